Context: an optimization exercise on an open-source flow, tuned for small area, a short achievable clock period and few clock cycles per item. The choices shown serve that exercise and are no tape-out recipe.
RTL that was checked went through simulation tests only; none was proved equivalent to the original.
Order is by start time. A run may have started before the one above it ended, and the first run may already hold edits.
The series may have gaps, and a smaller design here may also do less where the tests do not look.
For runs 2 to 7, 11, 22, 33 and 41, only the layout was checked, not whether the RTL still works.
No driver is modelled on the clock port, so clocking that relies on it looks cheaper here than on a real chip.
No activity file was given, so power comes from the tool's default toggle rates.

**design.v**
```verilog
module main(
    input clk, rst, start,
    input [3:0] ip,
    output reg [59:0] ans,
    output reg finish
    );
    reg [3:0]  d;       
    reg [6:0]  cnt;     
    reg [47:0] s;       
    reg [11:0] v;       
    wire [11:0] g, keep, frz;
    genvar i;
    generate
        for (i = 0; i < 12; i = i + 1) begin : pos
            assign g[i]    = v[i] && (s[4*i+:4] >= d);
            assign frz[i]  = (cnt >= 90 + i);
            assign keep[i] = frz[i] || (|g[11:i]);
        end
    endgenerate
    wire [11:0] vn = {keep[10:0], 1'b1};
    wire [11:0] wr = vn & ~keep;
    wire [3:0] s11 = s[47:44];
    wire [3:0] u = (v[11] && s11 >= d) ? s11 : d;
    wire [47:0] num = {s[3:0], s[7:4], s[11:8], s[15:12], s[19:16], s[23:20],
                       s[27:24], s[31:28], s[35:32], s[39:36], s[43:40], u};
    reg [59:0] sum;
    reg [15:0] c;
    integer k;
    always @(*) begin
        c[0] = 1'b0;
        for (k = 0; k < 15; k = k + 1) begin : add
            reg [4:0] t;
            t = ans[4*k+:4] + (k < 12 ? num[4*k+:4] : 4'd0) + c[k];
            if (t > 9) begin
                sum[4*k+:4] = t - 10;
                c[k+1] = 1'b1;
            end else begin
                sum[4*k+:4] = t[3:0];
                c[k+1] = 1'b0;
            end
        end
    end
    always @(posedge clk) begin
        d <= ip;
        if (rst) begin
            finish <= 1'b1;
            ans <= 60'd0;
        end else if (finish) begin
            cnt <= 7'd0;
            if (start) finish <= 1'b0;
        end else begin
            cnt <= cnt + 7'd1;
            if (cnt == 7'd0) v <= 12'd0;
            else begin
                v <= vn;
                for (k = 0; k < 12; k = k + 1)
                    if (wr[k]) s[4*k+:4] <= d;
            end
            if (cnt == 7'd100) begin
                finish <= 1'b1;
                ans <= sum;
            end
        end
    end
endmodule
```
**run.sh**
```bash
#!/bin/bash
# synth_recipe.tcl (not shown) runs the flow's synth.tcl, then flattens the netlist and writes it again
# the make line also repeats each setting of config.mk as NAME=value (left out here)
make -C /OpenROAD-flow-scripts/flow DESIGN_CONFIG=/design/flow/config.mk WORK_HOME=/design/flow/orfs CLKGATE_MAP_FILE= SYNTH_SCRIPT=/design/flow/synth_recipe.tcl finish
```
**config.mk**
```make
export PLATFORM = sky130hd
export DESIGN_NAME = main
export DESIGN_NICKNAME = main
export VERILOG_FILES = /design/flow/design.v
export SDC_FILE = /design/flow/constraint.sdc
export NUM_CORES = 4
export LEC_CHECK = 0
export CAP_MARGIN = 20
export CORE_MARGIN = 2
export CORE_UTILIZATION = 40
export SLEW_MARGIN = 20
```
**constraint.sdc**
```tcl
create_clock -name core_clock -period 25.0 [get_ports {clk}]
set_input_delay 5.0000 -clock core_clock [delete_from_list [all_inputs] [get_ports {clk}]]
set_output_delay 5.0000 -clock core_clock [all_outputs]
set_load 0.01 [all_outputs]
```
==> results of run 1 <==
-- worst min-delay path: stages, from the launching register on --
cell	delay [ps]
dfxtp_1	330
nand2_1	60
a21oi_1	50
-- worst max-delay path by stage --
stage	from	to	cells after the start
floorplan	d[2]	ans[57]	122
global placement	s[44]	ans[57]	120
detailed placement	s[44]	ans[57]	118
CTS	s[44]	ans[57]	125
global route	s[44]	ans[57]	122
finish	d[1]	ans[57]	122
-- metrics by stage --
stage               power (mW)   util  setup WS [ps]  area (µm²)
floorplan                0.283      -           40.8        9330
global placement         0.302  0.461           -357       10500
detailed placement       0.303  0.461          -1280       10500
CTS                      0.547  0.492           16.0       11200
global route             0.570  0.517           -266       11700
finish                   0.546  0.517           1070       11700
-- cell type report --
type                       count  area [µm²]  area share
clock inverter                15         131      0.0112
sequential                   132        3320       0.282
multi-input combinational    716        6100       0.519
tap                          285         357      0.0304
timing repair buffer         128        1120      0.0957
inverter                      79         297      0.0252
clock buffer                  17         425      0.0362
-- layer usage --
layer  GRT usage  part of all wire  wire length [µm]  vias up
li1            -                 -                 -     3697
met1       0.252              0.47             10300     3497
met2       0.303              0.47             10400      139
met3      0.0415             0.056              1240       20
met4      0.0428             0.012               255        0
met5           0                 0                 0        -
-- power by group --
| part | switching [mW] | internal [mW] |
|---|---|---|
| sequential | 0.00388 | 0.232 |
| clock | 0.105 | 0.137 |
| combinational | 0.0378 | 0.0313 |
-- cell families after synthesis --
family | after synthesis | synth area share
and+or+nand+nor | 275 | 0.151
AOI/OAI and AO/OA | 248 | 0.183
adders and majority gates | 147 | 0.217
DFF | 132 | 0.357
buffers and inverters | 108 | 0.0463
xor gates and xnor gates | 33 | 0.0312
muxes | 13 | 0.0142
-- layout by cell type, fill, tap and decap left out, drive strengths merged, types with 11 or more instances in the layout --
cell | synthesis | routed
ha | 124 | 124
nand2 | 88 | 88
inv | 79 | 82
nor2 | 70 | 70
edfxtp | 67 | 67
clkdlybuf4s50 | 0 | 66
dfxtp | 65 | 65
buf | 14 | 62
a21oi | 57 | 57
o21ai | 52 | 52
a21o | 36 | 36
xnor2 | 28 | 28
fa | 23 | 23
nor3 | 19 | 19
nand2b | 19 | 19
o21a | 17 | 17
clkbuf | 15 | 17
a211oi | 16 | 16
nand3 | 15 | 15
or3 | 12 | 12
mux2i | 12 | 12
and3b | 11 | 11
a41oi | 11 | 11
-- sequential cells by signal, indices dropped and copies added, names as in the netlist --
signal / flops
ans: 60
s: 48
v: 12
cnt: 7
d: 4
finish: 1
-- what timing repair did --
action / in CTS / in global routing
endpoints found under the setup margin: 4 / 7
setup buffers: 5 / 25
pin swaps: 6 / 57
hold endpoints to repair: 0 / 0
resized for setup: 27 / 107
==> results.py, run 1 <==
metrics = {
    "floorplanning": {
        "initial_utilization": 0.408,
        "dieArea_um2": 24400,
        "die_y_um": 156,
        "die_w_um": 156,
        "top_level_ports": 68,
        "rows": 55,
        "coreArea_um2": 22700,
    },
    "worst_setup_path": {
        "endpoint_kind": "register",
        "critPathArrivalTime_ps": 24250,
        "crit_slowest_cell": "fa_2",
        "critPathMaxFanout": 4,
        "regToRegStartpoint": "d[1]",
        "timing.rr.end": "ans[57]",
        "cpPeakStageDelay_ps": 590,
        "critPathTopFamily": "adder cells",
        "start_kind": "register",
        "required_ps": 25320,
        "r2r_setup_slack_ps": 1070,
        "crit_buf_inv": 35,
        "worst-r2r-cell-count": 122,
        "path_class": "register to register",
    },
    "timing": {
        "drv_slew": 0,
        "fin_crit_ps": 23930,
        "hold_viol_final": 0,
        "fin_worst_skew_ps": 8.88,
        "period_share": 0.957,
        "max_slew_margin": 0.360,
        "hold_ws_ps": 479,
        "tightest_slew_ps": 959,
        "tns_ps": 0,
        "setup_viol": 0,
        "max_freq_mhz": 41.8,
    },
    "min_path": {
        "hold_depth": 2,
        "hold_path_end": "ans[22]",
        "hp-class": "register to register",
        "hp-start": "ans[22]",
    },
    "cells_and_area": {
        "drive_gt1_frac": 0.208,
        "antenna_cells": 0,
        "fillers": 2061,
        "final_nets": 1228,
        "area_growth_pct": 26.7,
        "final_cells": 1372,
    },
    "run": {
        "cap_violations": 0,
    },
    "clock_tree": {
        "clk_pin_slew_ps": 60,
        "cts_tree": "done",
        "cts-root-buf": "clkbuf_16",
        "cts_sinks": 132,
        "htreeDepth": 4,
        "holdBufCountCts": 0,
        "clockBufferDepth": 2,
        "cts_buffers": 17,
        "insertion_delay_ps": 430,
    },
    "pwr": {
        "p_leak_nw": 4.87,
        "peakVddDrop_mv": 0.0342,
        "power_density_nw_per_um2": 46.5,
    },
    "place": {
        "gp_congestion": 0.846,
        "io_buffers": 67,
        "dp_cells": 1310,
        "detailed_place_hpwl_um": 14900,
    },
    "synth": {
        "synth_common_cells": "ha_1 (124), nand2_1 (86), inv_1 (79), nor2_1 (69), edfxtp_1 (67)",
        "netlist_area_um2": 9270,
        "ys_warn_count": 1,
        "synth_most_common_cell": "ha_1",
        "avgSynthCellArea_um2": 9.70,
        "synthFlopType": "edfxtp_1",
        "syn_inst": 956,
        "yosys.area.top_type": "edfxtp_1",
        "synth-seq-cells": 132,
        "synth.top_cell.area_share": 0.217,
        "synthDistinctLibCells": 65,
        "yosys-top-cells-area": "edfxtp_1 (22%), ha_1 (17%), dfxtp_1 (14%)",
        "async_flop_share": 0,
        "synth_edf_count": 67,
        "synth_seq_area_share": 0.357,
    },
    "global_routing": {
        "grt_max_degree": 61,
        "grt_use_total": 0.186,
        "antenna_found_initial": 0,
        "grt_pass1_wl_um": 36100,
        "overflow": 0,
        "first_global_vias": 7216,
    },
    "routing": {
        "antenna_left": 0,
        "remaining_drc_errors": 0,
        "num_vias": 7353,
        "drt-total-wl_um": 22200,
        "firstDrtPassIters": 4,
        "drt_iter0_markers": 345,
        "post_drt_wl_per_cell_um": 16.2,
        "vias_per_cell": 5.36,
    },
    "outcome": {
        "status": "complete, no violations",
    },
}
Testbench counts, summed over its fixed seeds: cycles 19,584, lines 192.
==> inputs of run 2 (changes only) <==
==> design.v (replaced) <==
module main(
    input clk, rst, start,
    input [3:0] ip,
    output reg [59:0] ans,
    output reg finish
    );
    function automatic ge4(input [3:0] x, input [3:0] y);
        reg r;
        integer j;
        begin
            r = 1'b1;
            for (j = 0; j < 4; j = j + 1)
                r = (x[j] ^ y[j]) ? x[j] : r;
            ge4 = r;
        end
    endfunction
    function automatic gek(input [6:0] x, input [6:0] k);
        reg r;
        integer j;
        begin
            r = 1'b1;
            for (j = 0; j < 7; j = j + 1)
                r = k[j] ? (x[j] & r) : (x[j] | r);
            gek = r;
        end
    endfunction
    reg [3:0]  d;       
    reg [6:0]  cnt;     
    reg [47:0] s;       
    reg [11:0] v;       
    wire [11:0] g, keep, frz;
    genvar i;
    generate
        for (i = 0; i < 12; i = i + 1) begin : pos
            assign g[i]    = v[i] & ge4(s[4*i+:4], d);
            assign frz[i]  = gek(cnt, 90 + i);
            assign keep[i] = frz[i] | (|g[11:i]);
        end
    endgenerate
    wire [11:0] vn = {keep[10:0], 1'b1};
    wire [11:0] wr = vn & ~keep;
    wire load = !finish && cnt == 7'd100;
    wire [3:0] s11 = s[47:44];
    wire [3:0] u = g[11] ? s11 : d;
    wire [47:0] num = {s[3:0], s[7:4], s[11:8], s[15:12], s[19:16], s[23:20],
                       s[27:24], s[31:28], s[35:32], s[39:36], s[43:40], u};
    wire [59:0] b = {12'd0, load ? num : 48'd0};
    wire [14:0] gd, pd;
    wire [14:0] s0;
    wire [2:0] m [0:14];
    generate
        for (i = 0; i < 15; i = i + 1) begin : dg
            wire [3:0] x = ans[4*i+:4];
            wire [3:0] y = b[4*i+:4];
            wire [4:0] sd;
            wire [4:0] c;
            assign c[0] = 1'b0;
            genvar j;
            for (j = 0; j < 4; j = j + 1) begin : rc
                assign sd[j] = x[j] ^ y[j] ^ c[j];
                assign c[j+1] = (x[j] & y[j]) | (c[j] & (x[j] ^ y[j]));
            end
            assign sd[4] = c[4];
            wire [3:0] h = sd[4:1];
            assign s0[i] = sd[0];
            assign gd[i] = h[3] | (h[2] & (h[1] | h[0]));
            assign pd[i] = h[2] & ~h[1] & ~h[0] & sd[0];
            assign m[i] = h[3] ? (h[0] ? 3'b100 : 3'b011) :
                          gd[i] ? {1'b0, h[1] & h[0], h[1] & ~h[0]} : h[2:0];
        end
    endgenerate
    wire [15:0] cy;
    assign cy[0] = 1'b0;
    generate
        for (i = 0; i < 15; i = i + 1) begin : cc
            assign cy[i+1] = gd[i] | (pd[i] & cy[i]);
        end
    endgenerate
    wire [59:0] sum;
    generate
        for (i = 0; i < 15; i = i + 1) begin : fin
            wire inc = s0[i] & cy[i];
            wire [2:0] mi = m[i];
            assign sum[4*i] = s0[i] ^ cy[i];
            assign sum[4*i+1+:3] = !inc ? mi :
                {mi[1] & mi[0], mi[1] ^ mi[0], ~mi[0] & ~mi[2]};
        end
    endgenerate
    always @(posedge clk) begin
        d <= ip;
        ans <= rst ? 60'd0 : sum;
        finish <= rst | (finish ? !start : load);
        cnt <= finish ? 7'd0 : cnt + 7'd1;
        v <= (cnt == 7'd0) ? 12'd0 : vn;
        for (integer k = 0; k < 12; k = k + 1)
            if (wr[k]) s[4*k+:4] <= d;
    end
endmodule
==> run 2 against run 1 <==
  * Synthesized cell count down 11%
  * Worst hold slack worse by 27 ps
  * Routed wire length fell by 29%
  * Fmax rose to 3.6 times the previous value
  * Design area shrank 20%
  * Combinational power fell by 77%
  * Non-clock buffer count fell by 55
  * Register-to-register slack improved by 18000 ps
  * Sequential share of layout area rose by 5.0 points
  * Sequential power decreased by 3%
  * Clock power grew 4%
==> results.py, run 2 <==
metrics = {
    "routing": {
        "post_drt_wl_per_cell_um": 13.3,
        "vias_per_cell": 4.93,
        "antenna_left": 0,
        "drt-total-wl_um": 15800,
        "drt_iter0_markers": 273,
        "firstDrtPassIters": 6,
        "remaining_drc_errors": 0,
        "num_vias": 5846,
    },
    "cells_and_area": {
        "largestRegisters": "ans x60, s x48, v x12",
        "top_register": "ans",
        "largest_reg_flops": 60,
        "final_nets": 994,
        "fillers": 1867,
        "multi_input_area_um2": 4370,
        "antenna_cells": 0,
        "mostFrequentLayoutCell": "nand2_1",
        "drive_gt1_frac": 0.0630,
        "area_growth_pct": 19.2,
        "final_cell_mix": "nand2_1 (96), dfxtp_1 (84), nor2_1 (76)",
        "fin_util": 0.485,
        "regArea_um2": 3120,
    },
    "timing": {
        "rsz0062_at_grt": "no",
        "hold_viol_final": 0,
        "fin_worst_skew_ps": 5.27,
        "tns_ps": 0,
        "drv_slew": 0,
        "tightest_slew_ps": 806,
        "setup_viol": 0,
        "fin_crit_ps": 6570,
        "period_share": 0.263,
        "max_freq_mhz": 152,
        "max_slew_margin": 0.463,
    },
    "worst_setup_path": {
        "timing.rr.end": "ans[57]",
        "required_ps": 20000,
        "r2r_setup_slack_ps": 19050,
        "path_class": "register to output port",
        "crit_buf_inv": 1,
        "critPathArrivalTime_ps": 1570,
        "endpoint_kind": "output port",
        "cpPeakStageDelay_ps": 620,
        "critPathMaxFanout": 10,
        "worst-r2r-cell-count": 22,
        "critPathTopFamily": "buffers and inverters",
        "crit_path_cell_trace": "clkdlybuf4s50_1",
        "crit_slowest_cell": "clkdlybuf4s50_1",
        "regToRegStartpoint": "d[2]",
        "start_kind": "register",
    },
    "clock_tree": {
        "clk_pin_slew_ps": 60,
        "cts_tree": "done",
        "insertion_delay_ps": 420,
        "cts-root-buf": "clkbuf_16",
        "post_cts_resized": 0,
        "clockBufferDepth": 2,
        "cts_setup_buffers": 0,
        "holdBufCountCts": 0,
        "cts_buffers": 17,
        "cts_sinks": 132,
        "htreeDepth": 4,
    },
    "min_path": {
        "hp-start": "cnt[0]",
        "hp-class": "register to register",
        "hold_depth": 1,
        "hold_path_end": "cnt[0]",
    },
    "synth": {
        "syn_inst": 847,
        "synthDistinctLibCells": 61,
        "synth_common_cells": "nand2_1 (96), dfxtp_1 (84), nor2_1 (76), inv_1 (68), a21oi_1 (49)",
        "synth_most_common_cell": "nand2_1",
        "netlist_area_um2": 7890,
        "async_flop_share": 0,
        "synth-seq-cells": 132,
        "synth.top_cell.area_share": 0.213,
        "yosys.area.top_type": "dfxtp_1",
        "synth_edf_count": 48,
        "synthFlopType": "dfxtp_1",
        "synth_seq_area_share": 0.396,
        "ys_warn_count": 1,
        "avgSynthCellArea_um2": 9.31,
        "yosys-top-cells-area": "dfxtp_1 (21%), edfxtp_1 (18%), fa_1 (9.1%)",
    },
    "floorplanning": {
        "die_y_um": 144,
        "die_w_um": 144,
        "coreArea_um2": 19400,
        "rows": 51,
        "dieArea_um2": 20900,
        "initial_utilization": 0.407,
        "top_level_ports": 68,
    },
    "global_routing": {
        "grt_pass1_wl_um": 26800,
        "first_global_vias": 5685,
        "antenna_found_initial": 0,
        "overflow": 0,
        "grt_use_total": 0.163,
        "grt_max_degree": 62,
    },
    "place": {
        "gp_congestion": 0.798,
        "io_buffers": 67,
        "detailed_place_hpwl_um": 11400,
    },
    "pwr": {
        "fin_total_pwr_uw": 497,
        "p_leak_nw": 3.47,
        "power_density_nw_per_um2": 52.8,
        "peakVddDrop_mv": 0.0466,
    },
    "run": {
        "cap_violations": 0,
    },
    "outcome": {
        "status": "complete, no violations",
    },
}
run 2: cell count changes after synthesis, sizes merged, moves of 13 or more:
cell    previous run  this run
nor2b              6        38
xnor2             28         5
dfxtp             65        84
a21o              36         7
edfxtp            67        48
clkbuf            15        29
and2               6        20
ha               124        44
o21a              17         4
maj3               0        29
a211oi            16         1
nor3              19         5
fa                23        36
run 2: how the worst max path moves through the flow:
stage / start / end / slack, ps / cells past startpoint
detailed placement: finish / finish / 18880 / 1
floorplan: rst / finish / 19290 / 3
CTS: finish / finish / 18420 / 1
finish: finish / finish / 18430 / 1
global placement: finish / finish / 18880 / 1
global route: finish / finish / 18360 / 1
run 2: stage by stage:
| stage | cells | hold WS, ps | cell area [µm²] | setup WS [ps] |
|---|---|---|---|---|
| after CTS | 1185 | 457 | 9400 | 18420 |
| final | 1185 | 453 | 9400 | 18430 |
| after global routing | 1185 | 482 | 9400 | 18360 |
| after detailed placement | 1153 | 442 | 8800 | 18880 |
| after global placement | 1153 | 434 | 8800 | 18880 |
| after floorplan | 847 | 415 | 7890 | 19290 |
run 2: logic make-up (layout without fill, tap and decap cells):
group           after synthesis  count (layout)  share of synthesized area
fa+ha+maj                   109             109                      0.200
xor+xnor                      9               9                    0.00999
mux                          23              23                     0.0303
compound gates              159             159                      0.119
buf+inv                     104             177                     0.0511
flops                       132             132                      0.396
simple gates                311             311                      0.194
run 2: per-layer routing:
layer  vias up  GRT usage  share of wire
met3        18     0.0305          0.029
met5         -          0              0
li1       3032          -              -
met1      2719      0.227           0.52
met2        77      0.255           0.44
met4         0     0.0531          0.015
run 2: power breakdown:
group	total, mW	leakage (nW)	internal [mW]	switching (mW)
combinational	0.0162	2.08	0.00632	0.00987
clock	0.251	0.273	0.155	0.0962
sequential	0.230	1.12	0.227	0.00289
total	0.497	3.47	0.388	0.109
run 2: area by class of cell:
class	instances	share of cell area
well taps	265	0.0353
flip-flops and latches	132	0.332
multi-input cells	611	0.465
repair buffers	73	0.0756
inverters	72	0.0288
clock buffers	20	0.0498
clock inverters	12	0.0136
==> inputs of run 3 (changes only) <==
--- a/config.mk
+++ b/config.mk
@@ -6,4 +6,5 @@
 export NUM_CORES = 4
 export LEC_CHECK = 0
+export ABC_AREA = 1
 export CAP_MARGIN = 20
 export CORE_MARGIN = 2
==> run 3 against run 2 <==
  * Count of clock-buffer cells in the layout shrank 3
  * Worst hold slack worse by 5.9 ps
  * First-iteration DRC count rose by 27%
  * Sequential power about the same
  * Cell count grew 12%
  * Design area fell by 0.20%
  * Area after synthesis down 0.97%
  * Setup slack got worse by 270 ps
  * Die area down 0.95%
  * Synthesized cell count up 15%
  * Sequential share of layout area is 0.066 points higher
  * Register-to-register slack worse by 330 ps
  * Critical endpoint is now ans[11]
  * Largest cell class unchanged
  * Largest power group unchanged
  * Highest routed layer unchanged
==> results.py, run 3 <==
metrics = {
    "cells_and_area": {
        "final_cell_mix": "inv_1 (220), nand2_1 (189), nor2_1 (113)",
        "largest_reg_flops": 60,
        "final_nets": 1132,
        "top_register": "ans",
        "mostFrequentLayoutCell": "inv_1",
        "fillers": 1871,
        "drive_gt1_frac": 0.0737,
        "largestRegisters": "ans x60, s x48, v x12",
        "antenna_cells": 0,
        "area_growth_pct": 20.1,
    },
    "synth": {
        "synth_common_cells": "inv_1 (220), nand2_1 (189), nor2_1 (113), dfxtp_1 (84), edfxtp_1 (48)",
        "async_flop_share": 0,
        "ys_warn_count": 1,
        "synth_most_common_cell": "inv_1",
        "synthFlopType": "dfxtp_1",
        "synth-seq-cells": 132,
        "syn_inst": 973,
        "synth.top_cell.area_share": 0.215,
        "yosys.area.top_type": "dfxtp_1",
        "synth_seq_area_share": 0.400,
        "synthDistinctLibCells": 36,
        "yosys-top-cells-area": "dfxtp_1 (22%), edfxtp_1 (18%), inv_1 (11%)",
        "synth_edf_count": 48,
        "avgSynthCellArea_um2": 8.03,
        "netlist_area_um2": 7810,
    },
    "timing": {
        "hold_viol_final": 0,
        "tns_ps": 0,
        "fin_worst_skew_ps": 6.78,
        "rsz0062_at_grt": "no",
        "hold_ws_ps": 447,
        "max_freq_mhz": 146,
        "period_share": 0.274,
        "drv_slew": 0,
        "setup_viol": 0,
        "max_slew_margin": 0.422,
        "tightest_slew_ps": 860,
        "fin_crit_ps": 6840,
    },
    "min_path": {
        "hp-start": "cnt[0]",
        "hp-class": "register to register",
    },
    "pwr": {
        "power_density_nw_per_um2": 53.7,
        "p_seq_frac": 0.457,
        "power_frac_clock": 0.508,
        "power_frac_comb": 0.035,
        "switching_share": 0.226,
        "power_switching_uw": 114,
        "p_int_uw": 390,
        "peakVddDrop_mv": 0.0461,
        "p_leak_nw": 4.39,
    },
    "outcome": {
        "status": "complete, no violations",
    },
    "clock_tree": {
        "holdBufCountCts": 0,
        "clk_pin_slew_ps": 60,
        "htreeDepth": 4,
        "cts-root-buf": "clkbuf_16",
        "cts_buffers": 17,
        "cts_setup_buffers": 0,
        "clockBufferDepth": 2,
        "cts_sinks": 132,
        "post_cts_resized": 0,
        "insertion_delay_ps": 420,
        "cts_tree": "done",
    },
    "worst_setup_path": {
        "r2r_setup_slack_ps": 18720,
        "crit_path_end": "ans[11]",
        "crit_start": "rst",
        "regToRegStartpoint": "d[1]",
        "critPathArrivalTime_ps": 7150,
        "path_class": "input port to register",
        "start_kind": "input port",
        "worst-r2r-cell-count": 46,
        "critPathMaxFanout": 43,
        "required_ps": 25310,
        "timing.rr.end": "ans[59]",
        "endpoint_kind": "register",
    },
    "place": {
        "detailed_place_hpwl_um": 11700,
        "gp_congestion": 0.819,
        "io_buffers": 67,
    },
    "routing": {
        "antenna_left": 0,
        "post_drt_wl_per_cell_um": 12.1,
        "drt_iter0_markers": 348,
        "drt-total-wl_um": 16000,
        "vias_per_cell": 4.66,
        "firstDrtPassIters": 6,
        "remaining_drc_errors": 0,
        "num_vias": 6169,
    },
    "floorplanning": {
        "rows": 51,
        "die_w_um": 144,
        "initial_utilization": 0.404,
        "dieArea_um2": 20700,
        "top_level_ports": 68,
        "die_y_um": 144,
        "coreArea_um2": 19300,
    },
    "global_routing": {
        "overflow": 0,
        "grt_max_degree": 44,
        "antenna_found_initial": 0,
        "grt_pass1_wl_um": 26400,
        "first_global_vias": 5635,
        "grt_use_total": 0.163,
    },
    "run": {
        "cap_violations": 0,
    },
}
run 3: changes by cell type after synthesis, sizes merged, moves of 16 or more:
cell | previous run | this run
inv | 72 | 224
nand2 | 96 | 219
nor2b | 38 | 0
and2 | 20 | 0
maj3 | 29 | 0
mux2i | 16 | 0
nor2 | 76 | 113
o22ai | 1 | 22
nand2b | 16 | 0
run 3: cell type report:
class / instances / area (µm²) / share of cell area
Clock buffer: 17 / 425 / 0.0454
Clock inverter: 15 / 181 / 0.0193
Inverter: 226 / 848 / 0.0904
Multi-Input combinational cell: 597 / 3770 / 0.402
Sequential cell: 132 / 3120 / 0.333
Tap cell: 265 / 332 / 0.0353
Timing Repair Buffer: 71 / 701 / 0.0747
run 3: worst min-delay path by stage:
stage	end	slack, ps	cells after the start
CTS	cnt[0]	440	1
detailed placement	cnt[0]	430	1
global route	cnt[0]	460	1
finish	cnt[0]	450	1
global placement	cnt[0]	420	1
floorplan	cnt[0]	400	1
run 3: critical path, cell delays in order:
cell             delay [ps]
clkdlybuf4s50_1         450
buf_4                   410
clkinv_1                810
o211ai_1                370
inv_1                    60
run 3: per-layer routing:
metal	vias up	track usage	routed length [µm]
met5	-	0	0
met1	2851	0.222	7960
met4	0	0.0516	211
met3	12	0.0347	504
met2	91	0.259	7340
li1	3215	-	-
run 3: logic make-up after synthesis:
family / synth area share
adders and majority gates: 0.163
buffers and inverters: 0.118
xor gates and xnor gates: 0.00224
and+or+nand+nor: 0.194
DFF: 0.400
AOI/OAI and AO/OA: 0.123
run 3: power groups by stage:
stage | Combinational, mW | Clock [mW] | Sequential, mW
after floorplan | 0.0124 | 0 | 0.234
after global placement | 0.0176 | 0 | 0.235
after detailed placement | 0.0178 | 0 | 0.235
after CTS | 0.0179 | 0.261 | 0.230
after global routing | 0.0201 | 0.270 | 0.231
final | 0.0177 | 0.256 | 0.230
run 3: metrics by stage:
step                instance area [µm²]  worst slack [ps]  power (mW)  utilization  std cells
CTS                                9380             18150       0.510        0.485       1323
finish                             9380             18160       0.504        0.485       1323
floorplan                          7810             19110       0.246            -        973
detailed placement                 8770             17700       0.253        0.454       1291
global route                       9380             18020       0.521        0.485       1323
global placement                   8770             17730       0.253        0.454       1291
==> inputs of run 4 (changes only) <==
--- a/design.v
+++ b/design.v
@@ -27,26 +27,24 @@
     reg [3:0]  d;       
     reg [6:0]  cnt;     
+    reg        busy;    
     reg [47:0] s;       
     reg [11:0] v;       
-    wire [11:0] g, keep, frz;
+    wire [11:0] keep;
     genvar i;
     generate
         for (i = 0; i < 12; i = i + 1) begin : pos
-            assign g[i]    = v[i] & ge4(s[4*i+:4], d);
-            assign frz[i]  = gek(cnt, 90 + i);
-            assign keep[i] = frz[i] | (|g[11:i]);
+            assign keep[i] = gek(cnt, 90 + i) | (v[i] & ge4(s[4*i+:4], d));
         end
     endgenerate
     wire [11:0] vn = {keep[10:0], 1'b1};
     wire [11:0] wr = vn & ~keep;
-    wire load = !finish && cnt == 7'd100;
+    wire load = busy && cnt == 7'd100;
     wire [3:0] s11 = s[47:44];
-    wire [3:0] u = g[11] ? s11 : d;
+    wire [3:0] u = (v[11] & ge4(s11, d)) ? s11 : d;
     wire [47:0] num = {s[3:0], s[7:4], s[11:8], s[15:12], s[19:16], s[23:20],
                        s[27:24], s[31:28], s[35:32], s[39:36], s[43:40], u};
     wire [59:0] b = {12'd0, load ? num : 48'd0};
     wire [14:0] gd, pd;
-    wire [14:0] s0;
-    wire [2:0] m [0:14];
+    wire [3:0] r [0:14];
     generate
         for (i = 0; i < 15; i = i + 1) begin : dg
@@ -62,10 +60,10 @@
             end
             assign sd[4] = c[4];
-            wire [3:0] h = sd[4:1];
-            assign s0[i] = sd[0];
+            wire [3:0] h = sd[4:1];       
             assign gd[i] = h[3] | (h[2] & (h[1] | h[0]));
-            assign pd[i] = h[2] & ~h[1] & ~h[0] & sd[0];
-            assign m[i] = h[3] ? (h[0] ? 3'b100 : 3'b011) :
-                          gd[i] ? {1'b0, h[1] & h[0], h[1] & ~h[0]} : h[2:0];
+            assign r[i][0] = sd[0];
+            assign r[i][3:1] = h[3] ? (h[0] ? 3'b100 : 3'b011) :
+                               gd[i] ? {1'b0, h[1] & h[0], h[1] & ~h[0]} : h[2:0];
+            assign pd[i] = r[i][3] & r[i][0];
         end
     endgenerate
@@ -80,9 +78,10 @@
     generate
         for (i = 0; i < 15; i = i + 1) begin : fin
-            wire inc = s0[i] & cy[i];
-            wire [2:0] mi = m[i];
-            assign sum[4*i] = s0[i] ^ cy[i];
-            assign sum[4*i+1+:3] = !inc ? mi :
-                {mi[1] & mi[0], mi[1] ^ mi[0], ~mi[0] & ~mi[2]};
+            wire [3:0] ri = r[i];
+            wire t = ri[0] & cy[i];
+            assign sum[4*i]   = ri[0] ^ cy[i];
+            assign sum[4*i+1] = (ri[1] ^ t) & ~(ri[3] & t);
+            assign sum[4*i+2] = ri[2] ^ (ri[1] & t);
+            assign sum[4*i+3] = (ri[3] & ~t) | (ri[2] & ri[1] & t);
         end
     endgenerate
@@ -91,5 +90,6 @@
         ans <= rst ? 60'd0 : sum;
         finish <= rst | (finish ? !start : load);
-        cnt <= finish ? 7'd0 : cnt + 7'd1;
+        busy <= !rst & (busy ? !load : (finish & start));
+        cnt <= busy ? cnt + 7'd1 : 7'd0;
         v <= (cnt == 7'd0) ? 12'd0 : vn;
         for (integer k = 0; k < 12; k = k + 1)
==> run 4 against run 3 <==
  * Die area shrank 2.1%
  * Sequential share of layout area grew 0.99 points
  * Fmax grew 4.8%
  * Worst hold slack gained 40 ps
  * Total power shrank 2.1%
  * Area after synthesis shrank 2.2%
  * Global-route usage grew 0.077 points
  * Clock skew grew 0.96 ps
  * First-iteration DRC count shrank 22%
  * Via count shrank 4.0%
  * Count of clock-buffer cells in the layout grew 12
  * Design area shrank 2.3%
==> results.py, run 4 <==
metrics = {
    "outcome": {
        "status": "complete, no violations",
    },
    "worst_setup_path": {
        "start_kind": "input port",
        "critPathMaxFanout": 23,
        "path_class": "input port to register",
        "required_ps": 25340,
        "endpoint_kind": "register",
        "critPathArrivalTime_ps": 6860,
    },
    "floorplanning": {
        "top_level_ports": 68,
        "die_w_um": 142,
        "dieArea_um2": 20200,
        "die_y_um": 142,
        "coreArea_um2": 18700,
        "rows": 50,
        "initial_utilization": 0.408,
    },
    "global_routing": {
        "antenna_found_initial": 0,
        "grt_max_degree": 45,
        "grt_pass1_wl_um": 26100,
        "overflow": 0,
        "grt_use_total": 0.163,
        "first_global_vias": 5665,
    },
    "timing": {
        "max_slew_margin": 0.498,
        "hold_viol_final": 0,
        "fin_worst_skew_ps": 7.75,
        "period_share": 0.261,
        "fin_crit_ps": 6520,
        "setup_viol": 0,
        "tns_ps": 0,
        "drv_slew": 0,
        "max_freq_mhz": 153,
        "tightest_slew_ps": 752,
        "rsz0062_at_grt": "no",
    },
    "routing": {
        "remaining_drc_errors": 0,
        "drt_iter0_markers": 273,
        "antenna_left": 0,
        "drt-total-wl_um": 15800,
        "post_drt_wl_per_cell_um": 12.8,
        "num_vias": 5922,
        "vias_per_cell": 4.80,
        "firstDrtPassIters": 5,
    },
    "clock_tree": {
        "clk_pin_slew_ps": 50,
        "insertion_delay_ps": 420,
        "post_cts_resized": 0,
        "cts_setup_buffers": 0,
        "cts_tree": "done",
        "cts-root-buf": "clkbuf_16",
        "htreeDepth": 4,
        "holdBufCountCts": 0,
        "cts_buffers": 17,
        "cts_sinks": 133,
        "clockBufferDepth": 2,
    },
    "cells_and_area": {
        "largest_reg_flops": 60,
        "top_register": "ans",
        "antenna_cells": 0,
        "stdcell_area_um2": 9170,
        "area_growth_pct": 20.0,
        "final_cell_mix": "inv_1 (151), nand2_1 (142), nor2_1 (112)",
        "final_nets": 1074,
        "drive_gt1_frac": 0.0960,
        "mostFrequentLayoutCell": "inv_1",
        "largestRegisters": "ans x60, s x48, v x12",
    },
    "synth": {
        "syn_inst": 913,
        "synth-adder-area-share": 0.168,
        "synth_edf_count": 48,
        "synth-compound-area-share": 0.134,
        "async_flop_share": 0,
        "synth.top_cell.area_share": 0.223,
        "synth_most_common_cell": "inv_1",
        "synth_seq_area_share": 0.411,
        "muxShareOfSynthArea": 0,
        "synth-seq-cells": 133,
        "yosys-top-cells-area": "dfxtp_1 (22%), edfxtp_1 (19%), fa_1 (9.4%)",
        "yosys.area_share.simple": 0.189,
        "synth_common_cells": "inv_1 (151), nand2_1 (142), nor2_1 (112), dfxtp_1 (85), a21oi_1 (73)",
        "avgSynthCellArea_um2": 8.37,
        "netlist_area_um2": 7640,
        "ys_warn_count": 1,
        "synthDistinctLibCells": 33,
        "yosys.area.top_type": "dfxtp_1",
        "synth_xor_xnor_area_share": 0.00229,
        "synth_top_family_by_area": "simple AND/OR/NAND/NOR gates",
        "synthFlopType": "dfxtp_1",
    },
    "place": {
        "io_buffers": 67,
        "gp_congestion": 0.765,
        "detailed_place_hpwl_um": 11200,
        "placed_area_um2": 8580,
    },
    "min_path": {
        "hp-class": "register to register",
    },
    "pwr": {
        "power_density_nw_per_um2": 53.8,
        "peakVddDrop_mv": 0.0515,
        "p_leak_nw": 4.39,
    },
    "run": {
        "cap_violations": 0,
    },
}
## run 4: cells by family after synthesis
logic type                 Yosys count
adders and majority gates           81
DFF                                133
AOI/OAI and AO/OA                  184
and+or+nand+nor                    317
xor gates and xnor gates             2
buffers and inverters              196
## run 4: final cells by class
class                           count  area [µm²]
Clock buffer                       29         520
Clock inverter                      3        65.1
Fill cell                        1797        9540
Inverter                          178         668
Multi-Input combinational cell    584        3760
Sequential cell                   133        3140
Tap cell                          234         293
Timing Repair Buffer               73         716
## run 4: critical path: stages
cell and delay, ps:
clkdlybuf4s50_1 390, buf_4 240, inv_1 530, buf_4 390
o21ai_0 130, a21oi_1 150
## run 4: final timing paths
| check | from | endpoint | slack, ps | cells after the start |
|---|---|---|---|---|
| worst min-delay path | cnt[4] | cnt[4] | 490 | 2 |
| worst max register to register | cnt[5] | ans[58] | 18620 | 44 |
| worst max-delay path | rst | ans[55] | 18480 | 6 |
| worst min register to register | cnt[4] | cnt[4] | 490 | 2 |
## run 4: power breakdown
part | total (mW) | internal, mW | switching [mW] | leakage, nW
combinational | 0.0162 | 0.00489 | 0.0113 | 2.98
sequential | 0.229 | 0.227 | 0.00176 | 1.12
clock | 0.248 | 0.160 | 0.0882 | 0.286
total | 0.493 | 0.392 | 0.101 | 4.39
## run 4: per-layer routing
layer  GRT usage  vias to the layer above  part of all wire
met2       0.263                      117              0.46
li1            -                     3078                 -
met1       0.217                     2707              0.49
met3      0.0377                       20             0.042
met4      0.0579                        0             0.015
met5           0                        -                 0
## run 4: through the flow
| stage | power (mW) | hold slack, ps | util | cells | setup slack, ps |
|---|---|---|---|---|---|
| after floorplan | 0.243 | 441 | - | 913 | 19390 |
| after global placement | 0.249 | 471 | 0.459 | 1202 | 18100 |
| after detailed placement | 0.250 | 479 | 0.459 | 1202 | 18060 |
| after CTS | 0.499 | 488 | 0.490 | 1234 | 18500 |
| after global routing | 0.510 | 506 | 0.490 | 1234 | 17980 |
| final | 0.493 | 486 | 0.490 | 1234 | 18480 |
==> inputs of run 5 (changes only) <==
--- a/config.mk
+++ b/config.mk
@@ -10,3 +10,6 @@
 export CORE_MARGIN = 2
 export CORE_UTILIZATION = 40
+export CTS_BUF_LIST = sky130_fd_sc_hd__clkbuf_4
+export CTS_CLUSTER_DIAMETER = 100
+export CTS_CLUSTER_SIZE = 40
 export SLEW_MARGIN = 20
==> run 5 against run 4 <==
  * Cell count stayed put
  * Still clean on timing, DRC and antenna
  * Design area is 3.5% lower
  * Total power is 22% lower
  * Fmax is 0.17% lower
  * Routed wire length is 0.81% lower
  * Setup slack worse by 11 ps
  * Largest power group is now sequential cells
  * Synthesized cell count stayed put
  * Count of clock-buffer cells in the layout is 5 lower
  * Clock power is 43% lower
  * Critical path depth is 5 lower
==> results.py, run 5 <==
metrics = {
    "cells_and_area": {
        "top_register": "ans",
        "fillers": 1845,
        "mostFrequentLayoutCell": "inv_1",
        "final_cell_mix": "inv_1 (151), nand2_1 (142), nor2_1 (112)",
        "regArea_um2": 3140,
        "antenna_cells": 0,
        "final_nets": 1074,
        "largest_reg_flops": 60,
        "area_growth_pct": 15.8,
        "largestRegisters": "ans x60, s x48, v x12",
        "drive_gt1_frac": 0.0980,
        "multi_input_area_um2": 3760,
    },
    "timing": {
        "setup_viol": 0,
        "tns_ps": 0,
        "fin_worst_skew_ps": 17.3,
        "rsz0062_at_grt": "no",
        "fin_crit_ps": 6540,
        "tightest_slew_ps": 744,
        "max_freq_mhz": 153,
        "hold_viol_final": 0,
        "max_slew_margin": 0.499,
        "drv_slew": 0,
        "period_share": 0.261,
    },
    "clock_tree": {
        "cts_buffers": 17,
        "clockBufferDepth": 2,
        "insertion_delay_ps": 550,
        "cts_sinks": 133,
        "post_cts_resized": 0,
        "cts-root-buf": "clkbuf_4",
        "holdBufCountCts": 0,
        "htreeDepth": 4,
        "clk_pin_slew_ps": 110,
        "cts_tree": "done",
        "cts_setup_buffers": 0,
    },
    "synth": {
        "ys_warn_count": 1,
        "async_flop_share": 0,
        "synth.top_cell.area_share": 0.223,
        "yosys.area.top_type": "dfxtp_1",
        "syn_inst": 913,
        "synth_most_common_cell": "inv_1",
        "synth_edf_count": 48,
        "synthFlopType": "dfxtp_1",
        "synthDistinctLibCells": 33,
        "synth_seq_area_share": 0.411,
        "avgSynthCellArea_um2": 8.37,
        "synth-seq-cells": 133,
        "yosys-top-cells-area": "dfxtp_1 (22%), edfxtp_1 (19%), fa_1 (9.4%)",
        "synth_common_cells": "inv_1 (151), nand2_1 (142), nor2_1 (112), dfxtp_1 (85), a21oi_1 (73)",
        "netlist_area_um2": 7640,
    },
    "place": {
        "gp_congestion": 0.765,
        "detailed_place_hpwl_um": 11200,
        "io_buffers": 67,
    },
    "worst_setup_path": {
        "endpoint_kind": "output port",
        "critPathArrivalTime_ps": 1540,
        "critPathTopFamily": "buffers and inverters",
        "crit_cells": 1,
        "crit_start": "ans[50]",
        "crit_path_end": "ans[50]",
        "crit_buf_inv": 1,
        "crit_path_cell_trace": "clkdlybuf4s50_1",
        "start_kind": "register",
        "required_ps": 20000,
        "path_class": "register to output port",
        "r2r_setup_slack_ps": 18620,
        "worst-r2r-cell-count": 46,
        "cpPeakStageDelay_ps": 570,
        "timing.rr.end": "ans[58]",
        "critPathMaxFanout": 5,
        "crit_slowest_cell": "clkdlybuf4s50_1",
        "regToRegStartpoint": "d[0]",
    },
    "run": {
        "cap_violations": 0,
    },
    "routing": {
        "remaining_drc_errors": 0,
        "antenna_left": 0,
        "drt-total-wl_um": 15600,
        "firstDrtPassIters": 5,
        "post_drt_wl_per_cell_um": 12.7,
        "vias_per_cell": 4.78,
        "drt_iter0_markers": 247,
        "num_vias": 5897,
    },
    "min_path": {
        "hp-class": "register to register",
    },
    "floorplanning": {
        "top_level_ports": 68,
        "coreArea_um2": 18700,
        "rows": 50,
        "initial_utilization": 0.408,
        "dieArea_um2": 20200,
        "die_y_um": 142,
        "die_w_um": 142,
    },
    "global_routing": {
        "grt_use_total": 0.164,
        "first_global_vias": 5607,
        "grt_pass1_wl_um": 26000,
        "grt_max_degree": 45,
        "overflow": 0,
        "antenna_found_initial": 0,
    },
    "pwr": {
        "peakVddDrop_mv": 0.0260,
        "fin_total_pwr_uw": 385,
        "p_leak_nw": 4.26,
        "power_density_nw_per_um2": 43.5,
    },
    "outcome": {
        "status": "complete, no violations",
    },
}
==> run 5: changes by cell type in the layout (fill, tap and decap cells not counted), sizes merged <==
| cell | change |
|---|---|
| clkbuf | -5 |
| clkinv | +5 |
==> run 5: cell type report <==
type,count,area share
clock buffer,24,0.0204
clock inverter,8,0.00948
inverter,178,0.0755
multi-input combinational,584,0.425
sequential,133,0.355
tap,234,0.0331
timing repair buffer,73,0.0809
==> run 5: cell families (layout without fill, tap and decap cells) <==
family	count (synthesis)	count (layout)	synth area share
AND/OR/NAND/NOR	317	317	0.189
AO/OA/AOI/OAI	184	184	0.134
buffers and inverters	196	283	0.0963
XOR/XNOR	2	2	0.00229
adder cells (fa/ha/maj)	81	81	0.168
flip-flops	133	133	0.411
==> run 5: power by group <==
part	switching, mW	internal (mW)
clock	0.0751	0.0654
combinational	0.0113	0.00489
sequential	0.00180	0.227
total	0.0882	0.297
==> run 5: layer usage <==
layer  up-vias  share of wire  GRT usage  routed length [µm]
met5         -              0          0                   0
met4         0          0.016     0.0616                 251
met3        20          0.040     0.0421                 627
met2        95           0.46      0.261                7210
met1      2699           0.48      0.215                7550
li1       3083              -          -                   -
==> run 5: per-stage QoR <==
step	instance area (µm²)	worst slack, ps	hold WS [ps]	instances	utilization
finish	8850	18460	493	1234	0.473
global route	8850	17980	514	1234	0.473
CTS	8850	18390	494	1234	0.473
detailed placement	8580	18060	479	1202	0.459
global placement	8580	18100	471	1202	0.459
floorplan	7640	19390	441	913	-
==> run 5: worst min-delay path by stage <==
stage | from | endpoint | slack [ps] | cells past startpoint
2_1_floorplan | cnt[0] | cnt[0] | 440 | 1
3_3_place_gp | cnt[0] | cnt[0] | 470 | 1
3_5_place_dp | cnt[4] | cnt[4] | 480 | 2
4_1_cts | cnt[4] | cnt[4] | 490 | 2
5_1_grt | cnt[4] | cnt[4] | 510 | 2
6_report | cnt[4] | cnt[4] | 490 | 2
==> inputs of run 6 (changes only) <==
==> flow/run.sh (new file) <==
#!/bin/bash
# Standard layout, with plain buffers on the ports.
set -euo pipefail
export BUFFER_PORTS_ARGS="-buffer_cell sky130_fd_sc_hd__buf_1"
bash standard.sh > standard.log 2>&1
==> standard.sh (new file) <==
#!/bin/bash
# synth_recipe.tcl (not shown) runs the flow's synth.tcl, then flattens the netlist and writes it again
# the make line also repeats each setting of config.mk as NAME=value (left out here)
make -C /OpenROAD-flow-scripts/flow DESIGN_CONFIG=/design/flow/config.mk WORK_HOME=/design/flow/orfs CLKGATE_MAP_FILE= SYNTH_SCRIPT=/design/flow/synth_recipe.tcl "${@:-finish}"
removed: run.sh
==> run 6 against run 5 <==
  * Via count down 2.5%
  * Count of clock-buffer cells in the layout down 7
  * Utilization down 2.2 points
  * Register-to-register slack better by 90 ps
  * Largest power group unchanged
==> results.py, run 6 <==
metrics = {
    "pwr": {
        "fin_total_pwr_uw": 383,
        "peakVddDrop_mv": 0.0267,
        "p_leak_nw": 4.10,
        "power_density_nw_per_um2": 45.4,
        "power_frac_comb": 0.040,
        "power_frac_clock": 0.364,
        "switching_share": 0.247,
        "power_switching_uw": 94.5,
        "p_int_uw": 289,
        "p_seq_frac": 0.596,
    },
    "clock_tree": {
        "htreeDepth": 4,
        "cts-root-buf": "clkbuf_4",
        "cts_setup_buffers": 0,
        "clk_pin_slew_ps": 120,
        "cts_sinks": 133,
        "insertion_delay_ps": 550,
        "post_cts_resized": 0,
        "cts_tree": "done",
        "clockBufferDepth": 2,
        "cts_buffers": 17,
        "holdBufCountCts": 0,
    },
    "worst_setup_path": {
        "start_kind": "register",
        "worst-r2r-cell-count": 46,
        "critPathMaxFanout": 13,
        "crit_start": "d[0]",
        "r2r_setup_slack_ps": 18710,
        "required_ps": 25490,
        "worst_path_most_repeated_cell": "nand2_2",
        "endpoint_kind": "register",
        "crit_path_end": "ans[58]",
        "crit_slowest_cell": "dfxtp_1",
        "path_class": "register to register",
        "timing.rr.end": "ans[58]",
        "crit_buf_inv": 4,
        "critPathTopFamily": "adder cells",
        "regToRegStartpoint": "d[0]",
        "critPathArrivalTime_ps": 6780,
        "crit_cells": 46,
        "cpPeakStageDelay_ps": 710,
    },
    "floorplanning": {
        "die_y_um": 142,
        "initial_utilization": 0.408,
        "rows": 50,
        "dieArea_um2": 20200,
        "top_level_ports": 68,
        "die_w_um": 142,
        "coreArea_um2": 18700,
    },
    "synth": {
        "synth_most_common_cell": "inv_1",
        "synth_seq_area_share": 0.411,
        "synth_common_cells": "inv_1 (151), nand2_1 (142), nor2_1 (112), dfxtp_1 (85), a21oi_1 (73)",
        "synth_edf_count": 48,
        "yosys.area.top_type": "dfxtp_1",
        "yosys-top-cells-area": "dfxtp_1 (22%), edfxtp_1 (19%), fa_1 (9.4%)",
        "synth.top_cell.area_share": 0.223,
        "syn_inst": 913,
        "ys_warn_count": 1,
        "async_flop_share": 0,
        "synthFlopType": "dfxtp_1",
        "avgSynthCellArea_um2": 8.37,
        "netlist_area_um2": 7640,
        "synth-seq-cells": 133,
        "synthDistinctLibCells": 33,
    },
    "place": {
        "placed_area_um2": 8160,
        "io_buffers": 67,
        "gp_congestion": 0.771,
        "detailed_place_hpwl_um": 11000,
        "dp_cells": 1202,
        "dp_slack_ps": 18410,
    },
    "global_routing": {
        "grt_pass1_wl_um": 25700,
        "grt_use_total": 0.161,
        "antenna_found_initial": 1,
        "overflow": 0,
        "grt_max_degree": 45,
        "first_global_vias": 5573,
    },
    "timing": {
        "hold_viol_final": 0,
        "tightest_slew_ps": 705,
        "drv_slew": 0,
        "max_freq_mhz": 159,
        "fin_ws_ps": 18710,
        "fin_worst_skew_ps": 13.4,
        "setup_viol": 0,
        "fin_crit_ps": 6290,
        "tns_ps": 0,
        "max_slew_margin": 0.530,
        "period_share": 0.251,
        "hold_ws_ps": 492,
        "rsz0062_at_grt": "no",
    },
    "routing": {
        "antenna_left": 0,
        "vias_per_cell": 4.65,
        "firstDrtPassIters": 7,
        "num_vias": 5749,
        "post_drt_wl_per_cell_um": 12.4,
        "drt-total-wl_um": 15300,
        "remaining_drc_errors": 0,
        "drt_iter0_markers": 270,
    },
    "cells_and_area": {
        "fillers": 1839,
        "stdcell_area_um2": 8430,
        "fin_util": 0.451,
        "mostFrequentLayoutCell": "inv_1",
        "largest_reg_flops": 60,
        "top_register": "ans",
        "final_cells": 1236,
        "drive_gt1_frac": 0.0990,
        "area_growth_pct": 10.4,
        "largestRegisters": "ans x60, s x48, v x12",
        "final_cell_mix": "inv_1 (151), nand2_1 (142), nor2_1 (112)",
        "final_nets": 1074,
    },
    "outcome": {
        "status": "complete, no violations",
    },
    "min_path": {
        "hp-class": "register to register",
    },
    "run": {
        "cap_violations": 0,
    },
}
[run 6: logic make-up after synthesis]
kind of cell / share of synthesized area
xor gates and xnor gates: 0.00229
and+or+nand+nor: 0.189
AOI/OAI and AO/OA: 0.134
adders and majority gates: 0.168
DFF: 0.411
buffers and inverters: 0.0963
[run 6: worst min-delay path by stage]
stage | start | endpoint | slack [ps] | cells past startpoint
2_1_floorplan | cnt[0] | cnt[0] | 440 | 1
3_3_place_gp | cnt[0] | cnt[0] | 470 | 1
3_5_place_dp | cnt[4] | cnt[4] | 480 | 2
4_1_cts | cnt[4] | cnt[4] | 490 | 2
5_1_grt | cnt[4] | cnt[4] | 540 | 2
6_report | cnt[4] | cnt[4] | 490 | 2
[run 6: worst reg2reg max path, delay by kind of cell, from the launching register on]
kind                     cells  cell delay, ps
adder cells (fa/ha/maj)      7            2190
buffers and inverters        4             530
AND/OR/NAND/NOR             29            1970
flip-flops                   1             710
AO/OA/AOI/OAI                6             820
[run 6: final cells by class]
class	count	area (µm²)	share of cell area
Multi-Input combinational cell	584	3760	0.446
Sequential cell	133	3140	0.373
Inverter	178	668	0.0792
Timing Repair Buffer	73	297	0.0352
Tap cell	234	293	0.0347
Clock inverter	15	138	0.0163
Clock buffer	17	128	0.0151
Antenna cell	2	5.00	0.000593
[run 6: layer usage]
metal | global-route usage | wire length [µm] | vias to the layer above
met4 | 0.0474 | 204 | 0
li1 | - | - | 3083
met1 | 0.213 | 7490 | 2556
met2 | 0.259 | 6870 | 96
met5 | 0 | 0 | -
met3 | 0.0434 | 711 | 14
[run 6: power groups by stage]
stage	combinational [mW]	sequential [mW]	clock (mW)
3_3_place_gp	0.0154	0.233	0
2_1_floorplan	0.00990	0.233	0
3_5_place_dp	0.0156	0.233	0
5_1_grt	0.0174	0.229	0.154
4_1_cts	0.0157	0.228	0.145
6_report	0.0154	0.228	0.140
==> inputs of run 7 (changes only) <==
==> flow/run.sh (replaced) <==
#!/bin/bash
# Standard layout, with plain buffers on the ports and timing repair aimed
# well past the 25 ns constraint.
set -euo pipefail
export BUFFER_PORTS_ARGS="-buffer_cell sky130_fd_sc_hd__buf_1"
export SETUP_SLACK_MARGIN=19
bash standard.sh > standard.log 2>&1
==> run 7 against run 6 <==
  * Combinational power rose by 16%
  * First-iteration DRC count up 6.7%
  * Sequential share of layout area fell by 3.5 points
  * Clock power is essentially flat
  * Routed wire length up 9.2%
  * Critical path depth decreased by 45
  * Highest routed layer unchanged
  * Setup slack better by 260 ps
  * Register-to-register slack improved by 690 ps
  * Clock skew up 2.2 ps
  * Critical path type is now register to output port
==> results.py, run 7 <==
metrics = {
    "outcome": {
        "status": "complete, no violations",
    },
    "synth": {
        "synthDistinctLibCells": 33,
        "synth.top_cell.area_share": 0.223,
        "synth_seq_area_share": 0.411,
        "async_flop_share": 0,
        "yosys.area_share.simple": 0.189,
        "yosys.area.top_type": "dfxtp_1",
        "netlist_area_um2": 7640,
        "synth-adder-area-share": 0.168,
        "synth_xor_xnor_area_share": 0.00229,
        "synth-compound-area-share": 0.134,
        "yosys-top-cells-area": "dfxtp_1 (22%), edfxtp_1 (19%), fa_1 (9.4%)",
        "ys_warn_count": 1,
        "synth_top_family_by_area": "simple AND/OR/NAND/NOR gates",
        "synth-seq-cells": 133,
        "synthFlopType": "dfxtp_1",
        "syn_inst": 913,
        "synth_most_common_cell": "inv_1",
        "avgSynthCellArea_um2": 8.37,
        "muxShareOfSynthArea": 0,
        "synth_edf_count": 48,
        "synth_common_cells": "inv_1 (151), nand2_1 (142), nor2_1 (112), dfxtp_1 (85), a21oi_1 (73)",
    },
    "worst_setup_path": {
        "crit_start": "finish",
        "path_class": "register to output port",
        "crit_path_cell_trace": "buf_6",
        "endpoint_kind": "output port",
        "critPathMaxFanout": 3,
        "regToRegStartpoint": "cnt[1]",
        "start_kind": "register",
        "critPathArrivalTime_ps": 1030,
        "cpPeakStageDelay_ps": 370,
        "crit_slowest_cell": "dfxtp_2",
        "critPathTopFamily": "flip-flops",
        "required_ps": 20000,
        "crit_cells": 1,
        "worst-r2r-cell-count": 47,
        "crit_buf_inv": 1,
    },
    "routing": {
        "vias_per_cell": 4.71,
        "remaining_drc_errors": 0,
        "drt_iter0_markers": 288,
        "post_drt_wl_per_cell_um": 12.8,
        "num_vias": 6112,
        "firstDrtPassIters": 4,
        "antenna_left": 0,
        "drt-total-wl_um": 16700,
    },
    "clock_tree": {
        "insertion_delay_ps": 550,
        "htreeDepth": 4,
        "cts_tree": "done",
        "clockBufferDepth": 2,
        "cts-root-buf": "clkbuf_4",
        "cts_sinks": 133,
        "cts_buffers": 17,
        "clk_pin_slew_ps": 120,
    },
    "cells_and_area": {
        "top_register": "ans",
        "final_cells": 1299,
        "mostFrequentLayoutCell": "inv_1",
        "largest_reg_flops": 60,
        "largestRegisters": "ans x60, s x48, v x12",
        "fin_util": 0.512,
        "area_growth_pct": 25.3,
        "drive_gt1_frac": 0.284,
        "final_nets": 1137,
        "final_cell_mix": "inv_1 (148), nand2_1 (140), nor2_1 (111)",
        "stdcell_area_um2": 9580,
    },
    "global_routing": {
        "grt_pass1_wl_um": 26700,
        "overflow": 0,
        "antenna_found_initial": 1,
        "grt_max_degree": 45,
        "grt_use_total": 0.167,
        "first_global_vias": 5851,
    },
    "timing": {
        "period_share": 0.241,
        "setup_viol": 0,
        "rsz0062_at_grt": "yes",
        "tns_ps": 0,
        "hold_viol_final": 0,
        "max_freq_mhz": 166,
        "hold_ws_ps": 463,
        "tightest_slew_ps": 606,
        "max_slew_margin": 0.594,
        "drv_slew": 0,
        "fin_crit_ps": 6030,
        "fin_worst_skew_ps": 15.7,
    },
    "floorplanning": {
        "coreArea_um2": 18700,
        "die_w_um": 142,
        "rows": 50,
        "initial_utilization": 0.408,
        "die_y_um": 142,
        "dieArea_um2": 20200,
        "top_level_ports": 68,
    },
    "place": {
        "dp_cells": 1202,
        "gp_congestion": 0.771,
        "detailed_place_hpwl_um": 11000,
        "placed_area_um2": 8160,
        "io_buffers": 67,
    },
    "pwr": {
        "switching_share": 0.249,
        "p_seq_frac": 0.591,
        "p_int_uw": 290,
        "power_frac_comb": 0.046,
        "p_leak_nw": 4.80,
        "power_switching_uw": 96.3,
        "peakVddDrop_mv": 0.0269,
        "power_frac_clock": 0.363,
        "power_density_nw_per_um2": 40.4,
    },
    "min_path": {
        "hold_depth": 1,
        "hp-start": "cnt[0]",
        "hp-class": "register to register",
    },
    "run": {
        "cap_violations": 0,
    },
}
run 7: cell types whose count changed in the layout (fill, tap and decap cells not counted), moves of 3 or more:
cell | previous run | this run
buf_1 | 67 | 6
buf_6 | 0 | 61
buf_4 | 6 | 63
dfxtp_1 | 85 | 19
inv_1 | 151 | 148
dfxtp_2 | 0 | 64
run 7: cell families (layout without fill, tap and decap cells):
logic type                 count (synthesis)  in the layout
DFF                                      133            133
xor gates and xnor gates                   2              2
AOI/OAI and AO/OA                        184            184
adders and majority gates                 81             81
and+or+nand+nor                          317            317
other                                      0              2
buffers and inverters                    196            346
run 7: metrics by stage:
step	power [mW]	setup WS, ps
finish	0.387	18970
global route	0.403	18880
CTS	0.390	18940
detailed placement	0.249	18410
global placement	0.249	18460
floorplan	0.243	19390
run 7: worst paths after layout:
check	slack [ps]	to
max reg2reg	19400	ans[58]
max	18970	finish
min reg2reg	460	cnt[0]
min	460	cnt[0]
run 7: metal layers:
layer / track usage / wire length (µm) / vias to the layer above
met5: 0 / 0 / -
met4: 0.0479 / 279 / 0
met3: 0.0437 / 781 / 23
met2: 0.273 / 7750 / 110
met1: 0.218 / 7870 / 2768
li1: - / - / 3211
run 7: what timing repair did:
item | in CTS | in global routing
hold buffers | 0 | 0
pin swaps | 0 | 5
gates resized for setup | 188 | 29
hold endpoints to repair | 0 | 0
endpoints found under the setup margin | 71 | 88
setup buffers | 47 | 12
gates cloned | 0 | 4
run 7: power by group through the flow:
stage / Sequential [mW] / Combinational (mW) / Clock [mW]
6_report: 0.228 / 0.0178 / 0.140
5_1_grt: 0.229 / 0.0197 / 0.155
4_1_cts: 0.228 / 0.0160 / 0.145
3_5_place_dp: 0.233 / 0.0156 / 0
3_3_place_gp: 0.233 / 0.0154 / 0
2_1_floorplan: 0.233 / 0.00990 / 0
run 7: cell type report:
cell class / instances / area (µm²)
timing repair buffer: 134 / 1270
fill: 1725 / 9130
inverter: 178 / 691
timing repair inverter: 2 / 10.0
antenna: 2 / 5.00
tap: 234 / 293
clock inverter: 15 / 138
sequential: 133 / 3230
clock buffer: 17 / 128
multi-input combinational: 584 / 3810
==> inputs of run 8 (changes only) <==
--- a/design.v
+++ b/design.v
@@ -69,10 +69,27 @@
     endgenerate
     wire [15:0] cy;
-    assign cy[0] = 1'b0;
+    wire [3:0] gg, pg, cg;
+    generate
+        for (i = 0; i < 4; i = i + 1) begin : grp
+            wire [3:0] gi = gd[4*i+:4];
+            wire [3:0] pi = (i == 3) ? {1'b0, pd[14:12]} : pd[4*i+:4];
+            assign gg[i] = gi[3] | (pi[3] & (gi[2] | (pi[2] & (gi[1] | (pi[1] & gi[0])))));
+            assign pg[i] = &pi;
+        end
+    endgenerate
+    assign cg[0] = 1'b0;
+    assign cg[1] = gg[0];
+    assign cg[2] = gg[1] | (pg[1] & gg[0]);
+    assign cg[3] = gg[2] | (pg[2] & gg[1]) | (pg[2] & pg[1] & gg[0]);
     generate
         for (i = 0; i < 15; i = i + 1) begin : cc
-            assign cy[i+1] = gd[i] | (pd[i] & cy[i]);
+            if (i % 4 == 0) begin : first
+                assign cy[i] = cg[i/4];
+            end else begin : next
+                assign cy[i] = gd[i-1] | (pd[i-1] & cy[i-1]);
+            end
         end
     endgenerate
+    assign cy[15] = 1'b0;
     wire [59:0] sum;
     generate
==> flow/run.sh (replaced) <==
#!/bin/bash
# Standard layout, with plain buffers on the ports.
set -euo pipefail
export BUFFER_PORTS_ARGS="-buffer_cell sky130_fd_sc_hd__buf_1"
bash standard.sh > standard.log 2>&1
==> run 8 against run 7 <==
  * Routed wire length fell by 2.0%
  * Combinational power fell by 16%
  * Register-to-register slack got worse by 110 ps
  * Still clean on timing, DRC and antenna
  * Global-route usage rose by 0.23 points
==> results.py, run 8 <==
metrics = {
    "worst_setup_path": {
        "start_kind": "register",
        "required_ps": 20000,
        "path_class": "register to output port",
        "crit_slowest_cell": "dfxtp_1",
        "critPathTopFamily": "flip-flops",
        "crit_buf_inv": 1,
        "cpPeakStageDelay_ps": 430,
        "crit_path_cell_trace": "buf_1",
        "critPathArrivalTime_ps": 1140,
        "endpoint_kind": "output port",
        "critPathMaxFanout": 2,
    },
    "routing": {
        "vias_per_cell": 4.76,
        "firstDrtPassIters": 5,
        "drt_iter0_markers": 390,
        "drt-total-wl_um": 16300,
        "antenna_left": 0,
        "post_drt_wl_per_cell_um": 13.0,
        "remaining_drc_errors": 0,
        "num_vias": 5971,
    },
    "pwr": {
        "power_switching_uw": 90.5,
        "fin_total_pwr_uw": 369,
        "p_leak_nw": 3.91,
        "p_seq_frac": 0.620,
        "power_density_nw_per_um2": 44.1,
        "power_frac_comb": 0.041,
        "switching_share": 0.246,
        "power_frac_clock": 0.340,
        "p_int_uw": 278,
        "peakVddDrop_mv": 0.0251,
    },
    "floorplanning": {
        "coreArea_um2": 18700,
        "die_w_um": 142,
        "dieArea_um2": 20200,
        "rows": 50,
        "die_y_um": 142,
        "top_level_ports": 68,
        "initial_utilization": 0.407,
    },
    "timing": {
        "fin_worst_skew_ps": 16.8,
        "setup_viol": 0,
        "max_freq_mhz": 163,
        "tns_ps": 0,
        "rsz0062_at_grt": "no",
        "hold_viol_final": 0,
        "max_slew_margin": 0.474,
        "period_share": 0.246,
        "fin_ws_ps": 18860,
        "tightest_slew_ps": 789,
        "fin_crit_ps": 6140,
        "drv_slew": 0,
    },
    "cells_and_area": {
        "drive_gt1_frac": 0.0686,
        "final_cells": 1255,
        "largestRegisters": "ans x60, s x48, v x12",
        "largest_reg_flops": 60,
        "mostFrequentLayoutCell": "inv_1",
        "area_growth_pct": 9.82,
        "fillers": 1874,
        "top_register": "ans",
        "final_nets": 1094,
        "final_cell_mix": "inv_1 (184), nand2_1 (149), nor2_1 (117)",
    },
    "synth": {
        "synth-seq-cells": 133,
        "yosys.area.top_type": "dfxtp_1",
        "synthFlopType": "dfxtp_1",
        "netlist_area_um2": 7620,
        "ys_warn_count": 2,
        "async_flop_share": 0,
        "syn_inst": 933,
        "synth.top_cell.area_share": 0.223,
        "synth_seq_area_share": 0.413,
        "synthDistinctLibCells": 38,
        "synth_common_cells": "inv_1 (184), nand2_1 (149), nor2_1 (117), dfxtp_1 (85), a21oi_1 (73)",
        "synth_edf_count": 48,
        "synth_most_common_cell": "inv_1",
        "avgSynthCellArea_um2": 8.17,
        "yosys-top-cells-area": "dfxtp_1 (22%), edfxtp_1 (19%), fa_1 (9.5%)",
    },
    "clock_tree": {
        "cts-root-buf": "clkbuf_4",
        "cts_buffers": 17,
        "post_cts_resized": 0,
        "cts_tree": "done",
        "holdBufCountCts": 0,
        "cts_sinks": 133,
        "clk_pin_slew_ps": 110,
        "insertion_delay_ps": 540,
        "htreeDepth": 4,
        "clockBufferDepth": 2,
        "cts_setup_buffers": 0,
    },
    "run": {
        "cap_violations": 0,
    },
    "place": {
        "dp_slack_ps": 18480,
        "dp_cells": 1222,
        "detailed_place_hpwl_um": 12000,
        "io_buffers": 67,
        "gp_congestion": 0.859,
    },
    "global_routing": {
        "first_global_vias": 5589,
        "grt_pass1_wl_um": 26700,
        "grt_use_total": 0.169,
        "antenna_found_initial": 1,
        "overflow": 0,
        "grt_max_degree": 29,
    },
    "min_path": {
        "hp-class": "register to register",
    },
    "outcome": {
        "status": "complete, no violations",
    },
}
## run 8: cell types whose count changed after synthesis, sizes merged, moves of 2 or more
| cell | delta |
|---|---|
| buf | +4 |
| o221ai | -3 |
| nand3 | +14 |
| o21a | +2 |
| inv | +13 |
| nand2 | -2 |
| clkinv | -3 |
| nor4 | -2 |
| nor2 | -5 |
| clkbuf | -4 |
| maj3 | +2 |
| a21oi | +3 |
## run 8: layout make-up
type	count	area (µm²)	share of cell area
diodes	1	2.50	0.000299
clock buffers	18	135	0.0162
clock inverters	14	93.8	0.0112
inverters	188	706	0.0843
multi-input cells	594	3700	0.442
flip-flops and latches	133	3140	0.376
well taps	234	293	0.0350
repair buffers	73	297	0.0354
## run 8: cell families (layout without fill, tap and decap cells)
| group | after synthesis | after routing | synth area share |
|---|---|---|---|
| flip-flops | 133 | 133 | 0.413 |
| XOR/XNOR | 1 | 1 | 0.00115 |
| AND/OR/NAND/NOR | 321 | 321 | 0.174 |
| buffers and inverters | 206 | 293 | 0.102 |
| adder cells (fa/ha/maj) | 83 | 83 | 0.171 |
| AO/OA/AOI/OAI | 189 | 189 | 0.139 |
| other | 0 | 1 | 0 |
## run 8: power groups by stage
stage	combinational, mW	sequential (mW)	clock, mW
after global routing	0.0169	0.229	0.141
after floorplan	0.00947	0.233	0
after CTS	0.0153	0.229	0.131
after global placement	0.0152	0.233	0
after detailed placement	0.0153	0.233	0
final	0.0150	0.228	0.125
## run 8: per-layer routing
layer | GRT usage | up-vias | wire [µm]
li1 | - | 3141 | -
met1 | 0.221 | 2708 | 7790
met2 | 0.281 | 101 | 7710
met3 | 0.0350 | 21 | 592
met4 | 0.0563 | 0 | 248
met5 | 0 | - | 0
## run 8: worst paths after layout
path / slack (ps) / to / depth (start not counted) / from
setup / recovery: 18860 / ans[27] / 1 / ans[27]
hold / removal: 460 / cnt[0] / 1 / cnt[0]
setup reg to reg: 19290 / ans[58] / 34 / d[0]
hold reg to reg: 460 / cnt[0] / 1 / cnt[0]
## run 8: per-stage QoR
stage          utilization  instance area [µm²]  hold slack [ps]
2_1_floorplan            -                 7620              417
3_3_place_gp         0.435                 8140              430
3_5_place_dp         0.435                 8140              440
4_1_cts              0.447                 8360              461
5_1_grt              0.447                 8370              473
6_report             0.447                 8370              463
Testbench counts for the RTL of run 8, summed over its fixed seeds: cycles 19,584, lines 192.
==> inputs of run 9 (changes only) <==
--- a/config.mk
+++ b/config.mk
@@ -10,6 +10,6 @@
 export CORE_MARGIN = 2
 export CORE_UTILIZATION = 40
-export CTS_BUF_LIST = sky130_fd_sc_hd__clkbuf_4
+export CTS_BUF_LIST = sky130_fd_sc_hd__clkbuf_8
 export CTS_CLUSTER_DIAMETER = 100
-export CTS_CLUSTER_SIZE = 40
+export CTS_CLUSTER_SIZE = 30
 export SLEW_MARGIN = 20
==> run 9 against run 8 <==
  * Synthesized cell count unchanged
  * Cell count about the same
  * Largest cell class unchanged
  * Design area up 1.7%
  * Total power rose by 12%
  * Sequential power barely moved
  * Combinational power about the same
  * Die area unchanged
  * Largest power group unchanged
==> results.py, run 9 <==
metrics = {
    "timing": {
        "fin_worst_skew_ps": 14.5,
        "setup_viol": 0,
        "period_share": 0.241,
        "hold_viol_final": 0,
        "drv_slew": 0,
        "tightest_slew_ps": 795,
        "fin_ws_ps": 18970,
        "fin_crit_ps": 6030,
        "max_freq_mhz": 166,
        "tns_ps": 0,
        "max_slew_margin": 0.469,
        "hold_ws_ps": 456,
        "rsz0062_at_grt": "no",
    },
    "pwr": {
        "power_density_nw_per_um2": 48.6,
        "peakVddDrop_mv": 0.0272,
        "p_leak_nw": 3.97,
        "fin_total_pwr_uw": 414,
    },
    "clock_tree": {
        "holdBufCountCts": 0,
        "htreeDepth": 4,
        "cts_sinks": 133,
        "cts_tree": "done",
        "cts_setup_buffers": 0,
        "clk_pin_slew_ps": 80,
        "post_cts_resized": 0,
        "clockBufferDepth": 2,
        "insertion_delay_ps": 440,
        "cts_buffers": 17,
        "cts-root-buf": "clkbuf_8",
    },
    "place": {
        "io_buffers": 67,
        "detailed_place_hpwl_um": 12000,
        "gp_congestion": 0.859,
        "dp_slack_ps": 18480,
    },
    "synth": {
        "synthFlopType": "dfxtp_1",
        "synthDistinctLibCells": 38,
        "synth.top_cell.area_share": 0.223,
        "avgSynthCellArea_um2": 8.17,
        "synth-seq-cells": 133,
        "yosys-top-cells-area": "dfxtp_1 (22%), edfxtp_1 (19%), fa_1 (9.5%)",
        "synth_common_cells": "inv_1 (184), nand2_1 (149), nor2_1 (117), dfxtp_1 (85), a21oi_1 (73)",
        "netlist_area_um2": 7620,
        "synth_edf_count": 48,
        "async_flop_share": 0,
        "synth_most_common_cell": "inv_1",
        "ys_warn_count": 2,
        "yosys.area.top_type": "dfxtp_1",
        "syn_inst": 933,
        "synth_seq_area_share": 0.413,
    },
    "routing": {
        "antenna_left": 0,
        "drt-total-wl_um": 16400,
        "firstDrtPassIters": 5,
        "num_vias": 5947,
        "vias_per_cell": 4.74,
        "remaining_drc_errors": 0,
        "post_drt_wl_per_cell_um": 13.0,
        "drt_iter0_markers": 372,
    },
    "cells_and_area": {
        "fin_util": 0.455,
        "final_nets": 1094,
        "antenna_cells": 0,
        "drive_gt1_frac": 0.0716,
        "top_register": "ans",
        "largest_reg_flops": 60,
        "mostFrequentLayoutCell": "inv_1",
        "fillers": 1855,
        "largestRegisters": "ans x60, s x48, v x12",
        "final_cell_mix": "inv_1 (185), nand2_1 (149), nor2_1 (117)",
        "area_growth_pct": 11.7,
    },
    "worst_setup_path": {
        "crit_path_cell_trace": "buf_1",
        "start_kind": "register",
        "timing.rr.end": "ans[58]",
        "worst-r2r-cell-count": 34,
        "regToRegStartpoint": "d[0]",
        "crit_buf_inv": 1,
        "critPathMaxFanout": 2,
        "crit_path_end": "ans[27]",
        "crit_slowest_cell": "dfxtp_1",
        "crit_start": "ans[27]",
        "r2r_setup_slack_ps": 19240,
        "required_ps": 20000,
        "critPathTopFamily": "flip-flops",
        "path_class": "register to output port",
        "endpoint_kind": "output port",
        "cpPeakStageDelay_ps": 410,
        "crit_cells": 1,
        "critPathArrivalTime_ps": 1030,
    },
    "floorplanning": {
        "coreArea_um2": 18700,
        "initial_utilization": 0.407,
        "dieArea_um2": 20200,
        "die_y_um": 142,
        "die_w_um": 142,
        "top_level_ports": 68,
        "rows": 50,
    },
    "global_routing": {
        "first_global_vias": 5601,
        "antenna_found_initial": 0,
        "grt_use_total": 0.169,
        "grt_max_degree": 29,
        "grt_pass1_wl_um": 26800,
        "overflow": 0,
    },
    "min_path": {
        "hp-class": "register to register",
    },
    "outcome": {
        "status": "complete, no violations",
    },
    "run": {
        "cap_violations": 0,
    },
}
run 9: kinds of logic (layout without fill, tap and decap cells):
family | Yosys count | after routing | share of synthesized area
compound gates | 189 | 189 | 0.139
flops | 133 | 133 | 0.413
buf+inv | 206 | 293 | 0.102
xor+xnor | 1 | 1 | 0.00115
simple gates | 321 | 321 | 0.174
fa+ha+maj | 83 | 83 | 0.171
run 9: worst min-delay path by stage:
stage / from / end / slack [ps] / cells past startpoint
floorplan: cnt[0] / cnt[0] / 420 / 1
global placement: cnt[0] / cnt[0] / 430 / 1
detailed placement: cnt[0] / cnt[0] / 440 / 1
CTS: cnt[0] / cnt[0] / 460 / 1
global route: cnt[0] / cnt[0] / 470 / 1
finish: cnt[0] / cnt[0] / 460 / 1
run 9: power breakdown:
group	switching, mW	internal (mW)
registers	0.00177	0.227
clock network	0.0827	0.0873
logic	0.0111	0.00391
run 9: cell type report:
type,count,area [µm²],share of cell area
flip-flops and latches,133,3140,0.369
repair buffers,73,297,0.0349
clock inverters,11,82.6,0.00971
well taps,234,293,0.0344
multi-input cells,594,3700,0.435
inverters,188,706,0.0830
clock buffers,21,289,0.0340
run 9: routing by layer:
metal,global-route usage,part of all wire,vias up
li1,-,-,3132
met1,0.224,0.48,2691
met2,0.280,0.46,104
met3,0.0313,0.036,20
met4,0.0595,0.017,0
met5,0,0,-
run 9: through the flow:
stage / instances / cell area (µm²)
floorplan: 933 / 7620
global placement: 1222 / 8140
detailed placement: 1222 / 8140
CTS: 1254 / 8510
global route: 1254 / 8510
finish: 1254 / 8510
run 9: worst register-to-register path, delay by kind of cell, from the launching register on:
family                     cells  cell delay (ps)
adders and majority gates      7             2170
AOI/OAI and AO/OA              6              840
DFF                            1              740
and+or+nand+nor               17             1270
buffers and inverters          4              710
==> inputs of run 10 (changes only) <==
==> run.sh (new file) <==
#!/bin/bash
# synth_recipe.tcl (not shown) runs the flow's synth.tcl, then flattens the netlist and writes it again
# the make line also repeats each setting of config.mk as NAME=value (left out here)
make -C /OpenROAD-flow-scripts/flow DESIGN_CONFIG=/design/flow/config.mk WORK_HOME=/design/flow/orfs CLKGATE_MAP_FILE= SYNTH_SCRIPT=/design/flow/synth_recipe.tcl finish
removed: flow/run.sh
removed: standard.sh
==> run 10 against run 9 <==
  * Sequential power about the same
  * First-iteration DRC count decreased by 20%
  * Setup slack worse by 370 ps
  * Combinational power is 4% higher
  * Critical endpoint is now ans[50]
  * Largest cell class unchanged
  * Highest routed layer unchanged
  * Largest power group unchanged
  * Non-clock buffer count unchanged
  * Critical path depth unchanged
==> results.py, run 10 <==
metrics = {
    "outcome": {
        "status": "complete, no violations",
    },
    "place": {
        "dp_cells": 1222,
        "detailed_place_hpwl_um": 11800,
        "gp_congestion": 0.843,
        "io_buffers": 67,
        "placed_area_um2": 8550,
    },
    "worst_setup_path": {
        "regToRegStartpoint": "d[0]",
        "endpoint_kind": "output port",
        "crit_cells": 1,
        "required_ps": 20000,
        "critPathArrivalTime_ps": 1400,
        "crit_buf_inv": 1,
        "cpPeakStageDelay_ps": 560,
        "worst-r2r-cell-count": 34,
        "crit_slowest_cell": "clkdlybuf4s50_1",
        "path_class": "register to output port",
        "timing.rr.end": "ans[58]",
        "crit_path_cell_trace": "clkdlybuf4s50_1",
        "r2r_setup_slack_ps": 19250,
        "critPathTopFamily": "buffers and inverters",
        "start_kind": "register",
        "critPathMaxFanout": 5,
    },
    "routing": {
        "num_vias": 5953,
        "drt_iter0_markers": 297,
        "antenna_left": 0,
        "drt-total-wl_um": 16000,
        "post_drt_wl_per_cell_um": 12.8,
        "firstDrtPassIters": 5,
        "vias_per_cell": 4.75,
        "remaining_drc_errors": 0,
    },
    "clock_tree": {
        "cts_tree": "done",
        "holdBufCountCts": 0,
        "cts_buffers": 17,
        "insertion_delay_ps": 440,
        "clockBufferDepth": 2,
        "cts_setup_buffers": 0,
        "htreeDepth": 4,
        "post_cts_resized": 0,
        "cts_sinks": 133,
        "cts-root-buf": "clkbuf_8",
        "clk_pin_slew_ps": 70,
    },
    "min_path": {
        "hp-start": "cnt[0]",
        "hold_depth": 1,
        "hp-class": "register to register",
        "hold_path_end": "cnt[0]",
    },
    "synth": {
        "synth-seq-cells": 133,
        "synth_seq_area_share": 0.413,
        "synthDistinctLibCells": 38,
        "async_flop_share": 0,
        "netlist_area_um2": 7620,
        "synth_most_common_cell": "inv_1",
        "synthFlopType": "dfxtp_1",
        "synth_edf_count": 48,
        "ys_warn_count": 2,
        "synth.top_cell.area_share": 0.223,
        "yosys-top-cells-area": "dfxtp_1 (22%), edfxtp_1 (19%), fa_1 (9.5%)",
        "yosys.area.top_type": "dfxtp_1",
        "syn_inst": 933,
        "avgSynthCellArea_um2": 8.17,
        "synth_common_cells": "inv_1 (184), nand2_1 (149), nor2_1 (117), dfxtp_1 (85), a21oi_1 (73)",
    },
    "cells_and_area": {
        "final_cells": 1254,
        "mostFrequentLayoutCell": "inv_1",
        "top_register": "ans",
        "stdcell_area_um2": 8890,
        "final_cell_mix": "inv_1 (185), nand2_1 (149), nor2_1 (117)",
        "fin_util": 0.475,
        "largest_reg_flops": 60,
        "largestRegisters": "ans x60, s x48, v x12",
        "area_growth_pct": 16.7,
        "antenna_cells": 0,
        "drive_gt1_frac": 0.0686,
        "final_nets": 1094,
    },
    "pwr": {
        "peakVddDrop_mv": 0.0317,
        "power_density_nw_per_um2": 45.1,
        "p_leak_nw": 4.10,
    },
    "floorplanning": {
        "initial_utilization": 0.407,
        "rows": 50,
        "coreArea_um2": 18700,
        "die_w_um": 142,
        "top_level_ports": 68,
        "dieArea_um2": 20200,
        "die_y_um": 142,
    },
    "timing": {
        "period_share": 0.256,
        "tns_ps": 0,
        "rsz0062_at_grt": "no",
        "hold_viol_final": 0,
        "tightest_slew_ps": 796,
        "drv_slew": 0,
        "fin_worst_skew_ps": 9.90,
        "max_freq_mhz": 156,
        "setup_viol": 0,
        "max_slew_margin": 0.469,
        "fin_crit_ps": 6400,
    },
    "global_routing": {
        "grt_use_total": 0.170,
        "grt_max_degree": 29,
        "overflow": 0,
        "antenna_found_initial": 0,
        "grt_pass1_wl_um": 27000,
        "first_global_vias": 5681,
    },
    "run": {
        "cap_violations": 0,
    },
}
==> run 10: cell counts after synthesis <==
Identical to the previous run, type by type.
==> run 10: report_power, final <==
part / internal (mW) / switching, mW / total (mW)
Sequential: 0.227 / 0.00174 / 0.229
Combinational: 0.00466 / 0.0109 / 0.0156
Clock: 0.0752 / 0.0818 / 0.157
==> run 10: metrics by stage <==
stage | power (mW) | worst slack [ps] | hold slack [ps]
3_5_place_dp | 0.249 | 18160 | 448
2_1_floorplan | 0.243 | 19420 | 417
5_1_grt | 0.420 | 18510 | 483
6_report | 0.401 | 18600 | 460
4_1_cts | 0.407 | 18550 | 465
3_3_place_gp | 0.249 | 18180 | 438
==> run 10: per-layer routing <==
metal  up-vias  global-route usage  routed length (µm)
met5         -                   0                   0
met4         0              0.0532                 203
met3        15              0.0357                 640
met2        87               0.275                7420
met1      2715               0.231                7780
li1       3136                   -                   -
==> run 10: cell families after synthesis <==
kind of cell,share of synthesized area
DFF,0.413
and+or+nand+nor,0.174
buffers and inverters,0.102
adders and majority gates,0.171
xor gates and xnor gates,0.00115
AOI/OAI and AO/OA,0.139
==> run 10: how the worst max path moves through the flow <==
stage / from / endpoint / slack [ps]
after detailed placement: rst / ans[26] / 18160
after floorplan: rst / ans[47] / 19420
after CTS: ans[31] / ans[31] / 18550
after global placement: rst / ans[42] / 18180
final: ans[50] / ans[50] / 18600
after global routing: rst / ans[46] / 18510
==> run 10: layout make-up <==
class | count | area [µm²]
sequential | 133 | 3140
tap | 234 | 293
multi-input combinational | 594 | 3700
timing repair buffer | 73 | 716
inverter | 188 | 706
fill | 1862 | 9820
clock buffer | 17 | 234
clock inverter | 15 | 98.8
==> inputs of run 11 (changes only) <==
==> design.v (replaced) <==
module main(
    input clk, rst, start,
    input [3:0] ip,
    output reg [59:0] ans,
    output reg finish
    );
    function automatic ge4(input [3:0] x, input [3:0] y);
        reg r;
        integer j;
        begin
            r = 1'b1;
            for (j = 0; j < 4; j = j + 1)
                r = (x[j] ^ y[j]) ? x[j] : r;
            ge4 = r;
        end
    endfunction
    function automatic gek(input [6:0] x, input [6:0] k);
        reg r;
        integer j;
        begin
            r = 1'b1;
            for (j = 0; j < 7; j = j + 1)
                r = k[j] ? (x[j] & r) : (x[j] | r);
            gek = r;
        end
    endfunction
    reg [3:0]  d;       
    reg [6:0]  cnt;     
    reg        busy;    
    reg [47:0] s;       
    reg [11:0] v;       
    wire [11:0] keep, frz;
    genvar i;
    generate
        for (i = 0; i < 12; i = i + 1) begin : pos
            assign frz[i]  = gek(cnt, 90 + i);
            assign keep[i] = frz[i] | (v[i] & ge4(s[4*i+:4], d));
        end
    endgenerate
    wire [11:0] vn = {keep[10:0], 1'b1};
    wire [11:0] wr = vn & ~keep;
    wire rot  = busy & gek(cnt, 86);
    wire addx = gek(cnt, 89);
    wire [11:0] sel = frz ^ {frz[10:0], addx};
    reg  [3:0] ss;
    reg        sv;
    integer k;
    always @(*) begin
        ss = 4'd0;
        sv = 1'b0;
        for (k = 0; k < 12; k = k + 1) begin
            ss = ss | (s[4*k+:4] & {4{sel[k]}});
            sv = sv | (v[k] & sel[k]);
        end
    end
    wire [3:0] x = (sv & ge4(ss, d)) ? ss : (d & {4{addx}});
    wire [3:0] a = ans[59:56];
    wire [4:0] sd;
    wire [4:0] c;
    assign c[0] = 1'b0;
    genvar j;
    generate
        for (j = 0; j < 4; j = j + 1) begin : rc
            assign sd[j] = a[j] ^ x[j] ^ c[j];
            assign c[j+1] = (a[j] & x[j]) | (c[j] & (a[j] ^ x[j]));
        end
    endgenerate
    assign sd[4] = c[4];
    wire [3:0] h = sd[4:1];
    wire cout = h[3] | (h[2] & (h[1] | h[0]));
    wire [3:0] lo = {h[3] ? (h[0] ? 3'b100 : 3'b011) :
                     cout ? {1'b0, h[1] & h[0], h[1] & ~h[0]} : h[2:0], sd[0]};
    wire [14:0] cy;
    assign cy[0] = cout;
    generate
        for (i = 0; i < 14; i = i + 1) begin : ch
            assign cy[i+1] = cy[i] & ans[4*i+3] & ans[4*i];
        end
    endgenerate
    wire [13:0] inc = cy[13:0] & {frz[10:0], 3'b111};
    wire [59:0] turned;
    assign turned[3:0] = lo;
    generate
        for (i = 1; i < 15; i = i + 1) begin : tn
            wire [3:0] q = ans[4*(i-1)+:4];
            wire t = inc[i-1];
            assign turned[4*i]   = q[0] ^ t;
            assign turned[4*i+1] = (q[1] ^ (t & q[0])) & ~(t & q[3]);
            assign turned[4*i+2] = q[2] ^ (t & q[1] & q[0]);
            assign turned[4*i+3] = q[3] ^ (t & q[0] & (q[3] | (q[2] & q[1])));
        end
    endgenerate
    always @(posedge clk) begin
        d <= ip;
        if (rst) ans <= 60'd0;
        else if (rot) ans <= turned;
        finish <= rst | (finish ? !start : (cnt == 7'd100));
        busy <= !rst & (busy ? (cnt != 7'd100) : (finish & start));
        cnt <= busy ? cnt + 7'd1 : 7'd0;
        v <= (cnt == 7'd0) ? 12'd0 : vn;
        for (k = 0; k < 12; k = k + 1)
            if (wr[k]) s[4*k+:4] <= d;
    end
endmodule
==> flow/run.sh (new file) <==
#!/bin/bash
# Standard layout, with plain buffers on the ports.
set -euo pipefail
export BUFFER_PORTS_ARGS="-buffer_cell sky130_fd_sc_hd__buf_1"
bash standard.sh > standard.log 2>&1
==> standard.sh (new file) <==
#!/bin/bash
# synth_recipe.tcl (not shown) runs the flow's synth.tcl, then flattens the netlist and writes it again
# the make line also repeats each setting of config.mk as NAME=value (left out here)
make -C /OpenROAD-flow-scripts/flow DESIGN_CONFIG=/design/flow/config.mk WORK_HOME=/design/flow/orfs CLKGATE_MAP_FILE= SYNTH_SCRIPT=/design/flow/synth_recipe.tcl "${@:-finish}"
removed: run.sh
==> run 11 against run 10 <==
  * Still clean
  * Sequential power barely moved
  * Clock power increased by about 40%
  * Die area decreased by 8.9%
  * Combinational power barely moved
  * Clock skew rose by 3.3 ps
  * Worst hold slack worse by 9.2 ps
  * Global-route usage is 2.2 points higher
  * Largest cell class unchanged
==> results.py, run 11 <==
metrics = {
    "worst_setup_path": {
        "start_kind": "register",
        "cpPeakStageDelay_ps": 540,
        "endpoint_kind": "register",
        "crit_slowest_cell": "fa_1",
        "critPathMaxFanout": 5,
        "worst_path_most_repeated_cell": "nand2_1",
        "critPathTopFamily": "simple AND/OR/NAND/NOR gates",
        "crit_buf_inv": 3,
        "required_ps": 25380,
        "critPathArrivalTime_ps": 7060,
        "path_class": "register to register",
        "r2r_setup_slack_ps": 18320,
    },
    "synth": {
        "avgSynthCellArea_um2": 7.75,
        "netlist_area_um2": 6930,
        "yosys-top-cells-area": "dfxtp_1 (25%), edfxtp_1 (21%), nand2_1 (9.6%)",
        "async_flop_share": 0,
        "synthFlopType": "dfxtp_1",
        "syn_inst": 894,
        "synth_edf_count": 48,
        "synth.top_cell.area_share": 0.246,
        "ys_warn_count": 1,
        "synth_common_cells": "nand2_1 (178), inv_1 (120), nor2_1 (101), dfxtp_1 (85), a21oi_1 (70)",
        "synth_most_common_cell": "nand2_1",
        "synth-seq-cells": 133,
        "yosys.area.top_type": "dfxtp_1",
        "synthDistinctLibCells": 44,
        "synth_seq_area_share": 0.454,
    },
    "routing": {
        "vias_per_cell": 5.05,
        "remaining_drc_errors": 0,
        "drt_iter0_markers": 355,
        "num_vias": 6041,
        "post_drt_wl_per_cell_um": 14.6,
        "firstDrtPassIters": 5,
        "drt-total-wl_um": 17500,
        "antenna_left": 0,
    },
    "global_routing": {
        "grt_pass1_wl_um": 27600,
        "first_global_vias": 5437,
        "antenna_found_initial": 0,
        "grt_use_total": 0.192,
        "grt_max_degree": 65,
        "overflow": 0,
    },
    "clock_tree": {
        "cts_setup_buffers": 0,
        "clockBufferDepth": 2,
        "cts_tree": "done",
        "htreeDepth": 4,
        "cts-root-buf": "clkbuf_8",
        "cts_buffers": 17,
        "cts_sinks": 133,
        "insertion_delay_ps": 470,
        "clk_pin_slew_ps": 80,
        "holdBufCountCts": 0,
        "post_cts_resized": 0,
    },
    "timing": {
        "rsz0062_at_grt": "no",
        "tightest_slew_ps": 1070,
        "setup_viol": 0,
        "tns_ps": 0,
        "max_slew_margin": 0.284,
        "max_freq_mhz": 150,
        "hold_viol_final": 0,
        "drv_slew": 0,
        "period_share": 0.267,
        "fin_crit_ps": 6680,
        "fin_worst_skew_ps": 13.2,
    },
    "pwr": {
        "peakVddDrop_mv": 0.0330,
        "power_density_nw_per_um2": 58.8,
        "p_leak_nw": 3.38,
        "fin_total_pwr_uw": 464,
    },
    "cells_and_area": {
        "regArea_um2": 3140,
        "area_growth_pct": 14.0,
        "final_nets": 988,
        "top_register": "ans",
        "mostFrequentLayoutCell": "nand2_1",
        "multi_input_area_um2": 3220,
        "antenna_cells": 0,
        "largest_reg_flops": 60,
        "drive_gt1_frac": 0.0772,
        "fillers": 1741,
        "final_cell_mix": "nand2_1 (178), inv_1 (121), nor2_1 (101)",
        "largestRegisters": "ans x60, s x48, v x12",
    },
    "floorplanning": {
        "top_level_ports": 68,
        "rows": 48,
        "initial_utilization": 0.405,
        "die_w_um": 136,
        "die_y_um": 136,
        "dieArea_um2": 18400,
        "coreArea_um2": 17100,
    },
    "place": {
        "detailed_place_hpwl_um": 12300,
        "gp_congestion": 0.813,
        "io_buffers": 67,
    },
    "outcome": {
        "status": "complete, no violations",
    },
    "min_path": {
        "hp-class": "register to register",
    },
    "run": {
        "cap_violations": 0,
    },
}
-- run 11: cell types whose count changed in the layout (fill, tap and decap cells not counted), moves of 7 or more --
| cell | change |
|---|---|
| nor2_1 | -16 |
| nand2_1 | +29 |
| fa_1 | -33 |
| inv_1 | -64 |
| o21ai_0 | -10 |
| a211oi_1 | +8 |
| nand3_1 | +33 |
| buf_1 | +67 |
| clkdlybuf4s50_1 | -67 |
| clkinv_2 | -7 |
| nand2_2 | -13 |
| ha_1 | -25 |
-- run 11: area by class of cell --
cell class,count,share of cell area
Timing Repair Buffer,73,0.0375
Tap cell,225,0.0356
Multi-Input combinational cell,609,0.408
Inverter,125,0.0594
Clock buffer,17,0.0296
Clock inverter,15,0.0318
Sequential cell,133,0.398
-- run 11: cells by family (layout without fill, tap and decap cells) --
| kind of cell | Yosys count | in the layout | share of synthesized area |
|---|---|---|---|
| AO/OA/AOI/OAI | 195 | 195 | 0.166 |
| flip-flops | 133 | 133 | 0.454 |
| buffers and inverters | 152 | 230 | 0.0824 |
| AND/OR/NAND/NOR | 378 | 378 | 0.234 |
| adder cells (fa/ha/maj) | 27 | 27 | 0.0502 |
| XOR/XNOR | 9 | 9 | 0.0136 |
-- run 11: metrics by stage --
step	utilization	cell area (µm²)	worst slack, ps	instances	hold slack [ps]
after global placement	0.433	7410	18370	1165	436
after floorplan	-	6930	19140	894	417
after CTS	0.461	7900	18370	1197	447
after detailed placement	0.433	7410	18380	1165	436
final	0.461	7900	18320	1197	451
after global routing	0.461	7900	17780	1197	485
-- run 11: path summary, 6_finish.rpt --
path | start | endpoint | cells past startpoint
min | cnt[0] | cnt[0] | 1
max reg2reg | cnt[1] | ans[55] | 38
min reg2reg | cnt[0] | cnt[0] | 1
max | cnt[1] | ans[55] | 38
-- run 11: worst register-to-register path: cells and delay by family (launching register included) --
family / cells / cell delay (ps)
and+or+nand+nor: 23 / 3050
adders and majority gates: 7 / 2280
AOI/OAI and AO/OA: 5 / 700
DFF: 1 / 370
buffers and inverters: 3 / 220
-- run 11: power by group --
group	switching, mW	leakage, nW	internal, mW
Sequential	0.00198	1.12	0.226
Combinational	0.0117	2.02	0.00428
Clock	0.0904	0.239	0.130
-- run 11: metal layers --
| metal | vias to the layer above | track usage | routed length, µm |
|---|---|---|---|
| met5 | - | 0 | 0 |
| met4 | 0 | 0.0579 | 205 |
| met3 | 16 | 0.0445 | 777 |
| met2 | 131 | 0.299 | 7950 |
| met1 | 2766 | 0.266 | 8570 |
| li1 | 3128 | - | - |
==> inputs of run 12 (changes only) <==
--- a/design.v
+++ b/design.v
@@ -42,5 +42,10 @@
     wire rot  = busy & gek(cnt, 86);
     wire addx = gek(cnt, 89);
-    wire [11:0] sel = frz ^ {frz[10:0], addx};
+    wire [11:0] sel;
+    generate
+        for (i = 0; i < 12; i = i + 1) begin : sl
+            assign sel[i] = cnt == 89 + i;
+        end
+    endgenerate
     reg  [3:0] ss;
     reg        sv;
@@ -71,12 +76,12 @@
     wire [3:0] lo = {h[3] ? (h[0] ? 3'b100 : 3'b011) :
                      cout ? {1'b0, h[1] & h[0], h[1] & ~h[0]} : h[2:0], sd[0]};
-    wire [14:0] cy;
-    assign cy[0] = cout;
+    wire [13:0] en;
+    assign en[0] = 1'b1;
     generate
-        for (i = 0; i < 14; i = i + 1) begin : ch
-            assign cy[i+1] = cy[i] & ans[4*i+3] & ans[4*i];
+        for (i = 0; i < 13; i = i + 1) begin : ch
+            assign en[i+1] = en[i] & ans[4*i+3] & ans[4*i];
         end
     endgenerate
-    wire [13:0] inc = cy[13:0] & {frz[10:0], 3'b111};
+    wire [13:0] inc = {14{cout}} & en & {frz[10:0], 3'b111};
     wire [59:0] turned;
     assign turned[3:0] = lo;
--- a/flow/run.sh
+++ b/flow/run.sh
@@ -3,3 +3,4 @@
 set -euo pipefail
 export BUFFER_PORTS_ARGS="-buffer_cell sky130_fd_sc_hd__buf_1"
+export SETUP_SLACK_MARGIN=19.2
 bash standard.sh > standard.log 2>&1
==> run 12 against run 11 <==
  * Highest routed layer unchanged
  * Non-clock buffer count rose by 71
  * Worst hold slack improved by 35 ps
  * Register-to-register slack improved by 1200 ps
  * Routed wire length rose by 20%
  * Sequential power barely moved
  * Cell count rose by 7.5%
==> results.py, run 12 <==
metrics = {
    "clock_tree": {
        "cts_buffers": 17,
        "cts-root-buf": "clkbuf_8",
        "cts_sinks": 133,
        "clockBufferDepth": 2,
        "holdBufCountCts": 0,
        "clk_pin_slew_ps": 70,
        "cts_tree": "done",
        "htreeDepth": 4,
        "insertion_delay_ps": 460,
    },
    "cells_and_area": {
        "final_nets": 1080,
        "mostFrequentLayoutCell": "nand2_1",
        "antenna_cells": 0,
        "drive_gt1_frac": 0.254,
        "top_register": "ans",
        "largest_reg_flops": 60,
        "largestRegisters": "ans x60, s x48, v x12",
        "final_cell_mix": "nand2_1 (168), nor2_1 (115), inv_1 (103)",
        "area_growth_pct": 27.9,
    },
    "routing": {
        "antenna_left": 0,
        "post_drt_wl_per_cell_um": 16.3,
        "drt-total-wl_um": 21000,
        "firstDrtPassIters": 5,
        "num_vias": 6739,
        "remaining_drc_errors": 0,
        "drt_iter0_markers": 488,
        "vias_per_cell": 5.24,
    },
    "timing": {
        "rsz0062_at_grt": "yes",
        "setup_viol": 0,
        "fin_crit_ps": 5940,
        "tightest_slew_ps": 1070,
        "fin_worst_skew_ps": 7.93,
        "period_share": 0.238,
        "max_freq_mhz": 168,
        "drv_slew": 0,
        "max_slew_margin": 0.287,
        "tns_ps": 0,
        "hold_viol_final": 0,
    },
    "worst_setup_path": {
        "endpoint_kind": "output port",
        "crit_buf_inv": 1,
        "critPathMaxFanout": 5,
        "crit_path_cell_trace": "buf_6",
        "start_kind": "register",
        "cpPeakStageDelay_ps": 390,
        "critPathArrivalTime_ps": 940,
        "required_ps": 20000,
        "critPathTopFamily": "flip-flops",
        "crit_slowest_cell": "dfxtp_4",
        "path_class": "register to output port",
    },
    "global_routing": {
        "antenna_found_initial": 0,
        "overflow": 0,
        "grt_max_degree": 67,
        "grt_use_total": 0.228,
        "first_global_vias": 6366,
        "grt_pass1_wl_um": 32900,
    },
    "synth": {
        "synthFlopType": "dfxtp_1",
        "synth.top_cell.area_share": 0.240,
        "synth_common_cells": "nand2_1 (168), nor2_1 (116), inv_1 (96), dfxtp_1 (85), nand3_1 (82)",
        "synth_seq_area_share": 0.444,
        "avgSynthCellArea_um2": 7.76,
        "syn_inst": 913,
        "synth_most_common_cell": "nand2_1",
        "synthDistinctLibCells": 44,
        "synth-seq-cells": 133,
        "ys_warn_count": 1,
        "async_flop_share": 0,
        "yosys.area.top_type": "dfxtp_1",
        "synth_edf_count": 48,
        "netlist_area_um2": 7090,
        "yosys-top-cells-area": "dfxtp_1 (24%), edfxtp_1 (20%), nand2_1 (8.9%)",
    },
    "floorplanning": {
        "rows": 48,
        "dieArea_um2": 18800,
        "die_w_um": 137,
        "coreArea_um2": 17300,
        "top_level_ports": 68,
        "initial_utilization": 0.410,
        "die_y_um": 137,
    },
    "outcome": {
        "status": "complete, no violations",
    },
    "min_path": {
        "hp-class": "register to register",
    },
    "pwr": {
        "power_density_nw_per_um2": 46.0,
        "p_leak_nw": 4.07,
        "fin_total_pwr_uw": 417,
        "peakVddDrop_mv": 0.0266,
    },
    "place": {
        "detailed_place_hpwl_um": 13200,
        "gp_congestion": 0.871,
        "io_buffers": 67,
    },
    "run": {
        "cap_violations": 0,
    },
}
run 12: area by class of cell:
cell class                 instances  area, µm²
clock buffer                      19        262
timing repair buffer             144       1300
fill                            1650       8230
multi-input combinational        644       3410
sequential                       133       3290
clock inverter                    13        105
tap                              225        282
inverter                         107        405
timing repair inverter             2       15.0
run 12: worst paths after layout:
path,start,to,slack [ps],depth (start not counted)
worst min register to register,cnt[0],cnt[0],490,1
worst max register to register,cnt[1],ans[23],19550,29
worst min-delay path,cnt[0],cnt[0],490,1
worst max-delay path,ans[4],ans[4],19060,1
run 12: repair_timing:
action                                  in CTS  in global routing
endpoints found under the setup margin     100                 84
pin swaps                                    0                  1
buffers inserted                            59                 14
gates resized for setup                    216                  3
cloned                                       2                  1
run 12: logic make-up after synthesis:
family / synth area share
xor gates and xnor gates: 0.0148
AOI/OAI and AO/OA: 0.135
buffers and inverters: 0.0786
adders and majority gates: 0.0625
DFF: 0.444
and+or+nand+nor: 0.262
muxes: 0.00300
run 12: routing by layer:
| layer | global-route usage | routed length (µm) | vias to the layer above |
|---|---|---|---|
| met5 | 0 | 0 | - |
| met1 | 0.307 | 9550 | 3171 |
| met2 | 0.357 | 9760 | 195 |
| met4 | 0.0756 | 387 | 0 |
| li1 | - | - | 3341 |
| met3 | 0.0574 | 1320 | 32 |
run 12: power by group:
group	switching, mW	leakage (nW)	internal (mW)
sequential	0.00355	1.16	0.224
clock	0.0825	0.219	0.0904
combinational	0.0117	2.68	0.00548
run 12: stage by stage:
step / utilization / hold WS (ps) / instance area, µm² / instances / worst slack, ps
floorplan: - / 433 / 7090 / 913 / 19210
global placement: 0.434 / 462 / 7500 / 1179 / 18370
detailed placement: 0.434 / 463 / 7500 / 1179 / 18300
CTS: 0.516 / 489 / 8930 / 1272 / 19030
global route: 0.524 / 506 / 9060 / 1287 / 19020
finish: 0.524 / 486 / 9060 / 1287 / 19060
Testbench counts for the RTL of run 12, summed over its fixed seeds: cycles 19,584, lines 192.
==> inputs of run 13 (changes only) <==
==> flow/run.sh (replaced) <==
#!/bin/bash
# Standard layout, with plain buffers on the ports.
set -euo pipefail
export BUFFER_PORTS_ARGS="-buffer_cell sky130_fd_sc_hd__buf_1"
export SETUP_SLACK_MARGIN=19.0
bash standard.sh > standard.log 2>&1
==> run 13 against run 12 <==
  * Design area fell by 8.2%
  * Area after synthesis did not move
  * Sequential share of layout area rose by 3.6 points
  * Worst hold slack got worse by 1.0 ps
  * Count of clock-buffer cells in the layout did not move
  * Global-route usage fell by 1.4 points
  * Die area did not move
  * Fmax fell by 0.36%
  * Non-clock buffer count fell by 53
  * Clock power barely moved
  * Combinational power fell by 9%
==> results.py, run 13 <==
metrics = {
    "synth": {
        "yosys-top-cells-area": "dfxtp_1 (24%), edfxtp_1 (20%), nand2_1 (8.9%)",
        "synth_edf_count": 48,
        "netlist_area_um2": 7090,
        "async_flop_share": 0,
        "yosys.area.top_type": "dfxtp_1",
        "avgSynthCellArea_um2": 7.76,
        "synth.top_cell.area_share": 0.240,
        "synth_most_common_cell": "nand2_1",
        "synthDistinctLibCells": 44,
        "synth_common_cells": "nand2_1 (168), nor2_1 (116), inv_1 (96), dfxtp_1 (85), nand3_1 (82)",
        "syn_inst": 913,
        "synth_seq_area_share": 0.444,
        "synth-seq-cells": 133,
        "synthFlopType": "dfxtp_1",
        "ys_warn_count": 1,
    },
    "cells_and_area": {
        "fin_util": 0.481,
        "top_register": "ans",
        "fillers": 1749,
        "multi_input_area_um2": 3390,
        "largest_reg_flops": 60,
        "drive_gt1_frac": 0.212,
        "final_cells": 1232,
        "largestRegisters": "ans x60, s x48, v x12",
        "stdcell_area_um2": 8320,
        "final_cell_mix": "nand2_1 (168), nor2_1 (116), inv_1 (103)",
        "area_growth_pct": 17.4,
        "mostFrequentLayoutCell": "nand2_1",
        "antenna_cells": 0,
        "final_nets": 1025,
        "regArea_um2": 3320,
    },
    "pwr": {
        "switching_share": 0.232,
        "p_leak_nw": 3.74,
        "power_density_nw_per_um2": 49.7,
        "p_int_uw": 317,
        "power_frac_clock": 0.415,
        "power_frac_comb": 0.038,
        "peakVddDrop_mv": 0.0264,
        "p_seq_frac": 0.547,
        "power_switching_uw": 95.9,
    },
    "routing": {
        "remaining_drc_errors": 0,
        "antenna_left": 0,
        "drt-total-wl_um": 19400,
        "firstDrtPassIters": 5,
        "post_drt_wl_per_cell_um": 15.7,
        "vias_per_cell": 5.16,
        "drt_iter0_markers": 498,
        "num_vias": 6354,
    },
    "timing": {
        "rsz0062_at_grt": "yes",
        "period_share": 0.239,
        "fin_crit_ps": 5970,
        "setup_viol": 0,
        "tightest_slew_ps": 1070,
        "hold_viol_final": 0,
        "tns_ps": 0,
        "max_freq_mhz": 168,
        "max_slew_margin": 0.283,
        "fin_worst_skew_ps": 11.7,
        "drv_slew": 0,
    },
    "global_routing": {
        "grt_pass1_wl_um": 30800,
        "grt_max_degree": 67,
        "antenna_found_initial": 0,
        "overflow": 0,
        "grt_use_total": 0.214,
        "first_global_vias": 5891,
    },
    "floorplanning": {
        "die_w_um": 137,
        "coreArea_um2": 17300,
        "die_y_um": 137,
        "top_level_ports": 68,
        "initial_utilization": 0.410,
        "dieArea_um2": 18800,
        "rows": 48,
    },
    "place": {
        "io_buffers": 67,
        "placed_area_um2": 7500,
        "detailed_place_hpwl_um": 13200,
        "dp_cells": 1179,
        "gp_congestion": 0.871,
    },
    "worst_setup_path": {
        "crit_start": "ans[59]",
        "crit_cells": 1,
        "crit_slowest_cell": "dfxtp_4",
        "path_class": "register to output port",
        "required_ps": 20000,
        "critPathMaxFanout": 3,
        "worst-r2r-cell-count": 28,
        "crit_buf_inv": 1,
        "regToRegStartpoint": "cnt[4]",
        "endpoint_kind": "output port",
        "start_kind": "register",
        "crit_path_cell_trace": "buf_4",
        "cpPeakStageDelay_ps": 360,
        "crit_path_end": "ans[59]",
        "r2r_setup_slack_ps": 19570,
        "timing.rr.end": "ans[23]",
        "critPathArrivalTime_ps": 970,
        "critPathTopFamily": "flip-flops",
    },
    "clock_tree": {
        "htreeDepth": 4,
        "cts-root-buf": "clkbuf_8",
        "cts_sinks": 133,
        "clk_pin_slew_ps": 70,
        "clockBufferDepth": 2,
        "insertion_delay_ps": 460,
        "cts_buffers": 17,
        "holdBufCountCts": 0,
        "cts_tree": "done",
    },
    "min_path": {
        "hp-class": "register to register",
    },
    "outcome": {
        "status": "complete, no violations",
    },
    "run": {
        "cap_violations": 0,
    },
}
## run 13: cell types whose count changed in the layout (fill, tap and decap cells not counted), sizes merged
cell | before | now
buf | 144 | 87
clkbuf | 19 | 23
clkinvlp | 3 | 2
nor2 | 127 | 126
## run 13: logic make-up after synthesis
group	count (synthesis)	synth area share
simple gates	421	0.262
compound gates	172	0.135
buf+inv	137	0.0786
flops	133	0.444
fa+ha+maj	36	0.0625
xor+xnor	12	0.0148
mux	2	0.00300
## run 13: layer usage
layer / vias to the layer above / GRT usage / share of wire
met3: 31 / 0.0489 / 0.051
met5: - / 0 / 0
met1: 2936 / 0.295 / 0.48
met2: 160 / 0.329 / 0.45
li1: 3227 / - / -
met4: 0 / 0.0722 / 0.019
## run 13: area by class of cell
type,instances,area share
Timing Repair inverter,1,0.000902
Clock inverter,13,0.0126
Sequential cell,133,0.399
Clock buffer,19,0.0314
Timing Repair Buffer,91,0.0664
Inverter,107,0.0487
Multi-Input combinational cell,643,0.408
Tap cell,225,0.0338
## run 13: worst reg2reg max path: cells and delay by family (launching register included)
family	cells	cell delay [ps]
flip-flops	1	480
adder cells (fa/ha/maj)	5	1860
AO/OA/AOI/OAI	4	540
buffers and inverters	2	120
AND/OR/NAND/NOR	17	2340
## run 13: worst min-delay path by stage
stage,from,end,slack [ps],depth (start not counted)
2_1_floorplan,cnt[0],cnt[0],430,1
3_3_place_gp,cnt[0],cnt[0],460,1
3_5_place_dp,cnt[0],cnt[0],460,1
4_1_cts,cnt[0],cnt[0],490,1
5_1_grt,cnt[0],cnt[0],510,1
6_report,cnt[0],cnt[0],480,1
## run 13: power groups by stage
stage | clock, mW | sequential [mW] | combinational (mW)
floorplan | 0 | 0.233 | 0.0108
global placement | 0 | 0.235 | 0.0150
detailed placement | 0 | 0.235 | 0.0153
CTS | 0.175 | 0.229 | 0.0157
global route | 0.185 | 0.226 | 0.0175
finish | 0.172 | 0.226 | 0.0157
## run 13: metrics by stage
| step | power [mW] | hold slack (ps) | setup WS, ps |
|---|---|---|---|
| after floorplan | 0.244 | 433 | 19210 |
| after global placement | 0.250 | 462 | 18370 |
| after detailed placement | 0.250 | 463 | 18300 |
| after CTS | 0.419 | 489 | 19000 |
| after global routing | 0.429 | 505 | 18970 |
| final | 0.413 | 485 | 19030 |
## run 13: what timing repair did
item                                    in CTS  in global routing
endpoints found under the setup margin      99                 44
buffers inserted                             1                 19
gates resized for setup                    131                 43
gates cloned                                 1                  0
==> inputs of run 14 (changes only) <==
==> flow/run.sh (replaced) <==
#!/bin/bash
# Standard layout, with plain buffers on the ports.
set -euo pipefail
export BUFFER_PORTS_ARGS="-buffer_cell sky130_fd_sc_hd__buf_1"
bash standard.sh > standard.log 2>&1
--- a/config.mk
+++ b/config.mk
@@ -9,5 +9,5 @@
 export CAP_MARGIN = 20
 export CORE_MARGIN = 2
-export CORE_UTILIZATION = 40
+export CORE_UTILIZATION = 60
 export CTS_BUF_LIST = sky130_fd_sc_hd__clkbuf_8
 export CTS_CLUSTER_DIAMETER = 100
==> run 14 against run 13 <==
  * Routed wire length is 6.1% lower
  * Critical path depth stayed put
  * Total power is 8.6% higher
  * Critical path type unchanged
==> results.py, run 14 <==
metrics = {
    "outcome": {
        "status": "complete, no violations",
    },
    "timing": {
        "hold_ws_ps": 474,
        "period_share": 0.247,
        "tightest_slew_ps": 1020,
        "fin_worst_skew_ps": 14.4,
        "hold_viol_final": 0,
        "rsz0062_at_grt": "no",
        "max_slew_margin": 0.318,
        "fin_ws_ps": 18840,
        "setup_viol": 0,
        "fin_crit_ps": 6160,
        "tns_ps": 0,
        "max_freq_mhz": 162,
        "drv_slew": 0,
    },
    "floorplanning": {
        "top_level_ports": 68,
        "die_w_um": 113,
        "initial_utilization": 0.618,
        "coreArea_um2": 11500,
        "dieArea_um2": 12700,
        "die_y_um": 113,
        "rows": 39,
    },
    "min_path": {
        "hp-class": "register to register",
    },
    "synth": {
        "synthFlopType": "dfxtp_1",
        "async_flop_share": 0,
        "yosys.area.top_type": "dfxtp_1",
        "synth_most_common_cell": "nand2_1",
        "synth.top_cell.area_share": 0.240,
        "yosys-top-cells-area": "dfxtp_1 (24%), edfxtp_1 (20%), nand2_1 (8.9%)",
        "syn_inst": 913,
        "ys_warn_count": 1,
        "netlist_area_um2": 7090,
        "synth-seq-cells": 133,
        "synth_seq_area_share": 0.444,
        "synth_edf_count": 48,
        "synthDistinctLibCells": 44,
        "synth_common_cells": "nand2_1 (168), nor2_1 (116), inv_1 (96), dfxtp_1 (85), nand3_1 (82)",
        "avgSynthCellArea_um2": 7.76,
    },
    "clock_tree": {
        "cts-root-buf": "clkbuf_8",
        "cts_sinks": 133,
        "post_cts_resized": 0,
        "clockBufferDepth": 2,
        "insertion_delay_ps": 460,
        "holdBufCountCts": 0,
        "clk_pin_slew_ps": 70,
        "cts_tree": "done",
        "htreeDepth": 4,
        "cts_buffers": 17,
        "cts_setup_buffers": 0,
    },
    "worst_setup_path": {
        "r2r_setup_slack_ps": 19550,
        "required_ps": 20000,
        "crit_path_cell_trace": "buf_1",
        "crit_buf_inv": 1,
        "start_kind": "register",
        "critPathTopFamily": "flip-flops",
        "crit_slowest_cell": "dfxtp_1",
        "path_class": "register to output port",
        "cpPeakStageDelay_ps": 490,
        "endpoint_kind": "output port",
        "critPathArrivalTime_ps": 1160,
        "critPathMaxFanout": 6,
    },
    "cells_and_area": {
        "largestRegisters": "ans x60, s x48, v x12",
        "antenna_cells": 0,
        "top_register": "ans",
        "area_growth_pct": 10.9,
        "final_nets": 1003,
        "largest_reg_flops": 60,
        "stdcell_area_um2": 7860,
        "mostFrequentLayoutCell": "nand2_1",
        "drive_gt1_frac": 0.0731,
        "final_cell_mix": "nand2_1 (168), nor2_1 (116), inv_1 (99)",
        "fillers": 989,
    },
    "place": {
        "placed_area_um2": 7370,
        "gp_congestion": 0.941,
        "io_buffers": 67,
        "dp_slack_ps": 18320,
        "detailed_place_hpwl_um": 12700,
    },
    "global_routing": {
        "first_global_vias": 6156,
        "overflow": 0,
        "grt_use_total": 0.301,
        "grt_max_degree": 67,
        "antenna_found_initial": 0,
        "grt_pass1_wl_um": 30500,
    },
    "pwr": {
        "power_frac_comb": 0.035,
        "power_density_nw_per_um2": 57.1,
        "p_seq_frac": 0.512,
        "fin_total_pwr_uw": 449,
        "p_int_uw": 350,
        "p_leak_nw": 3.35,
        "peakVddDrop_mv": 0.0447,
        "power_switching_uw": 98.2,
        "power_frac_clock": 0.453,
        "switching_share": 0.219,
    },
    "routing": {
        "drt_iter0_markers": 668,
        "met3_length_um": 1080,
        "post_drt_wl_per_cell_um": 16.1,
        "antenna_left": 0,
        "vias_per_cell": 5.77,
        "wl_met2_um": 8160,
        "drt-total-wl_um": 18200,
        "wl_met1_um": 8490,
        "firstDrtPassIters": 5,
        "num_vias": 6509,
        "routed.top_layer": "met4",
        "remaining_drc_errors": 0,
    },
    "run": {
        "cap_violations": 0,
    },
}
[run 14: changes by cell type in the layout (fill, tap and decap cells not counted), moves of 3 or more]
cell       delta
buf_4        -26
dfxtp_2      -22
buf_2        -48
dfxtp_1      +61
buf_1        +61
dfxtp_4      -39
inv_1         -4
bufinv_16     +3
buf_6         -6
clkbuf_2      -4
[run 14: cell families (layout without fill, tap and decap cells)]
group,count (synthesis),after routing,synth area share
compound gates,172,172,0.135
xor+xnor,12,12,0.0148
fa+ha+maj,36,36,0.0625
buf+inv,137,209,0.0786
flops,133,133,0.444
mux,2,2,0.00300
simple gates,421,421,0.262
[run 14: path summary, 6_finish.rpt]
kind | startpoint | end | cells after the start
max | ans[0] | ans[0] | 1
min reg2reg | cnt[0] | cnt[0] | 1
min | cnt[0] | cnt[0] | 1
max reg2reg | cnt[4] | ans[23] | 26
[run 14: layout make-up]
class | instances | area [µm²] | share of cell area
timing repair buffer | 70 | 304 | 0.0387
clock inverter | 14 | 193 | 0.0245
inverter | 107 | 402 | 0.0511
sequential | 133 | 3140 | 0.400
clock buffer | 18 | 248 | 0.0315
tap | 143 | 179 | 0.0228
multi-input combinational | 643 | 3390 | 0.432
[run 14: per-stage QoR]
stage | utilization | instances
after floorplan | - | 913
after global placement | 0.643 | 1094
after detailed placement | 0.643 | 1094
after CTS | 0.682 | 1126
after global routing | 0.685 | 1128
final | 0.685 | 1128
[run 14: power groups by stage]
stage	Clock, mW	Combinational [mW]	Sequential [mW]
floorplan	0	0.0108	0.233
global placement	0	0.0144	0.235
detailed placement	0	0.0149	0.235
CTS	0.204	0.0150	0.230
global route	0.213	0.0172	0.230
finish	0.203	0.0155	0.230
[run 14: layer usage]
metal / vias to the layer above / global-route usage
li1: 3192 / -
met1: 3033 / 0.420
met2: 245 / 0.467
met3: 39 / 0.0513
met4: 0 / 0.120
met5: - / 0
==> inputs of run 15 (changes only) <==
--- a/config.mk
+++ b/config.mk
@@ -9,6 +9,6 @@
 export CAP_MARGIN = 20
 export CORE_MARGIN = 2
-export CORE_UTILIZATION = 60
-export CTS_BUF_LIST = sky130_fd_sc_hd__clkbuf_8
+export CORE_UTILIZATION = 40
+export CTS_BUF_LIST = sky130_fd_sc_hd__clkbuf_16
 export CTS_CLUSTER_DIAMETER = 100
 export CTS_CLUSTER_SIZE = 30
==> run 15 against run 14 <==
  * Cell count up 7.4%
  * Sequential power about the same
  * Largest cell class unchanged
  * Still clean
  * Largest power group is now the clock network
  * Clock skew down 6.2 ps
==> results.py, run 15 <==
metrics = {
    "outcome": {
        "status": "complete, no violations",
    },
    "floorplanning": {
        "die_y_um": 137,
        "rows": 48,
        "coreArea_um2": 17300,
        "initial_utilization": 0.410,
        "die_w_um": 137,
        "dieArea_um2": 18800,
        "top_level_ports": 68,
    },
    "synth": {
        "syn_inst": 913,
        "synth_top_family_by_area": "simple AND/OR/NAND/NOR gates",
        "synth-seq-cells": 133,
        "synth-compound-area-share": 0.135,
        "yosys.area.top_type": "dfxtp_1",
        "yosys.area_share.simple": 0.262,
        "avgSynthCellArea_um2": 7.76,
        "async_flop_share": 0,
        "synthFlopType": "dfxtp_1",
        "synth_seq_area_share": 0.444,
        "synth_common_cells": "nand2_1 (168), nor2_1 (116), inv_1 (96), dfxtp_1 (85), nand3_1 (82)",
        "synth_edf_count": 48,
        "ys_warn_count": 1,
        "synth.top_cell.area_share": 0.240,
        "yosys-top-cells-area": "dfxtp_1 (24%), edfxtp_1 (20%), nand2_1 (8.9%)",
        "muxShareOfSynthArea": 0.00300,
        "synth-adder-area-share": 0.0625,
        "synth_xor_xnor_area_share": 0.0148,
        "netlist_area_um2": 7090,
        "synthDistinctLibCells": 44,
        "synth_most_common_cell": "nand2_1",
    },
    "routing": {
        "post_drt_wl_per_cell_um": 15.8,
        "antenna_left": 0,
        "remaining_drc_errors": 0,
        "firstDrtPassIters": 5,
        "drt_iter0_markers": 521,
        "drt-total-wl_um": 19200,
        "vias_per_cell": 5.20,
        "num_vias": 6296,
    },
    "cells_and_area": {
        "largest_reg_flops": 60,
        "drive_gt1_frac": 0.0700,
        "antenna_cells": 0,
        "final_nets": 1004,
        "top_register": "ans",
        "largestRegisters": "ans x60, s x48, v x12",
        "final_cell_mix": "nand2_1 (168), nor2_1 (116), inv_1 (103)",
        "final_cells": 1211,
        "area_growth_pct": 13.4,
        "mostFrequentLayoutCell": "nand2_1",
    },
    "pwr": {
        "fin_total_pwr_uw": 479,
        "peakVddDrop_mv": 0.0496,
        "p_leak_nw": 3.41,
        "power_density_nw_per_um2": 59.6,
    },
    "timing": {
        "tns_ps": 0,
        "fin_crit_ps": 6090,
        "setup_viol": 0,
        "max_slew_margin": 0.286,
        "hold_viol_final": 0,
        "period_share": 0.243,
        "tightest_slew_ps": 1070,
        "max_freq_mhz": 164,
        "drv_slew": 0,
        "fin_worst_skew_ps": 8.20,
        "rsz0062_at_grt": "no",
        "fin_ws_ps": 18910,
    },
    "global_routing": {
        "grt_pass1_wl_um": 30600,
        "overflow": 0,
        "grt_use_total": 0.213,
        "grt_max_degree": 67,
        "antenna_found_initial": 0,
        "first_global_vias": 5880,
    },
    "clock_tree": {
        "cts_buffers": 17,
        "cts_tree": "done",
        "holdBufCountCts": 0,
        "clockBufferDepth": 2,
        "htreeDepth": 4,
        "cts_setup_buffers": 0,
        "clk_pin_slew_ps": 60,
        "cts_sinks": 133,
        "post_cts_resized": 0,
        "insertion_delay_ps": 430,
        "cts-root-buf": "clkbuf_16",
    },
    "worst_setup_path": {
        "crit_slowest_cell": "dfxtp_1",
        "crit_path_cell_trace": "buf_1",
        "crit_cells": 1,
        "critPathTopFamily": "flip-flops",
        "start_kind": "register",
        "endpoint_kind": "output port",
        "crit_buf_inv": 1,
        "cpPeakStageDelay_ps": 470,
        "required_ps": 20000,
        "critPathArrivalTime_ps": 1090,
        "path_class": "register to output port",
        "worst-r2r-cell-count": 28,
        "critPathMaxFanout": 6,
    },
    "place": {
        "io_buffers": 67,
        "detailed_place_hpwl_um": 13200,
        "dp_cells": 1179,
        "gp_congestion": 0.871,
        "dp_slack_ps": 18300,
    },
    "min_path": {
        "hold_depth": 1,
        "hp-class": "register to register",
    },
    "run": {
        "cap_violations": 0,
    },
}
[run 15: layer usage]
layer	share of wire	global-route usage	wire length, µm	up-vias
met5	0	0	0	-
met4	0.014	0.0739	274	0
met3	0.043	0.0526	829	19
met2	0.46	0.328	8820	137
met1	0.48	0.292	9230	2951
li1	-	-	-	3189
[run 15: cells by family after synthesis]
logic type | after synthesis
compound gates | 172
xor+xnor | 12
fa+ha+maj | 36
buf+inv | 137
flops | 133
mux | 2
simple gates | 421
[run 15: metrics by stage]
stage | util | hold slack, ps | instance area, µm²
after global placement | 0.434 | 462 | 7500
final | 0.465 | 482 | 8040
after detailed placement | 0.434 | 463 | 7500
after floorplan | - | 433 | 7090
after CTS | 0.465 | 485 | 8040
after global routing | 0.465 | 501 | 8040
[run 15: layout make-up]
type	instances	area, µm²
multi-input combinational	643	3390
clock inverter	15	113
timing repair buffer	71	282
fill	1762	9260
clock buffer	17	425
sequential	133	3140
inverter	107	402
tap	225	282
[run 15: where the power goes]
part	internal [mW]	switching, mW
sequential	0.227	0.00356
combinational	0.00450	0.0109
clock	0.142	0.0906
total	0.374	0.105
[run 15: worst paths after layout]
| check | from | end | slack, ps |
|---|---|---|---|
| worst min register to register | cnt[0] | cnt[0] | 480 |
| worst max register to register | cnt[4] | ans[23] | 19580 |
| worst min-delay path | cnt[0] | cnt[0] | 480 |
| worst max-delay path | ans[3] | ans[3] | 18910 |
==> inputs of run 16 (changes only) <==
--- a/config.mk
+++ b/config.mk
@@ -6,9 +6,8 @@
 export NUM_CORES = 4
 export LEC_CHECK = 0
-export ABC_AREA = 1
 export CAP_MARGIN = 20
 export CORE_MARGIN = 2
 export CORE_UTILIZATION = 40
-export CTS_BUF_LIST = sky130_fd_sc_hd__clkbuf_16
+export CTS_BUF_LIST = sky130_fd_sc_hd__clkbuf_8
 export CTS_CLUSTER_DIAMETER = 100
 export CTS_CLUSTER_SIZE = 30
==> run 16 against run 15 <==
  * Still clean
  * Total power down 10%
  * Sequential share of layout area increased by 2.4 points
  * Critical path depth is 23 higher
  * Setup slack lost 860 ps
  * First-iteration DRC count increased by 2.7%
  * Clock power is 22% lower
  * Worst hold slack improved by 31 ps
  * Critical endpoint is now ans[57]
==> results.py, run 16 <==
metrics = {
    "worst_setup_path": {
        "crit_start": "cnt[1]",
        "regToRegStartpoint": "cnt[1]",
        "endpoint_kind": "register",
        "crit_path_cell_trace": "inv_1 > ha_1 > and4bb_2 > and2_0 > a2bb2oi_1 > and3_1 > maj3_1 > o21ai_0 > a22oi_2 > mux2i_1 > ha_1 > fa_1 > fa_1 > fa_1 > o21a_1 > o2111a_2 > nand4_4 > nor4_2 > nand2_1 > nor3_1 > ha_1 > xor2_1 > nand3_1 > a21oi_1",
        "r2r_setup_slack_ps": 18050,
        "critPathArrivalTime_ps": 7320,
        "cpPeakStageDelay_ps": 720,
        "crit_buf_inv": 1,
        "timing.rr.end": "ans[57]",
        "worst-r2r-cell-count": 24,
        "crit_slowest_cell": "nor4_2",
        "start_kind": "register",
        "required_ps": 25380,
        "critPathTopFamily": "adder cells",
        "critPathMaxFanout": 12,
        "path_class": "register to register",
    },
    "synth": {
        "synthFlopType": "dfxtp_1",
        "synth_seq_area_share": 0.467,
        "synth_edf_count": 48,
        "syn_inst": 700,
        "netlist_area_um2": 6730,
        "synth_most_common_cell": "dfxtp_1",
        "avgSynthCellArea_um2": 9.62,
        "async_flop_share": 0,
        "synthDistinctLibCells": 58,
        "yosys.area.top_type": "dfxtp_1",
        "synth.top_cell.area_share": 0.253,
        "synth_common_cells": "dfxtp_1 (85), nand2_1 (67), nor2_1 (61), edfxtp_1 (48), a21oi_1 (47)",
        "ys_warn_count": 1,
        "yosys-top-cells-area": "dfxtp_1 (25%), edfxtp_1 (21%), ha_1 (3.9%)",
        "synth-seq-cells": 133,
    },
    "cells_and_area": {
        "drive_gt1_frac": 0.0638,
        "final_nets": 786,
        "final_cell_mix": "dfxtp_1 (85), nand2_1 (67), buf_1 (66)",
        "antenna_cells": 0,
        "fin_util": 0.458,
        "fillers": 1559,
        "top_register": "ans",
        "largestRegisters": "ans x60, s x48, v x12",
        "largest_reg_flops": 60,
        "area_growth_pct": 12.4,
        "mostFrequentLayoutCell": "dfxtp_1",
    },
    "global_routing": {
        "grt_pass1_wl_um": 29600,
        "grt_use_total": 0.213,
        "overflow": 0,
        "grt_max_degree": 77,
        "first_global_vias": 5323,
        "antenna_found_initial": 0,
    },
    "min_path": {
        "hp-class": "register to register",
        "hold_depth": 2,
        "hp-start": "v[3]",
        "hold_path_end": "v[4]",
    },
    "run": {
        "cap_violations": 0,
    },
    "timing": {
        "fin_worst_skew_ps": 15.1,
        "rsz0062_at_grt": "no",
        "tightest_slew_ps": 798,
        "hold_ws_ps": 513,
        "hold_viol_final": 0,
        "period_share": 0.278,
        "setup_viol": 0,
        "fin_crit_ps": 6950,
        "max_freq_mhz": 144,
        "tns_ps": 0,
        "max_slew_margin": 0.468,
        "drv_slew": 0,
    },
    "floorplanning": {
        "dieArea_um2": 17900,
        "die_y_um": 134,
        "rows": 47,
        "top_level_ports": 68,
        "coreArea_um2": 16500,
        "die_w_um": 134,
        "initial_utilization": 0.408,
    },
    "pwr": {
        "p_leak_nw": 2.55,
        "peakVddDrop_mv": 0.0321,
        "power_density_nw_per_um2": 56.6,
    },
    "place": {
        "io_buffers": 67,
        "gp_congestion": 0.984,
        "detailed_place_hpwl_um": 13200,
    },
    "routing": {
        "num_vias": 5714,
        "vias_per_cell": 5.78,
        "post_drt_wl_per_cell_um": 19.1,
        "firstDrtPassIters": 7,
        "antenna_left": 0,
        "drt_iter0_markers": 535,
        "drt-total-wl_um": 18800,
        "remaining_drc_errors": 0,
    },
    "clock_tree": {
        "cts_tree": "done",
        "holdBufCountCts": 0,
        "cts_setup_buffers": 0,
        "post_cts_resized": 0,
        "clockBufferDepth": 2,
        "cts_sinks": 133,
        "htreeDepth": 4,
        "cts_buffers": 17,
        "insertion_delay_ps": 450,
        "clk_pin_slew_ps": 80,
        "cts-root-buf": "clkbuf_8",
    },
    "outcome": {
        "status": "complete, no violations",
    },
}
==> run 16: how the worst max path moves through the flow <==
stage              end  cells after the start
5_1_grt        ans[53]                     25
3_3_place_gp   ans[53]                     25
2_1_floorplan  ans[53]                     25
3_5_place_dp   ans[57]                     24
4_1_cts        ans[57]                     24
6_report       ans[57]                     24
==> run 16: worst reg2reg max path, cell delays in order (launching register included) <==
cell and delay, ps:
dfxtp_1 370, inv_1 140, ha_1 410, and4bb_2 320, and2_0 330, a2bb2oi_1 160, and3_1 200, maj3_1 360
o21ai_0 260, a22oi_2 170, mux2i_1 150, ha_1 210, fa_1 410, fa_1 430, fa_1 590, o21a_1 160
o2111a_2 250, nand4_4 150, nor4_2 720, nand2_1 200, nor3_1 240, ha_1 230, xor2_1 170, nand3_1 100
a21oi_1 160
==> run 16: through the flow <==
| step | area [µm²] | instances | setup WS, ps | power [mW] |
|---|---|---|---|---|
| 3_5_place_dp | 7160 | 956 | 17830 | 0.251 |
| 3_3_place_gp | 7160 | 956 | 17980 | 0.251 |
| 4_1_cts | 7560 | 988 | 17800 | 0.432 |
| 5_1_grt | 7570 | 988 | 17610 | 0.444 |
| 2_1_floorplan | 6730 | 700 | 18950 | 0.245 |
| 6_report | 7570 | 988 | 18050 | 0.429 |
==> run 16: layout make-up <==
type | count | area (µm²) | share of cell area
flip-flops and latches | 133 | 3140 | 0.415
repair buffers | 75 | 313 | 0.0413
multi-input cells | 507 | 3360 | 0.444
inverters | 21 | 78.8 | 0.0104
clock inverters | 15 | 166 | 0.0220
well taps | 220 | 275 | 0.0364
clock buffers | 17 | 234 | 0.0309
==> run 16: per-layer routing <==
layer	vias to the layer above	GRT usage	wire (µm)
met1	2803	0.284	8470
met3	25	0.0422	939
met2	195	0.349	9120
met4	0	0.0662	304
met5	-	0	0
li1	2691	-	-
==> run 16: logic make-up after synthesis <==
logic type	share of synthesized area
XOR/XNOR	0.0416
multiplexers	0.0106
AND/OR/NAND/NOR	0.197
adder cells (fa/ha/maj)	0.0851
AO/OA/AOI/OAI	0.163
buffers and inverters	0.0353
flip-flops	0.467
==> run 16: report_power, final <==
group	switching, mW	internal, mW
combinational	0.0114	0.00579
sequential	0.00285	0.227
clock	0.0844	0.0974
==> inputs of run 17 (changes only) <==
--- a/config.mk
+++ b/config.mk
@@ -6,4 +6,5 @@
 export NUM_CORES = 4
 export LEC_CHECK = 0
+export ABC_AREA = 1
 export CAP_MARGIN = 20
 export CORE_MARGIN = 2
==> run 17 against run 16 <==
  * Still clean on timing, DRC and antenna
  * Routed wire length grew 0.41%
  * Worst hold slack lost 32 ps
  * Design area grew 3.9%
  * Sequential share of layout area shrank 1.6 points
  * Fmax grew 14%
  * Setup slack gained 830 ps
  * First-iteration DRC count shrank 18%
  * Clock skew shrank 7.1 ps
  * Die area grew 5.1%
  * Critical endpoint is now ans[1]
  * Largest power group unchanged
  * Highest routed layer unchanged
==> results.py, run 17 <==
metrics = {
    "clock_tree": {
        "cts-root-buf": "clkbuf_8",
        "cts_tree": "done",
        "post_cts_resized": 0,
        "cts_sinks": 133,
        "clk_pin_slew_ps": 70,
        "htreeDepth": 4,
        "cts_setup_buffers": 0,
        "cts_buffers": 17,
        "holdBufCountCts": 0,
        "insertion_delay_ps": 460,
        "clockBufferDepth": 2,
    },
    "outcome": {
        "status": "complete, no violations",
    },
    "timing": {
        "hold_viol_final": 0,
        "fin_worst_skew_ps": 7.94,
        "drv_slew": 0,
        "rsz0062_at_grt": "no",
        "max_freq_mhz": 163,
        "setup_viol": 0,
        "tightest_slew_ps": 1050,
        "fin_crit_ps": 6120,
        "tns_ps": 0,
        "period_share": 0.245,
        "max_slew_margin": 0.296,
    },
    "worst_setup_path": {
        "regToRegStartpoint": "cnt[4]",
        "endpoint_kind": "output port",
        "crit_path_cell_trace": "buf_1",
        "crit_buf_inv": 1,
        "critPathTopFamily": "flip-flops",
        "cpPeakStageDelay_ps": 450,
        "critPathArrivalTime_ps": 1120,
        "critPathMaxFanout": 5,
        "crit_cells": 1,
        "start_kind": "register",
        "worst-r2r-cell-count": 28,
        "timing.rr.end": "ans[23]",
        "crit_slowest_cell": "dfxtp_1",
        "r2r_setup_slack_ps": 19590,
        "required_ps": 20000,
        "path_class": "register to output port",
    },
    "pwr": {
        "switching_share": 0.231,
        "power_frac_clock": 0.413,
        "p_seq_frac": 0.550,
        "p_leak_nw": 3.33,
        "p_int_uw": 322,
        "power_switching_uw": 96.8,
        "power_frac_comb": 0.037,
        "peakVddDrop_mv": 0.0258,
        "power_density_nw_per_um2": 53.2,
    },
    "synth": {
        "syn_inst": 913,
        "synth-seq-cells": 133,
        "netlist_area_um2": 7090,
        "avgSynthCellArea_um2": 7.76,
        "yosys.area.top_type": "dfxtp_1",
        "async_flop_share": 0,
        "synth_most_common_cell": "nand2_1",
        "yosys-top-cells-area": "dfxtp_1 (24%), edfxtp_1 (20%), nand2_1 (8.9%)",
        "synth_common_cells": "nand2_1 (168), nor2_1 (116), inv_1 (96), dfxtp_1 (85), nand3_1 (82)",
        "synth_seq_area_share": 0.444,
        "synth_edf_count": 48,
        "synthFlopType": "dfxtp_1",
        "synthDistinctLibCells": 44,
        "ys_warn_count": 1,
        "synth.top_cell.area_share": 0.240,
    },
    "cells_and_area": {
        "area_growth_pct": 11.0,
        "drive_gt1_frac": 0.0710,
        "largest_reg_flops": 60,
        "largestRegisters": "ans x60, s x48, v x12",
        "final_nets": 1004,
        "mostFrequentLayoutCell": "nand2_1",
        "fillers": 1791,
        "antenna_cells": 0,
        "final_cells": 1211,
        "top_register": "ans",
        "final_cell_mix": "nand2_1 (168), nor2_1 (116), inv_1 (103)",
    },
    "routing": {
        "antenna_left": 0,
        "vias_per_cell": 5.24,
        "post_drt_wl_per_cell_um": 15.6,
        "drt-total-wl_um": 18900,
        "num_vias": 6341,
        "firstDrtPassIters": 5,
        "remaining_drc_errors": 0,
        "drt_iter0_markers": 441,
    },
    "place": {
        "gp_congestion": 0.871,
        "detailed_place_hpwl_um": 13200,
        "io_buffers": 67,
        "dp_cells": 1179,
    },
    "floorplanning": {
        "die_w_um": 137,
        "dieArea_um2": 18800,
        "initial_utilization": 0.410,
        "rows": 48,
        "top_level_ports": 68,
        "coreArea_um2": 17300,
        "die_y_um": 137,
    },
    "global_routing": {
        "antenna_found_initial": 0,
        "grt_pass1_wl_um": 30400,
        "overflow": 0,
        "first_global_vias": 5848,
        "grt_use_total": 0.210,
        "grt_max_degree": 67,
    },
    "min_path": {
        "hold_path_end": "cnt[0]",
        "hp-class": "register to register",
        "hp-start": "cnt[0]",
        "hold_depth": 1,
    },
    "run": {
        "cap_violations": 0,
    },
}
==> run 17: cell types whose count changed after synthesis, sizes merged, moves of 14 or more <==
cell,delta
a211oi,-14
a311oi,-15
and2,-18
and3,-15
inv,+84
nand2,+107
nand2b,-16
nand3,+66
nand4b,-15
nor2,+65
o21ai,+48
xnor2,-18
==> run 17: how the worst max path moves through the flow <==
stage	from	end	slack [ps]
global placement	rst	ans[1]	18370
detailed placement	rst	ans[1]	18300
finish	ans[1]	ans[1]	18880
CTS	rst	ans[17]	18790
global route	ans[0]	ans[0]	18790
floorplan	rst	ans[44]	19210
==> run 17: cell families after synthesis <==
group,after synthesis,synth area share
muxes,2,0.00300
and+or+nand+nor,421,0.262
adders and majority gates,36,0.0625
DFF,133,0.444
AOI/OAI and AO/OA,172,0.135
buffers and inverters,137,0.0786
xor gates and xnor gates,12,0.0148
==> run 17: per-layer routing <==
layer	GRT usage	vias up	wire, µm
met5	0	-	0
met4	0.0722	0	406
met3	0.0500	30	927
met2	0.323	163	8600
met1	0.289	2962	8980
li1	-	3186	-
==> run 17: power by group through the flow <==
stage	Clock [mW]	Combinational, mW	Sequential, mW
floorplan	0	0.0108	0.233
global placement	0	0.0150	0.235
detailed placement	0	0.0153	0.235
CTS	0.175	0.0154	0.230
global route	0.185	0.0172	0.231
finish	0.173	0.0154	0.230
==> run 17: cell type report <==
cell class	instances	area (µm²)	area share
clock buffer	19	262	0.0332
clock inverter	13	105	0.0134
sequential	133	3140	0.400
inverter	107	402	0.0511
timing repair buffer	71	282	0.0358
tap	225	282	0.0358
multi-input combinational	643	3390	0.431
==> run 17: per-stage QoR <==
step | cell area (µm²) | hold slack [ps] | power, mW | utilization | setup WS [ps]
floorplan | 7090 | 433 | 0.244 | - | 19210
finish | 7870 | 481 | 0.418 | 0.455 | 18880
global placement | 7500 | 462 | 0.250 | 0.434 | 18370
CTS | 7870 | 489 | 0.421 | 0.455 | 18790
global route | 7870 | 505 | 0.433 | 0.455 | 18790
detailed placement | 7500 | 463 | 0.250 | 0.434 | 18300
==> inputs of run 18 (changes only) <==
--- a/design.v
+++ b/design.v
@@ -26,4 +26,5 @@
     endfunction
     reg [3:0]  d;       
+    localparam [6:0] B = 7'd26;
     reg [6:0]  cnt;     
     reg        busy;    
@@ -34,5 +35,5 @@
     generate
         for (i = 0; i < 12; i = i + 1) begin : pos
-            assign frz[i]  = gek(cnt, 90 + i);
+            assign frz[i]  = gek(cnt, B + 90 + i);
             assign keep[i] = frz[i] | (v[i] & ge4(s[4*i+:4], d));
         end
@@ -40,10 +41,10 @@
     wire [11:0] vn = {keep[10:0], 1'b1};
     wire [11:0] wr = vn & ~keep;
-    wire rot  = busy & gek(cnt, 86);
-    wire addx = gek(cnt, 89);
+    wire rot  = busy & gek(cnt, B + 86);
+    wire addx = gek(cnt, B + 89);
     wire [11:0] sel;
     generate
         for (i = 0; i < 12; i = i + 1) begin : sl
-            assign sel[i] = cnt == 89 + i;
+            assign sel[i] = cnt == B + 89 + i;
         end
     endgenerate
@@ -90,8 +91,9 @@
             wire [3:0] q = ans[4*(i-1)+:4];
             wire t = inc[i-1];
+            wire t0 = t & q[0];
             assign turned[4*i]   = q[0] ^ t;
-            assign turned[4*i+1] = (q[1] ^ (t & q[0])) & ~(t & q[3]);
-            assign turned[4*i+2] = q[2] ^ (t & q[1] & q[0]);
-            assign turned[4*i+3] = q[3] ^ (t & q[0] & (q[3] | (q[2] & q[1])));
+            assign turned[4*i+1] = q[1] ^ (t0 & ~q[3]);
+            assign turned[4*i+2] = q[2] ^ (t0 & q[1]);
+            assign turned[4*i+3] = q[3] ^ (t0 & (q[3] | (q[2] & q[1])));
         end
     endgenerate
@@ -100,8 +102,8 @@
         if (rst) ans <= 60'd0;
         else if (rot) ans <= turned;
-        finish <= rst | (finish ? !start : (cnt == 7'd100));
-        busy <= !rst & (busy ? (cnt != 7'd100) : (finish & start));
-        cnt <= busy ? cnt + 7'd1 : 7'd0;
-        v <= (cnt == 7'd0) ? 12'd0 : vn;
+        finish <= rst | (finish ? !start : (cnt == B + 7'd100));
+        busy <= !rst & (busy ? (cnt != B + 7'd100) : (finish & start));
+        cnt <= busy ? cnt + 7'd1 : B;
+        v <= (cnt == B) ? 12'd0 : vn;
         for (k = 0; k < 12; k = k + 1)
             if (wr[k]) s[4*k+:4] <= d;
==> run 18 against run 17 <==
  * Count of clock-buffer cells in the layout shrank 1
  * Fmax grew 0.77%
  * Register-to-register slack lost 630 ps
  * Routed wire length shrank 12%
  * Still clean
  * Design area shrank 4.7%
  * Critical path depth is the same
  * Combinational power grew 5%
  * Global-route usage shrank 1.6 points
  * First-iteration DRC count shrank 31%
  * Via count shrank 12%
==> results.py, run 18 <==
metrics = {
    "min_path": {
        "hp-class": "register to register",
    },
    "worst_setup_path": {
        "crit_buf_inv": 1,
        "crit_slowest_cell": "dfxtp_1",
        "required_ps": 20000,
        "start_kind": "register",
        "crit_path_end": "ans[3]",
        "critPathTopFamily": "flip-flops",
        "r2r_setup_slack_ps": 18960,
        "crit_cells": 1,
        "crit_path_cell_trace": "buf_1",
        "crit_start": "ans[3]",
        "regToRegStartpoint": "cnt[6]",
        "critPathArrivalTime_ps": 1070,
        "endpoint_kind": "output port",
        "path_class": "register to output port",
        "critPathMaxFanout": 6,
        "cpPeakStageDelay_ps": 430,
        "timing.rr.end": "ans[29]",
        "worst-r2r-cell-count": 29,
    },
    "routing": {
        "firstDrtPassIters": 5,
        "post_drt_wl_per_cell_um": 15.0,
        "drt_iter0_markers": 305,
        "vias_per_cell": 5.07,
        "drt-total-wl_um": 16600,
        "antenna_left": 0,
        "remaining_drc_errors": 0,
        "num_vias": 5588,
    },
    "cells_and_area": {
        "top_register": "ans",
        "multi_input_area_um2": 3170,
        "largest_reg_flops": 60,
        "fin_util": 0.457,
        "stdcell_area_um2": 7500,
        "mostFrequentLayoutCell": "nand2_1",
        "antenna_cells": 0,
        "drive_gt1_frac": 0.0839,
        "regArea_um2": 3140,
        "area_growth_pct": 12.6,
        "final_cell_mix": "nand2_1 (140), nor2_1 (138), dfxtp_1 (85)",
        "fillers": 1684,
        "largestRegisters": "ans x60, s x48, v x12",
        "final_nets": 900,
    },
    "place": {
        "gp_congestion": 0.845,
        "io_buffers": 67,
        "detailed_place_hpwl_um": 11700,
        "placed_area_um2": 7090,
    },
    "timing": {
        "period_share": 0.243,
        "drv_slew": 0,
        "hold_viol_final": 0,
        "fin_worst_skew_ps": 11.4,
        "max_slew_margin": 0.357,
        "max_freq_mhz": 165,
        "tightest_slew_ps": 963,
        "fin_crit_ps": 6070,
        "rsz0062_at_grt": "no",
        "setup_viol": 0,
        "tns_ps": 0,
    },
    "clock_tree": {
        "clockBufferDepth": 2,
        "cts_sinks": 133,
        "cts_tree": "done",
        "insertion_delay_ps": 450,
        "cts_buffers": 17,
        "holdBufCountCts": 0,
        "cts_setup_buffers": 0,
        "htreeDepth": 4,
        "clk_pin_slew_ps": 70,
        "post_cts_resized": 0,
        "cts-root-buf": "clkbuf_8",
    },
    "synth": {
        "synth-seq-cells": 133,
        "synth_edf_count": 48,
        "netlist_area_um2": 6660,
        "synth_common_cells": "nand2_1 (140), nor2_1 (138), dfxtp_1 (85), a21oi_1 (66), inv_1 (52)",
        "synth.top_cell.area_share": 0.255,
        "synthDistinctLibCells": 42,
        "yosys.area.top_type": "dfxtp_1",
        "synthFlopType": "dfxtp_1",
        "synth_most_common_cell": "nand2_1",
        "yosys-top-cells-area": "dfxtp_1 (26%), edfxtp_1 (22%), nand2_1 (7.9%)",
        "ys_warn_count": 1,
        "async_flop_share": 0,
        "syn_inst": 810,
        "synth_seq_area_share": 0.472,
        "avgSynthCellArea_um2": 8.22,
    },
    "pwr": {
        "power_density_nw_per_um2": 57.7,
        "switching_share": 0.231,
        "p_seq_frac": 0.533,
        "p_leak_nw": 2.99,
        "power_frac_clock": 0.429,
        "p_int_uw": 333,
        "peakVddDrop_mv": 0.0285,
        "power_switching_uw": 99.8,
        "power_frac_comb": 0.037,
        "fin_total_pwr_uw": 432,
    },
    "outcome": {
        "status": "complete, no violations",
    },
    "floorplanning": {
        "die_y_um": 133,
        "die_w_um": 133,
        "top_level_ports": 68,
        "initial_utilization": 0.406,
        "rows": 47,
        "dieArea_um2": 17700,
        "coreArea_um2": 16400,
    },
    "global_routing": {
        "grt_use_total": 0.194,
        "grt_max_degree": 63,
        "antenna_found_initial": 0,
        "grt_pass1_wl_um": 27000,
        "overflow": 0,
        "first_global_vias": 5254,
    },
    "run": {
        "cap_violations": 0,
    },
}
-- run 18: power groups by stage --
stage / registers, mW / logic [mW] / clock network [mW]
floorplan: 0.234 / 0.0121 / 0
global placement: 0.236 / 0.0163 / 0
detailed placement: 0.236 / 0.0163 / 0
CTS: 0.231 / 0.0164 / 0.190
global route: 0.231 / 0.0183 / 0.199
finish: 0.231 / 0.0162 / 0.186
-- run 18: worst min-delay path by stage --
stage / end / slack [ps] / start / cells past startpoint
after global routing: cnt[0] / 510 / cnt[0] / 1
after detailed placement: cnt[0] / 460 / cnt[0] / 1
after global placement: cnt[0] / 460 / cnt[0] / 1
final: cnt[0] / 480 / cnt[0] / 1
after CTS: cnt[0] / 480 / cnt[0] / 1
after floorplan: cnt[0] / 430 / cnt[0] / 1
-- run 18: stage by stage --
step                hold WS, ps  instances  worst slack, ps
floorplan                   433        810            19320
global placement            455       1070            18700
detailed placement          464       1070            18710
CTS                         482       1102            18890
global route                512       1102            18310
finish                      478       1102            18930
-- run 18: logic make-up (layout without fill, tap and decap cells) --
kind of cell               count (synthesis)  in the layout  share of synthesized area
and+or+nand+nor                          374            374                      0.250
AOI/OAI and AO/OA                        163            163                      0.140
DFF                                      133            133                      0.472
buffers and inverters                     90            162                     0.0537
adders and majority gates                 34             34                     0.0635
xor gates and xnor gates                  16             16                     0.0210
-- run 18: per-layer routing --
layer  track usage  share of wire  vias up
li1              -              -     2873
met1         0.258           0.47     2601
met2         0.318           0.48       98
met3        0.0398          0.035       16
met4        0.0585          0.014        0
met5             0              0        -
-- run 18: layout make-up --
| class | instances | share of cell area |
|---|---|---|
| Multi-Input combinational cell | 587 | 0.422 |
| Tap cell | 220 | 0.0367 |
| Timing Repair Buffer | 70 | 0.0367 |
| Clock buffer | 18 | 0.0330 |
| Clock inverter | 14 | 0.0217 |
| Sequential cell | 133 | 0.419 |
| Inverter | 60 | 0.0304 |
Testbench counts for the RTL of run 18, summed over its fixed seeds: cycles 19,584, lines 192.
==> inputs of run 19 (changes only) <==
==> flow/run.sh (replaced) <==
#!/bin/bash
# The standard layout with two changes: plain buf_1 cells as the port
# buffers, and the flip-flops that drive the outputs one size up.
set -euo pipefail
export BUFFER_PORTS_ARGS="-buffer_cell sky130_fd_sc_hd__buf_1"
export PRE_RESIZE_TCL="$PWD/flow/upsize_out.tcl"
bash standard.sh > standard.log 2>&1
==> flow/upsize_out.tcl (new file) <==
# Hook run before the resize step: the flip-flops that drive output ports
# through their port buffers get a stronger drive (same function, same cell
# type, larger size), to speed up the paths to the outputs.
set n 0
foreach p [get_ports *] {
  if {[get_property $p direction] != "output"} { continue }
  set net [get_nets [get_name $p]]
  foreach pin [get_pins -of_objects $net -filter "direction==output"] {
    set buf [get_cells -of_objects $pin]
    foreach in [get_pins -of_objects $buf -filter "direction==input"] {
      set n2 [get_nets -of_objects $in]
      foreach dp [get_pins -of_objects $n2 -filter "direction==output"] {
        set ff [get_cells -of_objects $dp]
        if {[get_property $ff ref_name] == "sky130_fd_sc_hd__dfxtp_1"} {
          replace_cell $ff sky130_fd_sc_hd__dfxtp_2
          incr n
        }
      }
    }
  }
}
puts "upsize_out: $n output flip-flops upsized"
==> run 19 against run 18 <==
  * Total power grew 1.9%
  * Non-clock buffer count did not move
  * Sequential share of layout area is 0.50 points higher
  * Sequential power about the same
  * Area after synthesis stayed put
  * Die area stayed put
  * Routed wire length down 0.15%
  * Utilization increased by 0.56 points
  * First-iteration DRC count increased by 17%
==> results.py, run 19 <==
metrics = {
    "routing": {
        "vias_per_cell": 5.06,
        "firstDrtPassIters": 4,
        "post_drt_wl_per_cell_um": 15.0,
        "num_vias": 5574,
        "drt-total-wl_um": 16500,
        "drt_iter0_markers": 358,
        "remaining_drc_errors": 0,
        "antenna_left": 0,
    },
    "synth": {
        "ys_warn_count": 1,
        "synth_edf_count": 48,
        "syn_inst": 810,
        "synth_seq_area_share": 0.472,
        "synth-compound-area-share": 0.140,
        "synth.top_cell.area_share": 0.255,
        "yosys.area.top_type": "dfxtp_1",
        "synth-seq-cells": 133,
        "synth-adder-area-share": 0.0635,
        "synthDistinctLibCells": 42,
        "muxShareOfSynthArea": 0,
        "synthFlopType": "dfxtp_1",
        "yosys-top-cells-area": "dfxtp_1 (26%), edfxtp_1 (22%), nand2_1 (7.9%)",
        "netlist_area_um2": 6660,
        "synth_xor_xnor_area_share": 0.0210,
        "yosys.area_share.simple": 0.250,
        "synth_top_family_by_area": "simple AND/OR/NAND/NOR gates",
        "synth_common_cells": "nand2_1 (140), nor2_1 (138), dfxtp_1 (85), a21oi_1 (66), inv_1 (52)",
        "async_flop_share": 0,
        "avgSynthCellArea_um2": 8.22,
        "synth_most_common_cell": "nand2_1",
    },
    "worst_setup_path": {
        "path_class": "register to register",
        "endpoint_kind": "register",
        "start_kind": "register",
        "crit_start": "cnt[6]",
        "cpPeakStageDelay_ps": 530,
        "crit_slowest_cell": "o21ai_1",
        "critPathArrivalTime_ps": 6420,
        "worst-r2r-cell-count": 29,
        "worst_path_most_repeated_cell": "nand2_1",
        "required_ps": 25320,
        "regToRegStartpoint": "cnt[6]",
        "critPathMaxFanout": 21,
    },
    "floorplanning": {
        "dieArea_um2": 17700,
        "die_y_um": 133,
        "top_level_ports": 68,
        "initial_utilization": 0.406,
        "die_w_um": 133,
        "rows": 47,
        "coreArea_um2": 16400,
    },
    "cells_and_area": {
        "stdcell_area_um2": 7590,
        "area_growth_pct": 13.9,
        "mostFrequentLayoutCell": "nand2_1",
        "drive_gt1_frac": 0.152,
        "top_register": "ans",
        "regArea_um2": 3220,
        "multi_input_area_um2": 3170,
        "largestRegisters": "ans x60, s x48, v x12",
        "final_cell_mix": "nand2_1 (140), nor2_1 (138), a21oi_1 (66), buf_1 (66), dfxtp_2 (61)",
        "fillers": 1671,
        "antenna_cells": 0,
        "largest_reg_flops": 60,
        "final_nets": 900,
    },
    "place": {
        "placed_area_um2": 7160,
        "gp_congestion": 0.845,
        "detailed_place_hpwl_um": 11700,
        "io_buffers": 67,
    },
    "timing": {
        "tightest_slew_ps": 968,
        "fin_worst_skew_ps": 12.1,
        "fin_crit_ps": 6100,
        "rsz0062_at_grt": "no",
        "period_share": 0.244,
        "tns_ps": 0,
        "hold_viol_final": 0,
        "max_slew_margin": 0.353,
        "drv_slew": 0,
        "max_freq_mhz": 164,
        "setup_viol": 0,
    },
    "clock_tree": {
        "clk_pin_slew_ps": 80,
        "clockBufferDepth": 2,
        "post_cts_resized": 0,
        "htreeDepth": 4,
        "holdBufCountCts": 0,
        "insertion_delay_ps": 450,
        "cts_setup_buffers": 0,
        "cts_sinks": 133,
        "cts-root-buf": "clkbuf_8",
        "cts_buffers": 17,
        "cts_tree": "done",
    },
    "pwr": {
        "p_leak_nw": 3.03,
        "peakVddDrop_mv": 0.0358,
        "power_density_nw_per_um2": 58.1,
        "p_int_uw": 340,
        "power_frac_comb": 0.037,
        "power_frac_clock": 0.440,
        "p_seq_frac": 0.523,
        "switching_share": 0.229,
        "power_switching_uw": 101,
    },
    "global_routing": {
        "grt_max_degree": 63,
        "grt_use_total": 0.193,
        "antenna_found_initial": 0,
        "first_global_vias": 5287,
        "overflow": 0,
        "grt_pass1_wl_um": 26900,
    },
    "run": {
        "cap_violations": 0,
    },
    "min_path": {
        "hp-start": "cnt[0]",
        "hp-class": "register to register",
        "hold_depth": 1,
    },
    "outcome": {
        "status": "complete, no violations",
    },
}
run 19: cell counts after synthesis:
Identical to the previous run, type by type.
run 19: per-layer routing:
| layer | track usage | share of wire | vias to the layer above |
|---|---|---|---|
| met1 | 0.262 | 0.48 | 2560 |
| met3 | 0.0410 | 0.037 | 31 |
| met5 | 0 | 0 | - |
| met2 | 0.301 | 0.46 | 109 |
| met4 | 0.0741 | 0.026 | 0 |
| li1 | - | - | 2874 |
run 19: final cells by class:
type                    count  share of cell area
inverters                  60              0.0300
clock buffers              17              0.0308
clock inverters            15              0.0252
flip-flops and latches    133               0.424
well taps                 220              0.0363
repair buffers             70              0.0363
multi-input cells         587               0.417
run 19: worst paths after layout:
| kind | to | slack, ps |
|---|---|---|
| worst max-delay path | ans[49] | 18900 |
| worst min-delay path | cnt[0] | 470 |
| worst max register to register | ans[49] | 18900 |
| worst min register to register | cnt[0] | 470 |
run 19: kinds of logic after synthesis:
| kind of cell | Yosys count |
|---|---|
| AO/OA/AOI/OAI | 163 |
| buffers and inverters | 90 |
| adder cells (fa/ha/maj) | 34 |
| flip-flops | 133 |
| AND/OR/NAND/NOR | 374 |
| XOR/XNOR | 16 |
run 19: power groups by stage:
stage / Sequential [mW] / Combinational (mW) / Clock, mW
floorplan: 0.234 / 0.0121 / 0
global placement: 0.236 / 0.0163 / 0
detailed placement: 0.236 / 0.0164 / 0
CTS: 0.231 / 0.0164 / 0.197
global route: 0.231 / 0.0183 / 0.207
finish: 0.231 / 0.0162 / 0.194
run 19: critical path, delay by kind of cell (launching register included):
family                     cells  cell delay (ps)
and+or+nand+nor               18             2310
DFF                            1              410
AOI/OAI and AO/OA              3              750
buffers and inverters          3              650
adders and majority gates      5             1810
run 19: through the flow:
step / utilization / power [mW] / worst slack, ps / instances / hold WS (ps)
after floorplan: - / 0.246 / 19320 / 810 / 433
after detailed placement: 0.437 / 0.252 / 18700 / 1070 / 465
after global routing: 0.463 / 0.456 / 18350 / 1102 / 498
final: 0.463 / 0.441 / 18900 / 1102 / 472
after global placement: 0.432 / 0.252 / 18700 / 1070 / 455
after CTS: 0.463 / 0.444 / 18890 / 1102 / 481
==> inputs of run 20 (changes only) <==
==> flow/run.sh (replaced) <==
#!/bin/bash
# The standard layout with three changes: plain buf_1 cells as the port
# buffers, the flip-flops that drive the outputs one size up, and the
# timing repair after global routing aimed past the 25 ns constraint.
set -euo pipefail
export BUFFER_PORTS_ARGS="-buffer_cell sky130_fd_sc_hd__buf_1"
export PRE_RESIZE_TCL="$PWD/flow/upsize_out.tcl"
bash standard.sh cts > standard_cts.log 2>&1
export SETUP_SLACK_MARGIN=19.05
bash standard.sh > standard.log 2>&1
==> run 20 against run 19 <==
  * Still clean
  * Cell count increased by 4.2%
  * Design area increased by 11%
  * Die area unchanged
  * Non-clock buffer count increased by 45
  * Register-to-register slack improved by 630 ps
  * Sequential power about the same
  * Global-route usage unchanged
  * Flip-flop and latch count unchanged
  * Count of clock-buffer cells in the layout unchanged
  * Critical path type is now register to output port
  * Critical endpoint is now ans[2]
  * Highest routed layer unchanged
==> results.py, run 20 <==
metrics = {
    "synth": {
        "yosys-top-cells-area": "dfxtp_1 (26%), edfxtp_1 (22%), nand2_1 (7.9%)",
        "async_flop_share": 0,
        "synth_most_common_cell": "nand2_1",
        "synth_common_cells": "nand2_1 (140), nor2_1 (138), dfxtp_1 (85), a21oi_1 (66), inv_1 (52)",
        "synth-seq-cells": 133,
        "syn_inst": 810,
        "synth.top_cell.area_share": 0.255,
        "synthDistinctLibCells": 42,
        "avgSynthCellArea_um2": 8.22,
        "synth_seq_area_share": 0.472,
        "synth_edf_count": 48,
        "ys_warn_count": 1,
        "yosys.area.top_type": "dfxtp_1",
        "synthFlopType": "dfxtp_1",
        "netlist_area_um2": 6660,
    },
    "cells_and_area": {
        "final_nets": 946,
        "mostFrequentLayoutCell": "nand2_1",
        "top_register": "ans",
        "antenna_cells": 0,
        "stdcell_area_um2": 8410,
        "largestRegisters": "ans x60, s x48, v x12",
        "largest_reg_flops": 60,
        "final_cell_mix": "nand2_1 (140), nor2_1 (138), a21oi_1 (66)",
        "drive_gt1_frac": 0.262,
        "area_growth_pct": 26.3,
    },
    "place": {
        "io_buffers": 67,
        "detailed_place_hpwl_um": 11700,
        "placed_area_um2": 7160,
        "gp_congestion": 0.845,
    },
    "routing": {
        "post_drt_wl_per_cell_um": 15.2,
        "drt-total-wl_um": 17500,
        "drt_iter0_markers": 359,
        "wl_met1_um": 8170,
        "met3_length_um": 638,
        "vias_per_cell": 5.06,
        "remaining_drc_errors": 0,
        "firstDrtPassIters": 4,
        "num_vias": 5808,
        "wl_met2_um": 8330,
        "antenna_left": 0,
        "routed.top_layer": "met4",
    },
    "timing": {
        "max_slew_margin": 0.342,
        "tns_ps": 0,
        "tightest_slew_ps": 986,
        "max_freq_mhz": 168,
        "period_share": 0.237,
        "drv_slew": 0,
        "setup_viol": 0,
        "rsz0062_at_grt": "yes",
        "fin_worst_skew_ps": 12.4,
        "hold_viol_final": 0,
        "fin_crit_ps": 5940,
    },
    "clock_tree": {
        "cts-root-buf": "clkbuf_8",
        "insertion_delay_ps": 450,
        "cts_tree": "done",
        "clockBufferDepth": 2,
        "cts_buffers": 17,
        "clk_pin_slew_ps": 80,
        "htreeDepth": 4,
        "holdBufCountCts": 0,
        "cts_sinks": 133,
    },
    "global_routing": {
        "grt_use_total": 0.193,
        "grt_max_degree": 63,
        "first_global_vias": 5287,
        "antenna_found_initial": 0,
        "overflow": 0,
        "grt_pass1_wl_um": 26900,
    },
    "worst_setup_path": {
        "crit_path_cell_trace": "buf_6",
        "cpPeakStageDelay_ps": 370,
        "critPathTopFamily": "flip-flops",
        "critPathArrivalTime_ps": 940,
        "required_ps": 20000,
        "crit_slowest_cell": "dfxtp_4",
        "critPathMaxFanout": 4,
        "path_class": "register to output port",
        "crit_buf_inv": 1,
        "endpoint_kind": "output port",
        "start_kind": "register",
    },
    "floorplanning": {
        "die_w_um": 133,
        "dieArea_um2": 17700,
        "die_y_um": 133,
        "coreArea_um2": 16400,
        "initial_utilization": 0.406,
        "top_level_ports": 68,
        "rows": 47,
    },
    "pwr": {
        "peakVddDrop_mv": 0.0364,
        "p_leak_nw": 3.57,
        "fin_total_pwr_uw": 438,
        "power_density_nw_per_um2": 52.1,
    },
    "min_path": {
        "hp-class": "register to register",
    },
    "outcome": {
        "status": "complete, no violations",
    },
    "run": {
        "cap_violations": 0,
    },
}
-- run 20: cell count changes in the layout (fill, tap and decap cells not counted), sizes merged --
cell	before	now
buf	69	103
clkbuf	18	29
clkinvlp	1	3
clkinv	7	6
-- run 20: area by class of cell --
class | instances | area, µm²
clock buffer | 17 | 234
timing repair inverter | 1 | 5.00
inverter | 60 | 234
tap | 220 | 275
clock inverter | 15 | 191
timing repair buffer | 115 | 992
multi-input combinational | 587 | 3180
fill | 1568 | 8000
sequential | 133 | 3290
-- run 20: layer usage --
metal | up-vias | GRT usage
met2 | 124 | 0.301
met4 | 0 | 0.0741
met1 | 2686 | 0.262
met3 | 22 | 0.0410
met5 | - | 0
li1 | 2976 | -
-- run 20: stage by stage --
| stage | setup WS (ps) | hold WS [ps] | instances | utilization |
|---|---|---|---|---|
| after global placement | 18700 | 455 | 1070 | 0.432 |
| after global routing | 18990 | 498 | 1148 | 0.513 |
| final | 19060 | 474 | 1148 | 0.513 |
| after detailed placement | 18700 | 465 | 1070 | 0.437 |
| after CTS | 18890 | 481 | 1102 | 0.463 |
| after floorplan | 19320 | 433 | 810 | - |
-- run 20: path summary, 6_finish.rpt --
path	startpoint	to	slack [ps]	cells past startpoint
max	ans[2]	ans[2]	19060	1
min	cnt[0]	cnt[0]	470	1
max reg2reg	cnt[5]	ans[49]	19530	29
min reg2reg	cnt[0]	cnt[0]	470	1
-- run 20: logic make-up after synthesis --
kind of cell | share of synthesized area
AND/OR/NAND/NOR | 0.250
AO/OA/AOI/OAI | 0.140
flip-flops | 0.472
buffers and inverters | 0.0537
adder cells (fa/ha/maj) | 0.0635
XOR/XNOR | 0.0210
-- run 20: report_power, final --
part	switching, mW	internal (mW)
registers	0.00377	0.224
clock network	0.0862	0.108
logic	0.0115	0.00514
total	0.101	0.337
-- run 20: timing repair --
item                       in CTS  in global routing
hold endpoints to repair        0                  0
gates resized for setup         0                204
buffers inserted                0                 45
setup endpoints to repair       0                110
-- run 20: worst reg2reg max path, delay by kind of cell, from the launching register on --
kind / cells / cell delay [ps]
buffers and inverters: 3 / 490
AOI/OAI and AO/OA: 3 / 520
and+or+nand+nor: 18 / 2080
DFF: 1 / 440
adders and majority gates: 5 / 1820
==> inputs of run 21 (changes only) <==
--- a/flow/run.sh
+++ b/flow/run.sh
@@ -7,4 +7,5 @@
 export PRE_RESIZE_TCL="$PWD/flow/upsize_out.tcl"
 bash standard.sh cts > standard_cts.log 2>&1
-export SETUP_SLACK_MARGIN=19.05
+export SETUP_SLACK_MARGIN=19.0
+export TNS_END_PERCENT=0
 bash standard.sh > standard.log 2>&1
==> run 21 against run 20 <==
  * Routed wire length decreased by 4.6%
  * Design area decreased by 9.2%
  * Sequential share of layout area increased by 3.0 points
  * Largest power group unchanged
  * Critical path depth unchanged
  * Still clean
  * Worst hold slack improved by 1.4 ps
==> results.py, run 21 <==
metrics = {
    "clock_tree": {
        "clockBufferDepth": 2,
        "post_cts_resized": 0,
        "cts_sinks": 133,
        "cts_buffers": 17,
        "clk_pin_slew_ps": 90,
        "cts_setup_buffers": 0,
        "cts_tree": "done",
        "insertion_delay_ps": 460,
        "cts-root-buf": "clkbuf_8",
        "htreeDepth": 4,
        "holdBufCountCts": 0,
    },
    "worst_setup_path": {
        "r2r_setup_slack_ps": 19480,
        "start_kind": "register",
        "crit_path_cell_trace": "buf_1",
        "path_class": "register to output port",
        "cpPeakStageDelay_ps": 350,
        "timing.rr.end": "ans[49]",
        "crit_buf_inv": 1,
        "crit_path_end": "ans[56]",
        "required_ps": 20000,
        "worst-r2r-cell-count": 29,
        "crit_cells": 1,
        "critPathTopFamily": "flip-flops",
        "crit_slowest_cell": "dfxtp_2",
        "critPathArrivalTime_ps": 990,
        "endpoint_kind": "output port",
        "critPathMaxFanout": 3,
        "regToRegStartpoint": "cnt[5]",
        "crit_start": "ans[56]",
    },
    "cells_and_area": {
        "mostFrequentLayoutCell": "nand2_1",
        "final_cells": 1103,
        "top_register": "ans",
        "antenna_cells": 0,
        "drive_gt1_frac": 0.176,
        "final_cell_mix": "nand2_1 (140), nor2_1 (138), a21oi_1 (66)",
        "largest_reg_flops": 60,
        "final_nets": 901,
        "fin_util": 0.466,
        "largestRegisters": "ans x60, s x48, v x12",
        "area_growth_pct": 14.7,
    },
    "synth": {
        "ys_warn_count": 1,
        "avgSynthCellArea_um2": 8.22,
        "synth-seq-cells": 133,
        "syn_inst": 810,
        "synth_common_cells": "nand2_1 (140), nor2_1 (138), dfxtp_1 (85), a21oi_1 (66), inv_1 (52)",
        "synth_edf_count": 48,
        "synth_seq_area_share": 0.472,
        "async_flop_share": 0,
        "yosys.area.top_type": "dfxtp_1",
        "synthDistinctLibCells": 42,
        "synth_most_common_cell": "nand2_1",
        "netlist_area_um2": 6660,
        "yosys-top-cells-area": "dfxtp_1 (26%), edfxtp_1 (22%), nand2_1 (7.9%)",
        "synthFlopType": "dfxtp_1",
        "synth.top_cell.area_share": 0.255,
    },
    "timing": {
        "max_freq_mhz": 167,
        "fin_ws_ps": 19010,
        "drv_slew": 0,
        "setup_viol": 0,
        "tns_ps": 0,
        "rsz0062_at_grt": "yes",
        "max_slew_margin": 0.348,
        "fin_crit_ps": 5990,
        "fin_worst_skew_ps": 15.4,
        "period_share": 0.240,
        "hold_viol_final": 0,
        "tightest_slew_ps": 976,
    },
    "pwr": {
        "fin_total_pwr_uw": 441,
        "peakVddDrop_mv": 0.0361,
        "power_density_nw_per_um2": 57.7,
        "p_leak_nw": 3.10,
    },
    "global_routing": {
        "antenna_found_initial": 0,
        "grt_pass1_wl_um": 26900,
        "grt_max_degree": 63,
        "overflow": 0,
        "first_global_vias": 5287,
        "grt_use_total": 0.193,
    },
    "floorplanning": {
        "coreArea_um2": 16400,
        "rows": 47,
        "initial_utilization": 0.406,
        "dieArea_um2": 17700,
        "die_w_um": 133,
        "die_y_um": 133,
        "top_level_ports": 68,
    },
    "place": {
        "gp_congestion": 0.845,
        "dp_cells": 1070,
        "io_buffers": 67,
        "detailed_place_hpwl_um": 11700,
        "dp_slack_ps": 18700,
    },
    "routing": {
        "drt-total-wl_um": 16700,
        "post_drt_wl_per_cell_um": 15.1,
        "firstDrtPassIters": 5,
        "vias_per_cell": 5.08,
        "remaining_drc_errors": 0,
        "drt_iter0_markers": 355,
        "num_vias": 5602,
        "antenna_left": 0,
    },
    "run": {
        "cap_violations": 0,
    },
    "min_path": {
        "hp-start": "cnt[0]",
        "hp-class": "register to register",
    },
    "outcome": {
        "status": "complete, no violations",
    },
}
==> run 21: layer usage <==
metal / global-route usage / vias to the layer above / share of wire
met5: 0 / - / 0
met2: 0.301 / 108 / 0.46
li1: - / 2880 / -
met3: 0.0410 / 30 / 0.038
met4: 0.0741 / 0 / 0.025
met1: 0.262 / 2584 / 0.48
==> run 21: worst min path at each step <==
stage                   to  slack (ps)  cells past startpoint
floorplan           cnt[0]         430                      1
global placement    cnt[0]         460                      1
detailed placement  cnt[0]         460                      1
CTS                 cnt[0]         480                      1
global route        cnt[0]         500                      1
finish              cnt[0]         480                      1
==> run 21: cell families after synthesis <==
family | count (synthesis) | share of synthesized area
fa+ha+maj | 34 | 0.0635
flops | 133 | 0.472
buf+inv | 90 | 0.0537
compound gates | 163 | 0.140
xor+xnor | 16 | 0.0210
simple gates | 374 | 0.250
==> run 21: cell type report <==
type,instances,area [µm²]
fillers,1656,8770
flip-flops and latches,133,3220
multi-input cells,587,3180
repair buffers,70,298
well taps,220,275
clock buffers,17,234
inverters,60,234
clock inverters,15,191
repair inverters,1,5.00
==> run 21: power breakdown <==
group	internal, mW	switching, mW	total (mW)
Clock	0.108	0.0862	0.194
Sequential	0.227	0.00375	0.231
Combinational	0.00499	0.0114	0.0164
Total	0.340	0.101	0.441
==> run 21: stage by stage <==
stage | cell area [µm²] | hold slack [ps]
finish | 7640 | 476
global route | 7640 | 498
detailed placement | 7160 | 465
CTS | 7590 | 481
floorplan | 6660 | 433
global placement | 7090 | 455
==> inputs of run 22 (changes only) <==
--- a/design.v
+++ b/design.v
@@ -43,20 +43,28 @@
     wire rot  = busy & gek(cnt, B + 86);
     wire addx = gek(cnt, B + 89);
-    wire [11:0] sel;
+    wire [11:0] nsel;
     generate
         for (i = 0; i < 12; i = i + 1) begin : sl
-            assign sel[i] = cnt == B + 89 + i;
+            assign nsel[i] = cnt == B + 88 + i;
         end
     endgenerate
-    reg  [3:0] ss;
-    reg        sv;
+    reg [3:0] ns;
+    reg       nv, nw;
     integer k;
     always @(*) begin
-        ss = 4'd0;
-        sv = 1'b0;
+        ns = 4'd0;
+        nv = 1'b0;
+        nw = 1'b0;
         for (k = 0; k < 12; k = k + 1) begin
-            ss = ss | (s[4*k+:4] & {4{sel[k]}});
-            sv = sv | (v[k] & sel[k]);
+            ns = ns | (s[4*k+:4] & {4{nsel[k]}});
+            nv = nv | (vn[k] & nsel[k]);
+            nw = nw | (wr[k] & nsel[k]);
         end
+    end
+    reg [3:0] ss;       
+    reg       sv;       
+    always @(posedge clk) begin
+        ss <= nw ? d : ns;
+        sv <= nv;
     end
     wire [3:0] x = (sv & ge4(ss, d)) ? ss : (d & {4{addx}});
@@ -106,6 +114,6 @@
         cnt <= busy ? cnt + 7'd1 : B;
         v <= (cnt == B) ? 12'd0 : vn;
-        for (k = 0; k < 12; k = k + 1)
-            if (wr[k]) s[4*k+:4] <= d;
+        for (integer m = 0; m < 12; m = m + 1)
+            if (wr[m]) s[4*m+:4] <= d;
     end
 endmodule
==> flow/run.sh (replaced) <==
#!/bin/bash
# The standard layout with two changes: plain buf_1 cells as the port
# buffers, and the flip-flops that drive the outputs one size up.
set -euo pipefail
export BUFFER_PORTS_ARGS="-buffer_cell sky130_fd_sc_hd__buf_1"
export PRE_RESIZE_TCL="$PWD/flow/upsize_out.tcl"
bash standard.sh > standard.log 2>&1
==> run 22 against run 21 <==
  * Still clean on timing, DRC and antenna
  * Clock power fell by 2%
  * Setup slack worse by 230 ps
  * Global-route usage up 0.68 points
  * Design area increased by 6.2%
  * Routed wire length grew 12%
  * Combinational power rose by 24%
  * Critical endpoint is now ans[57]
  * Largest power group unchanged
==> results.py, run 22 <==
metrics = {
    "cells_and_area": {
        "mostFrequentLayoutCell": "nand2_1",
        "final_nets": 1020,
        "antenna_cells": 0,
        "final_cells": 1231,
        "largestRegisters": "ans x60, s x48, v x12",
        "largest_reg_flops": 60,
        "drive_gt1_frac": 0.142,
        "area_growth_pct": 12.6,
        "top_register": "ans",
        "regArea_um2": 3320,
        "final_cell_mix": "nand2_1 (213), nor2_1 (122), inv_1 (107)",
        "multi_input_area_um2": 3370,
        "stdcell_area_um2": 8110,
        "fillers": 1800,
    },
    "clock_tree": {
        "cts-root-buf": "clkbuf_8",
        "cts_tree": "done",
        "holdBufCountCts": 0,
        "cts_setup_buffers": 0,
        "clk_pin_slew_ps": 80,
        "clockBufferDepth": 2,
        "post_cts_resized": 0,
        "cts_sinks": 138,
        "insertion_delay_ps": 450,
        "cts_buffers": 17,
        "htreeDepth": 4,
    },
    "synth": {
        "async_flop_share": 0,
        "synth.top_cell.area_share": 0.250,
        "synthDistinctLibCells": 47,
        "synthFlopType": "dfxtp_1",
        "synth_seq_area_share": 0.450,
        "yosys.area.top_type": "dfxtp_1",
        "avgSynthCellArea_um2": 7.77,
        "synth_common_cells": "nand2_1 (213), nor2_1 (122), inv_1 (106), dfxtp_1 (90), o21ai_0 (67)",
        "ys_warn_count": 1,
        "synth-seq-cells": 138,
        "synth_most_common_cell": "nand2_1",
        "yosys-top-cells-area": "dfxtp_1 (25%), edfxtp_1 (20%), nand2_1 (11%)",
        "netlist_area_um2": 7210,
        "synth_edf_count": 48,
        "syn_inst": 927,
    },
    "global_routing": {
        "overflow": 0,
        "first_global_vias": 5903,
        "antenna_found_initial": 1,
        "grt_use_total": 0.199,
        "grt_pass1_wl_um": 30700,
        "grt_max_degree": 64,
    },
    "outcome": {
        "status": "complete, no violations",
    },
    "worst_setup_path": {
        "path_class": "input port to register",
        "start_kind": "input port",
        "endpoint_kind": "register",
        "crit_path_cell_trace": "clkbuf_2 > inv_1 > o21ai_0 > a21oi_1",
        "critPathArrivalTime_ps": 6530,
        "critPathMaxFanout": 41,
        "crit_slowest_cell": "clkbuf_2",
        "cpPeakStageDelay_ps": 680,
        "r2r_setup_slack_ps": 19390,
        "crit_buf_inv": 2,
        "required_ps": 25300,
        "critPathTopFamily": "buffers and inverters",
    },
    "min_path": {
        "hp-class": "register to register",
    },
    "place": {
        "detailed_place_hpwl_um": 13600,
        "gp_congestion": 0.913,
        "placed_area_um2": 7710,
        "io_buffers": 67,
        "dp_slack_ps": 18310,
        "dp_cells": 1199,
    },
    "timing": {
        "drv_slew": 0,
        "tightest_slew_ps": 972,
        "fin_ws_ps": 18770,
        "tns_ps": 0,
        "rsz0062_at_grt": "no",
        "max_freq_mhz": 161,
        "fin_worst_skew_ps": 15.0,
        "hold_viol_final": 0,
        "period_share": 0.249,
        "fin_crit_ps": 6230,
        "setup_viol": 0,
        "max_slew_margin": 0.351,
    },
    "floorplanning": {
        "die_y_um": 138,
        "dieArea_um2": 19100,
        "top_level_ports": 68,
        "initial_utilization": 0.404,
        "die_w_um": 138,
        "rows": 49,
        "coreArea_um2": 17800,
    },
    "routing": {
        "remaining_drc_errors": 0,
        "drt_iter0_markers": 464,
        "post_drt_wl_per_cell_um": 15.1,
        "antenna_left": 0,
        "num_vias": 6226,
        "firstDrtPassIters": 5,
        "drt-total-wl_um": 18600,
        "vias_per_cell": 5.06,
    },
    "run": {
        "cap_violations": 0,
    },
    "pwr": {
        "p_leak_nw": 3.52,
        "power_density_nw_per_um2": 55.2,
        "peakVddDrop_mv": 0.0372,
        "fin_total_pwr_uw": 448,
    },
}
[run 22: metal layers]
metal | part of all wire | routed length, µm | vias to the layer above | track usage
met5 | 0 | 0 | - | 0
met4 | 0.017 | 308 | 0 | 0.0585
met3 | 0.048 | 900 | 24 | 0.0430
met2 | 0.46 | 8490 | 144 | 0.313
met1 | 0.48 | 8890 | 2883 | 0.279
li1 | - | - | 3175 | -
[run 22: logic make-up after synthesis]
family          count (synthesis)  share of synthesized area
buf+inv                       145                     0.0828
flops                         138                      0.450
compound gates                181                      0.147
fa+ha+maj                      24                     0.0448
xor+xnor                       15                     0.0182
simple gates                  424                      0.257
[run 22: metrics by stage]
| stage | hold slack (ps) | util |
|---|---|---|
| floorplan | 419 | - |
| global placement | 457 | 0.428 |
| detailed placement | 463 | 0.432 |
| CTS | 483 | 0.455 |
| global route | 529 | 0.455 |
| finish | 482 | 0.455 |
[run 22: worst paths after layout]
kind	start	end	cells after the start
hold reg to reg	cnt[0]	cnt[0]	1
hold / removal	cnt[0]	cnt[0]	1
setup reg to reg	d[1]	ans[29]	25
setup / recovery	rst	ans[57]	4
[run 22: power breakdown]
group,total [mW],leakage (nW),switching (mW),internal [mW]
logic,0.0203,2.11,0.0150,0.00528
clock network,0.190,0.214,0.0909,0.0989
registers,0.238,1.20,0.00279,0.235
total,0.448,3.52,0.109,0.339
[run 22: layout make-up]
class | instances | share of cell area
Inverter | 116 | 0.0540
Tap cell | 229 | 0.0353
Clock inverter | 15 | 0.0213
Timing Repair Buffer | 72 | 0.0358
Multi-Input combinational cell | 644 | 0.416
Clock buffer | 17 | 0.0288
Sequential cell | 138 | 0.409
==> inputs of run 23 (changes only) <==
--- a/design.v
+++ b/design.v
@@ -43,28 +43,20 @@
     wire rot  = busy & gek(cnt, B + 86);
     wire addx = gek(cnt, B + 89);
-    wire [11:0] nsel;
+    wire [11:0] sel;
     generate
         for (i = 0; i < 12; i = i + 1) begin : sl
-            assign nsel[i] = cnt == B + 88 + i;
+            assign sel[i] = cnt == B + 89 + i;
         end
     endgenerate
-    reg [3:0] ns;
-    reg       nv, nw;
+    reg  [3:0] ss;
+    reg        sv;
     integer k;
     always @(*) begin
-        ns = 4'd0;
-        nv = 1'b0;
-        nw = 1'b0;
+        ss = 4'd0;
+        sv = 1'b0;
         for (k = 0; k < 12; k = k + 1) begin
-            ns = ns | (s[4*k+:4] & {4{nsel[k]}});
-            nv = nv | (vn[k] & nsel[k]);
-            nw = nw | (wr[k] & nsel[k]);
+            ss = ss | (s[4*k+:4] & {4{sel[k]}});
+            sv = sv | (v[k] & sel[k]);
         end
-    end
-    reg [3:0] ss;       
-    reg       sv;       
-    always @(posedge clk) begin
-        ss <= nw ? d : ns;
-        sv <= nv;
     end
     wire [3:0] x = (sv & ge4(ss, d)) ? ss : (d & {4{addx}});
@@ -114,6 +106,6 @@
         cnt <= busy ? cnt + 7'd1 : B;
         v <= (cnt == B) ? 12'd0 : vn;
-        for (integer m = 0; m < 12; m = m + 1)
-            if (wr[m]) s[4*m+:4] <= d;
+        for (k = 0; k < 12; k = k + 1)
+            if (wr[k]) s[4*k+:4] <= d;
     end
 endmodule
==> flow/run.sh (replaced) <==
#!/bin/bash
# The standard layout with three changes: plain buf_1 cells as the port
# buffers, the flip-flops that drive the outputs one size up, and the
# timing repair after global routing aimed at its worst path, past the
# 25 ns constraint.
set -euo pipefail
export BUFFER_PORTS_ARGS="-buffer_cell sky130_fd_sc_hd__buf_1"
export PRE_RESIZE_TCL="$PWD/flow/upsize_out.tcl"
bash standard.sh cts > standard_cts.log 2>&1
export SETUP_SLACK_MARGIN=19.0
export TNS_END_PERCENT=0
bash standard.sh > standard.log 2>&1
==> run 23 against run 22 <==
  * Still clean
  * Design area is 5.8% lower
  * Register-to-register slack gained 90 ps
  * Flip-flop and latch count is 5 lower
  * Worst hold slack worse by 5.8 ps
==> results.py, run 23 <==
metrics = {
    "place": {
        "dp_slack_ps": 18700,
        "gp_congestion": 0.845,
        "io_buffers": 67,
        "detailed_place_hpwl_um": 11700,
        "placed_area_um2": 7160,
    },
    "pwr": {
        "p_leak_nw": 3.10,
        "power_density_nw_per_um2": 57.7,
        "peakVddDrop_mv": 0.0361,
        "fin_total_pwr_uw": 441,
    },
    "clock_tree": {
        "clk_pin_slew_ps": 90,
        "cts_sinks": 133,
        "cts_buffers": 17,
        "insertion_delay_ps": 460,
        "cts-root-buf": "clkbuf_8",
        "cts_tree": "done",
        "cts_setup_buffers": 0,
        "clockBufferDepth": 2,
        "htreeDepth": 4,
    },
    "floorplanning": {
        "initial_utilization": 0.406,
        "dieArea_um2": 17700,
        "die_y_um": 133,
        "coreArea_um2": 16400,
        "rows": 47,
        "die_w_um": 133,
        "top_level_ports": 68,
    },
    "routing": {
        "num_vias": 5602,
        "antenna_left": 0,
        "vias_per_cell": 5.08,
        "drt-total-wl_um": 16700,
        "firstDrtPassIters": 5,
        "remaining_drc_errors": 0,
        "drt_iter0_markers": 355,
        "post_drt_wl_per_cell_um": 15.1,
    },
    "worst_setup_path": {
        "crit_slowest_cell": "dfxtp_2",
        "crit_buf_inv": 1,
        "required_ps": 20000,
        "cpPeakStageDelay_ps": 350,
        "start_kind": "register",
        "critPathArrivalTime_ps": 990,
        "crit_path_cell_trace": "buf_1",
        "path_class": "register to output port",
        "endpoint_kind": "output port",
        "critPathMaxFanout": 3,
        "critPathTopFamily": "flip-flops",
    },
    "synth": {
        "async_flop_share": 0,
        "synth_edf_count": 48,
        "synth-compound-area-share": 0.140,
        "synth.top_cell.area_share": 0.255,
        "synth_most_common_cell": "nand2_1",
        "synth_seq_area_share": 0.472,
        "netlist_area_um2": 6660,
        "synth-seq-cells": 133,
        "synth_xor_xnor_area_share": 0.0210,
        "yosys.area.top_type": "dfxtp_1",
        "avgSynthCellArea_um2": 8.22,
        "synth-adder-area-share": 0.0635,
        "yosys-top-cells-area": "dfxtp_1 (26%), edfxtp_1 (22%), nand2_1 (7.9%)",
        "synth_common_cells": "nand2_1 (140), nor2_1 (138), dfxtp_1 (85), a21oi_1 (66), inv_1 (52)",
        "yosys.area_share.simple": 0.250,
        "ys_warn_count": 1,
        "synthFlopType": "dfxtp_1",
        "syn_inst": 810,
        "muxShareOfSynthArea": 0,
        "synthDistinctLibCells": 42,
        "synth_top_family_by_area": "simple AND/OR/NAND/NOR gates",
    },
    "cells_and_area": {
        "largestRegisters": "ans x60, s x48, v x12",
        "largest_reg_flops": 60,
        "fillers": 1656,
        "drive_gt1_frac": 0.176,
        "mostFrequentLayoutCell": "nand2_1",
        "multi_input_area_um2": 3180,
        "regArea_um2": 3220,
        "antenna_cells": 0,
        "stdcell_area_um2": 7640,
        "final_nets": 901,
        "top_register": "ans",
        "area_growth_pct": 14.7,
        "final_cell_mix": "nand2_1 (140), nor2_1 (138), a21oi_1 (66)",
    },
    "global_routing": {
        "first_global_vias": 5287,
        "grt_pass1_wl_um": 26900,
        "antenna_found_initial": 0,
        "grt_max_degree": 63,
        "grt_use_total": 0.193,
        "overflow": 0,
    },
    "timing": {
        "fin_ws_ps": 19010,
        "period_share": 0.240,
        "max_freq_mhz": 167,
        "tns_ps": 0,
        "drv_slew": 0,
        "fin_crit_ps": 5990,
        "max_slew_margin": 0.348,
        "setup_viol": 0,
        "tightest_slew_ps": 976,
        "rsz0062_at_grt": "yes",
        "hold_viol_final": 0,
        "fin_worst_skew_ps": 15.4,
    },
    "min_path": {
        "hp-class": "register to register",
    },
    "outcome": {
        "status": "complete, no violations",
    },
    "run": {
        "cap_violations": 0,
    },
}
run 23: changes by cell type after synthesis, sizes merged, moves of 8 or more:
cell / previous run / this run
nor3: 25 / 17
nand3: 27 / 42
nor2: 130 / 156
a31oi: 1 / 10
maj3: 0 / 10
o21ai: 69 / 43
inv: 116 / 58
nand2: 218 / 145
run 23: cells by family after synthesis:
group | Yosys count
compound gates | 163
xor+xnor | 16
fa+ha+maj | 34
buf+inv | 90
flops | 133
simple gates | 374
run 23: timing repair:
| item | CTS | global route |
|---|---|---|
| setup endpoints to repair | 0 | 103 |
| hold buffers | 0 | 0 |
| resized for setup | 0 | 25 |
| hold endpoints to repair | 0 | 0 |
run 23: area by class of cell:
type	count	share of cell area
Clock buffer	17	0.0306
Clock inverter	15	0.0251
Inverter	60	0.0306
Multi-Input combinational cell	587	0.416
Sequential cell	133	0.422
Tap cell	220	0.0360
Timing Repair Buffer	70	0.0390
Timing Repair inverter	1	0.000655
run 23: routing by layer:
| layer | GRT usage | share of wire | vias to the layer above |
|---|---|---|---|
| met4 | 0.0741 | 0.025 | 0 |
| met2 | 0.301 | 0.46 | 108 |
| met3 | 0.0410 | 0.038 | 30 |
| met5 | 0 | 0 | - |
| met1 | 0.262 | 0.48 | 2584 |
| li1 | - | - | 2880 |
run 23: stage by stage:
stage,cells,utilization,hold WS [ps]
floorplan,810,-,433
global placement,1070,0.432,455
detailed placement,1070,0.437,465
CTS,1102,0.463,481
global route,1103,0.466,498
finish,1103,0.466,476
run 23: final timing paths:
path,from,endpoint,slack (ps),cells after the start
hold / removal,cnt[0],cnt[0],480,1
setup reg to reg,cnt[5],ans[49],19480,29
hold reg to reg,cnt[0],cnt[0],480,1
setup / recovery,ans[56],ans[56],19010,1
run 23: report_power, final:
| group | internal [mW] | leakage (nW) | switching, mW | total [mW] |
|---|---|---|---|---|
| combinational | 0.00499 | 1.71 | 0.0114 | 0.0164 |
| clock | 0.108 | 0.225 | 0.0862 | 0.194 |
| sequential | 0.227 | 1.16 | 0.00375 | 0.231 |
| total | 0.340 | 3.10 | 0.101 | 0.441 |
Testbench counts for the RTL of run 23, summed over its fixed seeds: cycles 19,584, lines 192.
==> inputs of run 24 (changes only) <==
--- a/flow/run.sh
+++ b/flow/run.sh
@@ -6,4 +6,5 @@
 set -euo pipefail
 export BUFFER_PORTS_ARGS="-buffer_cell sky130_fd_sc_hd__buf_1"
+export REMOVE_ABC_BUFFERS=1
 export PRE_RESIZE_TCL="$PWD/flow/upsize_out.tcl"
 bash standard.sh cts > standard_cts.log 2>&1
==> run 24 against run 23 <==
  * Combinational power is essentially flat
  * Die area stayed put
  * Area after synthesis unchanged
  * Highest routed layer unchanged
  * Register-to-register slack better by 160 ps
  * Synthesized cell count stayed put
  * Sequential power about the same
  * Routed wire length fell by 2.0%
  * Design area decreased by 0.95%
  * Still clean on timing, DRC and antenna
  * Clock power down 11%
==> results.py, run 24 <==
metrics = {
    "pwr": {
        "p_int_uw": 324,
        "switching_share": 0.230,
        "p_seq_frac": 0.549,
        "power_switching_uw": 96.5,
        "power_frac_comb": 0.039,
        "p_leak_nw": 3.02,
        "power_frac_clock": 0.412,
        "power_density_nw_per_um2": 55.6,
        "peakVddDrop_mv": 0.0284,
    },
    "routing": {
        "num_vias": 5579,
        "drt_iter0_markers": 354,
        "drt-total-wl_um": 16300,
        "remaining_drc_errors": 0,
        "post_drt_wl_per_cell_um": 14.8,
        "firstDrtPassIters": 5,
        "vias_per_cell": 5.06,
        "antenna_left": 0,
    },
    "clock_tree": {
        "clockBufferDepth": 2,
        "cts_sinks": 133,
        "clk_pin_slew_ps": 80,
        "htreeDepth": 4,
        "cts_buffers": 17,
        "cts-root-buf": "clkbuf_8",
        "cts_tree": "done",
        "insertion_delay_ps": 450,
    },
    "synth": {
        "yosys.area_share.simple": 0.250,
        "muxShareOfSynthArea": 0,
        "synth.top_cell.area_share": 0.255,
        "synth_xor_xnor_area_share": 0.0210,
        "synth-adder-area-share": 0.0635,
        "syn_inst": 810,
        "synth_common_cells": "nand2_1 (140), nor2_1 (138), dfxtp_1 (85), a21oi_1 (66), inv_1 (52)",
        "ys_warn_count": 1,
        "synth_edf_count": 48,
        "avgSynthCellArea_um2": 8.22,
        "synth_most_common_cell": "nand2_1",
        "synth_seq_area_share": 0.472,
        "netlist_area_um2": 6660,
        "yosys-top-cells-area": "dfxtp_1 (26%), edfxtp_1 (22%), nand2_1 (7.9%)",
        "synth-compound-area-share": 0.140,
        "synth_top_family_by_area": "simple AND/OR/NAND/NOR gates",
        "async_flop_share": 0,
        "synthDistinctLibCells": 42,
        "synth-seq-cells": 133,
        "synthFlopType": "dfxtp_1",
        "yosys.area.top_type": "dfxtp_1",
    },
    "place": {
        "dp_cells": 1070,
        "io_buffers": 67,
        "detailed_place_hpwl_um": 11500,
        "gp_congestion": 0.868,
    },
    "floorplanning": {
        "dieArea_um2": 17700,
        "top_level_ports": 68,
        "die_y_um": 133,
        "coreArea_um2": 16400,
        "rows": 47,
        "initial_utilization": 0.406,
        "die_w_um": 133,
    },
    "global_routing": {
        "grt_use_total": 0.189,
        "first_global_vias": 5172,
        "antenna_found_initial": 0,
        "grt_max_degree": 63,
        "grt_pass1_wl_um": 26200,
        "overflow": 0,
    },
    "timing": {
        "max_slew_margin": 0.346,
        "drv_slew": 0,
        "tightest_slew_ps": 980,
        "fin_worst_skew_ps": 15.8,
        "hold_viol_final": 0,
        "hold_ws_ps": 478,
        "period_share": 0.241,
        "max_freq_mhz": 166,
        "rsz0062_at_grt": "yes",
        "tns_ps": 0,
        "setup_viol": 0,
        "fin_crit_ps": 6020,
    },
    "cells_and_area": {
        "top_register": "ans",
        "antenna_cells": 0,
        "fillers": 1655,
        "final_nets": 900,
        "final_cell_mix": "nand2_1 (140), nor2_1 (138), a21oi_1 (66), buf_1 (66), dfxtp_2 (61)",
        "drive_gt1_frac": 0.155,
        "area_growth_pct": 13.6,
        "largestRegisters": "ans x60, s x48, v x12",
        "final_cells": 1102,
        "mostFrequentLayoutCell": "nand2_1",
        "largest_reg_flops": 60,
    },
    "min_path": {
        "hp-class": "register to register",
        "hp-start": "cnt[0]",
    },
    "worst_setup_path": {
        "critPathArrivalTime_ps": 1020,
        "crit_buf_inv": 1,
        "regToRegStartpoint": "cnt[1]",
        "critPathMaxFanout": 4,
        "endpoint_kind": "output port",
        "path_class": "register to output port",
        "cpPeakStageDelay_ps": 380,
        "crit_path_cell_trace": "buf_1",
        "start_kind": "register",
        "crit_start": "ans[54]",
        "crit_slowest_cell": "dfxtp_2",
        "required_ps": 20000,
        "critPathTopFamily": "flip-flops",
    },
    "outcome": {
        "status": "complete, no violations",
    },
    "run": {
        "cap_violations": 0,
    },
}
-- run 24: changes by cell type in the layout (fill, tap and decap cells not counted), sizes merged --
cell and change:
clkbuf -16, clkinvlp -2, inv -1, bufinv -2, clkinv +2, buf +18
-- run 24: layer usage --
layer  vias to the layer above  GRT usage  share of wire
li1                       2871          -              -
met1                      2601      0.251           0.48
met2                        87      0.304           0.47
met3                        20     0.0375          0.034
met4                         0     0.0711          0.018
met5                         -          0              0
-- run 24: final timing paths --
path                  end  slack [ps]  cells past startpoint
setup / recovery  ans[54]       18980                      1
hold reg to reg    cnt[0]         480                      1
hold / removal     cnt[0]         480                      1
setup reg to reg  ans[49]       19640                     31
-- run 24: cell families (layout without fill, tap and decap cells) --
logic type	after synthesis	after routing
AO/OA/AOI/OAI	163	163
XOR/XNOR	16	16
adder cells (fa/ha/maj)	34	34
buffers and inverters	90	162
flip-flops	133	133
AND/OR/NAND/NOR	374	374
-- run 24: area by class of cell --
type | instances | area, µm² | area share
clock buffers | 19 | 262 | 0.0346
multi-input cells | 587 | 3180 | 0.421
clock inverters | 13 | 116 | 0.0154
repair buffers | 70 | 275 | 0.0364
flip-flops and latches | 133 | 3220 | 0.426
inverters | 60 | 234 | 0.0309
well taps | 220 | 275 | 0.0364
-- run 24: what timing repair did --
action / CTS / global route
setup buffers: 0 / 0
endpoints found under the setup margin: 0 / 101
hold buffers: 0 / 0
gates resized for setup: 0 / 6
-- run 24: power groups by stage --
stage | logic [mW] | registers [mW] | clock network (mW)
6_report | 0.0164 | 0.231 | 0.173
5_1_grt | 0.0183 | 0.231 | 0.187
4_1_cts | 0.0165 | 0.231 | 0.177
3_5_place_dp | 0.0164 | 0.236 | 0
3_3_place_gp | 0.0162 | 0.236 | 0
2_1_floorplan | 0.0107 | 0.234 | 0
-- run 24: through the flow --
step                 util  total power, mW  area (µm²)  setup slack (ps)
floorplan               -            0.245        6530             19440
global placement    0.432            0.252        7090             18710
detailed placement  0.437            0.252        7160             18680
CTS                 0.460            0.425        7540             18930
global route        0.461            0.436        7570             18930
finish              0.461            0.420        7570             18980
==> inputs of run 25 (changes only) <==
--- a/flow/run.sh
+++ b/flow/run.sh
@@ -7,4 +7,5 @@
 export BUFFER_PORTS_ARGS="-buffer_cell sky130_fd_sc_hd__buf_1"
 export REMOVE_ABC_BUFFERS=1
+export CTS_ARGS="-sink_clustering_enable -repair_clock_nets -sink_clustering_size 30 -sink_clustering_max_diameter 100 -buf_list sky130_fd_sc_hd__clkbuf_8 -root_buf sky130_fd_sc_hd__clkbuf_16 -dont_use_dummy_load"
 export PRE_RESIZE_TCL="$PWD/flow/upsize_out.tcl"
 bash standard.sh cts > standard_cts.log 2>&1
==> run 25 against run 24 <==
  * Still clean on timing, DRC and antenna
  * Clock skew increased by 6.7 ps
  * Combinational power about the same
  * Clock power decreased by 23%
  * Count of clock-buffer cells in the layout decreased by 2
  * Design area decreased by 1.8%
  * Largest cell class unchanged
  * Highest routed layer unchanged
==> results.py, run 25 <==
metrics = {
    "synth": {
        "syn_inst": 810,
        "synth_most_common_cell": "nand2_1",
        "async_flop_share": 0,
        "synth_seq_area_share": 0.472,
        "yosys-top-cells-area": "dfxtp_1 (26%), edfxtp_1 (22%), nand2_1 (7.9%)",
        "netlist_area_um2": 6660,
        "avgSynthCellArea_um2": 8.22,
        "synth_common_cells": "nand2_1 (140), nor2_1 (138), dfxtp_1 (85), a21oi_1 (66), inv_1 (52)",
        "ys_warn_count": 1,
        "synth-seq-cells": 133,
        "synthDistinctLibCells": 42,
        "synthFlopType": "dfxtp_1",
        "synth_edf_count": 48,
        "yosys.area.top_type": "dfxtp_1",
        "synth.top_cell.area_share": 0.255,
    },
    "floorplanning": {
        "dieArea_um2": 17700,
        "die_y_um": 133,
        "rows": 47,
        "top_level_ports": 68,
        "coreArea_um2": 16400,
        "die_w_um": 133,
        "initial_utilization": 0.406,
    },
    "timing": {
        "tightest_slew_ps": 981,
        "rsz0062_at_grt": "yes",
        "fin_worst_skew_ps": 22.5,
        "hold_ws_ps": 479,
        "max_freq_mhz": 168,
        "period_share": 0.238,
        "drv_slew": 0,
        "tns_ps": 0,
        "max_slew_margin": 0.345,
        "fin_crit_ps": 5950,
        "setup_viol": 0,
        "hold_viol_final": 0,
        "fin_ws_ps": 19050,
    },
    "place": {
        "io_buffers": 67,
        "gp_congestion": 0.868,
        "detailed_place_hpwl_um": 11500,
        "placed_area_um2": 7160,
        "dp_slack_ps": 18680,
    },
    "clock_tree": {
        "cts_setup_buffers": 0,
        "clk_pin_slew_ps": 70,
        "cts_sinks": 133,
        "cts_buffers": 17,
        "clockBufferDepth": 2,
        "insertion_delay_ps": 370,
        "holdBufCountCts": 0,
        "cts_tree": "done",
        "cts-root-buf": "clkbuf_16",
        "htreeDepth": 4,
    },
    "routing": {
        "drt-total-wl_um": 16400,
        "vias_per_cell": 5.09,
        "antenna_left": 0,
        "remaining_drc_errors": 0,
        "firstDrtPassIters": 5,
        "drt_iter0_markers": 338,
        "num_vias": 5534,
        "post_drt_wl_per_cell_um": 15.1,
    },
    "cells_and_area": {
        "drive_gt1_frac": 0.144,
        "antenna_cells": 0,
        "top_register": "ans",
        "mostFrequentLayoutCell": "nand2_1",
        "area_growth_pct": 11.6,
        "largest_reg_flops": 60,
        "final_nets": 900,
        "largestRegisters": "ans x60, s x48, v x12",
        "final_cell_mix": "nand2_1 (140), nor2_1 (138), a21oi_1 (66), buf_1 (66), dfxtp_2 (61)",
        "stdcell_area_um2": 7430,
    },
    "global_routing": {
        "grt_use_total": 0.188,
        "first_global_vias": 5134,
        "grt_max_degree": 63,
        "grt_pass1_wl_um": 26100,
        "overflow": 0,
        "antenna_found_initial": 0,
    },
    "worst_setup_path": {
        "endpoint_kind": "register",
        "critPathMaxFanout": 41,
        "path_class": "input port to register",
        "critPathArrivalTime_ps": 6150,
        "start_kind": "input port",
        "required_ps": 25210,
    },
    "pwr": {
        "p_leak_nw": 2.94,
        "power_density_nw_per_um2": 51.3,
        "peakVddDrop_mv": 0.0348,
    },
    "min_path": {
        "hp-class": "register to register",
    },
    "run": {
        "cap_violations": 0,
    },
    "outcome": {
        "status": "complete, no violations",
    },
}
run 25: cell counts after synthesis:
No cell type changed its count.
run 25: cells by family after synthesis:
family,share of synthesized area
simple gates,0.250
compound gates,0.140
flops,0.472
buf+inv,0.0537
fa+ha+maj,0.0635
xor+xnor,0.0210
run 25: metal layers:
layer / global-route usage / up-vias / part of all wire
li1: - / 2861 / -
met1: 0.250 / 2553 / 0.48
met2: 0.303 / 102 / 0.47
met3: 0.0364 / 18 / 0.032
met4: 0.0711 / 0 / 0.018
met5: 0 / - / 0
run 25: power breakdown:
part	switching, mW	internal (mW)	leakage (nW)
clock network	0.0697	0.0639	0.127
logic	0.0114	0.00500	1.65
registers	0.00384	0.227	1.16
total	0.0849	0.296	2.94
run 25: critical path: stages:
cell and delay, ps:
clkbuf_2 70, buf_4 390, inv_1 420, o21ai_0 170
a21oi_1 70
run 25: cell type report:
type	count	area (µm²)
fill	1661	8970
sequential	133	3220
multi-input combinational	587	3180
timing repair buffer	70	275
tap	220	275
clock buffer	17	245
inverter	60	234
run 25: final timing paths:
check / startpoint / endpoint / slack, ps / cells after the start
min: cnt[0] / cnt[0] / 480 / 1
min reg2reg: cnt[0] / cnt[0] / 480 / 1
max: rst / ans[8] / 19050 / 5
max reg2reg: d[2] / ans[29] / 19620 / 23
run 25: repair_timing:
action,CTS,global route
endpoints found under the hold margin,0,0
resized for setup,0,6
setup endpoints to repair,0,54
run 25: through the flow:
step           power (mW)  instances   util
2_1_floorplan       0.245        780      -
3_3_place_gp        0.252       1070  0.432
3_5_place_dp        0.252       1070  0.437
4_1_cts             0.385       1087  0.452
5_1_grt             0.396       1087  0.453
6_report            0.381       1087  0.453
==> inputs of run 26 (changes only) <==
--- a/flow/run.sh
+++ b/flow/run.sh
@@ -7,5 +7,5 @@
 export BUFFER_PORTS_ARGS="-buffer_cell sky130_fd_sc_hd__buf_1"
 export REMOVE_ABC_BUFFERS=1
-export CTS_ARGS="-sink_clustering_enable -repair_clock_nets -sink_clustering_size 30 -sink_clustering_max_diameter 100 -buf_list sky130_fd_sc_hd__clkbuf_8 -root_buf sky130_fd_sc_hd__clkbuf_16 -dont_use_dummy_load"
+export CTS_ARGS="-sink_clustering_enable -repair_clock_nets -sink_clustering_size 30 -sink_clustering_max_diameter 100 -buf_list sky130_fd_sc_hd__clkbuf_8 -dont_use_dummy_load"
 export PRE_RESIZE_TCL="$PWD/flow/upsize_out.tcl"
 bash standard.sh cts > standard_cts.log 2>&1
==> run 26 against run 25 <==
  * Count of clock-buffer cells in the layout is the same
  * Largest cell class unchanged
  * Critical endpoint is now ans[54]
  * Critical path type is now register to output port
  * Utilization shrank 0.069 points
  * Critical path depth shrank 4
  * Setup slack lost 68 ps
  * Still clean on timing, DRC and antenna
  * Clock power shrank 4%
  * Worst hold slack lost 0.82 ps
==> results.py, run 26 <==
metrics = {
    "timing": {
        "setup_viol": 0,
        "tns_ps": 0,
        "max_slew_margin": 0.345,
        "period_share": 0.241,
        "rsz0062_at_grt": "yes",
        "fin_crit_ps": 6020,
        "hold_viol_final": 0,
        "max_freq_mhz": 166,
        "fin_worst_skew_ps": 22.7,
        "tightest_slew_ps": 981,
        "drv_slew": 0,
    },
    "synth": {
        "synth-seq-cells": 133,
        "avgSynthCellArea_um2": 8.22,
        "synth_common_cells": "nand2_1 (140), nor2_1 (138), dfxtp_1 (85), a21oi_1 (66), inv_1 (52)",
        "netlist_area_um2": 6660,
        "synth_most_common_cell": "nand2_1",
        "synthFlopType": "dfxtp_1",
        "yosys-top-cells-area": "dfxtp_1 (26%), edfxtp_1 (22%), nand2_1 (7.9%)",
        "async_flop_share": 0,
        "synth_seq_area_share": 0.472,
        "synthDistinctLibCells": 42,
        "yosys.area.top_type": "dfxtp_1",
        "synth_edf_count": 48,
        "ys_warn_count": 1,
        "syn_inst": 810,
        "synth.top_cell.area_share": 0.255,
    },
    "min_path": {
        "hp-start": "cnt[0]",
        "hp-class": "register to register",
        "hold_path_end": "cnt[0]",
        "hold_depth": 1,
    },
    "cells_and_area": {
        "antenna_cells": 0,
        "fin_util": 0.452,
        "final_nets": 900,
        "final_cell_mix": "nand2_1 (140), nor2_1 (138), a21oi_1 (66), buf_1 (66), dfxtp_2 (61)",
        "mostFrequentLayoutCell": "nand2_1",
        "area_growth_pct": 11.4,
        "largestRegisters": "ans x60, s x48, v x12",
        "largest_reg_flops": 60,
        "drive_gt1_frac": 0.144,
        "top_register": "ans",
        "stdcell_area_um2": 7420,
    },
    "floorplanning": {
        "die_w_um": 133,
        "dieArea_um2": 17700,
        "rows": 47,
        "top_level_ports": 68,
        "die_y_um": 133,
        "coreArea_um2": 16400,
        "initial_utilization": 0.406,
    },
    "run": {
        "cap_violations": 0,
    },
    "worst_setup_path": {
        "critPathTopFamily": "flip-flops",
        "path_class": "register to output port",
        "critPathMaxFanout": 4,
        "required_ps": 20000,
        "crit_path_cell_trace": "buf_1",
        "crit_slowest_cell": "dfxtp_2",
        "cpPeakStageDelay_ps": 380,
        "critPathArrivalTime_ps": 1020,
        "r2r_setup_slack_ps": 19610,
        "timing.rr.end": "ans[49]",
        "start_kind": "register",
        "regToRegStartpoint": "d[2]",
        "crit_buf_inv": 1,
        "endpoint_kind": "output port",
        "worst-r2r-cell-count": 23,
    },
    "place": {
        "io_buffers": 67,
        "gp_congestion": 0.868,
        "placed_area_um2": 7160,
        "detailed_place_hpwl_um": 11500,
    },
    "routing": {
        "remaining_drc_errors": 0,
        "vias_per_cell": 5.10,
        "drt-total-wl_um": 16400,
        "num_vias": 5539,
        "post_drt_wl_per_cell_um": 15.1,
        "antenna_left": 0,
        "firstDrtPassIters": 5,
        "drt_iter0_markers": 353,
    },
    "global_routing": {
        "grt_use_total": 0.188,
        "antenna_found_initial": 0,
        "grt_pass1_wl_um": 26100,
        "overflow": 0,
        "first_global_vias": 5137,
        "grt_max_degree": 63,
    },
    "clock_tree": {
        "cts_tree": "done",
        "cts_setup_buffers": 0,
        "clockBufferDepth": 2,
        "cts-root-buf": "clkbuf_8",
        "holdBufCountCts": 0,
        "htreeDepth": 4,
        "clk_pin_slew_ps": 80,
        "insertion_delay_ps": 440,
        "post_cts_resized": 0,
        "cts_sinks": 133,
        "cts_buffers": 17,
    },
    "pwr": {
        "power_density_nw_per_um2": 50.8,
        "peakVddDrop_mv": 0.0282,
        "p_leak_nw": 2.93,
    },
    "outcome": {
        "status": "complete, no violations",
    },
}
## run 26: final cells by class
class                           instances  area (µm²)
Fill cell                            1661        8980
Multi-Input combinational cell        587        3180
Inverter                               60         234
Tap cell                              220         275
Clock buffer                           17         234
Timing Repair Buffer                   70         275
Sequential cell                       133        3220
## run 26: cell families after synthesis
group	count (synthesis)	share of synthesized area
AO/OA/AOI/OAI	163	0.140
flip-flops	133	0.472
buffers and inverters	90	0.0537
AND/OR/NAND/NOR	374	0.250
adder cells (fa/ha/maj)	34	0.0635
XOR/XNOR	16	0.0210
## run 26: stage by stage
| step | worst slack [ps] | total power, mW | instances | hold slack (ps) |
|---|---|---|---|---|
| 3_3_place_gp | 18710 | 0.252 | 1070 | 458 |
| 5_1_grt | 18930 | 0.391 | 1087 | 522 |
| 3_5_place_dp | 18680 | 0.252 | 1070 | 464 |
| 4_1_cts | 18940 | 0.381 | 1087 | 483 |
| 2_1_floorplan | 19440 | 0.245 | 780 | 433 |
| 6_report | 18980 | 0.377 | 1087 | 478 |
## run 26: worst max-delay path by stage
stage / start / end / slack (ps) / cells after the start
5_1_grt: ans[53] / ans[53] / 18930 / 1
3_5_place_dp: rst / ans[8] / 18680 / 5
2_1_floorplan: rst / ans[1] / 19440 / 3
4_1_cts: ans[54] / ans[54] / 18940 / 1
3_3_place_gp: rst / ans[8] / 18710 / 5
6_report: ans[54] / ans[54] / 18980 / 1
## run 26: where the power goes
group	switching (mW)	internal, mW
clock network	0.0698	0.0597
logic	0.0114	0.00500
registers	0.00386	0.227
## run 26: routing by layer
| metal | GRT usage | up-vias | part of all wire | wire length [µm] |
|---|---|---|---|---|
| met5 | 0 | - | 0 | 0 |
| met4 | 0.0711 | 0 | 0.018 | 293 |
| met3 | 0.0364 | 18 | 0.035 | 569 |
| met2 | 0.303 | 106 | 0.46 | 7610 |
| met1 | 0.250 | 2556 | 0.48 | 7920 |
| li1 | - | 2859 | - | - |
==> inputs of run 27 (changes only) <==
==> flow/run.sh (replaced) <==
#!/bin/bash
# The standard layout with three changes: plain buf_1 cells as the port
# buffers, the flip-flops that drive the outputs one size up, and the
# timing repair after global routing aimed at its worst path, past the
# 25 ns constraint.
set -euo pipefail
export BUFFER_PORTS_ARGS="-buffer_cell sky130_fd_sc_hd__buf_1"
export REMOVE_ABC_BUFFERS=1
export CTS_ARGS="-sink_clustering_enable -repair_clock_nets -sink_clustering_size 30 -sink_clustering_max_diameter 100 -buf_list sky130_fd_sc_hd__clkbuf_8 -root_buf sky130_fd_sc_hd__clkbuf_16 -dont_use_dummy_load"
export PRE_RESIZE_TCL="$PWD/flow/upsize_out.tcl"
bash standard.sh cts > standard_cts.log 2>&1
export SETUP_SLACK_MARGIN=19.1
export TNS_END_PERCENT=0
bash standard.sh > standard.log 2>&1
==> run 27 against run 26 <==
  * Still clean
  * Die area did not move
  * Sequential share of layout area fell by 0.15 points
  * Clock skew barely moved
  * Global-route usage did not move
  * Worst hold slack improved by 0.64 ps
  * Clock power rose by 4%
  * Cell count barely moved
  * Count of clock-buffer cells in the layout did not move
  * Routed wire length rose by 0.57%
  * Register-to-register slack barely moved
  * Synthesized cell count did not move
  * Critical path type unchanged
  * Largest power group unchanged
==> results.py, run 27 <==
metrics = {
    "timing": {
        "rsz0062_at_grt": "yes",
        "tightest_slew_ps": 986,
        "hold_viol_final": 0,
        "max_slew_margin": 0.342,
        "setup_viol": 0,
        "tns_ps": 0,
        "fin_ws_ps": 19060,
        "drv_slew": 0,
        "period_share": 0.238,
        "fin_worst_skew_ps": 22.6,
        "fin_crit_ps": 5940,
        "max_freq_mhz": 168,
        "hold_ws_ps": 479,
    },
    "routing": {
        "remaining_drc_errors": 0,
        "vias_per_cell": 5.11,
        "firstDrtPassIters": 5,
        "num_vias": 5557,
        "drt_iter0_markers": 351,
        "drt-total-wl_um": 16500,
        "post_drt_wl_per_cell_um": 15.2,
        "antenna_left": 0,
    },
    "worst_setup_path": {
        "crit_cells": 1,
        "crit_path_cell_trace": "buf_1",
        "required_ps": 20000,
        "crit_slowest_cell": "dfxtp_2",
        "cpPeakStageDelay_ps": 380,
        "worst-r2r-cell-count": 23,
        "critPathMaxFanout": 4,
        "endpoint_kind": "output port",
        "critPathTopFamily": "flip-flops",
        "path_class": "register to output port",
        "start_kind": "register",
        "crit_buf_inv": 1,
        "critPathArrivalTime_ps": 940,
    },
    "outcome": {
        "status": "complete, no violations",
    },
    "pwr": {
        "p_leak_nw": 2.93,
        "power_density_nw_per_um2": 51.3,
        "peakVddDrop_mv": 0.0348,
    },
    "cells_and_area": {
        "final_cells": 1088,
        "fillers": 1656,
        "antenna_cells": 0,
        "final_nets": 901,
        "regArea_um2": 3220,
        "area_growth_pct": 11.8,
        "fin_util": 0.454,
        "drive_gt1_frac": 0.146,
        "largestRegisters": "ans x60, s x48, v x12",
        "mostFrequentLayoutCell": "nand2_1",
        "multi_input_area_um2": 3180,
        "top_register": "ans",
        "final_cell_mix": "nand2_1 (140), nor2_1 (138), a21oi_1 (66), buf_1 (66), dfxtp_2 (61)",
        "largest_reg_flops": 60,
    },
    "floorplanning": {
        "rows": 47,
        "coreArea_um2": 16400,
        "initial_utilization": 0.406,
        "dieArea_um2": 17700,
        "die_w_um": 133,
        "die_y_um": 133,
        "top_level_ports": 68,
    },
    "clock_tree": {
        "cts_buffers": 17,
        "insertion_delay_ps": 370,
        "clockBufferDepth": 2,
        "clk_pin_slew_ps": 70,
        "cts_sinks": 133,
        "cts_tree": "done",
        "holdBufCountCts": 0,
        "cts-root-buf": "clkbuf_16",
        "htreeDepth": 4,
    },
    "synth": {
        "ys_warn_count": 1,
        "async_flop_share": 0,
        "yosys-top-cells-area": "dfxtp_1 (26%), edfxtp_1 (22%), nand2_1 (7.9%)",
        "avgSynthCellArea_um2": 8.22,
        "netlist_area_um2": 6660,
        "synth_most_common_cell": "nand2_1",
        "syn_inst": 810,
        "synth.top_cell.area_share": 0.255,
        "yosys.area.top_type": "dfxtp_1",
        "synth-seq-cells": 133,
        "synth_seq_area_share": 0.472,
        "synthDistinctLibCells": 42,
        "synth_edf_count": 48,
        "synthFlopType": "dfxtp_1",
        "synth_common_cells": "nand2_1 (140), nor2_1 (138), dfxtp_1 (85), a21oi_1 (66), inv_1 (52)",
    },
    "global_routing": {
        "grt_max_degree": 63,
        "grt_pass1_wl_um": 26100,
        "first_global_vias": 5134,
        "antenna_found_initial": 0,
        "overflow": 0,
        "grt_use_total": 0.188,
    },
    "place": {
        "dp_slack_ps": 18680,
        "gp_congestion": 0.868,
        "detailed_place_hpwl_um": 11500,
        "dp_cells": 1070,
        "io_buffers": 67,
    },
    "min_path": {
        "hp-class": "register to register",
        "hold_depth": 1,
    },
    "run": {
        "cap_violations": 0,
    },
}
==> run 27: cell counts after synthesis <==
No cell type changed its count.
==> run 27: where the power goes <==
| group | switching [mW] | total [mW] | internal (mW) |
|---|---|---|---|
| clock network | 0.0701 | 0.134 | 0.0639 |
| logic | 0.0116 | 0.0167 | 0.00511 |
| registers | 0.00382 | 0.231 | 0.227 |
==> run 27: kinds of logic after synthesis <==
logic type | Yosys count | share of synthesized area
buffers and inverters | 90 | 0.0537
AOI/OAI and AO/OA | 163 | 0.140
adders and majority gates | 34 | 0.0635
and+or+nand+nor | 374 | 0.250
xor gates and xnor gates | 16 | 0.0210
DFF | 133 | 0.472
==> run 27: area by class of cell <==
cell class              instances  share of cell area
clock buffers                  17              0.0329
inverters                      60              0.0319
multi-input cells             587               0.428
flip-flops and latches        133               0.432
well taps                     220              0.0370
repair buffers                 70              0.0375
repair inverters                1             0.00101
==> run 27: routing by layer <==
metal,vias up,share of wire,global-route usage
met3,18,0.036,0.0364
met4,0,0.018,0.0711
met1,2571,0.48,0.250
li1,2859,-,-
met5,-,0,0
met2,109,0.47,0.303
==> run 27: path summary, 6_finish.rpt <==
path	slack [ps]	from	end
worst max-delay path	19060	ans[54]	ans[54]
worst min register to register	480	cnt[0]	cnt[0]
worst max register to register	19610	d[2]	ans[29]
worst min-delay path	480	cnt[0]	cnt[0]
==> run 27: metrics by stage <==
stage	cell area, µm²	power [mW]
global placement	7090	0.252
detailed placement	7160	0.252
floorplan	6530	0.245
CTS	7410	0.385
finish	7450	0.382
global route	7450	0.396
==> run 27: repair_timing <==
action                     in CTS  in global routing
setup endpoints to repair       0                112
buffers inserted                0                  0
gates resized for setup         0                  9
hold endpoints to repair        0                  0
==> inputs of run 28 (changes only) <==
--- a/flow/run.sh
+++ b/flow/run.sh
@@ -10,5 +10,5 @@
 export PRE_RESIZE_TCL="$PWD/flow/upsize_out.tcl"
 bash standard.sh cts > standard_cts.log 2>&1
-export SETUP_SLACK_MARGIN=19.1
+export SETUP_SLACK_MARGIN=19.2
 export TNS_END_PERCENT=0
 bash standard.sh > standard.log 2>&1
==> run 28 against run 27 <==
  * Worst hold slack got worse by 1.5 ps
  * Global-route usage unchanged
  * Synthesized cell count unchanged
  * Routed wire length up 3.9%
  * Combinational power increased by 2%
  * Largest power group unchanged
  * Highest routed layer unchanged
==> results.py, run 28 <==
metrics = {
    "cells_and_area": {
        "largestRegisters": "ans x60, s x48, v x12",
        "final_cell_mix": "nand2_1 (140), nor2_1 (138), a21oi_1 (66)",
        "drive_gt1_frac": 0.247,
        "top_register": "ans",
        "multi_input_area_um2": 3190,
        "mostFrequentLayoutCell": "nand2_1",
        "largest_reg_flops": 60,
        "antenna_cells": 0,
        "fillers": 1609,
        "stdcell_area_um2": 7990,
        "regArea_um2": 3260,
        "fin_util": 0.487,
        "final_nets": 936,
        "area_growth_pct": 19.9,
    },
    "synth": {
        "synth-seq-cells": 133,
        "yosys.area.top_type": "dfxtp_1",
        "async_flop_share": 0,
        "synth_common_cells": "nand2_1 (140), nor2_1 (138), dfxtp_1 (85), a21oi_1 (66), inv_1 (52)",
        "synth_most_common_cell": "nand2_1",
        "ys_warn_count": 1,
        "yosys-top-cells-area": "dfxtp_1 (26%), edfxtp_1 (22%), nand2_1 (7.9%)",
        "avgSynthCellArea_um2": 8.22,
        "netlist_area_um2": 6660,
        "synth.top_cell.area_share": 0.255,
        "synth_edf_count": 48,
        "syn_inst": 810,
        "synthFlopType": "dfxtp_1",
        "synth_seq_area_share": 0.472,
        "synthDistinctLibCells": 42,
    },
    "clock_tree": {
        "cts-root-buf": "clkbuf_16",
        "insertion_delay_ps": 370,
        "htreeDepth": 4,
        "cts_sinks": 133,
        "cts_buffers": 17,
        "clockBufferDepth": 2,
        "cts_tree": "done",
        "clk_pin_slew_ps": 80,
    },
    "pwr": {
        "power_density_nw_per_um2": 47.6,
        "peakVddDrop_mv": 0.0350,
        "p_leak_nw": 3.37,
    },
    "worst_setup_path": {
        "required_ps": 20000,
        "critPathMaxFanout": 2,
        "endpoint_kind": "output port",
        "crit_slowest_cell": "dfxtp_4",
        "crit_buf_inv": 1,
        "crit_path_cell_trace": "buf_2",
        "critPathTopFamily": "flip-flops",
        "start_kind": "register",
        "critPathArrivalTime_ps": 860,
        "cpPeakStageDelay_ps": 360,
        "path_class": "register to output port",
    },
    "floorplanning": {
        "die_y_um": 133,
        "dieArea_um2": 17700,
        "top_level_ports": 68,
        "initial_utilization": 0.406,
        "coreArea_um2": 16400,
        "die_w_um": 133,
        "rows": 47,
    },
    "routing": {
        "vias_per_cell": 5.14,
        "drt_iter0_markers": 337,
        "remaining_drc_errors": 0,
        "post_drt_wl_per_cell_um": 15.2,
        "drt-total-wl_um": 17100,
        "antenna_left": 0,
        "num_vias": 5767,
        "firstDrtPassIters": 5,
    },
    "global_routing": {
        "grt_use_total": 0.188,
        "antenna_found_initial": 0,
        "first_global_vias": 5134,
        "grt_pass1_wl_um": 26100,
        "grt_max_degree": 63,
        "overflow": 0,
    },
    "timing": {
        "fin_ws_ps": 19140,
        "tns_ps": 0,
        "rsz0062_at_grt": "yes",
        "max_slew_margin": 0.350,
        "drv_slew": 0,
        "period_share": 0.234,
        "hold_viol_final": 0,
        "hold_ws_ps": 477,
        "setup_viol": 0,
        "tightest_slew_ps": 973,
        "max_freq_mhz": 171,
        "fin_crit_ps": 5860,
        "fin_worst_skew_ps": 23.7,
    },
    "place": {
        "dp_slack_ps": 18680,
        "io_buffers": 67,
        "detailed_place_hpwl_um": 11500,
        "gp_congestion": 0.868,
        "placed_area_um2": 7160,
    },
    "outcome": {
        "status": "complete, no violations",
    },
    "min_path": {
        "hp-class": "register to register",
    },
    "run": {
        "cap_violations": 0,
    },
}
[run 28: cell counts after synthesis]
No cell type changed its count.
[run 28: routing by layer]
metal | track usage | wire, µm | up-vias
li1 | - | - | 2928
met4 | 0.0711 | 317 | 0
met3 | 0.0364 | 666 | 18
met5 | 0 | 0 | -
met2 | 0.303 | 8090 | 124
met1 | 0.250 | 8050 | 2697
[run 28: power breakdown]
part	internal, mW	leakage (nW)	switching (mW)
sequential	0.225	1.16	0.00382
combinational	0.00531	2.08	0.0118
clock	0.0639	0.127	0.0701
[run 28: cell families (layout without fill, tap and decap cells)]
family,Yosys count,after routing,share of synthesized area
and+or+nand+nor,374,374,0.250
AOI/OAI and AO/OA,163,163,0.140
buffers and inverters,90,183,0.0537
DFF,133,133,0.472
xor gates and xnor gates,16,16,0.0210
adders and majority gates,34,34,0.0635
[run 28: area by class of cell]
cell class / instances / area share
timing repair buffer: 104 / 0.0953
sequential: 133 / 0.409
tap: 220 / 0.0345
inverter: 60 / 0.0301
clock buffer: 17 / 0.0307
multi-input combinational: 587 / 0.399
timing repair inverter: 2 / 0.00157
[run 28: worst paths after layout]
| kind | cells after the start | start | to | slack (ps) |
|---|---|---|---|---|
| worst min-delay path | 1 | cnt[0] | cnt[0] | 480 |
| worst max register to register | 31 | cnt[1] | ans[29] | 19690 |
| worst max-delay path | 1 | ans[52] | ans[52] | 19140 |
| worst min register to register | 1 | cnt[0] | cnt[0] | 480 |
[run 28: through the flow]
| stage | instances | power, mW |
|---|---|---|
| floorplan | 780 | 0.245 |
| global placement | 1070 | 0.252 |
| detailed placement | 1070 | 0.252 |
| CTS | 1087 | 0.385 |
| global route | 1123 | 0.394 |
| finish | 1123 | 0.380 |
[run 28: timing repair]
| item | CTS | global route |
|---|---|---|
| resized for setup | 0 | 150 |
| buffers inserted | 0 | 34 |
| hold buffers | 0 | 0 |
| endpoints found under the hold margin | 0 | 0 |
| endpoints found under the setup margin | 0 | 121 |
==> inputs of run 29 (changes only) <==
==> flow/run.sh (replaced) <==
#!/bin/bash
# The standard layout (standard.sh) with these changes:
# - plain buf_1 cells as the port buffers;
# - buffers that Yosys/ABC put in the netlist are removed at floorplan
#   (repair_design adds back what slew and load need);
# - clock tree: clkbuf_16 at the root, clkbuf_8 below, no dummy loads;
# - the flip-flops that drive the outputs one size up (flow/upsize_out.tcl);
# - the timing repair after global routing aimed at its worst path, past
#   the 25 ns constraint (the constraint itself is unchanged).
# Each step's full log is in orfs/logs/; standard.sh's own output goes to
# standard_cts.log and standard.log here.
set -euo pipefail
export BUFFER_PORTS_ARGS="-buffer_cell sky130_fd_sc_hd__buf_1"
export REMOVE_ABC_BUFFERS=1
export CTS_ARGS="-sink_clustering_enable -repair_clock_nets -sink_clustering_size 30 -sink_clustering_max_diameter 100 -buf_list sky130_fd_sc_hd__clkbuf_8 -root_buf sky130_fd_sc_hd__clkbuf_16 -dont_use_dummy_load"
export PRE_RESIZE_TCL="$PWD/flow/upsize_out.tcl"
bash standard.sh cts > standard_cts.log 2>&1
export SETUP_SLACK_MARGIN=19.1
export TNS_END_PERCENT=0
bash standard.sh > standard.log 2>&1
==> run 29 against run 28 <==
  * Register-to-register slack got worse by 80 ps
  * Area after synthesis did not move
  * Fmax fell by 1.4%
  * Setup slack got worse by 81 ps
  * Still clean
==> results.py, run 29 <==
metrics = {
    "cells_and_area": {
        "drive_gt1_frac": 0.146,
        "area_growth_pct": 11.8,
        "antenna_cells": 0,
        "final_nets": 901,
        "final_cell_mix": "nand2_1 (140), nor2_1 (138), a21oi_1 (66), buf_1 (66), dfxtp_2 (61)",
        "largest_reg_flops": 60,
        "top_register": "ans",
        "mostFrequentLayoutCell": "nand2_1",
        "fillers": 1656,
        "largestRegisters": "ans x60, s x48, v x12",
    },
    "synth": {
        "yosys.area.top_type": "dfxtp_1",
        "synthFlopType": "dfxtp_1",
        "synth_top_family_by_area": "simple AND/OR/NAND/NOR gates",
        "synth-seq-cells": 133,
        "synth_most_common_cell": "nand2_1",
        "async_flop_share": 0,
        "syn_inst": 810,
        "synth.top_cell.area_share": 0.255,
        "netlist_area_um2": 6660,
        "synth_xor_xnor_area_share": 0.0210,
        "synth_seq_area_share": 0.472,
        "synth_common_cells": "nand2_1 (140), nor2_1 (138), dfxtp_1 (85), a21oi_1 (66), inv_1 (52)",
        "synth-adder-area-share": 0.0635,
        "synth-compound-area-share": 0.140,
        "avgSynthCellArea_um2": 8.22,
        "muxShareOfSynthArea": 0,
        "synthDistinctLibCells": 42,
        "ys_warn_count": 1,
        "yosys-top-cells-area": "dfxtp_1 (26%), edfxtp_1 (22%), nand2_1 (7.9%)",
        "synth_edf_count": 48,
        "yosys.area_share.simple": 0.250,
    },
    "worst_setup_path": {
        "endpoint_kind": "output port",
        "path_class": "register to output port",
        "start_kind": "register",
        "crit_path_cell_trace": "buf_1",
        "critPathArrivalTime_ps": 940,
        "cpPeakStageDelay_ps": 380,
        "critPathMaxFanout": 4,
        "critPathTopFamily": "flip-flops",
        "crit_buf_inv": 1,
        "crit_slowest_cell": "dfxtp_2",
        "required_ps": 20000,
    },
    "timing": {
        "max_slew_margin": 0.342,
        "hold_ws_ps": 479,
        "tns_ps": 0,
        "fin_crit_ps": 5940,
        "max_freq_mhz": 168,
        "drv_slew": 0,
        "rsz0062_at_grt": "yes",
        "fin_worst_skew_ps": 22.6,
        "setup_viol": 0,
        "period_share": 0.238,
        "hold_viol_final": 0,
        "tightest_slew_ps": 986,
    },
    "routing": {
        "routed.top_layer": "met4",
        "firstDrtPassIters": 5,
        "vias_per_cell": 5.11,
        "met3_length_um": 597,
        "num_vias": 5557,
        "drt_iter0_markers": 351,
        "post_drt_wl_per_cell_um": 15.2,
        "drt-total-wl_um": 16500,
        "remaining_drc_errors": 0,
        "wl_met1_um": 7870,
        "antenna_left": 0,
        "wl_met2_um": 7720,
    },
    "pwr": {
        "power_frac_clock": 0.351,
        "p_seq_frac": 0.605,
        "peakVddDrop_mv": 0.0348,
        "power_frac_comb": 0.044,
        "power_switching_uw": 85.5,
        "switching_share": 0.224,
        "p_int_uw": 296,
        "power_density_nw_per_um2": 51.3,
        "p_leak_nw": 2.93,
    },
    "global_routing": {
        "grt_max_degree": 63,
        "grt_use_total": 0.188,
        "overflow": 0,
        "antenna_found_initial": 0,
        "first_global_vias": 5134,
        "grt_pass1_wl_um": 26100,
    },
    "clock_tree": {
        "cts_tree": "done",
        "clk_pin_slew_ps": 70,
        "holdBufCountCts": 0,
        "clockBufferDepth": 2,
        "cts_sinks": 133,
        "htreeDepth": 4,
        "cts_buffers": 17,
        "insertion_delay_ps": 370,
        "cts-root-buf": "clkbuf_16",
    },
    "floorplanning": {
        "die_w_um": 133,
        "die_y_um": 133,
        "rows": 47,
        "coreArea_um2": 16400,
        "dieArea_um2": 17700,
        "top_level_ports": 68,
        "initial_utilization": 0.406,
    },
    "min_path": {
        "hp-class": "register to register",
    },
    "place": {
        "gp_congestion": 0.868,
        "detailed_place_hpwl_um": 11500,
        "io_buffers": 67,
    },
    "run": {
        "cap_violations": 0,
    },
    "outcome": {
        "status": "complete, no violations",
    },
}
## run 29: cell counts after synthesis
No cell type changed its count.
## run 29: final cells by class
class | count | area (µm²) | area share
Clock buffer | 17 | 245 | 0.0329
Inverter | 60 | 238 | 0.0319
Multi-Input combinational cell | 587 | 3180 | 0.428
Sequential cell | 133 | 3220 | 0.432
Tap cell | 220 | 275 | 0.0370
Timing Repair Buffer | 70 | 279 | 0.0375
Timing Repair inverter | 1 | 7.51 | 0.00101
## run 29: what timing repair did
| action | in CTS | in global routing |
|---|---|---|
| endpoints found under the setup margin | 0 | 112 |
| resized for setup | 0 | 9 |
| buffers inserted | 0 | 0 |
## run 29: per-stage QoR
step                      utilization  area [µm²]  setup slack, ps  power, mW  instances
after floorplan                     -        6530            19440      0.245        780
after global routing            0.454        7450            19010      0.396       1088
after detailed placement        0.437        7160            18680      0.252       1070
after global placement          0.432        7090            18710      0.252       1070
after CTS                       0.452        7410            18980      0.385       1087
final                           0.454        7450            19060      0.382       1088
## run 29: power by group through the flow
stage | logic, mW | registers [mW] | clock network [mW]
after detailed placement | 0.0164 | 0.236 | 0
final | 0.0167 | 0.231 | 0.134
after global placement | 0.0162 | 0.236 | 0
after CTS | 0.0165 | 0.231 | 0.137
after floorplan | 0.0107 | 0.234 | 0
after global routing | 0.0187 | 0.231 | 0.146
## run 29: layer usage
layer,GRT usage,vias up
met5,0,-
met4,0.0711,0
met3,0.0364,18
met2,0.303,109
met1,0.250,2571
li1,-,2859
## run 29: logic make-up (layout without fill, tap and decap cells)
family	count (synthesis)	after routing
compound gates	163	163
buf+inv	90	148
simple gates	374	374
fa+ha+maj	34	34
flops	133	133
xor+xnor	16	16
## run 29: final timing paths
path              startpoint  cells past startpoint  endpoint  slack, ps
hold / removal        cnt[0]                      1    cnt[0]        480
hold reg to reg       cnt[0]                      1    cnt[0]        480
setup reg to reg        d[2]                     23   ans[29]      19610
setup / recovery     ans[54]                      1   ans[54]      19060
==> inputs of run 30 (changes only) <==
--- a/flow/run.sh
+++ b/flow/run.sh
@@ -4,5 +4,7 @@
 # - buffers that Yosys/ABC put in the netlist are removed at floorplan
 #   (repair_design adds back what slew and load need);
-# - clock tree: clkbuf_16 at the root, clkbuf_8 below, no dummy loads;
+# - clock tree made by flow/mcts.tcl instead of TritonCTS: the clock port
+#   drives one clkbuf_16, which drives one buffer per group of nearby
+#   flip-flops;
 # - the flip-flops that drive the outputs one size up (flow/upsize_out.tcl);
 # - the timing repair after global routing aimed at its worst path, past
@@ -13,5 +15,7 @@
 export BUFFER_PORTS_ARGS="-buffer_cell sky130_fd_sc_hd__buf_1"
 export REMOVE_ABC_BUFFERS=1
-export CTS_ARGS="-sink_clustering_enable -repair_clock_nets -sink_clustering_size 30 -sink_clustering_max_diameter 100 -buf_list sky130_fd_sc_hd__clkbuf_8 -root_buf sky130_fd_sc_hd__clkbuf_16 -dont_use_dummy_load"
+export MCTS_GROUPS=${MCTS_GROUPS:-5}
+export MCTS_LEAF=${MCTS_LEAF:-sky130_fd_sc_hd__clkbuf_16}
+export PRE_CTS_TCL="$PWD/flow/mcts.tcl"
 export PRE_RESIZE_TCL="$PWD/flow/upsize_out.tcl"
 bash standard.sh cts > standard_cts.log 2>&1
==> flow/mcts.tcl (new file) <==
# Hand-made clock tree: the clock port drives one clkbuf_16, which drives
# one buffer per group of nearby flip-flops (groups from k-means on the
# flip-flops' placed locations).
proc mcts_build { ngroups leafbuf } {
  set block [ord::get_db_block]
  set clknet [$block findNet clk]
  set sinks {}
  foreach it [$clknet getITerms] {
    if {[[$it getMTerm] getName] == "CLK"} { lappend sinks $it }
  }
  set pts {}
  foreach it $sinks {
    set inst [$it getInst]
    set b [$inst getBBox]
    lappend pts [list [expr {([$b xMin] + [$b xMax]) / 2}] [expr {([$b yMin] + [$b yMax]) / 2}]]
  }
  set n [llength $pts]
  # k-means, seeded with points spread along the sorted order
  set order [lsort -integer -index 0 [lmap p $pts {lindex $p 0}]]
  set cent {}
  set sorted [lsort -real -index 0 $pts]
  for {set g 0} {$g < $ngroups} {incr g} {
    lappend cent [lindex $sorted [expr {int(($g + 0.5) * $n / $ngroups)}]]
  }
  for {set iter 0} {$iter < 30} {incr iter} {
    set asg {}
    foreach p $pts {
      set best 0; set bd 1e30
      for {set g 0} {$g < $ngroups} {incr g} {
        set c [lindex $cent $g]
        set dd [expr {abs([lindex $p 0] - [lindex $c 0]) + abs([lindex $p 1] - [lindex $c 1])}]
        if {$dd < $bd} { set bd $dd; set best $g }
      }
      lappend asg $best
    }
    set newc {}
    for {set g 0} {$g < $ngroups} {incr g} {
      set sx 0; set sy 0; set k 0
      foreach p $pts a $asg { if {$a == $g} { incr sx [lindex $p 0]; incr sy [lindex $p 1]; incr k } }
      if {$k == 0} { lappend newc [lindex $cent $g] } else { lappend newc [list [expr {$sx / $k}] [expr {$sy / $k}]] }
    }
    set cent $newc
  }
  set master16 [[ord::get_db] findMaster sky130_fd_sc_hd__clkbuf_16]
  set master8 [[ord::get_db] findMaster $leafbuf]
  set rootnet [odb::dbNet_create $block clknet_root]
  $rootnet setSigType CLOCK
  set root [odb::dbInst_create $block $master16 clkbuf_root]
  set rx 0; set ry 0
  foreach c $cent { incr rx [lindex $c 0]; incr ry [lindex $c 1] }
  $root setLocation [expr {$rx / $ngroups}] [expr {$ry / $ngroups}]
  $root setPlacementStatus PLACED
  [$root findITerm A] connect $clknet
  [$root findITerm X] connect $rootnet
  for {set g 0} {$g < $ngroups} {incr g} {
    set net [odb::dbNet_create $block clknet_leaf_$g]
    $net setSigType CLOCK
    set buf [odb::dbInst_create $block $master8 clkbuf_leaf_$g]
    set c [lindex $cent $g]
    $buf setLocation [lindex $c 0] [lindex $c 1]
    $buf setPlacementStatus PLACED
    [$buf findITerm A] connect $rootnet
    [$buf findITerm X] connect $net
    foreach it $sinks a $asg {
      if {$a == $g} { $it disconnect; $it connect $net }
    }
  }
  puts "mcts: $n sinks in $ngroups groups"
}

# Run as the PRE_CTS hook: build the tree, then have TritonCTS leave its
# nets alone (the clock port's net now has a single sink and is skipped).
mcts_build $::env(MCTS_GROUPS) $::env(MCTS_LEAF)
set mcts_nets {clknet_root}
for {set g 0} {$g < $::env(MCTS_GROUPS)} {incr g} { lappend mcts_nets clknet_leaf_$g }
set_cts_config -skip_nets $mcts_nets
==> run 30 against run 29 <==
  * Still clean on timing, DRC and antenna
  * Combinational power about the same
  * Die area unchanged
  * Via count down 0.94%
  * Synthesized cell count unchanged
  * Largest power group unchanged
==> results.py, run 30 <==
metrics = {
    "outcome": {
        "status": "complete, no violations",
    },
    "routing": {
        "firstDrtPassIters": 5,
        "post_drt_wl_per_cell_um": 15.2,
        "vias_per_cell": 5.11,
        "drt-total-wl_um": 16400,
        "antenna_left": 0,
        "remaining_drc_errors": 0,
        "drt_iter0_markers": 337,
        "num_vias": 5505,
    },
    "pwr": {
        "p_leak_nw": 2.88,
        "peakVddDrop_mv": 0.0299,
        "power_density_nw_per_um2": 48.5,
    },
    "synth": {
        "synth_edf_count": 48,
        "syn_inst": 810,
        "synth_common_cells": "nand2_1 (140), nor2_1 (138), dfxtp_1 (85), a21oi_1 (66), inv_1 (52)",
        "synthFlopType": "dfxtp_1",
        "synth.top_cell.area_share": 0.255,
        "avgSynthCellArea_um2": 8.22,
        "yosys.area.top_type": "dfxtp_1",
        "async_flop_share": 0,
        "ys_warn_count": 1,
        "synth-seq-cells": 133,
        "synthDistinctLibCells": 42,
        "netlist_area_um2": 6660,
        "synth_seq_area_share": 0.472,
        "synth_most_common_cell": "nand2_1",
        "yosys-top-cells-area": "dfxtp_1 (26%), edfxtp_1 (22%), nand2_1 (7.9%)",
    },
    "floorplanning": {
        "dieArea_um2": 17700,
        "coreArea_um2": 16400,
        "initial_utilization": 0.406,
        "die_y_um": 133,
        "die_w_um": 133,
        "top_level_ports": 68,
        "rows": 47,
    },
    "timing": {
        "max_slew_margin": 0.332,
        "fin_worst_skew_ps": 18.7,
        "fin_crit_ps": 5930,
        "setup_viol": 0,
        "tightest_slew_ps": 1000,
        "max_freq_mhz": 169,
        "drv_slew": 0,
        "rsz0062_at_grt": "yes",
        "hold_viol_final": 0,
        "period_share": 0.237,
        "fin_ws_ps": 19070,
        "tns_ps": 0,
    },
    "global_routing": {
        "grt_use_total": 0.176,
        "use_met3": 0.0123,
        "first_global_vias": 5059,
        "overflow": 0,
        "use_met1": 0.251,
        "antenna_found_initial": 0,
        "busiest_layer": "met2",
        "grt_pass1_wl_um": 25800,
        "grt_max_degree": 63,
        "grtUsageMet2": 0.298,
    },
    "clock_tree": {
        "cts_setup_buffers": 0,
        "clk_pin_slew_ps": 100,
        "insertion_delay_ps": 360,
    },
    "worst_setup_path": {
        "crit_slowest_cell": "dfxtp_2",
        "crit_buf_inv": 1,
        "critPathArrivalTime_ps": 930,
        "path_class": "register to output port",
        "start_kind": "register",
        "required_ps": 20000,
        "cpPeakStageDelay_ps": 390,
        "critPathMaxFanout": 4,
        "endpoint_kind": "output port",
        "critPathTopFamily": "flip-flops",
        "crit_path_cell_trace": "buf_1",
    },
    "cells_and_area": {
        "antenna_cells": 0,
        "final_cell_mix": "nand2_1 (140), nor2_1 (138), a21oi_1 (66), buf_1 (66), dfxtp_2 (61)",
        "fillers": 1666,
        "area_growth_pct": 10.4,
        "regArea_um2": 3220,
        "largest_reg_flops": 60,
        "fin_util": 0.448,
        "mostFrequentLayoutCell": "nand2_1",
        "final_nets": 890,
        "top_register": "ans",
        "largestRegisters": "ans x60, s x48, v x12",
        "drive_gt1_frac": 0.135,
        "multi_input_area_um2": 3180,
    },
    "min_path": {
        "hp-class": "register to register",
    },
    "place": {
        "io_buffers": 67,
        "gp_congestion": 0.868,
        "detailed_place_hpwl_um": 11500,
        "dp_slack_ps": 18680,
    },
    "run": {
        "cap_violations": 0,
    },
}
## run 30: cell counts after synthesis
Identical to the previous run, type by type.
## run 30: area by class of cell
class / count / area share
repair buffers: 70 / 0.0379
inverters: 60 / 0.0323
well taps: 220 / 0.0374
flip-flops and latches: 133 / 0.438
multi-input cells: 587 / 0.433
repair inverters: 1 / 0.00102
plain buffers: 6 / 0.0204
## run 30: worst reg2reg max path, stage by stage (launching register included)
cell and delay (ps):
dfxtp_1 770, clkinvlp_4 660, nand2_1 210, nand2_1 70
inv_1 50, nand2_1 50, nand2_2 70, nand2_4 60
nand3_1 90, nand2_1 90, ha_1 200, fa_1 410
fa_1 420, fa_1 510, inv_1 80, o21ai_4 290
nand3_1 170, nor4_1 320, ha_1 240, nand2_1 90
nor2_1 130, nor3_1 80, a21oi_1 150, nor2_1 50
## run 30: cell families after synthesis
family,share of synthesized area
adder cells (fa/ha/maj),0.0635
XOR/XNOR,0.0210
AND/OR/NAND/NOR,0.250
AO/OA/AOI/OAI,0.140
buffers and inverters,0.0537
flip-flops,0.472
## run 30: metrics by stage
step,instances,power (mW),hold WS [ps],cell area [µm²]
after floorplan,780,0.245,433,6530
after global placement,1070,0.252,458,7090
after detailed placement,1070,0.252,464,7160
after CTS,1076,0.333,464,7310
after global routing,1077,0.369,528,7350
final,1077,0.357,484,7350
## run 30: timing repair
action	4_1_cts	5_1_grt
hold buffers	0	0
setup endpoints to repair	0	118
gates resized for setup	0	9
## run 30: final timing paths
| path | startpoint | end | slack [ps] | cells past startpoint |
|---|---|---|---|---|
| max reg2reg | d[2] | ans[49] | 19610 | 23 |
| min reg2reg | cnt[0] | cnt[0] | 480 | 1 |
| min | cnt[0] | cnt[0] | 480 | 1 |
| max | ans[54] | ans[54] | 19070 | 1 |
## run 30: power breakdown
group          internal, mW  leakage [nW]  switching, mW  total (mW)
clock                0.0437        0.0739         0.0655       0.109
combinational       0.00510          1.65         0.0116      0.0167
sequential            0.227          1.16        0.00379       0.231
total                 0.276          2.88         0.0808       0.357
## run 30: layer usage
metal | share of wire | wire length (µm) | vias to the layer above
met5 | 0 | 0 | -
met4 | 0.017 | 284 | 0
met2 | 0.47 | 7680 | 71
met3 | 0.029 | 468 | 18
li1 | - | - | 2845
met1 | 0.49 | 7980 | 2571
==> inputs of run 31 (changes only) <==
--- a/flow/run.sh
+++ b/flow/run.sh
@@ -15,5 +15,5 @@
 export BUFFER_PORTS_ARGS="-buffer_cell sky130_fd_sc_hd__buf_1"
 export REMOVE_ABC_BUFFERS=1
-export MCTS_GROUPS=${MCTS_GROUPS:-5}
+export MCTS_GROUPS=${MCTS_GROUPS:-6}
 export MCTS_LEAF=${MCTS_LEAF:-sky130_fd_sc_hd__clkbuf_16}
 export PRE_CTS_TCL="$PWD/flow/mcts.tcl"
==> run 31 against run 30 <==
  * Design area is 0.66% higher
  * Clock skew increased by 12 ps
  * Cell count up 0.19%
  * Fmax grew 0.36%
  * Clock power increased by 6%
  * Setup slack better by 21 ps
  * Synthesized cell count stayed put
  * Critical path depth stayed put
  * Worst hold slack better by 15 ps
  * Utilization up 0.30 points
  * Critical path type unchanged
  * Largest cell class unchanged
==> results.py, run 31 <==
metrics = {
    "synth": {
        "synth.top_cell.area_share": 0.255,
        "syn_inst": 810,
        "synthDistinctLibCells": 42,
        "async_flop_share": 0,
        "avgSynthCellArea_um2": 8.22,
        "yosys.area_share.simple": 0.250,
        "synth_xor_xnor_area_share": 0.0210,
        "synthFlopType": "dfxtp_1",
        "muxShareOfSynthArea": 0,
        "netlist_area_um2": 6660,
        "synth-adder-area-share": 0.0635,
        "synth_most_common_cell": "nand2_1",
        "synth_edf_count": 48,
        "yosys-top-cells-area": "dfxtp_1 (26%), edfxtp_1 (22%), nand2_1 (7.9%)",
        "synth-seq-cells": 133,
        "synth_common_cells": "nand2_1 (140), nor2_1 (138), dfxtp_1 (85), a21oi_1 (66), inv_1 (52)",
        "synth_top_family_by_area": "simple AND/OR/NAND/NOR gates",
        "synth_seq_area_share": 0.472,
        "ys_warn_count": 1,
        "synth-compound-area-share": 0.140,
        "yosys.area.top_type": "dfxtp_1",
    },
    "min_path": {
        "hp-class": "register to register",
        "hold_depth": 1,
    },
    "outcome": {
        "status": "complete, no violations",
    },
    "cells_and_area": {
        "antenna_cells": 0,
        "drive_gt1_frac": 0.144,
        "fin_util": 0.451,
        "largest_reg_flops": 60,
        "largestRegisters": "ans x60, s x48, v x12",
        "mostFrequentLayoutCell": "nand2_1",
        "area_growth_pct": 11.1,
        "final_cell_mix": "nand2_1 (140), nor2_1 (138), a21oi_1 (66)",
        "final_nets": 892,
        "fillers": 1659,
        "top_register": "ans",
    },
    "worst_setup_path": {
        "crit_buf_inv": 1,
        "start_kind": "register",
        "critPathArrivalTime_ps": 910,
        "critPathMaxFanout": 6,
        "endpoint_kind": "output port",
        "required_ps": 20000,
        "crit_slowest_cell": "dfxtp_4",
        "path_class": "register to output port",
        "cpPeakStageDelay_ps": 390,
        "crit_cells": 1,
        "crit_path_cell_trace": "buf_1",
        "worst-r2r-cell-count": 21,
        "critPathTopFamily": "flip-flops",
    },
    "floorplanning": {
        "top_level_ports": 68,
        "initial_utilization": 0.406,
        "rows": 47,
        "die_w_um": 133,
        "coreArea_um2": 16400,
        "dieArea_um2": 17700,
        "die_y_um": 133,
    },
    "routing": {
        "remaining_drc_errors": 0,
        "vias_per_cell": 5.14,
        "drt_iter0_markers": 340,
        "post_drt_wl_per_cell_um": 15.3,
        "num_vias": 5549,
        "drt-total-wl_um": 16500,
        "antenna_left": 0,
        "firstDrtPassIters": 7,
    },
    "global_routing": {
        "grt_use_total": 0.177,
        "first_global_vias": 5092,
        "grt_pass1_wl_um": 25900,
        "overflow": 0,
        "antenna_found_initial": 0,
        "grt_max_degree": 63,
    },
    "timing": {
        "hold_viol_final": 0,
        "max_freq_mhz": 169,
        "drv_slew": 0,
        "tns_ps": 0,
        "tightest_slew_ps": 988,
        "rsz0062_at_grt": "yes",
        "period_share": 0.236,
        "fin_crit_ps": 5910,
        "max_slew_margin": 0.340,
        "setup_viol": 0,
        "fin_worst_skew_ps": 31.0,
    },
    "pwr": {
        "p_leak_nw": 2.91,
        "power_density_nw_per_um2": 49.1,
        "peakVddDrop_mv": 0.0296,
    },
    "run": {
        "cap_violations": 0,
    },
    "clock_tree": {
        "insertion_delay_ps": 370,
        "cts_setup_buffers": 0,
        "clk_pin_slew_ps": 100,
    },
    "place": {
        "gp_congestion": 0.868,
        "detailed_place_hpwl_um": 11500,
        "io_buffers": 67,
    },
}
[run 31: cell types whose count changed in the layout (fill, tap and decap cells not counted), moves of 4 or more]
cell and change:
dfxtp_4 +4, dfxtp_2 -4, clkbuf_2 +5, buf_1 -5
[run 31: final timing paths]
kind | slack (ps) | endpoint | startpoint
worst min-delay path | 500 | cnt[0] | cnt[0]
worst min register to register | 500 | cnt[0] | cnt[0]
worst max-delay path | 19090 | ans[3] | ans[3]
worst max register to register | 19640 | ans[49] | d[3]
[run 31: cell type report]
| cell class | instances | area, µm² | share of cell area |
|---|---|---|---|
| repair inverters | 2 | 12.5 | 0.00169 |
| plain buffers | 7 | 175 | 0.0237 |
| flip-flops and latches | 133 | 3230 | 0.436 |
| inverters | 60 | 238 | 0.0321 |
| well taps | 220 | 275 | 0.0372 |
| repair buffers | 70 | 285 | 0.0385 |
| multi-input cells | 587 | 3190 | 0.431 |
[run 31: timing repair]
item | CTS | global route
setup endpoints to repair | 0 | 111
gates resized for setup | 0 | 19
hold buffers | 0 | 0
[run 31: routing by layer]
layer	vias up	routed length (µm)	GRT usage	share of wire
li1	2846	-	-	-
met1	2589	7850	0.253	0.47
met2	99	7770	0.298	0.47
met3	15	671	0.0134	0.041
met4	0	242	0.0287	0.015
met5	-	0	0	0
[run 31: per-stage QoR]
stage / cell area (µm²) / total power, mW / hold WS [ps] / setup WS [ps] / instances
final: 7400 / 0.364 / 499 / 19090 / 1079
after global routing: 7400 / 0.377 / 533 / 19050 / 1079
after CTS: 7340 / 0.341 / 484 / 18690 / 1077
after detailed placement: 7160 / 0.252 / 464 / 18680 / 1070
after global placement: 7090 / 0.252 / 458 / 18710 / 1070
after floorplan: 6530 / 0.245 / 433 / 19440 / 780
[run 31: cells by family (layout without fill, tap and decap cells)]
group                      count (synthesis)  count (layout)
AOI/OAI and AO/OA                        163             163
xor gates and xnor gates                  16              16
adders and majority gates                 34              34
buffers and inverters                     90             139
DFF                                      133             133
and+or+nand+nor                          374             374
[run 31: power by group]
group,leakage [nW],internal (mW),switching [mW]
registers,1.16,0.226,0.00386
logic,1.66,0.00514,0.0117
clock network,0.0863,0.0505,0.0660
==> inputs of run 32 (changes only) <==
--- a/flow/run.sh
+++ b/flow/run.sh
@@ -15,6 +15,6 @@
 export BUFFER_PORTS_ARGS="-buffer_cell sky130_fd_sc_hd__buf_1"
 export REMOVE_ABC_BUFFERS=1
-export MCTS_GROUPS=${MCTS_GROUPS:-6}
-export MCTS_LEAF=${MCTS_LEAF:-sky130_fd_sc_hd__clkbuf_16}
+export MCTS_GROUPS=6
+export MCTS_LEAF=sky130_fd_sc_hd__clkbuf_16
 export PRE_CTS_TCL="$PWD/flow/mcts.tcl"
 export PRE_RESIZE_TCL="$PWD/flow/upsize_out.tcl"
==> run 32 against run 31 <==
  * Highest routed layer unchanged
  * Die area is the same
  * Cell count is the same
  * Critical path depth is the same
  * First-iteration DRC count is the same
  * Sequential share of layout area is the same
  * Setup slack is the same
  * Synthesized cell count is the same
  * Register-to-register slack is essentially flat
  * Worst hold slack is the same
==> results.py, run 32 <==
metrics = {
    "outcome": {
        "status": "complete, no violations",
    },
    "timing": {
        "fin_ws_ps": 19090,
        "tightest_slew_ps": 988,
        "rsz0062_at_grt": "yes",
        "fin_crit_ps": 5910,
        "period_share": 0.236,
        "hold_viol_final": 0,
        "tns_ps": 0,
        "fin_worst_skew_ps": 31.0,
        "setup_viol": 0,
        "max_freq_mhz": 169,
        "max_slew_margin": 0.340,
        "drv_slew": 0,
    },
    "synth": {
        "synth.top_cell.area_share": 0.255,
        "synth-seq-cells": 133,
        "async_flop_share": 0,
        "synth_most_common_cell": "nand2_1",
        "ys_warn_count": 1,
        "avgSynthCellArea_um2": 8.22,
        "synthFlopType": "dfxtp_1",
        "yosys.area.top_type": "dfxtp_1",
        "yosys-top-cells-area": "dfxtp_1 (26%), edfxtp_1 (22%), nand2_1 (7.9%)",
        "synth_edf_count": 48,
        "synth_common_cells": "nand2_1 (140), nor2_1 (138), dfxtp_1 (85), a21oi_1 (66), inv_1 (52)",
        "synthDistinctLibCells": 42,
        "synth_seq_area_share": 0.472,
        "netlist_area_um2": 6660,
        "syn_inst": 810,
    },
    "global_routing": {
        "grt_max_degree": 63,
        "grt_use_total": 0.177,
        "overflow": 0,
        "grt_pass1_wl_um": 25900,
        "first_global_vias": 5092,
        "antenna_found_initial": 0,
    },
    "cells_and_area": {
        "final_nets": 892,
        "fillers": 1659,
        "final_cell_mix": "nand2_1 (140), nor2_1 (138), a21oi_1 (66)",
        "area_growth_pct": 11.1,
        "drive_gt1_frac": 0.144,
        "largest_reg_flops": 60,
        "antenna_cells": 0,
        "largestRegisters": "ans x60, s x48, v x12",
        "top_register": "ans",
        "stdcell_area_um2": 7400,
        "mostFrequentLayoutCell": "nand2_1",
        "final_cells": 1079,
    },
    "pwr": {
        "power_density_nw_per_um2": 49.1,
        "power_switching_uw": 81.6,
        "peakVddDrop_mv": 0.0296,
        "p_int_uw": 282,
        "power_frac_clock": 0.320,
        "power_frac_comb": 0.046,
        "fin_total_pwr_uw": 364,
        "switching_share": 0.224,
        "p_leak_nw": 2.91,
        "p_seq_frac": 0.633,
    },
    "place": {
        "placed_area_um2": 7160,
        "io_buffers": 67,
        "gp_congestion": 0.868,
        "dp_slack_ps": 18680,
        "detailed_place_hpwl_um": 11500,
        "dp_cells": 1070,
    },
    "floorplanning": {
        "top_level_ports": 68,
        "rows": 47,
        "coreArea_um2": 16400,
        "initial_utilization": 0.406,
        "die_w_um": 133,
        "dieArea_um2": 17700,
        "die_y_um": 133,
    },
    "worst_setup_path": {
        "crit_cells": 1,
        "critPathArrivalTime_ps": 910,
        "required_ps": 20000,
        "crit_slowest_cell": "dfxtp_4",
        "crit_path_cell_trace": "buf_1",
        "critPathTopFamily": "flip-flops",
        "timing.rr.end": "ans[49]",
        "crit_start": "ans[3]",
        "start_kind": "register",
        "cpPeakStageDelay_ps": 390,
        "crit_buf_inv": 1,
        "worst-r2r-cell-count": 21,
        "path_class": "register to output port",
        "crit_path_end": "ans[3]",
        "r2r_setup_slack_ps": 19640,
        "endpoint_kind": "output port",
        "regToRegStartpoint": "d[3]",
        "critPathMaxFanout": 6,
    },
    "routing": {
        "num_vias": 5549,
        "antenna_left": 0,
        "post_drt_wl_per_cell_um": 15.3,
        "drt_iter0_markers": 340,
        "drt-total-wl_um": 16500,
        "firstDrtPassIters": 7,
        "remaining_drc_errors": 0,
        "vias_per_cell": 5.14,
    },
    "clock_tree": {
        "clk_pin_slew_ps": 100,
        "cts_setup_buffers": 0,
        "insertion_delay_ps": 370,
    },
    "min_path": {
        "hp-class": "register to register",
    },
    "run": {
        "cap_violations": 0,
    },
}
## run 32: cell counts after synthesis
No cell type changed its count.
## run 32: layout make-up
class                      count  area (µm²)  area share
sequential                   133        3230       0.436
multi-input combinational    587        3190       0.431
timing repair buffer          70         285      0.0385
tap                          220         275      0.0372
inverter                      60         238      0.0321
buffer                         7         175      0.0237
timing repair inverter         2        12.5     0.00169
## run 32: routing by layer
metal | global-route usage | up-vias | routed length (µm)
met3 | 0.0134 | 15 | 671
met2 | 0.298 | 99 | 7770
met5 | 0 | - | 0
met4 | 0.0287 | 0 | 242
li1 | - | 2846 | -
met1 | 0.253 | 2589 | 7850
## run 32: cell families after synthesis
family / share of synthesized area
AO/OA/AOI/OAI: 0.140
AND/OR/NAND/NOR: 0.250
adder cells (fa/ha/maj): 0.0635
flip-flops: 0.472
buffers and inverters: 0.0537
XOR/XNOR: 0.0210
## run 32: metrics by stage
stage | hold WS [ps] | util
after global placement | 458 | 0.432
after global routing | 533 | 0.451
final | 499 | 0.451
after CTS | 484 | 0.447
after detailed placement | 464 | 0.437
after floorplan | 433 | -
## run 32: worst min path at each step
| stage | cells after the start | start | end | slack (ps) |
|---|---|---|---|---|
| 2_1_floorplan | 1 | cnt[0] | cnt[0] | 430 |
| 3_3_place_gp | 1 | cnt[0] | cnt[0] | 460 |
| 3_5_place_dp | 1 | cnt[0] | cnt[0] | 460 |
| 4_1_cts | 1 | cnt[0] | cnt[0] | 480 |
| 5_1_grt | 1 | cnt[0] | cnt[0] | 530 |
| 6_report | 1 | cnt[0] | cnt[0] | 500 |
## run 32: power by group through the flow
stage               Sequential (mW)  Clock (mW)  Combinational, mW
CTS                           0.236      0.0884             0.0165
global route                  0.231       0.127             0.0188
detailed placement            0.236           0             0.0164
floorplan                     0.234           0             0.0107
global placement              0.236           0             0.0162
finish                        0.230       0.116             0.0169
## run 32: timing repair
| item | CTS | global route |
|---|---|---|
| hold buffers | 0 | 0 |
| setup endpoints to repair | 0 | 111 |
| resized for setup | 0 | 19 |
==> inputs of run 33 (changes only) <==
--- a/design.v
+++ b/design.v
@@ -28,5 +28,5 @@
     localparam [6:0] B = 7'd26;
     reg [6:0]  cnt;     
-    reg        busy;    
+    wire       busy = !finish;    
     reg [47:0] s;       
     reg [11:0] v;       
@@ -103,5 +103,4 @@
         else if (rot) ans <= turned;
         finish <= rst | (finish ? !start : (cnt == B + 7'd100));
-        busy <= !rst & (busy ? (cnt != B + 7'd100) : (finish & start));
         cnt <= busy ? cnt + 7'd1 : B;
         v <= (cnt == B) ? 12'd0 : vn;
==> run 33 against run 32 <==
  * Routed wire length is 6.8% higher
  * Design area is 0.52% higher
  * First-iteration DRC count is 26% higher
  * Clock skew is 7.1 ps higher
  * Total power is 0.85% higher
  * Critical endpoint is now ans[53]
==> results.py, run 33 <==
metrics = {
    "cells_and_area": {
        "antenna_cells": 0,
        "fin_util": 0.454,
        "final_nets": 902,
        "area_growth_pct": 12.2,
        "largest_reg_flops": 60,
        "drive_gt1_frac": 0.155,
        "final_cell_mix": "nor2_1 (137), nand2_1 (128), a21oi_1 (68)",
        "mostFrequentLayoutCell": "nor2_1",
        "top_register": "ans",
        "largestRegisters": "ans x60, s x48, v x12",
        "stdcell_area_um2": 7440,
    },
    "place": {
        "placed_area_um2": 7140,
        "gp_congestion": 0.860,
        "io_buffers": 67,
        "detailed_place_hpwl_um": 12500,
    },
    "worst_setup_path": {
        "start_kind": "register",
        "worst-r2r-cell-count": 35,
        "critPathTopFamily": "flip-flops",
        "crit_slowest_cell": "dfxtp_2",
        "crit_buf_inv": 1,
        "endpoint_kind": "output port",
        "crit_path_cell_trace": "buf_1",
        "critPathArrivalTime_ps": 950,
        "critPathMaxFanout": 5,
        "timing.rr.end": "ans[53]",
        "cpPeakStageDelay_ps": 390,
        "required_ps": 20000,
        "path_class": "register to output port",
        "regToRegStartpoint": "cnt[1]",
        "r2r_setup_slack_ps": 19480,
    },
    "clock_tree": {
        "clk_pin_slew_ps": 110,
        "insertion_delay_ps": 380,
        "holdBufCountCts": 0,
    },
    "synth": {
        "yosys.area.top_type": "dfxtp_1",
        "synth-seq-cells": 132,
        "synthDistinctLibCells": 45,
        "netlist_area_um2": 6630,
        "synth.top_cell.area_share": 0.254,
        "syn_inst": 813,
        "synth_common_cells": "nor2_1 (142), nand2_1 (130), dfxtp_1 (84), a21oi_1 (68), inv_1 (60)",
        "avgSynthCellArea_um2": 8.16,
        "yosys-top-cells-area": "dfxtp_1 (25%), edfxtp_1 (22%), nor2_1 (8.0%)",
        "synth_seq_area_share": 0.471,
        "synthFlopType": "dfxtp_1",
        "ys_warn_count": 1,
        "synth_edf_count": 48,
        "async_flop_share": 0,
        "synth_most_common_cell": "nor2_1",
    },
    "pwr": {
        "power_density_nw_per_um2": 49.3,
        "p_leak_nw": 2.92,
        "peakVddDrop_mv": 0.0365,
    },
    "floorplanning": {
        "initial_utilization": 0.404,
        "die_w_um": 133,
        "die_y_um": 133,
        "dieArea_um2": 17600,
        "top_level_ports": 68,
        "coreArea_um2": 16400,
        "rows": 47,
    },
    "min_path": {
        "hp-class": "register to register",
        "hp-start": "cnt[0]",
        "hold_depth": 1,
        "hold_path_end": "cnt[0]",
    },
    "timing": {
        "period_share": 0.238,
        "rsz0062_at_grt": "yes",
        "max_slew_margin": 0.343,
        "fin_crit_ps": 5950,
        "tightest_slew_ps": 984,
        "hold_viol_final": 0,
        "setup_viol": 0,
        "fin_worst_skew_ps": 38.1,
        "drv_slew": 0,
        "tns_ps": 0,
        "max_freq_mhz": 168,
    },
    "routing": {
        "antenna_left": 0,
        "drt_iter0_markers": 430,
        "vias_per_cell": 5.19,
        "firstDrtPassIters": 9,
        "num_vias": 5648,
        "remaining_drc_errors": 0,
        "drt-total-wl_um": 17700,
        "post_drt_wl_per_cell_um": 16.2,
    },
    "run": {
        "cap_violations": 0,
    },
    "global_routing": {
        "antenna_found_initial": 0,
        "overflow": 0,
        "grt_max_degree": 63,
        "first_global_vias": 5283,
        "grt_use_total": 0.194,
        "grt_pass1_wl_um": 28000,
    },
    "outcome": {
        "status": "complete, no violations",
    },
}
-- run 33: repair_timing --
action                                  in CTS  in global routing
endpoints found under the setup margin       0                 97
resized for setup                            0                 26
setup buffers                                0                  6
-- run 33: layout make-up --
cell class | instances | area (µm²)
Fill cell | 1665 | 8970
Sequential cell | 132 | 3210
Multi-Input combinational cell | 581 | 3170
Timing Repair Buffer | 77 | 334
Tap cell | 220 | 275
Inverter | 71 | 273
Buffer | 7 | 175
Timing Repair inverter | 1 | 7.51
-- run 33: per-stage QoR --
step	setup slack [ps]	hold WS [ps]	power, mW	cells
floorplan	19440	433	0.246	784
global placement	18370	459	0.254	1075
detailed placement	18350	466	0.254	1075
CTS	18350	466	0.342	1082
global route	18990	465	0.379	1089
finish	19050	441	0.367	1089
-- run 33: kinds of logic after synthesis --
group	Yosys count	synth area share
xor+xnor	15	0.0198
compound gates	167	0.146
buf+inv	100	0.0600
fa+ha+maj	32	0.0607
simple gates	367	0.242
flops	132	0.471
-- run 33: worst max-delay path by stage --
stage | endpoint | depth (start not counted) | slack, ps | from
CTS | ans[2] | 4 | 18350 | rst
finish | ans[53] | 1 | 19050 | ans[53]
detailed placement | ans[2] | 4 | 18350 | rst
floorplan | ans[1] | 3 | 19440 | rst
global placement | ans[8] | 4 | 18370 | rst
global route | ans[53] | 35 | 18990 | cnt[1]
-- run 33: report_power, final --
| part | switching (mW) | internal [mW] |
|---|---|---|
| Clock | 0.0664 | 0.0505 |
| Sequential | 0.00348 | 0.226 |
| Combinational | 0.0141 | 0.00608 |
| Total | 0.0840 | 0.283 |
-- run 33: layer usage --
metal  GRT usage  vias up  routed length [µm]
met4      0.0317        0                 285
met3      0.0280       18                1070
met5           0        -                   0
met1       0.269     2590                8160
met2       0.327      163                8140
li1            -     2877                   -
==> inputs of run 34 (changes only) <==
--- a/design.v
+++ b/design.v
@@ -28,5 +28,5 @@
     localparam [6:0] B = 7'd26;
     reg [6:0]  cnt;     
-    wire       busy = !finish;    
+    reg        busy;    
     reg [47:0] s;       
     reg [11:0] v;       
@@ -103,4 +103,5 @@
         else if (rot) ans <= turned;
         finish <= rst | (finish ? !start : (cnt == B + 7'd100));
+        busy <= !rst & (busy ? (cnt != B + 7'd100) : (finish & start));
         cnt <= busy ? cnt + 7'd1 : B;
         v <= (cnt == B) ? 12'd0 : vn;
--- a/flow/run.sh
+++ b/flow/run.sh
@@ -7,5 +7,7 @@
 #   drives one clkbuf_16, which drives one buffer per group of nearby
 #   flip-flops;
-# - the flip-flops that drive the outputs one size up (flow/upsize_out.tcl);
+# - logic cells that synthesis sized up set back to their smallest size
+#   (flow/downsize.tcl), and the flip-flops that drive the outputs one size
+#   up (flow/upsize_out.tcl);
 # - the timing repair after global routing aimed at its worst path, past
 #   the 25 ns constraint (the constraint itself is unchanged).
@@ -18,5 +20,5 @@
 export MCTS_LEAF=sky130_fd_sc_hd__clkbuf_16
 export PRE_CTS_TCL="$PWD/flow/mcts.tcl"
-export PRE_RESIZE_TCL="$PWD/flow/upsize_out.tcl"
+export PRE_RESIZE_TCL="$PWD/flow/pre_resize.tcl"
 bash standard.sh cts > standard_cts.log 2>&1
 export SETUP_SLACK_MARGIN=19.1
==> flow/downsize.tcl (new file) <==
# Hook run before the resize step: logic cells that synthesis sized up are
# set back to the smallest cell with the same function; the repair steps
# that follow size up again where slew, load or timing need it.
set n 0
set saved 0.0
foreach inst [get_cells *] {
  set ref [get_property $inst ref_name]
  if {![regexp {^(sky130_fd_sc_hd__(\w+?))_(\d+)$} $ref -> stem base drv]} { continue }
  if {[regexp {^(df|edf|sdf|dl|clk|buf|tap|fill|decap|conb|dly)} $base]} { continue }
  set best $ref
  set barea [get_property [get_lib_cells */$ref] area]
  foreach lc [get_lib_cells */${stem}_*] {
    set nm [get_name $lc]
    if {![regexp "^${stem}_\\d+\$" $nm]} { continue }
    if {[get_property $lc is_dont_use]} { continue }
    set a [get_property $lc area]
    if {$a < $barea} { set best $nm; set barea $a }
  }
  if {$best ne $ref} {
    set saved [expr {$saved + [get_property [get_lib_cells */$ref] area] - $barea}]
    replace_cell $inst $best
    incr n
  }
}
puts "downsize: $n cells, [format %.1f $saved] um2"
==> flow/pre_resize.tcl (new file) <==
source [file dirname [info script]]/downsize.tcl
source [file dirname [info script]]/upsize_out.tcl
==> run 34 against run 33 <==
  * Area after synthesis is 0.42% higher
  * Synthesized cell count is 0.37% lower
  * The run now fails in placement repair (3_4_place_resized)
==> results.py, run 34 <==
metrics = {
    "synth": {
        "synth.top_cell.area_share": 0.255,
        "synth_edf_count": 48,
        "synth_most_common_cell": "nand2_1",
        "ys_warn_count": 1,
        "avgSynthCellArea_um2": 8.22,
        "synth-seq-cells": 133,
        "yosys.area.top_type": "dfxtp_1",
        "synth_common_cells": "nand2_1 (140), nor2_1 (138), dfxtp_1 (85), a21oi_1 (66), inv_1 (52)",
        "synthDistinctLibCells": 42,
        "netlist_area_um2": 6660,
        "synthFlopType": "dfxtp_1",
        "async_flop_share": 0,
        "yosys-top-cells-area": "dfxtp_1 (26%), edfxtp_1 (22%), nand2_1 (7.9%)",
        "synth_seq_area_share": 0.472,
        "syn_inst": 810,
    },
    "floorplanning": {
        "initial_utilization": 0.406,
        "die_y_um": 133,
        "rows": 47,
        "top_level_ports": 68,
        "die_w_um": 133,
    },
    "place": {
        "io_buffers": 67,
        "gp_congestion": 0.868,
    },
    "outcome": {
        "error": "Error: resize.tcl, 5 liberty_cell objects do not have a is_dont_use property.",
        "haltStage": "placement repair (3_4_place_resized)",
        "status": "stopped before the end",
    },
}
-- run 34: kinds of logic after synthesis --
kind of cell / after synthesis / synth area share
flip-flops: 133 / 0.472
buffers and inverters: 90 / 0.0537
AO/OA/AOI/OAI: 163 / 0.140
AND/OR/NAND/NOR: 374 / 0.250
adder cells (fa/ha/maj): 34 / 0.0635
XOR/XNOR: 16 / 0.0210
-- run 34: power groups by stage --
stage	clock network, mW	registers, mW	logic (mW)
after floorplan	0	0.234	0.0107
after global placement	0	0.236	0.0162
-- run 34: worst max path at each step --
stage | endpoint | slack (ps)
3_3_place_gp | ans[8] | 18710
2_1_floorplan | ans[1] | 19440
-- run 34: through the flow --
| step | std cells | hold WS (ps) | setup WS, ps | power, mW | area, µm² |
|---|---|---|---|---|---|
| global placement | 1070 | 458 | 18710 | 0.252 | 7090 |
| floorplan | 780 | 433 | 19440 | 0.245 | 6530 |
Testbench counts for the RTL of run 34, summed over its fixed seeds: cycles 19,584, lines 192.
==> inputs of run 35 (changes only) <==
--- a/flow/downsize.tcl
+++ b/flow/downsize.tcl
@@ -13,5 +13,4 @@
     set nm [get_name $lc]
     if {![regexp "^${stem}_\\d+\$" $nm]} { continue }
-    if {[get_property $lc is_dont_use]} { continue }
     set a [get_property $lc area]
     if {$a < $barea} { set best $nm; set barea $a }
==> run 35 against run 34 <==
  * The run now finishes clean
  * Area after synthesis unchanged
  * Synthesized cell count unchanged
==> results.py, run 35 <==
metrics = {
    "outcome": {
        "status": "complete, no violations",
    },
    "cells_and_area": {
        "largestRegisters": "ans x60, s x48, v x12",
        "final_cell_mix": "nor2_1 (146), nand2_1 (145), a21oi_1 (66)",
        "top_register": "ans",
        "final_nets": 892,
        "mostFrequentLayoutCell": "nor2_1",
        "largest_reg_flops": 60,
        "area_growth_pct": 10.0,
        "antenna_cells": 0,
        "fin_util": 0.447,
        "drive_gt1_frac": 0.147,
        "stdcell_area_um2": 7330,
    },
    "global_routing": {
        "grt_max_degree": 63,
        "grt_pass1_wl_um": 25900,
        "overflow": 0,
        "antenna_found_initial": 0,
        "first_global_vias": 5014,
        "grt_use_total": 0.177,
    },
    "place": {
        "io_buffers": 67,
        "gp_congestion": 0.868,
        "dp_slack_ps": 18680,
        "placed_area_um2": 7000,
        "detailed_place_hpwl_um": 11500,
    },
    "floorplanning": {
        "top_level_ports": 68,
        "coreArea_um2": 16400,
        "die_w_um": 133,
        "initial_utilization": 0.406,
        "die_y_um": 133,
        "rows": 47,
        "dieArea_um2": 17700,
    },
    "worst_setup_path": {
        "worst-r2r-cell-count": 23,
        "path_class": "register to output port",
        "critPathMaxFanout": 6,
        "crit_path_cell_trace": "buf_1",
        "r2r_setup_slack_ps": 19590,
        "critPathTopFamily": "flip-flops",
        "start_kind": "register",
        "critPathArrivalTime_ps": 900,
        "crit_start": "ans[3]",
        "crit_buf_inv": 1,
        "crit_slowest_cell": "dfxtp_4",
        "crit_cells": 1,
        "timing.rr.end": "ans[49]",
        "endpoint_kind": "output port",
        "cpPeakStageDelay_ps": 390,
        "regToRegStartpoint": "d[2]",
        "required_ps": 20000,
    },
    "pwr": {
        "peakVddDrop_mv": 0.0297,
        "power_frac_comb": 0.044,
        "switching_share": 0.223,
        "p_seq_frac": 0.635,
        "p_int_uw": 282,
        "p_leak_nw": 2.96,
        "power_switching_uw": 80.7,
        "power_density_nw_per_um2": 49.5,
        "power_frac_clock": 0.321,
    },
    "synth": {
        "synth_common_cells": "nand2_1 (140), nor2_1 (138), dfxtp_1 (85), a21oi_1 (66), inv_1 (52)",
        "synthFlopType": "dfxtp_1",
        "synth-seq-cells": 133,
        "yosys.area.top_type": "dfxtp_1",
        "avgSynthCellArea_um2": 8.22,
        "ys_warn_count": 1,
        "netlist_area_um2": 6660,
        "synth_seq_area_share": 0.472,
        "yosys-top-cells-area": "dfxtp_1 (26%), edfxtp_1 (22%), nand2_1 (7.9%)",
        "synth.top_cell.area_share": 0.255,
        "async_flop_share": 0,
        "synth_edf_count": 48,
        "synthDistinctLibCells": 42,
        "syn_inst": 810,
        "synth_most_common_cell": "nand2_1",
    },
    "timing": {
        "fin_crit_ps": 5900,
        "max_freq_mhz": 169,
        "rsz0062_at_grt": "yes",
        "fin_worst_skew_ps": 26.6,
        "tightest_slew_ps": 963,
        "hold_viol_final": 0,
        "setup_viol": 0,
        "tns_ps": 0,
        "fin_ws_ps": 19100,
        "period_share": 0.236,
        "drv_slew": 0,
        "max_slew_margin": 0.357,
    },
    "clock_tree": {
        "holdBufCountCts": 0,
        "insertion_delay_ps": 370,
        "clk_pin_slew_ps": 100,
    },
    "routing": {
        "post_drt_wl_per_cell_um": 15.1,
        "remaining_drc_errors": 0,
        "drt_iter0_markers": 286,
        "firstDrtPassIters": 5,
        "vias_per_cell": 5.09,
        "drt-total-wl_um": 16300,
        "antenna_left": 0,
        "num_vias": 5490,
    },
    "min_path": {
        "hp-class": "register to register",
        "hp-start": "cnt[0]",
        "hold_depth": 1,
        "hold_path_end": "cnt[0]",
    },
    "run": {
        "cap_violations": 0,
    },
}
run 35: cell counts after synthesis:
Identical to the previous run, type by type.
run 35: layer usage:
metal,wire length [µm],vias up,track usage
met5,0,-,0
met4,347,0,0.0335
met3,430,22,0.0107
met2,7710,78,0.293
met1,7810,2554,0.257
li1,-,2836,-
run 35: timing repair:
item / 4_1_cts / 5_1_grt
buffers inserted: 0 / 1
endpoints found under the hold margin: 0 / 0
resized for setup: 0 / 59
endpoints found under the setup margin: 0 / 116
run 35: cells by family (layout without fill, tap and decap cells):
kind of cell | count (synthesis) | in the layout | synth area share
adder cells (fa/ha/maj) | 34 | 34 | 0.0635
AO/OA/AOI/OAI | 163 | 163 | 0.140
XOR/XNOR | 16 | 16 | 0.0210
flip-flops | 133 | 133 | 0.472
AND/OR/NAND/NOR | 374 | 374 | 0.250
buffers and inverters | 90 | 139 | 0.0537
run 35: worst max-delay path by stage:
stage	endpoint	slack, ps
after floorplan	ans[1]	19440
after detailed placement	ans[8]	18680
final	ans[3]	19100
after global routing	ans[1]	19070
after CTS	ans[8]	18690
after global placement	ans[8]	18710
run 35: layout make-up:
cell class,instances,area (µm²)
fill,1640,9080
sequential,133,3230
multi-input combinational,587,3080
timing repair buffer,71,323
tap,220,275
inverter,60,235
buffer,7,175
timing repair inverter,1,7.51
run 35: power groups by stage:
stage / Combinational, mW / Clock, mW / Sequential [mW]
2_1_floorplan: 0.0107 / 0 / 0.234
3_3_place_gp: 0.0162 / 0 / 0.236
3_5_place_dp: 0.0153 / 0 / 0.236
4_1_cts: 0.0153 / 0.0884 / 0.236
5_1_grt: 0.0179 / 0.128 / 0.231
6_report: 0.0159 / 0.116 / 0.230
run 35: through the flow:
stage | cells | hold slack (ps) | total power, mW
2_1_floorplan | 780 | 433 | 0.245
3_3_place_gp | 1070 | 458 | 0.252
3_5_place_dp | 1070 | 468 | 0.251
4_1_cts | 1077 | 471 | 0.339
5_1_grt | 1079 | 518 | 0.376
6_report | 1079 | 495 | 0.362
==> inputs of run 36 (changes only) <==
--- a/config.mk
+++ b/config.mk
@@ -6,5 +6,4 @@
 export NUM_CORES = 4
 export LEC_CHECK = 0
-export ABC_AREA = 1
 export CAP_MARGIN = 20
 export CORE_MARGIN = 2
==> run 36 against run 35 <==
  * Still clean on timing, DRC and antenna
  * Setup slack got worse by 170 ps
  * Register-to-register slack got worse by 660 ps
  * Cell count fell by 8.6%
  * Die area rose by 1.1%
  * Via count fell by 0.97%
  * Sequential power barely moved
  * Design area rose by 5.4%
  * Flip-flop and latch count did not move
  * Sequential share of layout area fell by 2.2 points
  * Utilization rose by 2.1 points
  * Critical endpoint is now ans[53]
==> results.py, run 36 <==
metrics = {
    "outcome": {
        "status": "complete, no violations",
    },
    "place": {
        "detailed_place_hpwl_um": 12300,
        "dp_slack_ps": 17440,
        "gp_congestion": 0.947,
        "io_buffers": 67,
    },
    "synth": {
        "synth_most_common_cell": "dfxtp_1",
        "async_flop_share": 0,
        "yosys.area.top_type": "dfxtp_1",
        "synth_edf_count": 48,
        "synthDistinctLibCells": 59,
        "synth_seq_area_share": 0.466,
        "ys_warn_count": 1,
        "synth_common_cells": "dfxtp_1 (85), nand2_1 (81), nor2_1 (68), edfxtp_1 (48), a21oi_1 (39)",
        "avgSynthCellArea_um2": 9.52,
        "yosys-top-cells-area": "dfxtp_1 (25%), edfxtp_1 (21%), nand2_1 (4.5%)",
        "netlist_area_um2": 6740,
        "synth-seq-cells": 133,
        "syn_inst": 708,
        "synthFlopType": "dfxtp_1",
        "synth.top_cell.area_share": 0.253,
    },
    "cells_and_area": {
        "final_cell_mix": "nand2_1 (82), buf_1 (66), nor2_1 (65)",
        "fin_util": 0.467,
        "largest_reg_flops": 60,
        "mostFrequentLayoutCell": "nand2_1",
        "drive_gt1_frac": 0.178,
        "largestRegisters": "ans x60, s x48, v x12",
        "antenna_cells": 0,
        "top_register": "ans",
        "area_growth_pct": 14.6,
        "final_nets": 799,
    },
    "timing": {
        "setup_viol": 0,
        "period_share": 0.243,
        "fin_ws_ps": 18930,
        "tightest_slew_ps": 898,
        "max_slew_margin": 0.402,
        "rsz0062_at_grt": "yes",
        "tns_ps": 0,
        "drv_slew": 0,
        "fin_worst_skew_ps": 23.3,
        "hold_viol_final": 0,
        "max_freq_mhz": 165,
        "fin_crit_ps": 6070,
    },
    "floorplanning": {
        "die_w_um": 134,
        "coreArea_um2": 16500,
        "initial_utilization": 0.408,
        "die_y_um": 134,
        "rows": 47,
        "top_level_ports": 68,
        "dieArea_um2": 17900,
    },
    "routing": {
        "vias_per_cell": 5.51,
        "remaining_drc_errors": 0,
        "antenna_left": 0,
        "post_drt_wl_per_cell_um": 17.9,
        "num_vias": 5437,
        "drt-total-wl_um": 17600,
        "firstDrtPassIters": 5,
        "drt_iter0_markers": 390,
    },
    "worst_setup_path": {
        "worst-r2r-cell-count": 26,
        "timing.rr.end": "ans[53]",
        "crit_cells": 26,
        "crit_buf_inv": 1,
        "cpPeakStageDelay_ps": 600,
        "endpoint_kind": "register",
        "required_ps": 25220,
        "critPathTopFamily": "adder cells",
        "path_class": "register to register",
        "critPathArrivalTime_ps": 6300,
        "crit_slowest_cell": "fa_2",
        "r2r_setup_slack_ps": 18930,
        "critPathMaxFanout": 8,
        "worst_path_most_repeated_cell": "fa_2",
        "regToRegStartpoint": "cnt[1]",
        "start_kind": "register",
    },
    "global_routing": {
        "overflow": 0,
        "grt_use_total": 0.187,
        "grt_max_degree": 91,
        "first_global_vias": 5027,
        "antenna_found_initial": 0,
        "grt_pass1_wl_um": 27400,
    },
    "min_path": {
        "hold_path_end": "ans[4]",
        "hold_depth": 2,
        "hp-class": "register to register",
        "hp-start": "ans[4]",
    },
    "pwr": {
        "p_leak_nw": 2.64,
        "power_density_nw_per_um2": 48.1,
        "peakVddDrop_mv": 0.0316,
    },
    "clock_tree": {
        "clk_pin_slew_ps": 90,
        "insertion_delay_ps": 380,
    },
    "run": {
        "cap_violations": 0,
    },
}
[run 36: changes by cell type in the layout (fill, tap and decap cells not counted), moves of 14 or more]
cell      previous run  this run
a21oi_1             66        39
maj3_1              10        25
o21ai_0             39        18
nand3_1             41        13
nor2_1             146        65
buf_4                3        21
xnor2_1              2        16
inv_1               52        24
clkbuf_2            30         1
nand2_1            145        82
buf_1               37        66
and2_1               0        14
nor2b_1              0        27
[run 36: area by class of cell]
cell class / instances / area [µm²]
multi-input cells: 511 / 3520
inverters: 25 / 97.6
flip-flops and latches: 133 / 3230
repair buffers: 90 / 423
plain buffers: 7 / 175
fillers: 1569 / 8800
well taps: 220 / 275
[run 36: timing repair]
action / in CTS / in global routing
gates resized for setup: 0 / 63
buffers inserted: 0 / 17
hold buffers: 0 / 0
endpoints found under the setup margin: 0 / 113
[run 36: layer usage]
metal | vias up | global-route usage | routed length, µm
met3 | 32 | 0.0166 | 954
li1 | 2659 | - | -
met5 | - | 0 | 0
met1 | 2590 | 0.267 | 8060
met4 | 0 | 0.0426 | 493
met2 | 156 | 0.309 | 8140
[run 36: metrics by stage]
| step | power, mW | cell area, µm² | std cells | hold WS [ps] |
|---|---|---|---|---|
| 6_report | 0.371 | 7720 | 986 | 476 |
| 5_1_grt | 0.383 | 7720 | 986 | 498 |
| 4_1_cts | 0.345 | 7320 | 969 | 465 |
| 3_5_place_dp | 0.257 | 7140 | 962 | 467 |
| 3_3_place_gp | 0.257 | 7120 | 962 | 473 |
| 2_1_floorplan | 0.247 | 6550 | 669 | 445 |
[run 36: worst max-delay path by stage]
stage                    to    from  slack [ps]
global route        ans[53]  cnt[1]       18670
CTS                 ans[53]  cnt[2]       17420
global placement    ans[57]  cnt[3]       18150
finish              ans[53]  cnt[1]       18930
floorplan           ans[53]  cnt[3]       18680
detailed placement  ans[53]  cnt[2]       17440
[run 36: power by group]
| group | internal (mW) | leakage (nW) | switching [mW] |
|---|---|---|---|
| clock | 0.0505 | 0.0863 | 0.0667 |
| combinational | 0.00832 | 1.39 | 0.0153 |
| sequential | 0.227 | 1.16 | 0.00385 |
| total | 0.286 | 2.64 | 0.0858 |
[run 36: cells by family (layout without fill, tap and decap cells)]
family          count (synthesis)  in the layout  synth area share
fa+ha+maj                      49             49            0.0850
buf+inv                        64            122            0.0420
xor+xnor                       32             32            0.0416
mux                             8              8            0.0121
simple gates                  264            264             0.189
compound gates                158            158             0.164
flops                         133            133             0.466
[run 36: worst min-delay path, cell delays in order (launching register included)]
cell	delay [ps]
dfxtp_2	340
nand2_1	50
a21oi_1	50
==> inputs of run 37 (changes only) <==
--- a/config.mk
+++ b/config.mk
@@ -6,7 +6,8 @@
 export NUM_CORES = 4
 export LEC_CHECK = 0
+export ABC_AREA = 1
 export CAP_MARGIN = 20
 export CORE_MARGIN = 2
-export CORE_UTILIZATION = 40
+export CORE_UTILIZATION = 30
 export CTS_BUF_LIST = sky130_fd_sc_hd__clkbuf_8
 export CTS_CLUSTER_DIAMETER = 100
==> run 37 against run 36 <==
  * Worst hold slack better by 4.9 ps
  * Flip-flop and latch count stayed put
  * Critical endpoint is now ans[17]
  * Cell count is 16% higher
  * Die area is 31% higher
  * Total power is 2.4% lower
  * Largest power group unchanged
  * Sequential power hardly changed
  * Highest routed layer unchanged
==> results.py, run 37 <==
metrics = {
    "outcome": {
        "status": "complete, no violations",
    },
    "place": {
        "dp_slack_ps": 18320,
        "dp_cells": 1130,
        "detailed_place_hpwl_um": 12800,
        "gp_congestion": 0.832,
        "io_buffers": 67,
        "placed_area_um2": 7080,
    },
    "timing": {
        "fin_crit_ps": 5910,
        "drv_slew": 0,
        "setup_viol": 0,
        "hold_ws_ps": 481,
        "rsz0062_at_grt": "yes",
        "hold_viol_final": 0,
        "max_freq_mhz": 169,
        "max_slew_margin": 0.366,
        "tns_ps": 0,
        "period_share": 0.236,
        "tightest_slew_ps": 949,
        "fin_ws_ps": 19090,
        "fin_worst_skew_ps": 48.6,
    },
    "worst_setup_path": {
        "crit_buf_inv": 1,
        "r2r_setup_slack_ps": 19540,
        "endpoint_kind": "output port",
        "path_class": "register to output port",
        "critPathMaxFanout": 4,
        "crit_path_cell_trace": "buf_1",
        "crit_slowest_cell": "dfxtp_2",
        "timing.rr.end": "ans[49]",
        "crit_path_end": "ans[17]",
        "critPathTopFamily": "flip-flops",
        "cpPeakStageDelay_ps": 370,
        "crit_start": "ans[17]",
        "regToRegStartpoint": "cnt[0]",
        "start_kind": "register",
        "crit_cells": 1,
        "critPathArrivalTime_ps": 910,
        "required_ps": 20000,
        "worst-r2r-cell-count": 31,
    },
    "cells_and_area": {
        "final_cells": 1148,
        "antenna_cells": 0,
        "largest_reg_flops": 60,
        "stdcell_area_um2": 7490,
        "fin_util": 0.343,
        "largestRegisters": "ans x60, s x48, v x12",
        "top_register": "ans",
        "final_nets": 901,
        "final_cell_mix": "nor2_1 (145), nand2_1 (145), a21oi_1 (66)",
        "area_growth_pct": 12.4,
        "drive_gt1_frac": 0.159,
    },
    "run": {
        "cap_violations": 0,
    },
    "synth": {
        "netlist_area_um2": 6660,
        "synth_common_cells": "nand2_1 (140), nor2_1 (138), dfxtp_1 (85), a21oi_1 (66), inv_1 (52)",
        "synthFlopType": "dfxtp_1",
        "synth_seq_area_share": 0.472,
        "yosys.area.top_type": "dfxtp_1",
        "yosys-top-cells-area": "dfxtp_1 (26%), edfxtp_1 (22%), nand2_1 (7.9%)",
        "syn_inst": 810,
        "async_flop_share": 0,
        "synthDistinctLibCells": 42,
        "synth.top_cell.area_share": 0.255,
        "synth_edf_count": 48,
        "synth-seq-cells": 133,
        "avgSynthCellArea_um2": 8.22,
        "ys_warn_count": 1,
        "synth_most_common_cell": "nand2_1",
    },
    "pwr": {
        "p_leak_nw": 3.01,
        "peakVddDrop_mv": 0.0375,
        "fin_total_pwr_uw": 363,
        "power_density_nw_per_um2": 48.4,
    },
    "clock_tree": {
        "clk_pin_slew_ps": 120,
        "holdBufCountCts": 0,
        "insertion_delay_ps": 380,
    },
    "routing": {
        "remaining_drc_errors": 0,
        "post_drt_wl_per_cell_um": 15.5,
        "antenna_left": 0,
        "vias_per_cell": 5.00,
        "firstDrtPassIters": 4,
        "num_vias": 5736,
        "drt_iter0_markers": 387,
        "drt-total-wl_um": 17800,
    },
    "floorplanning": {
        "rows": 54,
        "die_y_um": 153,
        "coreArea_um2": 21800,
        "die_w_um": 153,
        "initial_utilization": 0.305,
        "top_level_ports": 68,
        "dieArea_um2": 23400,
    },
    "global_routing": {
        "grt_max_degree": 63,
        "grt_pass1_wl_um": 28300,
        "first_global_vias": 5369,
        "grt_use_total": 0.144,
        "antenna_found_initial": 0,
        "overflow": 0,
    },
    "min_path": {
        "hp-class": "register to register",
    },
}
[run 37: logic make-up (layout without fill, tap and decap cells)]
| family | Yosys count | count (layout) | synth area share |
|---|---|---|---|
| fa+ha+maj | 34 | 34 | 0.0635 |
| buf+inv | 90 | 148 | 0.0537 |
| compound gates | 163 | 163 | 0.140 |
| flops | 133 | 133 | 0.472 |
| simple gates | 374 | 374 | 0.250 |
| xor+xnor | 16 | 16 | 0.0210 |
[run 37: cell type report]
type                            instances  area, µm²
Tap cell                              280        350
Multi-Input combinational cell        587       3070
Buffer                                  7        175
Sequential cell                       133       3260
Fill cell                            2311      14300
Timing Repair inverter                  2       12.5
Timing Repair Buffer                   79        388
Inverter                               60        238
[run 37: how the worst min path moves through the flow]
stage | slack, ps | to | from | depth (start not counted)
floorplan | 430 | cnt[0] | cnt[0] | 1
global placement | 460 | cnt[0] | cnt[0] | 1
detailed placement | 460 | cnt[0] | cnt[0] | 1
CTS | 460 | cnt[0] | cnt[0] | 1
global route | 510 | cnt[0] | cnt[0] | 1
finish | 480 | cnt[0] | cnt[0] | 1
[run 37: worst register-to-register path: cells and delay by family (launching register included)]
kind | cells | cell delay (ps)
DFF | 1 | 350
buffers and inverters | 4 | 300
AOI/OAI and AO/OA | 2 | 440
adders and majority gates | 6 | 2070
and+or+nand+nor | 19 | 2180
[run 37: where the power goes]
part           leakage, nW  internal [mW]  switching [mW]
sequential            1.16          0.225         0.00331
clock               0.0863         0.0505          0.0668
combinational         1.77        0.00486          0.0118
total                 3.01          0.281          0.0820
[run 37: repair_timing]
action                     4_1_cts  5_1_grt
setup endpoints to repair        0      118
setup buffers                    0        9
resized for setup                0       77
[run 37: per-layer routing]
layer	vias up	part of all wire	global-route usage
li1	2864	-	-
met1	2772	0.47	0.190
met2	79	0.48	0.253
met3	21	0.035	0.0179
met4	0	0.019	0.0287
met5	-	0	0
==> inputs of run 38 (changes only) <==
--- a/config.mk
+++ b/config.mk
@@ -9,5 +9,5 @@
 export CAP_MARGIN = 20
 export CORE_MARGIN = 2
-export CORE_UTILIZATION = 30
+export CORE_UTILIZATION = 55
 export CTS_BUF_LIST = sky130_fd_sc_hd__clkbuf_8
 export CTS_CLUSTER_DIAMETER = 100
==> run 38 against run 37 <==
  * Sequential power about the same
  * Largest cell class unchanged
  * Worst hold slack better by 6.1 ps
  * Cell count down 12%
  * Register-to-register slack worse by 30 ps
==> results.py, run 38 <==
metrics = {
    "outcome": {
        "status": "complete, no violations",
    },
    "worst_setup_path": {
        "start_kind": "register",
        "crit_slowest_cell": "dfxtp_2",
        "path_class": "register to output port",
        "required_ps": 20000,
        "critPathMaxFanout": 5,
        "critPathArrivalTime_ps": 910,
        "crit_buf_inv": 1,
        "cpPeakStageDelay_ps": 390,
        "critPathTopFamily": "flip-flops",
        "crit_path_cell_trace": "buf_1",
        "endpoint_kind": "output port",
    },
    "synth": {
        "synthDistinctLibCells": 42,
        "async_flop_share": 0,
        "synth-seq-cells": 133,
        "syn_inst": 810,
        "avgSynthCellArea_um2": 8.22,
        "netlist_area_um2": 6660,
        "yosys.area.top_type": "dfxtp_1",
        "synth_most_common_cell": "nand2_1",
        "yosys-top-cells-area": "dfxtp_1 (26%), edfxtp_1 (22%), nand2_1 (7.9%)",
        "synth_common_cells": "nand2_1 (140), nor2_1 (138), dfxtp_1 (85), a21oi_1 (66), inv_1 (52)",
        "synth_edf_count": 48,
        "ys_warn_count": 1,
        "synth_seq_area_share": 0.472,
        "synthFlopType": "dfxtp_1",
        "synth.top_cell.area_share": 0.255,
    },
    "cells_and_area": {
        "top_register": "ans",
        "mostFrequentLayoutCell": "nor2_1",
        "regArea_um2": 3220,
        "multi_input_area_um2": 3060,
        "antenna_cells": 0,
        "final_cell_mix": "nor2_1 (149), nand2_1 (145), a21oi_1 (66)",
        "fillers": 1155,
        "drive_gt1_frac": 0.120,
        "area_growth_pct": 7.87,
        "largest_reg_flops": 60,
        "final_nets": 893,
        "largestRegisters": "ans x60, s x48, v x12",
        "stdcell_area_um2": 7180,
    },
    "timing": {
        "fin_worst_skew_ps": 27.7,
        "tns_ps": 0,
        "max_slew_margin": 0.371,
        "tightest_slew_ps": 942,
        "period_share": 0.236,
        "hold_viol_final": 0,
        "setup_viol": 0,
        "fin_crit_ps": 5910,
        "rsz0062_at_grt": "yes",
        "fin_ws_ps": 19090,
        "drv_slew": 0,
        "max_freq_mhz": 169,
        "hold_ws_ps": 487,
    },
    "routing": {
        "antenna_left": 0,
        "post_drt_wl_per_cell_um": 16.7,
        "firstDrtPassIters": 5,
        "num_vias": 5722,
        "remaining_drc_errors": 0,
        "drt-total-wl_um": 16800,
        "vias_per_cell": 5.68,
        "drt_iter0_markers": 441,
    },
    "global_routing": {
        "grt_pass1_wl_um": 26400,
        "overflow": 0,
        "antenna_found_initial": 0,
        "grt_max_degree": 63,
        "grt_use_total": 0.250,
        "first_global_vias": 5428,
    },
    "floorplanning": {
        "dieArea_um2": 13000,
        "die_y_um": 114,
        "coreArea_um2": 11900,
        "initial_utilization": 0.559,
        "rows": 40,
        "top_level_ports": 68,
        "die_w_um": 114,
    },
    "place": {
        "detailed_place_hpwl_um": 11800,
        "io_buffers": 67,
        "gp_congestion": 0.899,
        "dp_slack_ps": 18330,
        "placed_area_um2": 6910,
    },
    "run": {
        "cap_violations": 0,
    },
    "clock_tree": {
        "holdBufCountCts": 0,
        "insertion_delay_ps": 360,
        "clk_pin_slew_ps": 80,
    },
    "pwr": {
        "fin_total_pwr_uw": 363,
        "p_leak_nw": 2.88,
        "peakVddDrop_mv": 0.0393,
        "power_density_nw_per_um2": 50.5,
    },
    "min_path": {
        "hp-class": "register to register",
    },
}
[run 38: cell counts after synthesis]
Identical to the previous run, type by type.
[run 38: path summary, 6_finish.rpt]
kind	from	slack, ps	to	cells past startpoint
worst max-delay path	ans[0]	19090	ans[0]	1
worst min-delay path	cnt[0]	490	cnt[0]	1
worst max register to register	d[3]	19510	ans[29]	21
worst min register to register	cnt[0]	490	cnt[0]	1
[run 38: cell type report]
cell class,count,share of cell area
Timing Repair inverter,2,0.00174
Sequential cell,133,0.448
Inverter,60,0.0327
Tap cell,147,0.0256
Timing Repair Buffer,71,0.0416
Multi-Input combinational cell,587,0.425
Buffer,7,0.0244
[run 38: what timing repair did]
item,in CTS,in global routing
buffers inserted,0,2
gates resized for setup,0,30
endpoints found under the setup margin,0,120
[run 38: power by group]
group	switching [mW]	internal (mW)
combinational	0.0115	0.00487
sequential	0.00362	0.227
clock	0.0653	0.0505
total	0.0804	0.282
[run 38: kinds of logic after synthesis]
logic type | Yosys count | synth area share
AOI/OAI and AO/OA | 163 | 0.140
xor gates and xnor gates | 16 | 0.0210
and+or+nand+nor | 374 | 0.250
buffers and inverters | 90 | 0.0537
DFF | 133 | 0.472
adders and majority gates | 34 | 0.0635
[run 38: metrics by stage]
step                 util  std cells
finish              0.603       1007
global route        0.603       1007
CTS                 0.595       1003
detailed placement  0.580        996
global placement    0.586        996
floorplan               -        780
[run 38: metal layers]
layer | vias to the layer above | wire length, µm | track usage
met4 | 0 | 329 | 0.0585
met5 | - | 0 | 0
met2 | 166 | 8230 | 0.454
met1 | 2699 | 7410 | 0.321
li1 | 2839 | - | -
met3 | 18 | 820 | 0.0244
==> inputs of run 39 (changes only) <==
--- a/config.mk
+++ b/config.mk
@@ -9,5 +9,5 @@
 export CAP_MARGIN = 20
 export CORE_MARGIN = 2
-export CORE_UTILIZATION = 55
+export CORE_UTILIZATION = 75
 export CTS_BUF_LIST = sky130_fd_sc_hd__clkbuf_8
 export CTS_CLUSTER_DIAMETER = 100
==> run 39 against run 38 <==
  * Still clean on timing, DRC and antenna
  * Flip-flop and latch count unchanged
  * Register-to-register slack worse by 190 ps
  * Die area fell by 26%
  * First-iteration DRC count is 40% higher
  * Utilization rose by 21 points
  * Critical path type unchanged
==> results.py, run 39 <==
metrics = {
    "synth": {
        "synthDistinctLibCells": 42,
        "avgSynthCellArea_um2": 8.22,
        "synth_most_common_cell": "nand2_1",
        "yosys.area.top_type": "dfxtp_1",
        "synth-seq-cells": 133,
        "netlist_area_um2": 6660,
        "synth_seq_area_share": 0.472,
        "ys_warn_count": 1,
        "synth.top_cell.area_share": 0.255,
        "yosys-top-cells-area": "dfxtp_1 (26%), edfxtp_1 (22%), nand2_1 (7.9%)",
        "async_flop_share": 0,
        "syn_inst": 810,
        "synth_common_cells": "nand2_1 (140), nor2_1 (138), dfxtp_1 (85), a21oi_1 (66), inv_1 (52)",
        "synth_edf_count": 48,
        "synthFlopType": "dfxtp_1",
    },
    "worst_setup_path": {
        "r2r_setup_slack_ps": 19320,
        "timing.rr.end": "ans[29]",
        "endpoint_kind": "output port",
        "regToRegStartpoint": "cnt[5]",
        "crit_buf_inv": 1,
        "critPathArrivalTime_ps": 930,
        "crit_path_cell_trace": "buf_1",
        "crit_start": "ans[57]",
        "path_class": "register to output port",
        "start_kind": "register",
        "critPathTopFamily": "flip-flops",
        "cpPeakStageDelay_ps": 370,
        "worst-r2r-cell-count": 29,
        "required_ps": 20000,
        "crit_slowest_cell": "dfxtp_2",
        "critPathMaxFanout": 3,
    },
    "place": {
        "placed_area_um2": 6850,
        "detailed_place_hpwl_um": 11500,
        "dp_cells": 957,
        "gp_congestion": 0.926,
        "io_buffers": 67,
    },
    "min_path": {
        "hp-start": "cnt[0]",
        "hp-class": "register to register",
        "hold_depth": 1,
        "hold_path_end": "cnt[0]",
    },
    "global_routing": {
        "use_met1": 0.417,
        "grt_use_total": 0.331,
        "overflow": 0,
        "antenna_found_initial": 0,
        "grt_pass1_wl_um": 26600,
        "grt_max_degree": 63,
        "first_global_vias": 5689,
        "grtUsageMet2": 0.595,
        "busiest_layer": "met2",
        "use_met3": 0.0451,
    },
    "clock_tree": {
        "cts_setup_buffers": 0,
        "post_cts_resized": 0,
        "clk_pin_slew_ps": 100,
        "holdBufCountCts": 0,
        "insertion_delay_ps": 360,
    },
    "timing": {
        "drv_slew": 0,
        "hold_viol_final": 0,
        "period_share": 0.237,
        "fin_crit_ps": 5930,
        "max_slew_margin": 0.360,
        "tightest_slew_ps": 958,
        "tns_ps": 0,
        "rsz0062_at_grt": "yes",
        "fin_worst_skew_ps": 22.4,
        "setup_viol": 0,
        "max_freq_mhz": 169,
    },
    "routing": {
        "drt_iter0_markers": 616,
        "num_vias": 6002,
        "antenna_left": 0,
        "remaining_drc_errors": 0,
        "post_drt_wl_per_cell_um": 17.3,
        "drt-total-wl_um": 16700,
        "vias_per_cell": 6.22,
        "firstDrtPassIters": 5,
    },
    "cells_and_area": {
        "final_cell_mix": "nor2_1 (149), nand2_1 (145), a21oi_1 (66), buf_1 (66), dfxtp_2 (61)",
        "stdcell_area_um2": 7090,
        "largestRegisters": "ans x60, s x48, v x12",
        "top_register": "ans",
        "area_growth_pct": 6.42,
        "fin_util": 0.817,
        "final_nets": 890,
        "antenna_cells": 0,
        "largest_reg_flops": 60,
        "mostFrequentLayoutCell": "nor2_1",
        "drive_gt1_frac": 0.106,
        "final_cells": 965,
    },
    "floorplanning": {
        "dieArea_um2": 9650,
        "rows": 34,
        "die_w_um": 98.2,
        "die_y_um": 98.2,
        "coreArea_um2": 8680,
        "top_level_ports": 68,
        "initial_utilization": 0.767,
    },
    "pwr": {
        "p_int_uw": 282,
        "power_frac_comb": 0.045,
        "peakVddDrop_mv": 0.0463,
        "fin_total_pwr_uw": 363,
        "power_switching_uw": 80.4,
        "p_leak_nw": 2.85,
        "power_density_nw_per_um2": 51.2,
        "power_frac_clock": 0.319,
        "switching_share": 0.222,
        "p_seq_frac": 0.636,
    },
    "outcome": {
        "status": "complete, no violations",
    },
    "run": {
        "cap_violations": 0,
    },
}
==> run 39: cell families (layout without fill, tap and decap cells) <==
family	Yosys count	count (layout)	share of synthesized area
DFF	133	133	0.472
and+or+nand+nor	374	374	0.250
buffers and inverters	90	137	0.0537
AOI/OAI and AO/OA	163	163	0.140
adders and majority gates	34	34	0.0635
xor gates and xnor gates	16	16	0.0210
==> run 39: power by group through the flow <==
stage	sequential [mW]	combinational, mW	clock, mW
after floorplan	0.234	0.0107	0
after global placement	0.235	0.0153	0
after detailed placement	0.235	0.0151	0
after CTS	0.235	0.0155	0.0884
after global routing	0.231	0.0180	0.121
final	0.231	0.0165	0.116
==> run 39: worst max-delay path by stage <==
stage,end,cells past startpoint,slack [ps]
5_1_grt,ans[53],25,18930
3_3_place_gp,ans[8],4,18460
3_5_place_dp,ans[58],4,18350
4_1_cts,ans[58],4,18350
6_report,ans[57],1,19070
2_1_floorplan,ans[1],3,19440
==> run 39: metrics by stage <==
step,hold slack (ps),setup slack (ps)
6_report,483,19070
3_5_place_dp,462,18350
2_1_floorplan,433,19440
3_3_place_gp,448,18460
5_1_grt,502,18930
4_1_cts,458,18350
==> run 39: final cells by class <==
cell class	count	area, µm²
timing repair inverter	1	7.51
buffer	7	175
timing repair buffer	69	270
inverter	60	231
tap	108	135
fill	572	1590
multi-input combinational	587	3050
sequential	133	3220
==> run 39: routing by layer <==
layer | vias to the layer above | wire (µm)
met3 | 55 | 1300
met2 | 290 | 8230
met5 | - | 0
met1 | 2814 | 6670
met4 | 0 | 529
li1 | 2843 | -
==> inputs of run 40 (changes only) <==
--- a/config.mk
+++ b/config.mk
@@ -9,5 +9,5 @@
 export CAP_MARGIN = 20
 export CORE_MARGIN = 2
-export CORE_UTILIZATION = 75
+export CORE_UTILIZATION = 65
 export CTS_BUF_LIST = sky130_fd_sc_hd__clkbuf_8
 export CTS_CLUSTER_DIAMETER = 100
==> run 40 against run 39 <==
  * Combinational power fell by 5%
  * Sequential share of layout area fell by 0.080 points
  * Highest routed layer unchanged
  * Worst hold slack got worse by 6.0 ps
  * Still clean on timing, DRC and antenna
==> results.py, run 40 <==
metrics = {
    "outcome": {
        "status": "complete, no violations",
    },
    "synth": {
        "yosys-top-cells-area": "dfxtp_1 (26%), edfxtp_1 (22%), nand2_1 (7.9%)",
        "ys_warn_count": 1,
        "async_flop_share": 0,
        "yosys.area.top_type": "dfxtp_1",
        "avgSynthCellArea_um2": 8.22,
        "synthFlopType": "dfxtp_1",
        "synth_most_common_cell": "nand2_1",
        "synth_seq_area_share": 0.472,
        "synth-seq-cells": 133,
        "synth_common_cells": "nand2_1 (140), nor2_1 (138), dfxtp_1 (85), a21oi_1 (66), inv_1 (52)",
        "netlist_area_um2": 6660,
        "synthDistinctLibCells": 42,
        "synth.top_cell.area_share": 0.255,
        "synth_edf_count": 48,
        "syn_inst": 810,
    },
    "routing": {
        "vias_per_cell": 5.83,
        "drt-total-wl_um": 16000,
        "antenna_left": 0,
        "drt_iter0_markers": 416,
        "remaining_drc_errors": 0,
        "firstDrtPassIters": 5,
        "post_drt_wl_per_cell_um": 16.2,
        "num_vias": 5768,
    },
    "cells_and_area": {
        "largest_reg_flops": 60,
        "fillers": 785,
        "top_register": "ans",
        "final_nets": 890,
        "multi_input_area_um2": 3030,
        "area_growth_pct": 6.61,
        "antenna_cells": 0,
        "regArea_um2": 3220,
        "drive_gt1_frac": 0.0992,
        "mostFrequentLayoutCell": "nor2_1",
        "final_cell_mix": "nor2_1 (155), nand2_1 (145), a21oi_1 (66), buf_1 (66), dfxtp_2 (61)",
        "fin_util": 0.720,
        "largestRegisters": "ans x60, s x48, v x12",
    },
    "place": {
        "detailed_place_hpwl_um": 11400,
        "dp_slack_ps": 18400,
        "gp_congestion": 0.857,
        "io_buffers": 67,
    },
    "worst_setup_path": {
        "critPathMaxFanout": 6,
        "required_ps": 20000,
        "cpPeakStageDelay_ps": 400,
        "critPathTopFamily": "flip-flops",
        "r2r_setup_slack_ps": 19440,
        "path_class": "register to output port",
        "start_kind": "register",
        "crit_slowest_cell": "dfxtp_2",
        "crit_path_cell_trace": "buf_1",
        "critPathArrivalTime_ps": 920,
        "crit_buf_inv": 1,
        "endpoint_kind": "output port",
    },
    "floorplanning": {
        "top_level_ports": 68,
        "initial_utilization": 0.675,
        "coreArea_um2": 9860,
        "dieArea_um2": 11100,
        "rows": 36,
        "die_y_um": 105,
        "die_w_um": 105,
    },
    "timing": {
        "rsz0062_at_grt": "yes",
        "hold_viol_final": 0,
        "max_slew_margin": 0.331,
        "drv_slew": 0,
        "fin_crit_ps": 5920,
        "tightest_slew_ps": 994,
        "fin_worst_skew_ps": 14.4,
        "tns_ps": 0,
        "period_share": 0.237,
        "max_freq_mhz": 169,
        "fin_ws_ps": 19080,
        "setup_viol": 0,
    },
    "min_path": {
        "hp-class": "register to register",
    },
    "pwr": {
        "p_int_uw": 282,
        "power_frac_comb": 0.044,
        "switching_share": 0.214,
        "power_switching_uw": 76.8,
        "p_leak_nw": 2.84,
        "peakVddDrop_mv": 0.0494,
        "power_frac_clock": 0.315,
        "fin_total_pwr_uw": 359,
        "power_density_nw_per_um2": 50.5,
        "p_seq_frac": 0.642,
    },
    "clock_tree": {
        "insertion_delay_ps": 350,
        "clk_pin_slew_ps": 90,
    },
    "global_routing": {
        "first_global_vias": 5484,
        "grt_pass1_wl_um": 25900,
        "overflow": 0,
        "grt_max_degree": 63,
        "grt_use_total": 0.279,
        "antenna_found_initial": 0,
    },
    "run": {
        "cap_violations": 0,
    },
}
## run 40: cell counts after synthesis
No cell type changed its count.
## run 40: stage by stage
step	cell area, µm²	std cells	hold slack (ps)
2_1_floorplan	6530	780	433
3_3_place_gp	6960	982	449
3_5_place_dp	6890	982	469
4_1_cts	7060	989	469
5_1_grt	7100	990	526
6_report	7100	990	477
## run 40: final cells by class
class                           count  area share
Sequential cell                   133       0.453
Multi-Input combinational cell    587       0.426
Timing Repair Buffer               69      0.0381
Inverter                           60      0.0330
Buffer                              7      0.0247
Tap cell                          133      0.0234
Timing Repair inverter              1     0.00106
## run 40: final timing paths
path / from / endpoint / depth (start not counted)
max: ans[3] / ans[3] / 1
min: cnt[0] / cnt[0] / 1
max reg2reg: cnt[5] / ans[29] / 27
min reg2reg: cnt[0] / cnt[0] / 1
## run 40: what timing repair did
item	in CTS	in global routing
endpoints found under the hold margin	0	0
setup endpoints to repair	0	93
gates resized for setup	0	11
setup buffers	0	0
hold buffers	0	0
## run 40: metal layers
metal  global-route usage  wire length, µm
met2                0.487             7570
met4               0.0790              548
met3               0.0371             1060
met1                0.365             6840
met5                    0                0
## run 40: cell families after synthesis
group	after synthesis	synth area share
adders and majority gates	34	0.0635
and+or+nand+nor	374	0.250
AOI/OAI and AO/OA	163	0.140
xor gates and xnor gates	16	0.0210
DFF	133	0.472
buffers and inverters	90	0.0537
## run 40: power by group through the flow
stage | Sequential, mW | Clock, mW | Combinational (mW)
floorplan | 0.234 | 0 | 0.0107
global placement | 0.235 | 0 | 0.0154
detailed placement | 0.235 | 0 | 0.0151
CTS | 0.235 | 0.0884 | 0.0151
global route | 0.231 | 0.121 | 0.0172
finish | 0.230 | 0.113 | 0.0156
==> inputs of run 41 (changes only) <==
--- a/design.v
+++ b/design.v
@@ -28,5 +28,5 @@
     localparam [6:0] B = 7'd26;
     reg [6:0]  cnt;     
-    reg        busy;    
+    wire       busy = !finish;    
     reg [47:0] s;       
     reg [11:0] v;       
@@ -103,5 +103,4 @@
         else if (rot) ans <= turned;
         finish <= rst | (finish ? !start : (cnt == B + 7'd100));
-        busy <= !rst & (busy ? (cnt != B + 7'd100) : (finish & start));
         cnt <= busy ? cnt + 7'd1 : B;
         v <= (cnt == B) ? 12'd0 : vn;
==> run 41 against run 40 <==
  * Die area is 0.40% lower
  * Largest power group unchanged
  * Setup slack better by 0.50 ps
  * Total power is 1.1% higher
  * Largest cell class unchanged
  * Highest routed layer unchanged
==> results.py, run 41 <==
metrics = {
    "timing": {
        "max_slew_margin": 0.388,
        "rsz0062_at_grt": "yes",
        "hold_viol_final": 0,
        "max_freq_mhz": 169,
        "fin_ws_ps": 19080,
        "tightest_slew_ps": 917,
        "tns_ps": 0,
        "setup_viol": 0,
        "drv_slew": 0,
        "fin_worst_skew_ps": 39.1,
        "period_share": 0.237,
        "fin_crit_ps": 5920,
    },
    "outcome": {
        "status": "complete, no violations",
    },
    "cells_and_area": {
        "largest_reg_flops": 60,
        "final_cell_mix": "nor2_1 (140), nand2_1 (133), a21oi_1 (68)",
        "fin_util": 0.739,
        "antenna_cells": 0,
        "drive_gt1_frac": 0.138,
        "mostFrequentLayoutCell": "nor2_1",
        "largestRegisters": "ans x60, s x48, v x12",
        "top_register": "ans",
        "final_nets": 900,
        "area_growth_pct": 9.41,
    },
    "synth": {
        "syn_inst": 813,
        "netlist_area_um2": 6630,
        "synth.top_cell.area_share": 0.254,
        "yosys-top-cells-area": "dfxtp_1 (25%), edfxtp_1 (22%), nor2_1 (8.0%)",
        "synth_common_cells": "nor2_1 (142), nand2_1 (130), dfxtp_1 (84), a21oi_1 (68), inv_1 (60)",
        "yosys.area.top_type": "dfxtp_1",
        "synth_seq_area_share": 0.471,
        "synthDistinctLibCells": 45,
        "synth_most_common_cell": "nor2_1",
        "ys_warn_count": 1,
        "synth-seq-cells": 132,
        "avgSynthCellArea_um2": 8.16,
        "synthFlopType": "dfxtp_1",
        "async_flop_share": 0,
        "synth_edf_count": 48,
    },
    "worst_setup_path": {
        "path_class": "register to output port",
        "critPathMaxFanout": 5,
        "worst-r2r-cell-count": 34,
        "required_ps": 20000,
        "crit_path_cell_trace": "buf_1",
        "endpoint_kind": "output port",
        "critPathArrivalTime_ps": 920,
        "cpPeakStageDelay_ps": 380,
        "crit_cells": 1,
        "start_kind": "register",
        "crit_buf_inv": 1,
        "critPathTopFamily": "flip-flops",
        "crit_slowest_cell": "dfxtp_2",
    },
    "floorplanning": {
        "die_y_um": 105,
        "top_level_ports": 68,
        "rows": 36,
        "die_w_um": 105,
        "coreArea_um2": 9820,
        "initial_utilization": 0.675,
        "dieArea_um2": 11000,
    },
    "place": {
        "dp_slack_ps": 18490,
        "detailed_place_hpwl_um": 12000,
        "gp_congestion": 0.911,
        "io_buffers": 67,
    },
    "global_routing": {
        "overflow": 0,
        "grt_max_degree": 63,
        "first_global_vias": 5702,
        "grt_use_total": 0.302,
        "grtUsageMet2": 0.534,
        "use_met3": 0.0331,
        "busiest_layer": "met2",
        "grt_pass1_wl_um": 27300,
        "antenna_found_initial": 0,
        "use_met1": 0.378,
    },
    "routing": {
        "remaining_drc_errors": 0,
        "drt_iter0_markers": 369,
        "vias_per_cell": 5.91,
        "drt-total-wl_um": 17000,
        "firstDrtPassIters": 5,
        "antenna_left": 0,
        "post_drt_wl_per_cell_um": 17.0,
        "num_vias": 5912,
    },
    "pwr": {
        "p_seq_frac": 0.635,
        "peakVddDrop_mv": 0.0540,
        "power_density_nw_per_um2": 50.0,
        "power_frac_clock": 0.314,
        "power_switching_uw": 80.7,
        "power_frac_comb": 0.052,
        "switching_share": 0.222,
        "p_int_uw": 282,
        "p_leak_nw": 2.87,
    },
    "clock_tree": {
        "holdBufCountCts": 0,
        "clk_pin_slew_ps": 80,
        "insertion_delay_ps": 370,
    },
    "min_path": {
        "hp-class": "register to register",
        "hold_depth": 1,
    },
    "run": {
        "cap_violations": 0,
    },
}
## run 41: final timing paths
kind	to	slack (ps)	start
hold reg to reg	cnt[0]	470	cnt[0]
setup / recovery	ans[53]	19080	ans[53]
setup reg to reg	ans[53]	19490	cnt[1]
hold / removal	cnt[0]	470	cnt[0]
## run 41: stage by stage
| stage | power, mW | std cells | hold WS (ps) | instance area, µm² |
|---|---|---|---|---|
| floorplan | 0.246 | 784 | 433 | 6500 |
| global placement | 0.252 | 988 | 450 | 6950 |
| detailed placement | 0.253 | 988 | 487 | 6910 |
| CTS | 0.341 | 995 | 493 | 7090 |
| global route | 0.373 | 1000 | 491 | 7260 |
| finish | 0.363 | 1000 | 471 | 7260 |
## run 41: per-layer routing
| layer | up-vias | share of wire | wire length [µm] |
|---|---|---|---|
| li1 | 2869 | - | - |
| met1 | 2756 | 0.41 | 6900 |
| met2 | 231 | 0.49 | 8300 |
| met3 | 56 | 0.059 | 1010 |
| met4 | 0 | 0.047 | 797 |
| met5 | - | 0 | 0 |
## run 41: kinds of logic (layout without fill, tap and decap cells)
family,count (synthesis),count (layout),synth area share
AO/OA/AOI/OAI,167,167,0.146
XOR/XNOR,15,15,0.0198
adder cells (fa/ha/maj),32,32,0.0607
buffers and inverters,100,154,0.0600
flip-flops,132,132,0.471
AND/OR/NAND/NOR,367,367,0.242
## run 41: power groups by stage
stage / logic (mW) / clock network (mW) / registers [mW]
after global placement: 0.0175 / 0 / 0.235
final: 0.0188 / 0.114 / 0.230
after global routing: 0.0209 / 0.121 / 0.231
after floorplan: 0.0116 / 0 / 0.234
after detailed placement: 0.0176 / 0 / 0.235
after CTS: 0.0177 / 0.0881 / 0.235
## run 41: area by class of cell
cell class / count / area, µm²
well taps: 133 / 166
repair inverters: 1 / 7.51
plain buffers: 7 / 175
multi-input cells: 581 / 3110
flip-flops and latches: 132 / 3210
repair buffers: 75 / 317
inverters: 71 / 274
fillers: 804 / 2560
## run 41: timing repair
action | CTS | global route
setup buffers | 0 | 4
setup endpoints to repair | 0 | 84
gates resized for setup | 0 | 44
==> inputs of run 42 (changes only) <==
--- a/design.v
+++ b/design.v
@@ -28,5 +28,5 @@
     localparam [6:0] B = 7'd26;
     reg [6:0]  cnt;     
-    wire       busy = !finish;    
+    reg        busy;    
     reg [47:0] s;       
     reg [11:0] v;       
@@ -103,4 +103,5 @@
         else if (rot) ans <= turned;
         finish <= rst | (finish ? !start : (cnt == B + 7'd100));
+        busy <= !rst & (busy ? (cnt != B + 7'd100) : (finish & start));
         cnt <= busy ? cnt + 7'd1 : B;
         v <= (cnt == B) ? 12'd0 : vn;
--- a/flow/run.sh
+++ b/flow/run.sh
@@ -17,5 +17,5 @@
 export BUFFER_PORTS_ARGS="-buffer_cell sky130_fd_sc_hd__buf_1"
 export REMOVE_ABC_BUFFERS=1
-export MCTS_GROUPS=6
+export MCTS_GROUPS=5
 export MCTS_LEAF=sky130_fd_sc_hd__clkbuf_16
 export PRE_CTS_TCL="$PWD/flow/mcts.tcl"
==> run 42 against run 41 <==
  * Area after synthesis rose by 0.42%
  * Sequential share of layout area rose by 1.3 points
  * Die area rose by 0.40%
  * Fmax fell by 0.21%
  * Critical path type unchanged
  * Critical endpoint is now ans[3]
==> results.py, run 42 <==
metrics = {
    "min_path": {
        "hp-start": "cnt[0]",
        "hold_path_end": "cnt[0]",
        "hp-class": "register to register",
        "hold_depth": 1,
    },
    "cells_and_area": {
        "top_register": "ans",
        "largestRegisters": "ans x60, s x48, v x12",
        "drive_gt1_frac": 0.0981,
        "final_nets": 889,
        "area_growth_pct": 6.24,
        "fillers": 789,
        "antenna_cells": 0,
        "mostFrequentLayoutCell": "nor2_1",
        "final_cell_mix": "nor2_1 (155), nand2_1 (145), a21oi_1 (66), buf_1 (66), dfxtp_2 (61)",
        "largest_reg_flops": 60,
    },
    "synth": {
        "ys_warn_count": 1,
        "syn_inst": 810,
        "yosys-top-cells-area": "dfxtp_1 (26%), edfxtp_1 (22%), nand2_1 (7.9%)",
        "synth_seq_area_share": 0.472,
        "synth.top_cell.area_share": 0.255,
        "netlist_area_um2": 6660,
        "synthFlopType": "dfxtp_1",
        "avgSynthCellArea_um2": 8.22,
        "synthDistinctLibCells": 42,
        "synth-seq-cells": 133,
        "synth_edf_count": 48,
        "async_flop_share": 0,
        "yosys.area.top_type": "dfxtp_1",
        "synth_most_common_cell": "nand2_1",
        "synth_common_cells": "nand2_1 (140), nor2_1 (138), dfxtp_1 (85), a21oi_1 (66), inv_1 (52)",
    },
    "place": {
        "dp_slack_ps": 18400,
        "io_buffers": 67,
        "gp_congestion": 0.857,
        "detailed_place_hpwl_um": 11400,
    },
    "routing": {
        "post_drt_wl_per_cell_um": 16.2,
        "num_vias": 5819,
        "remaining_drc_errors": 0,
        "drt_iter0_markers": 464,
        "firstDrtPassIters": 5,
        "antenna_left": 0,
        "vias_per_cell": 5.88,
        "drt-total-wl_um": 16000,
    },
    "timing": {
        "fin_worst_skew_ps": 19.5,
        "max_freq_mhz": 169,
        "fin_crit_ps": 5930,
        "rsz0062_at_grt": "yes",
        "tns_ps": 0,
        "hold_viol_final": 0,
        "setup_viol": 0,
        "fin_ws_ps": 19070,
        "max_slew_margin": 0.319,
        "tightest_slew_ps": 1010,
        "drv_slew": 0,
        "period_share": 0.237,
    },
    "worst_setup_path": {
        "r2r_setup_slack_ps": 19430,
        "path_class": "register to output port",
        "cpPeakStageDelay_ps": 410,
        "endpoint_kind": "output port",
        "crit_slowest_cell": "dfxtp_2",
        "critPathArrivalTime_ps": 930,
        "required_ps": 20000,
        "crit_buf_inv": 1,
        "timing.rr.end": "ans[29]",
        "worst-r2r-cell-count": 31,
        "crit_path_cell_trace": "buf_1",
        "regToRegStartpoint": "cnt[1]",
        "crit_start": "ans[3]",
        "critPathTopFamily": "flip-flops",
        "start_kind": "register",
        "critPathMaxFanout": 6,
    },
    "pwr": {
        "power_frac_clock": 0.299,
        "peakVddDrop_mv": 0.0645,
        "p_seq_frac": 0.656,
        "power_switching_uw": 75.8,
        "switching_share": 0.216,
        "power_frac_comb": 0.045,
        "power_density_nw_per_um2": 49.6,
        "p_int_uw": 275,
        "p_leak_nw": 2.83,
    },
    "outcome": {
        "status": "complete, no violations",
    },
    "clock_tree": {
        "cts_setup_buffers": 0,
        "clk_pin_slew_ps": 110,
        "insertion_delay_ps": 350,
        "holdBufCountCts": 0,
    },
    "floorplanning": {
        "coreArea_um2": 9860,
        "top_level_ports": 68,
        "die_w_um": 105,
        "initial_utilization": 0.675,
        "die_y_um": 105,
        "dieArea_um2": 11100,
        "rows": 36,
    },
    "global_routing": {
        "antenna_found_initial": 0,
        "grt_max_degree": 63,
        "first_global_vias": 5490,
        "overflow": 0,
        "grt_use_total": 0.280,
        "grt_pass1_wl_um": 26000,
    },
    "run": {
        "cap_violations": 0,
    },
}
-- run 42: cell types whose count changed after synthesis, sizes merged, moves of 3 or more --
cell,change
nand2,+8
nand4,-3
nor3,-3
clkbuf,+3
inv,-11
o221ai,-4
nor2,+4
-- run 42: per-stage QoR --
step | hold WS [ps] | util | power [mW] | std cells | cell area (µm²)
6_report | 487 | 0.717 | 0.351 | 989 | 7080
5_1_grt | 529 | 0.717 | 0.362 | 989 | 7080
4_1_cts | 469 | 0.713 | 0.331 | 988 | 7040
3_5_place_dp | 469 | 0.698 | 0.250 | 982 | 6890
3_3_place_gp | 449 | 0.706 | 0.251 | 982 | 6960
2_1_floorplan | 433 | - | 0.245 | 780 | 6530
-- run 42: layout make-up --
cell class / count / area (µm²) / share of cell area
Timing Repair Buffer: 69 / 270 / 0.0382
Buffer: 6 / 150 / 0.0212
Timing Repair inverter: 1 / 7.51 / 0.00106
Multi-Input combinational cell: 587 / 3030 / 0.428
Tap cell: 133 / 166 / 0.0235
Inverter: 60 / 234 / 0.0331
Sequential cell: 133 / 3220 / 0.455
-- run 42: cell families after synthesis --
kind of cell	share of synthesized area
flops	0.472
fa+ha+maj	0.0635
simple gates	0.250
xor+xnor	0.0210
buf+inv	0.0537
compound gates	0.140
-- run 42: layer usage --
metal	GRT usage	share of wire
met5	0	0
met4	0.0714	0.030
met3	0.0377	0.065
met2	0.490	0.48
met1	0.366	0.43
-- run 42: worst max path at each step --
| stage | to | slack, ps | cells past startpoint |
|---|---|---|---|
| 2_1_floorplan | ans[1] | 19440 | 3 |
| 3_3_place_gp | ans[8] | 18460 | 4 |
| 3_5_place_dp | ans[1] | 18400 | 4 |
| 4_1_cts | ans[1] | 18410 | 4 |
| 5_1_grt | ans[29] | 18920 | 29 |
| 6_report | ans[3] | 19070 | 1 |
-- run 42: repair_timing --
item | CTS | global route
setup endpoints to repair | 0 | 101
resized for setup | 0 | 11
hold endpoints to repair | 0 | 0
-- run 42: power by group through the flow --
stage / clock, mW / combinational [mW] / sequential, mW
2_1_floorplan: 0 / 0.0107 / 0.234
4_1_cts: 0.0804 / 0.0151 / 0.235
6_report: 0.105 / 0.0157 / 0.230
5_1_grt: 0.114 / 0.0172 / 0.231
3_5_place_dp: 0 / 0.0151 / 0.235
3_3_place_gp: 0 / 0.0154 / 0.235
Testbench counts for the RTL of run 42, summed over its fixed seeds: cycles 19,584, lines 192.
==> inputs of run 43 (changes only) <==
--- a/flow/run.sh
+++ b/flow/run.sh
@@ -17,5 +17,5 @@
 export BUFFER_PORTS_ARGS="-buffer_cell sky130_fd_sc_hd__buf_1"
 export REMOVE_ABC_BUFFERS=1
-export MCTS_GROUPS=5
+export MCTS_GROUPS=6
 export MCTS_LEAF=sky130_fd_sc_hd__clkbuf_16
 export PRE_CTS_TCL="$PWD/flow/mcts.tcl"
--- a/config.mk
+++ b/config.mk
@@ -13,3 +13,4 @@
 export CTS_CLUSTER_DIAMETER = 100
 export CTS_CLUSTER_SIZE = 30
+export PLACE_DENSITY = 0.5
 export SLEW_MARGIN = 20
==> run 43 against run 42 <==
  * Largest cell class unchanged
  * Global-route usage barely moved
  * Worst hold slack worse by 9.8 ps
  * Highest routed layer unchanged
  * Synthesized cell count unchanged
  * Via count fell by 0.88%
  * First-iteration DRC count shrank 10%
  * Clock skew down 5.2 ps
  * Sequential power about the same
  * Setup slack gained 12 ps
  * Fmax increased by 0.20%
  * Register-to-register slack barely moved
  * Critical path depth is the same
  * Combinational power barely moved
==> results.py, run 43 <==
metrics = {
    "timing": {
        "fin_ws_ps": 19080,
        "max_freq_mhz": 169,
        "hold_viol_final": 0,
        "tns_ps": 0,
        "fin_worst_skew_ps": 14.4,
        "tightest_slew_ps": 994,
        "period_share": 0.237,
        "drv_slew": 0,
        "fin_crit_ps": 5920,
        "setup_viol": 0,
        "rsz0062_at_grt": "yes",
        "max_slew_margin": 0.331,
    },
    "synth": {
        "ys_warn_count": 1,
        "synth_common_cells": "nand2_1 (140), nor2_1 (138), dfxtp_1 (85), a21oi_1 (66), inv_1 (52)",
        "async_flop_share": 0,
        "synth-seq-cells": 133,
        "synth_seq_area_share": 0.472,
        "synthFlopType": "dfxtp_1",
        "yosys-top-cells-area": "dfxtp_1 (26%), edfxtp_1 (22%), nand2_1 (7.9%)",
        "syn_inst": 810,
        "yosys.area.top_type": "dfxtp_1",
        "synth_edf_count": 48,
        "netlist_area_um2": 6660,
        "synth.top_cell.area_share": 0.255,
        "synthDistinctLibCells": 42,
        "avgSynthCellArea_um2": 8.22,
        "synth_most_common_cell": "nand2_1",
    },
    "floorplanning": {
        "coreArea_um2": 9860,
        "dieArea_um2": 11100,
        "top_level_ports": 68,
        "rows": 36,
        "die_w_um": 105,
        "die_y_um": 105,
        "initial_utilization": 0.675,
    },
    "routing": {
        "routed.top_layer": "met4",
        "antenna_left": 0,
        "vias_per_cell": 5.83,
        "met3_length_um": 1060,
        "drt_iter0_markers": 416,
        "wl_met2_um": 7570,
        "post_drt_wl_per_cell_um": 16.2,
        "num_vias": 5768,
        "firstDrtPassIters": 5,
        "wl_met1_um": 6840,
        "remaining_drc_errors": 0,
        "drt-total-wl_um": 16000,
    },
    "cells_and_area": {
        "mostFrequentLayoutCell": "nor2_1",
        "final_nets": 890,
        "regArea_um2": 3220,
        "top_register": "ans",
        "largest_reg_flops": 60,
        "multi_input_area_um2": 3030,
        "fillers": 785,
        "largestRegisters": "ans x60, s x48, v x12",
        "stdcell_area_um2": 7100,
        "area_growth_pct": 6.61,
        "antenna_cells": 0,
        "final_cell_mix": "nor2_1 (155), nand2_1 (145), a21oi_1 (66), buf_1 (66), dfxtp_2 (61)",
        "drive_gt1_frac": 0.0992,
    },
    "global_routing": {
        "grt_use_total": 0.279,
        "grt_pass1_wl_um": 25900,
        "overflow": 0,
        "antenna_found_initial": 0,
        "grt_max_degree": 63,
        "first_global_vias": 5484,
    },
    "pwr": {
        "power_frac_clock": 0.315,
        "peakVddDrop_mv": 0.0494,
        "power_switching_uw": 76.8,
        "power_density_nw_per_um2": 50.5,
        "switching_share": 0.214,
        "p_seq_frac": 0.642,
        "p_leak_nw": 2.84,
        "power_frac_comb": 0.044,
        "p_int_uw": 282,
    },
    "outcome": {
        "status": "complete, no violations",
    },
    "worst_setup_path": {
        "cpPeakStageDelay_ps": 400,
        "crit_buf_inv": 1,
        "critPathArrivalTime_ps": 920,
        "endpoint_kind": "output port",
        "crit_slowest_cell": "dfxtp_2",
        "critPathTopFamily": "flip-flops",
        "required_ps": 20000,
        "start_kind": "register",
        "crit_path_cell_trace": "buf_1",
        "path_class": "register to output port",
        "critPathMaxFanout": 6,
    },
    "clock_tree": {
        "clk_pin_slew_ps": 90,
        "insertion_delay_ps": 350,
        "cts_setup_buffers": 0,
        "holdBufCountCts": 0,
    },
    "place": {
        "detailed_place_hpwl_um": 11400,
        "placed_area_um2": 6890,
        "io_buffers": 67,
        "gp_congestion": 0.857,
        "dp_slack_ps": 18400,
    },
    "run": {
        "cap_violations": 0,
    },
    "min_path": {
        "hp-class": "register to register",
    },
}
## run 43: path summary, 6_finish.rpt
check         start  endpoint  cells past startpoint  slack (ps)
max          ans[3]    ans[3]                      1       19080
min          cnt[0]    cnt[0]                      1         480
max reg2reg  cnt[5]   ans[29]                     27       19440
min reg2reg  cnt[0]    cnt[0]                      1         480
## run 43: cells by family (layout without fill, tap and decap cells)
| group | after synthesis | count (layout) | synth area share |
|---|---|---|---|
| flops | 133 | 133 | 0.472 |
| simple gates | 374 | 374 | 0.250 |
| xor+xnor | 16 | 16 | 0.0210 |
| buf+inv | 90 | 137 | 0.0537 |
| fa+ha+maj | 34 | 34 | 0.0635 |
| compound gates | 163 | 163 | 0.140 |
## run 43: timing repair
item | 4_1_cts | 5_1_grt
setup endpoints to repair | 0 | 93
resized for setup | 0 | 11
endpoints found under the hold margin | 0 | 0
## run 43: power groups by stage
stage               logic [mW]  clock network (mW)  registers (mW)
finish                  0.0156               0.113           0.230
global route            0.0172               0.121           0.231
CTS                     0.0151              0.0884           0.235
detailed placement      0.0151                   0           0.235
global placement        0.0154                   0           0.235
floorplan               0.0107                   0           0.234
## run 43: area by class of cell
type,count,area share
Timing Repair inverter,1,0.00106
Buffer,7,0.0247
Inverter,60,0.0330
Multi-Input combinational cell,587,0.426
Timing Repair Buffer,69,0.0381
Sequential cell,133,0.453
Tap cell,133,0.0234
## run 43: metal layers
layer	vias to the layer above	track usage
met5	-	0
met4	0	0.0790
met3	44	0.0371
met2	197	0.487
met1	2680	0.365
li1	2847	-
## run 43: through the flow
stage | util | total power, mW | hold slack [ps] | instances
3_3_place_gp | 0.706 | 0.251 | 449 | 982
6_report | 0.720 | 0.359 | 477 | 990
2_1_floorplan | - | 0.245 | 433 | 780
4_1_cts | 0.716 | 0.339 | 469 | 989
3_5_place_dp | 0.698 | 0.250 | 469 | 982
5_1_grt | 0.720 | 0.369 | 526 | 990
==> inputs of run 44 (changes only) <==
--- a/config.mk
+++ b/config.mk
@@ -13,4 +13,4 @@
 export CTS_CLUSTER_DIAMETER = 100
 export CTS_CLUSTER_SIZE = 30
-export PLACE_DENSITY = 0.5
+export PLACE_DENSITY = 0.75
 export SLEW_MARGIN = 20
==> run 44 against run 43 <==
  * Still clean on timing, DRC and antenna
  * Register-to-register slack is essentially flat
  * First-iteration DRC count is the same
  * Global-route usage unchanged
  * Critical path type unchanged
==> results.py, run 44 <==
metrics = {
    "timing": {
        "tns_ps": 0,
        "period_share": 0.237,
        "drv_slew": 0,
        "fin_crit_ps": 5920,
        "rsz0062_at_grt": "yes",
        "setup_viol": 0,
        "fin_worst_skew_ps": 14.4,
        "hold_viol_final": 0,
        "max_slew_margin": 0.331,
        "tightest_slew_ps": 994,
        "max_freq_mhz": 169,
    },
    "routing": {
        "drt-total-wl_um": 16000,
        "drt_iter0_markers": 416,
        "num_vias": 5768,
        "remaining_drc_errors": 0,
        "firstDrtPassIters": 5,
        "vias_per_cell": 5.83,
        "antenna_left": 0,
        "post_drt_wl_per_cell_um": 16.2,
    },
    "cells_and_area": {
        "final_cell_mix": "nor2_1 (155), nand2_1 (145), a21oi_1 (66), buf_1 (66), dfxtp_2 (61)",
        "drive_gt1_frac": 0.0992,
        "antenna_cells": 0,
        "multi_input_area_um2": 3030,
        "fin_util": 0.720,
        "largestRegisters": "ans x60, s x48, v x12",
        "fillers": 785,
        "final_nets": 890,
        "largest_reg_flops": 60,
        "stdcell_area_um2": 7100,
        "top_register": "ans",
        "regArea_um2": 3220,
        "mostFrequentLayoutCell": "nor2_1",
        "area_growth_pct": 6.61,
    },
    "floorplanning": {
        "coreArea_um2": 9860,
        "initial_utilization": 0.675,
        "rows": 36,
        "dieArea_um2": 11100,
        "die_y_um": 105,
        "top_level_ports": 68,
        "die_w_um": 105,
    },
    "global_routing": {
        "grtUsageMet2": 0.487,
        "busiest_layer": "met2",
        "use_met1": 0.365,
        "first_global_vias": 5484,
        "use_met3": 0.0371,
        "grt_pass1_wl_um": 25900,
        "grt_use_total": 0.279,
        "overflow": 0,
        "antenna_found_initial": 0,
        "grt_max_degree": 63,
    },
    "outcome": {
        "status": "complete, no violations",
    },
    "pwr": {
        "peakVddDrop_mv": 0.0494,
        "power_density_nw_per_um2": 50.5,
        "p_leak_nw": 2.84,
    },
    "clock_tree": {
        "holdBufCountCts": 0,
        "insertion_delay_ps": 350,
        "clk_pin_slew_ps": 90,
        "post_cts_resized": 0,
        "cts_setup_buffers": 0,
    },
    "synth": {
        "ys_warn_count": 1,
        "async_flop_share": 0,
        "synthDistinctLibCells": 42,
        "avgSynthCellArea_um2": 8.22,
        "syn_inst": 810,
        "netlist_area_um2": 6660,
        "yosys.area.top_type": "dfxtp_1",
        "synth_common_cells": "nand2_1 (140), nor2_1 (138), dfxtp_1 (85), a21oi_1 (66), inv_1 (52)",
        "synth_most_common_cell": "nand2_1",
        "synthFlopType": "dfxtp_1",
        "synth-seq-cells": 133,
        "synth_edf_count": 48,
        "yosys-top-cells-area": "dfxtp_1 (26%), edfxtp_1 (22%), nand2_1 (7.9%)",
        "synth_seq_area_share": 0.472,
        "synth.top_cell.area_share": 0.255,
    },
    "worst_setup_path": {
        "path_class": "register to output port",
        "crit_buf_inv": 1,
        "critPathMaxFanout": 6,
        "critPathTopFamily": "flip-flops",
        "cpPeakStageDelay_ps": 400,
        "critPathArrivalTime_ps": 920,
        "start_kind": "register",
        "endpoint_kind": "output port",
        "crit_path_cell_trace": "buf_1",
        "r2r_setup_slack_ps": 19440,
        "crit_slowest_cell": "dfxtp_2",
        "required_ps": 20000,
    },
    "place": {
        "io_buffers": 67,
        "placed_area_um2": 6890,
        "detailed_place_hpwl_um": 11400,
        "gp_congestion": 0.857,
    },
    "run": {
        "cap_violations": 0,
    },
    "min_path": {
        "hp-class": "register to register",
    },
}
run 44: cell counts after synthesis:
No cell type changed its count.
run 44: metal layers:
| layer | part of all wire | wire [µm] |
|---|---|---|
| met2 | 0.47 | 7570 |
| met3 | 0.066 | 1060 |
| met5 | 0 | 0 |
| met1 | 0.43 | 6840 |
| met4 | 0.034 | 548 |
run 44: cells by family after synthesis:
family          count (synthesis)  share of synthesized area
compound gates                163                      0.140
xor+xnor                       16                     0.0210
fa+ha+maj                      34                     0.0635
buf+inv                        90                     0.0537
flops                         133                      0.472
simple gates                  374                      0.250
run 44: layout make-up:
type,count,share of cell area
Sequential cell,133,0.453
Multi-Input combinational cell,587,0.426
Timing Repair Buffer,69,0.0381
Timing Repair inverter,1,0.00106
Tap cell,133,0.0234
Buffer,7,0.0247
Inverter,60,0.0330
run 44: final timing paths:
kind,cells after the start,to,startpoint
setup / recovery,1,ans[3],ans[3]
hold reg to reg,1,cnt[0],cnt[0]
hold / removal,1,cnt[0],cnt[0]
setup reg to reg,27,ans[29],cnt[5]
run 44: report_power, final:
| group | switching [mW] | internal (mW) | leakage (nW) |
|---|---|---|---|
| Sequential | 0.00338 | 0.227 | 1.16 |
| Clock | 0.0625 | 0.0504 | 0.0863 |
| Combinational | 0.0109 | 0.00470 | 1.60 |
| Total | 0.0768 | 0.282 | 2.84 |
run 44: stage by stage:
| stage | hold slack [ps] | cells | total power [mW] | setup slack, ps |
|---|---|---|---|---|
| 4_1_cts | 469 | 989 | 0.339 | 18410 |
| 2_1_floorplan | 433 | 780 | 0.245 | 19440 |
| 5_1_grt | 526 | 990 | 0.369 | 18940 |
| 6_report | 477 | 990 | 0.359 | 19080 |
| 3_5_place_dp | 469 | 982 | 0.250 | 18400 |
| 3_3_place_gp | 449 | 982 | 0.251 | 18460 |

==> port drivers added, routing unchanged <==
The flow's constraints put no driver on any port. The routed layouts listed below were extracted and timed again, unchanged, in two steps. Step 1 assumes that a clkbuf_16 drives the clock port and a buf_2 every other input. Step 2 also shifts input and output timing later by t, the mid clock arrival at the registers, as if the neighbouring blocks saw the same clock. Slacks: ideal ports / drivers / drivers and shift; pairs: ideal ports / drivers.
run | shift t [ns] | slack for setup (ns) | worst setup path at the end | clock arrival spread, ns | slew at the worst register clock pin (ns)
run 1 | 0.477 | 1.068 / 1.068 / 1.068 | register to register | 0.009 / 0.008 | 0.06 / 0.06
run 2 | 0.464 | 18.429 / 18.384 / 18.848 | register to output | 0.005 / 0.005 | 0.06 / 0.06
run 3 | 0.460 | 18.161 / 18.181 / 17.721 | input to register | 0.007 / 0.007 | 0.06 / 0.06
run 4 | 0.455 | 18.476 / 18.499 / 18.044 | input to register | 0.008 / 0.008 | 0.06 / 0.06
run 5 | 0.575 | 18.464 / 18.429 / 18.067 | input to register | 0.017 / 0.017 | 0.12 / 0.12
run 6 | 0.582 | 18.714 / 18.714 / 18.475 | input to register | 0.014 / 0.014 | 0.12 / 0.12
run 7 | 0.579 | 18.972 / 18.932 / 18.562 | input to register | 0.016 / 0.016 | 0.12 / 0.12
run 8 | 0.567 | 18.856 / 18.818 / 18.531 | input to register | 0.017 / 0.017 | 0.12 / 0.12
run 9 | 0.474 | 18.972 / 18.933 / 18.529 | input to register | 0.015 / 0.014 | 0.08 / 0.08
run 10 | 0.467 | 18.598 / 18.561 / 18.197 | input to register | 0.010 / 0.010 | 0.08 / 0.08
run 11 | 0.494 | 18.323 / 18.323 / 18.323 | register to register | 0.013 / 0.013 | 0.09 / 0.09
run 12 | 0.492 | 19.056 / 19.017 / 18.788 | input to register | 0.008 / 0.007 | 0.08 / 0.08
run 13 | 0.493 | 19.035 / 18.996 / 18.655 | input to register | 0.011 / 0.012 | 0.08 / 0.08
run 14 | 0.492 | 18.837 / 18.800 / 18.604 | input to register | 0.015 / 0.015 | 0.08 / 0.08
run 15 | 0.473 | 18.914 / 18.867 / 18.709 | input to register | 0.008 / 0.008 | 0.06 / 0.06
run 16 | 0.480 | 18.051 / 18.051 / 18.051 | register to register | 0.015 / 0.015 | 0.08 / 0.08
run 17 | 0.491 | 18.880 / 18.842 / 18.722 | input to register | 0.008 / 0.008 | 0.08 / 0.08
run 18 | 0.479 | 18.927 / 18.890 / 18.734 | input to register | 0.012 / 0.012 | 0.08 / 0.08
run 19 | 0.484 | 18.896 / 18.896 / 18.678 | input to register | 0.012 / 0.012 | 0.08 / 0.08
run 20 | 0.484 | 19.063 / 19.024 / 18.657 | input to register | 0.012 / 0.013 | 0.08 / 0.08
run 21 | 0.487 | 19.007 / 18.969 / 18.689 | input to register | 0.015 / 0.016 | 0.09 / 0.09
run 22 | 0.475 | 18.773 / 18.789 / 18.315 | input to register | 0.022 / 0.021 | 0.09 / 0.09
run 23 | 0.487 | 19.007 / 18.969 / 18.689 | input to register | 0.015 / 0.016 | 0.09 / 0.09
run 24 | 0.476 | 18.980 / 18.943 / 18.672 | input to register | 0.015 / 0.015 | 0.08 / 0.08
run 25 | 0.398 | 19.053 / 19.020 / 18.673 | input to register | 0.023 / 0.023 | 0.07 / 0.07
run 26 | 0.468 | 18.985 / 18.948 / 18.671 | input to register | 0.022 / 0.023 | 0.08 / 0.08
run 27 | 0.398 | 19.057 / 19.016 / 18.872 | input to register | 0.023 / 0.023 | 0.07 / 0.07
run 28 | 0.401 | 19.138 / 19.097 / 18.846 | input to register | 0.024 / 0.024 | 0.08 / 0.08
run 29 | 0.398 | 19.057 / 19.016 / 18.872 | input to register | 0.023 / 0.023 | 0.07 / 0.07
run 30 | 0.400 | 19.071 / 19.025 / 18.884 | input to register | 0.020 / 0.020 | 0.11 / 0.11
run 31 | 0.395 | 19.092 / 19.048 / 18.882 | input to register | 0.031 / 0.031 | 0.10 / 0.10
run 32 | 0.395 | 19.092 / 19.048 / 18.882 | input to register | 0.031 / 0.031 | 0.10 / 0.10
run 33 | 0.398 | 19.046 / 19.005 / 18.772 | input to register | 0.038 / 0.038 | 0.11 / 0.11
run 35 | 0.403 | 19.096 / 19.050 / 18.890 | input to register | 0.027 / 0.026 | 0.10 / 0.10
run 36 | 0.408 | 18.925 / 18.925 / 18.925 | register to register | 0.023 / 0.023 | 0.10 / 0.10
run 37 | 0.397 | 19.089 / 19.049 / 18.839 | input to register | 0.048 / 0.049 | 0.12 / 0.12
run 38 | 0.393 | 19.089 / 19.047 / 18.967 | input to register | 0.028 / 0.028 | 0.10 / 0.10
run 39 | 0.391 | 19.073 / 19.032 / 18.737 | input to register | 0.023 / 0.022 | 0.10 / 0.10
run 40 | 0.384 | 19.084 / 19.043 / 18.793 | input to register | 0.014 / 0.014 | 0.09 / 0.09
run 41 | 0.385 | 19.085 / 19.050 / 18.865 | input to register | 0.039 / 0.039 | 0.11 / 0.11
run 42 | 0.381 | 19.072 / 19.032 / 18.803 | input to register | 0.019 / 0.020 | 0.11 / 0.11
run 43 | 0.384 | 19.084 / 19.043 / 18.793 | input to register | 0.014 / 0.014 | 0.09 / 0.09
run 44 | 0.384 | 19.084 / 19.043 / 18.793 | input to register | 0.014 / 0.014 | 0.09 / 0.09
After both steps every run listed still meets setup and hold. For run 22, which loses most, drivers alone change the setup slack by +0.016 ns; drivers and shift together by -0.458 ns.
